This design comes from an exercise in tuning for small area and a short achievable clock period on the open sky130 flow, not from production work. RTL that was checked went through simulation tests only; none was proved equivalent to the original. Runs are listed by start time; runs that overlapped did not see each other's results, and the first one shown may already differ from the original design. Not every run is shown, and edits may drop behaviour that the tests do not exercise. No functional check of the RTL was part of runs 1, 2, 5, 12 and 17. The flow treats the clock pin as an ideal source, which a real chip does not have.

### design/flow/config.mk
export PLATFORM = sky130hd
export DESIGN_NAME = fir_filter_16_tap
export DESIGN_NICKNAME = fir_filter_16_tap
export VERILOG_FILES = /design/flow/design.v
export SDC_FILE = /design/flow/constraint.sdc
export NUM_CORES = 8
export LEC_CHECK = 0
export CAP_MARGIN = 20
export CORE_MARGIN = 2
export CORE_UTILIZATION = 40
export SLEW_MARGIN = 20
### design/flow/constraint.sdc
create_clock -name core_clock -period 25.0 [get_ports {clk}]
set_input_delay 5.0000 -clock core_clock [delete_from_list [all_inputs] [get_ports {clk}]]
set_output_delay 5.0000 -clock core_clock [all_outputs]
set_load 0.01 [all_outputs]
### design/flow/design.v
module full_adder (a,b,cin,sum,carry);
    input a, b, cin;
    output sum, carry;
    assign sum = a ^ b ^ cin;
    assign carry = (a & b) | (b & cin) | (a & cin);
endmodule
module half_adder (a,b,sum,carry);
    input a, b;
    output sum, carry;
    assign sum = a ^ b;
    assign carry = a & b;
endmodule
module ripple_carry_adder_32bit(A, B, Cin, Sum);
    input [31:0] A, B;
    input Cin;
    output [31:0] Sum;
    wire [31:0] carry;
    full_adder FA0(A[0], B[0], Cin, Sum[0], carry[0]);
    full_adder FA1(A[1], B[1], carry[0], Sum[1], carry[1]);
    full_adder FA2(A[2], B[2], carry[1], Sum[2], carry[2]);
    full_adder FA3(A[3], B[3], carry[2], Sum[3], carry[3]);
    full_adder FA4(A[4], B[4], carry[3], Sum[4], carry[4]);
    full_adder FA5(A[5], B[5], carry[4], Sum[5], carry[5]);
    full_adder FA6(A[6], B[6], carry[5], Sum[6], carry[6]);
    full_adder FA7(A[7], B[7], carry[6], Sum[7], carry[7]);
    full_adder FA8(A[8], B[8], carry[7], Sum[8], carry[8]);
    full_adder FA9(A[9], B[9], carry[8], Sum[9], carry[9]);
    full_adder FA10(A[10], B[10], carry[9], Sum[10], carry[10]);
    full_adder FA11(A[11], B[11], carry[10], Sum[11], carry[11]);
    full_adder FA12(A[12], B[12], carry[11], Sum[12], carry[12]);
    full_adder FA13(A[13], B[13], carry[12], Sum[13], carry[13]);
    full_adder FA14(A[14], B[14], carry[13], Sum[14], carry[14]);
    full_adder FA15(A[15], B[15], carry[14], Sum[15], carry[15]);
    full_adder FA16(A[16], B[16], carry[15], Sum[16], carry[16]);
    full_adder FA17(A[17], B[17], carry[16], Sum[17], carry[17]);
    full_adder FA18(A[18], B[18], carry[17], Sum[18], carry[18]);
    full_adder FA19(A[19], B[19], carry[18], Sum[19], carry[19]);
    full_adder FA20(A[20], B[20], carry[19], Sum[20], carry[20]);
    full_adder FA21(A[21], B[21], carry[20], Sum[21], carry[21]);
    full_adder FA22(A[22], B[22], carry[21], Sum[22], carry[22]);
    full_adder FA23(A[23], B[23], carry[22], Sum[23], carry[23]);
    full_adder FA24(A[24], B[24], carry[23], Sum[24], carry[24]);
    full_adder FA25(A[25], B[25], carry[24], Sum[25], carry[25]);
    full_adder FA26(A[26], B[26], carry[25], Sum[26], carry[26]);
    full_adder FA27(A[27], B[27], carry[26], Sum[27], carry[27]);
    full_adder FA28(A[28], B[28], carry[27], Sum[28], carry[28]);
    full_adder FA29(A[29], B[29], carry[28], Sum[29], carry[29]);
    full_adder FA30(A[30], B[30], carry[29], Sum[30], carry[30]);
    full_adder FA31(A[31], B[31], carry[30], Sum[31], carry[31]);
endmodule
module booth_multiplier_16x16 (
    input  [15:0] A,
    input  [15:0] B,
    output [31:0] P
);
    reg [31:0] product;
    reg [33:0] temp;  
    reg [31:0] partial_sum;
    integer i;
    always @(*) begin
        product = 32'd0;
        temp = {B, 1'b0};   
        for (i = 0; i < 16; i = i + 1) begin
            case ({temp[i+1], temp[i]})
                2'b01: partial_sum = A << i;        
                2'b10: partial_sum = ~(A << i) + 1;  
                default: partial_sum = 32'd0;
            endcase
            product = product + partial_sum;
        end
    end
    assign P = product;
endmodule
module fir_filter_16_tap (
    input clk, 
    input rst, 
    input [15:0] x_in, 
    input [15:0] h0, h1, h2, h3, h4, h5, h6, h7,
    input [15:0] h8, h9, h10, h11, h12, h13, h14, h15,
    output reg [31:0] y_out
);
    reg [15:0] tap0, tap1, tap2, tap3, tap4, tap5, tap6, tap7;
    reg [15:0] tap8, tap9, tap10, tap11, tap12, tap13, tap14, tap15;
    wire [31:0] p0, p1, p2, p3, p4, p5, p6, p7;
    wire [31:0] p8, p9, p10, p11, p12, p13, p14, p15;
    booth_multiplier_16x16 m0 (.A(tap0), .B(h0), .P(p0));
    booth_multiplier_16x16 m1 (.A(tap1), .B(h1), .P(p1));
    booth_multiplier_16x16 m2 (.A(tap2), .B(h2), .P(p2));
    booth_multiplier_16x16 m3 (.A(tap3), .B(h3), .P(p3));
    booth_multiplier_16x16 m4 (.A(tap4), .B(h4), .P(p4));
    booth_multiplier_16x16 m5 (.A(tap5), .B(h5), .P(p5));
    booth_multiplier_16x16 m6 (.A(tap6), .B(h6), .P(p6));
    booth_multiplier_16x16 m7 (.A(tap7), .B(h7), .P(p7));
    booth_multiplier_16x16 m8 (.A(tap8), .B(h8), .P(p8));
    booth_multiplier_16x16 m9 (.A(tap9), .B(h9), .P(p9));
    booth_multiplier_16x16 m10 (.A(tap10), .B(h10), .P(p10));
    booth_multiplier_16x16 m11 (.A(tap11), .B(h11), .P(p11));
    booth_multiplier_16x16 m12 (.A(tap12), .B(h12), .P(p12));
    booth_multiplier_16x16 m13 (.A(tap13), .B(h13), .P(p13));
    booth_multiplier_16x16 m14 (.A(tap14), .B(h14), .P(p14));
    booth_multiplier_16x16 m15 (.A(tap15), .B(h15), .P(p15));
    wire [31:0] sum0, sum1, sum2, sum3, sum4, sum5, sum6, sum7;
    wire [31:0] sum8, sum9, sum10, sum11, sum12, sum13, sum14;
    ripple_carry_adder_32bit adder0 (.A(p0), .B(p1), .Cin(1'b0), .Sum(sum0));
    ripple_carry_adder_32bit adder1 (.A(p2), .B(p3), .Cin(1'b0), .Sum(sum1));
    ripple_carry_adder_32bit adder2 (.A(p4), .B(p5), .Cin(1'b0), .Sum(sum2));
    ripple_carry_adder_32bit adder3 (.A(p6), .B(p7), .Cin(1'b0), .Sum(sum3));
    ripple_carry_adder_32bit adder4 (.A(p8), .B(p9), .Cin(1'b0), .Sum(sum4));
    ripple_carry_adder_32bit adder5 (.A(p10), .B(p11), .Cin(1'b0), .Sum(sum5));
    ripple_carry_adder_32bit adder6 (.A(p12), .B(p13), .Cin(1'b0), .Sum(sum6));
    ripple_carry_adder_32bit adder7 (.A(p14), .B(p15), .Cin(1'b0), .Sum(sum7));
    ripple_carry_adder_32bit adder8 (.A(sum0), .B(sum1), .Cin(1'b0), .Sum(sum8));
    ripple_carry_adder_32bit adder9 (.A(sum2), .B(sum3), .Cin(1'b0), .Sum(sum9));
    ripple_carry_adder_32bit adder10 (.A(sum4), .B(sum5), .Cin(1'b0), .Sum(sum10));
    ripple_carry_adder_32bit adder11 (.A(sum6), .B(sum7), .Cin(1'b0), .Sum(sum11));
    ripple_carry_adder_32bit adder12 (.A(sum8), .B(sum9), .Cin(1'b0), .Sum(sum12));
    ripple_carry_adder_32bit adder13 (.A(sum10), .B(sum11), .Cin(1'b0), .Sum(sum13));
    ripple_carry_adder_32bit adder14 (.A(sum12), .B(sum13), .Cin(1'b0), .Sum(sum14));
    always @(posedge clk or posedge rst) begin
        if (rst) begin
            tap0 <= 16'd0; tap1 <= 16'd0; tap2 <= 16'd0; tap3 <= 16'd0;
            tap4 <= 16'd0; tap5 <= 16'd0; tap6 <= 16'd0; tap7 <= 16'd0;
            tap8 <= 16'd0; tap9 <= 16'd0; tap10 <= 16'd0; tap11 <= 16'd0;
            tap12 <= 16'd0; tap13 <= 16'd0; tap14 <= 16'd0; tap15 <= 16'd0;
            y_out <= 32'd0;
        end else begin
            tap15 <= tap14; tap14 <= tap13; tap13 <= tap12; tap12 <= tap11;
            tap11 <= tap10; tap10 <= tap9; tap9 <= tap8; tap8 <= tap7;
            tap7 <= tap6; tap6 <= tap5; tap5 <= tap4; tap4 <= tap3;
            tap3 <= tap2; tap2 <= tap1; tap1 <= tap0; tap0 <= x_in;
            y_out <= sum14;
        end
    end
endmodule
### design/flow/run.sh
#!/bin/bash
# synth_recipe.tcl (not shown) runs the flow's synth.tcl, then flattens the netlist and writes it again
# the make line also repeats each setting of config.mk as NAME=value (left out here)
make -C /OpenROAD-flow-scripts/flow DESIGN_CONFIG=/design/flow/config.mk WORK_HOME=/design/flow/orfs CLKGATE_MAP_FILE= SYNTH_SCRIPT=/design/flow/synth_recipe.tcl finish
==> reports/results.ini, run 1 <==
[timing]
timing.final.crit_period_ns = 24.21
skew_ns = 0.02604
slew_headroom_pct = 19.87
rsz0062_at_grt = false
setup_viol = 0
slew_viol_final = 0
hold_violations = 0
period_share_pct = 96.84
max_freq_mhz = 41.30
hold_ws_ns = 0.3787
worstMarginPinSlew_ns = 1.193
setup_tns_ns = 0

[clock_network]
cts_made_buffers = 30
h-tree-depth = 1
worstSkewPairLatency_ns = 0.71
path_clk_slew_ns = 0.08
cts_setup_buffers = 0
clkSinkCount = 288
ctsHoldBuffers = 0
cts_tree = done
clk_path_buf_depth = 3
cts_resized = 0
ctsRootBufferMaster = clkbuf_16

[flow_run]
cap_violations = 0

[floorplanning]
die_x_um = 761.9
boundaryPins = 306
initial_utilization_pct = 40.13
die_y_um = 761.9
coreArea_um2 = 572500
rows = 278
dieArea_um2 = 580500

[finish]
top_register = y_out
drive_gt1_share_pct = 6.271
fin_nets = 32455
fill_cells = 56424
area_delta_synth_final_pct = 6.984
fin_area_um2 = 245800
largest_reg_flops = 32
postLayoutCoreUtil_pct = 42.93

[yosys]
synth_top_area_share_pct = 46.86
synth-async-reset-ratio_pct = 100.0
synthTopCellsByArea = fa_1, ha_1, inv_1, a22oi_1, o21ai_0
ys_seq_area_share_pct = 3.137
synth_seq_cells = 288
synth.distinct_cells = 83
synth_ff_type = dfrtp_1
synth_area_per_cell_um2 = 8.853
synth_common_cells = fa_1, inv_1, clkbuf_1
synth_cells = 25953
yosysTopAreaCell = fa_1
synth.most_common_cell = fa_1
synth-edff-count = 0
syn-cell-area_um2 = 229800
synth_warnings = 2

[global_route]
grt_usage_pct = 31.05
grt_use_met2_pct = 48.17
grt_pass1_wl_um = 1349000
use_met1_pct = 38.71
antenna_found_initial = 77
busiest_layer = met2
grt_pass1_vias = 202280
globalRouteOverflowTotal = 0
grt_start_max_net_pins = 79
grt_use_met3_pct = 5.709

[critical_path]
crit_type = input port to flop
slowest_delay_ns = 0.68
crit_slowest_cell = fa_1
worstPathRequired_ns = 25.59
crit_top_cell = fa_1
crit_path_max_fanout = 6
critPathCaptureType = flop
crit_arrival_ns = 24.80
worstSetupStartpointType = input port

[routing]
firstDrtPassIters = 9
wl_um = 907700
drc = 0
drt_iter0_markers = 22226
vias = 195897
routed_via_density = 5.934
routedWlPerCell_um = 27.50
ant_nets = 0

[status]
outcome = finished clean

[min_path]
hold_class = flop to flop

[place]
dpl_cell_area_um2 = 244600
gp_congestion = 1.002
io_buffers = 305
dp_hpwl_um = 733300

[through the flow]
| stage | instances | setup slack (ns) |
|---|---|---|
| floorplan | 25953 | 2.212 |
| global placement | 32907 | 0.2330 |
| detailed placement | 32908 | 0.1965 |
| CTS | 32962 | 0.8926 |
| global route | 32996 | 0.1091 |
| finish | 33010 | 0.7888 |
[cells by family (layout without fill, tap and decap cells)]
kind of cell               Yosys count  count (layout)  share of synthesized area, %
AOI/OAI and AO/OA                 6063            6063                         16.92
xor gates and xnor gates          1003            1003                         3.878
adders and majority gates         6801            6801                         54.61
buffers and inverters             6171            5620                         10.09
DFF                                288             288                         3.137
other                                0              48                             0
and+or+nand+nor                   5627            5627                         11.37
[final cells by class]
class / instances / area [um2] / share of cell area [%]
well taps: 7560 / 9459 / 3.848
diodes: 48 / 120.1 / 0.04886
inverters: 3922 / 14730 / 5.992
flip-flops and latches: 288 / 7208 / 2.932
clock inverters: 17 / 236.5 / 0.09620
multi-input cells: 19494 / 200000 / 81.35
clock buffers: 37 / 838.3 / 0.3410
repair buffers: 1644 / 13250 / 5.389
[layer usage]
layer	part of all wire, %	up-vias
met5	0.0082	-
met1	36	99401
li1	-	82552
met3	9.4	2371
met2	45	11567
met4	9.2	6
[final timing paths]
check / from / to / slack [ns] / cells after the start
max in group asynchronous: rst / tap1[14]$_DFF_PP0_ / 17.11 / 5
worst max-delay path: h1[1] / y_out[31]$_DFF_PP0_ / 0.79 / 63
worst max register to register: tap12[0]$_DFF_PP0_ / y_out[31]$_DFF_PP0_ / 3.38 / 64
worst min-delay path: tap13[1]$_DFF_PP0_ / tap14[1]$_DFF_PP0_ / 0.38 / 0
min in group asynchronous: rst / tap9[0]$_DFF_PP0_ / 5.23 / 2
worst min register to register: tap13[1]$_DFF_PP0_ / tap14[1]$_DFF_PP0_ / 0.38 / 0
[worst max-delay path: cells and delay by family]
| family | cells | cell delay, ns |
|---|---|---|
| buffers and inverters | 12 | 1.73 |
| adders and majority gates | 35 | 14.65 |
| and+or+nand+nor | 1 | 0.26 |
| AOI/OAI and AO/OA | 1 | 0.34 |
| xor gates and xnor gates | 14 | 2.80 |
[cells in the final DEF, fill, tap and decap left out, drive strengths merged, types with 534 or more instances in the layout]
master	count
nor2	1153
a21oi	1432
ha	1423
buf	1339
inv	3918
xnor2	788
nor3	1003
a22oi	1307
a22o	754
o21ai	1612
fa	5378
nand2	2007
o31ai	534
Power of run 1 is not shown: default switching activity piles up to over one toggle a cycle in this logic, so the estimate is an artifact.
==> run 2: too many edits to list; what changed since run 1 <==
design/flow/design.v: 134 -> 2542 lines; modules unchanged: 2
  times3: new, 15 lines
  fir_pp_gen: new, 178 lines
  sel3: new, 3 lines
  sel2: new, 3 lines
  fir_filter_16_tap: edited, 61 -> 2331 lines, shown in part
  removed: ripple_carry_adder_32bit, booth_multiplier_16x16
==> module times3 as of run 2 <==
module times3 (
    input  [15:0] a,
    output [17:0] t
);
    wire [16:0] c;
    assign t[0] = a[0];
    half_adder h1 (.a(a[1]), .b(a[0]), .sum(t[1]), .carry(c[2]));
    genvar i;
    generate
        for (i = 2; i < 16; i = i + 1) begin : fa_
            full_adder f (.a(a[i]), .b(a[i-1]), .cin(c[i]), .sum(t[i]), .carry(c[i+1]));
        end
    endgenerate
    half_adder h16 (.a(a[15]), .b(c[16]), .sum(t[16]), .carry(t[17]));
endmodule
==> module fir_pp_gen as of run 2 <==
module fir_pp_gen (
    input  [15:0] a,
    input  [15:0] h,
    output [144:0] nb
);
    wire [17:0] t;    
    times3 u_t3 (.a(a), .t(t));
    wire d1_0 = ~h[1] &  h[0];
    wire d2_0 =  h[1] & ~h[0];
    wire d3_0 =  h[1] &  h[0];
    wire d1_1 = ~h[3] &  h[2];
    wire d2_1 =  h[3] & ~h[2];
    wire d3_1 =  h[3] &  h[2];
    wire d1_2 = ~h[5] &  h[4];
    wire d2_2 =  h[5] & ~h[4];
    wire d3_2 =  h[5] &  h[4];
    wire d1_3 = ~h[7] &  h[6];
    wire d2_3 =  h[7] & ~h[6];
    wire d3_3 =  h[7] &  h[6];
    wire d1_4 = ~h[9] &  h[8];
    wire d2_4 =  h[9] & ~h[8];
    wire d3_4 =  h[9] &  h[8];
    wire d1_5 = ~h[11] &  h[10];
    wire d2_5 =  h[11] & ~h[10];
    wire d3_5 =  h[11] &  h[10];
    wire d1_6 = ~h[13] &  h[12];
    wire d2_6 =  h[13] & ~h[12];
    wire d3_6 =  h[13] &  h[12];
    assign nb[0] = ~(h[0] & a[0]);
    sel3 s0_1 (.d1(d1_0), .x1(a[1]), .d2(d2_0), .x2(a[0]), .d3(d3_0), .x3(t[1]), .y(nb[1]));
    sel3 s0_2 (.d1(d1_0), .x1(a[2]), .d2(d2_0), .x2(a[1]), .d3(d3_0), .x3(t[2]), .y(nb[2]));
    sel3 s0_3 (.d1(d1_0), .x1(a[3]), .d2(d2_0), .x2(a[2]), .d3(d3_0), .x3(t[3]), .y(nb[3]));
    sel3 s0_4 (.d1(d1_0), .x1(a[4]), .d2(d2_0), .x2(a[3]), .d3(d3_0), .x3(t[4]), .y(nb[4]));
    sel3 s0_5 (.d1(d1_0), .x1(a[5]), .d2(d2_0), .x2(a[4]), .d3(d3_0), .x3(t[5]), .y(nb[5]));
    sel3 s0_6 (.d1(d1_0), .x1(a[6]), .d2(d2_0), .x2(a[5]), .d3(d3_0), .x3(t[6]), .y(nb[6]));
    sel3 s0_7 (.d1(d1_0), .x1(a[7]), .d2(d2_0), .x2(a[6]), .d3(d3_0), .x3(t[7]), .y(nb[7]));
    sel3 s0_8 (.d1(d1_0), .x1(a[8]), .d2(d2_0), .x2(a[7]), .d3(d3_0), .x3(t[8]), .y(nb[8]));
    sel3 s0_9 (.d1(d1_0), .x1(a[9]), .d2(d2_0), .x2(a[8]), .d3(d3_0), .x3(t[9]), .y(nb[9]));
    sel3 s0_10 (.d1(d1_0), .x1(a[10]), .d2(d2_0), .x2(a[9]), .d3(d3_0), .x3(t[10]), .y(nb[10]));
    sel3 s0_11 (.d1(d1_0), .x1(a[11]), .d2(d2_0), .x2(a[10]), .d3(d3_0), .x3(t[11]), .y(nb[11]));
    sel3 s0_12 (.d1(d1_0), .x1(a[12]), .d2(d2_0), .x2(a[11]), .d3(d3_0), .x3(t[12]), .y(nb[12]));
    sel3 s0_13 (.d1(d1_0), .x1(a[13]), .d2(d2_0), .x2(a[12]), .d3(d3_0), .x3(t[13]), .y(nb[13]));
    sel3 s0_14 (.d1(d1_0), .x1(a[14]), .d2(d2_0), .x2(a[13]), .d3(d3_0), .x3(t[14]), .y(nb[14]));
    sel3 s0_15 (.d1(d1_0), .x1(a[15]), .d2(d2_0), .x2(a[14]), .d3(d3_0), .x3(t[15]), .y(nb[15]));
    sel2 s0_16 (.d1(d2_0), .x1(a[15]), .d2(d3_0), .x2(t[16]), .y(nb[16]));
    assign nb[17] = ~(d3_0 & t[17]);
    assign nb[18] = ~(h[2] & a[0]);
    sel3 s1_1 (.d1(d1_1), .x1(a[1]), .d2(d2_1), .x2(a[0]), .d3(d3_1), .x3(t[1]), .y(nb[19]));
    sel3 s1_2 (.d1(d1_1), .x1(a[2]), .d2(d2_1), .x2(a[1]), .d3(d3_1), .x3(t[2]), .y(nb[20]));
    sel3 s1_3 (.d1(d1_1), .x1(a[3]), .d2(d2_1), .x2(a[2]), .d3(d3_1), .x3(t[3]), .y(nb[21]));
    sel3 s1_4 (.d1(d1_1), .x1(a[4]), .d2(d2_1), .x2(a[3]), .d3(d3_1), .x3(t[4]), .y(nb[22]));
    sel3 s1_5 (.d1(d1_1), .x1(a[5]), .d2(d2_1), .x2(a[4]), .d3(d3_1), .x3(t[5]), .y(nb[23]));
    sel3 s1_6 (.d1(d1_1), .x1(a[6]), .d2(d2_1), .x2(a[5]), .d3(d3_1), .x3(t[6]), .y(nb[24]));
    sel3 s1_7 (.d1(d1_1), .x1(a[7]), .d2(d2_1), .x2(a[6]), .d3(d3_1), .x3(t[7]), .y(nb[25]));
    sel3 s1_8 (.d1(d1_1), .x1(a[8]), .d2(d2_1), .x2(a[7]), .d3(d3_1), .x3(t[8]), .y(nb[26]));
    sel3 s1_9 (.d1(d1_1), .x1(a[9]), .d2(d2_1), .x2(a[8]), .d3(d3_1), .x3(t[9]), .y(nb[27]));
    sel3 s1_10 (.d1(d1_1), .x1(a[10]), .d2(d2_1), .x2(a[9]), .d3(d3_1), .x3(t[10]), .y(nb[28]));
    sel3 s1_11 (.d1(d1_1), .x1(a[11]), .d2(d2_1), .x2(a[10]), .d3(d3_1), .x3(t[11]), .y(nb[29]));
    sel3 s1_12 (.d1(d1_1), .x1(a[12]), .d2(d2_1), .x2(a[11]), .d3(d3_1), .x3(t[12]), .y(nb[30]));
    sel3 s1_13 (.d1(d1_1), .x1(a[13]), .d2(d2_1), .x2(a[12]), .d3(d3_1), .x3(t[13]), .y(nb[31]));
    sel3 s1_14 (.d1(d1_1), .x1(a[14]), .d2(d2_1), .x2(a[13]), .d3(d3_1), .x3(t[14]), .y(nb[32]));
    sel3 s1_15 (.d1(d1_1), .x1(a[15]), .d2(d2_1), .x2(a[14]), .d3(d3_1), .x3(t[15]), .y(nb[33]));
    sel2 s1_16 (.d1(d2_1), .x1(a[15]), .d2(d3_1), .x2(t[16]), .y(nb[34]));
    assign nb[35] = ~(d3_1 & t[17]);
    assign nb[36] = ~(h[4] & a[0]);
    sel3 s2_1 (.d1(d1_2), .x1(a[1]), .d2(d2_2), .x2(a[0]), .d3(d3_2), .x3(t[1]), .y(nb[37]));
    sel3 s2_2 (.d1(d1_2), .x1(a[2]), .d2(d2_2), .x2(a[1]), .d3(d3_2), .x3(t[2]), .y(nb[38]));
    sel3 s2_3 (.d1(d1_2), .x1(a[3]), .d2(d2_2), .x2(a[2]), .d3(d3_2), .x3(t[3]), .y(nb[39]));
    sel3 s2_4 (.d1(d1_2), .x1(a[4]), .d2(d2_2), .x2(a[3]), .d3(d3_2), .x3(t[4]), .y(nb[40]));
    sel3 s2_5 (.d1(d1_2), .x1(a[5]), .d2(d2_2), .x2(a[4]), .d3(d3_2), .x3(t[5]), .y(nb[41]));
    sel3 s2_6 (.d1(d1_2), .x1(a[6]), .d2(d2_2), .x2(a[5]), .d3(d3_2), .x3(t[6]), .y(nb[42]));
    sel3 s2_7 (.d1(d1_2), .x1(a[7]), .d2(d2_2), .x2(a[6]), .d3(d3_2), .x3(t[7]), .y(nb[43]));
    sel3 s2_8 (.d1(d1_2), .x1(a[8]), .d2(d2_2), .x2(a[7]), .d3(d3_2), .x3(t[8]), .y(nb[44]));
    sel3 s2_9 (.d1(d1_2), .x1(a[9]), .d2(d2_2), .x2(a[8]), .d3(d3_2), .x3(t[9]), .y(nb[45]));
    sel3 s2_10 (.d1(d1_2), .x1(a[10]), .d2(d2_2), .x2(a[9]), .d3(d3_2), .x3(t[10]), .y(nb[46]));
    sel3 s2_11 (.d1(d1_2), .x1(a[11]), .d2(d2_2), .x2(a[10]), .d3(d3_2), .x3(t[11]), .y(nb[47]));
    sel3 s2_12 (.d1(d1_2), .x1(a[12]), .d2(d2_2), .x2(a[11]), .d3(d3_2), .x3(t[12]), .y(nb[48]));
    sel3 s2_13 (.d1(d1_2), .x1(a[13]), .d2(d2_2), .x2(a[12]), .d3(d3_2), .x3(t[13]), .y(nb[49]));
    sel3 s2_14 (.d1(d1_2), .x1(a[14]), .d2(d2_2), .x2(a[13]), .d3(d3_2), .x3(t[14]), .y(nb[50]));
    sel3 s2_15 (.d1(d1_2), .x1(a[15]), .d2(d2_2), .x2(a[14]), .d3(d3_2), .x3(t[15]), .y(nb[51]));
    sel2 s2_16 (.d1(d2_2), .x1(a[15]), .d2(d3_2), .x2(t[16]), .y(nb[52]));
    assign nb[53] = ~(d3_2 & t[17]);
    assign nb[54] = ~(h[6] & a[0]);
    sel3 s3_1 (.d1(d1_3), .x1(a[1]), .d2(d2_3), .x2(a[0]), .d3(d3_3), .x3(t[1]), .y(nb[55]));
    sel3 s3_2 (.d1(d1_3), .x1(a[2]), .d2(d2_3), .x2(a[1]), .d3(d3_3), .x3(t[2]), .y(nb[56]));
    sel3 s3_3 (.d1(d1_3), .x1(a[3]), .d2(d2_3), .x2(a[2]), .d3(d3_3), .x3(t[3]), .y(nb[57]));
    sel3 s3_4 (.d1(d1_3), .x1(a[4]), .d2(d2_3), .x2(a[3]), .d3(d3_3), .x3(t[4]), .y(nb[58]));
    sel3 s3_5 (.d1(d1_3), .x1(a[5]), .d2(d2_3), .x2(a[4]), .d3(d3_3), .x3(t[5]), .y(nb[59]));
    sel3 s3_6 (.d1(d1_3), .x1(a[6]), .d2(d2_3), .x2(a[5]), .d3(d3_3), .x3(t[6]), .y(nb[60]));
    sel3 s3_7 (.d1(d1_3), .x1(a[7]), .d2(d2_3), .x2(a[6]), .d3(d3_3), .x3(t[7]), .y(nb[61]));
    sel3 s3_8 (.d1(d1_3), .x1(a[8]), .d2(d2_3), .x2(a[7]), .d3(d3_3), .x3(t[8]), .y(nb[62]));
    sel3 s3_9 (.d1(d1_3), .x1(a[9]), .d2(d2_3), .x2(a[8]), .d3(d3_3), .x3(t[9]), .y(nb[63]));
    sel3 s3_10 (.d1(d1_3), .x1(a[10]), .d2(d2_3), .x2(a[9]), .d3(d3_3), .x3(t[10]), .y(nb[64]));
    sel3 s3_11 (.d1(d1_3), .x1(a[11]), .d2(d2_3), .x2(a[10]), .d3(d3_3), .x3(t[11]), .y(nb[65]));
    sel3 s3_12 (.d1(d1_3), .x1(a[12]), .d2(d2_3), .x2(a[11]), .d3(d3_3), .x3(t[12]), .y(nb[66]));
    sel3 s3_13 (.d1(d1_3), .x1(a[13]), .d2(d2_3), .x2(a[12]), .d3(d3_3), .x3(t[13]), .y(nb[67]));
    sel3 s3_14 (.d1(d1_3), .x1(a[14]), .d2(d2_3), .x2(a[13]), .d3(d3_3), .x3(t[14]), .y(nb[68]));
    sel3 s3_15 (.d1(d1_3), .x1(a[15]), .d2(d2_3), .x2(a[14]), .d3(d3_3), .x3(t[15]), .y(nb[69]));
    sel2 s3_16 (.d1(d2_3), .x1(a[15]), .d2(d3_3), .x2(t[16]), .y(nb[70]));
    assign nb[71] = ~(d3_3 & t[17]);
    assign nb[72] = ~(h[8] & a[0]);
    sel3 s4_1 (.d1(d1_4), .x1(a[1]), .d2(d2_4), .x2(a[0]), .d3(d3_4), .x3(t[1]), .y(nb[73]));
    sel3 s4_2 (.d1(d1_4), .x1(a[2]), .d2(d2_4), .x2(a[1]), .d3(d3_4), .x3(t[2]), .y(nb[74]));
    sel3 s4_3 (.d1(d1_4), .x1(a[3]), .d2(d2_4), .x2(a[2]), .d3(d3_4), .x3(t[3]), .y(nb[75]));
    sel3 s4_4 (.d1(d1_4), .x1(a[4]), .d2(d2_4), .x2(a[3]), .d3(d3_4), .x3(t[4]), .y(nb[76]));
    sel3 s4_5 (.d1(d1_4), .x1(a[5]), .d2(d2_4), .x2(a[4]), .d3(d3_4), .x3(t[5]), .y(nb[77]));
    sel3 s4_6 (.d1(d1_4), .x1(a[6]), .d2(d2_4), .x2(a[5]), .d3(d3_4), .x3(t[6]), .y(nb[78]));
    sel3 s4_7 (.d1(d1_4), .x1(a[7]), .d2(d2_4), .x2(a[6]), .d3(d3_4), .x3(t[7]), .y(nb[79]));
    sel3 s4_8 (.d1(d1_4), .x1(a[8]), .d2(d2_4), .x2(a[7]), .d3(d3_4), .x3(t[8]), .y(nb[80]));
    sel3 s4_9 (.d1(d1_4), .x1(a[9]), .d2(d2_4), .x2(a[8]), .d3(d3_4), .x3(t[9]), .y(nb[81]));
    sel3 s4_10 (.d1(d1_4), .x1(a[10]), .d2(d2_4), .x2(a[9]), .d3(d3_4), .x3(t[10]), .y(nb[82]));
    sel3 s4_11 (.d1(d1_4), .x1(a[11]), .d2(d2_4), .x2(a[10]), .d3(d3_4), .x3(t[11]), .y(nb[83]));
    sel3 s4_12 (.d1(d1_4), .x1(a[12]), .d2(d2_4), .x2(a[11]), .d3(d3_4), .x3(t[12]), .y(nb[84]));
    sel3 s4_13 (.d1(d1_4), .x1(a[13]), .d2(d2_4), .x2(a[12]), .d3(d3_4), .x3(t[13]), .y(nb[85]));
    sel3 s4_14 (.d1(d1_4), .x1(a[14]), .d2(d2_4), .x2(a[13]), .d3(d3_4), .x3(t[14]), .y(nb[86]));
    sel3 s4_15 (.d1(d1_4), .x1(a[15]), .d2(d2_4), .x2(a[14]), .d3(d3_4), .x3(t[15]), .y(nb[87]));
    sel2 s4_16 (.d1(d2_4), .x1(a[15]), .d2(d3_4), .x2(t[16]), .y(nb[88]));
    assign nb[89] = ~(d3_4 & t[17]);
    assign nb[90] = ~(h[10] & a[0]);
    sel3 s5_1 (.d1(d1_5), .x1(a[1]), .d2(d2_5), .x2(a[0]), .d3(d3_5), .x3(t[1]), .y(nb[91]));
    sel3 s5_2 (.d1(d1_5), .x1(a[2]), .d2(d2_5), .x2(a[1]), .d3(d3_5), .x3(t[2]), .y(nb[92]));
    sel3 s5_3 (.d1(d1_5), .x1(a[3]), .d2(d2_5), .x2(a[2]), .d3(d3_5), .x3(t[3]), .y(nb[93]));
    sel3 s5_4 (.d1(d1_5), .x1(a[4]), .d2(d2_5), .x2(a[3]), .d3(d3_5), .x3(t[4]), .y(nb[94]));
    sel3 s5_5 (.d1(d1_5), .x1(a[5]), .d2(d2_5), .x2(a[4]), .d3(d3_5), .x3(t[5]), .y(nb[95]));
    sel3 s5_6 (.d1(d1_5), .x1(a[6]), .d2(d2_5), .x2(a[5]), .d3(d3_5), .x3(t[6]), .y(nb[96]));
    sel3 s5_7 (.d1(d1_5), .x1(a[7]), .d2(d2_5), .x2(a[6]), .d3(d3_5), .x3(t[7]), .y(nb[97]));
    sel3 s5_8 (.d1(d1_5), .x1(a[8]), .d2(d2_5), .x2(a[7]), .d3(d3_5), .x3(t[8]), .y(nb[98]));
    sel3 s5_9 (.d1(d1_5), .x1(a[9]), .d2(d2_5), .x2(a[8]), .d3(d3_5), .x3(t[9]), .y(nb[99]));
    sel3 s5_10 (.d1(d1_5), .x1(a[10]), .d2(d2_5), .x2(a[9]), .d3(d3_5), .x3(t[10]), .y(nb[100]));
    sel3 s5_11 (.d1(d1_5), .x1(a[11]), .d2(d2_5), .x2(a[10]), .d3(d3_5), .x3(t[11]), .y(nb[101]));
    sel3 s5_12 (.d1(d1_5), .x1(a[12]), .d2(d2_5), .x2(a[11]), .d3(d3_5), .x3(t[12]), .y(nb[102]));
    sel3 s5_13 (.d1(d1_5), .x1(a[13]), .d2(d2_5), .x2(a[12]), .d3(d3_5), .x3(t[13]), .y(nb[103]));
    sel3 s5_14 (.d1(d1_5), .x1(a[14]), .d2(d2_5), .x2(a[13]), .d3(d3_5), .x3(t[14]), .y(nb[104]));
    sel3 s5_15 (.d1(d1_5), .x1(a[15]), .d2(d2_5), .x2(a[14]), .d3(d3_5), .x3(t[15]), .y(nb[105]));
    sel2 s5_16 (.d1(d2_5), .x1(a[15]), .d2(d3_5), .x2(t[16]), .y(nb[106]));
    assign nb[107] = ~(d3_5 & t[17]);
    assign nb[108] = ~(h[12] & a[0]);
    sel3 s6_1 (.d1(d1_6), .x1(a[1]), .d2(d2_6), .x2(a[0]), .d3(d3_6), .x3(t[1]), .y(nb[109]));
    sel3 s6_2 (.d1(d1_6), .x1(a[2]), .d2(d2_6), .x2(a[1]), .d3(d3_6), .x3(t[2]), .y(nb[110]));
    sel3 s6_3 (.d1(d1_6), .x1(a[3]), .d2(d2_6), .x2(a[2]), .d3(d3_6), .x3(t[3]), .y(nb[111]));
    sel3 s6_4 (.d1(d1_6), .x1(a[4]), .d2(d2_6), .x2(a[3]), .d3(d3_6), .x3(t[4]), .y(nb[112]));
    sel3 s6_5 (.d1(d1_6), .x1(a[5]), .d2(d2_6), .x2(a[4]), .d3(d3_6), .x3(t[5]), .y(nb[113]));
    sel3 s6_6 (.d1(d1_6), .x1(a[6]), .d2(d2_6), .x2(a[5]), .d3(d3_6), .x3(t[6]), .y(nb[114]));
    sel3 s6_7 (.d1(d1_6), .x1(a[7]), .d2(d2_6), .x2(a[6]), .d3(d3_6), .x3(t[7]), .y(nb[115]));
    sel3 s6_8 (.d1(d1_6), .x1(a[8]), .d2(d2_6), .x2(a[7]), .d3(d3_6), .x3(t[8]), .y(nb[116]));
    sel3 s6_9 (.d1(d1_6), .x1(a[9]), .d2(d2_6), .x2(a[8]), .d3(d3_6), .x3(t[9]), .y(nb[117]));
    sel3 s6_10 (.d1(d1_6), .x1(a[10]), .d2(d2_6), .x2(a[9]), .d3(d3_6), .x3(t[10]), .y(nb[118]));
    sel3 s6_11 (.d1(d1_6), .x1(a[11]), .d2(d2_6), .x2(a[10]), .d3(d3_6), .x3(t[11]), .y(nb[119]));
    sel3 s6_12 (.d1(d1_6), .x1(a[12]), .d2(d2_6), .x2(a[11]), .d3(d3_6), .x3(t[12]), .y(nb[120]));
    sel3 s6_13 (.d1(d1_6), .x1(a[13]), .d2(d2_6), .x2(a[12]), .d3(d3_6), .x3(t[13]), .y(nb[121]));
    sel3 s6_14 (.d1(d1_6), .x1(a[14]), .d2(d2_6), .x2(a[13]), .d3(d3_6), .x3(t[14]), .y(nb[122]));
    sel3 s6_15 (.d1(d1_6), .x1(a[15]), .d2(d2_6), .x2(a[14]), .d3(d3_6), .x3(t[15]), .y(nb[123]));
    sel2 s6_16 (.d1(d2_6), .x1(a[15]), .d2(d3_6), .x2(t[16]), .y(nb[124]));
    assign nb[125] = ~(d3_6 & t[17]);
    wire dp1 = ~h[15] &  h[14];
    wire dm1 =  h[15] &  h[14];
    wire dm2 =  h[15] & ~h[14];
    wire [15:0] na = ~a;
    assign nb[126] = ~((dp1 & a[0]) | (dm1 & na[0]) | dm2);
    sel3 s7_1 (.d1(dp1), .x1(a[1]), .d2(dm1), .x2(na[1]), .d3(dm2), .x3(na[0]), .y(nb[127]));
    sel3 s7_2 (.d1(dp1), .x1(a[2]), .d2(dm1), .x2(na[2]), .d3(dm2), .x3(na[1]), .y(nb[128]));
    sel3 s7_3 (.d1(dp1), .x1(a[3]), .d2(dm1), .x2(na[3]), .d3(dm2), .x3(na[2]), .y(nb[129]));
    sel3 s7_4 (.d1(dp1), .x1(a[4]), .d2(dm1), .x2(na[4]), .d3(dm2), .x3(na[3]), .y(nb[130]));
    sel3 s7_5 (.d1(dp1), .x1(a[5]), .d2(dm1), .x2(na[5]), .d3(dm2), .x3(na[4]), .y(nb[131]));
    sel3 s7_6 (.d1(dp1), .x1(a[6]), .d2(dm1), .x2(na[6]), .d3(dm2), .x3(na[5]), .y(nb[132]));
    sel3 s7_7 (.d1(dp1), .x1(a[7]), .d2(dm1), .x2(na[7]), .d3(dm2), .x3(na[6]), .y(nb[133]));
    sel3 s7_8 (.d1(dp1), .x1(a[8]), .d2(dm1), .x2(na[8]), .d3(dm2), .x3(na[7]), .y(nb[134]));
    sel3 s7_9 (.d1(dp1), .x1(a[9]), .d2(dm1), .x2(na[9]), .d3(dm2), .x3(na[8]), .y(nb[135]));
    sel3 s7_10 (.d1(dp1), .x1(a[10]), .d2(dm1), .x2(na[10]), .d3(dm2), .x3(na[9]), .y(nb[136]));
    sel3 s7_11 (.d1(dp1), .x1(a[11]), .d2(dm1), .x2(na[11]), .d3(dm2), .x3(na[10]), .y(nb[137]));
    sel3 s7_12 (.d1(dp1), .x1(a[12]), .d2(dm1), .x2(na[12]), .d3(dm2), .x3(na[11]), .y(nb[138]));
    sel3 s7_13 (.d1(dp1), .x1(a[13]), .d2(dm1), .x2(na[13]), .d3(dm2), .x3(na[12]), .y(nb[139]));
    sel3 s7_14 (.d1(dp1), .x1(a[14]), .d2(dm1), .x2(na[14]), .d3(dm2), .x3(na[13]), .y(nb[140]));
    sel3 s7_15 (.d1(dp1), .x1(a[15]), .d2(dm1), .x2(na[15]), .d3(dm2), .x3(na[14]), .y(nb[141]));
    assign nb[142] = ~(dm1 | (dm2 & na[15]));
    assign nb[143] = ~h[15];
    assign nb[144] = h[15];
endmodule
==> module sel3 as of run 2 <==
module sel3 (input d1, x1, d2, x2, d3, x3, output y);
    assign y = ~((d1 & x1) | (d2 & x2) | (d3 & x3));
endmodule
==> module sel2 as of run 2 <==
module sel2 (input d1, x1, d2, x2, output y);
    assign y = ~((d1 & x1) | (d2 & x2));
endmodule
==> module fir_filter_16_tap as of run 2, first 28 of 2331 lines <==
module fir_filter_16_tap (
    input clk,
    input rst,
    input [15:0] x_in,
    input [15:0] h0, h1, h2, h3, h4, h5, h6, h7,
    input [15:0] h8, h9, h10, h11, h12, h13, h14, h15,
    output reg [31:0] y_out
);
    reg [15:0] tap0, tap1, tap2, tap3, tap4, tap5, tap6, tap7;
    reg [15:0] tap8, tap9, tap10, tap11, tap12, tap13, tap14, tap15;
    wire [144:0] pp0, pp1, pp2, pp3, pp4, pp5, pp6, pp7;
    wire [144:0] pp8, pp9, pp10, pp11, pp12, pp13, pp14, pp15;
    fir_pp_gen m0 (.a(tap0), .h(h0), .nb(pp0));
    fir_pp_gen m1 (.a(tap1), .h(h1), .nb(pp1));
    fir_pp_gen m2 (.a(tap2), .h(h2), .nb(pp2));
    fir_pp_gen m3 (.a(tap3), .h(h3), .nb(pp3));
    fir_pp_gen m4 (.a(tap4), .h(h4), .nb(pp4));
    fir_pp_gen m5 (.a(tap5), .h(h5), .nb(pp5));
    fir_pp_gen m6 (.a(tap6), .h(h6), .nb(pp6));
    fir_pp_gen m7 (.a(tap7), .h(h7), .nb(pp7));
    fir_pp_gen m8 (.a(tap8), .h(h8), .nb(pp8));
    fir_pp_gen m9 (.a(tap9), .h(h9), .nb(pp9));
    fir_pp_gen m10 (.a(tap10), .h(h10), .nb(pp10));
    fir_pp_gen m11 (.a(tap11), .h(h11), .nb(pp11));
    fir_pp_gen m12 (.a(tap12), .h(h12), .nb(pp12));
    fir_pp_gen m13 (.a(tap13), .h(h13), .nb(pp13));
    fir_pp_gen m14 (.a(tap14), .h(h14), .nb(pp14));
    fir_pp_gen m15 (.a(tap15), .h(h15), .nb(pp15));
--- a/design/flow/config.mk
+++ b/design/flow/config.mk
@@ -8,4 +8,5 @@
 export CAP_MARGIN = 20
 export CORE_MARGIN = 2
-export CORE_UTILIZATION = 40
+export CORE_UTILIZATION = 30
 export SLEW_MARGIN = 20
+export SYNTH_HIERARCHICAL = 1
==> run 2 against run 1 <==
Clock-buffer cell count grew 18. Highest routed layer unchanged. Non-clock buffer count fell by 922. Cell area fell by 61%. First-iteration DRC count rose by 39%. Cell count decreased by 68%. Largest cell class unchanged. Clock skew is 0.00084 ns higher. Critical path type is now flop to flop. Critical endpoint is now y_out[26]$_DFF_PP0_. Still clean on timing, DRC and antenna.
==> reports/results.ini, run 2 <==
[status]
outcome = finished clean  ; unchanged

[timing]
setup_tns_ns = 0  ; unchanged
max_freq_mhz = 64.07  ; was 41.30 MHz
setup_viol = 0  ; unchanged
worstMarginPinSlew_ns = 1.339  ; was 1.193 ns
slew_viol_final = 0  ; unchanged
period_share_pct = 62.43  ; was 96.84%
timing.final.crit_period_ns = 15.61  ; was 24.21 ns
rsz0062_at_grt = false  ; unchanged
skew_ns = 0.02688  ; was 0.02604 ns
slew_headroom_pct = 10.42  ; was 19.87%
hold_violations = 0  ; unchanged

[global_route]
grt_start_max_net_pins = 71  ; was 79
grt_usage_pct = 48.53  ; was 31.05%
grt_pass1_wl_um = 891300  ; was 1349000 um
grt_pass1_vias = 80453  ; was 202280
globalRouteOverflowTotal = 0  ; unchanged
antenna_found_initial = 44  ; was 77

[flow_run]
cap_violations = 0  ; unchanged

[place]
dp_hpwl_um = 592500  ; was 733300 um
gp_congestion = 1.122  ; was 1.002
io_buffers = 305  ; unchanged

[critical_path]
critPathCaptureType = flop  ; unchanged
reg2reg_setup_slack_ns = 9.39  ; was 3.38 ns
crit_top_cell = fa_1  ; unchanged
path_delay_family = adder cells  ; unchanged
slowest_delay_ns = 0.98  ; was 0.68 ns
crit_path_max_fanout = 18  ; was 6
crit_type = flop to flop  ; was input port to flop
crit_arrival_ns = 16.27  ; was 24.80 ns
crit_slowest_cell = a222oi_1  ; was fa_1
worstSetupStartpointType = flop  ; was input port
cp_num_buf_inv = 0  ; was 12
worstPathRequired_ns = 25.67  ; was 25.59 ns
rr_worst_depth = 32  ; was 64
reg2reg_from = tap6[0]$_DFF_PP0_  ; was tap12[0]$_DFF_PP0_
timing.rr.end = y_out[26]$_DFF_PP0_  ; was y_out[31]$_DFF_PP0_

[finish]
area_delta_synth_final_pct = 14.56  ; was 6.984%
top_register = y_out  ; unchanged
drive_gt1_share_pct = 10.12  ; was 6.271%
fin_nets = 9514  ; was 32455
largest_reg_flops = 32  ; unchanged
mostFrequentLayoutCell = fa_1  ; unchanged
fill_cells = 27381  ; was 56424
final_cell_mix = fa_1, a222oi_1, buf_4, clkdlybuf4s50_1, dfrtp_1  ; was fa_1, inv_1, nand2_1, o21ai_0, a21oi_1

[yosys]
syn-cell-area_um2 = 84100  ; was 229800 um2
synth_warnings = 7  ; was 2
synth_cells = 5954  ; was 25953
synth_area_per_cell_um2 = 14.12  ; was 8.853 um2

[routing]
routed_via_density = 7.862  ; was 5.934
firstDrtPassIters = 23  ; was 9
drc = 0  ; unchanged
wl_um = 705300  ; was 907700 um
vias = 82365  ; was 195897
drt_iter0_markers = 30831  ; was 22226
routedWlPerCell_um = 67.32  ; was 27.50 um
ant_nets = 0  ; unchanged

[floorplanning]
coreArea_um2 = 279100  ; was 572500 um2
initial_utilization_pct = 30.13  ; was 40.13%
dieArea_um2 = 284600  ; was 580500 um2
boundaryPins = 306  ; unchanged
die_x_um = 533.5  ; was 761.9 um
die_y_um = 533.5  ; was 761.9 um
rows = 194  ; was 278

[min_path]
min_path_cells = 1  ; was 0
hold_class = flop to flop  ; unchanged
hold_path_end = tap12[7]$_DFF_PP0_  ; was tap14[1]$_DFF_PP0_
hold_start = tap11[7]$_DFF_PP0_  ; was tap13[1]$_DFF_PP0_

[clock_network]
ctsHoldBuffers = 0  ; unchanged
worstSkewPairLatency_ns = 0.76  ; was 0.71 ns
cts_made_buffers = 46  ; was 30
path_clk_slew_ns = 0.07  ; was 0.08 ns
h-tree-depth = 2  ; was 1
cts_resized = 0  ; unchanged
cts_tree = done  ; unchanged
clk_path_buf_depth = 3  ; unchanged
clkSinkCount = 288  ; unchanged
ctsRootBufferMaster = clkbuf_16  ; unchanged
cts_setup_buffers = 0  ; unchanged

run 2: how the worst max path moves through the flow:
stage	from	endpoint	slack (ns)	cells after the start
floorplan	h0[13]	y_out[30]$_DFF_PP0_	11.78	22
global placement	h15[2]	y_out[26]$_DFF_PP0_	8.77	23
detailed placement	h0[15]	y_out[30]$_DFF_PP0_	9.12	24
CTS	tap6[0]$_DFF_PP0_	y_out[26]$_DFF_PP0_	9.80	32
global route	tap3[1]$_DFF_PP0_	y_out[30]$_DFF_PP0_	9.50	33
finish	tap6[0]$_DFF_PP0_	y_out[26]$_DFF_PP0_	9.39	32
run 2: metrics by stage:
stage	instances	util (%)	instance area, um2	hold slack (ns)	worst slack [ns]
CTS	10461	34.48	96260	0.6336	9.796
floorplan	5968	-	84150	0.5229	11.78
global route	10468	34.51	96320	0.6561	9.500
finish	10477	34.51	96340	0.6394	9.393
global placement	10353	33.86	94510	0.6236	8.767
detailed placement	10377	33.92	94690	0.6278	9.124
run 2: cell type report:
class / count / area (um2) / share of cell area [%]
antenna: 11 / 27.53 / 0.02857
clock buffer: 55 / 1235 / 1.282
clock inverter: 29 / 335.3 / 0.3481
inverter: 290 / 1096 / 1.138
multi-input combinational: 5358 / 75610 / 78.48
sequential: 288 / 7207 / 7.481
tap: 3724 / 4659 / 4.836
timing repair buffer: 722 / 6176 / 6.410
run 2: metal layers:
| metal | global-route usage [%] | wire length (um) | up-vias |
|---|---|---|---|
| met2 | 66.99 | 282300 | 9316 |
| met3 | 19.59 | 104900 | 1831 |
| met1 | 60.99 | 249400 | 43974 |
| met5 | 0.4164 | 447 | - |
| met4 | 35.10 | 68180 | 48 |
| li1 | - | - | 27196 |
Power of run 2 is left out for the same reason.
## Run 3: large edit since run 2, in outline
design/flow/design.v: 2542 -> 2542 lines; modules unchanged: 6
  fir_filter_16_tap: edited, 2331 -> 2331 lines, shown in part
==> module fir_filter_16_tap as of run 3, first 28 of 2331 lines <==
module fir_filter_16_tap (
    input clk,
    input rst,
    input [15:0] x_in,
    input [15:0] h0, h1, h2, h3, h4, h5, h6, h7,
    input [15:0] h8, h9, h10, h11, h12, h13, h14, h15,
    output reg [31:0] y_out
);
    reg [15:0] tap0, tap1, tap2, tap3, tap4, tap5, tap6, tap7;
    reg [15:0] tap8, tap9, tap10, tap11, tap12, tap13, tap14, tap15;
    wire [144:0] pp0, pp1, pp2, pp3, pp4, pp5, pp6, pp7;
    wire [144:0] pp8, pp9, pp10, pp11, pp12, pp13, pp14, pp15;
    fir_pp_gen m0 (.a(tap0), .h(h0), .nb(pp0));
    fir_pp_gen m1 (.a(tap1), .h(h1), .nb(pp1));
    fir_pp_gen m2 (.a(tap2), .h(h2), .nb(pp2));
    fir_pp_gen m3 (.a(tap3), .h(h3), .nb(pp3));
    fir_pp_gen m4 (.a(tap4), .h(h4), .nb(pp4));
    fir_pp_gen m5 (.a(tap5), .h(h5), .nb(pp5));
    fir_pp_gen m6 (.a(tap6), .h(h6), .nb(pp6));
    fir_pp_gen m7 (.a(tap7), .h(h7), .nb(pp7));
    fir_pp_gen m8 (.a(tap8), .h(h8), .nb(pp8));
    fir_pp_gen m9 (.a(tap9), .h(h9), .nb(pp9));
    fir_pp_gen m10 (.a(tap10), .h(h10), .nb(pp10));
    fir_pp_gen m11 (.a(tap11), .h(h11), .nb(pp11));
    fir_pp_gen m12 (.a(tap12), .h(h12), .nb(pp12));
    fir_pp_gen m13 (.a(tap13), .h(h13), .nb(pp13));
    fir_pp_gen m14 (.a(tap14), .h(h14), .nb(pp14));
    fir_pp_gen m15 (.a(tap15), .h(h15), .nb(pp15));
==> run 3 against run 2 <==
Via count decreased by 2.7%. Core utilization increased by 0.31 points. Critical path depth increased by 2. Clock skew increased by 0.0091 ns. Wire length decreased by 17%. Sequential share of layout area decreased by 0.066 points. Clock-buffer cell count increased by 6. Fmax increased by 2.7%. Global-route usage decreased by 8.2 points. First-iteration DRC count decreased by 13%. Synthesized cell count about the same. Register-to-register slack improved by 0.42 ns.
==> reports/results.ini, run 3 <==
[finish]
top_register = y_out  ; unchanged
fin_nets = 9605  ; was 9514
final_cell_mix = fa_1, a222oi_1, buf_4, clkdlybuf4s50_1, dfrtp_1  ; unchanged
mostFrequentLayoutCell = fa_1  ; unchanged
largest_reg_flops = 32  ; unchanged
drive_gt1_share_pct = 12.02  ; was 10.12%
fin_area_um2 = 97220  ; was 96340 um2
area_delta_synth_final_pct = 15.54  ; was 14.56%

[clock_network]
h-tree-depth = 2  ; unchanged
cts_made_buffers = 48  ; was 46
clk_path_buf_depth = 3  ; unchanged
cts_resized = 0  ; unchanged
worstSkewPairLatency_ns = 0.77  ; was 0.76 ns
clkSinkCount = 288  ; unchanged
cts_setup_buffers = 0  ; unchanged
cts_tree = done  ; unchanged
path_clk_slew_ns = 0.06  ; was 0.07 ns
ctsRootBufferMaster = clkbuf_16  ; unchanged
ctsHoldBuffers = 0  ; unchanged

[timing]
slew_viol_final = 0  ; unchanged
setup_tns_ns = 0  ; unchanged
worstMarginPinSlew_ns = 1.358  ; was 1.339 ns
hold_ws_ns = 0.6220  ; was 0.6394 ns
skew_ns = 0.03597  ; was 0.02688 ns
setup_viol = 0  ; unchanged
timing.final.crit_period_ns = 15.19  ; was 15.61 ns
max_freq_mhz = 65.83  ; was 64.07 MHz
rsz0062_at_grt = false  ; unchanged
period_share_pct = 60.76  ; was 62.43%
slew_headroom_pct = 9.490  ; was 10.42%
hold_violations = 0  ; unchanged

[yosys]
synth_area_per_cell_um2 = 14.13  ; was 14.12 um2
synth_warnings = 7  ; unchanged
synth_cells = 5955  ; was 5954
syn-cell-area_um2 = 84140  ; was 84100 um2

[routing]
routed_via_density = 7.584  ; was 7.862
routedWlPerCell_um = 55.30  ; was 67.32 um
ant_nets = 0  ; unchanged
wl_um = 584600  ; was 705300 um
vias = 80176  ; was 82365
drt_iter0_markers = 26911  ; was 30831
firstDrtPassIters = 19  ; was 23
drc = 0  ; unchanged

[critical_path]
worstPathRequired_ns = 25.65  ; was 25.67 ns
crit_path_max_fanout = 19  ; was 18
worstSetupStartpointType = flop  ; unchanged
crit_arrival_ns = 15.84  ; was 16.27 ns
critPathCaptureType = flop  ; unchanged
rr_worst_depth = 34  ; was 32
crit_top_cell = fa_1  ; unchanged
crit_slowest_cell = a222oi_1  ; unchanged
crit_type = flop to flop  ; unchanged
reg2reg_from = tap9[1]$_DFF_PP0_  ; was tap6[0]$_DFF_PP0_
reg2reg_setup_slack_ns = 9.81  ; was 9.39 ns
slowest_delay_ns = 1.05  ; was 0.98 ns
timing.rr.end = y_out[31]$_DFF_PP0_  ; was y_out[26]$_DFF_PP0_

[global_route]
antenna_found_initial = 36  ; was 44
globalRouteOverflowTotal = 0  ; unchanged
grt_pass1_wl_um = 776700  ; was 891300 um
grt_pass1_vias = 81777  ; was 80453
grt_usage_pct = 40.35  ; was 48.53%
grt_start_max_net_pins = 117  ; was 71

[place]
io_buffers = 305  ; unchanged
dpl_cell_area_um2 = 95450  ; was 94690 um2
dp_hpwl_um = 472700  ; was 592500 um
gp_congestion = 1.077  ; was 1.122

[floorplanning]
boundaryPins = 306  ; unchanged
dieArea_um2 = 284700  ; was 284600 um2
die_x_um = 533.6  ; was 533.5 um
initial_utilization_pct = 30.14  ; was 30.13%
die_y_um = 533.6  ; was 533.5 um
rows = 194  ; unchanged
coreArea_um2 = 279100  ; unchanged

[flow_run]
cap_violations = 0  ; unchanged

[min_path]
hold_class = flop to flop  ; unchanged
hold_start = tap4[7]$_DFF_PP0_  ; was tap11[7]$_DFF_PP0_
min_path_cells = 1  ; unchanged
hold_path_end = tap5[7]$_DFF_PP0_  ; was tap12[7]$_DFF_PP0_

[status]
outcome = finished clean  ; unchanged

==> run 3: routing by layer <==
layer | wire length, um | up-vias | global-route usage (%)
met2 | 242100 | 8438 | 57.48
met3 | 92050 | 1671 | 18.49
li1 | - | 27395 | -
met1 | 201700 | 42650 | 49.20
met4 | 48560 | 22 | 25.57
met5 | 156 | - | 0
==> run 3: worst max path at each step <==
stage	startpoint	end
floorplan	h0[5]	y_out[31]$_DFF_PP0_
global placement	h14[15]	y_out[31]$_DFF_PP0_
detailed placement	h14[15]	y_out[31]$_DFF_PP0_
CTS	tap4[1]$_DFF_PP0_	y_out[31]$_DFF_PP0_
global route	tap9[1]$_DFF_PP0_	y_out[31]$_DFF_PP0_
finish	tap9[1]$_DFF_PP0_	y_out[31]$_DFF_PP0_
==> run 3: through the flow <==
stage / std cells / util, % / setup WS [ns]
final: 10572 / 34.83 / 9.810
after global routing: 10566 / 34.82 / 9.679
after CTS: 10541 / 34.78 / 10.10
after detailed placement: 10456 / 34.19 / 9.623
after global placement: 10438 / 34.15 / 9.500
after floorplan: 5969 / - / 11.75
==> run 3: critical path, delay by kind of cell, from the launching register on <==
family | cells | cell delay [ns]
fa+ha+maj | 26 | 12.02
flops | 1 | 0.35
simple gates | 1 | 0.12
buf+inv | 1 | 0.22
compound gates | 5 | 2.12
xor+xnor | 1 | 0.19
==> run 3: cell type report <==
| class | count | area, um2 |
|---|---|---|
| fill | 27368 | 181900 |
| multi-input combinational | 5361 | 75780 |
| sequential | 288 | 7208 |
| timing repair buffer | 808 | 6810 |
| tap | 3724 | 4659 |
| clock buffer | 61 | 1381 |
| inverter | 288 | 1089 |
| clock inverter | 24 | 249.0 |
| antenna | 18 | 45.04 |
Power of run 3 is left out for the same reason.
==> inputs of run 4 (changes only) <==
==> design/flow/flow/run.sh (new file) <==
#!/bin/bash
set -euo pipefail
MARGIN=${SETUP_MARGIN_NS:-11.5}
bash standard.sh \
  "BUFFER_PORTS_ARGS=-buffer_cell sky130_fd_sc_hd__buf_2" \
  "SETUP_SLACK_MARGIN=$MARGIN" \
  finish > flow_make.log 2>&1
==> design/flow/standard.sh (new file) <==
#!/bin/bash
# synth_recipe.tcl (not shown) runs the flow's synth.tcl, then flattens the netlist and writes it again
# the make line also repeats each setting of config.mk as NAME=value (left out here)
make -C /OpenROAD-flow-scripts/flow DESIGN_CONFIG=/design/flow/config.mk WORK_HOME=/design/flow/orfs CLKGATE_MAP_FILE= SYNTH_SCRIPT=/design/flow/synth_recipe.tcl "${@:-finish}"
removed: design/flow/run.sh
==> run 4 against run 3 <==
Still clean. Cell area up 2.0%. Non-clock buffer count up 180. Sequential share of layout area down 0.12 points. Cell count up 1.7%. Hold slack worse by 0.10 ns. First-iteration DRC count up 4.8%. Critical path type is now input port to flop.
==> reports/results.ini, run 4 <==
[status]
outcome = finished clean  ; unchanged

[routing]
wl_met3_um = 96780  ; was 92050 um
drc = 0  ; unchanged
drt_iter0_markers = 28192  ; was 26911
wl_met1_um = 198300  ; was 201700 um
ant_nets = 0  ; unchanged
wl_um = 585200  ; was 584600 um
wl_met2_um = 238000  ; was 242100 um
routed_via_density = 7.653  ; was 7.584
top_layer = met5  ; unchanged
vias = 82280  ; was 80176
routedWlPerCell_um = 54.42  ; was 55.30 um
firstDrtPassIters = 22  ; was 19

[floorplanning]
coreArea_um2 = 279100  ; unchanged
die_y_um = 533.6  ; unchanged
dieArea_um2 = 284700  ; unchanged
boundaryPins = 306  ; unchanged
initial_utilization_pct = 30.14  ; unchanged
die_x_um = 533.6  ; unchanged
rows = 194  ; unchanged

[timing]
slew_headroom_pct = 10.89  ; was 9.490%
rsz0062_at_grt = true  ; was false
max_freq_mhz = 73.18  ; was 65.83 MHz
hold_violations = 0  ; unchanged
skew_ns = 0.05278  ; was 0.03597 ns
setup_viol = 0  ; unchanged
setup_tns_ns = 0  ; unchanged
slew_viol_final = 0  ; unchanged
period_share_pct = 54.66  ; was 60.76%
worstMarginPinSlew_ns = 1.331  ; was 1.358 ns
hold_ws_ns = 0.5224  ; was 0.6220 ns
timing.final.crit_period_ns = 13.67  ; was 15.19 ns

[global_route]
antenna_found_initial = 29  ; was 36
grt_start_max_net_pins = 107  ; was 117
grt_pass1_wl_um = 774700  ; was 776700 um
grt_pass1_vias = 83020  ; was 81777
grt_usage_pct = 40.13  ; was 40.35%
globalRouteOverflowTotal = 0  ; unchanged

[flow_run]
cap_violations = 0  ; unchanged

[finish]
fin_nets = 9787  ; was 9605
seq_area_um2 = 7238  ; was 7208 um2
fill_cells = 27234  ; was 27368
area_delta_synth_final_pct = 17.87  ; was 15.54%
fin_area_um2 = 99180  ; was 97220 um2
drive_gt1_share_pct = 25.56  ; was 12.02%
top_register = y_out  ; unchanged
largest_reg_flops = 32  ; unchanged
final_cell_mix = fa_1, a222oi_1, buf_4, fa_2, buf_2  ; was fa_1, a222oi_1, buf_4, clkdlybuf4s50_1, dfrtp_1
multiInputGateArea_um2 = 77270  ; was 75780 um2
mostFrequentLayoutCell = fa_1  ; unchanged
postLayoutCoreUtil_pct = 35.53  ; was 34.83%

[yosys]
synth_area_per_cell_um2 = 14.13  ; unchanged
synth_cells = 5955  ; unchanged
syn-cell-area_um2 = 84140  ; unchanged
synth_warnings = 7  ; unchanged

[critical_path]
worstSetupStartpointType = input port  ; was flop
crit_path_max_fanout = 15  ; was 19
critPathCaptureType = flop  ; unchanged
worstPathRequired_ns = 25.67  ; was 25.65 ns
crit_type = input port to flop  ; was flop to flop
path_cells = buf_2, nor2b_2, a222oi_1, fa_1, fa_1, fa_1, fa_1, fa_1, fa_1, fa_1, fa_1, fa_1, fa_2, fa_2, fa_2, ha_4, ha_4, nand4_1, buf_4, a21o_1, nand2_2, o2111ai_4, a31oi_2, xnor2_1
path_delay_family = adder cells  ; unchanged
slowest_delay_ns = 1.04  ; was 1.05 ns
crit_slowest_cell = nor2b_2  ; was a222oi_1
crit_arrival_ns = 14.34  ; was 15.84 ns
crit_top_cell = fa_1  ; unchanged
cp_num_buf_inv = 2  ; was 1

[place]
io_buffers = 305  ; unchanged
dp_hpwl_um = 461200  ; was 472700 um
dpl_cell_area_um2 = 94130  ; was 95450 um2
gp_congestion = 1.091  ; was 1.077

[clock_network]
clkSinkCount = 288  ; unchanged
ctsRootBufferMaster = clkbuf_16  ; unchanged
cts_made_buffers = 50  ; was 48
worstSkewPairLatency_ns = 0.78  ; was 0.77 ns
path_clk_slew_ns = 0.06  ; about the same
h-tree-depth = 2  ; unchanged
clk_path_buf_depth = 3  ; unchanged
cts_tree = done  ; unchanged

[min_path]
hold_class = flop to flop  ; unchanged

[run 4: per-layer routing]
| metal | GRT usage [%] | up-vias |
|---|---|---|
| li1 | - | 27753 |
| met1 | 48.65 | 43184 |
| met2 | 57.26 | 9163 |
| met3 | 18.99 | 2156 |
| met4 | 24.79 | 24 |
| met5 | 0.5330 | - |
[run 4: stage by stage]
stage	instances	worst slack, ns
floorplan	5969	11.75
global placement	10467	9.686
detailed placement	10484	9.970
CTS	10676	11.35
global route	10748	11.31
finish	10752	11.33
[run 4: what timing repair did]
item,4_1_cts,5_1_grt
setup endpoints to repair,13,12
buffers inserted,99,57
resized for setup,425,181
hold buffers,0,0
pin swaps,275,284
[run 4: cell type report]
type,count,area share [%]
repair buffers,988,7.118
diodes,10,0.02523
multi-input cells,5361,77.91
well taps,3724,4.698
flip-flops and latches,288,7.298
clock inverters,29,0.4264
clock buffers,64,1.427
inverters,288,1.103
[run 4: final timing paths]
path / startpoint / endpoint / slack, ns / depth (start not counted)
worst min-delay path: tap13[0]$_DFF_PP0_ / tap14[0]$_DFF_PP0_ / 0.52 / 1
min in group asynchronous: rst / tap14[15]$_DFF_PP0_ / 4.32 / 2
worst min register to register: tap13[0]$_DFF_PP0_ / tap14[0]$_DFF_PP0_ / 0.52 / 1
max in group asynchronous: rst / tap1[1]$_DFF_PP0_ / 18.80 / 3
worst max register to register: tap8[1]$_DFF_PP0_ / y_out[30]$_DFF_PP0_ / 11.41 / 36
worst max-delay path: h9[4] / y_out[31]$_DFF_PP0_ / 11.33 / 24
Power of run 4 is left out for the same reason.
==> inputs of run 5 (changes only) <==
--- a/design/flow/design.v
+++ b/design/flow/design.v
@@ -33,172 +33,180 @@
     wire [17:0] t;    
     times3 u_t3 (.a(a), .t(t));
-    wire d1_0 = ~h[1] &  h[0];
-    wire d2_0 =  h[1] & ~h[0];
-    wire d3_0 =  h[1] &  h[0];
-    wire d1_1 = ~h[3] &  h[2];
-    wire d2_1 =  h[3] & ~h[2];
-    wire d3_1 =  h[3] &  h[2];
-    wire d1_2 = ~h[5] &  h[4];
-    wire d2_2 =  h[5] & ~h[4];
-    wire d3_2 =  h[5] &  h[4];
-    wire d1_3 = ~h[7] &  h[6];
-    wire d2_3 =  h[7] & ~h[6];
-    wire d3_3 =  h[7] &  h[6];
-    wire d1_4 = ~h[9] &  h[8];
-    wire d2_4 =  h[9] & ~h[8];
-    wire d3_4 =  h[9] &  h[8];
-    wire d1_5 = ~h[11] &  h[10];
-    wire d2_5 =  h[11] & ~h[10];
-    wire d3_5 =  h[11] &  h[10];
-    wire d1_6 = ~h[13] &  h[12];
-    wire d2_6 =  h[13] & ~h[12];
-    wire d3_6 =  h[13] &  h[12];
+    wire d1_0_0, d2_0_0, d3_0_0;
+    dec_u u_dec0_0 (.h1(h[1]), .h0(h[0]), .d1(d1_0_0), .d2(d2_0_0), .d3(d3_0_0));
+    wire d1_0_1, d2_0_1, d3_0_1;
+    dec_u u_dec0_1 (.h1(h[1]), .h0(h[0]), .d1(d1_0_1), .d2(d2_0_1), .d3(d3_0_1));
+    wire d1_1_0, d2_1_0, d3_1_0;
+    dec_u u_dec1_0 (.h1(h[3]), .h0(h[2]), .d1(d1_1_0), .d2(d2_1_0), .d3(d3_1_0));
+    wire d1_1_1, d2_1_1, d3_1_1;
+    dec_u u_dec1_1 (.h1(h[3]), .h0(h[2]), .d1(d1_1_1), .d2(d2_1_1), .d3(d3_1_1));
+    wire d1_2_0, d2_2_0, d3_2_0;
+    dec_u u_dec2_0 (.h1(h[5]), .h0(h[4]), .d1(d1_2_0), .d2(d2_2_0), .d3(d3_2_0));
+    wire d1_2_1, d2_2_1, d3_2_1;
+    dec_u u_dec2_1 (.h1(h[5]), .h0(h[4]), .d1(d1_2_1), .d2(d2_2_1), .d3(d3_2_1));
+    wire d1_3_0, d2_3_0, d3_3_0;
+    dec_u u_dec3_0 (.h1(h[7]), .h0(h[6]), .d1(d1_3_0), .d2(d2_3_0), .d3(d3_3_0));
+    wire d1_3_1, d2_3_1, d3_3_1;
+    dec_u u_dec3_1 (.h1(h[7]), .h0(h[6]), .d1(d1_3_1), .d2(d2_3_1), .d3(d3_3_1));
+    wire d1_4_0, d2_4_0, d3_4_0;
+    dec_u u_dec4_0 (.h1(h[9]), .h0(h[8]), .d1(d1_4_0), .d2(d2_4_0), .d3(d3_4_0));
+    wire d1_4_1, d2_4_1, d3_4_1;
+    dec_u u_dec4_1 (.h1(h[9]), .h0(h[8]), .d1(d1_4_1), .d2(d2_4_1), .d3(d3_4_1));
+    wire d1_5_0, d2_5_0, d3_5_0;
+    dec_u u_dec5_0 (.h1(h[11]), .h0(h[10]), .d1(d1_5_0), .d2(d2_5_0), .d3(d3_5_0));
+    wire d1_5_1, d2_5_1, d3_5_1;
+    dec_u u_dec5_1 (.h1(h[11]), .h0(h[10]), .d1(d1_5_1), .d2(d2_5_1), .d3(d3_5_1));
+    wire d1_6_0, d2_6_0, d3_6_0;
+    dec_u u_dec6_0 (.h1(h[13]), .h0(h[12]), .d1(d1_6_0), .d2(d2_6_0), .d3(d3_6_0));
+    wire d1_6_1, d2_6_1, d3_6_1;
+    dec_u u_dec6_1 (.h1(h[13]), .h0(h[12]), .d1(d1_6_1), .d2(d2_6_1), .d3(d3_6_1));
     assign nb[0] = ~(h[0] & a[0]);
-    sel3 s0_1 (.d1(d1_0), .x1(a[1]), .d2(d2_0), .x2(a[0]), .d3(d3_0), .x3(t[1]), .y(nb[1]));
-    sel3 s0_2 (.d1(d1_0), .x1(a[2]), .d2(d2_0), .x2(a[1]), .d3(d3_0), .x3(t[2]), .y(nb[2]));
-    sel3 s0_3 (.d1(d1_0), .x1(a[3]), .d2(d2_0), .x2(a[2]), .d3(d3_0), .x3(t[3]), .y(nb[3]));
-    sel3 s0_4 (.d1(d1_0), .x1(a[4]), .d2(d2_0), .x2(a[3]), .d3(d3_0), .x3(t[4]), .y(nb[4]));
-    sel3 s0_5 (.d1(d1_0), .x1(a[5]), .d2(d2_0), .x2(a[4]), .d3(d3_0), .x3(t[5]), .y(nb[5]));
-    sel3 s0_6 (.d1(d1_0), .x1(a[6]), .d2(d2_0), .x2(a[5]), .d3(d3_0), .x3(t[6]), .y(nb[6]));
-    sel3 s0_7 (.d1(d1_0), .x1(a[7]), .d2(d2_0), .x2(a[6]), .d3(d3_0), .x3(t[7]), .y(nb[7]));
-    sel3 s0_8 (.d1(d1_0), .x1(a[8]), .d2(d2_0), .x2(a[7]), .d3(d3_0), .x3(t[8]), .y(nb[8]));
-    sel3 s0_9 (.d1(d1_0), .x1(a[9]), .d2(d2_0), .x2(a[8]), .d3(d3_0), .x3(t[9]), .y(nb[9]));
-    sel3 s0_10 (.d1(d1_0), .x1(a[10]), .d2(d2_0), .x2(a[9]), .d3(d3_0), .x3(t[10]), .y(nb[10]));
-    sel3 s0_11 (.d1(d1_0), .x1(a[11]), .d2(d2_0), .x2(a[10]), .d3(d3_0), .x3(t[11]), .y(nb[11]));
-    sel3 s0_12 (.d1(d1_0), .x1(a[12]), .d2(d2_0), .x2(a[11]), .d3(d3_0), .x3(t[12]), .y(nb[12]));
-    sel3 s0_13 (.d1(d1_0), .x1(a[13]), .d2(d2_0), .x2(a[12]), .d3(d3_0), .x3(t[13]), .y(nb[13]));
-    sel3 s0_14 (.d1(d1_0), .x1(a[14]), .d2(d2_0), .x2(a[13]), .d3(d3_0), .x3(t[14]), .y(nb[14]));
-    sel3 s0_15 (.d1(d1_0), .x1(a[15]), .d2(d2_0), .x2(a[14]), .d3(d3_0), .x3(t[15]), .y(nb[15]));
-    sel2 s0_16 (.d1(d2_0), .x1(a[15]), .d2(d3_0), .x2(t[16]), .y(nb[16]));
-    assign nb[17] = ~(d3_0 & t[17]);
+    sel3 s0_1 (.d1(d1_0_0), .x1(a[1]), .d2(d2_0_0), .x2(a[0]), .d3(d3_0_0), .x3(t[1]), .y(nb[1]));
+    sel3 s0_2 (.d1(d1_0_0), .x1(a[2]), .d2(d2_0_0), .x2(a[1]), .d3(d3_0_0), .x3(t[2]), .y(nb[2]));
+    sel3 s0_3 (.d1(d1_0_0), .x1(a[3]), .d2(d2_0_0), .x2(a[2]), .d3(d3_0_0), .x3(t[3]), .y(nb[3]));
+    sel3 s0_4 (.d1(d1_0_0), .x1(a[4]), .d2(d2_0_0), .x2(a[3]), .d3(d3_0_0), .x3(t[4]), .y(nb[4]));
+    sel3 s0_5 (.d1(d1_0_0), .x1(a[5]), .d2(d2_0_0), .x2(a[4]), .d3(d3_0_0), .x3(t[5]), .y(nb[5]));
+    sel3 s0_6 (.d1(d1_0_0), .x1(a[6]), .d2(d2_0_0), .x2(a[5]), .d3(d3_0_0), .x3(t[6]), .y(nb[6]));
+    sel3 s0_7 (.d1(d1_0_0), .x1(a[7]), .d2(d2_0_0), .x2(a[6]), .d3(d3_0_0), .x3(t[7]), .y(nb[7]));
+    sel3 s0_8 (.d1(d1_0_0), .x1(a[8]), .d2(d2_0_0), .x2(a[7]), .d3(d3_0_0), .x3(t[8]), .y(nb[8]));
+    sel3 s0_9 (.d1(d1_0_1), .x1(a[9]), .d2(d2_0_1), .x2(a[8]), .d3(d3_0_1), .x3(t[9]), .y(nb[9]));
+    sel3 s0_10 (.d1(d1_0_1), .x1(a[10]), .d2(d2_0_1), .x2(a[9]), .d3(d3_0_1), .x3(t[10]), .y(nb[10]));
+    sel3 s0_11 (.d1(d1_0_1), .x1(a[11]), .d2(d2_0_1), .x2(a[10]), .d3(d3_0_1), .x3(t[11]), .y(nb[11]));
+    sel3 s0_12 (.d1(d1_0_1), .x1(a[12]), .d2(d2_0_1), .x2(a[11]), .d3(d3_0_1), .x3(t[12]), .y(nb[12]));
+    sel3 s0_13 (.d1(d1_0_1), .x1(a[13]), .d2(d2_0_1), .x2(a[12]), .d3(d3_0_1), .x3(t[13]), .y(nb[13]));
+    sel3 s0_14 (.d1(d1_0_1), .x1(a[14]), .d2(d2_0_1), .x2(a[13]), .d3(d3_0_1), .x3(t[14]), .y(nb[14]));
+    sel3 s0_15 (.d1(d1_0_1), .x1(a[15]), .d2(d2_0_1), .x2(a[14]), .d3(d3_0_1), .x3(t[15]), .y(nb[15]));
+    sel2 s0_16 (.d1(d2_0_1), .x1(a[15]), .d2(d3_0_1), .x2(t[16]), .y(nb[16]));
+    assign nb[17] = ~(d3_0_1 & t[17]);
     assign nb[18] = ~(h[2] & a[0]);
-    sel3 s1_1 (.d1(d1_1), .x1(a[1]), .d2(d2_1), .x2(a[0]), .d3(d3_1), .x3(t[1]), .y(nb[19]));
-    sel3 s1_2 (.d1(d1_1), .x1(a[2]), .d2(d2_1), .x2(a[1]), .d3(d3_1), .x3(t[2]), .y(nb[20]));
-    sel3 s1_3 (.d1(d1_1), .x1(a[3]), .d2(d2_1), .x2(a[2]), .d3(d3_1), .x3(t[3]), .y(nb[21]));
-    sel3 s1_4 (.d1(d1_1), .x1(a[4]), .d2(d2_1), .x2(a[3]), .d3(d3_1), .x3(t[4]), .y(nb[22]));
-    sel3 s1_5 (.d1(d1_1), .x1(a[5]), .d2(d2_1), .x2(a[4]), .d3(d3_1), .x3(t[5]), .y(nb[23]));
-    sel3 s1_6 (.d1(d1_1), .x1(a[6]), .d2(d2_1), .x2(a[5]), .d3(d3_1), .x3(t[6]), .y(nb[24]));
-    sel3 s1_7 (.d1(d1_1), .x1(a[7]), .d2(d2_1), .x2(a[6]), .d3(d3_1), .x3(t[7]), .y(nb[25]));
-    sel3 s1_8 (.d1(d1_1), .x1(a[8]), .d2(d2_1), .x2(a[7]), .d3(d3_1), .x3(t[8]), .y(nb[26]));
-    sel3 s1_9 (.d1(d1_1), .x1(a[9]), .d2(d2_1), .x2(a[8]), .d3(d3_1), .x3(t[9]), .y(nb[27]));
-    sel3 s1_10 (.d1(d1_1), .x1(a[10]), .d2(d2_1), .x2(a[9]), .d3(d3_1), .x3(t[10]), .y(nb[28]));
-    sel3 s1_11 (.d1(d1_1), .x1(a[11]), .d2(d2_1), .x2(a[10]), .d3(d3_1), .x3(t[11]), .y(nb[29]));
-    sel3 s1_12 (.d1(d1_1), .x1(a[12]), .d2(d2_1), .x2(a[11]), .d3(d3_1), .x3(t[12]), .y(nb[30]));
-    sel3 s1_13 (.d1(d1_1), .x1(a[13]), .d2(d2_1), .x2(a[12]), .d3(d3_1), .x3(t[13]), .y(nb[31]));
-    sel3 s1_14 (.d1(d1_1), .x1(a[14]), .d2(d2_1), .x2(a[13]), .d3(d3_1), .x3(t[14]), .y(nb[32]));
-    sel3 s1_15 (.d1(d1_1), .x1(a[15]), .d2(d2_1), .x2(a[14]), .d3(d3_1), .x3(t[15]), .y(nb[33]));
-    sel2 s1_16 (.d1(d2_1), .x1(a[15]), .d2(d3_1), .x2(t[16]), .y(nb[34]));
-    assign nb[35] = ~(d3_1 & t[17]);
+    sel3 s1_1 (.d1(d1_1_0), .x1(a[1]), .d2(d2_1_0), .x2(a[0]), .d3(d3_1_0), .x3(t[1]), .y(nb[19]));
+    sel3 s1_2 (.d1(d1_1_0), .x1(a[2]), .d2(d2_1_0), .x2(a[1]), .d3(d3_1_0), .x3(t[2]), .y(nb[20]));
+    sel3 s1_3 (.d1(d1_1_0), .x1(a[3]), .d2(d2_1_0), .x2(a[2]), .d3(d3_1_0), .x3(t[3]), .y(nb[21]));
+    sel3 s1_4 (.d1(d1_1_0), .x1(a[4]), .d2(d2_1_0), .x2(a[3]), .d3(d3_1_0), .x3(t[4]), .y(nb[22]));
+    sel3 s1_5 (.d1(d1_1_0), .x1(a[5]), .d2(d2_1_0), .x2(a[4]), .d3(d3_1_0), .x3(t[5]), .y(nb[23]));
+    sel3 s1_6 (.d1(d1_1_0), .x1(a[6]), .d2(d2_1_0), .x2(a[5]), .d3(d3_1_0), .x3(t[6]), .y(nb[24]));
+    sel3 s1_7 (.d1(d1_1_0), .x1(a[7]), .d2(d2_1_0), .x2(a[6]), .d3(d3_1_0), .x3(t[7]), .y(nb[25]));
+    sel3 s1_8 (.d1(d1_1_0), .x1(a[8]), .d2(d2_1_0), .x2(a[7]), .d3(d3_1_0), .x3(t[8]), .y(nb[26]));
+    sel3 s1_9 (.d1(d1_1_1), .x1(a[9]), .d2(d2_1_1), .x2(a[8]), .d3(d3_1_1), .x3(t[9]), .y(nb[27]));
+    sel3 s1_10 (.d1(d1_1_1), .x1(a[10]), .d2(d2_1_1), .x2(a[9]), .d3(d3_1_1), .x3(t[10]), .y(nb[28]));
+    sel3 s1_11 (.d1(d1_1_1), .x1(a[11]), .d2(d2_1_1), .x2(a[10]), .d3(d3_1_1), .x3(t[11]), .y(nb[29]));
+    sel3 s1_12 (.d1(d1_1_1), .x1(a[12]), .d2(d2_1_1), .x2(a[11]), .d3(d3_1_1), .x3(t[12]), .y(nb[30]));
+    sel3 s1_13 (.d1(d1_1_1), .x1(a[13]), .d2(d2_1_1), .x2(a[12]), .d3(d3_1_1), .x3(t[13]), .y(nb[31]));
+    sel3 s1_14 (.d1(d1_1_1), .x1(a[14]), .d2(d2_1_1), .x2(a[13]), .d3(d3_1_1), .x3(t[14]), .y(nb[32]));
+    sel3 s1_15 (.d1(d1_1_1), .x1(a[15]), .d2(d2_1_1), .x2(a[14]), .d3(d3_1_1), .x3(t[15]), .y(nb[33]));
+    sel2 s1_16 (.d1(d2_1_1), .x1(a[15]), .d2(d3_1_1), .x2(t[16]), .y(nb[34]));
+    assign nb[35] = ~(d3_1_1 & t[17]);
     assign nb[36] = ~(h[4] & a[0]);
-    sel3 s2_1 (.d1(d1_2), .x1(a[1]), .d2(d2_2), .x2(a[0]), .d3(d3_2), .x3(t[1]), .y(nb[37]));
-    sel3 s2_2 (.d1(d1_2), .x1(a[2]), .d2(d2_2), .x2(a[1]), .d3(d3_2), .x3(t[2]), .y(nb[38]));
-    sel3 s2_3 (.d1(d1_2), .x1(a[3]), .d2(d2_2), .x2(a[2]), .d3(d3_2), .x3(t[3]), .y(nb[39]));
-    sel3 s2_4 (.d1(d1_2), .x1(a[4]), .d2(d2_2), .x2(a[3]), .d3(d3_2), .x3(t[4]), .y(nb[40]));
-    sel3 s2_5 (.d1(d1_2), .x1(a[5]), .d2(d2_2), .x2(a[4]), .d3(d3_2), .x3(t[5]), .y(nb[41]));
-    sel3 s2_6 (.d1(d1_2), .x1(a[6]), .d2(d2_2), .x2(a[5]), .d3(d3_2), .x3(t[6]), .y(nb[42]));
-    sel3 s2_7 (.d1(d1_2), .x1(a[7]), .d2(d2_2), .x2(a[6]), .d3(d3_2), .x3(t[7]), .y(nb[43]));
-    sel3 s2_8 (.d1(d1_2), .x1(a[8]), .d2(d2_2), .x2(a[7]), .d3(d3_2), .x3(t[8]), .y(nb[44]));
-    sel3 s2_9 (.d1(d1_2), .x1(a[9]), .d2(d2_2), .x2(a[8]), .d3(d3_2), .x3(t[9]), .y(nb[45]));
-    sel3 s2_10 (.d1(d1_2), .x1(a[10]), .d2(d2_2), .x2(a[9]), .d3(d3_2), .x3(t[10]), .y(nb[46]));
-    sel3 s2_11 (.d1(d1_2), .x1(a[11]), .d2(d2_2), .x2(a[10]), .d3(d3_2), .x3(t[11]), .y(nb[47]));
-    sel3 s2_12 (.d1(d1_2), .x1(a[12]), .d2(d2_2), .x2(a[11]), .d3(d3_2), .x3(t[12]), .y(nb[48]));
-    sel3 s2_13 (.d1(d1_2), .x1(a[13]), .d2(d2_2), .x2(a[12]), .d3(d3_2), .x3(t[13]), .y(nb[49]));
-    sel3 s2_14 (.d1(d1_2), .x1(a[14]), .d2(d2_2), .x2(a[13]), .d3(d3_2), .x3(t[14]), .y(nb[50]));
-    sel3 s2_15 (.d1(d1_2), .x1(a[15]), .d2(d2_2), .x2(a[14]), .d3(d3_2), .x3(t[15]), .y(nb[51]));
-    sel2 s2_16 (.d1(d2_2), .x1(a[15]), .d2(d3_2), .x2(t[16]), .y(nb[52]));
-    assign nb[53] = ~(d3_2 & t[17]);
+    sel3 s2_1 (.d1(d1_2_0), .x1(a[1]), .d2(d2_2_0), .x2(a[0]), .d3(d3_2_0), .x3(t[1]), .y(nb[37]));
+    sel3 s2_2 (.d1(d1_2_0), .x1(a[2]), .d2(d2_2_0), .x2(a[1]), .d3(d3_2_0), .x3(t[2]), .y(nb[38]));
+    sel3 s2_3 (.d1(d1_2_0), .x1(a[3]), .d2(d2_2_0), .x2(a[2]), .d3(d3_2_0), .x3(t[3]), .y(nb[39]));
+    sel3 s2_4 (.d1(d1_2_0), .x1(a[4]), .d2(d2_2_0), .x2(a[3]), .d3(d3_2_0), .x3(t[4]), .y(nb[40]));
+    sel3 s2_5 (.d1(d1_2_0), .x1(a[5]), .d2(d2_2_0), .x2(a[4]), .d3(d3_2_0), .x3(t[5]), .y(nb[41]));
+    sel3 s2_6 (.d1(d1_2_0), .x1(a[6]), .d2(d2_2_0), .x2(a[5]), .d3(d3_2_0), .x3(t[6]), .y(nb[42]));
+    sel3 s2_7 (.d1(d1_2_0), .x1(a[7]), .d2(d2_2_0), .x2(a[6]), .d3(d3_2_0), .x3(t[7]), .y(nb[43]));
+    sel3 s2_8 (.d1(d1_2_0), .x1(a[8]), .d2(d2_2_0), .x2(a[7]), .d3(d3_2_0), .x3(t[8]), .y(nb[44]));
+    sel3 s2_9 (.d1(d1_2_1), .x1(a[9]), .d2(d2_2_1), .x2(a[8]), .d3(d3_2_1), .x3(t[9]), .y(nb[45]));
+    sel3 s2_10 (.d1(d1_2_1), .x1(a[10]), .d2(d2_2_1), .x2(a[9]), .d3(d3_2_1), .x3(t[10]), .y(nb[46]));
+    sel3 s2_11 (.d1(d1_2_1), .x1(a[11]), .d2(d2_2_1), .x2(a[10]), .d3(d3_2_1), .x3(t[11]), .y(nb[47]));
+    sel3 s2_12 (.d1(d1_2_1), .x1(a[12]), .d2(d2_2_1), .x2(a[11]), .d3(d3_2_1), .x3(t[12]), .y(nb[48]));
+    sel3 s2_13 (.d1(d1_2_1), .x1(a[13]), .d2(d2_2_1), .x2(a[12]), .d3(d3_2_1), .x3(t[13]), .y(nb[49]));
+    sel3 s2_14 (.d1(d1_2_1), .x1(a[14]), .d2(d2_2_1), .x2(a[13]), .d3(d3_2_1), .x3(t[14]), .y(nb[50]));
+    sel3 s2_15 (.d1(d1_2_1), .x1(a[15]), .d2(d2_2_1), .x2(a[14]), .d3(d3_2_1), .x3(t[15]), .y(nb[51]));
+    sel2 s2_16 (.d1(d2_2_1), .x1(a[15]), .d2(d3_2_1), .x2(t[16]), .y(nb[52]));
+    assign nb[53] = ~(d3_2_1 & t[17]);
     assign nb[54] = ~(h[6] & a[0]);
-    sel3 s3_1 (.d1(d1_3), .x1(a[1]), .d2(d2_3), .x2(a[0]), .d3(d3_3), .x3(t[1]), .y(nb[55]));
-    sel3 s3_2 (.d1(d1_3), .x1(a[2]), .d2(d2_3), .x2(a[1]), .d3(d3_3), .x3(t[2]), .y(nb[56]));
-    sel3 s3_3 (.d1(d1_3), .x1(a[3]), .d2(d2_3), .x2(a[2]), .d3(d3_3), .x3(t[3]), .y(nb[57]));
-    sel3 s3_4 (.d1(d1_3), .x1(a[4]), .d2(d2_3), .x2(a[3]), .d3(d3_3), .x3(t[4]), .y(nb[58]));
-    sel3 s3_5 (.d1(d1_3), .x1(a[5]), .d2(d2_3), .x2(a[4]), .d3(d3_3), .x3(t[5]), .y(nb[59]));
-    sel3 s3_6 (.d1(d1_3), .x1(a[6]), .d2(d2_3), .x2(a[5]), .d3(d3_3), .x3(t[6]), .y(nb[60]));
-    sel3 s3_7 (.d1(d1_3), .x1(a[7]), .d2(d2_3), .x2(a[6]), .d3(d3_3), .x3(t[7]), .y(nb[61]));
-    sel3 s3_8 (.d1(d1_3), .x1(a[8]), .d2(d2_3), .x2(a[7]), .d3(d3_3), .x3(t[8]), .y(nb[62]));
-    sel3 s3_9 (.d1(d1_3), .x1(a[9]), .d2(d2_3), .x2(a[8]), .d3(d3_3), .x3(t[9]), .y(nb[63]));
-    sel3 s3_10 (.d1(d1_3), .x1(a[10]), .d2(d2_3), .x2(a[9]), .d3(d3_3), .x3(t[10]), .y(nb[64]));
-    sel3 s3_11 (.d1(d1_3), .x1(a[11]), .d2(d2_3), .x2(a[10]), .d3(d3_3), .x3(t[11]), .y(nb[65]));
-    sel3 s3_12 (.d1(d1_3), .x1(a[12]), .d2(d2_3), .x2(a[11]), .d3(d3_3), .x3(t[12]), .y(nb[66]));
-    sel3 s3_13 (.d1(d1_3), .x1(a[13]), .d2(d2_3), .x2(a[12]), .d3(d3_3), .x3(t[13]), .y(nb[67]));
-    sel3 s3_14 (.d1(d1_3), .x1(a[14]), .d2(d2_3), .x2(a[13]), .d3(d3_3), .x3(t[14]), .y(nb[68]));
-    sel3 s3_15 (.d1(d1_3), .x1(a[15]), .d2(d2_3), .x2(a[14]), .d3(d3_3), .x3(t[15]), .y(nb[69]));
-    sel2 s3_16 (.d1(d2_3), .x1(a[15]), .d2(d3_3), .x2(t[16]), .y(nb[70]));
-    assign nb[71] = ~(d3_3 & t[17]);
+    sel3 s3_1 (.d1(d1_3_0), .x1(a[1]), .d2(d2_3_0), .x2(a[0]), .d3(d3_3_0), .x3(t[1]), .y(nb[55]));
+    sel3 s3_2 (.d1(d1_3_0), .x1(a[2]), .d2(d2_3_0), .x2(a[1]), .d3(d3_3_0), .x3(t[2]), .y(nb[56]));
+    sel3 s3_3 (.d1(d1_3_0), .x1(a[3]), .d2(d2_3_0), .x2(a[2]), .d3(d3_3_0), .x3(t[3]), .y(nb[57]));
+    sel3 s3_4 (.d1(d1_3_0), .x1(a[4]), .d2(d2_3_0), .x2(a[3]), .d3(d3_3_0), .x3(t[4]), .y(nb[58]));
+    sel3 s3_5 (.d1(d1_3_0), .x1(a[5]), .d2(d2_3_0), .x2(a[4]), .d3(d3_3_0), .x3(t[5]), .y(nb[59]));
+    sel3 s3_6 (.d1(d1_3_0), .x1(a[6]), .d2(d2_3_0), .x2(a[5]), .d3(d3_3_0), .x3(t[6]), .y(nb[60]));
+    sel3 s3_7 (.d1(d1_3_0), .x1(a[7]), .d2(d2_3_0), .x2(a[6]), .d3(d3_3_0), .x3(t[7]), .y(nb[61]));
+    sel3 s3_8 (.d1(d1_3_0), .x1(a[8]), .d2(d2_3_0), .x2(a[7]), .d3(d3_3_0), .x3(t[8]), .y(nb[62]));
+    sel3 s3_9 (.d1(d1_3_1), .x1(a[9]), .d2(d2_3_1), .x2(a[8]), .d3(d3_3_1), .x3(t[9]), .y(nb[63]));
+    sel3 s3_10 (.d1(d1_3_1), .x1(a[10]), .d2(d2_3_1), .x2(a[9]), .d3(d3_3_1), .x3(t[10]), .y(nb[64]));
+    sel3 s3_11 (.d1(d1_3_1), .x1(a[11]), .d2(d2_3_1), .x2(a[10]), .d3(d3_3_1), .x3(t[11]), .y(nb[65]));
+    sel3 s3_12 (.d1(d1_3_1), .x1(a[12]), .d2(d2_3_1), .x2(a[11]), .d3(d3_3_1), .x3(t[12]), .y(nb[66]));
+    sel3 s3_13 (.d1(d1_3_1), .x1(a[13]), .d2(d2_3_1), .x2(a[12]), .d3(d3_3_1), .x3(t[13]), .y(nb[67]));
+    sel3 s3_14 (.d1(d1_3_1), .x1(a[14]), .d2(d2_3_1), .x2(a[13]), .d3(d3_3_1), .x3(t[14]), .y(nb[68]));
+    sel3 s3_15 (.d1(d1_3_1), .x1(a[15]), .d2(d2_3_1), .x2(a[14]), .d3(d3_3_1), .x3(t[15]), .y(nb[69]));
+    sel2 s3_16 (.d1(d2_3_1), .x1(a[15]), .d2(d3_3_1), .x2(t[16]), .y(nb[70]));
+    assign nb[71] = ~(d3_3_1 & t[17]);
     assign nb[72] = ~(h[8] & a[0]);
-    sel3 s4_1 (.d1(d1_4), .x1(a[1]), .d2(d2_4), .x2(a[0]), .d3(d3_4), .x3(t[1]), .y(nb[73]));
-    sel3 s4_2 (.d1(d1_4), .x1(a[2]), .d2(d2_4), .x2(a[1]), .d3(d3_4), .x3(t[2]), .y(nb[74]));
-    sel3 s4_3 (.d1(d1_4), .x1(a[3]), .d2(d2_4), .x2(a[2]), .d3(d3_4), .x3(t[3]), .y(nb[75]));
-    sel3 s4_4 (.d1(d1_4), .x1(a[4]), .d2(d2_4), .x2(a[3]), .d3(d3_4), .x3(t[4]), .y(nb[76]));
-    sel3 s4_5 (.d1(d1_4), .x1(a[5]), .d2(d2_4), .x2(a[4]), .d3(d3_4), .x3(t[5]), .y(nb[77]));
-    sel3 s4_6 (.d1(d1_4), .x1(a[6]), .d2(d2_4), .x2(a[5]), .d3(d3_4), .x3(t[6]), .y(nb[78]));
-    sel3 s4_7 (.d1(d1_4), .x1(a[7]), .d2(d2_4), .x2(a[6]), .d3(d3_4), .x3(t[7]), .y(nb[79]));
-    sel3 s4_8 (.d1(d1_4), .x1(a[8]), .d2(d2_4), .x2(a[7]), .d3(d3_4), .x3(t[8]), .y(nb[80]));
-    sel3 s4_9 (.d1(d1_4), .x1(a[9]), .d2(d2_4), .x2(a[8]), .d3(d3_4), .x3(t[9]), .y(nb[81]));
-    sel3 s4_10 (.d1(d1_4), .x1(a[10]), .d2(d2_4), .x2(a[9]), .d3(d3_4), .x3(t[10]), .y(nb[82]));
-    sel3 s4_11 (.d1(d1_4), .x1(a[11]), .d2(d2_4), .x2(a[10]), .d3(d3_4), .x3(t[11]), .y(nb[83]));
-    sel3 s4_12 (.d1(d1_4), .x1(a[12]), .d2(d2_4), .x2(a[11]), .d3(d3_4), .x3(t[12]), .y(nb[84]));
-    sel3 s4_13 (.d1(d1_4), .x1(a[13]), .d2(d2_4), .x2(a[12]), .d3(d3_4), .x3(t[13]), .y(nb[85]));
-    sel3 s4_14 (.d1(d1_4), .x1(a[14]), .d2(d2_4), .x2(a[13]), .d3(d3_4), .x3(t[14]), .y(nb[86]));
-    sel3 s4_15 (.d1(d1_4), .x1(a[15]), .d2(d2_4), .x2(a[14]), .d3(d3_4), .x3(t[15]), .y(nb[87]));
-    sel2 s4_16 (.d1(d2_4), .x1(a[15]), .d2(d3_4), .x2(t[16]), .y(nb[88]));
-    assign nb[89] = ~(d3_4 & t[17]);
+    sel3 s4_1 (.d1(d1_4_0), .x1(a[1]), .d2(d2_4_0), .x2(a[0]), .d3(d3_4_0), .x3(t[1]), .y(nb[73]));
+    sel3 s4_2 (.d1(d1_4_0), .x1(a[2]), .d2(d2_4_0), .x2(a[1]), .d3(d3_4_0), .x3(t[2]), .y(nb[74]));
+    sel3 s4_3 (.d1(d1_4_0), .x1(a[3]), .d2(d2_4_0), .x2(a[2]), .d3(d3_4_0), .x3(t[3]), .y(nb[75]));
+    sel3 s4_4 (.d1(d1_4_0), .x1(a[4]), .d2(d2_4_0), .x2(a[3]), .d3(d3_4_0), .x3(t[4]), .y(nb[76]));
+    sel3 s4_5 (.d1(d1_4_0), .x1(a[5]), .d2(d2_4_0), .x2(a[4]), .d3(d3_4_0), .x3(t[5]), .y(nb[77]));
+    sel3 s4_6 (.d1(d1_4_0), .x1(a[6]), .d2(d2_4_0), .x2(a[5]), .d3(d3_4_0), .x3(t[6]), .y(nb[78]));
+    sel3 s4_7 (.d1(d1_4_0), .x1(a[7]), .d2(d2_4_0), .x2(a[6]), .d3(d3_4_0), .x3(t[7]), .y(nb[79]));
+    sel3 s4_8 (.d1(d1_4_0), .x1(a[8]), .d2(d2_4_0), .x2(a[7]), .d3(d3_4_0), .x3(t[8]), .y(nb[80]));
+    sel3 s4_9 (.d1(d1_4_1), .x1(a[9]), .d2(d2_4_1), .x2(a[8]), .d3(d3_4_1), .x3(t[9]), .y(nb[81]));
+    sel3 s4_10 (.d1(d1_4_1), .x1(a[10]), .d2(d2_4_1), .x2(a[9]), .d3(d3_4_1), .x3(t[10]), .y(nb[82]));
+    sel3 s4_11 (.d1(d1_4_1), .x1(a[11]), .d2(d2_4_1), .x2(a[10]), .d3(d3_4_1), .x3(t[11]), .y(nb[83]));
+    sel3 s4_12 (.d1(d1_4_1), .x1(a[12]), .d2(d2_4_1), .x2(a[11]), .d3(d3_4_1), .x3(t[12]), .y(nb[84]));
+    sel3 s4_13 (.d1(d1_4_1), .x1(a[13]), .d2(d2_4_1), .x2(a[12]), .d3(d3_4_1), .x3(t[13]), .y(nb[85]));
+    sel3 s4_14 (.d1(d1_4_1), .x1(a[14]), .d2(d2_4_1), .x2(a[13]), .d3(d3_4_1), .x3(t[14]), .y(nb[86]));
+    sel3 s4_15 (.d1(d1_4_1), .x1(a[15]), .d2(d2_4_1), .x2(a[14]), .d3(d3_4_1), .x3(t[15]), .y(nb[87]));
+    sel2 s4_16 (.d1(d2_4_1), .x1(a[15]), .d2(d3_4_1), .x2(t[16]), .y(nb[88]));
+    assign nb[89] = ~(d3_4_1 & t[17]);
     assign nb[90] = ~(h[10] & a[0]);
-    sel3 s5_1 (.d1(d1_5), .x1(a[1]), .d2(d2_5), .x2(a[0]), .d3(d3_5), .x3(t[1]), .y(nb[91]));
-    sel3 s5_2 (.d1(d1_5), .x1(a[2]), .d2(d2_5), .x2(a[1]), .d3(d3_5), .x3(t[2]), .y(nb[92]));
-    sel3 s5_3 (.d1(d1_5), .x1(a[3]), .d2(d2_5), .x2(a[2]), .d3(d3_5), .x3(t[3]), .y(nb[93]));
-    sel3 s5_4 (.d1(d1_5), .x1(a[4]), .d2(d2_5), .x2(a[3]), .d3(d3_5), .x3(t[4]), .y(nb[94]));
-    sel3 s5_5 (.d1(d1_5), .x1(a[5]), .d2(d2_5), .x2(a[4]), .d3(d3_5), .x3(t[5]), .y(nb[95]));
-    sel3 s5_6 (.d1(d1_5), .x1(a[6]), .d2(d2_5), .x2(a[5]), .d3(d3_5), .x3(t[6]), .y(nb[96]));
-    sel3 s5_7 (.d1(d1_5), .x1(a[7]), .d2(d2_5), .x2(a[6]), .d3(d3_5), .x3(t[7]), .y(nb[97]));
-    sel3 s5_8 (.d1(d1_5), .x1(a[8]), .d2(d2_5), .x2(a[7]), .d3(d3_5), .x3(t[8]), .y(nb[98]));
-    sel3 s5_9 (.d1(d1_5), .x1(a[9]), .d2(d2_5), .x2(a[8]), .d3(d3_5), .x3(t[9]), .y(nb[99]));
-    sel3 s5_10 (.d1(d1_5), .x1(a[10]), .d2(d2_5), .x2(a[9]), .d3(d3_5), .x3(t[10]), .y(nb[100]));
-    sel3 s5_11 (.d1(d1_5), .x1(a[11]), .d2(d2_5), .x2(a[10]), .d3(d3_5), .x3(t[11]), .y(nb[101]));
-    sel3 s5_12 (.d1(d1_5), .x1(a[12]), .d2(d2_5), .x2(a[11]), .d3(d3_5), .x3(t[12]), .y(nb[102]));
-    sel3 s5_13 (.d1(d1_5), .x1(a[13]), .d2(d2_5), .x2(a[12]), .d3(d3_5), .x3(t[13]), .y(nb[103]));
-    sel3 s5_14 (.d1(d1_5), .x1(a[14]), .d2(d2_5), .x2(a[13]), .d3(d3_5), .x3(t[14]), .y(nb[104]));
-    sel3 s5_15 (.d1(d1_5), .x1(a[15]), .d2(d2_5), .x2(a[14]), .d3(d3_5), .x3(t[15]), .y(nb[105]));
-    sel2 s5_16 (.d1(d2_5), .x1(a[15]), .d2(d3_5), .x2(t[16]), .y(nb[106]));
-    assign nb[107] = ~(d3_5 & t[17]);
+    sel3 s5_1 (.d1(d1_5_0), .x1(a[1]), .d2(d2_5_0), .x2(a[0]), .d3(d3_5_0), .x3(t[1]), .y(nb[91]));
+    sel3 s5_2 (.d1(d1_5_0), .x1(a[2]), .d2(d2_5_0), .x2(a[1]), .d3(d3_5_0), .x3(t[2]), .y(nb[92]));
+    sel3 s5_3 (.d1(d1_5_0), .x1(a[3]), .d2(d2_5_0), .x2(a[2]), .d3(d3_5_0), .x3(t[3]), .y(nb[93]));
+    sel3 s5_4 (.d1(d1_5_0), .x1(a[4]), .d2(d2_5_0), .x2(a[3]), .d3(d3_5_0), .x3(t[4]), .y(nb[94]));
+    sel3 s5_5 (.d1(d1_5_0), .x1(a[5]), .d2(d2_5_0), .x2(a[4]), .d3(d3_5_0), .x3(t[5]), .y(nb[95]));
+    sel3 s5_6 (.d1(d1_5_0), .x1(a[6]), .d2(d2_5_0), .x2(a[5]), .d3(d3_5_0), .x3(t[6]), .y(nb[96]));
+    sel3 s5_7 (.d1(d1_5_0), .x1(a[7]), .d2(d2_5_0), .x2(a[6]), .d3(d3_5_0), .x3(t[7]), .y(nb[97]));
+    sel3 s5_8 (.d1(d1_5_0), .x1(a[8]), .d2(d2_5_0), .x2(a[7]), .d3(d3_5_0), .x3(t[8]), .y(nb[98]));
+    sel3 s5_9 (.d1(d1_5_1), .x1(a[9]), .d2(d2_5_1), .x2(a[8]), .d3(d3_5_1), .x3(t[9]), .y(nb[99]));
+    sel3 s5_10 (.d1(d1_5_1), .x1(a[10]), .d2(d2_5_1), .x2(a[9]), .d3(d3_5_1), .x3(t[10]), .y(nb[100]));
+    sel3 s5_11 (.d1(d1_5_1), .x1(a[11]), .d2(d2_5_1), .x2(a[10]), .d3(d3_5_1), .x3(t[11]), .y(nb[101]));
+    sel3 s5_12 (.d1(d1_5_1), .x1(a[12]), .d2(d2_5_1), .x2(a[11]), .d3(d3_5_1), .x3(t[12]), .y(nb[102]));
+    sel3 s5_13 (.d1(d1_5_1), .x1(a[13]), .d2(d2_5_1), .x2(a[12]), .d3(d3_5_1), .x3(t[13]), .y(nb[103]));
+    sel3 s5_14 (.d1(d1_5_1), .x1(a[14]), .d2(d2_5_1), .x2(a[13]), .d3(d3_5_1), .x3(t[14]), .y(nb[104]));
+    sel3 s5_15 (.d1(d1_5_1), .x1(a[15]), .d2(d2_5_1), .x2(a[14]), .d3(d3_5_1), .x3(t[15]), .y(nb[105]));
+    sel2 s5_16 (.d1(d2_5_1), .x1(a[15]), .d2(d3_5_1), .x2(t[16]), .y(nb[106]));
+    assign nb[107] = ~(d3_5_1 & t[17]);
     assign nb[108] = ~(h[12] & a[0]);
-    sel3 s6_1 (.d1(d1_6), .x1(a[1]), .d2(d2_6), .x2(a[0]), .d3(d3_6), .x3(t[1]), .y(nb[109]));
-    sel3 s6_2 (.d1(d1_6), .x1(a[2]), .d2(d2_6), .x2(a[1]), .d3(d3_6), .x3(t[2]), .y(nb[110]));
-    sel3 s6_3 (.d1(d1_6), .x1(a[3]), .d2(d2_6), .x2(a[2]), .d3(d3_6), .x3(t[3]), .y(nb[111]));
-    sel3 s6_4 (.d1(d1_6), .x1(a[4]), .d2(d2_6), .x2(a[3]), .d3(d3_6), .x3(t[4]), .y(nb[112]));
-    sel3 s6_5 (.d1(d1_6), .x1(a[5]), .d2(d2_6), .x2(a[4]), .d3(d3_6), .x3(t[5]), .y(nb[113]));
-    sel3 s6_6 (.d1(d1_6), .x1(a[6]), .d2(d2_6), .x2(a[5]), .d3(d3_6), .x3(t[6]), .y(nb[114]));
-    sel3 s6_7 (.d1(d1_6), .x1(a[7]), .d2(d2_6), .x2(a[6]), .d3(d3_6), .x3(t[7]), .y(nb[115]));
-    sel3 s6_8 (.d1(d1_6), .x1(a[8]), .d2(d2_6), .x2(a[7]), .d3(d3_6), .x3(t[8]), .y(nb[116]));
-    sel3 s6_9 (.d1(d1_6), .x1(a[9]), .d2(d2_6), .x2(a[8]), .d3(d3_6), .x3(t[9]), .y(nb[117]));
-    sel3 s6_10 (.d1(d1_6), .x1(a[10]), .d2(d2_6), .x2(a[9]), .d3(d3_6), .x3(t[10]), .y(nb[118]));
-    sel3 s6_11 (.d1(d1_6), .x1(a[11]), .d2(d2_6), .x2(a[10]), .d3(d3_6), .x3(t[11]), .y(nb[119]));
-    sel3 s6_12 (.d1(d1_6), .x1(a[12]), .d2(d2_6), .x2(a[11]), .d3(d3_6), .x3(t[12]), .y(nb[120]));
-    sel3 s6_13 (.d1(d1_6), .x1(a[13]), .d2(d2_6), .x2(a[12]), .d3(d3_6), .x3(t[13]), .y(nb[121]));
-    sel3 s6_14 (.d1(d1_6), .x1(a[14]), .d2(d2_6), .x2(a[13]), .d3(d3_6), .x3(t[14]), .y(nb[122]));
-    sel3 s6_15 (.d1(d1_6), .x1(a[15]), .d2(d2_6), .x2(a[14]), .d3(d3_6), .x3(t[15]), .y(nb[123]));
-    sel2 s6_16 (.d1(d2_6), .x1(a[15]), .d2(d3_6), .x2(t[16]), .y(nb[124]));
-    assign nb[125] = ~(d3_6 & t[17]);
-    wire dp1 = ~h[15] &  h[14];
-    wire dm1 =  h[15] &  h[14];
-    wire dm2 =  h[15] & ~h[14];
+    sel3 s6_1 (.d1(d1_6_0), .x1(a[1]), .d2(d2_6_0), .x2(a[0]), .d3(d3_6_0), .x3(t[1]), .y(nb[109]));
+    sel3 s6_2 (.d1(d1_6_0), .x1(a[2]), .d2(d2_6_0), .x2(a[1]), .d3(d3_6_0), .x3(t[2]), .y(nb[110]));
+    sel3 s6_3 (.d1(d1_6_0), .x1(a[3]), .d2(d2_6_0), .x2(a[2]), .d3(d3_6_0), .x3(t[3]), .y(nb[111]));
+    sel3 s6_4 (.d1(d1_6_0), .x1(a[4]), .d2(d2_6_0), .x2(a[3]), .d3(d3_6_0), .x3(t[4]), .y(nb[112]));
+    sel3 s6_5 (.d1(d1_6_0), .x1(a[5]), .d2(d2_6_0), .x2(a[4]), .d3(d3_6_0), .x3(t[5]), .y(nb[113]));
+    sel3 s6_6 (.d1(d1_6_0), .x1(a[6]), .d2(d2_6_0), .x2(a[5]), .d3(d3_6_0), .x3(t[6]), .y(nb[114]));
+    sel3 s6_7 (.d1(d1_6_0), .x1(a[7]), .d2(d2_6_0), .x2(a[6]), .d3(d3_6_0), .x3(t[7]), .y(nb[115]));
+    sel3 s6_8 (.d1(d1_6_0), .x1(a[8]), .d2(d2_6_0), .x2(a[7]), .d3(d3_6_0), .x3(t[8]), .y(nb[116]));
+    sel3 s6_9 (.d1(d1_6_1), .x1(a[9]), .d2(d2_6_1), .x2(a[8]), .d3(d3_6_1), .x3(t[9]), .y(nb[117]));
+    sel3 s6_10 (.d1(d1_6_1), .x1(a[10]), .d2(d2_6_1), .x2(a[9]), .d3(d3_6_1), .x3(t[10]), .y(nb[118]));
+    sel3 s6_11 (.d1(d1_6_1), .x1(a[11]), .d2(d2_6_1), .x2(a[10]), .d3(d3_6_1), .x3(t[11]), .y(nb[119]));
+    sel3 s6_12 (.d1(d1_6_1), .x1(a[12]), .d2(d2_6_1), .x2(a[11]), .d3(d3_6_1), .x3(t[12]), .y(nb[120]));
+    sel3 s6_13 (.d1(d1_6_1), .x1(a[13]), .d2(d2_6_1), .x2(a[12]), .d3(d3_6_1), .x3(t[13]), .y(nb[121]));
+    sel3 s6_14 (.d1(d1_6_1), .x1(a[14]), .d2(d2_6_1), .x2(a[13]), .d3(d3_6_1), .x3(t[14]), .y(nb[122]));
+    sel3 s6_15 (.d1(d1_6_1), .x1(a[15]), .d2(d2_6_1), .x2(a[14]), .d3(d3_6_1), .x3(t[15]), .y(nb[123]));
+    sel2 s6_16 (.d1(d2_6_1), .x1(a[15]), .d2(d3_6_1), .x2(t[16]), .y(nb[124]));
+    assign nb[125] = ~(d3_6_1 & t[17]);
+    wire dp1_0, dm1_0, dm2_0;
+    dec_s u_decs_0 (.h15(h[15]), .h14(h[14]), .dp1(dp1_0), .dm1(dm1_0), .dm2(dm2_0));
+    wire dp1_1, dm1_1, dm2_1;
+    dec_s u_decs_1 (.h15(h[15]), .h14(h[14]), .dp1(dp1_1), .dm1(dm1_1), .dm2(dm2_1));
     wire [15:0] na = ~a;
-    assign nb[126] = ~((dp1 & a[0]) | (dm1 & na[0]) | dm2);
-    sel3 s7_1 (.d1(dp1), .x1(a[1]), .d2(dm1), .x2(na[1]), .d3(dm2), .x3(na[0]), .y(nb[127]));
-    sel3 s7_2 (.d1(dp1), .x1(a[2]), .d2(dm1), .x2(na[2]), .d3(dm2), .x3(na[1]), .y(nb[128]));
-    sel3 s7_3 (.d1(dp1), .x1(a[3]), .d2(dm1), .x2(na[3]), .d3(dm2), .x3(na[2]), .y(nb[129]));
-    sel3 s7_4 (.d1(dp1), .x1(a[4]), .d2(dm1), .x2(na[4]), .d3(dm2), .x3(na[3]), .y(nb[130]));
-    sel3 s7_5 (.d1(dp1), .x1(a[5]), .d2(dm1), .x2(na[5]), .d3(dm2), .x3(na[4]), .y(nb[131]));
-    sel3 s7_6 (.d1(dp1), .x1(a[6]), .d2(dm1), .x2(na[6]), .d3(dm2), .x3(na[5]), .y(nb[132]));
-    sel3 s7_7 (.d1(dp1), .x1(a[7]), .d2(dm1), .x2(na[7]), .d3(dm2), .x3(na[6]), .y(nb[133]));
-    sel3 s7_8 (.d1(dp1), .x1(a[8]), .d2(dm1), .x2(na[8]), .d3(dm2), .x3(na[7]), .y(nb[134]));
-    sel3 s7_9 (.d1(dp1), .x1(a[9]), .d2(dm1), .x2(na[9]), .d3(dm2), .x3(na[8]), .y(nb[135]));
-    sel3 s7_10 (.d1(dp1), .x1(a[10]), .d2(dm1), .x2(na[10]), .d3(dm2), .x3(na[9]), .y(nb[136]));
-    sel3 s7_11 (.d1(dp1), .x1(a[11]), .d2(dm1), .x2(na[11]), .d3(dm2), .x3(na[10]), .y(nb[137]));
-    sel3 s7_12 (.d1(dp1), .x1(a[12]), .d2(dm1), .x2(na[12]), .d3(dm2), .x3(na[11]), .y(nb[138]));
-    sel3 s7_13 (.d1(dp1), .x1(a[13]), .d2(dm1), .x2(na[13]), .d3(dm2), .x3(na[12]), .y(nb[139]));
-    sel3 s7_14 (.d1(dp1), .x1(a[14]), .d2(dm1), .x2(na[14]), .d3(dm2), .x3(na[13]), .y(nb[140]));
-    sel3 s7_15 (.d1(dp1), .x1(a[15]), .d2(dm1), .x2(na[15]), .d3(dm2), .x3(na[14]), .y(nb[141]));
-    assign nb[142] = ~(dm1 | (dm2 & na[15]));
+    assign nb[126] = ~((dp1_0 & a[0]) | (dm1_0 & na[0]) | dm2_0);
+    sel3 s7_1 (.d1(dp1_0), .x1(a[1]), .d2(dm1_0), .x2(na[1]), .d3(dm2_0), .x3(na[0]), .y(nb[127]));
+    sel3 s7_2 (.d1(dp1_0), .x1(a[2]), .d2(dm1_0), .x2(na[2]), .d3(dm2_0), .x3(na[1]), .y(nb[128]));
+    sel3 s7_3 (.d1(dp1_0), .x1(a[3]), .d2(dm1_0), .x2(na[3]), .d3(dm2_0), .x3(na[2]), .y(nb[129]));
+    sel3 s7_4 (.d1(dp1_0), .x1(a[4]), .d2(dm1_0), .x2(na[4]), .d3(dm2_0), .x3(na[3]), .y(nb[130]));
+    sel3 s7_5 (.d1(dp1_0), .x1(a[5]), .d2(dm1_0), .x2(na[5]), .d3(dm2_0), .x3(na[4]), .y(nb[131]));
+    sel3 s7_6 (.d1(dp1_0), .x1(a[6]), .d2(dm1_0), .x2(na[6]), .d3(dm2_0), .x3(na[5]), .y(nb[132]));
+    sel3 s7_7 (.d1(dp1_0), .x1(a[7]), .d2(dm1_0), .x2(na[7]), .d3(dm2_0), .x3(na[6]), .y(nb[133]));
+    sel3 s7_8 (.d1(dp1_0), .x1(a[8]), .d2(dm1_0), .x2(na[8]), .d3(dm2_0), .x3(na[7]), .y(nb[134]));
+    sel3 s7_9 (.d1(dp1_1), .x1(a[9]), .d2(dm1_1), .x2(na[9]), .d3(dm2_1), .x3(na[8]), .y(nb[135]));
+    sel3 s7_10 (.d1(dp1_1), .x1(a[10]), .d2(dm1_1), .x2(na[10]), .d3(dm2_1), .x3(na[9]), .y(nb[136]));
+    sel3 s7_11 (.d1(dp1_1), .x1(a[11]), .d2(dm1_1), .x2(na[11]), .d3(dm2_1), .x3(na[10]), .y(nb[137]));
+    sel3 s7_12 (.d1(dp1_1), .x1(a[12]), .d2(dm1_1), .x2(na[12]), .d3(dm2_1), .x3(na[11]), .y(nb[138]));
+    sel3 s7_13 (.d1(dp1_1), .x1(a[13]), .d2(dm1_1), .x2(na[13]), .d3(dm2_1), .x3(na[12]), .y(nb[139]));
+    sel3 s7_14 (.d1(dp1_1), .x1(a[14]), .d2(dm1_1), .x2(na[14]), .d3(dm2_1), .x3(na[13]), .y(nb[140]));
+    sel3 s7_15 (.d1(dp1_1), .x1(a[15]), .d2(dm1_1), .x2(na[15]), .d3(dm2_1), .x3(na[14]), .y(nb[141]));
+    assign nb[142] = ~(dm1_1 | (dm2_1 & na[15]));
     assign nb[143] = ~h[15];
     assign nb[144] = h[15];
@@ -210,4 +218,14 @@
     assign y = ~((d1 & x1) | (d2 & x2));
 endmodule
+module dec_u (input h1, h0, output d1, d2, d3);
+    assign d1 = ~h1 &  h0;
+    assign d2 =  h1 & ~h0;
+    assign d3 =  h1 &  h0;
+endmodule
+module dec_s (input h15, h14, output dp1, dm1, dm2);
+    assign dp1 = ~h15 &  h14;
+    assign dm1 =  h15 &  h14;
+    assign dm2 =  h15 & ~h14;
+endmodule
 module fir_filter_16_tap (
     input clk,
--- a/design/flow/flow/run.sh
+++ b/design/flow/flow/run.sh
@@ -5,3 +5,4 @@
   "BUFFER_PORTS_ARGS=-buffer_cell sky130_fd_sc_hd__buf_2" \
   "SETUP_SLACK_MARGIN=$MARGIN" \
+  "FASTROUTE_TCL=$PWD/flow/fastroute.tcl" \
   finish > flow_make.log 2>&1
==> design/flow/flow/fastroute.tcl (new file) <==
# Global-routing capacity derating: met1 and met2 carry most of the cells' pin access, so the
# global router is steered towards met3-met5 to leave the detailed router room there.
set_global_routing_layer_adjustment met1 0.6
set_global_routing_layer_adjustment met2 0.45
set_global_routing_layer_adjustment met3-$::env(MAX_ROUTING_LAYER) 0.1

set_routing_layers -clock $::env(MIN_CLK_ROUTING_LAYER)-$::env(MAX_ROUTING_LAYER)
set_routing_layers -signal $::env(MIN_ROUTING_LAYER)-$::env(MAX_ROUTING_LAYER)
==> run 5 against run 4 <==
Cell area increased by 0.89%. Wire length is 5.2% lower. Critical path type is now flop to flop. Non-clock buffer count down 316. Critical endpoint is now y_out[29]$_DFF_PP0_. Hold slack better by 0.072 ns. Still clean. Sequential cell count unchanged.
==> reports/results.ini, run 5 <==
[clock_network]
worstSkewPairLatency_ns = 0.80  ; was 0.78 ns
clk_path_buf_depth = 3  ; unchanged
cts_made_buffers = 50  ; unchanged
ctsRootBufferMaster = clkbuf_16  ; unchanged
ctsHoldBuffers = 0  ; unchanged
h-tree-depth = 2  ; unchanged
cts_tree = done  ; unchanged
clkSinkCount = 288  ; unchanged
path_clk_slew_ns = 0.07  ; was 0.06 ns

[timing]
skew_ns = 0.08033  ; was 0.05278 ns
max_freq_mhz = 72.52  ; was 73.18 MHz
timing.final.crit_period_ns = 13.79  ; was 13.67 ns
period_share_pct = 55.16  ; was 54.66%
rsz0062_at_grt = true  ; unchanged
setup_tns_ns = 0  ; unchanged
worstMarginPinSlew_ns = 1.325  ; was 1.331 ns
slew_headroom_pct = 11.49  ; was 10.89%
setup_viol = 0  ; unchanged
slew_viol_final = 0  ; unchanged
hold_violations = 0  ; unchanged

[floorplanning]
initial_utilization_pct = 30.11  ; was 30.14%
coreArea_um2 = 290300  ; was 279100 um2
die_y_um = 543.8  ; was 533.6 um
die_x_um = 543.8  ; was 533.6 um
boundaryPins = 306  ; unchanged
rows = 198  ; was 194
dieArea_um2 = 295700  ; was 284700 um2

[critical_path]
slowest_delay_ns = 0.96  ; was 1.04 ns
crit_top_cell = fa_2  ; was fa_1
crit_type = flop to flop  ; was input port to flop
crit_arrival_ns = 14.48  ; was 14.34 ns
worstPathRequired_ns = 25.69  ; was 25.67 ns
rr_worst_depth = 35  ; was 36
critPathCaptureType = flop  ; unchanged
crit_slowest_cell = a222oi_1  ; was nor2b_2
crit_path_max_fanout = 3  ; was 15
worstSetupStartpointType = flop  ; was input port

[finish]
fill_cells = 28622  ; was 27234
seq_area_um2 = 7253  ; was 7238 um2
top_register = y_out  ; unchanged
area_delta_synth_final_pct = 14.46  ; was 17.87%
final_cell_mix = fa_1, a222oi_1, fa_2, buf_2, buf_4  ; was fa_1, a222oi_1, buf_4, fa_2, buf_2
multiInputGateArea_um2 = 80390  ; was 77270 um2
drive_gt1_share_pct = 26.09  ; was 25.56%
largest_reg_flops = 32  ; unchanged
mostFrequentLayoutCell = fa_1  ; unchanged
fin_nets = 9855  ; was 9787

[routing]
ant_nets = 0  ; unchanged
routedWlPerCell_um = 50.14  ; was 54.42 um
drc = 0  ; unchanged
firstDrtPassIters = 17  ; was 22
drt_iter0_markers = 13202  ; was 28192
routed_via_density = 7.158  ; was 7.653
wl_um = 554700  ; was 585200 um
vias = 79197  ; was 82280

[global_route]
grt_usage_pct = 47.84  ; was 40.13%
grt_pass1_wl_um = 754700  ; was 774700 um
grt_start_max_net_pins = 59  ; was 107
antenna_found_initial = 71  ; was 29
globalRouteOverflowTotal = 0  ; unchanged
grt_pass1_vias = 94535  ; was 83020

[place]
io_buffers = 305  ; unchanged
dp_hpwl_um = 470800  ; was 461200 um
gp_congestion = 1.124  ; was 1.091

[yosys]
synth_warnings = 7  ; unchanged
synth_cells = 6341  ; was 5955
synth_area_per_cell_um2 = 13.79  ; was 14.13 um2
syn-cell-area_um2 = 87420  ; was 84140 um2

[min_path]
min_path_cells = 1  ; unchanged
hold_class = flop to flop  ; unchanged

[status]
outcome = finished clean  ; unchanged

[flow_run]
cap_violations = 0  ; unchanged

[run 5: repair_timing]
item / CTS / global route
gates cloned: 0 / 0
resized for setup: 408 / 120
endpoints found under the setup margin: 16 / 14
pin swaps: 275 / 205
setup buffers: 79 / 30
[run 5: area by class of cell]
cell class	count	share of cell area, %
clock inverters	26	0.3526
clock buffers	65	1.377
diodes	80	0.2001
well taps	3900	4.877
repair buffers	672	4.518
multi-input cells	5746	80.34
inverters	287	1.084
flip-flops and latches	288	7.249
[run 5: final timing paths]
check | startpoint | to | slack [ns]
setup / recovery | tap10[1]$_DFF_PP0_ | y_out[29]$_DFF_PP0_ | 11.21
hold / removal | tap13[0]$_DFF_PP0_ | tap14[0]$_DFF_PP0_ | 0.59
setup reg to reg | tap10[1]$_DFF_PP0_ | y_out[29]$_DFF_PP0_ | 11.21
hold reg to reg | tap13[0]$_DFF_PP0_ | tap14[0]$_DFF_PP0_ | 0.59
max in group asynchronous | rst | tap0[2]$_DFF_PP0_ | 17.92
min in group asynchronous | rst | tap3[1]$_DFF_PP0_ | 4.31
[run 5: per-layer routing]
layer	vias to the layer above	track usage, %	wire (um)
met5	-	5.130	2220
met4	64	41.87	84260
met3	2719	37.16	119700
met2	8598	62.15	195900
met1	39356	60.50	152700
li1	28460	-	-
[run 5: worst max-delay path: cells and delay by family (launching register included)]
| family | cells | cell delay [ns] |
|---|---|---|
| buf+inv | 1 | 0.13 |
| xor+xnor | 1 | 0.21 |
| flops | 1 | 0.40 |
| fa+ha+maj | 27 | 10.85 |
| simple gates | 1 | 0.13 |
| compound gates | 5 | 1.95 |
[run 5: metrics by stage]
| step | instance area, um2 | hold slack [ns] | cells | setup WS, ns | util [%] |
|---|---|---|---|---|---|
| after global routing | 99990 | 0.6222 | 11034 | 11.03 | 34.44 |
| after floorplan | 87480 | 0.5229 | 6355 | 11.83 | - |
| after global placement | 95300 | 0.6174 | 10754 | 9.707 | 32.82 |
| final | 100100 | 0.5944 | 11064 | 11.21 | 34.46 |
| after CTS | 99050 | 0.5746 | 10929 | 11.30 | 34.11 |
| after detailed placement | 95340 | 0.6221 | 10759 | 9.750 | 32.84 |
Power of run 5 is left out for the same reason.
--- run 6: outline of the changes from run 5 ---
design/flow/design.v: 2560 -> 2690 lines; modules unchanged: 6
  times3: edited, 15 -> 41 lines
  fir_pp_gen: edited, 186 -> 178 lines
  fir_filter_16_tap: edited, 2331 -> 2443 lines, shown in part
==> module times3 as of run 6 <==
module times3 (
    input  [15:0] a,
    output [17:0] t,
    output [0:0] cb
);
    assign t[0] = a[0];
    wire c2;
    half_adder h1 (.a(a[1]), .b(a[0]), .sum(t[1]), .carry(c2));
    wire c3;
    full_adder f2 (.a(a[2]), .b(a[1]), .cin(c2), .sum(t[2]), .carry(c3));
    wire c4;
    full_adder f3 (.a(a[3]), .b(a[2]), .cin(c3), .sum(t[3]), .carry(c4));
    wire c5;
    full_adder f4 (.a(a[4]), .b(a[3]), .cin(c4), .sum(t[4]), .carry(c5));
    wire c6;
    full_adder f5 (.a(a[5]), .b(a[4]), .cin(c5), .sum(t[5]), .carry(c6));
    wire c7;
    full_adder f6 (.a(a[6]), .b(a[5]), .cin(c6), .sum(t[6]), .carry(c7));
    wire c8;
    full_adder f7 (.a(a[7]), .b(a[6]), .cin(c7), .sum(t[7]), .carry(c8));
    wire c9;
    full_adder f8 (.a(a[8]), .b(a[7]), .cin(c8), .sum(t[8]), .carry(c9));
    assign cb[0] = c9;    
    wire c10;
    half_adder h9 (.a(a[9]), .b(a[8]), .sum(t[9]), .carry(c10));
    wire c11;
    full_adder f10 (.a(a[10]), .b(a[9]), .cin(c10), .sum(t[10]), .carry(c11));
    wire c12;
    full_adder f11 (.a(a[11]), .b(a[10]), .cin(c11), .sum(t[11]), .carry(c12));
    wire c13;
    full_adder f12 (.a(a[12]), .b(a[11]), .cin(c12), .sum(t[12]), .carry(c13));
    wire c14;
    full_adder f13 (.a(a[13]), .b(a[12]), .cin(c13), .sum(t[13]), .carry(c14));
    wire c15;
    full_adder f14 (.a(a[14]), .b(a[13]), .cin(c14), .sum(t[14]), .carry(c15));
    wire c16;
    full_adder f15 (.a(a[15]), .b(a[14]), .cin(c15), .sum(t[15]), .carry(c16));
    wire c17;
    half_adder h16 (.a(a[15]), .b(c16), .sum(t[16]), .carry(c17));
    assign t[17] = c17;
endmodule
==> module fir_pp_gen as of run 6 <==
module fir_pp_gen (
    input  [15:0] a,
    input  [15:0] h,
    output [151:0] nb
);
    wire [17:0] t;    
    wire [0:0] cb;
    times3 u_t3 (.a(a), .t(t), .cb(cb));
    wire d1_0_0, d2_0_0, d3_0_0;
    dec_u u_dec0_0 (.h1(h[1]), .h0(h[0]), .d1(d1_0_0), .d2(d2_0_0), .d3(d3_0_0));
    wire d1_1_0, d2_1_0, d3_1_0;
    dec_u u_dec1_0 (.h1(h[3]), .h0(h[2]), .d1(d1_1_0), .d2(d2_1_0), .d3(d3_1_0));
    wire d1_2_0, d2_2_0, d3_2_0;
    dec_u u_dec2_0 (.h1(h[5]), .h0(h[4]), .d1(d1_2_0), .d2(d2_2_0), .d3(d3_2_0));
    wire d1_3_0, d2_3_0, d3_3_0;
    dec_u u_dec3_0 (.h1(h[7]), .h0(h[6]), .d1(d1_3_0), .d2(d2_3_0), .d3(d3_3_0));
    wire d1_4_0, d2_4_0, d3_4_0;
    dec_u u_dec4_0 (.h1(h[9]), .h0(h[8]), .d1(d1_4_0), .d2(d2_4_0), .d3(d3_4_0));
    wire d1_5_0, d2_5_0, d3_5_0;
    dec_u u_dec5_0 (.h1(h[11]), .h0(h[10]), .d1(d1_5_0), .d2(d2_5_0), .d3(d3_5_0));
    wire d1_6_0, d2_6_0, d3_6_0;
    dec_u u_dec6_0 (.h1(h[13]), .h0(h[12]), .d1(d1_6_0), .d2(d2_6_0), .d3(d3_6_0));
    assign nb[0] = ~(h[0] & a[0]);
    sel3 s0_1 (.d1(d1_0_0), .x1(a[1]), .d2(d2_0_0), .x2(a[0]), .d3(d3_0_0), .x3(t[1]), .y(nb[1]));
    sel3 s0_2 (.d1(d1_0_0), .x1(a[2]), .d2(d2_0_0), .x2(a[1]), .d3(d3_0_0), .x3(t[2]), .y(nb[2]));
    sel3 s0_3 (.d1(d1_0_0), .x1(a[3]), .d2(d2_0_0), .x2(a[2]), .d3(d3_0_0), .x3(t[3]), .y(nb[3]));
    sel3 s0_4 (.d1(d1_0_0), .x1(a[4]), .d2(d2_0_0), .x2(a[3]), .d3(d3_0_0), .x3(t[4]), .y(nb[4]));
    sel3 s0_5 (.d1(d1_0_0), .x1(a[5]), .d2(d2_0_0), .x2(a[4]), .d3(d3_0_0), .x3(t[5]), .y(nb[5]));
    sel3 s0_6 (.d1(d1_0_0), .x1(a[6]), .d2(d2_0_0), .x2(a[5]), .d3(d3_0_0), .x3(t[6]), .y(nb[6]));
    sel3 s0_7 (.d1(d1_0_0), .x1(a[7]), .d2(d2_0_0), .x2(a[6]), .d3(d3_0_0), .x3(t[7]), .y(nb[7]));
    sel3 s0_8 (.d1(d1_0_0), .x1(a[8]), .d2(d2_0_0), .x2(a[7]), .d3(d3_0_0), .x3(t[8]), .y(nb[8]));
    sel3 s0_9 (.d1(d1_0_0), .x1(a[9]), .d2(d2_0_0), .x2(a[8]), .d3(d3_0_0), .x3(t[9]), .y(nb[9]));
    sel3 s0_10 (.d1(d1_0_0), .x1(a[10]), .d2(d2_0_0), .x2(a[9]), .d3(d3_0_0), .x3(t[10]), .y(nb[10]));
    sel3 s0_11 (.d1(d1_0_0), .x1(a[11]), .d2(d2_0_0), .x2(a[10]), .d3(d3_0_0), .x3(t[11]), .y(nb[11]));
    sel3 s0_12 (.d1(d1_0_0), .x1(a[12]), .d2(d2_0_0), .x2(a[11]), .d3(d3_0_0), .x3(t[12]), .y(nb[12]));
    sel3 s0_13 (.d1(d1_0_0), .x1(a[13]), .d2(d2_0_0), .x2(a[12]), .d3(d3_0_0), .x3(t[13]), .y(nb[13]));
    sel3 s0_14 (.d1(d1_0_0), .x1(a[14]), .d2(d2_0_0), .x2(a[13]), .d3(d3_0_0), .x3(t[14]), .y(nb[14]));
    sel3 s0_15 (.d1(d1_0_0), .x1(a[15]), .d2(d2_0_0), .x2(a[14]), .d3(d3_0_0), .x3(t[15]), .y(nb[15]));
    sel2 s0_16 (.d1(d2_0_0), .x1(a[15]), .d2(d3_0_0), .x2(t[16]), .y(nb[16]));
    assign nb[17] = ~(d3_0_0 & t[17]);
    assign nb[18] = ~(h[2] & a[0]);
    sel3 s1_1 (.d1(d1_1_0), .x1(a[1]), .d2(d2_1_0), .x2(a[0]), .d3(d3_1_0), .x3(t[1]), .y(nb[19]));
    sel3 s1_2 (.d1(d1_1_0), .x1(a[2]), .d2(d2_1_0), .x2(a[1]), .d3(d3_1_0), .x3(t[2]), .y(nb[20]));
    sel3 s1_3 (.d1(d1_1_0), .x1(a[3]), .d2(d2_1_0), .x2(a[2]), .d3(d3_1_0), .x3(t[3]), .y(nb[21]));
    sel3 s1_4 (.d1(d1_1_0), .x1(a[4]), .d2(d2_1_0), .x2(a[3]), .d3(d3_1_0), .x3(t[4]), .y(nb[22]));
    sel3 s1_5 (.d1(d1_1_0), .x1(a[5]), .d2(d2_1_0), .x2(a[4]), .d3(d3_1_0), .x3(t[5]), .y(nb[23]));
    sel3 s1_6 (.d1(d1_1_0), .x1(a[6]), .d2(d2_1_0), .x2(a[5]), .d3(d3_1_0), .x3(t[6]), .y(nb[24]));
    sel3 s1_7 (.d1(d1_1_0), .x1(a[7]), .d2(d2_1_0), .x2(a[6]), .d3(d3_1_0), .x3(t[7]), .y(nb[25]));
    sel3 s1_8 (.d1(d1_1_0), .x1(a[8]), .d2(d2_1_0), .x2(a[7]), .d3(d3_1_0), .x3(t[8]), .y(nb[26]));
    sel3 s1_9 (.d1(d1_1_0), .x1(a[9]), .d2(d2_1_0), .x2(a[8]), .d3(d3_1_0), .x3(t[9]), .y(nb[27]));
    sel3 s1_10 (.d1(d1_1_0), .x1(a[10]), .d2(d2_1_0), .x2(a[9]), .d3(d3_1_0), .x3(t[10]), .y(nb[28]));
    sel3 s1_11 (.d1(d1_1_0), .x1(a[11]), .d2(d2_1_0), .x2(a[10]), .d3(d3_1_0), .x3(t[11]), .y(nb[29]));
    sel3 s1_12 (.d1(d1_1_0), .x1(a[12]), .d2(d2_1_0), .x2(a[11]), .d3(d3_1_0), .x3(t[12]), .y(nb[30]));
    sel3 s1_13 (.d1(d1_1_0), .x1(a[13]), .d2(d2_1_0), .x2(a[12]), .d3(d3_1_0), .x3(t[13]), .y(nb[31]));
    sel3 s1_14 (.d1(d1_1_0), .x1(a[14]), .d2(d2_1_0), .x2(a[13]), .d3(d3_1_0), .x3(t[14]), .y(nb[32]));
    sel3 s1_15 (.d1(d1_1_0), .x1(a[15]), .d2(d2_1_0), .x2(a[14]), .d3(d3_1_0), .x3(t[15]), .y(nb[33]));
    sel2 s1_16 (.d1(d2_1_0), .x1(a[15]), .d2(d3_1_0), .x2(t[16]), .y(nb[34]));
    assign nb[35] = ~(d3_1_0 & t[17]);
    assign nb[36] = ~(h[4] & a[0]);
    sel3 s2_1 (.d1(d1_2_0), .x1(a[1]), .d2(d2_2_0), .x2(a[0]), .d3(d3_2_0), .x3(t[1]), .y(nb[37]));
    sel3 s2_2 (.d1(d1_2_0), .x1(a[2]), .d2(d2_2_0), .x2(a[1]), .d3(d3_2_0), .x3(t[2]), .y(nb[38]));
    sel3 s2_3 (.d1(d1_2_0), .x1(a[3]), .d2(d2_2_0), .x2(a[2]), .d3(d3_2_0), .x3(t[3]), .y(nb[39]));
    sel3 s2_4 (.d1(d1_2_0), .x1(a[4]), .d2(d2_2_0), .x2(a[3]), .d3(d3_2_0), .x3(t[4]), .y(nb[40]));
    sel3 s2_5 (.d1(d1_2_0), .x1(a[5]), .d2(d2_2_0), .x2(a[4]), .d3(d3_2_0), .x3(t[5]), .y(nb[41]));
    sel3 s2_6 (.d1(d1_2_0), .x1(a[6]), .d2(d2_2_0), .x2(a[5]), .d3(d3_2_0), .x3(t[6]), .y(nb[42]));
    sel3 s2_7 (.d1(d1_2_0), .x1(a[7]), .d2(d2_2_0), .x2(a[6]), .d3(d3_2_0), .x3(t[7]), .y(nb[43]));
    sel3 s2_8 (.d1(d1_2_0), .x1(a[8]), .d2(d2_2_0), .x2(a[7]), .d3(d3_2_0), .x3(t[8]), .y(nb[44]));
    sel3 s2_9 (.d1(d1_2_0), .x1(a[9]), .d2(d2_2_0), .x2(a[8]), .d3(d3_2_0), .x3(t[9]), .y(nb[45]));
    sel3 s2_10 (.d1(d1_2_0), .x1(a[10]), .d2(d2_2_0), .x2(a[9]), .d3(d3_2_0), .x3(t[10]), .y(nb[46]));
    sel3 s2_11 (.d1(d1_2_0), .x1(a[11]), .d2(d2_2_0), .x2(a[10]), .d3(d3_2_0), .x3(t[11]), .y(nb[47]));
    sel3 s2_12 (.d1(d1_2_0), .x1(a[12]), .d2(d2_2_0), .x2(a[11]), .d3(d3_2_0), .x3(t[12]), .y(nb[48]));
    sel3 s2_13 (.d1(d1_2_0), .x1(a[13]), .d2(d2_2_0), .x2(a[12]), .d3(d3_2_0), .x3(t[13]), .y(nb[49]));
    sel3 s2_14 (.d1(d1_2_0), .x1(a[14]), .d2(d2_2_0), .x2(a[13]), .d3(d3_2_0), .x3(t[14]), .y(nb[50]));
    sel3 s2_15 (.d1(d1_2_0), .x1(a[15]), .d2(d2_2_0), .x2(a[14]), .d3(d3_2_0), .x3(t[15]), .y(nb[51]));
    sel2 s2_16 (.d1(d2_2_0), .x1(a[15]), .d2(d3_2_0), .x2(t[16]), .y(nb[52]));
    assign nb[53] = ~(d3_2_0 & t[17]);
    assign nb[54] = ~(h[6] & a[0]);
    sel3 s3_1 (.d1(d1_3_0), .x1(a[1]), .d2(d2_3_0), .x2(a[0]), .d3(d3_3_0), .x3(t[1]), .y(nb[55]));
    sel3 s3_2 (.d1(d1_3_0), .x1(a[2]), .d2(d2_3_0), .x2(a[1]), .d3(d3_3_0), .x3(t[2]), .y(nb[56]));
    sel3 s3_3 (.d1(d1_3_0), .x1(a[3]), .d2(d2_3_0), .x2(a[2]), .d3(d3_3_0), .x3(t[3]), .y(nb[57]));
    sel3 s3_4 (.d1(d1_3_0), .x1(a[4]), .d2(d2_3_0), .x2(a[3]), .d3(d3_3_0), .x3(t[4]), .y(nb[58]));
    sel3 s3_5 (.d1(d1_3_0), .x1(a[5]), .d2(d2_3_0), .x2(a[4]), .d3(d3_3_0), .x3(t[5]), .y(nb[59]));
    sel3 s3_6 (.d1(d1_3_0), .x1(a[6]), .d2(d2_3_0), .x2(a[5]), .d3(d3_3_0), .x3(t[6]), .y(nb[60]));
    sel3 s3_7 (.d1(d1_3_0), .x1(a[7]), .d2(d2_3_0), .x2(a[6]), .d3(d3_3_0), .x3(t[7]), .y(nb[61]));
    sel3 s3_8 (.d1(d1_3_0), .x1(a[8]), .d2(d2_3_0), .x2(a[7]), .d3(d3_3_0), .x3(t[8]), .y(nb[62]));
    sel3 s3_9 (.d1(d1_3_0), .x1(a[9]), .d2(d2_3_0), .x2(a[8]), .d3(d3_3_0), .x3(t[9]), .y(nb[63]));
    sel3 s3_10 (.d1(d1_3_0), .x1(a[10]), .d2(d2_3_0), .x2(a[9]), .d3(d3_3_0), .x3(t[10]), .y(nb[64]));
    sel3 s3_11 (.d1(d1_3_0), .x1(a[11]), .d2(d2_3_0), .x2(a[10]), .d3(d3_3_0), .x3(t[11]), .y(nb[65]));
    sel3 s3_12 (.d1(d1_3_0), .x1(a[12]), .d2(d2_3_0), .x2(a[11]), .d3(d3_3_0), .x3(t[12]), .y(nb[66]));
    sel3 s3_13 (.d1(d1_3_0), .x1(a[13]), .d2(d2_3_0), .x2(a[12]), .d3(d3_3_0), .x3(t[13]), .y(nb[67]));
    sel3 s3_14 (.d1(d1_3_0), .x1(a[14]), .d2(d2_3_0), .x2(a[13]), .d3(d3_3_0), .x3(t[14]), .y(nb[68]));
    sel3 s3_15 (.d1(d1_3_0), .x1(a[15]), .d2(d2_3_0), .x2(a[14]), .d3(d3_3_0), .x3(t[15]), .y(nb[69]));
    sel2 s3_16 (.d1(d2_3_0), .x1(a[15]), .d2(d3_3_0), .x2(t[16]), .y(nb[70]));
    assign nb[71] = ~(d3_3_0 & t[17]);
    assign nb[72] = ~(h[8] & a[0]);
    sel3 s4_1 (.d1(d1_4_0), .x1(a[1]), .d2(d2_4_0), .x2(a[0]), .d3(d3_4_0), .x3(t[1]), .y(nb[73]));
    sel3 s4_2 (.d1(d1_4_0), .x1(a[2]), .d2(d2_4_0), .x2(a[1]), .d3(d3_4_0), .x3(t[2]), .y(nb[74]));
    sel3 s4_3 (.d1(d1_4_0), .x1(a[3]), .d2(d2_4_0), .x2(a[2]), .d3(d3_4_0), .x3(t[3]), .y(nb[75]));
    sel3 s4_4 (.d1(d1_4_0), .x1(a[4]), .d2(d2_4_0), .x2(a[3]), .d3(d3_4_0), .x3(t[4]), .y(nb[76]));
    sel3 s4_5 (.d1(d1_4_0), .x1(a[5]), .d2(d2_4_0), .x2(a[4]), .d3(d3_4_0), .x3(t[5]), .y(nb[77]));
    sel3 s4_6 (.d1(d1_4_0), .x1(a[6]), .d2(d2_4_0), .x2(a[5]), .d3(d3_4_0), .x3(t[6]), .y(nb[78]));
    sel3 s4_7 (.d1(d1_4_0), .x1(a[7]), .d2(d2_4_0), .x2(a[6]), .d3(d3_4_0), .x3(t[7]), .y(nb[79]));
    sel3 s4_8 (.d1(d1_4_0), .x1(a[8]), .d2(d2_4_0), .x2(a[7]), .d3(d3_4_0), .x3(t[8]), .y(nb[80]));
    sel3 s4_9 (.d1(d1_4_0), .x1(a[9]), .d2(d2_4_0), .x2(a[8]), .d3(d3_4_0), .x3(t[9]), .y(nb[81]));
    sel3 s4_10 (.d1(d1_4_0), .x1(a[10]), .d2(d2_4_0), .x2(a[9]), .d3(d3_4_0), .x3(t[10]), .y(nb[82]));
    sel3 s4_11 (.d1(d1_4_0), .x1(a[11]), .d2(d2_4_0), .x2(a[10]), .d3(d3_4_0), .x3(t[11]), .y(nb[83]));
    sel3 s4_12 (.d1(d1_4_0), .x1(a[12]), .d2(d2_4_0), .x2(a[11]), .d3(d3_4_0), .x3(t[12]), .y(nb[84]));
    sel3 s4_13 (.d1(d1_4_0), .x1(a[13]), .d2(d2_4_0), .x2(a[12]), .d3(d3_4_0), .x3(t[13]), .y(nb[85]));
    sel3 s4_14 (.d1(d1_4_0), .x1(a[14]), .d2(d2_4_0), .x2(a[13]), .d3(d3_4_0), .x3(t[14]), .y(nb[86]));
    sel3 s4_15 (.d1(d1_4_0), .x1(a[15]), .d2(d2_4_0), .x2(a[14]), .d3(d3_4_0), .x3(t[15]), .y(nb[87]));
    sel2 s4_16 (.d1(d2_4_0), .x1(a[15]), .d2(d3_4_0), .x2(t[16]), .y(nb[88]));
    assign nb[89] = ~(d3_4_0 & t[17]);
    assign nb[90] = ~(h[10] & a[0]);
    sel3 s5_1 (.d1(d1_5_0), .x1(a[1]), .d2(d2_5_0), .x2(a[0]), .d3(d3_5_0), .x3(t[1]), .y(nb[91]));
    sel3 s5_2 (.d1(d1_5_0), .x1(a[2]), .d2(d2_5_0), .x2(a[1]), .d3(d3_5_0), .x3(t[2]), .y(nb[92]));
    sel3 s5_3 (.d1(d1_5_0), .x1(a[3]), .d2(d2_5_0), .x2(a[2]), .d3(d3_5_0), .x3(t[3]), .y(nb[93]));
    sel3 s5_4 (.d1(d1_5_0), .x1(a[4]), .d2(d2_5_0), .x2(a[3]), .d3(d3_5_0), .x3(t[4]), .y(nb[94]));
    sel3 s5_5 (.d1(d1_5_0), .x1(a[5]), .d2(d2_5_0), .x2(a[4]), .d3(d3_5_0), .x3(t[5]), .y(nb[95]));
    sel3 s5_6 (.d1(d1_5_0), .x1(a[6]), .d2(d2_5_0), .x2(a[5]), .d3(d3_5_0), .x3(t[6]), .y(nb[96]));
    sel3 s5_7 (.d1(d1_5_0), .x1(a[7]), .d2(d2_5_0), .x2(a[6]), .d3(d3_5_0), .x3(t[7]), .y(nb[97]));
    sel3 s5_8 (.d1(d1_5_0), .x1(a[8]), .d2(d2_5_0), .x2(a[7]), .d3(d3_5_0), .x3(t[8]), .y(nb[98]));
    sel3 s5_9 (.d1(d1_5_0), .x1(a[9]), .d2(d2_5_0), .x2(a[8]), .d3(d3_5_0), .x3(t[9]), .y(nb[99]));
    sel3 s5_10 (.d1(d1_5_0), .x1(a[10]), .d2(d2_5_0), .x2(a[9]), .d3(d3_5_0), .x3(t[10]), .y(nb[100]));
    sel3 s5_11 (.d1(d1_5_0), .x1(a[11]), .d2(d2_5_0), .x2(a[10]), .d3(d3_5_0), .x3(t[11]), .y(nb[101]));
    sel3 s5_12 (.d1(d1_5_0), .x1(a[12]), .d2(d2_5_0), .x2(a[11]), .d3(d3_5_0), .x3(t[12]), .y(nb[102]));
    sel3 s5_13 (.d1(d1_5_0), .x1(a[13]), .d2(d2_5_0), .x2(a[12]), .d3(d3_5_0), .x3(t[13]), .y(nb[103]));
    sel3 s5_14 (.d1(d1_5_0), .x1(a[14]), .d2(d2_5_0), .x2(a[13]), .d3(d3_5_0), .x3(t[14]), .y(nb[104]));
    sel3 s5_15 (.d1(d1_5_0), .x1(a[15]), .d2(d2_5_0), .x2(a[14]), .d3(d3_5_0), .x3(t[15]), .y(nb[105]));
    sel2 s5_16 (.d1(d2_5_0), .x1(a[15]), .d2(d3_5_0), .x2(t[16]), .y(nb[106]));
    assign nb[107] = ~(d3_5_0 & t[17]);
    assign nb[108] = ~(h[12] & a[0]);
    sel3 s6_1 (.d1(d1_6_0), .x1(a[1]), .d2(d2_6_0), .x2(a[0]), .d3(d3_6_0), .x3(t[1]), .y(nb[109]));
    sel3 s6_2 (.d1(d1_6_0), .x1(a[2]), .d2(d2_6_0), .x2(a[1]), .d3(d3_6_0), .x3(t[2]), .y(nb[110]));
    sel3 s6_3 (.d1(d1_6_0), .x1(a[3]), .d2(d2_6_0), .x2(a[2]), .d3(d3_6_0), .x3(t[3]), .y(nb[111]));
    sel3 s6_4 (.d1(d1_6_0), .x1(a[4]), .d2(d2_6_0), .x2(a[3]), .d3(d3_6_0), .x3(t[4]), .y(nb[112]));
    sel3 s6_5 (.d1(d1_6_0), .x1(a[5]), .d2(d2_6_0), .x2(a[4]), .d3(d3_6_0), .x3(t[5]), .y(nb[113]));
    sel3 s6_6 (.d1(d1_6_0), .x1(a[6]), .d2(d2_6_0), .x2(a[5]), .d3(d3_6_0), .x3(t[6]), .y(nb[114]));
    sel3 s6_7 (.d1(d1_6_0), .x1(a[7]), .d2(d2_6_0), .x2(a[6]), .d3(d3_6_0), .x3(t[7]), .y(nb[115]));
    sel3 s6_8 (.d1(d1_6_0), .x1(a[8]), .d2(d2_6_0), .x2(a[7]), .d3(d3_6_0), .x3(t[8]), .y(nb[116]));
    sel3 s6_9 (.d1(d1_6_0), .x1(a[9]), .d2(d2_6_0), .x2(a[8]), .d3(d3_6_0), .x3(t[9]), .y(nb[117]));
    sel3 s6_10 (.d1(d1_6_0), .x1(a[10]), .d2(d2_6_0), .x2(a[9]), .d3(d3_6_0), .x3(t[10]), .y(nb[118]));
    sel3 s6_11 (.d1(d1_6_0), .x1(a[11]), .d2(d2_6_0), .x2(a[10]), .d3(d3_6_0), .x3(t[11]), .y(nb[119]));
    sel3 s6_12 (.d1(d1_6_0), .x1(a[12]), .d2(d2_6_0), .x2(a[11]), .d3(d3_6_0), .x3(t[12]), .y(nb[120]));
    sel3 s6_13 (.d1(d1_6_0), .x1(a[13]), .d2(d2_6_0), .x2(a[12]), .d3(d3_6_0), .x3(t[13]), .y(nb[121]));
    sel3 s6_14 (.d1(d1_6_0), .x1(a[14]), .d2(d2_6_0), .x2(a[13]), .d3(d3_6_0), .x3(t[14]), .y(nb[122]));
    sel3 s6_15 (.d1(d1_6_0), .x1(a[15]), .d2(d2_6_0), .x2(a[14]), .d3(d3_6_0), .x3(t[15]), .y(nb[123]));
    sel2 s6_16 (.d1(d2_6_0), .x1(a[15]), .d2(d3_6_0), .x2(t[16]), .y(nb[124]));
    assign nb[125] = ~(d3_6_0 & t[17]);
    wire dp1_0, dm1_0, dm2_0;
    dec_s u_decs_0 (.h15(h[15]), .h14(h[14]), .dp1(dp1_0), .dm1(dm1_0), .dm2(dm2_0));
    wire [15:0] na = ~a;
    assign nb[126] = ~((dp1_0 & a[0]) | (dm1_0 & na[0]) | dm2_0);
    sel3 s7_1 (.d1(dp1_0), .x1(a[1]), .d2(dm1_0), .x2(na[1]), .d3(dm2_0), .x3(na[0]), .y(nb[127]));
    sel3 s7_2 (.d1(dp1_0), .x1(a[2]), .d2(dm1_0), .x2(na[2]), .d3(dm2_0), .x3(na[1]), .y(nb[128]));
    sel3 s7_3 (.d1(dp1_0), .x1(a[3]), .d2(dm1_0), .x2(na[3]), .d3(dm2_0), .x3(na[2]), .y(nb[129]));
    sel3 s7_4 (.d1(dp1_0), .x1(a[4]), .d2(dm1_0), .x2(na[4]), .d3(dm2_0), .x3(na[3]), .y(nb[130]));
    sel3 s7_5 (.d1(dp1_0), .x1(a[5]), .d2(dm1_0), .x2(na[5]), .d3(dm2_0), .x3(na[4]), .y(nb[131]));
    sel3 s7_6 (.d1(dp1_0), .x1(a[6]), .d2(dm1_0), .x2(na[6]), .d3(dm2_0), .x3(na[5]), .y(nb[132]));
    sel3 s7_7 (.d1(dp1_0), .x1(a[7]), .d2(dm1_0), .x2(na[7]), .d3(dm2_0), .x3(na[6]), .y(nb[133]));
    sel3 s7_8 (.d1(dp1_0), .x1(a[8]), .d2(dm1_0), .x2(na[8]), .d3(dm2_0), .x3(na[7]), .y(nb[134]));
    sel3 s7_9 (.d1(dp1_0), .x1(a[9]), .d2(dm1_0), .x2(na[9]), .d3(dm2_0), .x3(na[8]), .y(nb[135]));
    sel3 s7_10 (.d1(dp1_0), .x1(a[10]), .d2(dm1_0), .x2(na[10]), .d3(dm2_0), .x3(na[9]), .y(nb[136]));
    sel3 s7_11 (.d1(dp1_0), .x1(a[11]), .d2(dm1_0), .x2(na[11]), .d3(dm2_0), .x3(na[10]), .y(nb[137]));
    sel3 s7_12 (.d1(dp1_0), .x1(a[12]), .d2(dm1_0), .x2(na[12]), .d3(dm2_0), .x3(na[11]), .y(nb[138]));
    sel3 s7_13 (.d1(dp1_0), .x1(a[13]), .d2(dm1_0), .x2(na[13]), .d3(dm2_0), .x3(na[12]), .y(nb[139]));
    sel3 s7_14 (.d1(dp1_0), .x1(a[14]), .d2(dm1_0), .x2(na[14]), .d3(dm2_0), .x3(na[13]), .y(nb[140]));
    sel3 s7_15 (.d1(dp1_0), .x1(a[15]), .d2(dm1_0), .x2(na[15]), .d3(dm2_0), .x3(na[14]), .y(nb[141]));
    assign nb[142] = ~(dm1_0 | (dm2_0 & na[15]));
    assign nb[145] = ~(d3_0_0 & cb[0]);
    assign nb[146] = ~(d3_1_0 & cb[0]);
    assign nb[147] = ~(d3_2_0 & cb[0]);
    assign nb[148] = ~(d3_3_0 & cb[0]);
    assign nb[149] = ~(d3_4_0 & cb[0]);
    assign nb[150] = ~(d3_5_0 & cb[0]);
    assign nb[151] = ~(d3_6_0 & cb[0]);
    assign nb[143] = ~h[15];
    assign nb[144] = h[15];
endmodule
==> module fir_filter_16_tap as of run 6, first 28 of 2443 lines <==
module fir_filter_16_tap (
    input clk,
    input rst,
    input [15:0] x_in,
    input [15:0] h0, h1, h2, h3, h4, h5, h6, h7,
    input [15:0] h8, h9, h10, h11, h12, h13, h14, h15,
    output reg [31:0] y_out
);
    reg [15:0] tap0, tap1, tap2, tap3, tap4, tap5, tap6, tap7;
    reg [15:0] tap8, tap9, tap10, tap11, tap12, tap13, tap14, tap15;
    wire [151:0] pp0, pp1, pp2, pp3, pp4, pp5, pp6, pp7;
    wire [151:0] pp8, pp9, pp10, pp11, pp12, pp13, pp14, pp15;
    fir_pp_gen m0 (.a(tap0), .h(h0), .nb(pp0));
    fir_pp_gen m1 (.a(tap1), .h(h1), .nb(pp1));
    fir_pp_gen m2 (.a(tap2), .h(h2), .nb(pp2));
    fir_pp_gen m3 (.a(tap3), .h(h3), .nb(pp3));
    fir_pp_gen m4 (.a(tap4), .h(h4), .nb(pp4));
    fir_pp_gen m5 (.a(tap5), .h(h5), .nb(pp5));
    fir_pp_gen m6 (.a(tap6), .h(h6), .nb(pp6));
    fir_pp_gen m7 (.a(tap7), .h(h7), .nb(pp7));
    fir_pp_gen m8 (.a(tap8), .h(h8), .nb(pp8));
    fir_pp_gen m9 (.a(tap9), .h(h9), .nb(pp9));
    fir_pp_gen m10 (.a(tap10), .h(h10), .nb(pp10));
    fir_pp_gen m11 (.a(tap11), .h(h11), .nb(pp11));
    fir_pp_gen m12 (.a(tap12), .h(h12), .nb(pp12));
    fir_pp_gen m13 (.a(tap13), .h(h13), .nb(pp13));
    fir_pp_gen m14 (.a(tap14), .h(h14), .nb(pp14));
    fir_pp_gen m15 (.a(tap15), .h(h15), .nb(pp15));
==> design/flow/flow/run.sh (replaced) <==
#!/bin/bash
# Own flow: the standard layout (standard.sh: the standard synthesis and ORFS steps),
# with these changes to how the layout is made:
#  - the port buffers are buf_2 cells rather than the cell buffer_ports picks by itself;
#  - the global router's layer capacities (flow/fastroute.tcl) move wiring off met1/met2,
#    which the detailed router otherwise spends most of its time on.
# Constraints (constraint.sdc) and everything else are the standard flow's. make's output goes to
# flow_make.log here; ORFS keeps each step's log under orfs/logs/.
set -euo pipefail
bash standard.sh \
  "BUFFER_PORTS_ARGS=-buffer_cell sky130_fd_sc_hd__buf_2" \
  "SETUP_SLACK_MARGIN=13" \
  "POST_CTS_TCL=$PWD/flow/post_cts.tcl" \
  "EXTRA_SETUP_MARGIN=13" \
  "FASTROUTE_TCL=$PWD/flow/fastroute.tcl" \
  finish > flow_make.log 2>&1
==> design/flow/flow/post_cts.tcl (new file) <==
# Extra setup-repair pass after CTS (see run.sh): a second repair_timing run, aimed at a
# slack of EXTRA_SETUP_MARGIN ns, then the placement is legalized again.
repair_timing -setup -setup_margin $::env(EXTRA_SETUP_MARGIN) -max_passes 300 -verbose
detailed_placement
check_placement -verbose
==> run 6 against run 5 <==
Core utilization rose by 1.4 points. Synthesized cell count shrank 2.4%. Die area fell by 0.30%. Critical path depth down 10. Hold slack improved by 0.017 ns. Critical path type is now input port to flop. Cell count about the same. Non-clock buffer count grew 206. Still clean on timing, DRC and antenna. First-iteration DRC count is 7.1% higher. Worst setup slack better by 0.70 ns.
==> reports/results.ini, run 6 <==
[finish]
mostFrequentLayoutCell = fa_1  ; unchanged
area_delta_synth_final_pct = 18.66  ; was 14.46%
final_cell_mix = fa_1, a222oi_1, buf_4, fa_2, nand2_1  ; was fa_1, a222oi_1, fa_2, buf_2, buf_4
drive_gt1_share_pct = 28.85  ; was 26.09%
top_register = y_out  ; unchanged
fill_cells = 27980  ; was 28622
largest_reg_flops = 32  ; unchanged
fin_nets = 10017  ; was 9855
fin_cells = 11074  ; was 11064
postLayoutCoreUtil_pct = 35.83  ; was 34.46%

[routing]
firstDrtPassIters = 17  ; unchanged
drt_iter0_markers = 14145  ; was 13202
routed_via_density = 7.490  ; was 7.158
drc = 0  ; unchanged
wl_um = 588200  ; was 554700 um
ant_nets = 0  ; unchanged
routedWlPerCell_um = 53.12  ; was 50.14 um
vias = 82949  ; was 79197

[status]
outcome = finished clean  ; unchanged

[timing]
slew_viol_final = 0  ; unchanged
skew_ns = 0.07235  ; was 0.08033 ns
fin_ws_ns = 11.91  ; was 11.21 ns
timing.final.crit_period_ns = 13.09  ; was 13.79 ns
worstMarginPinSlew_ns = 1.278  ; was 1.325 ns
rsz0062_at_grt = true  ; unchanged
hold_violations = 0  ; unchanged
slew_headroom_pct = 14.82  ; was 11.49%
setup_viol = 0  ; unchanged
period_share_pct = 52.34  ; was 55.16%
setup_tns_ns = 0  ; unchanged
max_freq_mhz = 76.42  ; was 72.52 MHz

[yosys]
synth_area_per_cell_um2 = 14.08  ; was 13.79 um2
synth_cells = 6191  ; was 6341
syn-cell-area_um2 = 87160  ; was 87420 um2
synth_warnings = 7  ; unchanged

[place]
dp_cells = 10556  ; was 10759
dp_hpwl_um = 462600  ; was 470800 um
preCtsSetupSlack_ns = 10.90  ; was 9.750 ns
io_buffers = 305  ; unchanged
gp_congestion = 1.183  ; was 1.124

[min_path]
hold_class = flop to flop  ; unchanged

[critical_path]
critPathCaptureType = flop  ; unchanged
crit_type = input port to flop  ; was flop to flop
crit_arrival_ns = 13.74  ; was 14.48 ns
worstSetupStartpointType = input port  ; was flop
worstPathRequired_ns = 25.65  ; was 25.69 ns
crit_path_max_fanout = 7  ; was 3

[global_route]
grt_pass1_vias = 99945  ; was 94535
globalRouteOverflowTotal = 0  ; unchanged
antenna_found_initial = 69  ; was 71
grt_usage_pct = 50.40  ; was 47.84%
grt_start_max_net_pins = 57  ; was 59
grt_pass1_wl_um = 797300  ; was 754700 um

[clock_network]
cts_tree = done  ; unchanged
path_clk_slew_ns = 0.07  ; about the same
worstSkewPairLatency_ns = 0.79  ; was 0.80 ns
clkSinkCount = 288  ; unchanged

[floorplanning]
coreArea_um2 = 288600  ; was 290300 um2
rows = 197  ; was 198
die_y_um = 543.0  ; was 543.8 um
die_x_um = 543.0  ; was 543.8 um
initial_utilization_pct = 30.20  ; was 30.11%
boundaryPins = 306  ; unchanged
dieArea_um2 = 294900  ; was 295700 um2

[flow_run]
cap_violations = 0  ; unchanged

-- run 6: final timing paths --
kind | startpoint | to | slack (ns) | cells after the start
max | h13[0] | y_out[26]$_DFF_PP0_ | 11.91 | 25
min | tap5[15]$_DFF_PP0_ | tap6[15]$_DFF_PP0_ | 0.61 | 1
max reg2reg | tap14[0]$_DFF_PP0_ | y_out[27]$_DFF_PP0_ | 12.80 | 28
min reg2reg | tap5[15]$_DFF_PP0_ | tap6[15]$_DFF_PP0_ | 0.61 | 1
max in group asynchronous | rst | tap15[13]$_DFF_PP0_ | 18.32 | 5
min in group asynchronous | rst | tap1[8]$_DFF_PP0_ | 4.25 | 2
-- run 6: metal layers --
| layer | vias up | share of wire, % | global-route usage [%] |
|---|---|---|---|
| met3 | 3347 | 23 | 42.90 |
| li1 | 28344 | - | - |
| met4 | 148 | 14 | 43.88 |
| met1 | 41128 | 26 | 57.72 |
| met5 | - | 1.2 | 19.60 |
| met2 | 9982 | 35 | 63.56 |
-- run 6: critical path, stage by stage --
cell      delay, ns
buf_6          0.12
nor2b_4        0.65
buf_4          0.24
buf_4          0.10
a222oi_1       0.11
fa_1           1.01
fa_2           0.60
fa_1           0.42
fa_1           0.44
fa_2           0.41
fa_1           0.49
fa_1           0.54
fa_2           0.41
fa_1           0.38
fa_1           0.51
fa_1           0.45
ha_4           0.30
ha_4           0.21
a21o_1         0.15
a21o_1         0.19
a31o_4         0.26
o21ai_4        0.22
o21ai_2        0.10
a21oi_2        0.19
xor2_2         0.22
-- run 6: layout make-up --
cell class	count	area (um2)	area share [%]
Sequential cell	288	7207	6.968
Clock inverter	27	285.3	0.2758
Tap cell	3880	4855	4.694
Timing Repair Buffer	878	6787	6.562
Clock buffer	60	1306	1.263
Antenna cell	60	150.1	0.1452
Inverter	288	1085	1.049
Multi-Input combinational cell	5593	81750	79.04
-- run 6: through the flow --
stage | instance area, um2 | hold WS (ns)
6_report | 103400 | 0.6114
5_1_grt | 103400 | 0.6294
3_5_place_dp | 96200 | 0.6319
3_3_place_gp | 96150 | 0.6294
2_1_floorplan | 88630 | 0.5229
Power of run 6 is left out for the same reason.
==> inputs of run 7 (changes only) <==
--- a/design/flow/design.v
+++ b/design/flow/design.v
@@ -62,16 +62,30 @@
     wire d1_0_0, d2_0_0, d3_0_0;
     dec_u u_dec0_0 (.h1(h[1]), .h0(h[0]), .d1(d1_0_0), .d2(d2_0_0), .d3(d3_0_0));
+    wire d1_0_1, d2_0_1, d3_0_1;
+    dec_u u_dec0_1 (.h1(h[1]), .h0(h[0]), .d1(d1_0_1), .d2(d2_0_1), .d3(d3_0_1));
     wire d1_1_0, d2_1_0, d3_1_0;
     dec_u u_dec1_0 (.h1(h[3]), .h0(h[2]), .d1(d1_1_0), .d2(d2_1_0), .d3(d3_1_0));
+    wire d1_1_1, d2_1_1, d3_1_1;
+    dec_u u_dec1_1 (.h1(h[3]), .h0(h[2]), .d1(d1_1_1), .d2(d2_1_1), .d3(d3_1_1));
     wire d1_2_0, d2_2_0, d3_2_0;
     dec_u u_dec2_0 (.h1(h[5]), .h0(h[4]), .d1(d1_2_0), .d2(d2_2_0), .d3(d3_2_0));
+    wire d1_2_1, d2_2_1, d3_2_1;
+    dec_u u_dec2_1 (.h1(h[5]), .h0(h[4]), .d1(d1_2_1), .d2(d2_2_1), .d3(d3_2_1));
     wire d1_3_0, d2_3_0, d3_3_0;
     dec_u u_dec3_0 (.h1(h[7]), .h0(h[6]), .d1(d1_3_0), .d2(d2_3_0), .d3(d3_3_0));
+    wire d1_3_1, d2_3_1, d3_3_1;
+    dec_u u_dec3_1 (.h1(h[7]), .h0(h[6]), .d1(d1_3_1), .d2(d2_3_1), .d3(d3_3_1));
     wire d1_4_0, d2_4_0, d3_4_0;
     dec_u u_dec4_0 (.h1(h[9]), .h0(h[8]), .d1(d1_4_0), .d2(d2_4_0), .d3(d3_4_0));
+    wire d1_4_1, d2_4_1, d3_4_1;
+    dec_u u_dec4_1 (.h1(h[9]), .h0(h[8]), .d1(d1_4_1), .d2(d2_4_1), .d3(d3_4_1));
     wire d1_5_0, d2_5_0, d3_5_0;
     dec_u u_dec5_0 (.h1(h[11]), .h0(h[10]), .d1(d1_5_0), .d2(d2_5_0), .d3(d3_5_0));
+    wire d1_5_1, d2_5_1, d3_5_1;
+    dec_u u_dec5_1 (.h1(h[11]), .h0(h[10]), .d1(d1_5_1), .d2(d2_5_1), .d3(d3_5_1));
     wire d1_6_0, d2_6_0, d3_6_0;
     dec_u u_dec6_0 (.h1(h[13]), .h0(h[12]), .d1(d1_6_0), .d2(d2_6_0), .d3(d3_6_0));
+    wire d1_6_1, d2_6_1, d3_6_1;
+    dec_u u_dec6_1 (.h1(h[13]), .h0(h[12]), .d1(d1_6_1), .d2(d2_6_1), .d3(d3_6_1));
     assign nb[0] = ~(h[0] & a[0]);
     sel3 s0_1 (.d1(d1_0_0), .x1(a[1]), .d2(d2_0_0), .x2(a[0]), .d3(d3_0_0), .x3(t[1]), .y(nb[1]));
@@ -83,13 +97,13 @@
     sel3 s0_7 (.d1(d1_0_0), .x1(a[7]), .d2(d2_0_0), .x2(a[6]), .d3(d3_0_0), .x3(t[7]), .y(nb[7]));
     sel3 s0_8 (.d1(d1_0_0), .x1(a[8]), .d2(d2_0_0), .x2(a[7]), .d3(d3_0_0), .x3(t[8]), .y(nb[8]));
-    sel3 s0_9 (.d1(d1_0_0), .x1(a[9]), .d2(d2_0_0), .x2(a[8]), .d3(d3_0_0), .x3(t[9]), .y(nb[9]));
-    sel3 s0_10 (.d1(d1_0_0), .x1(a[10]), .d2(d2_0_0), .x2(a[9]), .d3(d3_0_0), .x3(t[10]), .y(nb[10]));
-    sel3 s0_11 (.d1(d1_0_0), .x1(a[11]), .d2(d2_0_0), .x2(a[10]), .d3(d3_0_0), .x3(t[11]), .y(nb[11]));
-    sel3 s0_12 (.d1(d1_0_0), .x1(a[12]), .d2(d2_0_0), .x2(a[11]), .d3(d3_0_0), .x3(t[12]), .y(nb[12]));
-    sel3 s0_13 (.d1(d1_0_0), .x1(a[13]), .d2(d2_0_0), .x2(a[12]), .d3(d3_0_0), .x3(t[13]), .y(nb[13]));
-    sel3 s0_14 (.d1(d1_0_0), .x1(a[14]), .d2(d2_0_0), .x2(a[13]), .d3(d3_0_0), .x3(t[14]), .y(nb[14]));
-    sel3 s0_15 (.d1(d1_0_0), .x1(a[15]), .d2(d2_0_0), .x2(a[14]), .d3(d3_0_0), .x3(t[15]), .y(nb[15]));
-    sel2 s0_16 (.d1(d2_0_0), .x1(a[15]), .d2(d3_0_0), .x2(t[16]), .y(nb[16]));
-    assign nb[17] = ~(d3_0_0 & t[17]);
+    sel3 s0_9 (.d1(d1_0_1), .x1(a[9]), .d2(d2_0_1), .x2(a[8]), .d3(d3_0_1), .x3(t[9]), .y(nb[9]));
+    sel3 s0_10 (.d1(d1_0_1), .x1(a[10]), .d2(d2_0_1), .x2(a[9]), .d3(d3_0_1), .x3(t[10]), .y(nb[10]));
+    sel3 s0_11 (.d1(d1_0_1), .x1(a[11]), .d2(d2_0_1), .x2(a[10]), .d3(d3_0_1), .x3(t[11]), .y(nb[11]));
+    sel3 s0_12 (.d1(d1_0_1), .x1(a[12]), .d2(d2_0_1), .x2(a[11]), .d3(d3_0_1), .x3(t[12]), .y(nb[12]));
+    sel3 s0_13 (.d1(d1_0_1), .x1(a[13]), .d2(d2_0_1), .x2(a[12]), .d3(d3_0_1), .x3(t[13]), .y(nb[13]));
+    sel3 s0_14 (.d1(d1_0_1), .x1(a[14]), .d2(d2_0_1), .x2(a[13]), .d3(d3_0_1), .x3(t[14]), .y(nb[14]));
+    sel3 s0_15 (.d1(d1_0_1), .x1(a[15]), .d2(d2_0_1), .x2(a[14]), .d3(d3_0_1), .x3(t[15]), .y(nb[15]));
+    sel2 s0_16 (.d1(d2_0_1), .x1(a[15]), .d2(d3_0_1), .x2(t[16]), .y(nb[16]));
+    assign nb[17] = ~(d3_0_1 & t[17]);
     assign nb[18] = ~(h[2] & a[0]);
     sel3 s1_1 (.d1(d1_1_0), .x1(a[1]), .d2(d2_1_0), .x2(a[0]), .d3(d3_1_0), .x3(t[1]), .y(nb[19]));
@@ -101,13 +115,13 @@
     sel3 s1_7 (.d1(d1_1_0), .x1(a[7]), .d2(d2_1_0), .x2(a[6]), .d3(d3_1_0), .x3(t[7]), .y(nb[25]));
     sel3 s1_8 (.d1(d1_1_0), .x1(a[8]), .d2(d2_1_0), .x2(a[7]), .d3(d3_1_0), .x3(t[8]), .y(nb[26]));
-    sel3 s1_9 (.d1(d1_1_0), .x1(a[9]), .d2(d2_1_0), .x2(a[8]), .d3(d3_1_0), .x3(t[9]), .y(nb[27]));
-    sel3 s1_10 (.d1(d1_1_0), .x1(a[10]), .d2(d2_1_0), .x2(a[9]), .d3(d3_1_0), .x3(t[10]), .y(nb[28]));
-    sel3 s1_11 (.d1(d1_1_0), .x1(a[11]), .d2(d2_1_0), .x2(a[10]), .d3(d3_1_0), .x3(t[11]), .y(nb[29]));
-    sel3 s1_12 (.d1(d1_1_0), .x1(a[12]), .d2(d2_1_0), .x2(a[11]), .d3(d3_1_0), .x3(t[12]), .y(nb[30]));
-    sel3 s1_13 (.d1(d1_1_0), .x1(a[13]), .d2(d2_1_0), .x2(a[12]), .d3(d3_1_0), .x3(t[13]), .y(nb[31]));
-    sel3 s1_14 (.d1(d1_1_0), .x1(a[14]), .d2(d2_1_0), .x2(a[13]), .d3(d3_1_0), .x3(t[14]), .y(nb[32]));
-    sel3 s1_15 (.d1(d1_1_0), .x1(a[15]), .d2(d2_1_0), .x2(a[14]), .d3(d3_1_0), .x3(t[15]), .y(nb[33]));
-    sel2 s1_16 (.d1(d2_1_0), .x1(a[15]), .d2(d3_1_0), .x2(t[16]), .y(nb[34]));
-    assign nb[35] = ~(d3_1_0 & t[17]);
+    sel3 s1_9 (.d1(d1_1_1), .x1(a[9]), .d2(d2_1_1), .x2(a[8]), .d3(d3_1_1), .x3(t[9]), .y(nb[27]));
+    sel3 s1_10 (.d1(d1_1_1), .x1(a[10]), .d2(d2_1_1), .x2(a[9]), .d3(d3_1_1), .x3(t[10]), .y(nb[28]));
+    sel3 s1_11 (.d1(d1_1_1), .x1(a[11]), .d2(d2_1_1), .x2(a[10]), .d3(d3_1_1), .x3(t[11]), .y(nb[29]));
+    sel3 s1_12 (.d1(d1_1_1), .x1(a[12]), .d2(d2_1_1), .x2(a[11]), .d3(d3_1_1), .x3(t[12]), .y(nb[30]));
+    sel3 s1_13 (.d1(d1_1_1), .x1(a[13]), .d2(d2_1_1), .x2(a[12]), .d3(d3_1_1), .x3(t[13]), .y(nb[31]));
+    sel3 s1_14 (.d1(d1_1_1), .x1(a[14]), .d2(d2_1_1), .x2(a[13]), .d3(d3_1_1), .x3(t[14]), .y(nb[32]));
+    sel3 s1_15 (.d1(d1_1_1), .x1(a[15]), .d2(d2_1_1), .x2(a[14]), .d3(d3_1_1), .x3(t[15]), .y(nb[33]));
+    sel2 s1_16 (.d1(d2_1_1), .x1(a[15]), .d2(d3_1_1), .x2(t[16]), .y(nb[34]));
+    assign nb[35] = ~(d3_1_1 & t[17]);
     assign nb[36] = ~(h[4] & a[0]);
     sel3 s2_1 (.d1(d1_2_0), .x1(a[1]), .d2(d2_2_0), .x2(a[0]), .d3(d3_2_0), .x3(t[1]), .y(nb[37]));
@@ -119,13 +133,13 @@
     sel3 s2_7 (.d1(d1_2_0), .x1(a[7]), .d2(d2_2_0), .x2(a[6]), .d3(d3_2_0), .x3(t[7]), .y(nb[43]));
     sel3 s2_8 (.d1(d1_2_0), .x1(a[8]), .d2(d2_2_0), .x2(a[7]), .d3(d3_2_0), .x3(t[8]), .y(nb[44]));
-    sel3 s2_9 (.d1(d1_2_0), .x1(a[9]), .d2(d2_2_0), .x2(a[8]), .d3(d3_2_0), .x3(t[9]), .y(nb[45]));
-    sel3 s2_10 (.d1(d1_2_0), .x1(a[10]), .d2(d2_2_0), .x2(a[9]), .d3(d3_2_0), .x3(t[10]), .y(nb[46]));
-    sel3 s2_11 (.d1(d1_2_0), .x1(a[11]), .d2(d2_2_0), .x2(a[10]), .d3(d3_2_0), .x3(t[11]), .y(nb[47]));
-    sel3 s2_12 (.d1(d1_2_0), .x1(a[12]), .d2(d2_2_0), .x2(a[11]), .d3(d3_2_0), .x3(t[12]), .y(nb[48]));
-    sel3 s2_13 (.d1(d1_2_0), .x1(a[13]), .d2(d2_2_0), .x2(a[12]), .d3(d3_2_0), .x3(t[13]), .y(nb[49]));
-    sel3 s2_14 (.d1(d1_2_0), .x1(a[14]), .d2(d2_2_0), .x2(a[13]), .d3(d3_2_0), .x3(t[14]), .y(nb[50]));
-    sel3 s2_15 (.d1(d1_2_0), .x1(a[15]), .d2(d2_2_0), .x2(a[14]), .d3(d3_2_0), .x3(t[15]), .y(nb[51]));
-    sel2 s2_16 (.d1(d2_2_0), .x1(a[15]), .d2(d3_2_0), .x2(t[16]), .y(nb[52]));
-    assign nb[53] = ~(d3_2_0 & t[17]);
+    sel3 s2_9 (.d1(d1_2_1), .x1(a[9]), .d2(d2_2_1), .x2(a[8]), .d3(d3_2_1), .x3(t[9]), .y(nb[45]));
+    sel3 s2_10 (.d1(d1_2_1), .x1(a[10]), .d2(d2_2_1), .x2(a[9]), .d3(d3_2_1), .x3(t[10]), .y(nb[46]));
+    sel3 s2_11 (.d1(d1_2_1), .x1(a[11]), .d2(d2_2_1), .x2(a[10]), .d3(d3_2_1), .x3(t[11]), .y(nb[47]));
+    sel3 s2_12 (.d1(d1_2_1), .x1(a[12]), .d2(d2_2_1), .x2(a[11]), .d3(d3_2_1), .x3(t[12]), .y(nb[48]));
+    sel3 s2_13 (.d1(d1_2_1), .x1(a[13]), .d2(d2_2_1), .x2(a[12]), .d3(d3_2_1), .x3(t[13]), .y(nb[49]));
+    sel3 s2_14 (.d1(d1_2_1), .x1(a[14]), .d2(d2_2_1), .x2(a[13]), .d3(d3_2_1), .x3(t[14]), .y(nb[50]));
+    sel3 s2_15 (.d1(d1_2_1), .x1(a[15]), .d2(d2_2_1), .x2(a[14]), .d3(d3_2_1), .x3(t[15]), .y(nb[51]));
+    sel2 s2_16 (.d1(d2_2_1), .x1(a[15]), .d2(d3_2_1), .x2(t[16]), .y(nb[52]));
+    assign nb[53] = ~(d3_2_1 & t[17]);
     assign nb[54] = ~(h[6] & a[0]);
     sel3 s3_1 (.d1(d1_3_0), .x1(a[1]), .d2(d2_3_0), .x2(a[0]), .d3(d3_3_0), .x3(t[1]), .y(nb[55]));
@@ -137,13 +151,13 @@
     sel3 s3_7 (.d1(d1_3_0), .x1(a[7]), .d2(d2_3_0), .x2(a[6]), .d3(d3_3_0), .x3(t[7]), .y(nb[61]));
     sel3 s3_8 (.d1(d1_3_0), .x1(a[8]), .d2(d2_3_0), .x2(a[7]), .d3(d3_3_0), .x3(t[8]), .y(nb[62]));
-    sel3 s3_9 (.d1(d1_3_0), .x1(a[9]), .d2(d2_3_0), .x2(a[8]), .d3(d3_3_0), .x3(t[9]), .y(nb[63]));
-    sel3 s3_10 (.d1(d1_3_0), .x1(a[10]), .d2(d2_3_0), .x2(a[9]), .d3(d3_3_0), .x3(t[10]), .y(nb[64]));
-    sel3 s3_11 (.d1(d1_3_0), .x1(a[11]), .d2(d2_3_0), .x2(a[10]), .d3(d3_3_0), .x3(t[11]), .y(nb[65]));
-    sel3 s3_12 (.d1(d1_3_0), .x1(a[12]), .d2(d2_3_0), .x2(a[11]), .d3(d3_3_0), .x3(t[12]), .y(nb[66]));
-    sel3 s3_13 (.d1(d1_3_0), .x1(a[13]), .d2(d2_3_0), .x2(a[12]), .d3(d3_3_0), .x3(t[13]), .y(nb[67]));
-    sel3 s3_14 (.d1(d1_3_0), .x1(a[14]), .d2(d2_3_0), .x2(a[13]), .d3(d3_3_0), .x3(t[14]), .y(nb[68]));
-    sel3 s3_15 (.d1(d1_3_0), .x1(a[15]), .d2(d2_3_0), .x2(a[14]), .d3(d3_3_0), .x3(t[15]), .y(nb[69]));
-    sel2 s3_16 (.d1(d2_3_0), .x1(a[15]), .d2(d3_3_0), .x2(t[16]), .y(nb[70]));
-    assign nb[71] = ~(d3_3_0 & t[17]);
+    sel3 s3_9 (.d1(d1_3_1), .x1(a[9]), .d2(d2_3_1), .x2(a[8]), .d3(d3_3_1), .x3(t[9]), .y(nb[63]));
+    sel3 s3_10 (.d1(d1_3_1), .x1(a[10]), .d2(d2_3_1), .x2(a[9]), .d3(d3_3_1), .x3(t[10]), .y(nb[64]));
+    sel3 s3_11 (.d1(d1_3_1), .x1(a[11]), .d2(d2_3_1), .x2(a[10]), .d3(d3_3_1), .x3(t[11]), .y(nb[65]));
+    sel3 s3_12 (.d1(d1_3_1), .x1(a[12]), .d2(d2_3_1), .x2(a[11]), .d3(d3_3_1), .x3(t[12]), .y(nb[66]));
+    sel3 s3_13 (.d1(d1_3_1), .x1(a[13]), .d2(d2_3_1), .x2(a[12]), .d3(d3_3_1), .x3(t[13]), .y(nb[67]));
+    sel3 s3_14 (.d1(d1_3_1), .x1(a[14]), .d2(d2_3_1), .x2(a[13]), .d3(d3_3_1), .x3(t[14]), .y(nb[68]));
+    sel3 s3_15 (.d1(d1_3_1), .x1(a[15]), .d2(d2_3_1), .x2(a[14]), .d3(d3_3_1), .x3(t[15]), .y(nb[69]));
+    sel2 s3_16 (.d1(d2_3_1), .x1(a[15]), .d2(d3_3_1), .x2(t[16]), .y(nb[70]));
+    assign nb[71] = ~(d3_3_1 & t[17]);
     assign nb[72] = ~(h[8] & a[0]);
     sel3 s4_1 (.d1(d1_4_0), .x1(a[1]), .d2(d2_4_0), .x2(a[0]), .d3(d3_4_0), .x3(t[1]), .y(nb[73]));
@@ -155,13 +169,13 @@
     sel3 s4_7 (.d1(d1_4_0), .x1(a[7]), .d2(d2_4_0), .x2(a[6]), .d3(d3_4_0), .x3(t[7]), .y(nb[79]));
     sel3 s4_8 (.d1(d1_4_0), .x1(a[8]), .d2(d2_4_0), .x2(a[7]), .d3(d3_4_0), .x3(t[8]), .y(nb[80]));
-    sel3 s4_9 (.d1(d1_4_0), .x1(a[9]), .d2(d2_4_0), .x2(a[8]), .d3(d3_4_0), .x3(t[9]), .y(nb[81]));
-    sel3 s4_10 (.d1(d1_4_0), .x1(a[10]), .d2(d2_4_0), .x2(a[9]), .d3(d3_4_0), .x3(t[10]), .y(nb[82]));
-    sel3 s4_11 (.d1(d1_4_0), .x1(a[11]), .d2(d2_4_0), .x2(a[10]), .d3(d3_4_0), .x3(t[11]), .y(nb[83]));
-    sel3 s4_12 (.d1(d1_4_0), .x1(a[12]), .d2(d2_4_0), .x2(a[11]), .d3(d3_4_0), .x3(t[12]), .y(nb[84]));
-    sel3 s4_13 (.d1(d1_4_0), .x1(a[13]), .d2(d2_4_0), .x2(a[12]), .d3(d3_4_0), .x3(t[13]), .y(nb[85]));
-    sel3 s4_14 (.d1(d1_4_0), .x1(a[14]), .d2(d2_4_0), .x2(a[13]), .d3(d3_4_0), .x3(t[14]), .y(nb[86]));
-    sel3 s4_15 (.d1(d1_4_0), .x1(a[15]), .d2(d2_4_0), .x2(a[14]), .d3(d3_4_0), .x3(t[15]), .y(nb[87]));
-    sel2 s4_16 (.d1(d2_4_0), .x1(a[15]), .d2(d3_4_0), .x2(t[16]), .y(nb[88]));
-    assign nb[89] = ~(d3_4_0 & t[17]);
+    sel3 s4_9 (.d1(d1_4_1), .x1(a[9]), .d2(d2_4_1), .x2(a[8]), .d3(d3_4_1), .x3(t[9]), .y(nb[81]));
+    sel3 s4_10 (.d1(d1_4_1), .x1(a[10]), .d2(d2_4_1), .x2(a[9]), .d3(d3_4_1), .x3(t[10]), .y(nb[82]));
+    sel3 s4_11 (.d1(d1_4_1), .x1(a[11]), .d2(d2_4_1), .x2(a[10]), .d3(d3_4_1), .x3(t[11]), .y(nb[83]));
+    sel3 s4_12 (.d1(d1_4_1), .x1(a[12]), .d2(d2_4_1), .x2(a[11]), .d3(d3_4_1), .x3(t[12]), .y(nb[84]));
+    sel3 s4_13 (.d1(d1_4_1), .x1(a[13]), .d2(d2_4_1), .x2(a[12]), .d3(d3_4_1), .x3(t[13]), .y(nb[85]));
+    sel3 s4_14 (.d1(d1_4_1), .x1(a[14]), .d2(d2_4_1), .x2(a[13]), .d3(d3_4_1), .x3(t[14]), .y(nb[86]));
+    sel3 s4_15 (.d1(d1_4_1), .x1(a[15]), .d2(d2_4_1), .x2(a[14]), .d3(d3_4_1), .x3(t[15]), .y(nb[87]));
+    sel2 s4_16 (.d1(d2_4_1), .x1(a[15]), .d2(d3_4_1), .x2(t[16]), .y(nb[88]));
+    assign nb[89] = ~(d3_4_1 & t[17]);
     assign nb[90] = ~(h[10] & a[0]);
     sel3 s5_1 (.d1(d1_5_0), .x1(a[1]), .d2(d2_5_0), .x2(a[0]), .d3(d3_5_0), .x3(t[1]), .y(nb[91]));
@@ -173,13 +187,13 @@
     sel3 s5_7 (.d1(d1_5_0), .x1(a[7]), .d2(d2_5_0), .x2(a[6]), .d3(d3_5_0), .x3(t[7]), .y(nb[97]));
     sel3 s5_8 (.d1(d1_5_0), .x1(a[8]), .d2(d2_5_0), .x2(a[7]), .d3(d3_5_0), .x3(t[8]), .y(nb[98]));
-    sel3 s5_9 (.d1(d1_5_0), .x1(a[9]), .d2(d2_5_0), .x2(a[8]), .d3(d3_5_0), .x3(t[9]), .y(nb[99]));
-    sel3 s5_10 (.d1(d1_5_0), .x1(a[10]), .d2(d2_5_0), .x2(a[9]), .d3(d3_5_0), .x3(t[10]), .y(nb[100]));
-    sel3 s5_11 (.d1(d1_5_0), .x1(a[11]), .d2(d2_5_0), .x2(a[10]), .d3(d3_5_0), .x3(t[11]), .y(nb[101]));
-    sel3 s5_12 (.d1(d1_5_0), .x1(a[12]), .d2(d2_5_0), .x2(a[11]), .d3(d3_5_0), .x3(t[12]), .y(nb[102]));
-    sel3 s5_13 (.d1(d1_5_0), .x1(a[13]), .d2(d2_5_0), .x2(a[12]), .d3(d3_5_0), .x3(t[13]), .y(nb[103]));
-    sel3 s5_14 (.d1(d1_5_0), .x1(a[14]), .d2(d2_5_0), .x2(a[13]), .d3(d3_5_0), .x3(t[14]), .y(nb[104]));
-    sel3 s5_15 (.d1(d1_5_0), .x1(a[15]), .d2(d2_5_0), .x2(a[14]), .d3(d3_5_0), .x3(t[15]), .y(nb[105]));
-    sel2 s5_16 (.d1(d2_5_0), .x1(a[15]), .d2(d3_5_0), .x2(t[16]), .y(nb[106]));
-    assign nb[107] = ~(d3_5_0 & t[17]);
+    sel3 s5_9 (.d1(d1_5_1), .x1(a[9]), .d2(d2_5_1), .x2(a[8]), .d3(d3_5_1), .x3(t[9]), .y(nb[99]));
+    sel3 s5_10 (.d1(d1_5_1), .x1(a[10]), .d2(d2_5_1), .x2(a[9]), .d3(d3_5_1), .x3(t[10]), .y(nb[100]));
+    sel3 s5_11 (.d1(d1_5_1), .x1(a[11]), .d2(d2_5_1), .x2(a[10]), .d3(d3_5_1), .x3(t[11]), .y(nb[101]));
+    sel3 s5_12 (.d1(d1_5_1), .x1(a[12]), .d2(d2_5_1), .x2(a[11]), .d3(d3_5_1), .x3(t[12]), .y(nb[102]));
+    sel3 s5_13 (.d1(d1_5_1), .x1(a[13]), .d2(d2_5_1), .x2(a[12]), .d3(d3_5_1), .x3(t[13]), .y(nb[103]));
+    sel3 s5_14 (.d1(d1_5_1), .x1(a[14]), .d2(d2_5_1), .x2(a[13]), .d3(d3_5_1), .x3(t[14]), .y(nb[104]));
+    sel3 s5_15 (.d1(d1_5_1), .x1(a[15]), .d2(d2_5_1), .x2(a[14]), .d3(d3_5_1), .x3(t[15]), .y(nb[105]));
+    sel2 s5_16 (.d1(d2_5_1), .x1(a[15]), .d2(d3_5_1), .x2(t[16]), .y(nb[106]));
+    assign nb[107] = ~(d3_5_1 & t[17]);
     assign nb[108] = ~(h[12] & a[0]);
     sel3 s6_1 (.d1(d1_6_0), .x1(a[1]), .d2(d2_6_0), .x2(a[0]), .d3(d3_6_0), .x3(t[1]), .y(nb[109]));
@@ -191,15 +205,17 @@
     sel3 s6_7 (.d1(d1_6_0), .x1(a[7]), .d2(d2_6_0), .x2(a[6]), .d3(d3_6_0), .x3(t[7]), .y(nb[115]));
     sel3 s6_8 (.d1(d1_6_0), .x1(a[8]), .d2(d2_6_0), .x2(a[7]), .d3(d3_6_0), .x3(t[8]), .y(nb[116]));
-    sel3 s6_9 (.d1(d1_6_0), .x1(a[9]), .d2(d2_6_0), .x2(a[8]), .d3(d3_6_0), .x3(t[9]), .y(nb[117]));
-    sel3 s6_10 (.d1(d1_6_0), .x1(a[10]), .d2(d2_6_0), .x2(a[9]), .d3(d3_6_0), .x3(t[10]), .y(nb[118]));
-    sel3 s6_11 (.d1(d1_6_0), .x1(a[11]), .d2(d2_6_0), .x2(a[10]), .d3(d3_6_0), .x3(t[11]), .y(nb[119]));
-    sel3 s6_12 (.d1(d1_6_0), .x1(a[12]), .d2(d2_6_0), .x2(a[11]), .d3(d3_6_0), .x3(t[12]), .y(nb[120]));
-    sel3 s6_13 (.d1(d1_6_0), .x1(a[13]), .d2(d2_6_0), .x2(a[12]), .d3(d3_6_0), .x3(t[13]), .y(nb[121]));
-    sel3 s6_14 (.d1(d1_6_0), .x1(a[14]), .d2(d2_6_0), .x2(a[13]), .d3(d3_6_0), .x3(t[14]), .y(nb[122]));
-    sel3 s6_15 (.d1(d1_6_0), .x1(a[15]), .d2(d2_6_0), .x2(a[14]), .d3(d3_6_0), .x3(t[15]), .y(nb[123]));
-    sel2 s6_16 (.d1(d2_6_0), .x1(a[15]), .d2(d3_6_0), .x2(t[16]), .y(nb[124]));
-    assign nb[125] = ~(d3_6_0 & t[17]);
+    sel3 s6_9 (.d1(d1_6_1), .x1(a[9]), .d2(d2_6_1), .x2(a[8]), .d3(d3_6_1), .x3(t[9]), .y(nb[117]));
+    sel3 s6_10 (.d1(d1_6_1), .x1(a[10]), .d2(d2_6_1), .x2(a[9]), .d3(d3_6_1), .x3(t[10]), .y(nb[118]));
+    sel3 s6_11 (.d1(d1_6_1), .x1(a[11]), .d2(d2_6_1), .x2(a[10]), .d3(d3_6_1), .x3(t[11]), .y(nb[119]));
+    sel3 s6_12 (.d1(d1_6_1), .x1(a[12]), .d2(d2_6_1), .x2(a[11]), .d3(d3_6_1), .x3(t[12]), .y(nb[120]));
+    sel3 s6_13 (.d1(d1_6_1), .x1(a[13]), .d2(d2_6_1), .x2(a[12]), .d3(d3_6_1), .x3(t[13]), .y(nb[121]));
+    sel3 s6_14 (.d1(d1_6_1), .x1(a[14]), .d2(d2_6_1), .x2(a[13]), .d3(d3_6_1), .x3(t[14]), .y(nb[122]));
+    sel3 s6_15 (.d1(d1_6_1), .x1(a[15]), .d2(d2_6_1), .x2(a[14]), .d3(d3_6_1), .x3(t[15]), .y(nb[123]));
+    sel2 s6_16 (.d1(d2_6_1), .x1(a[15]), .d2(d3_6_1), .x2(t[16]), .y(nb[124]));
+    assign nb[125] = ~(d3_6_1 & t[17]);
     wire dp1_0, dm1_0, dm2_0;
     dec_s u_decs_0 (.h15(h[15]), .h14(h[14]), .dp1(dp1_0), .dm1(dm1_0), .dm2(dm2_0));
+    wire dp1_1, dm1_1, dm2_1;
+    dec_s u_decs_1 (.h15(h[15]), .h14(h[14]), .dp1(dp1_1), .dm1(dm1_1), .dm2(dm2_1));
     wire [15:0] na = ~a;
     assign nb[126] = ~((dp1_0 & a[0]) | (dm1_0 & na[0]) | dm2_0);
@@ -212,19 +228,19 @@
     sel3 s7_7 (.d1(dp1_0), .x1(a[7]), .d2(dm1_0), .x2(na[7]), .d3(dm2_0), .x3(na[6]), .y(nb[133]));
     sel3 s7_8 (.d1(dp1_0), .x1(a[8]), .d2(dm1_0), .x2(na[8]), .d3(dm2_0), .x3(na[7]), .y(nb[134]));
-    sel3 s7_9 (.d1(dp1_0), .x1(a[9]), .d2(dm1_0), .x2(na[9]), .d3(dm2_0), .x3(na[8]), .y(nb[135]));
-    sel3 s7_10 (.d1(dp1_0), .x1(a[10]), .d2(dm1_0), .x2(na[10]), .d3(dm2_0), .x3(na[9]), .y(nb[136]));
-    sel3 s7_11 (.d1(dp1_0), .x1(a[11]), .d2(dm1_0), .x2(na[11]), .d3(dm2_0), .x3(na[10]), .y(nb[137]));
-    sel3 s7_12 (.d1(dp1_0), .x1(a[12]), .d2(dm1_0), .x2(na[12]), .d3(dm2_0), .x3(na[11]), .y(nb[138]));
-    sel3 s7_13 (.d1(dp1_0), .x1(a[13]), .d2(dm1_0), .x2(na[13]), .d3(dm2_0), .x3(na[12]), .y(nb[139]));
-    sel3 s7_14 (.d1(dp1_0), .x1(a[14]), .d2(dm1_0), .x2(na[14]), .d3(dm2_0), .x3(na[13]), .y(nb[140]));
-    sel3 s7_15 (.d1(dp1_0), .x1(a[15]), .d2(dm1_0), .x2(na[15]), .d3(dm2_0), .x3(na[14]), .y(nb[141]));
-    assign nb[142] = ~(dm1_0 | (dm2_0 & na[15]));
-    assign nb[145] = ~(d3_0_0 & cb[0]);
-    assign nb[146] = ~(d3_1_0 & cb[0]);
-    assign nb[147] = ~(d3_2_0 & cb[0]);
-    assign nb[148] = ~(d3_3_0 & cb[0]);
-    assign nb[149] = ~(d3_4_0 & cb[0]);
-    assign nb[150] = ~(d3_5_0 & cb[0]);
-    assign nb[151] = ~(d3_6_0 & cb[0]);
+    sel3 s7_9 (.d1(dp1_1), .x1(a[9]), .d2(dm1_1), .x2(na[9]), .d3(dm2_1), .x3(na[8]), .y(nb[135]));
+    sel3 s7_10 (.d1(dp1_1), .x1(a[10]), .d2(dm1_1), .x2(na[10]), .d3(dm2_1), .x3(na[9]), .y(nb[136]));
+    sel3 s7_11 (.d1(dp1_1), .x1(a[11]), .d2(dm1_1), .x2(na[11]), .d3(dm2_1), .x3(na[10]), .y(nb[137]));
+    sel3 s7_12 (.d1(dp1_1), .x1(a[12]), .d2(dm1_1), .x2(na[12]), .d3(dm2_1), .x3(na[11]), .y(nb[138]));
+    sel3 s7_13 (.d1(dp1_1), .x1(a[13]), .d2(dm1_1), .x2(na[13]), .d3(dm2_1), .x3(na[12]), .y(nb[139]));
+    sel3 s7_14 (.d1(dp1_1), .x1(a[14]), .d2(dm1_1), .x2(na[14]), .d3(dm2_1), .x3(na[13]), .y(nb[140]));
+    sel3 s7_15 (.d1(dp1_1), .x1(a[15]), .d2(dm1_1), .x2(na[15]), .d3(dm2_1), .x3(na[14]), .y(nb[141]));
+    assign nb[142] = ~(dm1_1 | (dm2_1 & na[15]));
+    assign nb[145] = ~(d3_0_1 & cb[0]);
+    assign nb[146] = ~(d3_1_1 & cb[0]);
+    assign nb[147] = ~(d3_2_1 & cb[0]);
+    assign nb[148] = ~(d3_3_1 & cb[0]);
+    assign nb[149] = ~(d3_4_1 & cb[0]);
+    assign nb[150] = ~(d3_5_1 & cb[0]);
+    assign nb[151] = ~(d3_6_1 & cb[0]);
     assign nb[143] = ~h[15];
     assign nb[144] = h[15];
--- a/design/flow/flow/run.sh
+++ b/design/flow/flow/run.sh
@@ -10,5 +10,5 @@
 bash standard.sh \
   "BUFFER_PORTS_ARGS=-buffer_cell sky130_fd_sc_hd__buf_2" \
-  "SETUP_SLACK_MARGIN=13" \
+  "SETUP_SLACK_MARGIN=11.5" \
   "POST_CTS_TCL=$PWD/flow/post_cts.tcl" \
   "EXTRA_SETUP_MARGIN=13" \
==> run 7 against run 6 <==
Still clean on timing, DRC and antenna. Register-to-register slack worse by 0.28 ns. Hold slack better by 0.024 ns. Core utilization down 1.9 points. Cell area down 1.9%. Critical path depth down 1. Sequential share of layout area up 0.14 points. Critical endpoint is now y_out[29]$_DFF_PP0_. Largest cell class unchanged. Highest routed layer unchanged.
==> reports/results.ini, run 7 <==
[timing]
hold_violations = 0  ; unchanged
worstMarginPinSlew_ns = 1.291  ; was 1.278 ns
skew_ns = 0.03606  ; was 0.07235 ns
setup_viol = 0  ; unchanged
max_freq_mhz = 75.22  ; was 76.42 MHz
period_share_pct = 53.18  ; was 52.34%
setup_tns_ns = 0  ; unchanged
slew_headroom_pct = 13.92  ; was 14.82%
rsz0062_at_grt = false  ; was true
timing.final.crit_period_ns = 13.30  ; was 13.09 ns
slew_viol_final = 0  ; unchanged

[yosys]
synth_cells = 6575  ; was 6191
syn-cell-area_um2 = 90040  ; was 87160 um2
synth_area_per_cell_um2 = 13.69  ; was 14.08 um2
synth_warnings = 7  ; unchanged

[routing]
ant_nets = 0  ; unchanged
routedWlPerCell_um = 52.00  ; was 53.12 um
drt_iter0_markers = 13947  ; was 14145
routed_via_density = 7.191  ; was 7.490
firstDrtPassIters = 17  ; unchanged
drc = 0  ; unchanged
wl_um = 584800  ; was 588200 um
vias = 80873  ; was 82949

[critical_path]
reg2reg_from = tap2[1]$_DFF_PP0_  ; was tap14[0]$_DFF_PP0_
crit_arrival_ns = 13.91  ; was 13.74 ns
worstSetupStartpointType = input port  ; unchanged
cp-startpoint = h12[7]  ; was h13[0]
worstPathRequired_ns = 25.61  ; was 25.65 ns
crit_path_max_fanout = 10  ; was 7
critPathCaptureType = flop  ; unchanged
crit_type = input port to flop  ; unchanged

[finish]
mostFrequentLayoutCell = fa_1  ; unchanged
final_cell_mix = fa_1, a222oi_1, nand2_1, buf_2  ; was fa_1, a222oi_1, buf_4, fa_2, nand2_1
top_register = y_out  ; unchanged
fin_nets = 10097  ; was 10017
largest_reg_flops = 32  ; unchanged
drive_gt1_share_pct = 22.78  ; was 28.85%
area_delta_synth_final_pct = 12.68  ; was 18.66%

[place]
io_buffers = 305  ; unchanged
gp_congestion = 1.146  ; was 1.183
dp_hpwl_um = 500900  ; was 462600 um

[flow_run]
cap_violations = 0  ; unchanged

[floorplanning]
die_x_um = 551.9  ; was 543.0 um
rows = 201  ; was 197
dieArea_um2 = 304500  ; was 294900 um2
initial_utilization_pct = 30.09  ; was 30.20%
boundaryPins = 306  ; unchanged
coreArea_um2 = 299300  ; was 288600 um2
die_y_um = 551.9  ; was 543.0 um

[global_route]
grt_pass1_wl_um = 791900  ; was 797300 um
antenna_found_initial = 81  ; was 69
grt_pass1_vias = 96295  ; was 99945
globalRouteOverflowTotal = 0  ; unchanged
grt_usage_pct = 48.98  ; was 50.40%
grt_start_max_net_pins = 76  ; was 57

[clock_network]
worstSkewPairLatency_ns = 0.74  ; was 0.79 ns
path_clk_slew_ns = 0.06  ; was 0.07 ns
clkSinkCount = 288  ; unchanged
cts_tree = done  ; unchanged

[min_path]
hold_start = tap4[12]$_DFF_PP0_  ; was tap5[15]$_DFF_PP0_
hold_class = flop to flop  ; unchanged

[status]
outcome = finished clean  ; unchanged

[run 7: metrics by stage]
stage / util, % / worst slack (ns) / cells / hold slack, ns / area, um2
2_1_floorplan: - / 12.05 / 6589 / 0.5229 / 90100
3_3_place_gp: 32.71 / 10.23 / 11033 / 0.6081 / 97880
3_5_place_dp: 32.73 / 10.46 / 11045 / 0.6074 / 97960
5_1_grt: 33.87 / 11.63 / 11214 / 0.6525 / 101400
6_report: 33.90 / 11.71 / 11247 / 0.6352 / 101500
[run 7: final cells by class]
class,instances,area (um2)
antenna,73,182.7
clock buffer,62,1388
clock inverter,29,360.3
fill,29366,197800
inverter,288,1089
multi-input combinational,5965,82570
sequential,288,7208
tap,3958,4952
timing repair buffer,584,3706
[run 7: path summary, 6_finish.rpt]
| path | to | slack (ns) | cells after the start |
|---|---|---|---|
| min in group asynchronous | tap0[15]$_DFF_PP0_ | 4.42 | 2 |
| max | y_out[29]$_DFF_PP0_ | 11.71 | 24 |
| min reg2reg | tap5[12]$_DFF_PP0_ | 0.64 | 1 |
| max in group asynchronous | tap9[4]$_DFF_PP0_ | 18.55 | 4 |
| min | tap5[12]$_DFF_PP0_ | 0.64 | 1 |
| max reg2reg | y_out[29]$_DFF_PP0_ | 12.52 | 30 |
[run 7: worst max-delay path, cell delays in order]
cell      delay (ns)
buf_2           0.18
and2_2          0.30
a222oi_1        1.08
fa_1            0.59
fa_2            0.65
fa_1            0.47
fa_2            0.41
fa_2            0.57
fa_2            0.52
fa_2            0.42
fa_2            0.39
fa_2            0.34
fa_2            0.35
fa_1            0.49
fa_1            0.57
ha_4            0.22
ha_4            0.31
nand3_2         0.09
a21oi_2         0.17
a21oi_4         0.10
o21ai_4         0.20
and3_1          0.19
o21ai_1         0.08
xor2_1          0.16
[run 7: layer usage]
metal	GRT usage (%)	routed length, um	vias up
met5	11.84	5158	-
met4	39.03	80090	113
met3	38.44	128000	2743
met2	65.48	211700	8492
met1	61.66	159800	40588
li1	-	-	28937
Power of run 7 is left out for the same reason.
==> inputs of run 8 (changes only) <==
==> design/flow/design.v: back to that of run 6 <==
==> run 8 against run 7 <==
Sequential cell count unchanged. Register-to-register slack got worse by 0.08 ns. Clock-buffer cell count unchanged. Sequential share of layout area increased by 0.18 points. Critical path type unchanged. Global-route usage increased by 0.24 points. Synthesized cell count decreased by 5.8%. Largest cell class unchanged. Still clean on timing, DRC and antenna. Highest routed layer unchanged. Die area decreased by 3.2%. Critical path depth decreased by 1. Cell count decreased by 3.7%. Area after synthesis decreased by 3.2%. Hold slack got worse by 0.019 ns.
==> reports/results.ini, run 8 <==
[critical_path]
critPathCaptureType = flop  ; unchanged
worstPathRequired_ns = 25.66  ; was 25.61 ns
slowest_delay_ns = 0.83  ; was 1.08 ns
crit_arrival_ns = 13.81  ; was 13.91 ns
crit_slowest_cell = fa_1  ; was a222oi_1
rr_worst_depth = 29  ; was 30
worstSetupStartpointType = input port  ; unchanged
cp-startpoint = h12[3]  ; was h12[7]
path_cells = buf_2, and2_2, a222oi_1, fa_1, fa_1, fa_1, fa_1, fa_1, fa_1, fa_1, fa_1, fa_1, ha_1, fa_2, fa_2, ha_4, nor3_2, nand2_1, a31o_1, o21ai_4, o21ba_4, o21bai_4, xnor2_4  ; was buf_2, and2_2, a222oi_1, fa_1, fa_2, fa_1, fa_2, fa_2, fa_2, fa_2, fa_2, fa_2, fa_2, fa_1, fa_1, ha_4, ha_4, nand3_2, a21oi_2, a21oi_4, o21ai_4, and3_1, o21ai_1, xor2_1
reg2reg_from = tap9[1]$_DFF_PP0_  ; was tap2[1]$_DFF_PP0_
crit_top_cell = fa_1  ; was fa_2
crit_type = input port to flop  ; unchanged
crit_path_max_fanout = 18  ; was 10

[floorplanning]
die_x_um = 543.0  ; was 551.9 um
dieArea_um2 = 294900  ; was 304500 um2
boundaryPins = 306  ; unchanged
initial_utilization_pct = 30.20  ; was 30.09%
die_y_um = 543.0  ; was 551.9 um
rows = 197  ; was 201
coreArea_um2 = 288600  ; was 299300 um2

[place]
io_buffers = 305  ; unchanged
dp_hpwl_um = 462800  ; was 500900 um
gp_congestion = 1.145  ; was 1.146
dpl_cell_area_um2 = 95540  ; was 97960 um2
preCtsSetupSlack_ns = 10.50  ; was 10.46 ns

[global_route]
globalRouteOverflowTotal = 0  ; unchanged
grt_pass1_wl_um = 781600  ; was 791900 um
grt_pass1_vias = 98729  ; was 96295
antenna_found_initial = 65  ; was 81
grt_usage_pct = 49.22  ; was 48.98%
grt_start_max_net_pins = 58  ; was 76

[finish]
fin_area_um2 = 98910  ; was 101500 um2
largest_reg_flops = 32  ; unchanged
fin_nets = 9782  ; was 10097
top_register = y_out  ; unchanged
area_delta_synth_final_pct = 13.48  ; was 12.68%
final_cell_mix = fa_1, a222oi_1, nand2_1, buf_4, buf_2  ; was fa_1, a222oi_1, nand2_1, buf_2
mostFrequentLayoutCell = fa_1  ; unchanged
drive_gt1_share_pct = 19.90  ; was 22.78%

[status]
outcome = finished clean  ; unchanged

[routing]
ant_nets = 0  ; unchanged
vias = 81089  ; was 80873
wl_um = 570000  ; was 584800 um
drc = 0  ; unchanged
firstDrtPassIters = 17  ; unchanged
drt_iter0_markers = 14425  ; was 13947
routedWlPerCell_um = 52.65  ; was 52.00 um
routed_via_density = 7.490  ; was 7.191

[timing]
skew_ns = 0.08921  ; was 0.03606 ns
max_freq_mhz = 76.02  ; was 75.22 MHz
worstMarginPinSlew_ns = 1.461  ; was 1.291 ns
rsz0062_at_grt = false  ; unchanged
period_share_pct = 52.61  ; was 53.18%
slew_viol_final = 0  ; unchanged
slew_headroom_pct = 2.595  ; was 13.92%
fin_ws_ns = 11.85  ; was 11.71 ns
setup_viol = 0  ; unchanged
hold_violations = 0  ; unchanged
setup_tns_ns = 0  ; unchanged
timing.final.crit_period_ns = 13.15  ; was 13.30 ns

[min_path]
hold_start = tap13[13]$_DFF_PP0_  ; was tap4[12]$_DFF_PP0_
min_path_cells = 1  ; unchanged
hold_class = flop to flop  ; unchanged

[yosys]
synth_cells = 6191  ; was 6575
synth_warnings = 7  ; unchanged
synth_area_per_cell_um2 = 14.08  ; was 13.69 um2
syn-cell-area_um2 = 87160  ; was 90040 um2

[clock_network]
cts_tree = done  ; unchanged
clkSinkCount = 288  ; unchanged
path_clk_slew_ns = 0.08  ; was 0.06 ns
worstSkewPairLatency_ns = 0.82  ; was 0.74 ns

[flow_run]
cap_violations = 0  ; unchanged

==> run 8: path summary, 6_finish.rpt <==
| check | to | slack, ns |
|---|---|---|
| worst max-delay path | y_out[30]$_DFF_PP0_ | 11.85 |
| worst min-delay path | tap14[13]$_DFF_PP0_ | 0.62 |
| worst max register to register | y_out[30]$_DFF_PP0_ | 12.44 |
| worst min register to register | tap14[13]$_DFF_PP0_ | 0.62 |
| max in group asynchronous | tap5[2]$_DFF_PP0_ | 18.63 |
| min in group asynchronous | y_out[30]$_DFF_PP0_ | 4.27 |
==> run 8: layout make-up <==
| cell class | count | area (um2) |
|---|---|---|
| fillers | 28237 | 189700 |
| multi-input cells | 5581 | 79510 |
| flip-flops and latches | 288 | 7207 |
| well taps | 3880 | 4855 |
| repair buffers | 649 | 4187 |
| clock buffers | 62 | 1453 |
| inverters | 288 | 1089 |
| clock inverters | 40 | 515.5 |
| diodes | 38 | 95.09 |
==> run 8: per-layer routing <==
layer,global-route usage (%),part of all wire (%)
met2,62.87,36
met5,15.55,0.97
met4,40.94,14
met1,58.45,27
met3,41.58,23
==> run 8: stage by stage <==
| step | utilization (%) | hold slack, ns | cells |
|---|---|---|---|
| after global routing | 34.26 | 0.6271 | 10812 |
| final | 34.27 | 0.6166 | 10826 |
| after global placement | 33.09 | 0.6120 | 10644 |
| after detailed placement | 33.10 | 0.6192 | 10650 |
| after floorplan | - | 0.5229 | 6205 |
==> run 8: worst max-delay path: cells and delay by family <==
kind                     cells  cell delay (ns)
XOR/XNOR                     1             0.36
AND/OR/NAND/NOR              3             0.67
AO/OA/AOI/OAI                5             1.25
adder cells (fa/ha/maj)     13             6.37
buffers and inverters        1             0.11
Power of run 8 is left out for the same reason.
==> inputs of run 9 (changes only) <==
--- a/design/flow/design.v
+++ b/design/flow/design.v
@@ -90,5 +90,5 @@
     sel3 s0_14 (.d1(d1_0_0), .x1(a[14]), .d2(d2_0_0), .x2(a[13]), .d3(d3_0_0), .x3(t[14]), .y(nb[14]));
     sel3 s0_15 (.d1(d1_0_0), .x1(a[15]), .d2(d2_0_0), .x2(a[14]), .d3(d3_0_0), .x3(t[15]), .y(nb[15]));
-    sel2 s0_16 (.d1(d2_0_0), .x1(a[15]), .d2(d3_0_0), .x2(t[16]), .y(nb[16]));
+    assign nb[16] = ~((d2_0_0 & a[15]) | (d3_0_0 & t[16]));
     assign nb[17] = ~(d3_0_0 & t[17]);
     assign nb[18] = ~(h[2] & a[0]);
@@ -108,5 +108,5 @@
     sel3 s1_14 (.d1(d1_1_0), .x1(a[14]), .d2(d2_1_0), .x2(a[13]), .d3(d3_1_0), .x3(t[14]), .y(nb[32]));
     sel3 s1_15 (.d1(d1_1_0), .x1(a[15]), .d2(d2_1_0), .x2(a[14]), .d3(d3_1_0), .x3(t[15]), .y(nb[33]));
-    sel2 s1_16 (.d1(d2_1_0), .x1(a[15]), .d2(d3_1_0), .x2(t[16]), .y(nb[34]));
+    assign nb[34] = ~((d2_1_0 & a[15]) | (d3_1_0 & t[16]));
     assign nb[35] = ~(d3_1_0 & t[17]);
     assign nb[36] = ~(h[4] & a[0]);
@@ -126,5 +126,5 @@
     sel3 s2_14 (.d1(d1_2_0), .x1(a[14]), .d2(d2_2_0), .x2(a[13]), .d3(d3_2_0), .x3(t[14]), .y(nb[50]));
     sel3 s2_15 (.d1(d1_2_0), .x1(a[15]), .d2(d2_2_0), .x2(a[14]), .d3(d3_2_0), .x3(t[15]), .y(nb[51]));
-    sel2 s2_16 (.d1(d2_2_0), .x1(a[15]), .d2(d3_2_0), .x2(t[16]), .y(nb[52]));
+    assign nb[52] = ~((d2_2_0 & a[15]) | (d3_2_0 & t[16]));
     assign nb[53] = ~(d3_2_0 & t[17]);
     assign nb[54] = ~(h[6] & a[0]);
@@ -144,5 +144,5 @@
     sel3 s3_14 (.d1(d1_3_0), .x1(a[14]), .d2(d2_3_0), .x2(a[13]), .d3(d3_3_0), .x3(t[14]), .y(nb[68]));
     sel3 s3_15 (.d1(d1_3_0), .x1(a[15]), .d2(d2_3_0), .x2(a[14]), .d3(d3_3_0), .x3(t[15]), .y(nb[69]));
-    sel2 s3_16 (.d1(d2_3_0), .x1(a[15]), .d2(d3_3_0), .x2(t[16]), .y(nb[70]));
+    assign nb[70] = ~((d2_3_0 & a[15]) | (d3_3_0 & t[16]));
     assign nb[71] = ~(d3_3_0 & t[17]);
     assign nb[72] = ~(h[8] & a[0]);
@@ -162,5 +162,5 @@
     sel3 s4_14 (.d1(d1_4_0), .x1(a[14]), .d2(d2_4_0), .x2(a[13]), .d3(d3_4_0), .x3(t[14]), .y(nb[86]));
     sel3 s4_15 (.d1(d1_4_0), .x1(a[15]), .d2(d2_4_0), .x2(a[14]), .d3(d3_4_0), .x3(t[15]), .y(nb[87]));
-    sel2 s4_16 (.d1(d2_4_0), .x1(a[15]), .d2(d3_4_0), .x2(t[16]), .y(nb[88]));
+    assign nb[88] = ~((d2_4_0 & a[15]) | (d3_4_0 & t[16]));
     assign nb[89] = ~(d3_4_0 & t[17]);
     assign nb[90] = ~(h[10] & a[0]);
@@ -180,5 +180,5 @@
     sel3 s5_14 (.d1(d1_5_0), .x1(a[14]), .d2(d2_5_0), .x2(a[13]), .d3(d3_5_0), .x3(t[14]), .y(nb[104]));
     sel3 s5_15 (.d1(d1_5_0), .x1(a[15]), .d2(d2_5_0), .x2(a[14]), .d3(d3_5_0), .x3(t[15]), .y(nb[105]));
-    sel2 s5_16 (.d1(d2_5_0), .x1(a[15]), .d2(d3_5_0), .x2(t[16]), .y(nb[106]));
+    assign nb[106] = ~((d2_5_0 & a[15]) | (d3_5_0 & t[16]));
     assign nb[107] = ~(d3_5_0 & t[17]);
     assign nb[108] = ~(h[12] & a[0]);
@@ -198,5 +198,5 @@
     sel3 s6_14 (.d1(d1_6_0), .x1(a[14]), .d2(d2_6_0), .x2(a[13]), .d3(d3_6_0), .x3(t[14]), .y(nb[122]));
     sel3 s6_15 (.d1(d1_6_0), .x1(a[15]), .d2(d2_6_0), .x2(a[14]), .d3(d3_6_0), .x3(t[15]), .y(nb[123]));
-    sel2 s6_16 (.d1(d2_6_0), .x1(a[15]), .d2(d3_6_0), .x2(t[16]), .y(nb[124]));
+    assign nb[124] = ~((d2_6_0 & a[15]) | (d3_6_0 & t[16]));
     assign nb[125] = ~(d3_6_0 & t[17]);
     wire dp1_0, dm1_0, dm2_0;
==> run 9 against run 8 <==
Still clean. Clock-buffer cell count shrank 1. Sequential cell count did not move. Register-to-register slack gained 0.25 ns. Via count down 0.19%. Highest routed layer unchanged.
==> reports/results.ini, run 9 <==
[status]
outcome = finished clean  ; unchanged

[routing]
vias = 80938  ; was 81089
firstDrtPassIters = 22  ; was 17
routed_via_density = 7.548  ; was 7.490
drc = 0  ; unchanged
ant_nets = 0  ; unchanged
drt_iter0_markers = 15389  ; was 14425
routedWlPerCell_um = 54.91  ; was 52.65 um
wl_um = 588800  ; was 570000 um

[finish]
final_cell_mix = fa_1, a222oi_1, nand2_1, buf_4, buf_2  ; unchanged
drive_gt1_share_pct = 18.84  ; was 19.90%
fin_nets = 9786  ; was 9782
fill_cells = 28270  ; was 28237
area_delta_synth_final_pct = 13.09  ; was 13.48%
mostFrequentLayoutCell = fa_1  ; unchanged
top_register = y_out  ; unchanged
largest_reg_flops = 32  ; unchanged

[timing]
setup_viol = 0  ; unchanged
slew_headroom_pct = 15.10  ; was 2.595%
rsz0062_at_grt = false  ; unchanged
hold_violations = 0  ; unchanged
setup_tns_ns = 0  ; unchanged
slew_viol_final = 0  ; unchanged
timing.final.crit_period_ns = 12.95  ; was 13.15 ns
max_freq_mhz = 77.23  ; was 76.02 MHz
worstMarginPinSlew_ns = 1.274  ; was 1.461 ns
skew_ns = 0.06371  ; was 0.08921 ns
period_share_pct = 51.79  ; was 52.61%

[critical_path]
crit_arrival_ns = 13.62  ; was 13.81 ns
crit_type = input port to flop  ; unchanged
reg2reg_from = tap1[1]$_DFF_PP0_  ; was tap9[1]$_DFF_PP0_
crit_path_max_fanout = 16  ; was 18
rr_worst_depth = 30  ; was 29
critPathCaptureType = flop  ; unchanged
worstSetupStartpointType = input port  ; unchanged
reg2reg_setup_slack_ns = 12.69  ; was 12.44 ns
timing.rr.end = y_out[30]$_DFF_PP0_  ; unchanged
worstPathRequired_ns = 25.67  ; was 25.66 ns

[yosys]
synth_warnings = 7  ; unchanged
synth_cells = 6207  ; was 6191
syn-cell-area_um2 = 86720  ; was 87160 um2
synth_area_per_cell_um2 = 13.97  ; was 14.08 um2

[place]
dp_hpwl_um = 478700  ; was 462800 um
io_buffers = 305  ; unchanged
gp_congestion = 1.151  ; was 1.145

[flow_run]
cap_violations = 0  ; unchanged

[clock_network]
path_clk_slew_ns = 0.08  ; about the same
clkSinkCount = 288  ; unchanged
cts_tree = done  ; unchanged
worstSkewPairLatency_ns = 0.79  ; was 0.82 ns

[global_route]
grt_pass1_vias = 98137  ; was 98729
antenna_found_initial = 70  ; was 65
grt_start_max_net_pins = 117  ; was 58
grt_usage_pct = 50.88  ; was 49.22%
globalRouteOverflowTotal = 0  ; unchanged
grt_pass1_wl_um = 797900  ; was 781600 um

[min_path]
hold_start = tap0[12]$_DFF_PP0_  ; was tap13[13]$_DFF_PP0_
hold_path_end = tap1[12]$_DFF_PP0_  ; was tap14[13]$_DFF_PP0_
min_path_cells = 1  ; unchanged
hold_class = flop to flop  ; unchanged

[floorplanning]
die_x_um = 541.7  ; was 543.0 um
die_y_um = 541.7  ; was 543.0 um
dieArea_um2 = 293400  ; was 294900 um2
initial_utilization_pct = 30.12  ; was 30.20%
boundaryPins = 306  ; unchanged
rows = 197  ; unchanged
coreArea_um2 = 287900  ; was 288600 um2

## run 9: worst max path at each step
stage / from / endpoint / slack (ns)
floorplan: rst / tap0[0]$_DFF_PP0_ / 12.05
global placement: h8[2] / y_out[30]$_DFF_PP0_ / 10.19
detailed placement: h4[3] / y_out[27]$_DFF_PP0_ / 10.66
global route: h13[15] / y_out[30]$_DFF_PP0_ / 11.89
finish: h13[15] / y_out[30]$_DFF_PP0_ / 12.05
## run 9: stage by stage
| stage | cell area (um2) | utilization [%] | instances | hold slack [ns] | worst slack, ns |
|---|---|---|---|---|---|
| after floorplan | 86770 | - | 6221 | 0.5229 | 12.05 |
| after global placement | 94830 | 32.94 | 10545 | 0.6133 | 10.19 |
| after detailed placement | 94930 | 32.97 | 10561 | 0.6140 | 10.66 |
| after global routing | 98040 | 34.05 | 10710 | 0.6311 | 11.89 |
| final | 98070 | 34.06 | 10723 | 0.6162 | 12.05 |
## run 9: area by class of cell
class | count | area [um2] | area share (%)
antenna | 36 | 90.09 | 0.09186
sequential | 288 | 7207 | 7.349
inverter | 288 | 1089 | 1.110
timing repair buffer | 657 | 4234 | 4.317
tap | 3781 | 4731 | 4.824
multi-input combinational | 5581 | 78980 | 80.53
clock buffer | 61 | 1354 | 1.380
clock inverter | 31 | 389.1 | 0.3968
## run 9: per-layer routing
| layer | part of all wire (%) | up-vias | GRT usage, % |
|---|---|---|---|
| li1 | - | 27836 | - |
| met5 | 1.0 | - | 15.35 |
| met1 | 27 | 40593 | 60.93 |
| met4 | 13 | 143 | 40.34 |
| met3 | 24 | 2895 | 44.57 |
| met2 | 35 | 9471 | 64.33 |
## run 9: worst max-delay path: stages
cell and delay (ns):
buf_2 0.22, nor2b_1 0.08, buf_4 0.20, a222oi_1 0.87
fa_1 0.67, fa_1 0.58, fa_1 0.45, fa_1 0.42
fa_1 0.38, fa_1 0.59, fa_1 0.47, fa_1 0.58
fa_1 0.44, fa_1 0.52, fa_1 0.43, ha_1 0.30
ha_1 0.39, nand3_1 0.16, or2_2 0.33, o21ba_4 0.23
o21bai_2 0.17, xnor2_2 0.13
Power of run 9 is left out for the same reason.
==> inputs of run 10 (changes only) <==
--- a/design/flow/flow/run.sh
+++ b/design/flow/flow/run.sh
@@ -10,7 +10,8 @@
 bash standard.sh \
   "BUFFER_PORTS_ARGS=-buffer_cell sky130_fd_sc_hd__buf_2" \
-  "SETUP_SLACK_MARGIN=11.5" \
+  "SETUP_SLACK_MARGIN=12.5" \
+  "TNS_END_PERCENT=0" \
   "POST_CTS_TCL=$PWD/flow/post_cts.tcl" \
-  "EXTRA_SETUP_MARGIN=13" \
+  "EXTRA_SETUP_MARGIN=14" \
   "FASTROUTE_TCL=$PWD/flow/fastroute.tcl" \
   finish > flow_make.log 2>&1
==> design/flow/flow/post_cts.tcl (replaced) <==
repair_timing -setup -setup_margin $::env(EXTRA_SETUP_MARGIN) -max_passes 300 -repair_tns 0 -verbose
detailed_placement
check_placement -verbose
==> run 10 against run 9 <==
Die area did not move. Still clean. Fmax rose by 0.41%. Clock-buffer cell count rose by 2.
==> reports/results.ini, run 10 <==
[status]
outcome = finished clean  ; unchanged

[place]
dp_hpwl_um = 440100  ; was 478700 um
gp_congestion = 1.172  ; was 1.151
dp_cells = 10537  ; was 10561
dpl_cell_area_um2 = 94740  ; was 94930 um2
io_buffers = 305  ; unchanged

[critical_path]
crit_type = input port to flop  ; unchanged
worstSetupStartpointType = input port  ; unchanged
rr_worst_depth = 26  ; was 30
crit_path_max_fanout = 15  ; was 16
reg2reg_from = tap9[0]$_DFF_PP0_  ; was tap1[1]$_DFF_PP0_
critPathCaptureType = flop  ; unchanged
worstPathRequired_ns = 25.54  ; was 25.67 ns
crit_arrival_ns = 13.43  ; was 13.62 ns
timing.rr.end = y_out[16]$_DFF_PP0_  ; was y_out[30]$_DFF_PP0_
reg2reg_setup_slack_ns = 12.64  ; was 12.69 ns

[floorplanning]
die_x_um = 541.7  ; unchanged
initial_utilization_pct = 30.12  ; unchanged
dieArea_um2 = 293400  ; unchanged
rows = 197  ; unchanged
coreArea_um2 = 287900  ; unchanged
die_y_um = 541.7  ; unchanged
boundaryPins = 306  ; unchanged

[timing]
skew_ns = 0.07054  ; was 0.06371 ns
max_freq_mhz = 77.55  ; was 77.23 MHz
slew_headroom_pct = 14.09  ; was 15.10%
period_share_pct = 51.58  ; was 51.79%
hold_ws_ns = 0.6095  ; was 0.6162 ns
rsz0062_at_grt = true  ; was false
hold_violations = 0  ; unchanged
worstMarginPinSlew_ns = 1.289  ; was 1.274 ns
setup_viol = 0  ; unchanged
setup_tns_ns = 0  ; unchanged
slew_viol_final = 0  ; unchanged
timing.final.crit_period_ns = 12.90  ; was 12.95 ns

[finish]
largest_reg_flops = 32  ; unchanged
area_delta_synth_final_pct = 13.45  ; was 13.09%
top_register = y_out  ; unchanged
mostFrequentLayoutCell = fa_1  ; unchanged
drive_gt1_share_pct = 19.23  ; was 18.84%
fin_nets = 9799  ; was 9786
fill_cells = 28205  ; was 28270
final_cell_mix = fa_1, a222oi_1, nand2_1, buf_4, buf_2  ; unchanged
fin_cells = 10774  ; was 10723
fin_area_um2 = 98380  ; was 98070 um2

[yosys]
synth_warnings = 7  ; unchanged
syn-cell-area_um2 = 86720  ; unchanged
synth_cells = 6207  ; unchanged
synth_area_per_cell_um2 = 13.97  ; unchanged

[min_path]
hold_path_end = tap6[14]$_DFF_PP0_  ; was tap1[12]$_DFF_PP0_
hold_class = flop to flop  ; unchanged
min_path_cells = 1  ; unchanged
hold_start = tap5[14]$_DFF_PP0_  ; was tap0[12]$_DFF_PP0_

[flow_run]
cap_violations = 0  ; unchanged

[routing]
routed_via_density = 7.612  ; was 7.548
drt_iter0_markers = 14876  ; was 15389
vias = 82015  ; was 80938
ant_nets = 0  ; unchanged
routedWlPerCell_um = 51.71  ; was 54.91 um
firstDrtPassIters = 23  ; was 22
drc = 0  ; unchanged
wl_um = 557200  ; was 588800 um

[global_route]
antenna_found_initial = 88  ; was 70
globalRouteOverflowTotal = 0  ; unchanged
grt_pass1_wl_um = 766800  ; was 797900 um
grt_start_max_net_pins = 87  ; was 117
grt_usage_pct = 48.13  ; was 50.88%
grt_pass1_vias = 99203  ; was 98137

[clock_network]
path_clk_slew_ns = 0.09  ; was 0.08 ns
worstSkewPairLatency_ns = 0.80  ; was 0.79 ns
clkSinkCount = 288  ; unchanged
cts_tree = done  ; unchanged

## run 10: per-stage QoR
step	worst slack, ns	util [%]
global placement	10.08	32.88
finish	12.10	34.17
detailed placement	10.74	32.91
floorplan	12.10	-
global route	11.96	34.15
## run 10: worst max-delay path by stage
| stage | cells past startpoint | endpoint | slack (ns) | from |
|---|---|---|---|---|
| 6_report | 21 | y_out[16]$_DFF_PP0_ | 12.10 | h9[0] |
| 3_5_place_dp | 24 | y_out[27]$_DFF_PP0_ | 10.74 | h14[8] |
| 2_1_floorplan | 23 | y_out[27]$_DFF_PP0_ | 12.10 | h4[0] |
| 5_1_grt | 22 | y_out[26]$_DFF_PP0_ | 11.96 | h9[5] |
| 3_3_place_gp | 25 | y_out[27]$_DFF_PP0_ | 10.08 | h8[0] |
## run 10: critical path, stage by stage
cell      delay (ns)
buf_2           0.12
nor2b_1         0.12
buf_4           0.21
a222oi_1        0.79
fa_1            0.60
fa_1            0.63
fa_1            0.88
fa_1            0.49
fa_1            0.42
fa_1            0.42
fa_1            0.41
fa_1            0.51
fa_1            0.42
ha_1            0.21
fa_1            0.39
fa_2            0.37
ha_4            0.30
nand4_1         0.14
nand2b_1        0.10
nand2_1         0.06
xor2_1          0.83
## run 10: metal layers
| layer | part of all wire [%] | up-vias | GRT usage (%) |
|---|---|---|---|
| met1 | 26 | 40893 | 54.63 |
| met3 | 23 | 3300 | 41.28 |
| met5 | 1.3 | - | 21.19 |
| met4 | 14 | 168 | 42.23 |
| met2 | 35 | 9738 | 60.13 |
| li1 | - | 27916 | - |
## run 10: cell type report
cell class / count / area [um2] / area share, %
sequential: 288 / 7207 / 7.325
antenna: 73 / 182.7 / 0.1857
clock inverter: 31 / 381.6 / 0.3879
inverter: 288 / 1085 / 1.103
multi-input combinational: 5582 / 79090 / 80.39
tap: 3781 / 4731 / 4.809
clock buffer: 63 / 1381 / 1.404
timing repair buffer: 668 / 4322 / 4.393
Power of run 10 is left out for the same reason.
==> inputs of run 11 (changes only) <==
==> design/flow/flow/run.sh (replaced) <==
#!/bin/bash
# Own flow: the standard layout (standard.sh: the standard synthesis and ORFS steps),
# with these changes to how the layout is made:
#  - the port buffers are buf_1 cells rather than the cell buffer_ports picks by itself;
#  - the global router's layer capacities (flow/fastroute.tcl) move wiring off met1/met2,
#    which the detailed router otherwise spends most of its time on.
# Constraints (constraint.sdc) and everything else are the standard flow's. make's output goes to
# flow_make.log here; ORFS keeps each step's log under orfs/logs/.
set -euo pipefail
bash standard.sh \
  "BUFFER_PORTS_ARGS=-buffer_cell sky130_fd_sc_hd__buf_1" \
  "SETUP_SLACK_MARGIN=11.5" \
  "POST_CTS_TCL=$PWD/flow/post_cts.tcl" \
  "EXTRA_SETUP_MARGIN=13" \
  "FASTROUTE_TCL=$PWD/flow/fastroute.tcl" \
  finish > flow_make.log 2>&1
==> design/flow/flow/post_cts.tcl (replaced) <==
# Extra setup-repair pass after CTS (see run.sh): a second repair_timing run, aimed at a
# slack of EXTRA_SETUP_MARGIN ns, then the placement is legalized again.
repair_timing -setup -setup_margin $::env(EXTRA_SETUP_MARGIN) -max_passes 300 -verbose
detailed_placement
check_placement -verbose
==> run 11 against run 10 <==
Still clean on timing, DRC and antenna. Wire length rose by 4.6%. Non-clock buffer count rose by 14. Area after synthesis did not move. Critical path depth did not move. Core utilization rose by 0.11 points. Fmax barely moved. Worst setup slack got worse by 0.0097 ns. Critical path type unchanged. Largest cell class unchanged. Highest routed layer unchanged.
==> reports/results.ini, run 11 <==
[floorplanning]
boundaryPins = 306  ; unchanged
rows = 197  ; unchanged
coreArea_um2 = 287900  ; unchanged
initial_utilization_pct = 30.12  ; unchanged
dieArea_um2 = 293400  ; unchanged
die_y_um = 541.7  ; unchanged
die_x_um = 541.7  ; unchanged

[routing]
top_layer = met5  ; unchanged
drt_iter0_markers = 14667  ; was 14876
wl_met2_um = 204700  ; was 195800 um
ant_nets = 0  ; unchanged
vias = 81545  ; was 82015
wl_met3_um = 134600  ; was 128200 um
wl_um = 583000  ; was 557200 um
routedWlPerCell_um = 54.17  ; was 51.71 um
routed_via_density = 7.576  ; was 7.612
wl_met1_um = 157800  ; was 146900 um
firstDrtPassIters = 22  ; was 23
drc = 0  ; unchanged

[critical_path]
critPathCaptureType = flop  ; unchanged
worstPathRequired_ns = 25.70  ; was 25.54 ns
crit_type = input port to flop  ; unchanged
worstSetupStartpointType = input port  ; unchanged
crit_arrival_ns = 13.61  ; was 13.43 ns
crit_path_max_fanout = 15  ; unchanged

[timing]
hold_violations = 0  ; unchanged
period_share_pct = 51.62  ; was 51.58%
worstMarginPinSlew_ns = 1.417  ; was 1.289 ns
slew_headroom_pct = 5.534  ; was 14.09%
slew_viol_final = 0  ; unchanged
max_freq_mhz = 77.49  ; was 77.55 MHz
rsz0062_at_grt = false  ; was true
skew_ns = 0.05160  ; was 0.07054 ns
setup_tns_ns = 0  ; unchanged
timing.final.crit_period_ns = 12.91  ; was 12.90 ns
setup_viol = 0  ; unchanged

[finish]
postLayoutCoreUtil_pct = 34.28  ; was 34.17%
mostFrequentLayoutCell = fa_1  ; unchanged
largest_reg_flops = 32  ; unchanged
drive_gt1_share_pct = 16.41  ; was 19.23%
top_register = y_out  ; unchanged
fin_nets = 9814  ; was 9799
area_delta_synth_final_pct = 13.82  ; was 13.45%
final_cell_mix = fa_1, a222oi_1, nand2_1, buf_4, dfrtp_1  ; was fa_1, a222oi_1, nand2_1, buf_4, buf_2

[yosys]
synth_warnings = 7  ; unchanged
synth_cells = 6207  ; unchanged
synth_area_per_cell_um2 = 13.97  ; unchanged
syn-cell-area_um2 = 86720  ; unchanged

[place]
io_buffers = 305  ; unchanged
gp_congestion = 1.121  ; was 1.172
dp_hpwl_um = 470600  ; was 440100 um

[global_route]
grt_pass1_wl_um = 795400  ; was 766800 um
globalRouteOverflowTotal = 0  ; unchanged
grt_usage_pct = 50.43  ; was 48.13%
grt_start_max_net_pins = 105  ; was 87
antenna_found_initial = 66  ; was 88
grt_pass1_vias = 98774  ; was 99203

[clock_network]
cts_tree = done  ; unchanged
worstSkewPairLatency_ns = 0.81  ; was 0.80 ns
path_clk_slew_ns = 0.08  ; was 0.09 ns
clkSinkCount = 288  ; unchanged

[flow_run]
cap_violations = 0  ; unchanged

[status]
outcome = finished clean  ; unchanged

[min_path]
hold_class = flop to flop  ; unchanged

-- run 11: cell types whose count changed in the layout (fill, tap and decap cells not counted), sizes merged, moves of 2 or more --
cell	before	now
clkinv	13	10
clkinvlp	5	7
diode	73	46
clkbuf	72	101
buf	659	641
inv	295	302
-- run 11: per-layer routing --
metal / GRT usage, % / up-vias
met4: 41.29 / 138
met5: 16.26 / -
met2: 64.25 / 9717
li1: - / 27936
met3: 42.75 / 3064
met1: 60.56 / 40690
-- run 11: per-stage QoR --
stage / area [um2] / cells / hold slack, ns / setup slack [ns]
after floorplan: 86770 / 6221 / 0.5229 / 12.05
after global placement: 94260 / 10513 / 0.4955 / 9.904
after detailed placement: 94330 / 10519 / 0.4929 / 10.45
after global routing: 98620 / 10730 / 0.5130 / 11.91
final: 98700 / 10763 / 0.4973 / 12.09
-- run 11: final cells by class --
cell class              instances  area [um2]
fillers                     28199      189200
multi-input cells            5582       79420
flip-flops and latches        288        7207
well taps                    3781        4731
repair buffers                682        4330
clock buffers                  60        1403
inverters                     288        1089
clock inverters                36       412.9
diodes                         46       115.1
-- run 11: worst paths after layout --
| kind | from | slack, ns | cells past startpoint | endpoint |
|---|---|---|---|---|
| max | h14[13] | 12.09 | 21 | y_out[30]$_DFF_PP0_ |
| min | tap6[15]$_DFF_PP0_ | 0.50 | 0 | tap7[15]$_DFF_PP0_ |
| max reg2reg | tap14[1]$_DFF_PP0_ | 12.84 | 29 | y_out[24]$_DFF_PP0_ |
| min reg2reg | tap6[15]$_DFF_PP0_ | 0.50 | 0 | tap7[15]$_DFF_PP0_ |
| max in group asynchronous | rst | 19.01 | 3 | tap12[7]$_DFF_PP0_ |
| min in group asynchronous | rst | 4.35 | 2 | tap1[8]$_DFF_PP0_ |
-- run 11: critical path, cell delays in order --
cell and delay (ns):
buf_1 0.22, nor2b_4 0.19, a222oi_1 1.02, fa_1 0.59, fa_1 0.48, fa_1 0.47
fa_1 0.55, fa_1 0.74, fa_1 0.49, fa_1 0.47, fa_1 0.45, fa_1 0.41
fa_1 0.50, fa_1 0.43, ha_1 0.33, ha_4 0.30, nand3_1 0.12, or2_2 0.30
o21ba_4 0.23, o21bai_2 0.15, xnor2_2 0.12
Power of run 11 is left out for the same reason.
==> inputs of run 12 (changes only) <==
--- a/design/flow/design.v
+++ b/design/flow/design.v
@@ -2257,419 +2257,419 @@
     full_adder f1980 (.a(pp2[0]), .b(pp3[0]), .cin(pp4[0]), .sum(n3953), .carry(n3954));
     full_adder f1981 (.a(pp5[0]), .b(pp6[0]), .cin(pp7[0]), .sum(n3955), .carry(n3956));
-    full_adder f1982 (.a(pp8[0]), .b(pp9[0]), .cin(pp10[0]), .sum(n3957), .carry(n3958));
-    full_adder f1983 (.a(pp11[0]), .b(pp12[0]), .cin(pp13[0]), .sum(n3959), .carry(n3960));
-    full_adder f1984 (.a(pp14[0]), .b(pp15[0]), .cin(n725), .sum(n3961), .carry(n3962));
-    full_adder f1985 (.a(n3953), .b(n3955), .cin(n3957), .sum(n3963), .carry(n3964));
-    full_adder f1986 (.a(n3959), .b(n3961), .cin(n3963), .sum(n3965), .carry(n3966));
-    full_adder f1987 (.a(pp2[1]), .b(pp3[1]), .cin(pp4[1]), .sum(n3967), .carry(n3968));
-    full_adder f1988 (.a(pp5[1]), .b(pp6[1]), .cin(pp7[1]), .sum(n3969), .carry(n3970));
-    full_adder f1989 (.a(pp8[1]), .b(pp9[1]), .cin(pp10[1]), .sum(n3971), .carry(n3972));
-    full_adder f1990 (.a(pp11[1]), .b(pp12[1]), .cin(pp13[1]), .sum(n3973), .carry(n3974));
-    full_adder f1991 (.a(pp14[1]), .b(pp15[1]), .cin(n726), .sum(n3975), .carry(n3976));
-    full_adder f1992 (.a(n3954), .b(n3956), .cin(n3958), .sum(n3977), .carry(n3978));
-    full_adder f1993 (.a(n3960), .b(n727), .cin(n3967), .sum(n3979), .carry(n3980));
-    full_adder f1994 (.a(n3969), .b(n3971), .cin(n3973), .sum(n3981), .carry(n3982));
-    full_adder f1995 (.a(n3962), .b(n3964), .cin(n3975), .sum(n3983), .carry(n3984));
-    full_adder f1996 (.a(n3977), .b(n3979), .cin(n3981), .sum(n3985), .carry(n3986));
-    full_adder f1997 (.a(n3966), .b(n3983), .cin(n3985), .sum(n3987), .carry(n3988));
-    full_adder f1998 (.a(pp7[2]), .b(pp7[18]), .cin(pp11[2]), .sum(n3989), .carry(n3990));
-    full_adder f1999 (.a(pp11[18]), .b(pp15[2]), .cin(pp15[18]), .sum(n3991), .carry(n3992));
-    full_adder f2000 (.a(n728), .b(n3968), .cin(n3970), .sum(n3993), .carry(n3994));
-    full_adder f2001 (.a(n3972), .b(n3974), .cin(n729), .sum(n3995), .carry(n3996));
-    full_adder f2002 (.a(n731), .b(n733), .cin(n1541), .sum(n3997), .carry(n3998));
-    full_adder f2003 (.a(n1543), .b(n2345), .cin(n2347), .sum(n3999), .carry(n4000));
-    full_adder f2004 (.a(n3149), .b(n3151), .cin(n3989), .sum(n4001), .carry(n4002));
-    full_adder f2005 (.a(n3991), .b(n3976), .cin(n3978), .sum(n4003), .carry(n4004));
-    full_adder f2006 (.a(n3980), .b(n3982), .cin(n3993), .sum(n4005), .carry(n4006));
-    full_adder f2007 (.a(n3995), .b(n3997), .cin(n3999), .sum(n4007), .carry(n4008));
-    full_adder f2008 (.a(n4001), .b(n3984), .cin(n4003), .sum(n4009), .carry(n4010));
-    full_adder f2009 (.a(n3986), .b(n4005), .cin(n4007), .sum(n4011), .carry(n4012));
-    full_adder f2010 (.a(n4009), .b(n3988), .cin(n4011), .sum(n4013), .carry(n4014));
-    full_adder f2011 (.a(n1544), .b(n2348), .cin(n3152), .sum(n4015), .carry(n4016));
-    full_adder f2012 (.a(n3990), .b(n3992), .cin(n735), .sum(n4017), .carry(n4018));
-    full_adder f2013 (.a(n737), .b(n739), .cin(n1545), .sum(n4019), .carry(n4020));
-    full_adder f2014 (.a(n1547), .b(n2349), .cin(n2351), .sum(n4021), .carry(n4022));
-    full_adder f2015 (.a(n3153), .b(n3155), .cin(n3994), .sum(n4023), .carry(n4024));
-    full_adder f2016 (.a(n741), .b(n1549), .cin(n2353), .sum(n4025), .carry(n4026));
-    full_adder f2017 (.a(n3157), .b(n3996), .cin(n3998), .sum(n4027), .carry(n4028));
-    full_adder f2018 (.a(n4000), .b(n4002), .cin(n4015), .sum(n4029), .carry(n4030));
-    full_adder f2019 (.a(n4017), .b(n4019), .cin(n4021), .sum(n4031), .carry(n4032));
-    full_adder f2020 (.a(n4004), .b(n4006), .cin(n4023), .sum(n4033), .carry(n4034));
-    full_adder f2021 (.a(n4008), .b(n4025), .cin(n4027), .sum(n4035), .carry(n4036));
-    full_adder f2022 (.a(n4029), .b(n4031), .cin(n4010), .sum(n4037), .carry(n4038));
-    full_adder f2023 (.a(n4033), .b(n4012), .cin(n4035), .sum(n4039), .carry(n4040));
-    full_adder f2024 (.a(n4037), .b(n4014), .cin(n4039), .sum(n4041), .carry(n4042));
-    full_adder f2025 (.a(n749), .b(n742), .cin(n1550), .sum(n4043), .carry(n4044));
-    full_adder f2026 (.a(n2354), .b(n3158), .cin(n4016), .sum(n4045), .carry(n4046));
-    full_adder f2027 (.a(n751), .b(n4018), .cin(n4020), .sum(n4047), .carry(n4048));
-    full_adder f2028 (.a(n4022), .b(n753), .cin(n1559), .sum(n4049), .carry(n4050));
-    full_adder f2029 (.a(n1561), .b(n2363), .cin(n2365), .sum(n4051), .carry(n4052));
-    full_adder f2030 (.a(n3167), .b(n3169), .cin(n4024), .sum(n4053), .carry(n4054));
-    full_adder f2031 (.a(n4026), .b(n4028), .cin(n4030), .sum(n4055), .carry(n4056));
-    full_adder f2032 (.a(n4043), .b(n4045), .cin(n4032), .sum(n4057), .carry(n4058));
-    full_adder f2033 (.a(n4047), .b(n4049), .cin(n4051), .sum(n4059), .carry(n4060));
-    full_adder f2034 (.a(n4034), .b(n4053), .cin(n4036), .sum(n4061), .carry(n4062));
-    full_adder f2035 (.a(n4055), .b(n4057), .cin(n4059), .sum(n4063), .carry(n4064));
-    full_adder f2036 (.a(n4038), .b(n4040), .cin(n4061), .sum(n4065), .carry(n4066));
-    full_adder f2037 (.a(n4063), .b(n4042), .cin(n4065), .sum(n4067), .carry(n4068));
-    full_adder f2038 (.a(n754), .b(n763), .cin(n1562), .sum(n4069), .carry(n4070));
-    full_adder f2039 (.a(n1571), .b(n2366), .cin(n2375), .sum(n4071), .carry(n4072));
-    full_adder f2040 (.a(n3170), .b(n3179), .cin(n765), .sum(n4073), .carry(n4074));
-    full_adder f2041 (.a(n1573), .b(n2377), .cin(n3181), .sum(n4075), .carry(n4076));
-    full_adder f2042 (.a(n4044), .b(n4046), .cin(n767), .sum(n4077), .carry(n4078));
-    full_adder f2043 (.a(n4048), .b(n1575), .cin(n2379), .sum(n4079), .carry(n4080));
-    full_adder f2044 (.a(n3183), .b(n4050), .cin(n4052), .sum(n4081), .carry(n4082));
-    full_adder f2045 (.a(n4069), .b(n4071), .cin(n4073), .sum(n4083), .carry(n4084));
-    full_adder f2046 (.a(n4075), .b(n4054), .cin(n4056), .sum(n4085), .carry(n4086));
-    full_adder f2047 (.a(n4058), .b(n4077), .cin(n4060), .sum(n4087), .carry(n4088));
-    full_adder f2048 (.a(n4079), .b(n4081), .cin(n4083), .sum(n4089), .carry(n4090));
-    full_adder f2049 (.a(n4062), .b(n4085), .cin(n4064), .sum(n4091), .carry(n4092));
-    full_adder f2050 (.a(n4087), .b(n4089), .cin(n4066), .sum(n4093), .carry(n4094));
-    full_adder f2051 (.a(n4091), .b(n4068), .cin(n4093), .sum(n4095), .carry(n4096));
-    full_adder f2052 (.a(n783), .b(n768), .cin(n785), .sum(n4097), .carry(n4098));
-    full_adder f2053 (.a(n1576), .b(n2380), .cin(n3184), .sum(n4099), .carry(n4100));
-    full_adder f2054 (.a(n4070), .b(n4072), .cin(n787), .sum(n4101), .carry(n4102));
-    full_adder f2055 (.a(n1593), .b(n2397), .cin(n3201), .sum(n4103), .carry(n4104));
-    full_adder f2056 (.a(n4074), .b(n4076), .cin(n1595), .sum(n4105), .carry(n4106));
-    full_adder f2057 (.a(n2399), .b(n3203), .cin(n4078), .sum(n4107), .carry(n4108));
-    full_adder f2058 (.a(n4080), .b(n4082), .cin(n4097), .sum(n4109), .carry(n4110));
-    full_adder f2059 (.a(n4099), .b(n4084), .cin(n4101), .sum(n4111), .carry(n4112));
-    full_adder f2060 (.a(n4103), .b(n4105), .cin(n4086), .sum(n4113), .carry(n4114));
-    full_adder f2061 (.a(n4107), .b(n4088), .cin(n4109), .sum(n4115), .carry(n4116));
-    full_adder f2062 (.a(n4090), .b(n4111), .cin(n4113), .sum(n4117), .carry(n4118));
-    full_adder f2063 (.a(n4092), .b(n4115), .cin(n4094), .sum(n4119), .carry(n4120));
-    full_adder f2064 (.a(n4117), .b(n4096), .cin(n4119), .sum(n4121), .carry(n4122));
-    full_adder f2065 (.a(n788), .b(n805), .cin(n1613), .sum(n4123), .carry(n4124));
-    full_adder f2066 (.a(n2417), .b(n3221), .cin(n807), .sum(n4125), .carry(n4126));
-    full_adder f2067 (.a(n1596), .b(n1615), .cin(n2400), .sum(n4127), .carry(n4128));
-    full_adder f2068 (.a(n2419), .b(n3204), .cin(n3223), .sum(n4129), .carry(n4130));
-    full_adder f2069 (.a(n809), .b(n4098), .cin(n4100), .sum(n4131), .carry(n4132));
-    full_adder f2070 (.a(n1617), .b(n2421), .cin(n3225), .sum(n4133), .carry(n4134));
-    full_adder f2071 (.a(n4102), .b(n4104), .cin(n4123), .sum(n4135), .carry(n4136));
-    full_adder f2072 (.a(n4106), .b(n4125), .cin(n4127), .sum(n4137), .carry(n4138));
-    full_adder f2073 (.a(n4129), .b(n4108), .cin(n4110), .sum(n4139), .carry(n4140));
-    full_adder f2074 (.a(n4131), .b(n4112), .cin(n4133), .sum(n4141), .carry(n4142));
-    full_adder f2075 (.a(n4135), .b(n4137), .cin(n4114), .sum(n4143), .carry(n4144));
-    full_adder f2076 (.a(n4116), .b(n4139), .cin(n4141), .sum(n4145), .carry(n4146));
-    full_adder f2077 (.a(n4118), .b(n4143), .cin(n4145), .sum(n4147), .carry(n4148));
-    full_adder f2078 (.a(n4120), .b(n4147), .cin(n4122), .sum(n4149), .carry(n4150));
-    full_adder f2079 (.a(n833), .b(n835), .cin(n810), .sum(n4151), .carry(n4152));
-    full_adder f2080 (.a(n1618), .b(n1643), .cin(n2422), .sum(n4153), .carry(n4154));
-    full_adder f2081 (.a(n2447), .b(n3226), .cin(n3251), .sum(n4155), .carry(n4156));
-    full_adder f2082 (.a(n4124), .b(n837), .cin(n4126), .sum(n4157), .carry(n4158));
-    full_adder f2083 (.a(n4128), .b(n4130), .cin(n1645), .sum(n4159), .carry(n4160));
-    full_adder f2084 (.a(n2449), .b(n3253), .cin(n4132), .sum(n4161), .carry(n4162));
-    full_adder f2085 (.a(n4151), .b(n4134), .cin(n4136), .sum(n4163), .carry(n4164));
-    full_adder f2086 (.a(n4153), .b(n4155), .cin(n4138), .sum(n4165), .carry(n4166));
-    full_adder f2087 (.a(n4157), .b(n4159), .cin(n4140), .sum(n4167), .carry(n4168));
-    full_adder f2088 (.a(n4161), .b(n4142), .cin(n4163), .sum(n4169), .carry(n4170));
-    full_adder f2089 (.a(n4165), .b(n4144), .cin(n4167), .sum(n4171), .carry(n4172));
-    full_adder f2090 (.a(n4146), .b(n4169), .cin(n4171), .sum(n4173), .carry(n4174));
-    full_adder f2091 (.a(n4148), .b(n4173), .cin(n4150), .sum(n4175), .carry(n4176));
-    full_adder f2092 (.a(n867), .b(n869), .cin(n1644), .sum(n4177), .carry(n4178));
-    full_adder f2093 (.a(n2448), .b(n3252), .cin(n838), .sum(n4179), .carry(n4180));
-    full_adder f2094 (.a(n1646), .b(n1677), .cin(n2450), .sum(n4181), .carry(n4182));
-    full_adder f2095 (.a(n2481), .b(n3254), .cin(n3285), .sum(n4183), .carry(n4184));
-    full_adder f2096 (.a(n871), .b(n1679), .cin(n2483), .sum(n4185), .carry(n4186));
-    full_adder f2097 (.a(n3287), .b(n4152), .cin(n4154), .sum(n4187), .carry(n4188));
-    full_adder f2098 (.a(n4156), .b(n4177), .cin(n4158), .sum(n4189), .carry(n4190));
-    full_adder f2099 (.a(n4179), .b(n4160), .cin(n4181), .sum(n4191), .carry(n4192));
-    full_adder f2100 (.a(n4183), .b(n4185), .cin(n4162), .sum(n4193), .carry(n4194));
-    full_adder f2101 (.a(n4164), .b(n4187), .cin(n4166), .sum(n4195), .carry(n4196));
-    full_adder f2102 (.a(n4189), .b(n4191), .cin(n4168), .sum(n4197), .carry(n4198));
-    full_adder f2103 (.a(n4193), .b(n4170), .cin(n4195), .sum(n4199), .carry(n4200));
-    full_adder f2104 (.a(n4172), .b(n4197), .cin(n4199), .sum(n4201), .carry(n4202));
-    full_adder f2105 (.a(n4174), .b(n4201), .cin(n4176), .sum(n4203), .carry(n4204));
-    full_adder f2106 (.a(n903), .b(n872), .cin(n905), .sum(n4205), .carry(n4206));
-    full_adder f2107 (.a(n907), .b(n1680), .cin(n1715), .sum(n4207), .carry(n4208));
-    full_adder f2108 (.a(n2484), .b(n2519), .cin(n3288), .sum(n4209), .carry(n4210));
-    full_adder f2109 (.a(n3323), .b(n4178), .cin(n4180), .sum(n4211), .carry(n4212));
-    full_adder f2110 (.a(n4182), .b(n4184), .cin(n1717), .sum(n4213), .carry(n4214));
-    full_adder f2111 (.a(n2521), .b(n3325), .cin(n4205), .sum(n4215), .carry(n4216));
-    full_adder f2112 (.a(n4186), .b(n4207), .cin(n4209), .sum(n4217), .carry(n4218));
-    full_adder f2113 (.a(n4188), .b(n4190), .cin(n4211), .sum(n4219), .carry(n4220));
-    full_adder f2114 (.a(n4192), .b(n4213), .cin(n4215), .sum(n4221), .carry(n4222));
-    full_adder f2115 (.a(n4217), .b(n4194), .cin(n4196), .sum(n4223), .carry(n4224));
-    full_adder f2116 (.a(n4219), .b(n4221), .cin(n4198), .sum(n4225), .carry(n4226));
-    full_adder f2117 (.a(n4200), .b(n4223), .cin(n4225), .sum(n4227), .carry(n4228));
-    full_adder f2118 (.a(n4202), .b(n4227), .cin(n4204), .sum(n4229), .carry(n4230));
-    full_adder f2119 (.a(n939), .b(n941), .cin(n1718), .sum(n4231), .carry(n4232));
-    full_adder f2120 (.a(n1751), .b(n2522), .cin(n2555), .sum(n4233), .carry(n4234));
-    full_adder f2121 (.a(n3326), .b(n3359), .cin(n4206), .sum(n4235), .carry(n4236));
-    full_adder f2122 (.a(n943), .b(n4208), .cin(n4210), .sum(n4237), .carry(n4238));
-    full_adder f2123 (.a(n1753), .b(n2557), .cin(n3361), .sum(n4239), .carry(n4240));
-    full_adder f2124 (.a(n4212), .b(n4214), .cin(n4216), .sum(n4241), .carry(n4242));
-    full_adder f2125 (.a(n4231), .b(n4233), .cin(n4235), .sum(n4243), .carry(n4244));
-    full_adder f2126 (.a(n4218), .b(n4237), .cin(n4239), .sum(n4245), .carry(n4246));
-    full_adder f2127 (.a(n4220), .b(n4222), .cin(n4241), .sum(n4247), .carry(n4248));
-    full_adder f2128 (.a(n4243), .b(n4245), .cin(n4224), .sum(n4249), .carry(n4250));
-    full_adder f2129 (.a(n4247), .b(n4226), .cin(n4249), .sum(n4251), .carry(n4252));
-    half_adder g0 (.a(n4228), .b(n4251), .sum(n4253), .carry(n4254));
-    full_adder f2130 (.a(n1752), .b(n1789), .cin(n2556), .sum(n4255), .carry(n4256));
-    full_adder f2131 (.a(n2593), .b(n3360), .cin(n3397), .sum(n4257), .carry(n4258));
-    full_adder f2132 (.a(n944), .b(n979), .cin(n1754), .sum(n4259), .carry(n4260));
-    full_adder f2133 (.a(n2558), .b(n3362), .cin(n1791), .sum(n4261), .carry(n4262));
-    full_adder f2134 (.a(n2595), .b(n3399), .cin(n981), .sum(n4263), .carry(n4264));
-    full_adder f2135 (.a(n4232), .b(n4234), .cin(n4236), .sum(n4265), .carry(n4266));
-    full_adder f2136 (.a(n4255), .b(n4257), .cin(n4238), .sum(n4267), .carry(n4268));
-    full_adder f2137 (.a(n4240), .b(n4259), .cin(n4261), .sum(n4269), .carry(n4270));
-    full_adder f2138 (.a(n4263), .b(n4242), .cin(n4244), .sum(n4271), .carry(n4272));
-    full_adder f2139 (.a(n4265), .b(n4267), .cin(n4246), .sum(n4273), .carry(n4274));
-    full_adder f2140 (.a(n4269), .b(n4248), .cin(n4271), .sum(n4275), .carry(n4276));
-    full_adder f2141 (.a(n4273), .b(n4250), .cin(n4275), .sum(n4277), .carry(n4278));
-    full_adder f2142 (.a(n4252), .b(n4277), .cin(n4254), .sum(n4279), .carry(n4280));
-    full_adder f2143 (.a(n1792), .b(n1825), .cin(n2596), .sum(n4281), .carry(n4282));
-    full_adder f2144 (.a(n2629), .b(n3400), .cin(n3433), .sum(n4283), .carry(n4284));
-    full_adder f2145 (.a(n982), .b(n1015), .cin(n1827), .sum(n4285), .carry(n4286));
-    full_adder f2146 (.a(n2631), .b(n3435), .cin(n4256), .sum(n4287), .carry(n4288));
-    full_adder f2147 (.a(n4258), .b(n1017), .cin(n4260), .sum(n4289), .carry(n4290));
-    full_adder f2148 (.a(n4262), .b(n4281), .cin(n4283), .sum(n4291), .carry(n4292));
-    full_adder f2149 (.a(n4264), .b(n4266), .cin(n4285), .sum(n4293), .carry(n4294));
-    full_adder f2150 (.a(n4287), .b(n4268), .cin(n4289), .sum(n4295), .carry(n4296));
-    full_adder f2151 (.a(n4270), .b(n4291), .cin(n4272), .sum(n4297), .carry(n4298));
-    full_adder f2152 (.a(n4293), .b(n4274), .cin(n4295), .sum(n4299), .carry(n4300));
-    full_adder f2153 (.a(n4276), .b(n4297), .cin(n4299), .sum(n4301), .carry(n4302));
-    full_adder f2154 (.a(n4278), .b(n4301), .cin(n4280), .sum(n4303), .carry(n4304));
-    full_adder f2155 (.a(n1826), .b(n2630), .cin(n3434), .sum(n4305), .carry(n4306));
-    full_adder f2156 (.a(n1859), .b(n2663), .cin(n3467), .sum(n4307), .carry(n4308));
-    full_adder f2157 (.a(n1051), .b(n1828), .cin(n1861), .sum(n4309), .carry(n4310));
-    full_adder f2158 (.a(n2632), .b(n2665), .cin(n3436), .sum(n4311), .carry(n4312));
-    full_adder f2159 (.a(n3469), .b(n1018), .cin(n4282), .sum(n4313), .carry(n4314));
-    full_adder f2160 (.a(n4284), .b(n4305), .cin(n1053), .sum(n4315), .carry(n4316));
-    full_adder f2161 (.a(n4307), .b(n4286), .cin(n4288), .sum(n4317), .carry(n4318));
-    full_adder f2162 (.a(n4309), .b(n4311), .cin(n4290), .sum(n4319), .carry(n4320));
-    full_adder f2163 (.a(n4292), .b(n4313), .cin(n4315), .sum(n4321), .carry(n4322));
-    full_adder f2164 (.a(n4294), .b(n4317), .cin(n4296), .sum(n4323), .carry(n4324));
-    full_adder f2165 (.a(n4319), .b(n4321), .cin(n4298), .sum(n4325), .carry(n4326));
-    full_adder f2166 (.a(n4300), .b(n4323), .cin(n4325), .sum(n4327), .carry(n4328));
-    half_adder g1 (.a(n4302), .b(n4327), .sum(n4329), .carry(n4330));
-    full_adder f2167 (.a(n1862), .b(n1897), .cin(n2666), .sum(n4331), .carry(n4332));
-    full_adder f2168 (.a(n2701), .b(n3470), .cin(n3505), .sum(n4333), .carry(n4334));
-    full_adder f2169 (.a(n4306), .b(n1054), .cin(n1089), .sum(n4335), .carry(n4336));
-    full_adder f2170 (.a(n4308), .b(n1899), .cin(n2703), .sum(n4337), .carry(n4338));
-    full_adder f2171 (.a(n3507), .b(n1091), .cin(n4310), .sum(n4339), .carry(n4340));
-    full_adder f2172 (.a(n4312), .b(n4331), .cin(n4333), .sum(n4341), .carry(n4342));
-    full_adder f2173 (.a(n4314), .b(n4316), .cin(n4335), .sum(n4343), .carry(n4344));
-    full_adder f2174 (.a(n4337), .b(n4318), .cin(n4339), .sum(n4345), .carry(n4346));
-    full_adder f2175 (.a(n4341), .b(n4320), .cin(n4322), .sum(n4347), .carry(n4348));
-    full_adder f2176 (.a(n4343), .b(n4345), .cin(n4324), .sum(n4349), .carry(n4350));
-    full_adder f2177 (.a(n4347), .b(n4326), .cin(n4349), .sum(n4351), .carry(n4352));
-    full_adder f2178 (.a(n4328), .b(n4351), .cin(n4330), .sum(n4353), .carry(n4354));
-    full_adder f2179 (.a(n1090), .b(n1125), .cin(n1900), .sum(n4355), .carry(n4356));
-    full_adder f2180 (.a(n1933), .b(n2704), .cin(n2737), .sum(n4357), .carry(n4358));
-    full_adder f2181 (.a(n3508), .b(n3541), .cin(n1092), .sum(n4359), .carry(n4360));
-    full_adder f2182 (.a(n1127), .b(n4332), .cin(n4334), .sum(n4361), .carry(n4362));
-    full_adder f2183 (.a(n1935), .b(n2739), .cin(n3543), .sum(n4363), .carry(n4364));
-    full_adder f2184 (.a(n4336), .b(n4338), .cin(n4355), .sum(n4365), .carry(n4366));
-    full_adder f2185 (.a(n4357), .b(n4340), .cin(n4342), .sum(n4367), .carry(n4368));
-    full_adder f2186 (.a(n4359), .b(n4361), .cin(n4363), .sum(n4369), .carry(n4370));
-    full_adder f2187 (.a(n4344), .b(n4365), .cin(n4346), .sum(n4371), .carry(n4372));
-    full_adder f2188 (.a(n4367), .b(n4369), .cin(n4348), .sum(n4373), .carry(n4374));
-    full_adder f2189 (.a(n4371), .b(n4350), .cin(n4373), .sum(n4375), .carry(n4376));
-    half_adder g2 (.a(n4352), .b(n4375), .sum(n4377), .carry(n4378));
-    full_adder f2190 (.a(n1934), .b(n1971), .cin(n2738), .sum(n4379), .carry(n4380));
-    full_adder f2191 (.a(n2775), .b(n3542), .cin(n3579), .sum(n4381), .carry(n4382));
-    full_adder f2192 (.a(n1128), .b(n1163), .cin(n1936), .sum(n4383), .carry(n4384));
-    full_adder f2193 (.a(n1973), .b(n2740), .cin(n2777), .sum(n4385), .carry(n4386));
-    full_adder f2194 (.a(n3544), .b(n3581), .cin(n1165), .sum(n4387), .carry(n4388));
-    full_adder f2195 (.a(n4356), .b(n4358), .cin(n4379), .sum(n4389), .carry(n4390));
-    full_adder f2196 (.a(n4381), .b(n4360), .cin(n4362), .sum(n4391), .carry(n4392));
-    full_adder f2197 (.a(n4364), .b(n4383), .cin(n4385), .sum(n4393), .carry(n4394));
-    full_adder f2198 (.a(n4387), .b(n4366), .cin(n4389), .sum(n4395), .carry(n4396));
-    full_adder f2199 (.a(n4368), .b(n4391), .cin(n4370), .sum(n4397), .carry(n4398));
-    full_adder f2200 (.a(n4393), .b(n4395), .cin(n4372), .sum(n4399), .carry(n4400));
-    full_adder f2201 (.a(n4397), .b(n4374), .cin(n4399), .sum(n4401), .carry(n4402));
-    half_adder g3 (.a(n4376), .b(n4401), .sum(n4403), .carry(n4404));
-    full_adder f2202 (.a(n1974), .b(n2011), .cin(n2778), .sum(n4405), .carry(n4406));
-    full_adder f2203 (.a(n2815), .b(n3582), .cin(n3619), .sum(n4407), .carry(n4408));
-    full_adder f2204 (.a(n1203), .b(n1166), .cin(n2013), .sum(n4409), .carry(n4410));
-    full_adder f2205 (.a(n2817), .b(n3621), .cin(n4380), .sum(n4411), .carry(n4412));
-    full_adder f2206 (.a(n4382), .b(n1205), .cin(n4384), .sum(n4413), .carry(n4414));
-    full_adder f2207 (.a(n4386), .b(n4405), .cin(n4407), .sum(n4415), .carry(n4416));
-    full_adder f2208 (.a(n4388), .b(n4390), .cin(n4409), .sum(n4417), .carry(n4418));
-    full_adder f2209 (.a(n4411), .b(n4392), .cin(n4394), .sum(n4419), .carry(n4420));
-    full_adder f2210 (.a(n4413), .b(n4415), .cin(n4396), .sum(n4421), .carry(n4422));
-    full_adder f2211 (.a(n4417), .b(n4398), .cin(n4419), .sum(n4423), .carry(n4424));
-    full_adder f2212 (.a(n4421), .b(n4400), .cin(n4423), .sum(n4425), .carry(n4426));
-    half_adder g4 (.a(n4402), .b(n4425), .sum(n4427), .carry(n4428));
-    full_adder f2213 (.a(n2012), .b(n2051), .cin(n2816), .sum(n4429), .carry(n4430));
-    full_adder f2214 (.a(n2855), .b(n3620), .cin(n3659), .sum(n4431), .carry(n4432));
-    full_adder f2215 (.a(n1243), .b(n2053), .cin(n2857), .sum(n4433), .carry(n4434));
-    full_adder f2216 (.a(n3661), .b(n2014), .cin(n2818), .sum(n4435), .carry(n4436));
-    full_adder f2217 (.a(n3622), .b(n1206), .cin(n4406), .sum(n4437), .carry(n4438));
-    full_adder f2218 (.a(n4408), .b(n4429), .cin(n4431), .sum(n4439), .carry(n4440));
-    full_adder f2219 (.a(n1245), .b(n4433), .cin(n4410), .sum(n4441), .carry(n4442));
-    full_adder f2220 (.a(n4412), .b(n4435), .cin(n4414), .sum(n4443), .carry(n4444));
-    full_adder f2221 (.a(n4416), .b(n4437), .cin(n4439), .sum(n4445), .carry(n4446));
-    full_adder f2222 (.a(n4418), .b(n4441), .cin(n4420), .sum(n4447), .carry(n4448));
-    full_adder f2223 (.a(n4443), .b(n4445), .cin(n4422), .sum(n4449), .carry(n4450));
-    full_adder f2224 (.a(n4424), .b(n4447), .cin(n4449), .sum(n4451), .carry(n4452));
-    half_adder g5 (.a(n4426), .b(n4451), .sum(n4453), .carry(n4454));
-    full_adder f2225 (.a(n2091), .b(n2895), .cin(n3699), .sum(n4455), .carry(n4456));
-    full_adder f2226 (.a(n2052), .b(n2856), .cin(n3660), .sum(n4457), .carry(n4458));
-    full_adder f2227 (.a(n1244), .b(n1283), .cin(n2054), .sum(n4459), .carry(n4460));
-    full_adder f2228 (.a(n2858), .b(n3662), .cin(n2093), .sum(n4461), .carry(n4462));
-    full_adder f2229 (.a(n2897), .b(n3701), .cin(n4455), .sum(n4463), .carry(n4464));
-    full_adder f2230 (.a(n1285), .b(n4430), .cin(n4432), .sum(n4465), .carry(n4466));
-    full_adder f2231 (.a(n4457), .b(n1246), .cin(n4434), .sum(n4467), .carry(n4468));
-    full_adder f2232 (.a(n4459), .b(n4461), .cin(n4436), .sum(n4469), .carry(n4470));
-    full_adder f2233 (.a(n4463), .b(n4438), .cin(n4440), .sum(n4471), .carry(n4472));
-    full_adder f2234 (.a(n4465), .b(n4467), .cin(n4442), .sum(n4473), .carry(n4474));
-    full_adder f2235 (.a(n4469), .b(n4444), .cin(n4446), .sum(n4475), .carry(n4476));
-    full_adder f2236 (.a(n4471), .b(n4473), .cin(n4448), .sum(n4477), .carry(n4478));
-    full_adder f2237 (.a(n4475), .b(n4450), .cin(n4477), .sum(n4479), .carry(n4480));
-    half_adder g6 (.a(n4452), .b(n4479), .sum(n4481), .carry(n4482));
-    full_adder f2238 (.a(n2092), .b(n2131), .cin(n2896), .sum(n4483), .carry(n4484));
-    full_adder f2239 (.a(n2935), .b(n3700), .cin(n3739), .sum(n4485), .carry(n4486));
-    full_adder f2240 (.a(n1323), .b(n2094), .cin(n2133), .sum(n4487), .carry(n4488));
-    full_adder f2241 (.a(n2898), .b(n2937), .cin(n3702), .sum(n4489), .carry(n4490));
-    full_adder f2242 (.a(n3741), .b(n4456), .cin(n4483), .sum(n4491), .carry(n4492));
-    full_adder f2243 (.a(n4485), .b(n1286), .cin(n4458), .sum(n4493), .carry(n4494));
-    full_adder f2244 (.a(n1325), .b(n4460), .cin(n4462), .sum(n4495), .carry(n4496));
-    full_adder f2245 (.a(n4487), .b(n4489), .cin(n4464), .sum(n4497), .carry(n4498));
-    full_adder f2246 (.a(n4491), .b(n4466), .cin(n4493), .sum(n4499), .carry(n4500));
-    full_adder f2247 (.a(n4468), .b(n4495), .cin(n4470), .sum(n4501), .carry(n4502));
-    full_adder f2248 (.a(n4497), .b(n4472), .cin(n4499), .sum(n4503), .carry(n4504));
-    full_adder f2249 (.a(n4474), .b(n4501), .cin(n4476), .sum(n4505), .carry(n4506));
-    full_adder f2250 (.a(n4503), .b(n4478), .cin(n4505), .sum(n4507), .carry(n4508));
-    half_adder g7 (.a(n4480), .b(n4507), .sum(n4509), .carry(n4510));
-    full_adder f2251 (.a(n2132), .b(n2171), .cin(n2936), .sum(n4511), .carry(n4512));
-    full_adder f2252 (.a(n2975), .b(n3740), .cin(n3779), .sum(n4513), .carry(n4514));
-    full_adder f2253 (.a(n1363), .b(n2134), .cin(n2173), .sum(n4515), .carry(n4516));
-    full_adder f2254 (.a(n2938), .b(n2977), .cin(n3742), .sum(n4517), .carry(n4518));
-    full_adder f2255 (.a(n3781), .b(n4484), .cin(n4486), .sum(n4519), .carry(n4520));
-    full_adder f2256 (.a(n4511), .b(n4513), .cin(n1326), .sum(n4521), .carry(n4522));
-    full_adder f2257 (.a(n1365), .b(n4488), .cin(n4490), .sum(n4523), .carry(n4524));
-    full_adder f2258 (.a(n4515), .b(n4517), .cin(n4492), .sum(n4525), .carry(n4526));
-    full_adder f2259 (.a(n4519), .b(n4494), .cin(n4521), .sum(n4527), .carry(n4528));
-    full_adder f2260 (.a(n4496), .b(n4523), .cin(n4498), .sum(n4529), .carry(n4530));
-    full_adder f2261 (.a(n4525), .b(n4500), .cin(n4527), .sum(n4531), .carry(n4532));
-    full_adder f2262 (.a(n4502), .b(n4529), .cin(n4504), .sum(n4533), .carry(n4534));
-    full_adder f2263 (.a(n4531), .b(n4506), .cin(n4533), .sum(n4535), .carry(n4536));
-    half_adder g8 (.a(n4508), .b(n4535), .sum(n4537), .carry(n4538));
-    full_adder f2264 (.a(n2172), .b(n2976), .cin(n3780), .sum(n4539), .carry(n4540));
-    full_adder f2265 (.a(n2207), .b(n3011), .cin(n3815), .sum(n4541), .carry(n4542));
-    full_adder f2266 (.a(n2209), .b(n3013), .cin(n3817), .sum(n4543), .carry(n4544));
-    full_adder f2267 (.a(n1364), .b(n2174), .cin(n2978), .sum(n4545), .carry(n4546));
-    full_adder f2268 (.a(n3782), .b(n4512), .cin(n4514), .sum(n4547), .carry(n4548));
-    full_adder f2269 (.a(n4539), .b(n4541), .cin(n1403), .sum(n4549), .carry(n4550));
-    full_adder f2270 (.a(n4543), .b(n1366), .cin(n4516), .sum(n4551), .carry(n4552));
-    full_adder f2271 (.a(n4518), .b(n4545), .cin(n4520), .sum(n4553), .carry(n4554));
-    full_adder f2272 (.a(n4547), .b(n4549), .cin(n4522), .sum(n4555), .carry(n4556));
-    full_adder f2273 (.a(n4524), .b(n4551), .cin(n4526), .sum(n4557), .carry(n4558));
-    full_adder f2274 (.a(n4553), .b(n4528), .cin(n4555), .sum(n4559), .carry(n4560));
-    full_adder f2275 (.a(n4530), .b(n4557), .cin(n4532), .sum(n4561), .carry(n4562));
-    full_adder f2276 (.a(n4559), .b(n4534), .cin(n4561), .sum(n4563), .carry(n4564));
-    half_adder g9 (.a(n4536), .b(n4563), .sum(n4565), .carry(n4566));
-    full_adder f2277 (.a(n2208), .b(n2237), .cin(n3012), .sum(n4567), .carry(n4568));
-    full_adder f2278 (.a(n3041), .b(n3816), .cin(n3845), .sum(n4569), .carry(n4570));
-    full_adder f2279 (.a(n2210), .b(n3014), .cin(n3818), .sum(n4571), .carry(n4572));
-    full_adder f2280 (.a(n1433), .b(n2239), .cin(n3043), .sum(n4573), .carry(n4574));
-    full_adder f2281 (.a(n3847), .b(n4540), .cin(n4542), .sum(n4575), .carry(n4576));
-    full_adder f2282 (.a(n4567), .b(n4569), .cin(n1404), .sum(n4577), .carry(n4578));
-    full_adder f2283 (.a(n1435), .b(n4544), .cin(n4571), .sum(n4579), .carry(n4580));
-    full_adder f2284 (.a(n4573), .b(n4546), .cin(n4548), .sum(n4581), .carry(n4582));
-    full_adder f2285 (.a(n4575), .b(n4550), .cin(n4577), .sum(n4583), .carry(n4584));
-    full_adder f2286 (.a(n4579), .b(n4552), .cin(n4554), .sum(n4585), .carry(n4586));
-    full_adder f2287 (.a(n4581), .b(n4583), .cin(n4556), .sum(n4587), .carry(n4588));
-    full_adder f2288 (.a(n4558), .b(n4585), .cin(n4560), .sum(n4589), .carry(n4590));
-    full_adder f2289 (.a(n4587), .b(n4562), .cin(n4589), .sum(n4591), .carry(n4592));
-    half_adder g10 (.a(n4564), .b(n4591), .sum(n4593), .carry(n4594));
-    full_adder f2290 (.a(n1461), .b(n2265), .cin(n3069), .sum(n4595), .carry(n4596));
-    full_adder f2291 (.a(n3873), .b(n1434), .cin(n2240), .sum(n4597), .carry(n4598));
-    full_adder f2292 (.a(n3044), .b(n3848), .cin(n1463), .sum(n4599), .carry(n4600));
-    full_adder f2293 (.a(n2267), .b(n3071), .cin(n3875), .sum(n4601), .carry(n4602));
-    full_adder f2294 (.a(n4568), .b(n4570), .cin(n4595), .sum(n4603), .carry(n4604));
-    full_adder f2295 (.a(n1436), .b(n4572), .cin(n4574), .sum(n4605), .carry(n4606));
-    full_adder f2296 (.a(n4597), .b(n4576), .cin(n4599), .sum(n4607), .carry(n4608));
-    full_adder f2297 (.a(n4601), .b(n4603), .cin(n4578), .sum(n4609), .carry(n4610));
-    full_adder f2298 (.a(n4580), .b(n4605), .cin(n4582), .sum(n4611), .carry(n4612));
-    full_adder f2299 (.a(n4607), .b(n4584), .cin(n4609), .sum(n4613), .carry(n4614));
-    full_adder f2300 (.a(n4586), .b(n4611), .cin(n4613), .sum(n4615), .carry(n4616));
-    full_adder f2301 (.a(n4588), .b(n4615), .cin(n4590), .sum(n4617), .carry(n4618));
-    half_adder g11 (.a(n4592), .b(n4617), .sum(n4619), .carry(n4620));
-    full_adder f2302 (.a(n1483), .b(n2287), .cin(n3091), .sum(n4621), .carry(n4622));
-    full_adder f2303 (.a(n3895), .b(n1462), .cin(n2266), .sum(n4623), .carry(n4624));
-    full_adder f2304 (.a(n3070), .b(n3874), .cin(n1485), .sum(n4625), .carry(n4626));
-    full_adder f2305 (.a(n2289), .b(n3093), .cin(n3897), .sum(n4627), .carry(n4628));
-    full_adder f2306 (.a(n4621), .b(n1464), .cin(n2268), .sum(n4629), .carry(n4630));
-    full_adder f2307 (.a(n3072), .b(n3876), .cin(n4596), .sum(n4631), .carry(n4632));
-    full_adder f2308 (.a(n4623), .b(n4598), .cin(n4625), .sum(n4633), .carry(n4634));
-    full_adder f2309 (.a(n4627), .b(n4600), .cin(n4602), .sum(n4635), .carry(n4636));
-    full_adder f2310 (.a(n4604), .b(n4629), .cin(n4631), .sum(n4637), .carry(n4638));
-    full_adder f2311 (.a(n4606), .b(n4633), .cin(n4608), .sum(n4639), .carry(n4640));
-    full_adder f2312 (.a(n4635), .b(n4637), .cin(n4610), .sum(n4641), .carry(n4642));
-    full_adder f2313 (.a(n4612), .b(n4639), .cin(n4614), .sum(n4643), .carry(n4644));
-    full_adder f2314 (.a(n4641), .b(n4616), .cin(n4643), .sum(n4645), .carry(n4646));
-    half_adder g12 (.a(n4645), .b(n4618), .sum(n4647), .carry(n4648));
-    full_adder f2315 (.a(n1503), .b(n1484), .cin(n2307), .sum(n4649), .carry(n4650));
-    full_adder f2316 (.a(n3111), .b(n3915), .cin(n1505), .sum(n4651), .carry(n4652));
-    full_adder f2317 (.a(n1486), .b(n2290), .cin(n3094), .sum(n4653), .carry(n4654));
-    full_adder f2318 (.a(n3898), .b(n2309), .cin(n3113), .sum(n4655), .carry(n4656));
-    full_adder f2319 (.a(n3917), .b(n4622), .cin(n4649), .sum(n4657), .carry(n4658));
-    full_adder f2320 (.a(n4651), .b(n4624), .cin(n4626), .sum(n4659), .carry(n4660));
-    full_adder f2321 (.a(n4628), .b(n4653), .cin(n4655), .sum(n4661), .carry(n4662));
-    full_adder f2322 (.a(n4657), .b(n4630), .cin(n4632), .sum(n4663), .carry(n4664));
-    full_adder f2323 (.a(n4634), .b(n4659), .cin(n4661), .sum(n4665), .carry(n4666));
-    full_adder f2324 (.a(n4636), .b(n4638), .cin(n4663), .sum(n4667), .carry(n4668));
-    full_adder f2325 (.a(n4665), .b(n4640), .cin(n4667), .sum(n4669), .carry(n4670));
-    full_adder f2326 (.a(n4642), .b(n4669), .cin(n4644), .sum(n4671), .carry(n4672));
-    half_adder g13 (.a(n4646), .b(n4671), .sum(n4673), .carry(n4674));
-    full_adder f2327 (.a(n1504), .b(n1517), .cin(n2321), .sum(n4675), .carry(n4676));
-    full_adder f2328 (.a(n3125), .b(n3929), .cin(n2308), .sum(n4677), .carry(n4678));
-    full_adder f2329 (.a(n3112), .b(n3916), .cin(n1506), .sum(n4679), .carry(n4680));
-    full_adder f2330 (.a(n1519), .b(n2323), .cin(n3127), .sum(n4681), .carry(n4682));
-    full_adder f2331 (.a(n3931), .b(n4675), .cin(n2310), .sum(n4683), .carry(n4684));
-    full_adder f2332 (.a(n3114), .b(n3918), .cin(n4650), .sum(n4685), .carry(n4686));
-    full_adder f2333 (.a(n4677), .b(n4652), .cin(n4679), .sum(n4687), .carry(n4688));
-    full_adder f2334 (.a(n4681), .b(n4654), .cin(n4656), .sum(n4689), .carry(n4690));
-    full_adder f2335 (.a(n4658), .b(n4683), .cin(n4685), .sum(n4691), .carry(n4692));
-    full_adder f2336 (.a(n4687), .b(n4660), .cin(n4662), .sum(n4693), .carry(n4694));
-    full_adder f2337 (.a(n4689), .b(n4691), .cin(n4664), .sum(n4695), .carry(n4696));
-    full_adder f2338 (.a(n4666), .b(n4693), .cin(n4668), .sum(n4697), .carry(n4698));
-    full_adder f2339 (.a(n4695), .b(n4670), .cin(n4697), .sum(n4699), .carry(n4700));
-    full_adder f2340 (.a(n4699), .b(n4672), .cin(n4674), .sum(n4701), .carry(n4702));
-    full_adder f2341 (.a(n1518), .b(n1529), .cin(n2333), .sum(n4703), .carry(n4704));
-    full_adder f2342 (.a(n3137), .b(n3941), .cin(n1520), .sum(n4705), .carry(n4706));
-    full_adder f2343 (.a(n1531), .b(n2324), .cin(n3128), .sum(n4707), .carry(n4708));
-    full_adder f2344 (.a(n3932), .b(n2335), .cin(n3139), .sum(n4709), .carry(n4710));
-    full_adder f2345 (.a(n3943), .b(n4676), .cin(n4703), .sum(n4711), .carry(n4712));
-    full_adder f2346 (.a(n4678), .b(n4680), .cin(n4682), .sum(n4713), .carry(n4714));
-    full_adder f2347 (.a(n4705), .b(n4707), .cin(n4709), .sum(n4715), .carry(n4716));
-    full_adder f2348 (.a(n4711), .b(n4684), .cin(n4686), .sum(n4717), .carry(n4718));
-    full_adder f2349 (.a(n4688), .b(n4713), .cin(n4715), .sum(n4719), .carry(n4720));
-    full_adder f2350 (.a(n4690), .b(n4692), .cin(n4717), .sum(n4721), .carry(n4722));
-    full_adder f2351 (.a(n4719), .b(n4694), .cin(n4721), .sum(n4723), .carry(n4724));
-    full_adder f2352 (.a(n4696), .b(n4723), .cin(n4698), .sum(n4725), .carry(n4726));
-    half_adder g14 (.a(n4700), .b(n4725), .sum(n4727), .carry(n4728));
-    full_adder f2353 (.a(n1535), .b(n2339), .cin(n3143), .sum(n4729), .carry(n4730));
-    full_adder f2354 (.a(n3947), .b(n1530), .cin(n2334), .sum(n4731), .carry(n4732));
-    full_adder f2355 (.a(n3138), .b(n3942), .cin(n1537), .sum(n4733), .carry(n4734));
-    full_adder f2356 (.a(n2341), .b(n3145), .cin(n3949), .sum(n4735), .carry(n4736));
-    full_adder f2357 (.a(n4729), .b(n1532), .cin(n2336), .sum(n4737), .carry(n4738));
-    full_adder f2358 (.a(n3140), .b(n3944), .cin(n4704), .sum(n4739), .carry(n4740));
-    full_adder f2359 (.a(n4731), .b(n4733), .cin(n4735), .sum(n4741), .carry(n4742));
-    full_adder f2360 (.a(n4706), .b(n4708), .cin(n4710), .sum(n4743), .carry(n4744));
-    full_adder f2361 (.a(n4737), .b(n4712), .cin(n4739), .sum(n4745), .carry(n4746));
-    full_adder f2362 (.a(n4741), .b(n4714), .cin(n4716), .sum(n4747), .carry(n4748));
-    full_adder f2363 (.a(n4743), .b(n4745), .cin(n4718), .sum(n4749), .carry(n4750));
-    full_adder f2364 (.a(n4720), .b(n4747), .cin(n4722), .sum(n4751), .carry(n4752));
-    full_adder f2365 (.a(n4749), .b(n4724), .cin(n4751), .sum(n4753), .carry(n4754));
-    full_adder f2366 (.a(n4753), .b(n4726), .cin(n4728), .sum(n4755), .carry(n4756));
-    assign n4757 = n1540 ^ n1534 ^ n1536;
-    assign n4758 = n2340 ^ n3144 ^ n3948;
-    assign n4759 = n2344 ^ n3148 ^ n3952;
-    assign n4760 = n1538 ^ n2342 ^ n3146;
-    assign n4761 = n3950 ^ n4730 ^ n4757;
-    assign n4762 = n4758 ^ n4759 ^ n4732;
-    assign n4763 = n4734 ^ n4736 ^ n4760;
-    assign n4764 = n4761 ^ n4738 ^ n4740;
-    assign n4765 = n4762 ^ n4742 ^ n4763;
-    assign n4766 = n4744 ^ n4746 ^ n4764;
-    assign n4767 = n4765 ^ n4748 ^ n4766;
-    assign n4768 = n4750 ^ n4767 ^ n4752;
-    assign n4769 = n4754 ^ n4768;
-    wire [31:0] row_s = {n4769, n4755, n4727, n4701, n4673, n4647, n4619, n4593, n4538, n4537, n4509, n4454, n4428, n4404, n4378, n4377, n4353, n4329, n4303, n4279, n4253, n4229, n4203, n4175, n4149, n4121, n4095, n4067, n4041, n4013, n3987, n3965};
-    wire [31:0] row_c = {n4756, 1'b0, n4702, 1'b0, n4648, n4620, n4594, n4566, n4565, n4510, n4482, n4481, n4453, n4427, n4403, n4354, 1'b0, n4304, 1'b0, 1'b0, n4230, 1'b0, 1'b0, 1'b0, 1'b0, 1'b0, 1'b0, 1'b0, 1'b0, 1'b0, 1'b0, 1'b0};
+    full_adder f1982 (.a(pp2[1]), .b(pp3[1]), .cin(pp4[1]), .sum(n3957), .carry(n3958));
+    full_adder f1983 (.a(pp5[1]), .b(pp6[1]), .cin(pp7[1]), .sum(n3959), .carry(n3960));
+    full_adder f1984 (.a(n726), .b(n3954), .cin(n3956), .sum(n3961), .carry(n3962));
+    full_adder f1985 (.a(n727), .b(n3957), .cin(n3959), .sum(n3963), .carry(n3964));
+    full_adder f1986 (.a(pp7[2]), .b(pp7[18]), .cin(n728), .sum(n3965), .carry(n3966));
+    full_adder f1987 (.a(n3958), .b(n3960), .cin(n729), .sum(n3967), .carry(n3968));
+    full_adder f1988 (.a(n731), .b(n733), .cin(n1541), .sum(n3969), .carry(n3970));
+    full_adder f1989 (.a(n1543), .b(n3962), .cin(n3964), .sum(n3971), .carry(n3972));
+    full_adder f1990 (.a(n3965), .b(n3967), .cin(n3969), .sum(n3973), .carry(n3974));
+    full_adder f1991 (.a(n1544), .b(n735), .cin(n737), .sum(n3975), .carry(n3976));
+    full_adder f1992 (.a(n739), .b(n1545), .cin(n1547), .sum(n3977), .carry(n3978));
+    full_adder f1993 (.a(n3966), .b(n741), .cin(n1549), .sum(n3979), .carry(n3980));
+    full_adder f1994 (.a(n3968), .b(n3970), .cin(n3975), .sum(n3981), .carry(n3982));
+    full_adder f1995 (.a(n3977), .b(n3972), .cin(n3974), .sum(n3983), .carry(n3984));
+    full_adder f1996 (.a(n749), .b(n742), .cin(n1550), .sum(n3985), .carry(n3986));
+    full_adder f1997 (.a(n751), .b(n3976), .cin(n3978), .sum(n3987), .carry(n3988));
+    full_adder f1998 (.a(n753), .b(n1559), .cin(n1561), .sum(n3989), .carry(n3990));
+    full_adder f1999 (.a(n3980), .b(n3985), .cin(n3982), .sum(n3991), .carry(n3992));
+    full_adder f2000 (.a(n3987), .b(n3989), .cin(n3984), .sum(n3993), .carry(n3994));
+    full_adder f2001 (.a(n754), .b(n763), .cin(n1562), .sum(n3995), .carry(n3996));
+    full_adder f2002 (.a(n1571), .b(n765), .cin(n1573), .sum(n3997), .carry(n3998));
+    full_adder f2003 (.a(n3986), .b(n767), .cin(n3988), .sum(n3999), .carry(n4000));
+    full_adder f2004 (.a(n1575), .b(n3990), .cin(n3995), .sum(n4001), .carry(n4002));
+    full_adder f2005 (.a(n3997), .b(n3992), .cin(n3999), .sum(n4003), .carry(n4004));
+    full_adder f2006 (.a(n783), .b(n768), .cin(n785), .sum(n4005), .carry(n4006));
+    full_adder f2007 (.a(n1576), .b(n3996), .cin(n787), .sum(n4007), .carry(n4008));
+    full_adder f2008 (.a(n1593), .b(n3998), .cin(n1595), .sum(n4009), .carry(n4010));
+    full_adder f2009 (.a(n4000), .b(n4002), .cin(n4005), .sum(n4011), .carry(n4012));
+    full_adder f2010 (.a(n4007), .b(n4009), .cin(n4004), .sum(n4013), .carry(n4014));
+    full_adder f2011 (.a(n788), .b(n805), .cin(n1613), .sum(n4015), .carry(n4016));
+    full_adder f2012 (.a(n807), .b(n1596), .cin(n1615), .sum(n4017), .carry(n4018));
+    full_adder f2013 (.a(n809), .b(n4006), .cin(n1617), .sum(n4019), .carry(n4020));
+    full_adder f2014 (.a(n4008), .b(n4015), .cin(n4010), .sum(n4021), .carry(n4022));
+    full_adder f2015 (.a(n4017), .b(n4012), .cin(n4019), .sum(n4023), .carry(n4024));
+    full_adder f2016 (.a(n833), .b(n835), .cin(n810), .sum(n4025), .carry(n4026));
+    full_adder f2017 (.a(n1618), .b(n1643), .cin(n4016), .sum(n4027), .carry(n4028));
+    full_adder f2018 (.a(n837), .b(n4018), .cin(n1645), .sum(n4029), .carry(n4030));
+    full_adder f2019 (.a(n4025), .b(n4020), .cin(n4027), .sum(n4031), .carry(n4032));
+    full_adder f2020 (.a(n4022), .b(n4029), .cin(n4024), .sum(n4033), .carry(n4034));
+    full_adder f2021 (.a(n867), .b(n869), .cin(n1644), .sum(n4035), .carry(n4036));
+    full_adder f2022 (.a(n838), .b(n1646), .cin(n1677), .sum(n4037), .carry(n4038));
+    full_adder f2023 (.a(n871), .b(n1679), .cin(n4026), .sum(n4039), .carry(n4040));
+    full_adder f2024 (.a(n4028), .b(n4035), .cin(n4030), .sum(n4041), .carry(n4042));
+    full_adder f2025 (.a(n4037), .b(n4039), .cin(n4032), .sum(n4043), .carry(n4044));
+    full_adder f2026 (.a(n903), .b(n872), .cin(n905), .sum(n4045), .carry(n4046));
+    full_adder f2027 (.a(n907), .b(n1680), .cin(n1715), .sum(n4047), .carry(n4048));
+    full_adder f2028 (.a(n4036), .b(n4038), .cin(n1717), .sum(n4049), .carry(n4050));
+    full_adder f2029 (.a(n4045), .b(n4047), .cin(n4040), .sum(n4051), .carry(n4052));
+    full_adder f2030 (.a(n4042), .b(n4049), .cin(n4051), .sum(n4053), .carry(n4054));
+    full_adder f2031 (.a(n939), .b(n941), .cin(n1718), .sum(n4055), .carry(n4056));
+    full_adder f2032 (.a(n1751), .b(n4046), .cin(n943), .sum(n4057), .carry(n4058));
+    full_adder f2033 (.a(n4048), .b(n1753), .cin(n4050), .sum(n4059), .carry(n4060));
+    full_adder f2034 (.a(n4055), .b(n4057), .cin(n4052), .sum(n4061), .carry(n4062));
+    full_adder f2035 (.a(n1752), .b(n1789), .cin(n944), .sum(n4063), .carry(n4064));
+    full_adder f2036 (.a(n979), .b(n1754), .cin(n1791), .sum(n4065), .carry(n4066));
+    full_adder f2037 (.a(n981), .b(n4056), .cin(n4058), .sum(n4067), .carry(n4068));
+    full_adder f2038 (.a(n4063), .b(n4065), .cin(n4060), .sum(n4069), .carry(n4070));
+    full_adder f2039 (.a(n1792), .b(n1825), .cin(n982), .sum(n4071), .carry(n4072));
+    full_adder f2040 (.a(n1015), .b(n1827), .cin(n4064), .sum(n4073), .carry(n4074));
+    full_adder f2041 (.a(n1017), .b(n4066), .cin(n4071), .sum(n4075), .carry(n4076));
+    full_adder f2042 (.a(n4068), .b(n4073), .cin(n4075), .sum(n4077), .carry(n4078));
+    full_adder f2043 (.a(n1826), .b(n1859), .cin(n1051), .sum(n4079), .carry(n4080));
+    full_adder f2044 (.a(n1828), .b(n1861), .cin(n1018), .sum(n4081), .carry(n4082));
+    full_adder f2045 (.a(n1053), .b(n4072), .cin(n4079), .sum(n4083), .carry(n4084));
+    full_adder f2046 (.a(n4074), .b(n4081), .cin(n4076), .sum(n4085), .carry(n4086));
+    full_adder f2047 (.a(n1862), .b(n1897), .cin(n1054), .sum(n4087), .carry(n4088));
+    full_adder f2048 (.a(n1089), .b(n1899), .cin(n1091), .sum(n4089), .carry(n4090));
+    full_adder f2049 (.a(n4080), .b(n4082), .cin(n4087), .sum(n4091), .carry(n4092));
+    full_adder f2050 (.a(n4084), .b(n4089), .cin(n4086), .sum(n4093), .carry(n4094));
+    full_adder f2051 (.a(n1090), .b(n1125), .cin(n1900), .sum(n4095), .carry(n4096));
+    full_adder f2052 (.a(n1933), .b(n1092), .cin(n1127), .sum(n4097), .carry(n4098));
+    full_adder f2053 (.a(n1935), .b(n4088), .cin(n4095), .sum(n4099), .carry(n4100));
+    full_adder f2054 (.a(n4090), .b(n4097), .cin(n4092), .sum(n4101), .carry(n4102));
+    full_adder f2055 (.a(n1934), .b(n1971), .cin(n1128), .sum(n4103), .carry(n4104));
+    full_adder f2056 (.a(n1163), .b(n1936), .cin(n1973), .sum(n4105), .carry(n4106));
+    full_adder f2057 (.a(n1165), .b(n4096), .cin(n4098), .sum(n4107), .carry(n4108));
+    full_adder f2058 (.a(n4103), .b(n4105), .cin(n4100), .sum(n4109), .carry(n4110));
+    full_adder f2059 (.a(n1974), .b(n2011), .cin(n1203), .sum(n4111), .carry(n4112));
+    full_adder f2060 (.a(n1166), .b(n2013), .cin(n1205), .sum(n4113), .carry(n4114));
+    full_adder f2061 (.a(n4104), .b(n4106), .cin(n4111), .sum(n4115), .carry(n4116));
+    full_adder f2062 (.a(n4108), .b(n4113), .cin(n4115), .sum(n4117), .carry(n4118));
+    full_adder f2063 (.a(n2012), .b(n2051), .cin(n1243), .sum(n4119), .carry(n4120));
+    full_adder f2064 (.a(n2053), .b(n2014), .cin(n1206), .sum(n4121), .carry(n4122));
+    full_adder f2065 (.a(n1245), .b(n4112), .cin(n4119), .sum(n4123), .carry(n4124));
+    full_adder f2066 (.a(n4114), .b(n4121), .cin(n4116), .sum(n4125), .carry(n4126));
+    full_adder f2067 (.a(n2091), .b(n2052), .cin(n1244), .sum(n4127), .carry(n4128));
+    full_adder f2068 (.a(n1283), .b(n2054), .cin(n2093), .sum(n4129), .carry(n4130));
+    full_adder f2069 (.a(n1285), .b(n1246), .cin(n4120), .sum(n4131), .carry(n4132));
+    full_adder f2070 (.a(n4127), .b(n4129), .cin(n4122), .sum(n4133), .carry(n4134));
+    full_adder f2071 (.a(n4124), .b(n4131), .cin(n4133), .sum(n4135), .carry(n4136));
+    full_adder f2072 (.a(n2092), .b(n2131), .cin(n1323), .sum(n4137), .carry(n4138));
+    full_adder f2073 (.a(n2094), .b(n2133), .cin(n1286), .sum(n4139), .carry(n4140));
+    full_adder f2074 (.a(n1325), .b(n4128), .cin(n4137), .sum(n4141), .carry(n4142));
+    full_adder f2075 (.a(n4130), .b(n4139), .cin(n4132), .sum(n4143), .carry(n4144));
+    full_adder f2076 (.a(n4141), .b(n4134), .cin(n4143), .sum(n4145), .carry(n4146));
+    full_adder f2077 (.a(n2132), .b(n2171), .cin(n1363), .sum(n4147), .carry(n4148));
+    full_adder f2078 (.a(n2134), .b(n2173), .cin(n1326), .sum(n4149), .carry(n4150));
+    full_adder f2079 (.a(n1365), .b(n4138), .cin(n4147), .sum(n4151), .carry(n4152));
+    full_adder f2080 (.a(n4140), .b(n4142), .cin(n4149), .sum(n4153), .carry(n4154));
+    full_adder f2081 (.a(n4151), .b(n4144), .cin(n4153), .sum(n4155), .carry(n4156));
+    full_adder f2082 (.a(n2172), .b(n2207), .cin(n2209), .sum(n4157), .carry(n4158));
+    full_adder f2083 (.a(n1364), .b(n2174), .cin(n1403), .sum(n4159), .carry(n4160));
+    full_adder f2084 (.a(n4157), .b(n1366), .cin(n4148), .sum(n4161), .carry(n4162));
+    full_adder f2085 (.a(n4159), .b(n4150), .cin(n4152), .sum(n4163), .carry(n4164));
+    full_adder f2086 (.a(n4161), .b(n4154), .cin(n4163), .sum(n4165), .carry(n4166));
+    full_adder f2087 (.a(n2208), .b(n2237), .cin(n2210), .sum(n4167), .carry(n4168));
+    full_adder f2088 (.a(n1433), .b(n2239), .cin(n1404), .sum(n4169), .carry(n4170));
+    full_adder f2089 (.a(n1435), .b(n4158), .cin(n4167), .sum(n4171), .carry(n4172));
+    full_adder f2090 (.a(n4160), .b(n4169), .cin(n4171), .sum(n4173), .carry(n4174));
+    full_adder f2091 (.a(n4162), .b(n4173), .cin(n4164), .sum(n4175), .carry(n4176));
+    full_adder f2092 (.a(n1461), .b(n2265), .cin(n1434), .sum(n4177), .carry(n4178));
+    full_adder f2093 (.a(n2240), .b(n1463), .cin(n2267), .sum(n4179), .carry(n4180));
+    full_adder f2094 (.a(n1436), .b(n4168), .cin(n4177), .sum(n4181), .carry(n4182));
+    full_adder f2095 (.a(n4179), .b(n4170), .cin(n4172), .sum(n4183), .carry(n4184));
+    full_adder f2096 (.a(n4181), .b(n4174), .cin(n4183), .sum(n4185), .carry(n4186));
+    full_adder f2097 (.a(n1483), .b(n2287), .cin(n1462), .sum(n4187), .carry(n4188));
+    full_adder f2098 (.a(n2266), .b(n1485), .cin(n2289), .sum(n4189), .carry(n4190));
+    full_adder f2099 (.a(n1464), .b(n2268), .cin(n4187), .sum(n4191), .carry(n4192));
+    full_adder f2100 (.a(n4178), .b(n4189), .cin(n4180), .sum(n4193), .carry(n4194));
+    full_adder f2101 (.a(n4191), .b(n4182), .cin(n4193), .sum(n4195), .carry(n4196));
+    full_adder f2102 (.a(n1503), .b(n1484), .cin(n2307), .sum(n4197), .carry(n4198));
+    full_adder f2103 (.a(n1505), .b(n1486), .cin(n2290), .sum(n4199), .carry(n4200));
+    full_adder f2104 (.a(n2309), .b(n4197), .cin(n4188), .sum(n4201), .carry(n4202));
+    full_adder f2105 (.a(n4190), .b(n4199), .cin(n4192), .sum(n4203), .carry(n4204));
+    full_adder f2106 (.a(n4201), .b(n4194), .cin(n4203), .sum(n4205), .carry(n4206));
+    full_adder f2107 (.a(n1504), .b(n1517), .cin(n2321), .sum(n4207), .carry(n4208));
+    full_adder f2108 (.a(n2308), .b(n1506), .cin(n1519), .sum(n4209), .carry(n4210));
+    full_adder f2109 (.a(n2323), .b(n4207), .cin(n2310), .sum(n4211), .carry(n4212));
+    full_adder f2110 (.a(n4198), .b(n4209), .cin(n4200), .sum(n4213), .carry(n4214));
+    full_adder f2111 (.a(n4211), .b(n4202), .cin(n4213), .sum(n4215), .carry(n4216));
+    full_adder f2112 (.a(n1518), .b(n1529), .cin(n2333), .sum(n4217), .carry(n4218));
+    full_adder f2113 (.a(n1520), .b(n1531), .cin(n2324), .sum(n4219), .carry(n4220));
+    full_adder f2114 (.a(n2335), .b(n4208), .cin(n4217), .sum(n4221), .carry(n4222));
+    full_adder f2115 (.a(n4210), .b(n4219), .cin(n4221), .sum(n4223), .carry(n4224));
+    full_adder f2116 (.a(n4212), .b(n4223), .cin(n4214), .sum(n4225), .carry(n4226));
+    full_adder f2117 (.a(n1535), .b(n2339), .cin(n1530), .sum(n4227), .carry(n4228));
+    full_adder f2118 (.a(n2334), .b(n1537), .cin(n2341), .sum(n4229), .carry(n4230));
+    full_adder f2119 (.a(n1532), .b(n2336), .cin(n4227), .sum(n4231), .carry(n4232));
+    full_adder f2120 (.a(n4218), .b(n4229), .cin(n4220), .sum(n4233), .carry(n4234));
+    full_adder f2121 (.a(n4231), .b(n4222), .cin(n4233), .sum(n4235), .carry(n4236));
+    assign n4237 = n1540 ^ n1534 ^ n1536;
+    assign n4238 = n2340 ^ n2344 ^ n1538;
+    assign n4239 = n2342 ^ n4237 ^ n4228;
+    assign n4240 = n4230 ^ n4238 ^ n4232;
+    assign n4241 = n4239 ^ n4234 ^ n4240;
+    full_adder f2127 (.a(pp8[0]), .b(pp9[0]), .cin(pp10[0]), .sum(n4242), .carry(n4243));
+    full_adder f2128 (.a(pp11[0]), .b(pp12[0]), .cin(pp13[0]), .sum(n4244), .carry(n4245));
+    full_adder f2129 (.a(pp14[0]), .b(pp15[0]), .cin(n4242), .sum(n4246), .carry(n4247));
+    full_adder f2130 (.a(pp8[1]), .b(pp9[1]), .cin(pp10[1]), .sum(n4248), .carry(n4249));
+    full_adder f2131 (.a(pp11[1]), .b(pp12[1]), .cin(pp13[1]), .sum(n4250), .carry(n4251));
+    full_adder f2132 (.a(pp14[1]), .b(pp15[1]), .cin(n4243), .sum(n4252), .carry(n4253));
+    full_adder f2133 (.a(n4245), .b(n4248), .cin(n4250), .sum(n4254), .carry(n4255));
+    full_adder f2134 (.a(pp11[2]), .b(pp11[18]), .cin(pp15[2]), .sum(n4256), .carry(n4257));
+    full_adder f2135 (.a(pp15[18]), .b(n4249), .cin(n4251), .sum(n4258), .carry(n4259));
+    full_adder f2136 (.a(n2345), .b(n2347), .cin(n3149), .sum(n4260), .carry(n4261));
+    full_adder f2137 (.a(n3151), .b(n4256), .cin(n4253), .sum(n4262), .carry(n4263));
+    full_adder f2138 (.a(n4255), .b(n4258), .cin(n4260), .sum(n4264), .carry(n4265));
+    full_adder f2139 (.a(n2348), .b(n3152), .cin(n4257), .sum(n4266), .carry(n4267));
+    full_adder f2140 (.a(n2349), .b(n2351), .cin(n3153), .sum(n4268), .carry(n4269));
+    full_adder f2141 (.a(n3155), .b(n4259), .cin(n2353), .sum(n4270), .carry(n4271));
+    full_adder f2142 (.a(n3157), .b(n4261), .cin(n4266), .sum(n4272), .carry(n4273));
+    full_adder f2143 (.a(n4268), .b(n4263), .cin(n4265), .sum(n4274), .carry(n4275));
+    full_adder f2144 (.a(n2354), .b(n3158), .cin(n4267), .sum(n4276), .carry(n4277));
+    full_adder f2145 (.a(n4269), .b(n2363), .cin(n2365), .sum(n4278), .carry(n4279));
+    full_adder f2146 (.a(n3167), .b(n3169), .cin(n4271), .sum(n4280), .carry(n4281));
+    full_adder f2147 (.a(n4273), .b(n4276), .cin(n4278), .sum(n4282), .carry(n4283));
+    full_adder f2148 (.a(n2366), .b(n2375), .cin(n3170), .sum(n4284), .carry(n4285));
+    full_adder f2149 (.a(n3179), .b(n2377), .cin(n3181), .sum(n4286), .carry(n4287));
+    full_adder f2150 (.a(n4277), .b(n2379), .cin(n3183), .sum(n4288), .carry(n4289));
+    full_adder f2151 (.a(n4279), .b(n4284), .cin(n4286), .sum(n4290), .carry(n4291));
+    full_adder f2152 (.a(n4281), .b(n4283), .cin(n4288), .sum(n4292), .carry(n4293));
+    full_adder f2153 (.a(n2380), .b(n3184), .cin(n4285), .sum(n4294), .carry(n4295));
+    full_adder f2154 (.a(n2397), .b(n3201), .cin(n4287), .sum(n4296), .carry(n4297));
+    full_adder f2155 (.a(n2399), .b(n3203), .cin(n4289), .sum(n4298), .carry(n4299));
+    full_adder f2156 (.a(n4294), .b(n4291), .cin(n4296), .sum(n4300), .carry(n4301));
+    full_adder f2157 (.a(n2417), .b(n3221), .cin(n2400), .sum(n4302), .carry(n4303));
+    full_adder f2158 (.a(n2419), .b(n3204), .cin(n3223), .sum(n4304), .carry(n4305));
+    full_adder f2159 (.a(n4295), .b(n2421), .cin(n3225), .sum(n4306), .carry(n4307));
+    full_adder f2160 (.a(n4297), .b(n4302), .cin(n4304), .sum(n4308), .carry(n4309));
+    full_adder f2161 (.a(n4299), .b(n4301), .cin(n4306), .sum(n4310), .carry(n4311));
+    full_adder f2162 (.a(n2422), .b(n2447), .cin(n3226), .sum(n4312), .carry(n4313));
+    full_adder f2163 (.a(n3251), .b(n4303), .cin(n4305), .sum(n4314), .carry(n4315));
+    full_adder f2164 (.a(n2449), .b(n3253), .cin(n4307), .sum(n4316), .carry(n4317));
+    full_adder f2165 (.a(n4312), .b(n4309), .cin(n4314), .sum(n4318), .carry(n4319));
+    full_adder f2166 (.a(n2448), .b(n3252), .cin(n2450), .sum(n4320), .carry(n4321));
+    full_adder f2167 (.a(n2481), .b(n3254), .cin(n3285), .sum(n4322), .carry(n4323));
+    full_adder f2168 (.a(n2483), .b(n3287), .cin(n4313), .sum(n4324), .carry(n4325));
+    full_adder f2169 (.a(n4315), .b(n4320), .cin(n4322), .sum(n4326), .carry(n4327));
+    full_adder f2170 (.a(n4317), .b(n4324), .cin(n4319), .sum(n4328), .carry(n4329));
+    full_adder f2171 (.a(n2484), .b(n2519), .cin(n3288), .sum(n4330), .carry(n4331));
+    full_adder f2172 (.a(n3323), .b(n4321), .cin(n4323), .sum(n4332), .carry(n4333));
+    full_adder f2173 (.a(n2521), .b(n3325), .cin(n4330), .sum(n4334), .carry(n4335));
+    full_adder f2174 (.a(n4325), .b(n4327), .cin(n4332), .sum(n4336), .carry(n4337));
+    full_adder f2175 (.a(n2522), .b(n2555), .cin(n3326), .sum(n4338), .carry(n4339));
+    full_adder f2176 (.a(n3359), .b(n4331), .cin(n2557), .sum(n4340), .carry(n4341));
+    full_adder f2177 (.a(n3361), .b(n4333), .cin(n4338), .sum(n4342), .carry(n4343));
+    full_adder f2178 (.a(n4335), .b(n4340), .cin(n4337), .sum(n4344), .carry(n4345));
+    full_adder f2179 (.a(n2556), .b(n2593), .cin(n3360), .sum(n4346), .carry(n4347));
+    full_adder f2180 (.a(n3397), .b(n2558), .cin(n3362), .sum(n4348), .carry(n4349));
+    full_adder f2181 (.a(n2595), .b(n3399), .cin(n4339), .sum(n4350), .carry(n4351));
+    full_adder f2182 (.a(n4346), .b(n4341), .cin(n4348), .sum(n4352), .carry(n4353));
+    full_adder f2183 (.a(n4343), .b(n4350), .cin(n4352), .sum(n4354), .carry(n4355));
+    full_adder f2184 (.a(n2596), .b(n2629), .cin(n3400), .sum(n4356), .carry(n4357));
+    full_adder f2185 (.a(n3433), .b(n2631), .cin(n3435), .sum(n4358), .carry(n4359));
+    full_adder f2186 (.a(n4347), .b(n4349), .cin(n4356), .sum(n4360), .carry(n4361));
+    full_adder f2187 (.a(n4351), .b(n4358), .cin(n4353), .sum(n4362), .carry(n4363));
+    full_adder f2188 (.a(n2630), .b(n3434), .cin(n2663), .sum(n4364), .carry(n4365));
+    full_adder f2189 (.a(n3467), .b(n2632), .cin(n2665), .sum(n4366), .carry(n4367));
+    full_adder f2190 (.a(n3436), .b(n3469), .cin(n4357), .sum(n4368), .carry(n4369));
+    full_adder f2191 (.a(n4364), .b(n4359), .cin(n4366), .sum(n4370), .carry(n4371));
+    full_adder f2192 (.a(n4361), .b(n4368), .cin(n4370), .sum(n4372), .carry(n4373));
+    full_adder f2193 (.a(n2666), .b(n2701), .cin(n3470), .sum(n4374), .carry(n4375));
+    full_adder f2194 (.a(n3505), .b(n4365), .cin(n2703), .sum(n4376), .carry(n4377));
+    full_adder f2195 (.a(n3507), .b(n4367), .cin(n4374), .sum(n4378), .carry(n4379));
+    full_adder f2196 (.a(n4369), .b(n4376), .cin(n4371), .sum(n4380), .carry(n4381));
+    full_adder f2197 (.a(n2704), .b(n2737), .cin(n3508), .sum(n4382), .carry(n4383));
+    full_adder f2198 (.a(n3541), .b(n4375), .cin(n2739), .sum(n4384), .carry(n4385));
+    full_adder f2199 (.a(n3543), .b(n4377), .cin(n4382), .sum(n4386), .carry(n4387));
+    full_adder f2200 (.a(n4379), .b(n4384), .cin(n4386), .sum(n4388), .carry(n4389));
+    full_adder f2201 (.a(n2738), .b(n2775), .cin(n3542), .sum(n4390), .carry(n4391));
+    full_adder f2202 (.a(n3579), .b(n2740), .cin(n2777), .sum(n4392), .carry(n4393));
+    full_adder f2203 (.a(n3544), .b(n3581), .cin(n4383), .sum(n4394), .carry(n4395));
+    full_adder f2204 (.a(n4390), .b(n4385), .cin(n4392), .sum(n4396), .carry(n4397));
+    full_adder f2205 (.a(n4387), .b(n4394), .cin(n4396), .sum(n4398), .carry(n4399));
+    full_adder f2206 (.a(n2778), .b(n2815), .cin(n3582), .sum(n4400), .carry(n4401));
+    full_adder f2207 (.a(n3619), .b(n2817), .cin(n3621), .sum(n4402), .carry(n4403));
+    full_adder f2208 (.a(n4391), .b(n4393), .cin(n4400), .sum(n4404), .carry(n4405));
+    full_adder f2209 (.a(n4395), .b(n4402), .cin(n4397), .sum(n4406), .carry(n4407));
+    full_adder f2210 (.a(n2816), .b(n2855), .cin(n3620), .sum(n4408), .carry(n4409));
+    full_adder f2211 (.a(n3659), .b(n2857), .cin(n3661), .sum(n4410), .carry(n4411));
+    full_adder f2212 (.a(n2818), .b(n3622), .cin(n4401), .sum(n4412), .carry(n4413));
+    full_adder f2213 (.a(n4408), .b(n4410), .cin(n4403), .sum(n4414), .carry(n4415));
+    full_adder f2214 (.a(n4405), .b(n4412), .cin(n4414), .sum(n4416), .carry(n4417));
+    full_adder f2215 (.a(n2895), .b(n3699), .cin(n2856), .sum(n4418), .carry(n4419));
+    full_adder f2216 (.a(n3660), .b(n2858), .cin(n3662), .sum(n4420), .carry(n4421));
+    full_adder f2217 (.a(n2897), .b(n3701), .cin(n4409), .sum(n4422), .carry(n4423));
+    full_adder f2218 (.a(n4418), .b(n4411), .cin(n4420), .sum(n4424), .carry(n4425));
+    full_adder f2219 (.a(n4413), .b(n4422), .cin(n4424), .sum(n4426), .carry(n4427));
+    full_adder f2220 (.a(n2896), .b(n2935), .cin(n3700), .sum(n4428), .carry(n4429));
+    full_adder f2221 (.a(n3739), .b(n2898), .cin(n2937), .sum(n4430), .carry(n4431));
+    full_adder f2222 (.a(n3702), .b(n3741), .cin(n4428), .sum(n4432), .carry(n4433));
+    full_adder f2223 (.a(n4419), .b(n4421), .cin(n4430), .sum(n4434), .carry(n4435));
+    full_adder f2224 (.a(n4432), .b(n4423), .cin(n4425), .sum(n4436), .carry(n4437));
+    full_adder f2225 (.a(n2936), .b(n2975), .cin(n3740), .sum(n4438), .carry(n4439));
+    full_adder f2226 (.a(n3779), .b(n2938), .cin(n2977), .sum(n4440), .carry(n4441));
+    full_adder f2227 (.a(n3742), .b(n3781), .cin(n4429), .sum(n4442), .carry(n4443));
+    full_adder f2228 (.a(n4438), .b(n4431), .cin(n4440), .sum(n4444), .carry(n4445));
+    full_adder f2229 (.a(n4433), .b(n4442), .cin(n4435), .sum(n4446), .carry(n4447));
+    full_adder f2230 (.a(n2976), .b(n3780), .cin(n3011), .sum(n4448), .carry(n4449));
+    full_adder f2231 (.a(n3815), .b(n3013), .cin(n3817), .sum(n4450), .carry(n4451));
+    full_adder f2232 (.a(n2978), .b(n3782), .cin(n4439), .sum(n4452), .carry(n4453));
+    full_adder f2233 (.a(n4448), .b(n4450), .cin(n4441), .sum(n4454), .carry(n4455));
+    full_adder f2234 (.a(n4443), .b(n4452), .cin(n4445), .sum(n4456), .carry(n4457));
+    full_adder f2235 (.a(n3012), .b(n3041), .cin(n3816), .sum(n4458), .carry(n4459));
+    full_adder f2236 (.a(n3845), .b(n3014), .cin(n3818), .sum(n4460), .carry(n4461));
+    full_adder f2237 (.a(n3043), .b(n3847), .cin(n4449), .sum(n4462), .carry(n4463));
+    full_adder f2238 (.a(n4458), .b(n4451), .cin(n4460), .sum(n4464), .carry(n4465));
+    full_adder f2239 (.a(n4453), .b(n4462), .cin(n4464), .sum(n4466), .carry(n4467));
+    full_adder f2240 (.a(n3069), .b(n3873), .cin(n3044), .sum(n4468), .carry(n4469));
+    full_adder f2241 (.a(n3848), .b(n3071), .cin(n3875), .sum(n4470), .carry(n4471));
+    full_adder f2242 (.a(n4459), .b(n4461), .cin(n4468), .sum(n4472), .carry(n4473));
+    full_adder f2243 (.a(n4463), .b(n4470), .cin(n4465), .sum(n4474), .carry(n4475));
+    full_adder f2244 (.a(n3091), .b(n3895), .cin(n3070), .sum(n4476), .carry(n4477));
+    full_adder f2245 (.a(n3874), .b(n3093), .cin(n3897), .sum(n4478), .carry(n4479));
+    full_adder f2246 (.a(n3072), .b(n3876), .cin(n4476), .sum(n4480), .carry(n4481));
+    full_adder f2247 (.a(n4469), .b(n4478), .cin(n4471), .sum(n4482), .carry(n4483));
+    full_adder f2248 (.a(n4480), .b(n4473), .cin(n4482), .sum(n4484), .carry(n4485));
+    full_adder f2249 (.a(n3111), .b(n3915), .cin(n3094), .sum(n4486), .carry(n4487));
+    full_adder f2250 (.a(n3898), .b(n3113), .cin(n3917), .sum(n4488), .carry(n4489));
+    full_adder f2251 (.a(n4477), .b(n4479), .cin(n4486), .sum(n4490), .carry(n4491));
+    full_adder f2252 (.a(n4488), .b(n4481), .cin(n4490), .sum(n4492), .carry(n4493));
+    full_adder f2253 (.a(n3125), .b(n3929), .cin(n3112), .sum(n4494), .carry(n4495));
+    full_adder f2254 (.a(n3916), .b(n3127), .cin(n3931), .sum(n4496), .carry(n4497));
+    full_adder f2255 (.a(n3114), .b(n3918), .cin(n4494), .sum(n4498), .carry(n4499));
+    full_adder f2256 (.a(n4496), .b(n4487), .cin(n4489), .sum(n4500), .carry(n4501));
+    full_adder f2257 (.a(n4498), .b(n4491), .cin(n4500), .sum(n4502), .carry(n4503));
+    full_adder f2258 (.a(n3137), .b(n3941), .cin(n3128), .sum(n4504), .carry(n4505));
+    full_adder f2259 (.a(n3932), .b(n3139), .cin(n3943), .sum(n4506), .carry(n4507));
+    full_adder f2260 (.a(n4495), .b(n4497), .cin(n4504), .sum(n4508), .carry(n4509));
+    full_adder f2261 (.a(n4506), .b(n4499), .cin(n4508), .sum(n4510), .carry(n4511));
+    full_adder f2262 (.a(n3143), .b(n3947), .cin(n3138), .sum(n4512), .carry(n4513));
+    full_adder f2263 (.a(n3942), .b(n3145), .cin(n3949), .sum(n4514), .carry(n4515));
+    full_adder f2264 (.a(n3140), .b(n3944), .cin(n4512), .sum(n4516), .carry(n4517));
+    full_adder f2265 (.a(n4514), .b(n4505), .cin(n4507), .sum(n4518), .carry(n4519));
+    full_adder f2266 (.a(n4516), .b(n4509), .cin(n4518), .sum(n4520), .carry(n4521));
+    assign n4522 = n3144 ^ n3948 ^ n3148;
+    assign n4523 = n3952 ^ n3146 ^ n3950;
+    assign n4524 = n4522 ^ n4513 ^ n4515;
+    assign n4525 = n4523 ^ n4517 ^ n4524;
+    full_adder f2271 (.a(n725), .b(n3953), .cin(n3955), .sum(n4526), .carry(n4527));
+    full_adder f2272 (.a(n4244), .b(n4246), .cin(n4526), .sum(n4528), .carry(n4529));
+    full_adder f2273 (.a(n3961), .b(n4247), .cin(n4252), .sum(n4530), .carry(n4531));
+    full_adder f2274 (.a(n4527), .b(n3963), .cin(n4254), .sum(n4532), .carry(n4533));
+    full_adder f2275 (.a(n4529), .b(n4530), .cin(n4532), .sum(n4534), .carry(n4535));
+    full_adder f2276 (.a(n4262), .b(n4531), .cin(n3971), .sum(n4536), .carry(n4537));
+    full_adder f2277 (.a(n4533), .b(n3973), .cin(n4264), .sum(n4538), .carry(n4539));
+    full_adder f2278 (.a(n4535), .b(n4536), .cin(n4538), .sum(n4540), .carry(n4541));
+    full_adder f2279 (.a(n3979), .b(n4270), .cin(n4272), .sum(n4542), .carry(n4543));
+    full_adder f2280 (.a(n3981), .b(n4537), .cin(n3983), .sum(n4544), .carry(n4545));
+    full_adder f2281 (.a(n4274), .b(n4539), .cin(n4542), .sum(n4546), .carry(n4547));
+    full_adder f2282 (.a(n4541), .b(n4544), .cin(n4546), .sum(n4548), .carry(n4549));
+    full_adder f2283 (.a(n4275), .b(n4280), .cin(n4543), .sum(n4550), .carry(n4551));
+    full_adder f2284 (.a(n3991), .b(n4282), .cin(n3993), .sum(n4552), .carry(n4553));
+    full_adder f2285 (.a(n4545), .b(n4547), .cin(n4550), .sum(n4554), .carry(n4555));
+    full_adder f2286 (.a(n4549), .b(n4552), .cin(n4554), .sum(n4556), .carry(n4557));
+    full_adder f2287 (.a(n4001), .b(n4290), .cin(n3994), .sum(n4558), .carry(n4559));
+    full_adder f2288 (.a(n4551), .b(n4003), .cin(n4292), .sum(n4560), .carry(n4561));
+    full_adder f2289 (.a(n4553), .b(n4555), .cin(n4558), .sum(n4562), .carry(n4563));
+    full_adder f2290 (.a(n4560), .b(n4557), .cin(n4562), .sum(n4564), .carry(n4565));
+    full_adder f2291 (.a(n4011), .b(n4293), .cin(n4298), .sum(n4566), .carry(n4567));
+    full_adder f2292 (.a(n4300), .b(n4559), .cin(n4013), .sum(n4568), .carry(n4569));
+    full_adder f2293 (.a(n4561), .b(n4566), .cin(n4563), .sum(n4570), .carry(n4571));
+    full_adder f2294 (.a(n4568), .b(n4565), .cin(n4570), .sum(n4572), .carry(n4573));
+    full_adder f2295 (.a(n4021), .b(n4308), .cin(n4014), .sum(n4574), .carry(n4575));
+    full_adder f2296 (.a(n4567), .b(n4023), .cin(n4310), .sum(n4576), .carry(n4577));
+    full_adder f2297 (.a(n4569), .b(n4574), .cin(n4576), .sum(n4578), .carry(n4579));
+    full_adder f2298 (.a(n4571), .b(n4578), .cin(n4573), .sum(n4580), .carry(n4581));
+    full_adder f2299 (.a(n4031), .b(n4311), .cin(n4316), .sum(n4582), .carry(n4583));
+    full_adder f2300 (.a(n4318), .b(n4575), .cin(n4033), .sum(n4584), .carry(n4585));
+    full_adder f2301 (.a(n4577), .b(n4582), .cin(n4579), .sum(n4586), .carry(n4587));
+    full_adder f2302 (.a(n4584), .b(n4586), .cin(n4581), .sum(n4588), .carry(n4589));
+    full_adder f2303 (.a(n4041), .b(n4326), .cin(n4034), .sum(n4590), .carry(n4591));
+    full_adder f2304 (.a(n4043), .b(n4583), .cin(n4328), .sum(n4592), .carry(n4593));
+    full_adder f2305 (.a(n4585), .b(n4590), .cin(n4592), .sum(n4594), .carry(n4595));
+    full_adder f2306 (.a(n4587), .b(n4594), .cin(n4589), .sum(n4596), .carry(n4597));
+    full_adder f2307 (.a(n4334), .b(n4044), .cin(n4329), .sum(n4598), .carry(n4599));
+    full_adder f2308 (.a(n4336), .b(n4053), .cin(n4591), .sum(n4600), .carry(n4601));
+    full_adder f2309 (.a(n4593), .b(n4598), .cin(n4600), .sum(n4602), .carry(n4603));
+    full_adder f2310 (.a(n4595), .b(n4602), .cin(n4597), .sum(n4604), .carry(n4605));
+    full_adder f2311 (.a(n4059), .b(n4342), .cin(n4054), .sum(n4606), .carry(n4607));
+    full_adder f2312 (.a(n4061), .b(n4599), .cin(n4344), .sum(n4608), .carry(n4609));
+    full_adder f2313 (.a(n4606), .b(n4601), .cin(n4608), .sum(n4610), .carry(n4611));
+    half_adder g0 (.a(n4603), .b(n4610), .sum(n4612), .carry(n4613));
+    full_adder f2314 (.a(n4067), .b(n4062), .cin(n4345), .sum(n4614), .carry(n4615));
+    full_adder f2315 (.a(n4069), .b(n4354), .cin(n4607), .sum(n4616), .carry(n4617));
+    full_adder f2316 (.a(n4609), .b(n4614), .cin(n4616), .sum(n4618), .carry(n4619));
+    full_adder f2317 (.a(n4611), .b(n4618), .cin(n4613), .sum(n4620), .carry(n4621));
+    full_adder f2318 (.a(n4360), .b(n4070), .cin(n4355), .sum(n4622), .carry(n4623));
+    full_adder f2319 (.a(n4362), .b(n4077), .cin(n4615), .sum(n4624), .carry(n4625));
+    full_adder f2320 (.a(n4617), .b(n4622), .cin(n4624), .sum(n4626), .carry(n4627));
+    full_adder f2321 (.a(n4619), .b(n4626), .cin(n4621), .sum(n4628), .carry(n4629));
+    full_adder f2322 (.a(n4083), .b(n4363), .cin(n4078), .sum(n4630), .carry(n4631));
+    full_adder f2323 (.a(n4085), .b(n4372), .cin(n4623), .sum(n4632), .carry(n4633));
+    full_adder f2324 (.a(n4630), .b(n4625), .cin(n4632), .sum(n4634), .carry(n4635));
+    half_adder g1 (.a(n4627), .b(n4634), .sum(n4636), .carry(n4637));
+    full_adder f2325 (.a(n4378), .b(n4091), .cin(n4373), .sum(n4638), .carry(n4639));
+    full_adder f2326 (.a(n4380), .b(n4093), .cin(n4631), .sum(n4640), .carry(n4641));
+    full_adder f2327 (.a(n4638), .b(n4633), .cin(n4640), .sum(n4642), .carry(n4643));
+    half_adder g2 (.a(n4635), .b(n4642), .sum(n4644), .carry(n4645));
+    full_adder f2328 (.a(n4099), .b(n4381), .cin(n4094), .sum(n4646), .carry(n4647));
+    full_adder f2329 (.a(n4101), .b(n4388), .cin(n4639), .sum(n4648), .carry(n4649));
+    full_adder f2330 (.a(n4641), .b(n4646), .cin(n4648), .sum(n4650), .carry(n4651));
+    half_adder g3 (.a(n4643), .b(n4650), .sum(n4652), .carry(n4653));
+    full_adder f2331 (.a(n4107), .b(n4102), .cin(n4109), .sum(n4654), .carry(n4655));
+    full_adder f2332 (.a(n4389), .b(n4398), .cin(n4647), .sum(n4656), .carry(n4657));
+    full_adder f2333 (.a(n4654), .b(n4649), .cin(n4656), .sum(n4658), .carry(n4659));
+    half_adder g4 (.a(n4651), .b(n4658), .sum(n4660), .carry(n4661));
+    full_adder f2334 (.a(n4404), .b(n4110), .cin(n4399), .sum(n4662), .carry(n4663));
+    full_adder f2335 (.a(n4406), .b(n4117), .cin(n4655), .sum(n4664), .carry(n4665));
+    full_adder f2336 (.a(n4662), .b(n4657), .cin(n4664), .sum(n4666), .carry(n4667));
+    half_adder g5 (.a(n4659), .b(n4666), .sum(n4668), .carry(n4669));
+    full_adder f2337 (.a(n4123), .b(n4407), .cin(n4118), .sum(n4670), .carry(n4671));
+    full_adder f2338 (.a(n4125), .b(n4416), .cin(n4663), .sum(n4672), .carry(n4673));
+    full_adder f2339 (.a(n4670), .b(n4665), .cin(n4672), .sum(n4674), .carry(n4675));
+    half_adder g6 (.a(n4667), .b(n4674), .sum(n4676), .carry(n4677));
+    full_adder f2340 (.a(n4415), .b(n4126), .cin(n4426), .sum(n4678), .carry(n4679));
+    full_adder f2341 (.a(n4417), .b(n4135), .cin(n4671), .sum(n4680), .carry(n4681));
+    full_adder f2342 (.a(n4678), .b(n4673), .cin(n4680), .sum(n4682), .carry(n4683));
+    half_adder g7 (.a(n4675), .b(n4682), .sum(n4684), .carry(n4685));
+    full_adder f2343 (.a(n4434), .b(n4427), .cin(n4436), .sum(n4686), .carry(n4687));
+    full_adder f2344 (.a(n4136), .b(n4145), .cin(n4679), .sum(n4688), .carry(n4689));
+    full_adder f2345 (.a(n4686), .b(n4681), .cin(n4688), .sum(n4690), .carry(n4691));
+    half_adder g8 (.a(n4683), .b(n4690), .sum(n4692), .carry(n4693));
+    full_adder f2346 (.a(n4444), .b(n4437), .cin(n4446), .sum(n4694), .carry(n4695));
+    full_adder f2347 (.a(n4146), .b(n4155), .cin(n4687), .sum(n4696), .carry(n4697));
+    full_adder f2348 (.a(n4694), .b(n4689), .cin(n4696), .sum(n4698), .carry(n4699));
+    half_adder g9 (.a(n4691), .b(n4698), .sum(n4700), .carry(n4701));
+    full_adder f2349 (.a(n4454), .b(n4447), .cin(n4456), .sum(n4702), .carry(n4703));
+    full_adder f2350 (.a(n4156), .b(n4165), .cin(n4695), .sum(n4704), .carry(n4705));
+    full_adder f2351 (.a(n4702), .b(n4697), .cin(n4704), .sum(n4706), .carry(n4707));
+    half_adder g10 (.a(n4699), .b(n4706), .sum(n4708), .carry(n4709));
+    full_adder f2352 (.a(n4455), .b(n4466), .cin(n4457), .sum(n4710), .carry(n4711));
+    full_adder f2353 (.a(n4166), .b(n4175), .cin(n4703), .sum(n4712), .carry(n4713));
+    full_adder f2354 (.a(n4710), .b(n4705), .cin(n4712), .sum(n4714), .carry(n4715));
+    half_adder g11 (.a(n4707), .b(n4714), .sum(n4716), .carry(n4717));
+    full_adder f2355 (.a(n4472), .b(n4467), .cin(n4474), .sum(n4718), .carry(n4719));
+    full_adder f2356 (.a(n4185), .b(n4718), .cin(n4176), .sum(n4720), .carry(n4721));
+    full_adder f2357 (.a(n4711), .b(n4720), .cin(n4713), .sum(n4722), .carry(n4723));
+    half_adder g12 (.a(n4715), .b(n4722), .sum(n4724), .carry(n4725));
+    full_adder f2358 (.a(n4184), .b(n4475), .cin(n4195), .sum(n4726), .carry(n4727));
+    full_adder f2359 (.a(n4484), .b(n4186), .cin(n4719), .sum(n4728), .carry(n4729));
+    full_adder f2360 (.a(n4726), .b(n4728), .cin(n4721), .sum(n4730), .carry(n4731));
+    half_adder g13 (.a(n4730), .b(n4723), .sum(n4732), .carry(n4733));
+    full_adder f2361 (.a(n4483), .b(n4492), .cin(n4196), .sum(n4734), .carry(n4735));
+    full_adder f2362 (.a(n4205), .b(n4485), .cin(n4727), .sum(n4736), .carry(n4737));
+    full_adder f2363 (.a(n4734), .b(n4729), .cin(n4736), .sum(n4738), .carry(n4739));
+    half_adder g14 (.a(n4731), .b(n4738), .sum(n4740), .carry(n4741));
+    full_adder f2364 (.a(n4204), .b(n4215), .cin(n4493), .sum(n4742), .carry(n4743));
+    full_adder f2365 (.a(n4502), .b(n4206), .cin(n4742), .sum(n4744), .carry(n4745));
+    full_adder f2366 (.a(n4735), .b(n4744), .cin(n4737), .sum(n4746), .carry(n4747));
+    half_adder g15 (.a(n4739), .b(n4746), .sum(n4748), .carry(n4749));
+    full_adder f2367 (.a(n4501), .b(n4510), .cin(n4216), .sum(n4750), .carry(n4751));
+    full_adder f2368 (.a(n4225), .b(n4503), .cin(n4743), .sum(n4752), .carry(n4753));
+    full_adder f2369 (.a(n4750), .b(n4745), .cin(n4752), .sum(n4754), .carry(n4755));
+    half_adder g16 (.a(n4754), .b(n4747), .sum(n4756), .carry(n4757));
+    full_adder f2370 (.a(n4224), .b(n4235), .cin(n4511), .sum(n4758), .carry(n4759));
+    full_adder f2371 (.a(n4520), .b(n4226), .cin(n4758), .sum(n4760), .carry(n4761));
+    full_adder f2372 (.a(n4751), .b(n4760), .cin(n4753), .sum(n4762), .carry(n4763));
+    half_adder g17 (.a(n4755), .b(n4762), .sum(n4764), .carry(n4765));
+    assign n4766 = n4519 ^ n4525 ^ n4236;
+    assign n4767 = n4241 ^ n4521 ^ n4759;
+    assign n4768 = n4766 ^ n4761 ^ n4767;
+    assign n4769 = n4768 ^ n4763 ^ n4765;
+    wire [31:0] row_s = {n4769, n4764, n4756, n4748, n4733, n4732, n4724, n4716, n4701, n4700, n4685, n4677, n4669, n4661, n4653, n4645, n4637, n4636, n4628, n4620, n4612, n4604, n4596, n4588, n4580, n4572, n4564, n4556, n4548, n4540, n4534, n4528};
+    wire [31:0] row_c = {1'b0, n4757, n4749, n4741, n4740, n4725, n4717, n4709, n4708, n4693, n4692, n4684, n4676, n4668, n4660, n4652, n4644, n4629, 1'b0, 1'b0, n4605, 1'b0, 1'b0, 1'b0, 1'b0, 1'b0, 1'b0, 1'b0, 1'b0, 1'b0, 1'b0, 1'b0};
     wire [31:0] y_next = ~(row_s + row_c);
     always @(posedge clk or posedge rst) begin
--- a/design/flow/flow/run.sh
+++ b/design/flow/flow/run.sh
@@ -2,5 +2,5 @@
 # Own flow: the standard layout (standard.sh: the standard synthesis and ORFS steps),
 # with these changes to how the layout is made:
-#  - the port buffers are buf_1 cells rather than the cell buffer_ports picks by itself;
+#  - the port buffers are buf_2 cells rather than the cell buffer_ports picks by itself;
 #  - the global router's layer capacities (flow/fastroute.tcl) move wiring off met1/met2,
 #    which the detailed router otherwise spends most of its time on.
@@ -9,5 +9,5 @@
 set -euo pipefail
 bash standard.sh \
-  "BUFFER_PORTS_ARGS=-buffer_cell sky130_fd_sc_hd__buf_1" \
+  "BUFFER_PORTS_ARGS=-buffer_cell sky130_fd_sc_hd__buf_2" \
   "SETUP_SLACK_MARGIN=11.5" \
   "POST_CTS_TCL=$PWD/flow/post_cts.tcl" \
==> run 12 against run 11 <==
Still clean on timing, DRC and antenna. Sequential cell count stayed put. Hold slack better by 0.13 ns. Cell area is 1.6% lower. Critical path type unchanged.
==> reports/results.ini, run 12 <==
[status]
outcome = finished clean  ; unchanged

[critical_path]
slowest_delay_ns = 0.97  ; was 1.02 ns
crit_arrival_ns = 13.85  ; was 13.61 ns
critPathCaptureType = flop  ; unchanged
crit_top_cell = fa_1  ; unchanged
path_delay_family = adder cells  ; unchanged
worstSetupStartpointType = input port  ; unchanged
cp_num_buf_inv = 1  ; unchanged
crit_type = input port to flop  ; unchanged
path_cells = buf_2, and2_2, a222oi_1, fa_1, fa_1, fa_1, fa_2, fa_1, fa_2, fa_2, fa_1, fa_1, fa_2, fa_2, ha_4, and4_4, o221ai_4, a221oi_2, o21ai_2, o221a_4, a311oi_2  ; was buf_1, nor2b_4, a222oi_1, fa_1, fa_1, fa_1, fa_1, fa_1, fa_1, fa_1, fa_1, fa_1, fa_1, fa_1, ha_1, ha_4, nand3_1, or2_2, o21ba_4, o21bai_2, xnor2_2
worstPathRequired_ns = 25.67  ; was 25.70 ns
crit_slowest_cell = fa_2  ; was a222oi_1
crit_path_max_fanout = 18  ; was 15

[floorplanning]
die_x_um = 542.0  ; was 541.7 um
initial_utilization_pct = 30.16  ; was 30.12%
rows = 197  ; unchanged
dieArea_um2 = 293700  ; was 293400 um2
die_y_um = 542.0  ; was 541.7 um
coreArea_um2 = 287900  ; unchanged
boundaryPins = 306  ; unchanged

[routing]
firstDrtPassIters = 19  ; was 22
routed_via_density = 7.516  ; was 7.576
wl_um = 519300  ; was 583000 um
vias = 80036  ; was 81545
drt_iter0_markers = 14961  ; was 14667
ant_nets = 0  ; unchanged
drc = 0  ; unchanged
routedWlPerCell_um = 48.77  ; was 54.17 um

[timing]
period_share_pct = 52.74  ; was 51.62%
rsz0062_at_grt = false  ; unchanged
slew_headroom_pct = 15.74  ; was 5.534%
max_freq_mhz = 75.84  ; was 77.49 MHz
worstMarginPinSlew_ns = 1.264  ; was 1.417 ns
slew_viol_final = 0  ; unchanged
hold_violations = 0  ; unchanged
timing.final.crit_period_ns = 13.19  ; was 12.91 ns
setup_tns_ns = 0  ; unchanged
skew_ns = 0.04717  ; was 0.05160 ns
setup_viol = 0  ; unchanged

[global_route]
grt_start_max_net_pins = 87  ; was 105
grt_usage_pct = 44.96  ; was 50.43%
globalRouteOverflowTotal = 0  ; unchanged
grt_pass1_wl_um = 726400  ; was 795400 um
grt_pass1_vias = 98594  ; was 98774
antenna_found_initial = 53  ; was 66

[clock_network]
cts_tree = done  ; unchanged
path_clk_slew_ns = 0.07  ; was 0.08 ns
clkSinkCount = 288  ; unchanged
worstSkewPairLatency_ns = 0.78  ; was 0.81 ns

[finish]
drive_gt1_share_pct = 16.58  ; was 16.41%
fin_nets = 9727  ; was 9814
postLayoutCoreUtil_pct = 33.75  ; was 34.28%
final_cell_mix = fa_1, a222oi_1, nand2_1, buf_2, dfrtp_1  ; was fa_1, a222oi_1, nand2_1, buf_4, dfrtp_1
area_delta_synth_final_pct = 11.92  ; was 13.82%
top_register = y_out  ; unchanged
largest_reg_flops = 32  ; unchanged
mostFrequentLayoutCell = fa_1  ; unchanged
fin_area_um2 = 97170  ; was 98700 um2

[yosys]
synth_area_per_cell_um2 = 13.96  ; was 13.97 um2
synth_cells = 6218  ; was 6207
syn-cell-area_um2 = 86820  ; was 86720 um2
synth_warnings = 7  ; unchanged

[place]
dp_hpwl_um = 414300  ; was 470600 um
dpl_cell_area_um2 = 94370  ; was 94330 um2
io_buffers = 305  ; unchanged
gp_congestion = 1.145  ; was 1.121

[min_path]
hold_class = flop to flop  ; unchanged

[flow_run]
cap_violations = 0  ; unchanged

[run 12: worst paths after layout]
kind / start / endpoint / slack [ns] / depth (start not counted)
hold / removal: tap0[13]$_DFF_PP0_ / tap1[13]$_DFF_PP0_ / 0.62 / 1
min in group asynchronous: rst / y_out[10]$_DFF_PP0_ / 4.35 / 2
max in group asynchronous: rst / tap10[11]$_DFF_PP0_ / 18.51 / 4
setup reg to reg: tap15[1]$_DFF_PP0_ / y_out[30]$_DFF_PP0_ / 12.64 / 28
setup / recovery: h10[7] / y_out[30]$_DFF_PP0_ / 11.81 / 21
hold reg to reg: tap0[13]$_DFF_PP0_ / tap1[13]$_DFF_PP0_ / 0.62 / 1
[run 12: layout make-up]
class	count	area (um2)
fillers	28273	190700
multi-input cells	5591	78730
flip-flops and latches	288	7207
well taps	3781	4731
repair buffers	589	3709
clock buffers	53	1259
inverters	288	1089
clock inverters	32	380.4
diodes	27	67.56
[run 12: per-layer routing]
| metal | vias up | global-route usage, % | part of all wire [%] |
|---|---|---|---|
| li1 | 27717 | - | - |
| met1 | 39820 | 54.62 | 27 |
| met2 | 9592 | 60.79 | 37 |
| met3 | 2835 | 35.33 | 21 |
| met4 | 72 | 37.44 | 14 |
| met5 | - | 7.102 | 0.49 |
[run 12: through the flow]
stage	setup slack, ns	instances	hold WS, ns
finish	11.81	10649	0.6230
global route	11.64	10640	0.6389
detailed placement	10.53	10485	0.6272
global placement	10.13	10478	0.6173
floorplan	12.00	6232	0.5229
Power of run 12 is left out for the same reason.
==> inputs of run 13 (changes only) <==
==> design/flow/design.v: back to that of run 9 <==
--- a/design/flow/flow/run.sh
+++ b/design/flow/flow/run.sh
@@ -3,4 +3,6 @@
 # with these changes to how the layout is made:
 #  - the port buffers are buf_2 cells rather than the cell buffer_ports picks by itself;
+#  - after global placement the y_out flip-flops are moved next to the gates that drive
+#    them (flow/post_gp.tcl), which the placer otherwise leaves out at the output pins;
 #  - the global router's layer capacities (flow/fastroute.tcl) move wiring off met1/met2,
 #    which the detailed router otherwise spends most of its time on.
@@ -11,4 +13,5 @@
   "BUFFER_PORTS_ARGS=-buffer_cell sky130_fd_sc_hd__buf_2" \
   "SETUP_SLACK_MARGIN=11.5" \
+  "POST_GLOBAL_PLACE_TCL=$PWD/flow/post_gp.tcl" \
   "POST_CTS_TCL=$PWD/flow/post_cts.tcl" \
   "EXTRA_SETUP_MARGIN=13" \
==> design/flow/flow/post_gp.tcl (new file) <==
# After global placement: put each y_out flip-flop on top of the cell that drives its D
# input (the last gate of the final adder); detailed placement then legalizes it next to
# that cell. The y_out flip-flops' D inputs end the critical paths, while their outputs
# (to the y_out ports, due 5 ns before the next edge) have most of the cycle to spare.
set block [ord::get_db_block]
set moved 0
foreach inst [$block getInsts] {
  if {![string match {y_out*} [$inst getName]]} continue
  set d [$inst findITerm D]
  if {$d == "NULL"} continue
  set net [$d getNet]
  set drv ""
  foreach it [$net getITerms] {
    if {[$it isOutputSignal]} { set drv [$it getInst] }
  }
  if {$drv == ""} continue
  set loc [$drv getLocation]
  $inst setLocation [lindex $loc 0] [lindex $loc 1]
  incr moved
}
puts "post_gp: moved $moved y_out flip-flops to their D drivers"
==> run 13 against run 12 <==
Clock-buffer cell count up 9. Worst setup slack better by 0.25 ns. First-iteration DRC count down 4.7%. Still clean. Clock skew up 0.0037 ns. Sequential cell count unchanged.
==> reports/results.ini, run 13 <==
[status]
outcome = finished clean  ; unchanged

[floorplanning]
coreArea_um2 = 287900  ; unchanged
die_y_um = 541.7  ; was 542.0 um
rows = 197  ; unchanged
boundaryPins = 306  ; unchanged
dieArea_um2 = 293400  ; was 293700 um2
initial_utilization_pct = 30.12  ; was 30.16%
die_x_um = 541.7  ; was 542.0 um

[timing]
setup_viol = 0  ; unchanged
hold_violations = 0  ; unchanged
timing.final.crit_period_ns = 12.94  ; was 13.19 ns
slew_viol_final = 0  ; unchanged
rsz0062_at_grt = false  ; unchanged
setup_tns_ns = 0  ; unchanged
max_freq_mhz = 77.28  ; was 75.84 MHz
period_share_pct = 51.76  ; was 52.74%
skew_ns = 0.05089  ; was 0.04717 ns
slew_headroom_pct = 12.55  ; was 15.74%
worstMarginPinSlew_ns = 1.312  ; was 1.264 ns

[min_path]
hold_class = flop to flop  ; unchanged

[global_route]
globalRouteOverflowTotal = 0  ; unchanged
grt_usage_pct = 50.98  ; was 44.96%
grt_start_max_net_pins = 117  ; was 87
grt_pass1_wl_um = 799400  ; was 726400 um
grt_pass1_vias = 98110  ; was 98594
antenna_found_initial = 78  ; was 53

[clock_network]
path_clk_slew_ns = 0.05  ; was 0.07 ns
clkSinkCount = 288  ; unchanged
cts_tree = done  ; unchanged
worstSkewPairLatency_ns = 0.79  ; was 0.78 ns

[critical_path]
crit_top_cell = fa_2  ; was fa_1
cp_num_buf_inv = 1  ; unchanged
crit_type = input port to flop  ; unchanged
crit_path_max_fanout = 16  ; was 18
crit_slowest_cell = fa_1  ; was fa_2
path_delay_family = adder cells  ; unchanged
worstSetupStartpointType = input port  ; unchanged
worstPathRequired_ns = 25.67  ; about the same
slowest_delay_ns = 1.18  ; was 0.97 ns
critPathCaptureType = flop  ; unchanged
crit_arrival_ns = 13.61  ; was 13.85 ns

[routing]
vias = 81285  ; was 80036
drc = 0  ; unchanged
routedWlPerCell_um = 54.97  ; was 48.77 um
drt_iter0_markers = 14258  ; was 14961
wl_um = 590200  ; was 519300 um
routed_via_density = 7.570  ; was 7.516
firstDrtPassIters = 17  ; was 19
ant_nets = 0  ; unchanged

[finish]
drive_gt1_share_pct = 19.37  ; was 16.58%
top_register = y_out  ; unchanged
fin_nets = 9795  ; was 9727
mostFrequentLayoutCell = fa_1  ; unchanged
largest_reg_flops = 32  ; unchanged
final_cell_mix = fa_1, a222oi_1, nand2_1, buf_4, buf_2  ; was fa_1, a222oi_1, nand2_1, buf_2, dfrtp_1
area_delta_synth_final_pct = 13.34  ; was 11.92%
fill_cells = 28161  ; was 28273

[yosys]
synth_area_per_cell_um2 = 13.97  ; was 13.96 um2
synth_cells = 6207  ; was 6218
synth_warnings = 7  ; unchanged
syn-cell-area_um2 = 86720  ; was 86820 um2

[flow_run]
cap_violations = 0  ; unchanged

[place]
io_buffers = 305  ; unchanged
dp_hpwl_um = 478300  ; was 414300 um

## run 13: cell types whose count changed in the layout (fill, tap and decap cells not counted), moves of 6 or more
cell	before	now
fa_2	109	229
fa_1	2455	2338
buf_4	261	327
diode_2	27	43
ha_1	77	63
ha_4	3	13
a21oi_1	27	21
clkbuf_1	0	6
## run 13: stage by stage
| stage | util (%) | hold WS, ns | area [um2] | std cells | setup slack [ns] |
|---|---|---|---|---|---|
| floorplan | - | 0.5229 | 86770 | 6221 | 12.05 |
| global placement | 32.94 | 0.6133 | 94830 | 10545 | 10.19 |
| detailed placement | 32.97 | 0.6128 | 94930 | 10561 | 10.69 |
| global route | 34.12 | 0.6371 | 98240 | 10720 | 11.90 |
| finish | 34.14 | 0.6296 | 98290 | 10738 | 12.06 |
## run 13: worst paths after layout
path,startpoint,slack [ns],end,depth (start not counted)
setup / recovery,h10[0],12.06,y_out[27]$_DFF_PP0_,25
hold / removal,tap9[14]$_DFF_PP0_,0.63,tap10[14]$_DFF_PP0_,1
setup reg to reg,tap1[1]$_DFF_PP0_,12.84,y_out[30]$_DFF_PP0_,29
hold reg to reg,tap9[14]$_DFF_PP0_,0.63,tap10[14]$_DFF_PP0_,1
max in group asynchronous,rst,18.55,tap6[7]$_DFF_PP0_,4
min in group asynchronous,rst,4.37,tap1[9]$_DFF_PP0_,2
## run 13: final cells by class
| class | instances | area [um2] | area share (%) |
|---|---|---|---|
| tap | 3781 | 4731 | 4.813 |
| inverter | 288 | 1089 | 1.108 |
| clock buffer | 62 | 1368 | 1.391 |
| multi-input combinational | 5581 | 79080 | 80.46 |
| antenna | 43 | 107.6 | 0.1095 |
| clock inverter | 28 | 341.6 | 0.3475 |
| timing repair buffer | 667 | 4363 | 4.439 |
| sequential | 288 | 7207 | 7.333 |
## run 13: metal layers
metal	GRT usage, %	share of wire (%)
met3	44.60	24
met5	13.38	0.85
met4	41.06	13
met1	61.31	27
met2	64.13	35
Power of run 13 is left out for the same reason.
==> inputs of run 14 (changes only) <==
--- a/design/flow/flow/run.sh
+++ b/design/flow/flow/run.sh
@@ -4,5 +4,6 @@
 #  - the port buffers are buf_2 cells rather than the cell buffer_ports picks by itself;
 #  - after global placement the y_out flip-flops are moved next to the gates that drive
-#    them (flow/post_gp.tcl), which the placer otherwise leaves out at the output pins;
+#    them, which the placer otherwise leaves out at the output pins, and each selector
+#    next to the full adder it drives (flow/post_gp.tcl);
 #  - the global router's layer capacities (flow/fastroute.tcl) move wiring off met1/met2,
 #    which the detailed router otherwise spends most of its time on.
==> design/flow/flow/post_gp.tcl (replaced) <==
# After global placement, two kinds of cells are moved on top of a neighbour; detailed
# placement then legalizes them next to it.
#  - Each y_out flip-flop goes to the gate that drives its D input (the last gate of the
#    final adder). Its D input ends the critical paths, while its output (to the y_out
#    port, due 5 ns before the next edge) has most of the cycle to spare.
set block [ord::get_db_block]
set moved 0
foreach inst [$block getInsts] {
  if {![string match {y_out*} [$inst getName]]} continue
  set d [$inst findITerm D]
  if {$d == "NULL"} continue
  set drv ""
  foreach it [[$d getNet] getITerms] {
    if {[$it isOutputSignal]} { set drv [$it getInst] }
  }
  if {$drv == ""} continue
  set loc [$drv getLocation]
  $inst setLocation [lindex $loc 0] [lindex $loc 1]
  incr moved
}
puts "post_gp: moved $moved y_out flip-flops to their D drivers"
set moved 0
foreach inst [$block getInsts] {
  if {[[$inst getMaster] getName] != "sky130_fd_sc_hd__a222oi_1"} continue
  set loads {}
  foreach it [[[$inst findITerm Y] getNet] getITerms] {
    if {[$it isInputSignal]} { lappend loads [$it getInst] }
  }
  if {[llength $loads] != 1} continue
  set loc [[lindex $loads 0] getLocation]
  $inst setLocation [lindex $loc 0] [lindex $loc 1]
  incr moved
}
puts "post_gp: moved $moved selectors to their loads"
==> run 14 against run 13 <==
Die area unchanged. Non-clock buffer count grew 197. Cell area up 2.9%. Core utilization is 0.99 points higher. Sequential cell count unchanged. Sequential share of layout area decreased by 0.20 points. Clock-buffer cell count is 2 lower. Clock skew rose by 0.0078 ns. Global-route usage is 4.3 points higher. Synthesized cell count unchanged. Via count grew 6.3%. Largest cell class unchanged.
==> reports/results.ini, run 14 <==
[finish]
postLayoutCoreUtil_pct = 35.13  ; was 34.14%
top_register = y_out  ; unchanged
fin_nets = 9991  ; was 9795
final_cell_mix = fa_1, a222oi_1, buf_4, fa_2, nand2_1  ; was fa_1, a222oi_1, nand2_1, buf_4, buf_2
mostFrequentLayoutCell = fa_1  ; unchanged
largest_reg_flops = 32  ; unchanged
area_delta_synth_final_pct = 16.62  ; was 13.34%
drive_gt1_share_pct = 24.06  ; was 19.37%

[routing]
routedWlPerCell_um = 58.38  ; was 54.97 um
drt_iter0_markers = 15145  ; was 14258
firstDrtPassIters = 17  ; unchanged
drc = 0  ; unchanged
wl_um = 640600  ; was 590200 um
vias = 86371  ; was 81285
ant_nets = 0  ; unchanged
routed_via_density = 7.871  ; was 7.570

[timing]
setup_viol = 0  ; unchanged
timing.final.crit_period_ns = 12.68  ; was 12.94 ns
slew_viol_final = 0  ; unchanged
setup_tns_ns = 0  ; unchanged
period_share_pct = 50.73  ; was 51.76%
worstMarginPinSlew_ns = 1.284  ; was 1.312 ns
rsz0062_at_grt = false  ; unchanged
skew_ns = 0.05872  ; was 0.05089 ns
slew_headroom_pct = 14.39  ; was 12.55%
max_freq_mhz = 78.84  ; was 77.28 MHz
hold_violations = 0  ; unchanged

[global_route]
grt_usage_pct = 55.27  ; was 50.98%
antenna_found_initial = 96  ; was 78
grt_pass1_vias = 104973  ; was 98110
grt_pass1_wl_um = 866300  ; was 799400 um
globalRouteOverflowTotal = 0  ; unchanged
grt_start_max_net_pins = 117  ; unchanged

[place]
io_buffers = 305  ; unchanged
dp_hpwl_um = 503000  ; was 478300 um

[critical_path]
worstSetupStartpointType = input port  ; unchanged
rr_worst_depth = 30  ; was 29
path_cells = buf_2, and2_4, a22oi_1, fa_1, fa_1, fa_1, fa_1, fa_1, fa_1, fa_1, fa_1, fa_1, fa_1, ha_1, fa_1, xnor2_1, xnor2_1, xnor2_1, xnor2_1, xnor2_1, xnor2_2, xnor2_1
reg2reg_setup_slack_ns = 12.78  ; was 12.84 ns
crit_path_max_fanout = 20  ; was 16
timing.rr.end = y_out[27]$_DFF_PP0_  ; was y_out[30]$_DFF_PP0_
worstPathRequired_ns = 25.67  ; about the same
crit_type = input port to flop  ; unchanged
crit_top_cell = fa_1  ; was fa_2
crit_slowest_cell = a22oi_1  ; was fa_1
critPathCaptureType = flop  ; unchanged
slowest_delay_ns = 0.92  ; was 1.18 ns
reg2reg_from = tap14[1]$_DFF_PP0_  ; was tap1[1]$_DFF_PP0_
crit_arrival_ns = 13.35  ; was 13.61 ns

[flow_run]
cap_violations = 0  ; unchanged

[min_path]
min_path_cells = 1  ; unchanged
hold_start = tap2[13]$_DFF_PP0_  ; was tap9[14]$_DFF_PP0_
hold_path_end = tap3[13]$_DFF_PP0_  ; was tap10[14]$_DFF_PP0_
hold_class = flop to flop  ; unchanged

[floorplanning]
boundaryPins = 306  ; unchanged
rows = 197  ; unchanged
initial_utilization_pct = 30.12  ; unchanged
die_y_um = 541.7  ; unchanged
die_x_um = 541.7  ; unchanged
coreArea_um2 = 287900  ; unchanged
dieArea_um2 = 293400  ; unchanged

[yosys]
syn-cell-area_um2 = 86720  ; unchanged
synth_area_per_cell_um2 = 13.97  ; unchanged
synth_cells = 6207  ; unchanged
synth_warnings = 7  ; unchanged

[clock_network]
clkSinkCount = 288  ; unchanged
cts_tree = done  ; unchanged
path_clk_slew_ns = 0.06  ; was 0.05 ns
worstSkewPairLatency_ns = 0.79  ; about the same

[status]
outcome = finished clean  ; unchanged

-- run 14: stage by stage --
step / hold WS, ns / instances / worst slack [ns] / area [um2]
detailed placement: 0.6282 / 10546 / 10.48 / 94860
floorplan: 0.5229 / 6221 / 12.05 / 86770
global placement: 0.6133 / 10545 / 10.19 / 94830
finish: 0.6473 / 10973 / 12.32 / 101100
global route: 0.6537 / 10939 / 12.12 / 101000
-- run 14: layout make-up --
| type | instances | area, um2 |
|---|---|---|
| clock buffers | 60 | 1338 |
| well taps | 3781 | 4731 |
| clock inverters | 26 | 365.4 |
| multi-input cells | 5582 | 79750 |
| repair buffers | 864 | 6439 |
| inverters | 288 | 1089 |
| fillers | 28100 | 186800 |
| flip-flops and latches | 288 | 7213 |
| diodes | 84 | 210.2 |
-- run 14: critical path: cells and delay by family --
| kind | cells | cell delay [ns] |
|---|---|---|
| and+or+nand+nor | 1 | 0.29 |
| adders and majority gates | 12 | 5.77 |
| buffers and inverters | 1 | 0.13 |
| xor gates and xnor gates | 7 | 1.23 |
| AOI/OAI and AO/OA | 1 | 0.92 |
-- run 14: how the worst max path moves through the flow --
stage | from | end | slack (ns) | cells after the start
2_1_floorplan | rst | tap0[0]$_DFF_PP0_ | 12.05 | 1
3_3_place_gp | h8[2] | y_out[30]$_DFF_PP0_ | 10.19 | 24
3_5_place_dp | h3[0] | y_out[27]$_DFF_PP0_ | 10.48 | 25
5_1_grt | h15[3] | y_out[27]$_DFF_PP0_ | 12.12 | 24
6_report | h6[9] | y_out[31]$_DFF_PP0_ | 12.32 | 22
-- run 14: metal layers --
layer  routed length (um)  global-route usage [%]
met5                 9506                   28.37
met2               220700                   67.26
met4                87220                   47.27
met3               150800                   49.15
met1               172300                   62.71
Power of run 14 is left out for the same reason.
==> inputs of run 15 (changes only) <==
--- a/design/flow/flow/run.sh
+++ b/design/flow/flow/run.sh
@@ -4,6 +4,6 @@
 #  - the port buffers are buf_2 cells rather than the cell buffer_ports picks by itself;
 #  - after global placement the y_out flip-flops are moved next to the gates that drive
-#    them, which the placer otherwise leaves out at the output pins, and each selector
-#    next to the full adder it drives (flow/post_gp.tcl);
+#    them, which the placer otherwise leaves out at the output pins, and selectors that
+#    lie far from the full adder they drive are moved next to it (flow/post_gp.tcl);
 #  - the global router's layer capacities (flow/fastroute.tcl) move wiring off met1/met2,
 #    which the detailed router otherwise spends most of its time on.
@@ -13,8 +13,10 @@
 bash standard.sh \
   "BUFFER_PORTS_ARGS=-buffer_cell sky130_fd_sc_hd__buf_2" \
-  "SETUP_SLACK_MARGIN=11.5" \
+  "SETUP_SLACK_MARGIN=12.5" \
+  "TNS_END_PERCENT=0" \
   "POST_GLOBAL_PLACE_TCL=$PWD/flow/post_gp.tcl" \
+  "SEL_MOVE_UM=40" \
   "POST_CTS_TCL=$PWD/flow/post_cts.tcl" \
-  "EXTRA_SETUP_MARGIN=13" \
+  "EXTRA_SETUP_MARGIN=14" \
   "FASTROUTE_TCL=$PWD/flow/fastroute.tcl" \
   finish > flow_make.log 2>&1
==> design/flow/flow/post_cts.tcl (replaced) <==
repair_timing -setup -setup_margin $::env(EXTRA_SETUP_MARGIN) -max_passes 300 -repair_tns 0 -verbose
detailed_placement
check_placement -verbose
--- a/design/flow/flow/post_gp.tcl
+++ b/design/flow/flow/post_gp.tcl
@@ -20,4 +20,5 @@
 }
 puts "post_gp: moved $moved y_out flip-flops to their D drivers"
+set limit [expr {$::env(SEL_MOVE_UM) * [$block getDbUnitsPerMicron]}]
 set moved 0
 foreach inst [$block getInsts] {
@@ -29,4 +30,7 @@
   if {[llength $loads] != 1} continue
   set loc [[lindex $loads 0] getLocation]
+  set here [$inst getLocation]
+  set dist [expr {abs([lindex $loc 0] - [lindex $here 0]) + abs([lindex $loc 1] - [lindex $here 1])}]
+  if {$dist <= $limit} continue
   $inst setLocation [lindex $loc 0] [lindex $loc 1]
   incr moved
==> run 15 against run 14 <==
Wire length fell by 8.1%. Worst setup slack got worse by 0.045 ns. Via count fell by 2.3%. Largest cell class unchanged. Sequential share of layout area rose by 0.15 points.
==> reports/results.ini, run 15 <==
[finish]
fill_cells = 28163  ; was 28100
area_delta_synth_final_pct = 14.22  ; was 16.62%
largest_reg_flops = 32  ; unchanged
fin_area_um2 = 99050  ; was 101100 um2
drive_gt1_share_pct = 20.95  ; was 24.06%
final_cell_mix = fa_1, a222oi_1, buf_4, nand2_1, fa_2  ; was fa_1, a222oi_1, buf_4, fa_2, nand2_1
fin_nets = 9824  ; was 9991
mostFrequentLayoutCell = fa_1  ; unchanged
top_register = y_out  ; unchanged

[critical_path]
worstPathRequired_ns = 25.68  ; was 25.67 ns
reg2reg_setup_slack_ns = 12.74  ; was 12.78 ns
timing.rr.end = y_out[24]$_DFF_PP0_  ; was y_out[27]$_DFF_PP0_
reg2reg_from = tap10[0]$_DFF_PP0_  ; was tap14[1]$_DFF_PP0_
critPathCaptureType = flop  ; unchanged
rr_worst_depth = 29  ; was 30
crit_path_max_fanout = 16  ; was 20
cp-startpoint = h3[0]  ; was h6[9]
crit_type = input port to flop  ; unchanged
crit_arrival_ns = 13.41  ; was 13.35 ns
worstSetupStartpointType = input port  ; unchanged

[global_route]
antenna_found_initial = 99  ; was 96
grt_pass1_vias = 102590  ; was 104973
grt_start_max_net_pins = 87  ; was 117
grt_usage_pct = 50.88  ; was 55.27%
globalRouteOverflowTotal = 0  ; unchanged
grt_pass1_wl_um = 806000  ; was 866300 um

[min_path]
min_path_cells = 1  ; unchanged
hold_path_end = tap6[14]$_DFF_PP0_  ; was tap3[13]$_DFF_PP0_
hold_class = flop to flop  ; unchanged
hold_start = tap5[14]$_DFF_PP0_  ; was tap2[13]$_DFF_PP0_

[floorplanning]
boundaryPins = 306  ; unchanged
initial_utilization_pct = 30.12  ; unchanged
die_y_um = 541.7  ; unchanged
rows = 197  ; unchanged
coreArea_um2 = 287900  ; unchanged
die_x_um = 541.7  ; unchanged
dieArea_um2 = 293400  ; unchanged

[routing]
wl_um = 588500  ; was 640600 um
drt_iter0_markers = 15529  ; was 15145
ant_nets = 0  ; unchanged
routedWlPerCell_um = 54.52  ; was 58.38 um
firstDrtPassIters = 22  ; was 17
routed_via_density = 7.815  ; was 7.871
vias = 84361  ; was 86371
drc = 0  ; unchanged

[place]
dp_hpwl_um = 457600  ; was 503000 um
io_buffers = 305  ; unchanged
dpl_cell_area_um2 = 94730  ; was 94860 um2

[timing]
setup_viol = 0  ; unchanged
worstMarginPinSlew_ns = 1.232  ; was 1.284 ns
slew_headroom_pct = 17.88  ; was 14.39%
hold_violations = 0  ; unchanged
rsz0062_at_grt = true  ; was false
skew_ns = 0.06783  ; was 0.05872 ns
max_freq_mhz = 78.57  ; was 78.84 MHz
setup_tns_ns = 0  ; unchanged
period_share_pct = 50.91  ; was 50.73%
timing.final.crit_period_ns = 12.73  ; was 12.68 ns
slew_viol_final = 0  ; unchanged

[clock_network]
path_clk_slew_ns = 0.09  ; was 0.06 ns
cts_tree = done  ; unchanged
worstSkewPairLatency_ns = 0.81  ; was 0.79 ns
clkSinkCount = 288  ; unchanged

[yosys]
synth_warnings = 7  ; unchanged
syn-cell-area_um2 = 86720  ; unchanged
synth_cells = 6207  ; unchanged
synth_area_per_cell_um2 = 13.97  ; unchanged

[flow_run]
cap_violations = 0  ; unchanged

[status]
outcome = finished clean  ; unchanged

-- run 15: worst max-delay path by stage --
| stage | slack, ns | endpoint | cells after the start |
|---|---|---|---|
| after detailed placement | 10.76 | y_out[29]$_DFF_PP0_ | 24 |
| final | 12.27 | y_out[29]$_DFF_PP0_ | 26 |
| after global routing | 12.14 | y_out[24]$_DFF_PP0_ | 24 |
| after global placement | 10.08 | y_out[27]$_DFF_PP0_ | 25 |
| after floorplan | 12.10 | y_out[27]$_DFF_PP0_ | 23 |
-- run 15: layout make-up --
class,instances,area (um2),area share [%]
clock buffer,62,1410,1.424
multi-input combinational,5581,79320,80.08
sequential,288,7212,7.281
clock inverter,32,350.3,0.3537
timing repair buffer,693,4763,4.809
antenna,70,175.2,0.1769
inverter,288,1085,1.095
tap,3781,4731,4.776
-- run 15: routing by layer --
metal | track usage [%] | up-vias | share of wire [%]
met5 | 26.34 | - | 1.5
met4 | 46.24 | 212 | 15
met3 | 45.07 | 3919 | 24
met2 | 61.44 | 10644 | 34
met1 | 55.83 | 41633 | 26
li1 | - | 27953 | -
-- run 15: per-stage QoR --
stage               utilization (%)  setup slack, ns  hold WS [ns]  instances
floorplan                         -            12.10        0.5229       6221
global placement              32.88            10.08        0.6192      10524
detailed placement            32.90            10.76        0.6262      10526
global route                  34.38            12.14        0.6312      10767
finish                        34.40            12.27        0.6258      10795
-- run 15: critical path, cell delays in order --
cell	delay, ns
buf_2	0.17
and2b_4	0.51
a222oi_1	0.12
buf_4	0.21
fa_1	0.48
fa_1	0.61
fa_1	0.71
fa_2	0.51
fa_2	0.40
fa_1	0.41
fa_1	0.39
fa_1	0.48
fa_2	0.36
fa_1	0.39
fa_1	0.40
fa_2	0.37
fa_1	0.38
ha_2	0.22
ha_1	0.22
nand3_2	0.12
a21oi_2	0.08
a21oi_4	0.27
o21ai_4	0.09
and3_1	0.21
o21ai_2	0.12
xor2_1	0.16
Power of run 15 is left out for the same reason.
==> inputs of run 16 (changes only) <==
--- a/design/flow/flow/run.sh
+++ b/design/flow/flow/run.sh
@@ -4,6 +4,5 @@
 #  - the port buffers are buf_2 cells rather than the cell buffer_ports picks by itself;
 #  - after global placement the y_out flip-flops are moved next to the gates that drive
-#    them, which the placer otherwise leaves out at the output pins, and selectors that
-#    lie far from the full adder they drive are moved next to it (flow/post_gp.tcl);
+#    them, which the placer otherwise leaves out at the output pins (flow/post_gp.tcl);
 #  - the global router's layer capacities (flow/fastroute.tcl) move wiring off met1/met2,
 #    which the detailed router otherwise spends most of its time on.
@@ -16,5 +15,4 @@
   "TNS_END_PERCENT=0" \
   "POST_GLOBAL_PLACE_TCL=$PWD/flow/post_gp.tcl" \
-  "SEL_MOVE_UM=40" \
   "POST_CTS_TCL=$PWD/flow/post_cts.tcl" \
   "EXTRA_SETUP_MARGIN=14" \
==> design/flow/flow/post_gp.tcl (replaced) <==
# After global placement: put each y_out flip-flop on top of the cell that drives its D
# input (the last gate of the final adder); detailed placement then legalizes it next to
# that cell. The y_out flip-flops' D inputs end the critical paths, while their outputs
# (to the y_out ports, due 5 ns before the next edge) have most of the cycle to spare.
set block [ord::get_db_block]
set moved 0
foreach inst [$block getInsts] {
  if {![string match {y_out*} [$inst getName]]} continue
  set d [$inst findITerm D]
  if {$d == "NULL"} continue
  set net [$d getNet]
  set drv ""
  foreach it [$net getITerms] {
    if {[$it isOutputSignal]} { set drv [$it getInst] }
  }
  if {$drv == ""} continue
  set loc [$drv getLocation]
  $inst setLocation [lindex $loc 0] [lindex $loc 1]
  incr moved
}
puts "post_gp: moved $moved y_out flip-flops to their D drivers"
==> run 16 against run 15 <==
Highest routed layer unchanged. Still clean on timing, DRC and antenna. Hold slack got worse by 0.017 ns. Die area is the same. Core utilization decreased by 0.30 points. Cell area shrank 0.88%. Global-route usage is 3.2 points lower. Clock skew decreased by 0.0023 ns. Fmax down 1.3%. Clock-buffer cell count shrank 1. First-iteration DRC count is 0.64% lower. Area after synthesis is the same. Largest cell class unchanged. Non-clock buffer count down 39.
==> reports/results.ini, run 16 <==
[status]
outcome = finished clean  ; unchanged

[global_route]
globalRouteOverflowTotal = 0  ; unchanged
grt_usage_pct = 47.72  ; was 50.88%
grt_start_max_net_pins = 87  ; unchanged
grt_pass1_wl_um = 760600  ; was 806000 um
antenna_found_initial = 74  ; was 99
grt_pass1_vias = 98866  ; was 102590

[yosys]
synth_warnings = 7  ; unchanged
synth_area_per_cell_um2 = 13.97  ; unchanged
synth_cells = 6207  ; unchanged
syn-cell-area_um2 = 86720  ; unchanged

[routing]
vias = 81560  ; was 84361
firstDrtPassIters = 22  ; unchanged
ant_nets = 0  ; unchanged
wl_um = 552700  ; was 588500 um
routed_via_density = 7.598  ; was 7.815
drc = 0  ; unchanged
drt_iter0_markers = 15430  ; was 15529
routedWlPerCell_um = 51.48  ; was 54.52 um

[critical_path]
crit_top_cell = fa_2  ; was fa_1
slowest_delay_ns = 0.99  ; was 0.71 ns
crit_arrival_ns = 13.53  ; was 13.41 ns
crit_slowest_cell = a222oi_1  ; was fa_1
path_delay_family = adder cells  ; unchanged
cp_num_buf_inv = 4  ; was 2
worstPathRequired_ns = 25.64  ; was 25.68 ns
critPathCaptureType = flop  ; unchanged
crit_path_max_fanout = 6  ; was 16
worstSetupStartpointType = input port  ; unchanged
crit_type = input port to flop  ; unchanged

[finish]
mostFrequentLayoutCell = fa_1  ; unchanged
largest_reg_flops = 32  ; unchanged
fin_nets = 9785  ; was 9824
area_delta_synth_final_pct = 13.21  ; was 14.22%
top_register = y_out  ; unchanged
final_cell_mix = fa_1, a222oi_1, nand2_1, buf_4, buf_2  ; was fa_1, a222oi_1, buf_4, nand2_1, fa_2
drive_gt1_share_pct = 19.15  ; was 20.95%

[timing]
period_share_pct = 51.56  ; was 50.91%
worstMarginPinSlew_ns = 1.293  ; was 1.232 ns
hold_ws_ns = 0.6091  ; was 0.6258 ns
slew_headroom_pct = 13.78  ; was 17.88%
setup_tns_ns = 0  ; unchanged
slew_viol_final = 0  ; unchanged
skew_ns = 0.06549  ; was 0.06783 ns
hold_violations = 0  ; unchanged
setup_viol = 0  ; unchanged
max_freq_mhz = 77.58  ; was 78.57 MHz
rsz0062_at_grt = true  ; unchanged
timing.final.crit_period_ns = 12.89  ; was 12.73 ns

[floorplanning]
die_x_um = 541.7  ; unchanged
rows = 197  ; unchanged
boundaryPins = 306  ; unchanged
die_y_um = 541.7  ; unchanged
initial_utilization_pct = 30.12  ; unchanged
coreArea_um2 = 287900  ; unchanged
dieArea_um2 = 293400  ; unchanged

[clock_network]
clkSinkCount = 288  ; unchanged
worstSkewPairLatency_ns = 0.79  ; was 0.81 ns
cts_tree = done  ; unchanged
path_clk_slew_ns = 0.08  ; was 0.09 ns

[place]
dp_hpwl_um = 437700  ; was 457600 um
io_buffers = 305  ; unchanged

[min_path]
hold_class = flop to flop  ; unchanged

[flow_run]
cap_violations = 0  ; unchanged

==> run 16: layout make-up <==
type                            count  area (um2)
Clock inverter                     37       354.1
Clock buffer                       61        1396
Fill cell                       28144      189700
Timing Repair Buffer              654        4255
Inverter                          288        1085
Sequential cell                   288        7207
Tap cell                         3781        4731
Antenna cell                       45       112.6
Multi-Input combinational cell   5581       79030
==> run 16: per-layer routing <==
layer | track usage [%] | share of wire, %
met3 | 40.98 | 23
met2 | 60.14 | 35
met4 | 41.59 | 14
met5 | 18.28 | 1.2
met1 | 54.19 | 26
==> run 16: through the flow <==
stage	utilization (%)	instance area, um2	setup slack (ns)	cells
3_3_place_gp	32.88	94650	10.08	10524
6_report	34.10	98170	12.11	10735
3_5_place_dp	32.91	94740	10.73	10537
5_1_grt	34.08	98120	12.15	10713
2_1_floorplan	-	86780	12.10	6221
==> run 16: path summary, 6_finish.rpt <==
| path | from | to | slack, ns | cells after the start |
|---|---|---|---|---|
| setup reg to reg | tap14[1]$_DFF_PP0_ | y_out[24]$_DFF_PP0_ | 12.83 | 28 |
| hold / removal | tap5[14]$_DFF_PP0_ | tap6[14]$_DFF_PP0_ | 0.61 | 1 |
| max in group asynchronous | rst | y_out[12]$_DFF_PP0_ | 18.55 | 4 |
| hold reg to reg | tap5[14]$_DFF_PP0_ | tap6[14]$_DFF_PP0_ | 0.61 | 1 |
| setup / recovery | h12[6] | y_out[23]$_DFF_PP0_ | 12.11 | 26 |
| min in group asynchronous | rst | tap0[9]$_DFF_PP0_ | 4.36 | 2 |
Power of run 16 is left out for the same reason.
## Run 17: large edit since run 16, in outline
design/flow/design.v: 2690 -> 2690 lines; modules unchanged: 8
  fir_filter_16_tap: edited, 2443 -> 2443 lines, shown in part
==> module fir_filter_16_tap as of run 17, first 28 of 2443 lines <==
module fir_filter_16_tap (
    input clk,
    input rst,
    input [15:0] x_in,
    input [15:0] h0, h1, h2, h3, h4, h5, h6, h7,
    input [15:0] h8, h9, h10, h11, h12, h13, h14, h15,
    output reg [31:0] y_out
);
    reg [15:0] tap0, tap1, tap2, tap3, tap4, tap5, tap6, tap7;
    reg [15:0] tap8, tap9, tap10, tap11, tap12, tap13, tap14, tap15;
    wire [151:0] pp0, pp1, pp2, pp3, pp4, pp5, pp6, pp7;
    wire [151:0] pp8, pp9, pp10, pp11, pp12, pp13, pp14, pp15;
    fir_pp_gen m0 (.a(tap0), .h(h0), .nb(pp0));
    fir_pp_gen m1 (.a(tap1), .h(h1), .nb(pp1));
    fir_pp_gen m2 (.a(tap2), .h(h2), .nb(pp2));
    fir_pp_gen m3 (.a(tap3), .h(h3), .nb(pp3));
    fir_pp_gen m4 (.a(tap4), .h(h4), .nb(pp4));
    fir_pp_gen m5 (.a(tap5), .h(h5), .nb(pp5));
    fir_pp_gen m6 (.a(tap6), .h(h6), .nb(pp6));
    fir_pp_gen m7 (.a(tap7), .h(h7), .nb(pp7));
    fir_pp_gen m8 (.a(tap8), .h(h8), .nb(pp8));
    fir_pp_gen m9 (.a(tap9), .h(h9), .nb(pp9));
    fir_pp_gen m10 (.a(tap10), .h(h10), .nb(pp10));
    fir_pp_gen m11 (.a(tap11), .h(h11), .nb(pp11));
    fir_pp_gen m12 (.a(tap12), .h(h12), .nb(pp12));
    fir_pp_gen m13 (.a(tap13), .h(h13), .nb(pp13));
    fir_pp_gen m14 (.a(tap14), .h(h14), .nb(pp14));
    fir_pp_gen m15 (.a(tap15), .h(h15), .nb(pp15));
==> run 17 against run 16 <==
Clock-buffer cell count is 5 lower. Still clean on timing, DRC and antenna. Cell count is 0.30% lower. Cell area is 0.61% higher. Worst setup slack worse by 0.18 ns. Clock skew is 0.028 ns higher. First-iteration DRC count is 3.7% lower. Critical endpoint is now y_out[31]$_DFF_PP0_. Critical path type unchanged. Synthesized cell count is 0.13% higher. Non-clock buffer count is 9 lower. Die area hardly changed. Largest cell class unchanged.
==> reports/results.ini, run 17 <==
[status]
outcome = finished clean  ; unchanged

[global_route]
grt_start_max_net_pins = 118  ; was 87
grt_pass1_vias = 97945  ; was 98866
antenna_found_initial = 55  ; was 74
grt_usage_pct = 47.22  ; was 47.72%
grt_pass1_wl_um = 753300  ; was 760600 um
globalRouteOverflowTotal = 0  ; unchanged

[routing]
firstDrtPassIters = 17  ; was 22
wl_um = 546000  ; was 552700 um
drt_iter0_markers = 14862  ; was 15430
routed_via_density = 7.502  ; was 7.598
ant_nets = 0  ; unchanged
routedWlPerCell_um = 51.02  ; was 51.48 um
vias = 80299  ; was 81560
drc = 0  ; unchanged

[clock_network]
path_clk_slew_ns = 0.08  ; about the same
cts_tree = done  ; unchanged
worstSkewPairLatency_ns = 0.81  ; was 0.79 ns
clkSinkCount = 288  ; unchanged

[timing]
hold_violations = 0  ; unchanged
setup_viol = 0  ; unchanged
slew_viol_final = 0  ; unchanged
rsz0062_at_grt = true  ; unchanged
max_freq_mhz = 76.51  ; was 77.58 MHz
hold_ws_ns = 0.5863  ; was 0.6091 ns
slew_headroom_pct = 10.78  ; was 13.78%
worstMarginPinSlew_ns = 1.338  ; was 1.293 ns
skew_ns = 0.09358  ; was 0.06549 ns
setup_tns_ns = 0  ; unchanged
timing.final.crit_period_ns = 13.07  ; was 12.89 ns
period_share_pct = 52.28  ; was 51.56%
fin_ws_ns = 11.93  ; was 12.11 ns

[critical_path]
crit_path_max_fanout = 18  ; was 6
reg2reg_setup_slack_ns = 12.60  ; was 12.83 ns
worstPathRequired_ns = 25.68  ; was 25.64 ns
critPathCaptureType = flop  ; unchanged
worstSetupStartpointType = input port  ; unchanged
crit_type = input port to flop  ; unchanged
crit_arrival_ns = 13.75  ; was 13.53 ns

[finish]
final_cell_mix = fa_1, a222oi_1, nand2_1, buf_4, buf_2  ; unchanged
multiInputGateArea_um2 = 79770  ; was 79030 um2
top_register = y_out  ; unchanged
area_delta_synth_final_pct = 13.78  ; was 13.21%
drive_gt1_share_pct = 19.57  ; was 19.15%
fill_cells = 28244  ; was 28144
fin_cells = 10703  ; was 10735
mostFrequentLayoutCell = fa_1  ; unchanged
seq_area_um2 = 7207  ; unchanged
fin_nets = 9781  ; was 9785
largest_reg_flops = 32  ; unchanged

[floorplanning]
dieArea_um2 = 293700  ; was 293400 um2
die_x_um = 541.9  ; was 541.7 um
die_y_um = 541.9  ; was 541.7 um
coreArea_um2 = 287900  ; unchanged
rows = 197  ; unchanged
initial_utilization_pct = 30.15  ; was 30.12%
boundaryPins = 306  ; unchanged

[yosys]
synth_cells = 6215  ; was 6207
synth_warnings = 7  ; unchanged
synth_area_per_cell_um2 = 13.97  ; about the same
syn-cell-area_um2 = 86810  ; was 86720 um2

[min_path]
hold_class = flop to flop  ; unchanged

[place]
dp_hpwl_um = 429500  ; was 437700 um
dp_cells = 10413  ; was 10537
preCtsSetupSlack_ns = 10.69  ; was 10.73 ns
io_buffers = 305  ; unchanged

[flow_run]
cap_violations = 0  ; unchanged

[run 17: final timing paths]
| kind | start | end | cells past startpoint |
|---|---|---|---|
| max | h5[3] | y_out[31]$_DFF_PP0_ | 23 |
| min | tap9[5]$_DFF_PP0_ | tap10[5]$_DFF_PP0_ | 1 |
| max reg2reg | tap2[1]$_DFF_PP0_ | y_out[31]$_DFF_PP0_ | 29 |
| min reg2reg | tap9[5]$_DFF_PP0_ | tap10[5]$_DFF_PP0_ | 1 |
| max in group asynchronous | rst | tap9[9]$_DFF_PP0_ | 4 |
| min in group asynchronous | rst | tap14[5]$_DFF_PP0_ | 2 |
[run 17: area by class of cell]
class | count | area share [%]
Antenna cell | 23 | 0.05827
Clock buffer | 56 | 1.297
Clock inverter | 32 | 0.3509
Inverter | 290 | 1.106
Multi-Input combinational cell | 5588 | 80.76
Sequential cell | 288 | 7.296
Tap cell | 3781 | 4.789
Timing Repair Buffer | 645 | 4.339
[run 17: critical path, cell delays in order]
cell and delay, ns:
buf_2 0.13, and2_4 0.24, a222oi_1 1.06, fa_2 0.71
fa_2 0.42, fa_1 0.56, fa_1 0.48, fa_1 0.48
fa_1 0.47, fa_1 0.58, fa_1 0.44, fa_1 0.42
fa_1 0.40, fa_1 0.40, fa_1 0.40, ha_2 0.22
ha_2 0.20, a31oi_4 0.18, o221ai_1 0.16, o211a_1 0.19
a221oi_4 0.35, a21oi_2 0.10, xnor2_1 0.14
[run 17: metrics by stage]
step	cell area, um2	utilization, %
6_report	98770	34.31
2_1_floorplan	87200	-
3_5_place_dp	94150	32.70
5_1_grt	98750	34.30
3_3_place_gp	94140	32.70
[run 17: layer usage]
metal	GRT usage [%]	vias to the layer above	part of all wire (%)	wire length (um)
li1	-	27831	-	-
met1	55.68	40114	26	143400
met2	60.10	9196	35	191900
met3	38.65	3046	22	122100
met4	42.55	112	15	84110
met5	11.77	-	0.83	4541
Power of run 17 is left out for the same reason.
==> inputs of run 18 (changes only) <==
==> design/flow/design.v: back to that of run 9 <==
--- a/design/flow/flow/run.sh
+++ b/design/flow/flow/run.sh
@@ -4,5 +4,6 @@
 #  - the port buffers are buf_2 cells rather than the cell buffer_ports picks by itself;
 #  - after global placement the y_out flip-flops are moved next to the gates that drive
-#    them, which the placer otherwise leaves out at the output pins (flow/post_gp.tcl);
+#    them, which the placer otherwise leaves out at the output pins, and selectors that
+#    lie far from the full adder they drive are moved halfway to it (flow/post_gp.tcl);
 #  - the global router's layer capacities (flow/fastroute.tcl) move wiring off met1/met2,
 #    which the detailed router otherwise spends most of its time on.
@@ -15,4 +16,5 @@
   "TNS_END_PERCENT=0" \
   "POST_GLOBAL_PLACE_TCL=$PWD/flow/post_gp.tcl" \
+  "SEL_MOVE_UM=20" \
   "POST_CTS_TCL=$PWD/flow/post_cts.tcl" \
   "EXTRA_SETUP_MARGIN=14" \
==> design/flow/flow/post_gp.tcl (replaced) <==
# After global placement, two kinds of cells are moved on top of a neighbour; detailed
# placement then legalizes them next to it.
#  - Each y_out flip-flop goes to the gate that drives its D input (the last gate of the
#    final adder). Its D input ends the critical paths, while its output (to the y_out
#    port, due 5 ns before the next edge) has most of the cycle to spare.
set block [ord::get_db_block]
set moved 0
foreach inst [$block getInsts] {
  if {![string match {y_out*} [$inst getName]]} continue
  set d [$inst findITerm D]
  if {$d == "NULL"} continue
  set drv ""
  foreach it [[$d getNet] getITerms] {
    if {[$it isOutputSignal]} { set drv [$it getInst] }
  }
  if {$drv == ""} continue
  set loc [$drv getLocation]
  $inst setLocation [lindex $loc 0] [lindex $loc 1]
  incr moved
}
puts "post_gp: moved $moved y_out flip-flops to their D drivers"
set limit [expr {$::env(SEL_MOVE_UM) * [$block getDbUnitsPerMicron]}]
set moved 0
foreach inst [$block getInsts] {
  if {[[$inst getMaster] getName] != "sky130_fd_sc_hd__a222oi_1"} continue
  set loads {}
  foreach it [[[$inst findITerm Y] getNet] getITerms] {
    if {[$it isInputSignal]} { lappend loads [$it getInst] }
  }
  if {[llength $loads] != 1} continue
  set loc [[lindex $loads 0] getLocation]
  set here [$inst getLocation]
  set dist [expr {abs([lindex $loc 0] - [lindex $here 0]) + abs([lindex $loc 1] - [lindex $here 1])}]
  if {$dist <= $limit} continue
  $inst setLocation [expr {([lindex $loc 0] + [lindex $here 0]) / 2}] [expr {([lindex $loc 1] + [lindex $here 1]) / 2}]
  incr moved
}
puts "post_gp: moved $moved selectors halfway to their loads"
==> run 18 against run 17 <==
Still clean. Worst setup slack better by 0.43 ns. Core utilization rose by 0.078 points. Die area hardly changed. Clock skew down 0.037 ns. Via count grew 3.9%. Sequential cell count did not move. Critical path type unchanged.
==> reports/results.ini, run 18 <==
[floorplanning]
coreArea_um2 = 287900  ; unchanged
initial_utilization_pct = 30.12  ; was 30.15%
boundaryPins = 306  ; unchanged
dieArea_um2 = 293400  ; was 293700 um2
die_x_um = 541.7  ; was 541.9 um
die_y_um = 541.7  ; was 541.9 um
rows = 197  ; unchanged

[flow_run]
cap_violations = 0  ; unchanged

[critical_path]
timing.rr.end = y_out[29]$_DFF_PP0_  ; was y_out[31]$_DFF_PP0_
crit_path_max_fanout = 7  ; was 18
worstSetupStartpointType = input port  ; unchanged
crit_type = input port to flop  ; unchanged
critPathCaptureType = flop  ; unchanged
rr_worst_depth = 30  ; was 29
reg2reg_setup_slack_ns = 12.83  ; was 12.60 ns
cp-startpoint = h9[0]  ; was h5[3]
worstPathRequired_ns = 25.67  ; was 25.68 ns
reg2reg_from = tap10[1]$_DFF_PP0_  ; was tap2[1]$_DFF_PP0_
endpoint = y_out[29]$_DFF_PP0_  ; was y_out[31]$_DFF_PP0_
crit_arrival_ns = 13.31  ; was 13.75 ns

[timing]
hold_violations = 0  ; unchanged
skew_ns = 0.05622  ; was 0.09358 ns
setup_tns_ns = 0  ; unchanged
rsz0062_at_grt = true  ; unchanged
slew_viol_final = 0  ; unchanged
timing.final.crit_period_ns = 12.64  ; was 13.07 ns
period_share_pct = 50.55  ; was 52.28%
hold_ws_ns = 0.5971  ; was 0.5863 ns
worstMarginPinSlew_ns = 1.216  ; was 1.338 ns
setup_viol = 0  ; unchanged
max_freq_mhz = 79.14  ; was 76.51 MHz
slew_headroom_pct = 18.90  ; was 10.78%

[status]
outcome = finished clean  ; unchanged

[place]
dp_hpwl_um = 445100  ; was 429500 um
dpl_cell_area_um2 = 94680  ; was 94150 um2
dp_cells = 10525  ; was 10413
io_buffers = 305  ; unchanged

[finish]
drive_gt1_share_pct = 21.62  ; was 19.57%
multiInputGateArea_um2 = 79640  ; was 79770 um2
fin_nets = 9802  ; was 9781
largest_reg_flops = 32  ; unchanged
mostFrequentLayoutCell = fa_1  ; unchanged
final_cell_mix = fa_1, a222oi_1, fa_2, nand2_1, buf_4  ; was fa_1, a222oi_1, nand2_1, buf_4, buf_2
fin_area_um2 = 99000  ; was 98770 um2
fill_cells = 28062  ; was 28244
top_register = y_out  ; unchanged
area_delta_synth_final_pct = 14.16  ; was 13.78%
fin_cells = 10769  ; was 10703
seq_area_um2 = 7207  ; unchanged

[routing]
wl_um = 571200  ; was 546000 um
drt_iter0_markers = 15624  ; was 14862
routedWlPerCell_um = 53.04  ; was 51.02 um
routed_via_density = 7.746  ; was 7.502
vias = 83414  ; was 80299
firstDrtPassIters = 17  ; unchanged
ant_nets = 0  ; unchanged
drc = 0  ; unchanged

[clock_network]
path_clk_slew_ns = 0.10  ; was 0.08 ns
cts_tree = done  ; unchanged
worstSkewPairLatency_ns = 0.78  ; was 0.81 ns
clkSinkCount = 288  ; unchanged

[min_path]
hold_class = flop to flop  ; unchanged

[global_route]
grt_pass1_vias = 101683  ; was 97945
grt_usage_pct = 49.17  ; was 47.22%
grt_pass1_wl_um = 782700  ; was 753300 um
globalRouteOverflowTotal = 0  ; unchanged
antenna_found_initial = 85  ; was 55
grt_start_max_net_pins = 87  ; was 118

[yosys]
synth_warnings = 7  ; unchanged
synth_cells = 6207  ; was 6215
syn-cell-area_um2 = 86720  ; was 86810 um2
synth_area_per_cell_um2 = 13.97  ; about the same

-- run 18: cell type report --
class,count,area share (%)
multi-input combinational,5584,80.44
antenna,64,0.1618
tap,3781,4.779
timing repair buffer,667,4.475
sequential,288,7.280
clock buffer,66,1.482
clock inverter,31,0.2831
inverter,288,1.096
-- run 18: worst min-delay path by stage --
stage	startpoint	endpoint	slack [ns]	cells after the start
2_1_floorplan	tap9[0]$_DFF_PP0_	tap10[0]$_DFF_PP0_	0.52	0
6_report	tap5[14]$_DFF_PP0_	tap6[14]$_DFF_PP0_	0.60	1
3_5_place_dp	tap10[2]$_DFF_PP0_	tap11[2]$_DFF_PP0_	0.62	1
3_3_place_gp	tap5[15]$_DFF_PP0_	tap6[15]$_DFF_PP0_	0.62	1
5_1_grt	tap5[14]$_DFF_PP0_	tap6[14]$_DFF_PP0_	0.62	1
-- run 18: critical path, stage by stage --
cell and delay, ns:
buf_2 0.12, nor2b_4 0.15, clkbuf_4 0.20, a222oi_1 0.47, fa_1 0.61, fa_1 0.49, fa_1 0.47, fa_1 0.49
fa_1 0.73, fa_2 0.67, fa_2 0.45, fa_2 0.37, fa_1 0.51, fa_1 0.41, ha_1 0.20, fa_2 0.36
ha_4 0.26, a21o_1 0.15, a21o_1 0.17, buf_4 0.14, a21oi_4 0.24, o21ai_4 0.11, and3_4 0.19, o21ai_2 0.14
xor2_1 0.17
-- run 18: through the flow --
stage | utilization (%) | setup WS (ns)
after floorplan | - | 12.10
after global placement | 32.88 | 10.08
after detailed placement | 32.89 | 10.68
after global routing | 34.37 | 12.19
final | 34.39 | 12.36
-- run 18: per-layer routing --
| metal | vias to the layer above | part of all wire (%) | track usage, % |
|---|---|---|---|
| met1 | 41228 | 26 | 54.71 |
| met3 | 3713 | 24 | 42.94 |
| li1 | 27906 | - | - |
| met4 | 196 | 14 | 43.65 |
| met2 | 10371 | 35 | 60.74 |
| met5 | - | 1.4 | 23.08 |
Power of run 18 is left out for the same reason.

==> static timing again, ports no longer ideal <==
The results above use ideal ports. As a check the final layouts listed here were re-extracted and re-timed, cells and wires unchanged.
Step 1 assumes that a clkbuf_16 drives the clock port and a buf_2 every other input.
Step 2 also shifts input and output timing later by t, the mid clock arrival at the registers, as if the neighbouring blocks saw the same clock.
Slacks: ideal ports / drivers / drivers and shift; pairs: ideal ports / drivers.
| run | t, ns | setup WS [ns] | worst setup path after step 2 | slew at the worst register clock pin (ns) | worst slew at a driven data input, ns |
|---|---|---|---|---|---|
| run 1 | 0.811 | 0.789 / 0.767 / -0.044 | input to register | 0.09 / 0.09 | 0.24 |
| run 2 | 0.851 | 9.393 / 9.393 / 8.721 | input to register | 0.07 / 0.07 | 0.08 |
| run 3 | 0.855 | 9.810 / 9.810 / 9.605 | input to register | 0.07 / 0.07 | 0.15 |
| run 4 | 0.845 | 11.334 / 11.410 / 10.564 | input to register | 0.08 / 0.08 | 0.12 |
| run 5 | 0.862 | 11.210 / 11.210 / 10.465 | input to register | 0.09 / 0.09 | 0.28 |
| run 6 | 0.851 | 11.914 / 11.968 / 11.117 | input to register | 0.08 / 0.08 | 0.22 |
| run 7 | 0.825 | 11.705 / 11.775 / 10.950 | input to register | 0.08 / 0.08 | 0.18 |
| run 8 | 0.877 | 11.846 / 11.905 / 11.027 | input to register | 0.08 / 0.08 | 0.25 |
| run 9 | 0.859 | 12.052 / 12.126 / 11.267 | input to register | 0.09 / 0.09 | 0.19 |
| run 10 | 0.864 | 12.105 / 12.183 / 11.319 | input to register | 0.09 / 0.09 | 0.22 |
| run 11 | 0.881 | 12.095 / 12.157 / 11.275 | input to register | 0.08 / 0.08 | 0.19 |
| run 12 | 0.851 | 11.814 / 11.894 / 11.044 | input to register | 0.08 / 0.08 | 0.19 |
| run 13 | 0.865 | 12.061 / 12.132 / 11.267 | input to register | 0.09 / 0.09 | 0.18 |
| run 14 | 0.863 | 12.317 / 12.331 / 11.467 | input to register | 0.08 / 0.08 | 0.19 |
| run 15 | 0.876 | 12.272 / 12.306 / 11.430 | input to register | 0.09 / 0.09 | 0.19 |
| run 16 | 0.849 | 12.110 / 12.184 / 11.335 | input to register | 0.08 / 0.08 | 0.23 |
| run 17 | 0.863 | 11.930 / 12.006 / 11.143 | input to register | 0.09 / 0.09 | 0.26 |
| run 18 | 0.859 | 12.363 / 12.346 / 11.487 | input to register | 0.10 / 0.10 | 0.19 |
With both steps, setup timing fails in run 1, where it was met with ideal ports. The setup slack of run 18, which loses most, moves by -0.017 ns with the drivers and by -0.876 ns with both steps.
